This is an optimization exercise on Yosys and OpenROAD, whose aim is small area, a short achievable clock period and few clock cycles per item, not a production implementation. RTL that was checked went through simulation tests only; none was proved equivalent to the original. Runs are listed by start time; runs that overlapped did not see each other's results, and the first one shown may already differ from the original design. Some runs may be left out. An edit can pass the tests and still lose a function that they never use. For runs 2 to 13, 15, 16, 29, 36 and 37, only the layout was checked, not whether the RTL still works. The clock cells of runs 30 and 34 to 39 come from the design's own scripts or RTL, not from TritonCTS. No driver is modelled on the clock port, so clock power and skew are understated where the tree is cut down; a real chip needs a root buffer or a tree. No activity file was given, so power comes from the tool's default toggle rates.

File: flow/constraint.sdc
create_clock -name core_clock -period 5.5 [get_ports {CLK}]
set_input_delay 1.1000 -clock core_clock [delete_from_list [all_inputs] [get_ports {CLK}]]
set_output_delay 1.1000 -clock core_clock [all_outputs]
set_load 0.01 [all_outputs]
File: flow/design.v
`timescale 1ns / 1ps
module counter_ctrl(
  CLK,
  RSTn,
  start_sig,   
  nxt_pix_sig,      
  cols,                          
  column_addr_sig,  
  row_addr_sig,    
  pix_done_sig  
    );
  input CLK;
  input RSTn;
  input start_sig;
  input nxt_pix_sig;
  input [9:0] cols;
  output pix_done_sig;  
  output [9:0] column_addr_sig;    
  output [9:0] row_addr_sig;   
  reg isCtrlDone;
  reg [17:0] imk;    
  reg [9:0] row_addr;   
  reg [9:0] column_addr;    
  reg start_sig_d;
  wire start_sig_rising_vld;
   always @ (posedge CLK or negedge RSTn)  
    if (!RSTn)
        start_sig_d <= 0;
     else 
        start_sig_d <= start_sig;
  assign start_sig_rising_vld = start_sig & (~start_sig_d);
  always @ (posedge CLK or negedge RSTn) 
    if (!RSTn)
       begin  
        imk <= 18'b0; 
        column_addr <= 10'b0; 
        row_addr <= 10'b0;
        isCtrlDone <= 1'b0;    
        end
     else if (start_sig_rising_vld)
       begin  
        imk <= 18'b1; 
        column_addr <= 10'b1; 
        row_addr <= 10'b1;
        isCtrlDone <= 1'b1;    
        end    
     else if ( nxt_pix_sig )
       begin  
          imk <= imk + 1'b1;
          row_addr <= imk / cols + 1;   
          column_addr <= imk % cols + 1;   
        isCtrlDone <= 1'b1; 
        end
     else isCtrlDone <= 1'b0;    
  assign row_addr_sig = row_addr;
  assign column_addr_sig = column_addr;
  assign pix_done_sig = isCtrlDone;
endmodule
`timescale 1ns / 1ps
module win3by3_gen(
  CLK,
  RSTn,
  center_pix_sig,
  cols,    
  rows,
  rom_data_win,    
  column_addr_sig,     
  row_addr_sig,          
  rom_addr_sig,             
  data_out0,            
  data_out1,
  data_out2,
  data_out3,
  data_out4,
  data_out5,
  data_out6,
  data_out7,
  data_out8,
  win_data_done_sig             
    );
  input CLK;
  input RSTn;
  input [7:0] rom_data_win;
  input [9:0] cols;
  input [9:0] rows;
  input center_pix_sig;  
  input [9:0] column_addr_sig;
  input [9:0] row_addr_sig;
  output [7:0] data_out0;            
  output [7:0] data_out1;
  output [7:0] data_out2;
  output [7:0] data_out3;
  output [7:0] data_out4;
  output [7:0] data_out5;
  output [7:0] data_out6;
  output [7:0] data_out7;
  output [7:0] data_out8;
  output [17:0] rom_addr_sig;
  output win_data_done_sig;
  reg [9:0] m;
  always @ ( posedge CLK or negedge RSTn )
    if ( !RSTn )
       m <= 10'd1;
     else if (  center_pix_sig )
       m <= row_addr_sig[9:0];
  reg [9:0] n;
  always @ ( posedge CLK or negedge RSTn )
    if ( !RSTn )
       n <= 10'd1;
     else if (  center_pix_sig )
       n <= column_addr_sig[9:0];
  reg [3:0] i;
  reg isWinDone;
  reg [17:0] rom_addr;
  reg [7:0] a11;
  reg [7:0] a12;
  reg [7:0] a13;
  reg [7:0] a21;
  reg [7:0] a22;
  reg [7:0] a23;
  reg [7:0] a31;
  reg [7:0] a32;
  reg [7:0] a33;
reg get_9point_vld;
always @ ( posedge CLK or negedge RSTn )
    if (!RSTn)
           get_9point_vld <= 1'b0;
     else if ( center_pix_sig )
            get_9point_vld <= 1'b1;
     else if ( i==4'd10 )
            get_9point_vld <= 1'b0;
always @ ( posedge CLK or negedge RSTn )
    if ( !RSTn )
           isWinDone <= 1'b0;
     else if ( i==4'd10 )
            isWinDone <= 1'b1;
     else
            isWinDone <= 1'b0;
always @ ( posedge CLK or negedge RSTn )
    if ( !RSTn )
           i <= 4'd0;
     else if (i == 4'd10)
            i <= 4'd0;
     else if ( get_9point_vld )
            i <= i + 1'b1;
always @ ( posedge CLK or negedge RSTn )
    if (!RSTn)
            rom_addr <= 0;
     else if ( get_9point_vld)
       case (i)
          4'd0:
            if(!(m==1 || n==1)) rom_addr <= (m-2)*cols + (n-1) -1;
          4'd1:
          if(!(m==1 )) rom_addr <= (m-2)*cols + n -1;
          4'd2:
            if(!(m==1 || n==cols)) rom_addr <= (m-2)*cols + (n+1) -1;
          4'd3:
            if(!(n==1)) rom_addr <= (m-1)*cols + (n-1) -1;
          4'd4:
            rom_addr <= (m-1)*cols + n -1;
          4'd5:
            if(!(n==cols)) rom_addr <= (m-1)*cols + (n+1) -1;
          4'd6:
            if(!(m==cols || n==1)) rom_addr <= m*cols + (n-1) -1;
          4'd7:
            if(!(m==cols)) rom_addr <= m*cols + n -1;
          4'd8:
            if(!(m==cols || n==cols)) rom_addr <= m*cols + (n+1) -1;
          default:;
        endcase
always @ ( posedge CLK or negedge RSTn )
    if (!RSTn)
       begin
          a11 <= 0;
          a12 <= 0;
          a13 <= 0;
          a21 <= 0;
          a22 <= 0;
          a23 <= 0;
          a31 <= 0;
          a32 <= 0;
          a33 <= 0;
        end
     else if ( get_9point_vld )
       case (i)
          4'd2:
          if ( m==1 || n==1 )
                a11 <= 0;
          else
                a11 <= rom_data_win;
          4'd3:
          if ( m==1 )  a12 <= 0;
          else a12 <= rom_data_win;
          4'd4:
          if ( m==1 || n==cols ) a13 <= 0;
          else a13 <= rom_data_win;
          4'd5:
          if ( n==1 ) a21 <= 0;
          else  a21 <= rom_data_win;
          4'd6:
          a22 <= rom_data_win;
          4'd7:
          if ( n==cols ) a23 <= 0;
          else a23 <= rom_data_win;
          4'd8:
          if ( m==cols || n==1 ) a31 <= 0;
          else a31 <= rom_data_win;
          4'd9:
          if ( m==cols ) a32 <= 0;
          else a32 <= rom_data_win;
          4'd10:
          if ( m==cols || n==cols ) a33 <= 0;
          else a33 <= rom_data_win;
          default:;
      endcase
  assign win_data_done_sig = isWinDone;
  assign rom_addr_sig = rom_addr;
  assign data_out0 = a11;
  assign data_out1 = a12;
  assign data_out2 = a13;
  assign data_out3 = a21;
  assign data_out4 = a22;
  assign data_out5 = a23;
  assign data_out6 = a31;
  assign data_out7 = a32;
  assign data_out8 = a33;
endmodule
`timescale 1ns / 1ps
module medfilter3by3(
  CLK,
  RSTn,
  win_data_sig,   
  medfilt_done_sig,    
  data_in0,         
  data_in1,
  data_in2,
  data_in3,
  data_in4,
  data_in5,
  data_in6,
  data_in7,
  data_in8,
  medfilt_data_out     
    );
  input CLK;
  input RSTn;
  input win_data_sig;
  input [7:0] data_in0;        
  input [7:0] data_in1;
  input [7:0] data_in2;
  input [7:0] data_in3;
  input [7:0] data_in4;
  input [7:0] data_in5;
  input [7:0] data_in6;
  input [7:0] data_in7;
  input [7:0] data_in8;
  output medfilt_done_sig;
  output [7:0] medfilt_data_out;
  reg [7:0] a11;
  reg [7:0] a12;
  reg [7:0] a13;
  reg [7:0] a21;
  reg [7:0] a22;
  reg [7:0] a23;
  reg [7:0] a31;
  reg [7:0] a32;
  reg [7:0] a33;
  reg [7:0] b11;
  reg [7:0] b12;
  reg [7:0] b13;
  reg [7:0] b21;
  reg [7:0] b22;
  reg [7:0] b23;
  reg [7:0] b31;
  reg [7:0] b32;
  reg [7:0] b33;
  reg [7:0] c11;
  reg [7:0] c12;
  reg [7:0] c13;
  reg [7:0] c21;
  reg [7:0] c22;
  reg [7:0] c23;
  reg [7:0] c31;
  reg [7:0] c32;
  reg [7:0] c33;
  reg [2:0] i;
  reg [7:0] medfilt_data;
  reg filt_done;
  reg cal_vld;
always @ ( posedge CLK or negedge RSTn )
    if (!RSTn)
      begin
            a11 <= 0;
            a12 <= 0;
            a13 <= 0;
            a21 <= 0;
            a22 <= 0;
            a23 <= 0;
            a31 <= 0;
            a32 <= 0;
            a33 <= 0;
        end
     else if (win_data_sig)
       begin
            a11 <= data_in0;
            a12 <= data_in1;
            a13 <= data_in2;
            a21 <= data_in3;
            a22 <= data_in4;
            a23 <= data_in5;
            a31 <= data_in6;
            a32 <= data_in7;
            a33 <= data_in8;
        end
  always @ ( posedge CLK or negedge RSTn )
    if (!RSTn)
            i <= 3'd0;
     else if( cal_vld & ( i!=3 ) )
            i <= i + 1;
     else 
            i <= 0;
  always @ ( posedge CLK or negedge RSTn )
    if (!RSTn)
            cal_vld <= 1'b0;
     else if( win_data_sig )
            cal_vld <= 1'b1;
     else if( i==3'd3 )
            cal_vld <= 0;            
  always @ ( posedge CLK or negedge RSTn )
    if (!RSTn)
       begin
        filt_done <= 1'b0;
        b11 <= 0;
        b12 <= 0;
        b13 <= 0;
        b21 <= 0;
        b22 <= 0;
        b23 <= 0;
        b31 <= 0;
        b32 <= 0;
        b33 <= 0;
        c11 <= 0;
        c12 <= 0;
        c13 <= 0;
        c21 <= 0;
        c22 <= 0;
        c23 <= 0;
        c31 <= 0;
        c32 <= 0;
        c33 <= 0;
        medfilt_data <= 0;
        end
     else if( cal_vld )
       case(i)
          3'd0:
            begin
             b11 <= max(a11, a21, a31); 
             b12 <= max(a12, a22, a32); 
             b13 <= max(a13, a23, a33);
             b21 <= med(a11, a21, a31); 
             b22 <= med(a12, a22, a32); 
             b23 <= med(a13, a23, a33);
             b31 <= min(a11, a21, a31); 
             b32 <= min(a12, a22, a32); 
             b33 <= min(a13, a23, a33);
            end
          3'd1:
            begin
             c31 <= max(b31, b32, b33);
             c22 <= med(b21, b22, b23);
             c13 <= min(b11, b12, b13); 
             end
          3'd2:
             begin
             medfilt_data <= med(c13, c22, c31);
             filt_done<=1'b1;
             end
          3'd3:
             filt_done <= 1'b0; 
            default:;
        endcase
function [7:0] max; 
  input [7:0] a, b, c;
  begin
    max = (((a >= b) ? a : b) >= c ) ?  ((a >= b) ? a : b) : c;
  end
endfunction
function [7:0] med;
  input [7:0] a, b, c;
  begin
     med = a < b ? (b < c ? b : a < c ? c : a) : (b > c ? b : a > c ? c : a);
  end
endfunction
function [7:0] min;
  input [7:0] a, b, c;
  begin
     min= (((a <= b) ? a : b) <= c ) ?  ((a <= b) ? a : b) : c;
  end
endfunction
  assign medfilt_data_out = medfilt_data;
  assign medfilt_done_sig = filt_done;
endmodule
`timescale 1ns / 1ps
module medfilter2  
(
  CLK, 
  RSTn,
  Start_sig,
  Done_sig,
  Data_out,
  Rom_addr,
  Rom_data
);
  input CLK;
  input RSTn;
  input Start_sig;
  output Done_sig;
  output [7:0] Data_out;
  output [17:0] Rom_addr;
  input [7:0] Rom_data;
  wire [7:0] rom_data; 
  wire [17:0] rom_addr; 
  wire [7:0] data_out0;       
  wire [7:0] data_out1;
  wire [7:0] data_out2;
  wire [7:0] data_out3;
  wire [7:0] data_out4;
  wire [7:0] data_out5;
  wire [7:0] data_out6;
  wire [7:0] data_out7;
  wire [7:0] data_out8;
  wire win_done_sig;
  wire win_start_sig;
  wire [2:0] pixel;
 wire [9:0] column_addr_sig;
 wire [9:0] row_addr_sig;
  win3by3_gen win3by3_gen_inst (
  .CLK(CLK), 
  .RSTn(RSTn),
  .center_pix_sig(win_start_sig), 
  .cols(10'd512),    
  .rows(10'd512),    
  .rom_data_win(rom_data),     
  .column_addr_sig(column_addr_sig),  
  .row_addr_sig(row_addr_sig),      
  .rom_addr_sig(rom_addr), 
  .data_out0(data_out0),    
  .data_out1(data_out1),
  .data_out2(data_out2),
  .data_out3(data_out3),
  .data_out4(data_out4),
  .data_out5(data_out5),
  .data_out6(data_out6),
  .data_out7(data_out7),
  .data_out8(data_out8),
  .win_data_done_sig(win_done_sig)  
    );
  counter_ctrl counter_ctrl_inst(
  .CLK(CLK),
  .RSTn(RSTn),
  .start_sig(Start_sig),   
  .nxt_pix_sig(win_done_sig),   
  .cols(10'd512), 
  .column_addr_sig(column_addr_sig),  
  .row_addr_sig(row_addr_sig),     
  .pix_done_sig(win_start_sig)     
  );
 wire medfilt_done_sig;
 wire [7:0] medfilt_data_wire;
 medfilter3by3 medfilter3by3_inst
(
  .CLK(CLK),
  .RSTn(RSTn), 
  .win_data_sig(win_done_sig),   
  .medfilt_done_sig(medfilt_done_sig),
  .data_in0(data_out0),       
  .data_in1(data_out1),
  .data_in2(data_out2),
  .data_in3(data_out3),
  .data_in4(data_out4),
  .data_in5(data_out5),
  .data_in6(data_out6),
  .data_in7(data_out7),
  .data_in8(data_out8),
  .medfilt_data_out(medfilt_data_wire)      
); 
 wire Done_sig;
 wire [7:0] Data_out;
 assign Done_sig = medfilt_done_sig;
 assign Data_out = medfilt_data_wire;
 assign Rom_addr = rom_addr;
 assign rom_data = Rom_data;
endmodule
File: flow/config.mk
export PLATFORM = sky130hd
export DESIGN_NAME = medfilter2
export DESIGN_NICKNAME = medfilter2
export VERILOG_FILES = /design/flow/design.v
export SDC_FILE = /design/flow/constraint.sdc
export NUM_CORES = 4
export LEC_CHECK = 0
export CAP_MARGIN = 20
export CORE_MARGIN = 2
export CORE_UTILIZATION = 40
export SLEW_MARGIN = 20
File: flow/run.sh
#!/bin/bash
# synth_recipe.tcl (not shown) runs the flow's synth.tcl, then flattens the netlist and writes it again
# the make line also repeats each setting of config.mk as NAME=value (left out here)
make -C /OpenROAD-flow-scripts/flow DESIGN_CONFIG=/design/flow/config.mk WORK_HOME=/design/flow/orfs CLKGATE_MAP_FILE= SYNTH_SCRIPT=/design/flow/synth_recipe.tcl finish
==> summary.txt, run 1 <==
Critical Path AT=about 5500 ps; Most used DFF post-synth=dfrtp_1; GRT Util Overall=23.6%; vias in the first global route=22.1k; first-pass GRT wire length=approximately 130 mm; Buffers on Ports=37; H-tree levels=2; worst slew pin tran=1020 ps; Mapped Area=between 20000 and 30000 sq um; fmax=198 MHz; post-DP HPWL=62.3 mm; core footprint=around 66000 sq um; Clock Sinks=around 330; Final min period=a little over 5000 ps; Placement Rows=between 90 and 100; status=no timing/DRC/antenna violations; commonest cells after routing, fill and taps aside=338 x nand2_1, 338 x ha_1, 325 x dfrtp_1; critical path peak fanout=7; RSZ-0062 raised after global routing=false; die area=about 68000 sq um; Post-synth EDFFs=0; syn nets=around 3.3k; Worst Setup End Kind=flop; Die H=approximately 260 microns; Worst-path clk slew=~70 ps; setup violators final=0; Clock Skews=27.9 ps; Post-Synthesis Cells=about 3.0k; post-synth top area share=about 30%; global placement routability congestion=0.950; CTS Hold Buffers Added=0; # diodes=0; Worst R2R Setup Slack=~440 ps; syn_area_per_cell=~9 sq um; Initial Utilization=40.4%; width of the die=roughly 260 microns; DR WL/cell=about 21 microns; grt ovf=0; clock buffer count from CTS=42; worst skew pair latency=590 ps; final hold violations=0; period utilization=about nine tenths; DRT antenna net count=0; maxcap violations=0; YS warnings=3; DRC=0; I/O pins=38; initial antenna violation count=0; capture point of the worst reg-to-reg path=win3by3_gen_inst.rom_addr[17]$_DFFE_PN0P_; via count=between 20k and 25k; sequential area share after synthesis=between 30% and 40%; top area cells in the synthesized netlist=dfrtp_1 31%, ha_1 16%, mux2_2 8.1%; routed wire length=about 80 mm; Max Root-Sink Buffers=3; Root Driver=clkbuf_16; via/cell ratio=5.70; Final Max Tran Viols=0; FF-to-FF path depth=19; largest net degree at the start of global routing=roughly 120; post-route setup TNS=0 ps; Synth cell types=81; First-pass DRT Iterations=6; Async S/R FF share, synth=between 90% and 100%; Hold Path Class=input pin to asynchronous set/reset pin; final net count=3319; TritonCTS clock tree=yes; critical path class=flop to flop; Slew headroom=a little under a third; Layout area overhead=10.6%; worst path required time=about 6000 ps; share of post-route cells with drive strength above 1=10.8%; Yosys top cell by area=dfrtp_1; r2r startpoint=win3by3_gen_inst.n[2]$_DFFE_PN0P_; DR iter-0 viols=approximately 1.5k; Yosys reg bits=328; Startpoint Class=flop
## routing by layer
layer	up-vias	wire length [microns]	global-route usage (%)
li1	10600	-	-
met1	10700	35800	30.9
met2	583	38500	40.2
met3	151	3530	2.94
met4	0	2750	7.94
met5	-	0	0
## registers in the layout, indices dropped and copies added, names as in the netlist, 10 cells and up
register and count:
win3by3_gen_inst.m 10, win3by3_gen_inst.rom_addr 18, counter_ctrl_inst.row_addr 10, counter_ctrl_inst.imk 18
win3by3_gen_inst.n 10
## synth_stat cells, drive strengths merged (12+ instances only)
cell / number
o2111ai: 14
nand2: 339
a21oi: 155
inv: 252
nand3: 45
o22ai: 22
and3: 21
mux2i: 106
a22o: 18
dfrtp: 326
clkbuf: 77
a21o: 80
nor2: 161
mux2: 190
o221ai: 27
xnor2: 85
a31oi: 12
o211ai: 15
nor2b: 33
nand4: 41
xor2: 57
nor3: 22
buf: 14
o21ai: 250
a31o: 12
a211oi: 16
nand2b: 37
ha: 338
o21bai: 17
o21a: 51
## how the worst max path moves through the flow
stage / from / endpoint / slack [ps] / cells after the start
2_1_floorplan: win3by3_gen_inst.n[0]$_DFFE_PN1P_ / win3by3_gen_inst.rom_addr[17]$_DFFE_PN0P_ / 880 / 18
3_3_place_gp: win3by3_gen_inst.n[2]$_DFFE_PN0P_ / win3by3_gen_inst.rom_addr[17]$_DFFE_PN0P_ / 470 / 19
3_5_place_dp: win3by3_gen_inst.n[2]$_DFFE_PN0P_ / win3by3_gen_inst.rom_addr[17]$_DFFE_PN0P_ / 340 / 19
4_1_cts: win3by3_gen_inst.n[2]$_DFFE_PN0P_ / win3by3_gen_inst.rom_addr[17]$_DFFE_PN0P_ / 310 / 19
5_1_grt: win3by3_gen_inst.n[2]$_DFFE_PN0P_ / win3by3_gen_inst.rom_addr[17]$_DFFE_PN0P_ / 110 / 19
6_report: win3by3_gen_inst.n[2]$_DFFE_PN0P_ / win3by3_gen_inst.rom_addr[17]$_DFFE_PN0P_ / 440 / 19
## through the flow
stage	utilization (%)	hold WS [ps]	instance area, sq um	setup WS, ps	cells
floorplan	-	437	26500	885	2951
global placement	42.4	460	27800	474	3787
detailed placement	42.4	471	27800	337	3787
CTS	44.6	476	29300	311	3860
global route	44.7	383	29300	109	3861
finish	44.7	379	29300	440	3861
## final cells by class
cell class / instances / area, sq um
clock inverters: 14 / 199
clock buffers: 59 / 1230
repair buffers: 64 / 623
inverters: 253 / 950
multi-input cells: 2279 / 17000
fillers: 6368 / 36300
well taps: 864 / 1080
flip-flops and latches: 328 / 8210
## worst max-delay path, stage by stage, from the launching register on
cell	delay [ps]
dfrtp_1	500
inv_1	190
ha_1	230
nand2_1	80
nand2_1	90
a21boi_1	330
nand3_1	170
xnor2_1	280
xnor2_1	180
inv_1	70
ha_1	250
a2111o_1	420
nor2_1	90
a32oi_1	130
a31o_2	330
a21oi_1	360
o22ai_1	200
mux2i_1	150
or4_1	520
o32a_1	350
## cell families (layout without fill, tap and decap cells)
group	count (synthesis)	in the layout	share of synthesized area, %
AO/OA/AOI/OAI	769	769	18.7
XOR/XNOR	142	142	4.69
adder cells (fa/ha/maj)	340	340	16.1
multiplexers	296	296	12.1
flip-flops	328	328	31.0
buffers and inverters	344	390	4.91
AND/OR/NAND/NOR	732	732	12.5
## timing repair
item / in CTS / in global routing
resized for setup: 0 / 1
setup endpoints to repair: 0 / 1
buffers inserted: 0 / 0
Testbench counts, summed over its fixed seeds: cycles 10,223,631, items 786,432.
Power of run 1 is left out: the tool's default activity adds up to more than one toggle a clock period on the data nets, which glitch-free logic cannot reach.
==> run 2, diff against run 1 <==
==> flow/design.v (replaced) <==
`timescale 1ns / 1ps
module medfilter2
(
  CLK,
  RSTn,
  Start_sig,
  Done_sig,
  Data_out,
  Rom_addr,
  Rom_data
);
  input CLK;
  input RSTn;
  input Start_sig;
  output Done_sig;
  output [7:0] Data_out;
  output [17:0] Rom_addr;
  input [7:0] Rom_data;
  reg       start_d;
  reg       run;
  reg [1:0] ph;        
  reg       z;         
  reg       first;     
  reg [8:0] rowA;
  reg [8:0] colA;
  reg       zq;        
  reg       done;
  wire start = Start_sig & ~start_d;
  always @(posedge CLK or negedge RSTn)
    if (!RSTn)
      start_d <= 1'b0;
    else
      start_d <= Start_sig;
  always @(posedge CLK or negedge RSTn)
    if (!RSTn) begin
      run   <= 1'b0;
      ph    <= 2'd0;
      z     <= 1'b0;
      first <= 1'b0;
      rowA  <= 9'd0;
      colA  <= 9'd0;
      zq    <= 1'b0;
      done  <= 1'b0;
    end else if (start) begin
      run   <= 1'b1;
      ph    <= 2'd0;
      z     <= 1'b1;
      first <= 1'b1;
      rowA  <= 9'd511;
      colA  <= 9'd0;
      zq    <= 1'b1;
      done  <= 1'b0;
    end else if (run) begin
      ph <= (ph == 2'd2) ? 2'd0 : ph + 2'd1;
      if (ph == 2'd2) begin
        if (z) begin
          z    <= 1'b0;
          rowA <= rowA - 9'd2;
        end else if (colA == 9'd511) begin
          z    <= 1'b1;
          colA <= 9'd0;
          rowA <= rowA - 9'd1;
        end else begin
          colA <= colA + 9'd1;
          rowA <= rowA - 9'd2;
        end
      end else
        rowA <= rowA + 9'd1;
      zq   <= z | (ph == 2'd0 && rowA == 9'd511) | (ph == 2'd2 && rowA == 9'd0);
      done <= (ph == 2'd0) & ~first & ~(~z & colA == 9'd3);
      if (ph == 2'd0 && !z && colA == 9'd2)
        first <= 1'b0;
    end
  assign Rom_addr = {rowA, colA};
  assign Done_sig = done;
  wire g0 = (ph == 2'd0);
  wire g1 = (ph == 2'd1);
  wire g2 = (ph == 2'd2);
  reg [7:0] s0, s1, s2, s3, s4, s5, s6, s7, s8, s9, s10;
  reg [7:0] r0, r1, r2;
  reg [7:0] dout;
  wire swa = (g0 | g1) & (s0 < s1);
  wire swb = g2 & (s2 < s3);
  wire gab = s10 > s7;
  wire gac = s10 > s4;
  wire gbc = s7 > s4;
  wire oa = g0 ? (gab & gac)   : g1 ? (gab ^ gac)    : (~gab & ~gac);
  wire ob = g0 ? (~gab & gbc)  : g1 ? ~(gab ^ gbc)   : (gab & ~gbc);
  wire oc = g0 ? (~gac & ~gbc) : g1 ? (gac ^ gbc)    : (gac & gbc);
  wire [7:0] op3 = ({8{oa}} & s10) | ({8{ob}} & s7) | ({8{oc}} & s4);
  wire fab = r2 > r1;
  wire fac = r2 > r0;
  wire fbc = r1 > r0;
  wire [7:0] fmed = ({8{fab ^ fac}} & r2) | ({8{~(fab ^ fbc)}} & r1) | ({8{fac ^ fbc}} & r0);
  always @(posedge CLK) begin
    s0  <= Rom_data & {8{~zq}};
    s1  <= swa ? s1 : s0;
    s2  <= swa ? s0 : s1;
    s3  <= swb ? s3 : s2;
    s4  <= swb ? s2 : s3;
    s5  <= s4;
    s6  <= s5;
    s7  <= s6;
    s8  <= s7;
    s9  <= s8;
    s10 <= s9;
    r0  <= op3;
    r1  <= r0;
    r2  <= r1;
    dout <= fmed;
  end
  assign Data_out = dout;
endmodule
==> run 2 against run 1 <==
Against the previous run:
- clock skew down 17 ps
- worst setup slack improved by 2100 ps
- first-iteration DRC count down 81%
- still clean on timing, DRC and antenna
- global-route usage decreased by 8.1 points
- non-clock buffer count fell by 26
- flip-flop and latch count fell by 182
==> summary.txt, run 2 <==
top area cells in the synthesized netlist=dfxtp_1 33%, ha_1 14%, dfrtp_1 10%; GRT Util Overall=15.5% (-8.1 points); Critical Path AT=3240 ps (-2270 ps); Slew headroom=46.7% (+15 points); fmax=338 MHz (+71%); Clock Skews=11.3 ps (-16.6 ps); syn nets=690 (-79%); post-CTS resize count=0 (unchanged); TritonCTS clock tree=yes; Final Max Tran Viols=0 (unchanged); via count=4540 (-79%); DR iter-0 viols=278 (-81%); global placement routability congestion=0.825 (-13%); core footprint=15700 sq um (-76%); die area=16900 sq um (-75%); worst skew pair latency=420 ps (-170 ps); Synth Area in Compound Gates=13.7% (-5.0 points); Initial Utilization=40.5% (+0.13 points); hold_ws=325 ps (-53.8 ps); clock buffer count from CTS=17 (-60%); post-synthesis mux area share=3.46% (-8.6 points); final hold violations=0 (unchanged); YS warnings=1 (-2); Top Registers=colA (9), rowA (9); crit-path max cell delay=440 ps (-80 ps); initial antenna violation count=0 (unchanged); Worst-path clk slew=60 ps (about the same); largest net degree at the start of global routing=27 (-78%); Mapped Area=6360 sq um (-76%); slowest CP cell=dfrtp_1; Max Root-Sink Buffers=2 (-1); top-count cell post-synth=dfxtp_1; Post-Synthesis Cells=607 (-79%); DRC=0 (unchanged); commonest cells after routing, fill and taps aside=104 x dfxtp_1, 72 x ha_1, 64 x inv_1; via/cell ratio=5.16 (-9.4%); # diodes=0 (unchanged); Startpoint Class=flop; DRT antenna net count=0 (unchanged); post-synthesis simple-gate area fraction=12.2% (-0.25 points); status=no timing/DRC/antenna violations; post-synth top area share=32.7% (+1.9 points); period utilization=53.8% (-38 points); RSZ-0062 raised after global routing=false; post-CTS repair timing setup buffer count=0 (unchanged); Async S/R FF share, synth=17.8% (-82 points); worst path required time=5780 ps (-170 ps); worst slew pin tran=799 ps (-226 ps); Placement Rows=46 (-51%); setup violators final=0 (unchanged); sequential area share after synthesis=50.5% (+19 points); Buffers on Ports=37 (unchanged); Synth cell types=56 (-31%); Layout area overhead=18.5%; Final WS setup=2540 ps (+2100 ps); Buf+Inv Stages, Crit Path=0 (-2); Worst path most repeated cell=and3_1; first-pass GRT wire length=20.8 mm (-84%); main combinational cell family by area after synthesis=adder cells; maxcap violations=0 (unchanged); I/O pins=38 (unchanged); Die H=130 microns (-50%); vias in the first global route=4516 (-80%); adder-cell share of the synthesized area=14.2% (-2.0 points); Clock Sinks=146 (-55%); CP top delay family=simple AND/OR/NAND/NOR gates; post-route setup TNS=0 ps (unchanged); post-DP HPWL=8.81 mm (-86%); syn_area_per_cell=10.5 sq um (+17%); width of the die=130 microns (-50%); Most used DFF post-synth=dfxtp_1; Yosys reg bits=146 (-55%); Root Driver=clkbuf_16; critical path peak fanout=9 (+2); grt ovf=0 (unchanged); post-synthesis xor/xnor area fraction=1.24% (-3.5 points); share of post-route cells with drive strength above 1=8.14% (-2.7 points); critical path class=flop to flop; CTS Hold Buffers Added=0 (unchanged); First-pass DRT Iterations=5 (-1); DR WL/cell=13.6 microns (-35%); final net count=733 (-78%); Commonest cells post-synth=104 x dfxtp_1, 72 x ha_1, 64 x inv_1; Hold Path Class=flop to flop; Final min period=2960 ps (-2100 ps); crit path cell chain=ha_1 -> and3_1 -> and3_1 -> and3_1 -> ha_1 -> nand2b_1 -> o21ai_0 -> nor4_1 -> a21o_1 -> nand2_1 -> xor2_1 -> nand2_1; Setup WS pre-CTS=2570 ps (+2230 ps); H-tree levels=4 (+2); Post-synth EDFFs=16 (+16); Yosys top cell by area=dfxtp_1; most common cell after layout, fill and taps aside=dfxtp_1; Worst Setup End Kind=flop; routed wire length=12.0 mm (-85%)
[run 2: layout make-up]
cell class,count,area [sq um]
clock inverters,8,63.8
inverters,64,240
well taps,216,270
multi-input cells,383,2850
clock buffers,24,526
repair buffers,38,378
fillers,1433,8170
flip-flops and latches,146,3210
[run 2: logic make-up after synthesis]
kind of cell | after synthesis
flops | 146
compound gates | 130
simple gates | 152
fa+ha+maj | 72
mux | 20
buf+inv | 78
xor+xnor | 9
[run 2: per-stage QoR]
step,cells,utilization (%),instance area (sq um)
floorplan,607,-,6360
finish,879,48.0,7540
detailed placement,847,44.2,6950
CTS,879,48.0,7540
global placement,847,44.2,6950
global route,879,48.0,7540
[run 2: worst paths after layout]
check                                         start  depth (start not counted)                  end  slack (ps)
worst min register to register        s6[5]$_DFF_P_                          0        s7[5]$_DFF_P_         330
worst max-delay path            colA[0]$_DFFE_PN0P_                         12  rowA[7]$_DFFE_PN0P_        2540
worst max register to register  colA[0]$_DFFE_PN0P_                         12  rowA[7]$_DFFE_PN0P_        2540
min in group asynchronous                      RSTn                          2  colA[7]$_DFFE_PN0P_        1060
worst min-delay path                  s6[5]$_DFF_P_                          0        s7[5]$_DFF_P_         330
max in group asynchronous                      RSTn                          2  rowA[0]$_DFFE_PN0P_        4180
[run 2: worst register-to-register path, cell delays in order (launching register included)]
cell	delay, ps
dfrtp_1	440
ha_1	280
and3_1	210
and3_1	210
and3_1	190
ha_1	180
nand2b_1	280
o21ai_0	210
nor4_1	340
a21o_1	180
nand2_1	60
xor2_1	170
nand2_1	70
[run 2: routing by layer]
metal | wire length, microns | GRT usage (%) | part of all wire (%)
met4 | 163 | 5.63 | 1.4
met1 | 5460 | 19.3 | 46
met5 | 0 | 0 | 0
met2 | 5960 | 25.5 | 50
met3 | 374 | 4.59 | 3.1
Power of run 2 is not shown: the default activity estimate is doubtful for this run.
==> run 3, diff against run 2 <==
--- a/flow/design.v
+++ b/flow/design.v
@@ -31,6 +31,10 @@
       start_d <= 1'b0;
     else
       start_d <= Start_sig;
+  reg       eor;       
+  wire [8:0] row_inc  = rowA + 9'd1;
+  wire [8:0] row_dec1 = rowA - 9'd1;
+  wire [8:0] row_dec2 = {rowA[8:1] - 8'd1, rowA[0]};
   always @(posedge CLK or negedge RSTn)
     if (!RSTn) begin
       run   <= 1'b0;
@@ -41,6 +45,7 @@
       colA  <= 9'd0;
       zq    <= 1'b0;
       done  <= 1'b0;
+      eor   <= 1'b0;
     end else if (start) begin
       run   <= 1'b1;
       ph    <= 2'd0;
@@ -50,23 +55,18 @@
       colA  <= 9'd0;
       zq    <= 1'b1;
       done  <= 1'b0;
+      eor   <= 1'b0;
     end else if (run) begin
-      ph <= (ph == 2'd2) ? 2'd0 : ph + 2'd1;
-      if (ph == 2'd2) begin
-        if (z) begin
-          z    <= 1'b0;
-          rowA <= rowA - 9'd2;
-        end else if (colA == 9'd511) begin
-          z    <= 1'b1;
-          colA <= 9'd0;
-          rowA <= rowA - 9'd1;
-        end else begin
+      ph  <= {ph[0], ~ph[1] & ~ph[0]};
+      eor <= ~z & (colA == 9'd511);
+      if (ph[1]) begin
+        z    <= eor;
+        rowA <= eor ? row_dec1 : row_dec2;
+        if (!z)
           colA <= colA + 9'd1;
-          rowA <= rowA - 9'd2;
-        end
       end else
-        rowA <= rowA + 9'd1;
-      zq   <= z | (ph == 2'd0 && rowA == 9'd511) | (ph == 2'd2 && rowA == 9'd0);
+        rowA <= row_inc;
+      zq   <= z | (ph == 2'd0 && rowA == 9'd511) | (ph[1] && rowA == 9'd0);
       done <= (ph == 2'd0) & ~first & ~(~z & colA == 9'd3);
       if (ph == 2'd0 && !z && colA == 9'd2)
         first <= 1'b0;
--- a/flow/config.mk
+++ b/flow/config.mk
@@ -8,4 +8,5 @@
 export CAP_MARGIN = 20
 export CORE_MARGIN = 2
 export CORE_UTILIZATION = 40
+export SETUP_SLACK_MARGIN = 3.3
 export SLEW_MARGIN = 20
==> run 3 against run 2 <==
Against the previous run:
- count of clock-buffer cells in the layout shrank 6
- clock skew about the same
- synthesized cell count unchanged
- core utilization grew 4.4 points
- via count rose by 1.3%
- routed wire length is 13% higher
- die area up 0.45%
- design area increased by 9.6%
- final cell count rose by 3.8%
- flip-flop and latch count rose by 1
- largest cell class is now multi-input gates
==> summary.txt, run 3 <==
Worst-path clk slew=60 ps (about the same); First-pass DRT Iterations=5 (unchanged); largest net degree at the start of global routing=28 (+3.7%); # diodes=0 (unchanged); DR WL/cell=14.8 microns (+8.9%); crit-path max cell delay=390 ps (-50 ps); worst path required time=5780 ps (about the same); Placement Rows=46 (unchanged); DRC=0 (unchanged); commonest cells after routing, fill and taps aside=90 x dfxtp_1, 64 x ha_1, 61 x inv_1; Max Root-Sink Buffers=2 (unchanged); Final Max Tran Viols=0 (unchanged); H-tree levels=4 (unchanged); CP Capture Point=r0[6]$_DFF_P_; Synth cell types=52 (-7.1%); Final min period=2490 ps (-470 ps); Slew headroom=57.1% (+10 points); most common cell after layout, fill and taps aside=dfxtp_1; Async S/R FF share, synth=18.4% (+0.56 points); initial antenna violation count=0 (unchanged); Hold Path Class=flop to flop; share of post-route cells with drive strength above 1=25.1% (+17 points); Startpoint Class=flop; status=no timing/DRC/antenna violations; die area=17000 sq um (+0.45%); maxcap violations=0 (unchanged); Yosys top cell by area=dfxtp_1; Initial Utilization=40.6% (+0.043 points); global placement routability congestion=0.911 (+10%); critical path peak fanout=7 (-2); DRT antenna net count=0 (unchanged); Root Driver=clkbuf_16; Critical Path AT=2770 ps (-470 ps); Cell Count, Final, Fillers Out=912 (+3.8%); post-DP HPWL=8.82 mm (+0.13%); Fill cells=1384 (-3.4%); GRT Util Overall=16.4% (+0.87 points); vias in the first global route=4671 (+3.4%); Placed Instances=848 (+0.12%); TritonCTS clock tree=yes; capture point of the worst reg-to-reg path=r0[6]$_DFF_P_; critical path class=flop to flop; worst slew pin tran=642 ps (-157 ps); post-route setup TNS=0 ps (unchanged); via count=4598 (+1.3%); Most used DFF post-synth=dfxtp_1; crit path cell chain=ha_4 -> nor2b_4 -> o211ai_1 -> a211oi_2 -> or2_4 -> and2b_2 -> a221oi_4 -> buf_12 -> o221ai_2; Top Registers=colA (9), rowA (9); sequential area share after synthesis=50.6% (+0.15 points); post-placement cell area=6970 sq um (+0.32%); syn_area_per_cell=10.5 sq um (+0.47%); Commonest cells post-synth=104 x dfxtp_1, 72 x ha_1, 65 x inv_1; Layout area overhead=29.2%; register area=3280 sq um (+2.0%); r2r startpoint=s10[1]$_DFF_P_; final hold violations=0 (unchanged); YS warnings=1 (unchanged); CTS Hold Buffers Added=0 (unchanged); fmax=402 MHz (+19%); Clock Sinks=147 (+0.68%); syn nets=690 (unchanged); first-pass GRT wire length=21.8 mm (+5.2%); final net count=766 (+4.5%); clock buffer count from CTS=17 (unchanged); Buf+Inv Stages, Crit Path=1 (+1); multi-input logic area=3280 sq um (+15%); RSZ-0062 raised after global routing=true; Clock Skews=11.0 ps (-0.308 ps); Mapped Area=6390 sq um (+0.47%); crit path from=s10[1]$_DFF_P_; slowest CP cell=dfxtp_2; Worst R2R Setup Slack=3010 ps (+470 ps); Post-Synthesis Cells=607 (unchanged); top area cells in the synthesized netlist=dfxtp_1 33%, ha_1 14%, dfrtp_1 11%; grt ovf=0 (unchanged); fin area=8260 sq um (+9.6%); core footprint=15800 sq um (+0.37%); CP top delay family=compound AO/OA/AOI/OAI gates; routed wire length=13.5 mm (+13%); Die H=130 microns (+0.23%); DR iter-0 viols=198 (-29%); FF-to-FF path depth=9 (-3); I/O pins=38 (unchanged); worst skew pair latency=420 ps (about the same); setup violators final=0 (unchanged); period utilization=45.2% (-8.5 points); Worst Setup End Kind=flop; Critical Path Stages=9 (-3); Buffers on Ports=37 (unchanged); Post-synth EDFFs=16 (unchanged); width of the die=130 microns (+0.23%); post-synth top area share=32.6% (-0.15 points); top-count cell post-synth=dfxtp_1; via/cell ratio=5.04 (-2.4%); Yosys reg bits=147 (+0.68%)
-- run 3: cell type report --
type	instances	area share [%]
clock buffers	18	5.19
clock inverters	14	1.71
inverters	66	3.03
multi-input cells	381	39.7
flip-flops and latches	147	39.7
well taps	216	3.27
repair buffers	70	7.43
-- run 3: cells by family after synthesis --
kind of cell | count (synthesis) | share of synthesized area (%)
AND/OR/NAND/NOR | 157 | 12.3
multiplexers | 19 | 3.29
buffers and inverters | 79 | 4.95
XOR/XNOR | 17 | 2.33
AO/OA/AOI/OAI | 116 | 12.4
flip-flops | 147 | 50.6
adder cells (fa/ha/maj) | 72 | 14.1
-- run 3: how the worst min path moves through the flow --
stage                   from              to  slack, ps  cells past startpoint
5_1_grt        s9[3]$_DFF_P_  s10[3]$_DFF_P_        330                      0
2_1_floorplan  s9[0]$_DFF_P_  s10[0]$_DFF_P_        310                      0
6_report       s6[7]$_DFF_P_   s7[7]$_DFF_P_        320                      0
3_3_place_gp   s6[4]$_DFF_P_   s7[4]$_DFF_P_        310                      0
4_1_cts        s8[3]$_DFF_P_   s9[3]$_DFF_P_        320                      0
3_5_place_dp   s8[2]$_DFF_P_   s9[2]$_DFF_P_        310                      0
-- run 3: timing repair --
action | in CTS | in global routing
endpoints found under the setup margin | 73 | 55
pin swaps | 24 | 18
gates resized for setup | 106 | 53
setup buffers | 27 | 5
cloned | 0 | 0
-- run 3: routing by layer --
metal / up-vias / GRT usage (%) / share of wire (%) / wire length [microns]
met2: 91 / 28.0 / 52 / 7000
li1: 2294 / - / - / -
met4: 0 / 6.20 / 1.9 / 259
met5: - / 0 / 0 / 0
met1: 2197 / 19.8 / 43 / 5810
met3: 16 / 4.48 / 3.2 / 437
-- run 3: per-stage QoR --
stage	util, %	worst slack (ps)	hold WS [ps]
after floorplan	-	3300	310
after global placement	44.2	2790	310
after detailed placement	44.2	2710	312
after CTS	51.1	3160	323
after global routing	52.4	2980	331
final	52.4	3010	320
Power of run 3 is not shown: the default activity estimate is doubtful for this run.
==> run 4, diff against run 3 <==
--- a/flow/config.mk
+++ b/flow/config.mk
@@ -8,5 +8,4 @@
 export CAP_MARGIN = 20
 export CORE_MARGIN = 2
 export CORE_UTILIZATION = 40
-export SETUP_SLACK_MARGIN = 3.3
 export SLEW_MARGIN = 20
==> run 4 against run 3 <==
Against the previous run:
- synthesized area unchanged
- critical path depth decreased by 4
- via count decreased by 4.2%
- flip-flop and latch count unchanged
- synthesized cell count unchanged
- still clean on timing, DRC and antenna
- highest routed layer unchanged
- core utilization decreased by 4.5 points
- clock skew decreased by 3.5 ps
- count of clock-buffer cells in the layout increased by 2
- register-to-register slack got worse by 370 ps
- sequential share of layout area increased by 3.2 points
- non-clock buffer count decreased by 32
- worst setup slack got worse by 370 ps
- critical path type unchanged
- largest cell class is now registers
==> summary.txt, run 4 <==
post-route setup TNS=0 ps (unchanged); M1 WL=5.47 mm (-5.9%); Final Max Tran Viols=0 (unchanged); Commonest cells post-synth=104 x dfxtp_1, 72 x ha_1, 65 x inv_1; I/O pins=38 (unchanged); CTS Hold Buffers Added=0 (unchanged); Worst Setup End Kind=flop; worst skew pair latency=420 ps (about the same); Clock Sinks=147 (unchanged); first-pass GRT wire length=20.8 mm (-4.6%); worst path required time=5630 ps (-150 ps); status=no timing/DRC/antenna violations; FF-to-FF path depth=5 (-4); global placement routability congestion=0.903 (-0.81%); sequential area share after synthesis=50.6% (unchanged); post-CTS resize count=0 (-100%); Initial Utilization=40.6% (unchanged); largest net degree at the start of global routing=28 (unchanged); via/cell ratio=5.00 (-0.76%); # diodes=0 (unchanged); Yosys reg bits=147 (unchanged); Placement Rows=46 (unchanged); First-pass DRT Iterations=4 (-1); width of the die=130 microns (unchanged); DRC=0 (unchanged); Slew headroom=34.3% (-23 points); YS warnings=1 (unchanged); grt ovf=0 (unchanged); critical path peak fanout=20 (+13); DR iter-0 viols=214 (+8.1%); Layout area overhead=18.2%; maxcap violations=0 (unchanged); Mapped Area=6390 sq um (unchanged); Most used DFF post-synth=dfxtp_1; initial antenna violation count=0 (unchanged); fmax=350 MHz (-13%); routed wl met3=422 microns (-3.4%); post-DP HPWL=8.93 mm (+1.2%); Synth cell types=52 (unchanged); Final min period=2850 ps (+367 ps); Die H=130 microns (unchanged); Critical Path AT=2980 ps (+210 ps); post-CTS repair timing setup buffer count=0 (-100%); Async S/R FF share, synth=18.4% (unchanged); top layer in use=met4; Worst-path clk slew=60 ps (about the same); commonest cells after routing, fill and taps aside=104 x dfxtp_1, 72 x ha_1, 65 x inv_1; top-count cell post-synth=dfxtp_1; via count=4403 (-4.2%); setup violators final=0 (unchanged); period utilization=51.9% (+6.7 points); r2r startpoint=ph[1]$_DFFE_PN0P_; crit path from=ph[1]$_DFFE_PN0P_; worst slew pin tran=984 ps (+342 ps); H-tree levels=4 (unchanged); DRT antenna net count=0 (unchanged); DR WL/cell=13.8 microns (-6.9%); Buffers on Ports=37 (unchanged); Clock Skews=7.43 ps (-3.55 ps); TritonCTS clock tree=yes; Hold Path Class=flop to flop; Post-synth EDFFs=16 (unchanged); die area=17000 sq um (unchanged); routed wire length=12.1 mm (-10%); syn nets=690 (unchanged); CP Capture Point=s3[4]$_DFFE_PN_; most common cell after layout, fill and taps aside=dfxtp_1; critical path class=flop to flop; final net count=734 (-4.2%); Startpoint Class=flop; met2 WL post-DR=5.93 mm (-15%); syn_area_per_cell=10.5 sq um (unchanged); capture point of the worst reg-to-reg path=s3[4]$_DFFE_PN_; RSZ-0062 raised after global routing=false; core footprint=15800 sq um (unchanged); GRT Util Overall=15.6% (-0.78 points); Max Root-Sink Buffers=2 (unchanged); Worst R2R Setup Slack=2650 ps (-370 ps); final hold violations=0 (unchanged); clock buffer count from CTS=17 (unchanged); post-synth top area share=32.6% (unchanged); Top Registers=colA (9), rowA (9); vias in the first global route=4542 (-2.8%); Yosys top cell by area=dfxtp_1; top area cells in the synthesized netlist=dfxtp_1 33%, ha_1 14%, dfrtp_1 11%; Root Driver=clkbuf_16; Post-Synthesis Cells=607 (unchanged); share of post-route cells with drive strength above 1=8.43% (-17 points)
[run 4: cell families after synthesis]
kind of cell               count (synthesis)  synth area share (%)
muxes                                     19                  3.29
xor gates and xnor gates                  17                  2.33
and+or+nand+nor                          157                  12.3
adders and majority gates                 72                  14.1
DFF                                      147                  50.6
buffers and inverters                     79                  4.95
AOI/OAI and AO/OA                        116                  12.4
[run 4: final cells by class]
cell class	instances	area [sq um]
multi-input cells	381	2840
fillers	1471	8210
well taps	216	270
inverters	66	248
clock inverters	12	115
repair buffers	38	378
clock buffers	20	467
flip-flops and latches	147	3240
[run 4: how the worst min path moves through the flow]
stage | slack [ps] | cells past startpoint | start | endpoint
CTS | 330 | 0 | s6[0]$_DFF_P_ | s7[0]$_DFF_P_
finish | 330 | 0 | s8[0]$_DFF_P_ | s9[0]$_DFF_P_
detailed placement | 310 | 0 | s6[0]$_DFF_P_ | s7[0]$_DFF_P_
global placement | 310 | 0 | s6[4]$_DFF_P_ | s7[4]$_DFF_P_
global route | 330 | 0 | s5[1]$_DFF_P_ | s6[1]$_DFF_P_
floorplan | 310 | 0 | s9[0]$_DFF_P_ | s10[0]$_DFF_P_
[run 4: metrics by stage]
stage          util (%)  instance area, sq um  hold slack (ps)  setup WS, ps  instances
6_report           47.9                  7560              325          2650        880
5_1_grt            47.9                  7560              332          2450        880
4_1_cts            47.9                  7560              326          2650        880
3_5_place_dp       44.2                  6970              312          2680        848
3_3_place_gp       44.2                  6970              310          2730        848
2_1_floorplan         -                  6390              310          3280        607
[run 4: critical path: stages (launching register included)]
cell	delay (ps)
dfrtp_1	780
clkinv_1	510
or3_1	490
nor3_1	160
a21o_1	370
inv_1	250
[run 4: metal layers]
metal / up-vias / global-route usage (%)
met3: 24 / 4.03
met2: 79 / 26.6
met1: 2078 / 18.2
met4: 0 / 7.82
li1: 2222 / -
met5: - / 0
Power of run 4 is not shown: the default activity estimate is doubtful for this run.
==> run 5, diff against run 4 <==
--- a/flow/design.v
+++ b/flow/design.v
@@ -79,19 +79,29 @@
   reg [7:0] s0, s1, s2, s3, s4, s5, s6, s7, s8, s9, s10;
   reg [7:0] r0, r1, r2;
   reg [7:0] dout;
-  wire swa = (g0 | g1) & (s0 < s1);
-  wire swb = g2 & (s2 < s3);
-  wire gab = s10 > s7;
-  wire gac = s10 > s4;
-  wire gbc = s7 > s4;
+  wire swa = (g0 | g1) & gt8(s1, s0);
+  wire swb = g2 & gt8(s3, s2);
+  wire gab = gt8(s10, s7);
+  wire gac = gt8(s10, s4);
+  wire gbc = gt8(s7, s4);
   wire oa = g0 ? (gab & gac)   : g1 ? (gab ^ gac)    : (~gab & ~gac);
   wire ob = g0 ? (~gab & gbc)  : g1 ? ~(gab ^ gbc)   : (gab & ~gbc);
   wire oc = g0 ? (~gac & ~gbc) : g1 ? (gac ^ gbc)    : (gac & gbc);
   wire [7:0] op3 = ({8{oa}} & s10) | ({8{ob}} & s7) | ({8{oc}} & s4);
-  wire fab = r2 > r1;
-  wire fac = r2 > r0;
-  wire fbc = r1 > r0;
+  wire fab = gt8(r2, r1);
+  wire fac = gt8(r2, r0);
+  wire fbc = gt8(r1, r0);
   wire [7:0] fmed = ({8{fab ^ fac}} & r2) | ({8{~(fab ^ fbc)}} & r1) | ({8{fac ^ fbc}} & r0);
+  function gt8;
+    input [7:0] a, b;
+    reg [7:0] g, p;
+    begin
+      g = a & ~b;
+      p = a | ~b;
+      gt8 = g[7] | p[7] & (g[6] | p[6] & (g[5] | p[5] & (g[4] | p[4] &
+            (g[3] | p[3] & (g[2] | p[2] & (g[1] | p[1] & g[0]))))));
+    end
+  endfunction
   always @(posedge CLK) begin
     s0  <= Rom_data & {8{~zq}};
     s1  <= swa ? s1 : s0;
--- a/flow/config.mk
+++ b/flow/config.mk
@@ -8,4 +8,5 @@
 export CAP_MARGIN = 20
 export CORE_MARGIN = 2
 export CORE_UTILIZATION = 40
+export SETUP_SLACK_MARGIN = 3.3
 export SLEW_MARGIN = 20
==> run 5 against run 4 <==
Against the previous run:
- still clean on timing, DRC and antenna
- synthesized area fell by 5.9%
- core utilization is 4.8 points higher
- first-iteration DRC count up 20%
- clock skew about the same
- worst hold slack lost 3.2 ps
- register-to-register slack improved by 220 ps
- count of clock-buffer cells in the layout is 3 higher
- global-route usage up 0.26 points
- non-clock buffer count rose by 34
- via count is 0.73% higher
- final cell count fell by 4.1%
- highest routed layer unchanged
==> summary.txt, run 5 <==
status=no timing/DRC/antenna violations; DRT antenna net count=0 (unchanged); # diodes=0 (unchanged); Worst R2R Setup Slack=2860 ps (+220 ps); global placement routability congestion=0.871 (-3.6%); Top Registers=colA (9), rowA (9); core footprint=14600 sq um (-7.1%); via count=4435 (+0.73%); adder-cell share of the synthesized area=4.74% (-9.3 points); Buffers on Ports=37 (unchanged); Root Driver=clkbuf_16; hold depth=0 (unchanged); Yosys reg bits=147 (unchanged); Async S/R FF share, synth=18.4% (unchanged); Hold Path Class=flop to flop; Placement Rows=44 (-4.3%); crit path cell chain=nand2b_4 -> maj3_2 -> maj3_2 -> maj3_2 -> o221ai_4 -> a21oi_2 -> maj3_2 -> nor2_8 -> mux2_4; r2r startpoint=s1[0]$_DFFE_PP_; register area=3270 sq um (+1.0%); top-count cell post-synth=dfxtp_1; Critical Path AT=2950 ps (-30 ps); post-route setup TNS=0 ps (unchanged); worst skew pair latency=420 ps (about the same); Worst-path clk slew=60 ps (about the same); maxcap violations=0 (unchanged); DR WL/cell=14.5 microns (+4.9%); largest net degree at the start of global routing=28 (unchanged); Max Root-Sink Buffers=2 (unchanged); capture point of the worst reg-to-reg path=s2[1]$_DFF_P_; Final min period=2640 ps (-218 ps); most common cell after layout, fill and taps aside=dfxtp_1; clock buffer count from CTS=17 (unchanged); Die H=127 microns (-2.9%); setup violators final=0 (unchanged); Synth cell types=70 (+35%); width of the die=127 microns (-2.9%); hold_sp=s9[3]$_DFF_P_; DRC=0 (unchanged); DR iter-0 viols=256 (+20%); critical path peak fanout=7 (-65%); vias in the first global route=4355 (-4.1%); Final Max Tran Viols=0 (unchanged); initial antenna violation count=0 (unchanged); share of post-route cells with drive strength above 1=24.4% (+16 points); via/cell ratio=5.25 (+5.0%); syn nets=589 (-15%); critical path class=flop to flop; FF-to-FF path depth=9 (+4); final hold violations=0 (unchanged); TritonCTS clock tree=yes; post-synthesis mux area share=3.78% (+0.50 points); period utilization=47.9% (-4.0 points); Commonest cells post-synth=104 x dfxtp_1, 44 x inv_1, 43 x nor2_1; die area=16000 sq um (-5.7%); Fill cells=1295 (-12%); worst path required time=5810 ps (+180 ps); Worst Hold End=s10[3]$_DFF_P_; H-tree levels=4 (unchanged); Synth Area in Compound Gates=14.9% (+2.6 points); Yosys top cell by area=dfxtp_1; Startpoint Class=flop; final net count=668 (-9.0%); Layout area overhead=28.1%; post-synthesis simple-gate area fraction=16.4% (+4.1 points); RSZ-0062 raised after global routing=true; Most used DFF post-synth=dfxtp_1; Mapped Area=6020 sq um (-5.9%); grt ovf=0 (unchanged); post-synthesis xor/xnor area fraction=2.62% (+0.29 points); fmax=379 MHz (+8.3%); Clock Sinks=147 (unchanged); main combinational cell family by area after synthesis=simple AND/OR/NAND/NOR gates; I/O pins=38 (unchanged); Initial Utilization=41.1% (+0.55 points); GRT Util Overall=15.8% (+0.26 points); commonest cells after routing, fill and taps aside=89 x dfxtp_1, 42 x inv_1, 40 x nor2_1; Post-synth EDFFs=16 (unchanged); first-pass GRT wire length=20.3 mm (-2.6%); YS warnings=1 (unchanged); worst slew pin tran=559 ps (-425 ps); Worst Setup End Kind=flop; sequential area share after synthesis=53.8% (+3.2 points); Post-Synthesis Cells=568 (-6.4%); crit-path max cell delay=390 ps (-390 ps); Worst path most repeated cell=maj3_2; slowest CP cell=edfxtp_1; Clock Skews=7.84 ps (+0.409 ps); post-DP HPWL=7.83 mm (-12%); Slew headroom=62.6% (+28 points); top area cells in the synthesized netlist=dfxtp_1 35%, dfrtp_1 11%, edfxtp_1 8.0%; syn_area_per_cell=10.6 sq um (+0.59%); CTS Hold Buffers Added=0 (unchanged); post-synth top area share=34.6% (+2.0 points); routed wire length=12.2 mm (+0.64%); multi-input logic area=2810 sq um (-1.1%); First-pass DRT Iterations=5 (+1)
-- run 5: critical path, delay by kind of cell, from the launching register on --
kind | cells | cell delay, ps
adder cells (fa/ha/maj) | 4 | 1300
flip-flops | 1 | 390
multiplexers | 1 | 320
AND/OR/NAND/NOR | 2 | 270
AO/OA/AOI/OAI | 2 | 240
-- run 5: per-stage QoR --
stage                     cells  setup slack (ps)  utilization [%]  hold slack (ps)  cell area (sq um)
final                       844              2860             52.7              322               7710
after global routing        844              2760             52.7              321               7710
after CTS                   841              2870             51.7              326               7570
after detailed placement    778              2820             45.4              312               6650
after global placement      778              2820             45.4              310               6650
after floorplan             568              2990                -              310               6090
-- run 5: final cells by class --
| class | instances | share of cell area, % |
|---|---|---|
| clock buffers | 23 | 6.76 |
| clock inverters | 9 | 1.17 |
| inverters | 46 | 2.30 |
| multi-input cells | 363 | 36.4 |
| flip-flops and latches | 147 | 42.4 |
| well taps | 184 | 2.98 |
| repair buffers | 72 | 7.93 |
-- run 5: repair_timing --
| action | 4_1_cts | 5_1_grt |
|---|---|---|
| endpoints found under the setup margin | 76 | 53 |
| gates resized for setup | 78 | 34 |
| setup buffers | 31 | 3 |
| pin swaps | 32 | 13 |
| gates cloned | 0 | 0 |
-- run 5: worst max path at each step --
| stage | start | endpoint | cells after the start |
|---|---|---|---|
| global route | s3[0]$_DFFE_PP_ | s3[2]$_DFFE_PP_ | 9 |
| detailed placement | Start_sig | colA[4]$_DFFE_PN0P_ | 3 |
| CTS | s3[0]$_DFFE_PP_ | s3[4]$_DFFE_PP_ | 9 |
| global placement | s4[3]$_DFF_P_ | r0[2]$_DFF_P_ | 8 |
| finish | s1[0]$_DFFE_PP_ | s2[1]$_DFF_P_ | 9 |
| floorplan | s0[0]$_DFF_P_ | s2[0]$_DFF_P_ | 9 |
-- run 5: cell families (layout without fill, tap and decap cells) --
group,after synthesis,after routing
AOI/OAI and AO/OA,116,116
and+or+nand+nor,185,185
DFF,147,147
xor gates and xnor gates,18,18
adders and majority gates,25,25
muxes,19,19
buffers and inverters,58,150
-- run 5: per-layer routing --
| layer | vias to the layer above | global-route usage [%] | part of all wire, % |
|---|---|---|---|
| li1 | 2178 | - | - |
| met3 | 21 | 3.75 | 3.3 |
| met4 | 0 | 7.82 | 2.2 |
| met2 | 92 | 26.3 | 49 |
| met1 | 2144 | 19.4 | 45 |
| met5 | - | 0 | 0 |
Power of run 5 is not shown: the default activity estimate is doubtful for this run.
==> run 6, diff against run 5 <==
--- a/flow/config.mk
+++ b/flow/config.mk
@@ -8,5 +8,4 @@
 export CAP_MARGIN = 20
 export CORE_MARGIN = 2
 export CORE_UTILIZATION = 40
-export SETUP_SLACK_MARGIN = 3.3
 export SLEW_MARGIN = 20
==> run 6 against run 5 <==
Against the previous run:
- synthesized cell count unchanged
- worst hold slack got worse by 0.80 ps
- core utilization shrank 3.9 points
- die area did not move
- non-clock buffer count down 34
- via count fell by 5.0%
- critical path type unchanged
- final cell count fell by 4.0%
- sequential share of layout area rose by 2.9 points
- global-route usage is 0.65 points lower
- clock skew barely moved
- first-iteration DRC count fell by 30%
- critical path depth unchanged
==> summary.txt, run 6 <==
status=no timing/DRC/antenna violations; Worst R2R Setup Slack=2720 ps (-150 ps); DRC=0 (unchanged); hold_sp=s8[2]$_DFF_P_; clock buffer count from CTS=17 (unchanged); Final min period=2780 ps (+147 ps); slowest CP cell=a221o_1; post-CTS repair timing setup buffer count=0 (-100%); global placement routability congestion=0.783 (-10%); DR iter-0 viols=178 (-30%); worst slew pin tran=919 ps (+360 ps); DR WL/cell=13.9 microns (-4.1%); Initial Utilization=41.1% (unchanged); vias in the first global route=4239 (-2.7%); Worst-path clk slew=60 ps (about the same); grt ovf=0 (unchanged); worst skew pair latency=420 ps (about the same); setup violators final=0 (unchanged); Setup WS pre-CTS=2770 ps (-50.8 ps); Yosys top cell by area=dfxtp_1; Root Driver=clkbuf_16; Max Root-Sink Buffers=2 (unchanged); syn nets=589 (unchanged); Worst Setup End Kind=flop; worst path required time=5810 ps (about the same); routed wire length=11.2 mm (-7.9%); via count=4212 (-5.0%); sequential area share after synthesis=53.8% (unchanged); Placement Rows=44 (unchanged); first-pass GRT wire length=19.5 mm (-3.8%); hold depth=0 (unchanged); top-count cell post-synth=dfxtp_1; GR peak layer=met2; Buffers on Ports=37 (unchanged); Top Registers=colA (9), rowA (9); crit path cell chain=nand2b_1 -> maj3_2 -> a221oi_1 -> a2111oi_0 -> o221a_2 -> nor2_1 -> mux2i_1 -> o211ai_1 -> a221o_1; Mapped Area=6020 sq um (unchanged); critical path peak fanout=8 (+1); post-DP HPWL=7.79 mm (-0.57%); top area cells in the synthesized netlist=dfxtp_1 35%, dfrtp_1 11%, edfxtp_1 8.0%; syn_area_per_cell=10.6 sq um (unchanged); Critical Path AT=3090 ps (+140 ps); initial antenna violation count=0 (unchanged); GRT met3 Usage=4.64% (+0.89 points); Synth cell types=70 (unchanged); TritonCTS clock tree=yes; GRT Util Overall=15.2% (-0.65 points); # diodes=0 (unchanged); post-CTS resize count=0 (-100%); Worst Hold End=s9[2]$_DFF_P_; FF-to-FF path depth=9 (unchanged); H-tree levels=4 (unchanged); final net count=634 (-5.1%); switching share of power=approximately 37%; Final WS setup=2720 ps (-147 ps); r2r startpoint=s4[0]$_DFF_P_; capture point of the worst reg-to-reg path=r0[0]$_DFF_P_; DRT antenna net count=0 (unchanged); die area=16000 sq um (unchanged); post-route setup TNS=0 ps (unchanged); logic gate share of total power=between 30 and 40%; largest net degree at the start of global routing=28 (unchanged); Async S/R FF share, synth=18.4% (unchanged); Post-synth EDFFs=16 (unchanged); commonest cells after routing, fill and taps aside=104 x dfxtp_1, 44 x inv_1, 43 x nor2_1; Commonest cells post-synth=104 x dfxtp_1, 44 x inv_1, 43 x nor2_1; final core utilization=48.8% (-3.9 points); Peak supply drop=between 200 and 300 uV; Power Density=678 nW/um^2; leak pwr=between 2 and 3 nW; share of post-route cells with drive strength above 1=9.74% (-15 points); Layout area overhead=18.7%; final hold violations=0 (unchanged); post-synth top area share=34.6% (unchanged); via/cell ratio=5.20 (-1.0%); internal power component=approximately 0.0031 W; most common cell after layout, fill and taps aside=dfxtp_1; Post-Synthesis Cells=568 (unchanged); RSZ-0062 raised after global routing=false; met2 GRT Util=25.2% (-1.0 points); Startpoint Class=flop; GR Util met1=18.3% (-1.1 points); Most used DFF post-synth=dfxtp_1; period utilization=50.6% (+2.7 points); clock power share=a little under a quarter; Clock Sinks=147 (unchanged); core footprint=14600 sq um (unchanged); width of the die=127 microns (unchanged); Seq pwr share=about two fifths; Die H=127 microns (unchanged); crit-path max cell delay=390 ps (about the same); First-pass DRT Iterations=4 (-1); critical path class=flop to flop; Slew headroom=38.6% (-24 points); Hold Path Class=flop to flop; YS warnings=1 (unchanged); CTS Hold Buffers Added=0 (unchanged); Psw=0.00177 W; I/O pins=38 (unchanged); Clock Skews=8.12 ps (+0.285 ps); maxcap violations=0 (unchanged); Yosys reg bits=147 (unchanged); fmax=359 MHz (-5.3%); Final Max Tran Viols=0 (unchanged)
[run 6: worst max-delay path by stage]
| stage | slack [ps] | cells after the start | startpoint | to |
|---|---|---|---|---|
| after floorplan | 2970 | 9 | s3[0]$_DFFE_PP_ | s3[0]$_DFFE_PP_ |
| after global placement | 2810 | 9 | s4[0]$_DFF_P_ | r0[0]$_DFF_P_ |
| after detailed placement | 2770 | 9 | s3[0]$_DFFE_PP_ | s3[1]$_DFFE_PP_ |
| after CTS | 2750 | 1 | rowA[2]$_DFFE_PN0P_ | Rom_addr[11] |
| after global routing | 2490 | 9 | s4[0]$_DFF_P_ | r0[7]$_DFF_P_ |
| final | 2720 | 9 | s4[0]$_DFF_P_ | r0[0]$_DFF_P_ |
[run 6: area by class of cell]
type	count	area (sq um)
Fill cell	1354	7500
Sequential cell	147	3240
Multi-Input combinational cell	363	2560
Clock buffer	19	433
Timing Repair Buffer	38	378
Tap cell	184	230
Inverter	46	173
Clock inverter	13	138
[run 6: routing by layer]
| metal | part of all wire (%) | vias up |
|---|---|---|
| li1 | - | 2108 |
| met1 | 46 | 2018 |
| met2 | 48 | 69 |
| met3 | 3.5 | 17 |
| met4 | 1.6 | 0 |
| met5 | 0 | - |
[run 6: metrics by stage]
step                power, W  instance area [sq um]  hold slack [ps]  instances
floorplan            0.00325                   6020              310        568
global placement     0.00369                   6580              310        778
detailed placement   0.00376                   6580              312        778
CTS                  0.00488                   7150              326        810
global route         0.00520                   7150              329        810
finish               0.00485                   7150              321        810
[run 6: worst max-delay path, delay by kind of cell, from the launching register on]
family | cells | cell delay [ps]
simple gates | 2 | 380
flops | 1 | 340
fa+ha+maj | 1 | 320
mux | 1 | 210
compound gates | 5 | 1430
[run 6: kinds of logic after synthesis]
| group | count (synthesis) | share of synthesized area (%) |
|---|---|---|
| xor+xnor | 18 | 2.62 |
| buf+inv | 58 | 3.70 |
| simple gates | 185 | 16.4 |
| flops | 147 | 53.8 |
| compound gates | 116 | 14.9 |
| mux | 19 | 3.78 |
| fa+ha+maj | 25 | 4.74 |
[run 6: power groups by stage]
stage               Clock [W]  Sequential, W  Combinational (W)
floorplan                   0        0.00182            0.00143
global placement            0        0.00191            0.00178
detailed placement          0        0.00194            0.00182
CTS                   0.00113        0.00192            0.00183
global route          0.00119        0.00199            0.00202
finish                0.00111        0.00192            0.00182
==> run 7, diff against run 6 <==
--- a/flow/config.mk
+++ b/flow/config.mk
@@ -5,7 +5,9 @@
 export SDC_FILE = /design/flow/constraint.sdc
 export NUM_CORES = 4
 export LEC_CHECK = 0
+export ABC_CLOCK_PERIOD_IN_PS = 2200
 export CAP_MARGIN = 20
 export CORE_MARGIN = 2
 export CORE_UTILIZATION = 40
+export SETUP_SLACK_MARGIN = 3.4
 export SLEW_MARGIN = 20
==> run 7 against run 6 <==
Against the previous run:
- still clean
- core utilization is 3.4 points higher
- final cell count rose by 4.0%
- count of clock-buffer cells in the layout increased by 1
- synthesized cell count unchanged
- design area is 7.0% higher
- fmax is 6.4% higher
- global-route usage grew 0.78 points
- via count up 3.3%
- non-clock buffer count rose by 32
- critical endpoint is now r0[5]$_DFF_P_
- largest cell class unchanged
==> summary.txt, run 7 <==
most common cell after layout, fill and taps aside=dfxtp_1; setup violators final=0 (unchanged); Top Registers=colA (9), rowA (9); sequential area share after synthesis=53.8% (unchanged); clock buffer count from CTS=17 (unchanged); commonest cells after routing, fill and taps aside=91 x dfxtp_1, 43 x inv_1, 39 x nor2_1; first-pass GRT wire length=20.3 mm (+4.2%); vias in the first global route=4297 (+1.4%); maxcap violations=0 (unchanged); final net count=666 (+5.0%); Clock Sinks=147 (unchanged); period utilization=47.6% (-3.0 points); fmax=382 MHz (+6.4%); Fill cells=1268 (-6.4%); CTS Hold Buffers Added=0 (unchanged); die area=16000 sq um (unchanged); post-DP HPWL=7.92 mm (+1.7%); Yosys reg bits=147 (unchanged); First-pass DRT Iterations=4 (unchanged); post-route setup TNS=0 ps (unchanged); status=no timing/DRC/antenna violations; final hold violations=0 (unchanged); I/O pins=38 (unchanged); Critical Path AT=2920 ps (-170 ps); crit path cell chain=nor2b_4 -> maj3_2 -> a41o_1 -> nor4b_2 -> a311oi_2 -> buf_4 -> buf_6 -> nor2b_4 -> mux2i_1 -> o211ai_1 -> buf_4 -> a221o_1; Worst Setup End Kind=flop; Commonest cells post-synth=104 x dfxtp_1, 44 x inv_1, 43 x nor2_1; top area cells in the synthesized netlist=dfxtp_1 35%, dfrtp_1 11%, edfxtp_1 8.0%; critical path class=flop to flop; worst path required time=5800 ps (about the same); top-count cell post-synth=dfxtp_1; DRT antenna net count=0 (unchanged); GRT Util Overall=16.0% (+0.78 points); Placement Rows=44 (unchanged); Placed Instances=778 (unchanged); routed wire length=12.3 mm (+9.0%); width of the die=127 microns (unchanged); Buffers on Ports=37 (unchanged); CP top delay family=compound AO/OA/AOI/OAI gates; critical path peak fanout=8 (unchanged); via count=4349 (+3.3%); worst skew pair latency=420 ps (about the same); Most used DFF post-synth=dfxtp_1; initial antenna violation count=0 (unchanged); TritonCTS clock tree=yes; syn_area_per_cell=10.6 sq um (unchanged); Final min period=2620 ps (-166 ps); routed wl met3=482 microns (+24%); Max Root-Sink Buffers=2 (unchanged); Synth cell types=70 (unchanged); register area=3280 sq um (+1.2%); Buf+Inv Stages, Crit Path=3 (+3); slowest CP cell=dfxtp_4; Worst-path clk slew=60 ps (about the same); syn nets=589 (unchanged); Die H=127 microns (unchanged); DRC=0 (unchanged); DR WL/cell=14.6 microns (+4.9%); Cell Count, Final, Fillers Out=842 (+4.0%); Initial Utilization=41.1% (unchanged); Async S/R FF share, synth=18.4% (unchanged); share of post-route cells with drive strength above 1=26.9% (+17 points); top layer in use=met4; RSZ-0062 raised after global routing=true; post-synth top area share=34.6% (unchanged); H-tree levels=4 (unchanged); core footprint=14600 sq um (unchanged); Hold Path Class=flop to flop; Clock Skews=8.93 ps (+0.804 ps); Final Max Tran Viols=0 (unchanged); Post-Synthesis Cells=568 (unchanged); via/cell ratio=5.17 (-0.67%); Startpoint Class=flop; Post-synth EDFFs=16 (unchanged); grt ovf=0 (unchanged); M1 WL=5.46 mm (+4.5%); multi-input logic area=2820 sq um (+10%); worst slew pin tran=552 ps (-367 ps); Mapped Area=6020 sq um (unchanged); crit-path max cell delay=360 ps (-30 ps); YS warnings=1 (unchanged); # diodes=0 (unchanged); Layout area overhead=27.0%; largest net degree at the start of global routing=28 (unchanged); global placement routability congestion=0.798 (+1.8%); Slew headroom=62.2% (+24 points); Root Driver=clkbuf_16; Yosys top cell by area=dfxtp_1; DR iter-0 viols=221 (+24%); met2 WL post-DR=6.00 mm (+10%)
run 7: final timing paths:
check / from / endpoint / slack, ps / cells past startpoint
max in group asynchronous: RSTn / ph[1]$_DFFE_PN0P_ / 4160 / 2
hold reg to reg: s6[2]$_DFF_P_ / s7[2]$_DFF_P_ / 320 / 0
hold / removal: s6[2]$_DFF_P_ / s7[2]$_DFF_P_ / 320 / 0
setup reg to reg: s4[4]$_DFF_P_ / r0[5]$_DFF_P_ / 2880 / 12
setup / recovery: s4[4]$_DFF_P_ / r0[5]$_DFF_P_ / 2880 / 12
min in group asynchronous: RSTn / colA[6]$_DFFE_PN0P_ / 1050 / 2
run 7: through the flow:
step / cell area, sq um / hold WS (ps) / worst slack, ps / utilization [%]
global route: 7650 / 328 / 2760 / 52.2
finish: 7650 / 319 / 2880 / 52.2
floorplan: 6100 / 310 / 2990 / -
detailed placement: 6660 / 312 / 2800 / 45.5
global placement: 6660 / 310 / 2830 / 45.5
CTS: 7470 / 324 / 2870 / 51.0
run 7: area by class of cell:
class,count,area share [%]
Multi-Input combinational cell,363,36.8
Clock inverter,12,1.16
Clock buffer,20,6.40
Tap cell,184,3.01
Sequential cell,147,42.8
Inverter,46,2.36
Timing Repair Buffer,70,7.41
run 7: worst register-to-register path, stage by stage (launching register included):
cell and delay [ps]:
dfxtp_4 360, nor2b_4 120, maj3_2 310, a41o_1 230, nor4b_2 240, a311oi_2 60
buf_4 170, buf_6 110, nor2b_4 110, mux2i_1 150, o211ai_1 130, buf_4 190
a221o_1 320
run 7: what timing repair did:
action	CTS	global route
pin swaps	30	18
endpoints found under the setup margin	86	55
buffers inserted	27	5
resized for setup	129	32
run 7: metal layers:
layer	GRT usage [%]	vias up
met3	3.71	20
met4	8.73	0
met1	19.2	2053
li1	-	2175
met5	0	-
met2	26.6	101
run 7: logic make-up after synthesis:
family                   count (synthesis)  share of synthesized area (%)
AND/OR/NAND/NOR                        185                           16.4
flip-flops                             147                           53.8
AO/OA/AOI/OAI                          116                           14.9
buffers and inverters                   58                           3.70
adder cells (fa/ha/maj)                 25                           4.74
multiplexers                            19                           3.78
XOR/XNOR                                18                           2.62
Power of run 7 is not shown: the default activity estimate is doubtful for this run.
==> run 8, diff against run 7 <==
--- a/flow/config.mk
+++ b/flow/config.mk
@@ -5,9 +5,9 @@
 export SDC_FILE = /design/flow/constraint.sdc
 export NUM_CORES = 4
 export LEC_CHECK = 0
-export ABC_CLOCK_PERIOD_IN_PS = 2200
+export ABC_CLOCK_PERIOD_IN_PS = 1500
 export CAP_MARGIN = 20
 export CORE_MARGIN = 2
 export CORE_UTILIZATION = 40
-export SETUP_SLACK_MARGIN = 3.4
+export SETUP_SLACK_MARGIN = 3.3
 export SLEW_MARGIN = 20
==> run 8 against run 7 <==
Against the previous run:
- design area grew 0.88%
- synthesized cell count is the same
- global-route usage shrank 0.13 points
- final cell count grew 0.24%
- clock skew shrank 1.1 ps
- worst setup slack lost 19 ps
- via count grew 2.0%
- die area is the same
- still clean
==> summary.txt, run 8 <==
commonest cells after routing, fill and taps aside=89 x dfxtp_1, 42 x inv_1, 40 x nor2_1; setup violators final=0 (unchanged); Async S/R FF share, synth=18.4% (unchanged); post-synth top area share=34.6% (unchanged); global placement routability congestion=0.871 (+9.2%); top area cells in the synthesized netlist=dfxtp_1 35%, dfrtp_1 11%, edfxtp_1 8.0%; TritonCTS clock tree=yes; Yosys reg bits=147 (unchanged); Buffers on Ports=37 (unchanged); Layout area overhead=28.1%; critical path class=flop to flop; YS warnings=1 (unchanged); width of the die=127 microns (unchanged); Post-Synthesis Cells=568 (unchanged); Placement Rows=44 (unchanged); via/cell ratio=5.25 (+1.7%); Worst Setup End Kind=flop; final net count=668 (+0.30%); largest net degree at the start of global routing=28 (unchanged); DR WL/cell=14.5 microns (-0.59%); DRC=0 (unchanged); I/O pins=38 (unchanged); status=no timing/DRC/antenna violations; DR iter-0 viols=256 (+16%); maxcap violations=0 (unchanged); Mapped Area=6020 sq um (unchanged); Yosys top cell by area=dfxtp_1; worst path required time=5810 ps (about the same); Top Registers=colA (9), rowA (9); Setup WS pre-CTS=2820 ps (+21.2 ps); die area=16000 sq um (unchanged); Clock Sinks=147 (unchanged); first-pass GRT wire length=20.3 mm (-0.20%); # diodes=0 (unchanged); Cell Count, Final, Fillers Out=844 (+0.24%); post-route setup TNS=0 ps (unchanged); Final Max Tran Viols=0 (unchanged); initial antenna violation count=0 (unchanged); critical path peak fanout=7 (-1); most common cell after layout, fill and taps aside=dfxtp_1; Final min period=2640 ps (+19.3 ps); fmax=379 MHz (-0.73%); H-tree levels=4 (unchanged); Die H=127 microns (unchanged); First-pass DRT Iterations=5 (+1); Post-synth EDFFs=16 (unchanged); sequential area share after synthesis=53.8% (unchanged); Hold Path Class=flop to flop; Slew headroom=62.6% (+0.40 points); Most used DFF post-synth=dfxtp_1; DRT antenna net count=0 (unchanged); Placed Instances=778 (unchanged); Critical Path AT=2950 ps (+30 ps); Worst R2R Setup Slack=2860 ps (-20 ps); final hold violations=0 (unchanged); Synth cell types=70 (unchanged); Root Driver=clkbuf_16; grt ovf=0 (unchanged); clock buffer count from CTS=17 (unchanged); Worst-path clk slew=60 ps (about the same); top-count cell post-synth=dfxtp_1; worst skew pair latency=420 ps (about the same); routed wire length=12.2 mm (-0.35%); post-DP HPWL=7.83 mm (-1.1%); GRT Util Overall=15.8% (-0.13 points); period utilization=47.9% (+0.35 points); Commonest cells post-synth=104 x dfxtp_1, 44 x inv_1, 43 x nor2_1; Startpoint Class=flop; worst slew pin tran=559 ps (+6.43 ps); syn nets=589 (unchanged); share of post-route cells with drive strength above 1=24.4% (-2.5 points); Clock Skews=7.84 ps (-1.09 ps); CTS Hold Buffers Added=0 (unchanged); syn_area_per_cell=10.6 sq um (unchanged); Initial Utilization=41.1% (unchanged); Max Root-Sink Buffers=2 (unchanged); Final WS setup=2860 ps (-19.3 ps); core footprint=14600 sq um (unchanged); vias in the first global route=4355 (+1.3%); via count=4435 (+2.0%); RSZ-0062 raised after global routing=true
run 8: layer usage:
layer	GRT usage, %	wire, microns	up-vias
met3	3.75	401	21
met2	26.3	6020	92
li1	-	-	2178
met5	0	0	-
met4	7.82	267	0
met1	19.4	5530	2144
run 8: final timing paths:
kind / from / to / cells past startpoint
setup / recovery: s1[0]$_DFFE_PP_ / s2[1]$_DFF_P_ / 9
hold / removal: s9[3]$_DFF_P_ / s10[3]$_DFF_P_ / 0
setup reg to reg: s1[0]$_DFFE_PP_ / s2[1]$_DFF_P_ / 9
hold reg to reg: s9[3]$_DFF_P_ / s10[3]$_DFF_P_ / 0
max in group asynchronous: RSTn / rowA[8]$_DFFE_PN0P_ / 2
min in group asynchronous: RSTn / colA[5]$_DFFE_PN0P_ / 2
run 8: repair_timing:
| action | in CTS | in global routing |
|---|---|---|
| pin swaps | 32 | 13 |
| gates cloned | 0 | 0 |
| setup endpoints to repair | 76 | 53 |
| buffers inserted | 31 | 3 |
| gates resized for setup | 78 | 34 |
run 8: layout make-up:
| cell class | instances | area (sq um) |
|---|---|---|
| Multi-Input combinational cell | 363 | 2810 |
| Tap cell | 184 | 230 |
| Timing Repair Buffer | 72 | 612 |
| Clock inverter | 9 | 90.1 |
| Inverter | 46 | 178 |
| Sequential cell | 147 | 3270 |
| Fill cell | 1295 | 6930 |
| Clock buffer | 23 | 522 |
run 8: worst max-delay path, cell delays in order (launching register included):
cell      delay (ps)
edfxtp_1         390
nand2b_4          60
maj3_2           310
maj3_2           310
maj3_2           330
o221ai_4         160
a21oi_2           80
maj3_2           350
nor2_8           210
mux2_4           320
run 8: cell families after synthesis:
group	Yosys count	share of synthesized area, %
XOR/XNOR	18	2.62
AO/OA/AOI/OAI	116	14.9
adder cells (fa/ha/maj)	25	4.74
buffers and inverters	58	3.70
multiplexers	19	3.78
AND/OR/NAND/NOR	185	16.4
flip-flops	147	53.8
run 8: stage by stage:
step	util, %	hold WS (ps)	instance area, sq um
2_1_floorplan	-	310	6090
3_3_place_gp	45.4	310	6650
3_5_place_dp	45.4	312	6650
4_1_cts	51.7	326	7570
5_1_grt	52.7	321	7710
6_report	52.7	322	7710
Power of run 8 is not shown: the default activity estimate is doubtful for this run.
==> run 9, diff against run 8 <==
--- a/flow/config.mk
+++ b/flow/config.mk
@@ -5,9 +5,9 @@
 export SDC_FILE = /design/flow/constraint.sdc
 export NUM_CORES = 4
 export LEC_CHECK = 0
-export ABC_CLOCK_PERIOD_IN_PS = 1500
 export CAP_MARGIN = 20
 export CORE_MARGIN = 2
 export CORE_UTILIZATION = 40
-export SETUP_SLACK_MARGIN = 3.3
+export CTS_CLUSTER_DIAMETER = 100
+export CTS_CLUSTER_SIZE = 40
 export SLEW_MARGIN = 20
==> run 9 against run 8 <==
Against the previous run:
- design area shrank 7.3%
- synthesized area is the same
- flip-flop and latch count is the same
- fmax shrank 5.3%
- global-route usage shrank 0.65 points
- still clean on timing, DRC and antenna
- worst hold slack lost 0.80 ps
- via count shrank 5.0%
- first-iteration DRC count shrank 30%
==> summary.txt, run 9 <==
leak pwr=about 2.8 nW; Final Max Tran Viols=0 (unchanged); largest net degree at the start of global routing=28 (unchanged); Async S/R FF share, synth=18.4% (unchanged); Max Root-Sink Buffers=2 (unchanged); initial antenna violation count=0 (unchanged); fin area=7150 sq um (-7.3%); Slew headroom=38.6% (-24 points); First-pass DRT Iterations=4 (-1); critical path class=flop to flop; Startpoint Class=flop; Post-Synthesis Cells=568 (unchanged); post-route setup TNS=0 ps (unchanged); Clock Skews=8.12 ps (+0.285 ps); setup violators final=0 (unchanged); most common cell after layout, fill and taps aside=dfxtp_1; post-CTS resize count=0 (-100%); Final WS setup=2720 ps (-147 ps); post-synth top area share=34.6% (unchanged); Yosys reg bits=147 (unchanged); post-CTS repair timing setup buffer count=0 (-100%); Initial Utilization=41.1% (unchanged); post-placement cell area=6580 sq um (-1.0%); RSZ-0062 raised after global routing=false; YS warnings=1 (unchanged); worst path required time=5810 ps (about the same); Clock Sinks=147 (unchanged); top-count cell post-synth=dfxtp_1; Post-synth EDFFs=16 (unchanged); Top Registers=colA (9), rowA (9); post-synthesis mux area share=3.78% (unchanged); crit-path max cell delay=390 ps (about the same); Hold Path Class=flop to flop; Die H=127 microns (unchanged); TritonCTS clock tree=yes; Placement Rows=44 (unchanged); period utilization=50.6% (+2.7 points); via/cell ratio=5.20 (-1.0%); status=no timing/DRC/antenna violations; syn nets=589 (unchanged); Worst R2R Setup Slack=2720 ps (-150 ps); CTS Hold Buffers Added=0 (unchanged); Synth Area in Compound Gates=14.9% (unchanged); H-tree levels=4 (unchanged); final core utilization=48.8% (-3.9 points); via count=4212 (-5.0%); core footprint=14600 sq um (unchanged); post-synthesis xor/xnor area fraction=2.62% (unchanged); critical path peak fanout=8 (+1); adder-cell share of the synthesized area=4.74% (unchanged); worst slew pin tran=919 ps (+360 ps); post-synthesis simple-gate area fraction=16.4% (unchanged); die area=16000 sq um (unchanged); global placement routability congestion=0.783 (-10%); Root Driver=clkbuf_16; Commonest cells post-synth=104 x dfxtp_1, 44 x inv_1, 43 x nor2_1; vias in the first global route=4239 (-2.7%); first-pass GRT wire length=19.5 mm (-3.8%); Peak supply drop=between 200 and 300 uV; Layout area overhead=18.7%; main combinational cell family by area after synthesis=simple AND/OR/NAND/NOR gates; grt ovf=0 (unchanged); DRC=0 (unchanged); Worst Setup End Kind=flop; slowest CP cell=a221o_1; Buffers on Ports=37 (unchanged); Synth cell types=70 (unchanged); Fill cells=1354 (+4.6%); final net count=634 (-5.1%); worst skew pair latency=420 ps (about the same); Critical Path AT=3090 ps (+140 ps); fmax=359 MHz (-5.3%); Final min period=2780 ps (+147 ps); post-DP HPWL=7.79 mm (-0.57%); Mapped Area=6020 sq um (unchanged); crit path cell chain=nand2b_1 -> maj3_2 -> a221oi_1 -> a2111oi_0 -> o221a_2 -> nor2_1 -> mux2i_1 -> o211ai_1 -> a221o_1; I/O pins=38 (unchanged); width of the die=127 microns (unchanged); Setup WS pre-CTS=2770 ps (-50.8 ps); share of post-route cells with drive strength above 1=9.74% (-15 points); # diodes=0 (unchanged); Power Density=roughly 680 nW/um^2; GRT Util Overall=15.2% (-0.65 points); syn_area_per_cell=10.6 sq um (unchanged); top area cells in the synthesized netlist=dfxtp_1 35%, dfrtp_1 11%, edfxtp_1 8.0%; hold_ws=321 ps (-0.798 ps); Worst-path clk slew=60 ps (about the same); routed wire length=11.2 mm (-7.9%); Most used DFF post-synth=dfxtp_1; final hold violations=0 (unchanged); commonest cells after routing, fill and taps aside=104 x dfxtp_1, 44 x inv_1, 43 x nor2_1; DRT antenna net count=0 (unchanged); clock buffer count from CTS=17 (unchanged); DR WL/cell=13.9 microns (-4.1%); DR iter-0 viols=178 (-30%); sequential area share after synthesis=53.8% (unchanged); Yosys top cell by area=dfxtp_1; maxcap violations=0 (unchanged)
==> run 9: cell counts after synthesis <==
No cell type changed its count.
==> run 9: metal layers <==
metal	up-vias	part of all wire [%]	wire length (microns)	GRT usage [%]
li1	2108	-	-	-
met1	2018	46	5220	18.3
met2	69	48	5450	25.2
met3	17	3.5	389	4.64
met4	0	1.6	178	6.59
met5	-	0	0	0
==> run 9: final timing paths <==
kind | start | end | cells after the start
worst max-delay path | s4[0]$_DFF_P_ | r0[0]$_DFF_P_ | 9
worst min-delay path | s8[2]$_DFF_P_ | s9[2]$_DFF_P_ | 0
worst max register to register | s4[0]$_DFF_P_ | r0[0]$_DFF_P_ | 9
worst min register to register | s8[2]$_DFF_P_ | s9[2]$_DFF_P_ | 0
max in group asynchronous | RSTn | colA[0]$_DFFE_PN0P_ | 2
min in group asynchronous | RSTn | colA[6]$_DFFE_PN0P_ | 2
==> run 9: final cells by class <==
cell class	count	area, sq um	area share (%)
inverter	46	173	2.42
clock inverter	13	138	1.93
multi-input combinational	363	2560	35.8
sequential	147	3240	45.3
timing repair buffer	38	378	5.29
clock buffer	19	433	6.06
tap	184	230	3.22
==> run 9: where the power goes <==
group	leakage, nW	switching [W]	internal (W)
registers	1.36	0.000380	0.00154
logic	1.20	0.000948	0.000874
clock network	0.264	0.000443	0.000665
total	2.82	0.00177	0.00308
==> run 9: cell families after synthesis <==
kind of cell    Yosys count
mux                      19
flops                   147
fa+ha+maj                25
xor+xnor                 18
compound gates          116
simple gates            185
buf+inv                  58
==> run 9: worst max-delay path: cells and delay by family (launching register included) <==
family	cells	cell delay [ps]
AOI/OAI and AO/OA	5	1430
adders and majority gates	1	320
DFF	1	340
muxes	1	210
and+or+nand+nor	2	380
==> run 9: stage by stage <==
| step | power (W) | instances |
|---|---|---|
| after global placement | 0.00369 | 778 |
| after global routing | 0.00520 | 810 |
| after floorplan | 0.00325 | 568 |
| final | 0.00485 | 810 |
| after detailed placement | 0.00376 | 778 |
| after CTS | 0.00488 | 810 |
==> run 10, diff against run 9 <==
--- a/flow/config.mk
+++ b/flow/config.mk
@@ -8,6 +8,7 @@
 export CAP_MARGIN = 20
 export CORE_MARGIN = 2
 export CORE_UTILIZATION = 40
-export CTS_CLUSTER_DIAMETER = 100
-export CTS_CLUSTER_SIZE = 40
+export CTS_BUF_LIST = sky130_fd_sc_hd__clkbuf_8
+export CTS_CLUSTER_DIAMETER = 200
+export CTS_CLUSTER_SIZE = 50
 export SLEW_MARGIN = 20
==> run 10 against run 9 <==
Against the previous run:
- still clean
- clock skew is essentially flat
- register-to-register slack hardly changed
- first-iteration DRC count is 2.8% lower
==> summary.txt, run 10 <==
status=no timing/DRC/antenna violations; Worst R2R Setup Slack=2720 ps (about the same); via count=4196 (-0.38%); FF-to-FF path depth=9 (unchanged); Final Max Tran Viols=0 (unchanged); capture point of the worst reg-to-reg path=r0[0]$_DFF_P_; Power Density=653 nW/um^2 (-3.7%); clock buffer count from CTS=17 (unchanged); post-synthesis xor/xnor area fraction=2.62% (unchanged); Max Root-Sink Buffers=2 (unchanged); crit path cell chain=nand2b_1 -> maj3_2 -> a221oi_1 -> a2111oi_0 -> o221a_2 -> nor2_1 -> mux2i_1 -> o211ai_1 -> a221o_1; Initial Utilization=41.1% (unchanged); Startpoint Class=flop; H-tree levels=4 (unchanged); largest net degree at the start of global routing=28 (unchanged); Die H=127 microns (unchanged); Placement Rows=44 (unchanged); hold_ws=328 ps (+6.39 ps); post-CTS repair timing setup buffer count=0 (unchanged); maxcap violations=0 (unchanged); Setup WS pre-CTS=2770 ps (unchanged); hold_sp=s8[6]$_DFF_P_; post-synthesis simple-gate area fraction=16.4% (unchanged); final net count=634 (unchanged); Final min period=2780 ps (-1.61 ps); I/O pins=38 (unchanged); sequential area share after synthesis=53.8% (unchanged); Yosys top cell by area=dfxtp_1; GR Util met1=18.1% (-0.15 points); leak pwr=2.74 nW (-2.8%); post-DP HPWL=7.79 mm (unchanged); first-pass GRT wire length=19.3 mm (-1.1%); final core utilization=47.5% (-1.3 points); adder-cell share of the synthesized area=4.74% (unchanged); most common cell after layout, fill and taps aside=dfxtp_1; GRT Util Overall=14.9% (-0.27 points); hold depth=0 (unchanged); fmax=359 MHz (about the same); syn_area_per_cell=10.6 sq um (unchanged); DRT antenna net count=0 (unchanged); grt ovf=0 (unchanged); final hold violations=0 (unchanged); Critical Path AT=3110 ps (+20 ps); post-synthesis mux area share=3.78% (unchanged); CTS Hold Buffers Added=0 (unchanged); critical path class=flop to flop; DR iter-0 viols=173 (-2.8%); GR peak layer=met2; via/cell ratio=5.18 (-0.38%); Slew headroom=39.2% (+0.57 points); worst skew pair latency=440 ps (+20 ps); RSZ-0062 raised after global routing=false; Critical Path Stages=9 (unchanged); TritonCTS clock tree=yes; Post-Synthesis Cells=568 (unchanged); worst path required time=5830 ps (+20 ps); DR WL/cell=13.8 microns (-0.52%); width of the die=127 microns (unchanged); top area cells in the synthesized netlist=dfxtp_1 35%, dfrtp_1 11%, edfxtp_1 8.0%; Worst Hold End=s9[6]$_DFF_P_; syn nets=589 (unchanged); post-CTS resize count=0 (unchanged); Async S/R FF share, synth=18.4% (unchanged); die area=16000 sq um (unchanged); Final WS setup=2720 ps (+1.61 ps); Commonest cells post-synth=104 x dfxtp_1, 44 x inv_1, 43 x nor2_1; Post-synth EDFFs=16 (unchanged); setup violators final=0 (unchanged); post-synth top area share=34.6% (unchanged); YS warnings=1 (unchanged); critical path peak fanout=8 (unchanged); Synth cell types=70 (unchanged); First-pass DRT Iterations=4 (unchanged); Cell Count, Final, Fillers Out=810 (unchanged); Buf+Inv Stages, Crit Path=0 (unchanged); vias in the first global route=4207 (-0.75%); commonest cells after routing, fill and taps aside=104 x dfxtp_1, 46 x inv_1, 43 x nor2_1; top-count cell post-synth=dfxtp_1; Root Driver=clkbuf_8; Buffers on Ports=37 (unchanged); Clock Skews=8.02 ps (-0.102 ps); r2r startpoint=s4[0]$_DFF_P_; Mapped Area=6020 sq um (unchanged); Most used DFF post-synth=dfxtp_1; Worst-path clk slew=80 ps (+20 ps); # diodes=0 (unchanged); Placed Instances=778 (unchanged); Layout area overhead=15.6%; share of post-route cells with drive strength above 1=9.74% (unchanged); main combinational cell family by area after synthesis=simple AND/OR/NAND/NOR gates; Clock Sinks=147 (unchanged); CP top delay family=compound AO/OA/AOI/OAI gates; global placement routability congestion=0.783 (unchanged); DRC=0 (unchanged); Worst Setup End Kind=flop; GRT met3 Usage=4.68% (+0.042 points); initial antenna violation count=0 (unchanged); Synth Area in Compound Gates=14.9% (unchanged); crit-path max cell delay=390 ps (about the same); post-route setup TNS=0 ps (unchanged); Top Registers=colA (9), rowA (9); Hold Path Class=flop to flop; met2 GRT Util=24.9% (-0.35 points); core footprint=14600 sq um (unchanged); Yosys reg bits=147 (unchanged); worst slew pin tran=911 ps (-8.49 ps); Peak supply drop=255 uV (-14%); period utilization=50.6% (about the same); Fill cells=1376 (+1.6%); routed wire length=11.2 mm (-0.52%); slowest CP cell=a221o_1
==> run 10: cell types whose count changed in the layout (fill, tap and decap cells not counted), sizes merged <==
cell    previous run  this run
inv               46        48
clkbuf            19        17
==> run 10: layout make-up <==
class                      count  area [sq um]  area share [%]
clock buffer                  17           234            3.36
clock inverter                15           145            2.09
inverter                      46           173            2.48
multi-input combinational    363          2560            36.8
sequential                   147          3240            46.5
tap                          184           230            3.31
timing repair buffer          38           378            5.43
==> run 10: per-layer routing <==
layer  vias to the layer above  wire length (microns)
met2                        78                   5390
met4                         0                    197
li1                       2102                      -
met3                        21                    435
met1                      1995                   5160
met5                         -                      0
==> run 10: stage by stage <==
| step | power (W) | area [sq um] |
|---|---|---|
| after CTS | 0.00457 | 6960 |
| after global routing | 0.00488 | 6960 |
| after global placement | 0.00369 | 6580 |
| final | 0.00454 | 6960 |
| after floorplan | 0.00325 | 6020 |
| after detailed placement | 0.00376 | 6580 |
==> run 10: how the worst max path moves through the flow <==
| stage | start | end | slack [ps] |
|---|---|---|---|
| 2_1_floorplan | s3[0]$_DFFE_PP_ | s3[0]$_DFFE_PP_ | 2970 |
| 3_3_place_gp | s4[0]$_DFF_P_ | r0[0]$_DFF_P_ | 2810 |
| 3_5_place_dp | s3[0]$_DFFE_PP_ | s3[1]$_DFFE_PP_ | 2770 |
| 4_1_cts | rowA[2]$_DFFE_PN0P_ | Rom_addr[11] | 2710 |
| 5_1_grt | s4[0]$_DFF_P_ | r0[7]$_DFF_P_ | 2490 |
| 6_report | s4[0]$_DFF_P_ | r0[0]$_DFF_P_ | 2720 |
==> run 10: cell families (layout without fill, tap and decap cells) <==
kind of cell | count (synthesis) | count (layout)
and+or+nand+nor | 185 | 185
DFF | 147 | 147
AOI/OAI and AO/OA | 116 | 116
buffers and inverters | 58 | 116
adders and majority gates | 25 | 25
muxes | 19 | 19
xor gates and xnor gates | 18 | 18
==> run 10: power breakdown <==
group / internal (W) / switching (W) / total [W]
sequential: 0.00154 / 0.000380 / 0.00191
clock: 0.000397 / 0.000402 / 0.000799
combinational: 0.000875 / 0.000954 / 0.00183
total: 0.00281 / 0.00174 / 0.00454
==> run 11, diff against run 10 <==
--- a/flow/design.v
+++ b/flow/design.v
@@ -95,11 +95,21 @@
   function gt8;
     input [7:0] a, b;
     reg [7:0] g, p;
+    reg [3:0] g2, p2;
+    reg [1:0] g4, p4;
+    integer i;
     begin
       g = a & ~b;
       p = a | ~b;
-      gt8 = g[7] | p[7] & (g[6] | p[6] & (g[5] | p[5] & (g[4] | p[4] &
-            (g[3] | p[3] & (g[2] | p[2] & (g[1] | p[1] & g[0]))))));
+      for (i = 0; i < 4; i = i + 1) begin
+        g2[i] = g[2*i+1] | p[2*i+1] & g[2*i];
+        p2[i] = p[2*i+1] & p[2*i];
+      end
+      for (i = 0; i < 2; i = i + 1) begin
+        g4[i] = g2[2*i+1] | p2[2*i+1] & g2[2*i];
+        p4[i] = p2[2*i+1] & p2[2*i];
+      end
+      gt8 = g4[1] | p4[1] & g4[0];
     end
   endfunction
   always @(posedge CLK) begin
--- a/flow/config.mk
+++ b/flow/config.mk
@@ -9,6 +9,5 @@
 export CORE_MARGIN = 2
 export CORE_UTILIZATION = 40
 export CTS_BUF_LIST = sky130_fd_sc_hd__clkbuf_8
-export CTS_CLUSTER_DIAMETER = 200
-export CTS_CLUSTER_SIZE = 50
+export SETUP_SLACK_MARGIN = 3.3
 export SLEW_MARGIN = 20
==> run 11 against run 10 <==
Against the previous run:
- still clean
- critical path depth stayed put
- core utilization is 4.3 points higher
- routed wire length is 1.4% lower
- via count is 0.95% lower
- count of clock-buffer cells in the layout is 1 higher
- fmax is 8.8% higher
- register-to-register slack better by 230 ps
- design area is 3.8% higher
- synthesized area is 4.6% lower
- worst hold slack worse by 5.5 ps
==> summary.txt, run 11 <==
status=no timing/DRC/antenna violations; syn_area_per_cell=10.6 sq um (+0.15%); top-count cell post-synth=dfxtp_1; Yosys top cell by area=dfxtp_1; core footprint=13900 sq um (-4.8%); via count=4156 (-0.95%); # diodes=0 (unchanged); Final min period=2560 ps (-226 ps); post-DP HPWL=7.29 mm (-6.3%); via/cell ratio=5.09 (-1.7%); Yosys reg bits=147 (unchanged); worst skew pair latency=430 ps (about the same); global placement routability congestion=0.793 (+1.2%); vias in the first global route=4028 (-4.3%); RSZ-0062 raised after global routing=true; GRT Util Overall=15.6% (+0.65 points); Fill cells=1221 (-11%); first-pass GRT wire length=18.6 mm (-3.6%); crit-path max cell delay=330 ps (-60 ps); Layout area overhead=25.8%; Initial Utilization=41.2% (+0.099 points); Die H=124 microns (-2.3%); setup violators final=0 (unchanged); period utilization=46.5% (-4.1 points); register area=3260 sq um (+0.62%); top area cells in the synthesized netlist=dfxtp_1 36%, dfrtp_1 12%, edfxtp_1 8.4%; slowest CP cell=a222oi_1; critical path class=flop to flop; DR WL/cell=13.5 microns (-2.1%); crit path cell chain=nand2b_4 -> maj3_2 -> a221o_1 -> a222oi_1 -> o221ai_2 -> and3_2 -> a311oi_4 -> buf_6 -> o211ai_1; First-pass DRT Iterations=5 (+1); Worst Setup End Kind=flop; worst path required time=5810 ps (-20 ps); Most used DFF post-synth=dfxtp_1; critical path peak fanout=8 (unchanged); CP top delay family=compound AO/OA/AOI/OAI gates; largest net degree at the start of global routing=28 (unchanged); Worst R2R Setup Slack=2940 ps (+230 ps); die area=15300 sq um (-4.5%); Slew headroom=63.5% (+24 points); Post-synth EDFFs=16 (unchanged); TritonCTS clock tree=yes; Buffers on Ports=37 (unchanged); worst slew pin tran=534 ps (-377 ps); H-tree levels=4 (unchanged); Root Driver=clkbuf_8; Worst-path clk slew=80 ps (about the same); share of post-route cells with drive strength above 1=24.7% (+15 points); post-route setup TNS=0 ps (unchanged); multi-input logic area=2510 sq um (-1.8%); Critical Path AT=2870 ps (-240 ps); sequential area share after synthesis=56.4% (+2.6 points); Clock Sinks=147 (unchanged); Mapped Area=5740 sq um (-4.6%); grt ovf=0 (unchanged); Commonest cells post-synth=104 x dfxtp_1, 52 x nand2_1, 51 x inv_1; Post-Synthesis Cells=541 (-4.8%); post-synth top area share=36.3% (+1.7 points); Synth cell types=63 (-10%); Clock Skews=8.19 ps (+0.167 ps); DR iter-0 viols=221 (+28%); routed wire length=11.0 mm (-1.4%); I/O pins=38 (unchanged); fmax=391 MHz (+8.8%); Hold Path Class=flop to flop; maxcap violations=0 (unchanged); most common cell after layout, fill and taps aside=dfxtp_1; final net count=644 (+1.6%); Async S/R FF share, synth=18.4% (unchanged); Startpoint Class=flop; Final Max Tran Viols=0 (unchanged); commonest cells after routing, fill and taps aside=98 x dfxtp_1, 52 x inv_1, 52 x nand2_1; clock buffer count from CTS=17 (unchanged); DRC=0 (unchanged); width of the die=124 microns (-2.3%); syn nets=562 (-4.6%); DRT antenna net count=0 (unchanged); Buf+Inv Stages, Crit Path=1 (+1); YS warnings=1 (unchanged); Max Root-Sink Buffers=2 (unchanged); initial antenna violation count=0 (unchanged); final hold violations=0 (unchanged); Placement Rows=43 (-2.3%); CTS Hold Buffers Added=0 (unchanged); Top Registers=colA (9), rowA (9)
==> run 11: worst register-to-register path: stages, from the launching register on <==
cell and delay (ps):
dfxtp_2 320, nand2b_4 120, maj3_2 290, a221o_1 310, a222oi_1 330, o221ai_2 250, and3_2 290, a311oi_4 280
buf_6 170, o211ai_1 80
==> run 11: kinds of logic (layout without fill, tap and decap cells) <==
kind of cell | Yosys count | after routing | synth area share (%)
buf+inv | 60 | 155 | 4.34
compound gates | 101 | 101 | 13.1
xor+xnor | 19 | 19 | 2.90
mux | 17 | 17 | 3.23
flops | 147 | 147 | 56.4
simple gates | 172 | 172 | 15.3
fa+ha+maj | 25 | 25 | 4.84
==> run 11: repair_timing <==
action                     CTS  global route
cloned                       0             0
setup endpoints to repair   73            66
setup buffers               28             5
pin swaps                   26            12
gates resized for setup    108            29
==> run 11: worst paths after layout <==
path / cells past startpoint / endpoint / start
max in group asynchronous: 2 / rowA[2]$_DFFE_PN0P_ / RSTn
setup reg to reg: 9 / r0[6]$_DFF_P_ / s4[0]$_DFF_P_
hold reg to reg: 0 / s7[2]$_DFF_P_ / s6[2]$_DFF_P_
min in group asynchronous: 2 / colA[6]$_DFFE_PN0P_ / RSTn
setup / recovery: 9 / r0[6]$_DFF_P_ / s4[0]$_DFF_P_
hold / removal: 0 / s7[2]$_DFF_P_ / s6[2]$_DFF_P_
==> run 11: per-layer routing <==
metal | track usage (%) | routed length, microns
met1 | 19.3 | 5050
met2 | 25.3 | 5490
met3 | 4.67 | 421
met4 | 6.32 | 75
met5 | 0 | 0
==> run 11: stage by stage <==
step	cells	hold WS (ps)	cell area [sq um]	worst slack (ps)	utilization, %
3_3_place_gp	751	310	6370	2850	45.7
5_1_grt	816	326	7220	2740	51.8
2_1_floorplan	541	310	5820	3140	-
3_5_place_dp	751	312	6370	2810	45.7
6_report	816	322	7220	2940	51.8
4_1_cts	811	326	7190	2940	51.6
==> run 11: area by class of cell <==
cell class / instances / area share [%]
Multi-Input combinational cell: 334 / 34.8
Clock inverter: 14 / 2.88
Sequential cell: 147 / 45.1
Timing Repair Buffer: 71 / 7.92
Inverter: 52 / 2.77
Clock buffer: 18 / 3.43
Tap cell: 180 / 3.12
Power of run 11 is not shown: the default activity estimate is doubtful for this run.
==> run 12, diff against run 11 <==
--- a/flow/design.v
+++ b/flow/design.v
@@ -67,8 +67,8 @@
       end else
         rowA <= row_inc;
       zq   <= z | (ph == 2'd0 && rowA == 9'd511) | (ph[1] && rowA == 9'd0);
-      done <= (ph == 2'd0) & ~first & ~(~z & colA == 9'd3);
-      if (ph == 2'd0 && !z && colA == 9'd2)
+      done <= ph[1] & ~first & ~(~z & colA == 9'd3);
+      if (ph[1] && !z && colA == 9'd2)
         first <= 1'b0;
     end
   assign Rom_addr = {rowA, colA};
@@ -76,22 +76,42 @@
   wire g0 = (ph == 2'd0);
   wire g1 = (ph == 2'd1);
   wire g2 = (ph == 2'd2);
-  reg [7:0] s0, s1, s2, s3, s4, s5, s6, s7, s8, s9, s10;
-  reg [7:0] r0, r1, r2;
+  reg [7:0] s0, s1, s2, s3, s4, s5;       
+  reg [7:0] t4, t5, t6, t7, t8, t9, t10, t11;   
+  reg [7:0] r0, r1, r2, r3;
   reg [7:0] dout;
-  wire swa = (g0 | g1) & gt8(s1, s0);
-  wire swb = g2 & gt8(s3, s2);
-  wire gab = gt8(s10, s7);
-  wire gac = gt8(s10, s4);
-  wire gbc = gt8(s7, s4);
-  wire oa = g0 ? (gab & gac)   : g1 ? (gab ^ gac)    : (~gab & ~gac);
-  wire ob = g0 ? (~gab & gbc)  : g1 ? ~(gab ^ gbc)   : (gab & ~gbc);
-  wire oc = g0 ? (~gac & ~gbc) : g1 ? (gac ^ gbc)    : (gac & gbc);
-  wire [7:0] op3 = ({8{oa}} & s10) | ({8{ob}} & s7) | ({8{oc}} & s4);
-  wire fab = gt8(r2, r1);
-  wire fac = gt8(r2, r0);
-  wire fbc = gt8(r1, r0);
-  wire [7:0] fmed = ({8{fab ^ fac}} & r2) | ({8{~(fab ^ fbc)}} & r1) | ({8{fac ^ fbc}} & r0);
+  reg qA, hab, hac, hbc;
+  wire cA = gt8(s1, s0);
+  wire cB = gt8(s2, s0);
+  wire a_lo  = ~hab & ~hac;
+  wire b_lo  =  hab & ~hbc;
+  wire c_lo  =  hac &  hbc;
+  wire a_mid =  hab ^ hac;
+  wire b_mid = ~(hab ^ hbc);
+  wire c_mid =  hac ^ hbc;
+  wire a_hi  =  hab &  hac;
+  wire b_hi  = ~hab &  hbc;
+  wire c_hi  = ~hac & ~hbc;
+  wire k1 = g2 & c_lo;
+  wire k2 = g2 & b_lo | g0 & c_mid;
+  wire k3 = g2 & a_lo | g0 & b_mid | g1 & c_hi;
+  wire k4 = g0 & a_mid | g1 & b_hi;
+  wire k5 = g1 & a_hi;
+  wire [7:0] srt = ({8{k1}} & s1) | ({8{k2}} & s2) | ({8{k3}} & s3) |
+                   ({8{k4}} & s4) | ({8{k5}} & s5);
+  reg q_bc, q_ac, x1, x2, x3;
+  wire gab = x3;
+  wire gac = q_ac;
+  wire gbc = q_bc;
+  wire oa = g1 ? (gab & gac)   : g2 ? (gab ^ gac)    : (~gab & ~gac);
+  wire ob = g1 ? (~gab & gbc)  : g2 ? ~(gab ^ gbc)   : (gab & ~gbc);
+  wire oc = g1 ? (~gac & ~gbc) : g2 ? (gac ^ gbc)    : (gac & gbc);
+  wire [7:0] op3 = ({8{oa}} & t11) | ({8{ob}} & t8) | ({8{oc}} & t5);
+  reg f1, f1d, f2;
+  wire fab = f1d;
+  wire fac = f2;
+  wire fbc = f1;
+  wire [7:0] fmed = ({8{fab ^ fac}} & r3) | ({8{~(fab ^ fbc)}} & r2) | ({8{fac ^ fbc}} & r1);
   function gt8;
     input [7:0] a, b;
     reg [7:0] g, p;
@@ -114,19 +134,37 @@
   endfunction
   always @(posedge CLK) begin
     s0  <= Rom_data & {8{~zq}};
-    s1  <= swa ? s1 : s0;
-    s2  <= swa ? s0 : s1;
-    s3  <= swb ? s3 : s2;
-    s4  <= swb ? s2 : s3;
+    s1  <= s0;
+    s2  <= s1;
+    s3  <= s2;
+    s4  <= s3;
     s5  <= s4;
-    s6  <= s5;
-    s7  <= s6;
-    s8  <= s7;
-    s9  <= s8;
-    s10 <= s9;
+    qA  <= cA;
+    if (g1) begin
+      hab <= qA;
+      hac <= cB;
+      hbc <= cA;
+    end
+    t4  <= srt;
+    t5  <= t4;
+    t6  <= t5;
+    t7  <= t6;
+    t8  <= t7;
+    t9  <= t8;
+    t10 <= t9;
+    t11 <= t10;
+    q_bc <= gt8(t7, t4);
+    q_ac <= gt8(t10, t4);
+    x1  <= q_bc;
+    x2  <= x1;
+    x3  <= x2;
     r0  <= op3;
     r1  <= r0;
     r2  <= r1;
+    r3  <= r2;
+    f1  <= gt8(r1, r0);
+    f2  <= gt8(r2, r0);
+    f1d <= f1;
     dout <= fmed;
   end
   assign Data_out = dout;
==> run 12 against run 11 <==
Against the previous run:
- still clean on timing, DRC and antenna
- flip-flop and latch count rose by 44
- final cell count is 10% higher
- first-iteration DRC count grew 3.6%
- die area rose by 15%
- critical path depth shrank 8
- worst setup slack improved by 380 ps
- synthesized cell count up 13%
- count of clock-buffer cells in the layout did not move
- sequential share of layout area is 6.8 points higher
- routed wire length is 8.6% higher
- synthesized area rose by 15%
- design area up 6.7%
==> summary.txt, run 12 <==
Root Driver=clkbuf_8; worst slew pin tran=751 ps (+217 ps); I/O pins=38 (unchanged); DR WL/cell=13.3 microns (-1.7%); Placement Rows=46 (+7.0%); slowest CP cell=dfrtp_2; final hold violations=0 (unchanged); Hold Path Class=flop to flop; post-synth top area share=48.8% (+12 points); share of post-route cells with drive strength above 1=13.3% (-11 points); Post-Synthesis Cells=611 (+13%); post-placement cell area=7200 sq um (+13%); Mapped Area=6610 sq um (+15%); Critical Path AT=1080 ps (-1790 ps); width of the die=133 microns (+7.1%); routed wire length=12.0 mm (+8.6%); die area=17600 sq um (+15%); Startpoint Class=flop; worst skew pair latency=440 ps (about the same); Final WS setup=3320 ps (+378 ps); Buffers on Ports=37 (unchanged); commonest cells after routing, fill and taps aside=161 x dfxtp_1, 61 x inv_1, 47 x nand2_1; top-count cell post-synth=dfxtp_1; Initial Utilization=41.3% (+0.11 points); Final Max Tran Viols=0 (unchanged); critical path class=flop to output pin; Power Density=between 500 and 600 nW/um^2; status=no timing/DRC/antenna violations; fmax=459 MHz (+17%); Worst-path clk slew=90 ps (about the same); Most used DFF post-synth=dfxtp_1; initial antenna violation count=0 (unchanged); Placed Instances=850 (+13%); Buf+Inv Stages, Crit Path=1 (unchanged); Slew headroom=50.0% (-14 points); Async S/R FF share, synth=14.1% (-4.2 points); DRT antenna net count=0 (unchanged); first-pass GRT wire length=20.7 mm (+11%); top area cells in the synthesized netlist=dfxtp_1 49%, dfrtp_1 10%, ha_1 4.2%; Top Registers=colA (9), rowA (9); DR iter-0 viols=229 (+3.6%); leak pwr=3.23 nW; RSZ-0062 raised after global routing=true; core footprint=16000 sq um (+15%); most common cell after layout, fill and taps aside=dfxtp_1; critical path peak fanout=2 (-6); Clock Skews=11.2 ps (+3.02 ps); period utilization=39.6% (-6.9 points); Yosys top cell by area=dfxtp_1; Clock Sinks=191 (+30%); syn nets=644 (+15%); Commonest cells post-synth=161 x dfxtp_1, 60 x inv_1, 47 x nand2_1; post-DP HPWL=8.19 mm (+12%); grt ovf=0 (unchanged); crit-path max cell delay=410 ps (+80 ps); sequential area share after synthesis=60.3% (+3.9 points); Post-synth EDFFs=3 (-13); Max Root-Sink Buffers=2 (unchanged); setup violators final=0 (unchanged); final net count=705 (+9.5%); largest net degree at the start of global routing=33 (+18%); Setup WS pre-CTS=2760 ps (-46.5 ps); clock buffer count from CTS=17 (unchanged); GRT Util Overall=14.3% (-1.2 points); CP top delay family=flip-flops; global placement routability congestion=0.826 (+4.2%); Die H=133 microns (+7.1%); H-tree levels=4 (unchanged); Synth cell types=50 (-21%); via count=4466 (+7.5%); # diodes=0 (unchanged); First-pass DRT Iterations=6 (+1); Cell Count, Final, Fillers Out=901 (+10%); Yosys reg bits=191 (+30%); worst path required time=4400 ps (-1410 ps); crit path cell chain=clkdlybuf4s15_1; vias in the first global route=4350 (+8.0%); Final min period=2180 ps (-378 ps); maxcap violations=0 (unchanged); Peak supply drop=about 240 uV; YS warnings=1 (unchanged); via/cell ratio=4.96 (-2.7%); post-route setup TNS=0 ps (unchanged); DRC=0 (unchanged); Layout area overhead=16.6%; TritonCTS clock tree=yes; fin area=7700 sq um (+6.7%); Worst Setup End Kind=output pin; syn_area_per_cell=10.8 sq um (+1.9%)
[run 12: layout make-up]
class / count / area, sq um
multi-input combinational: 344 / 2340
fill: 1520 / 8300
tap: 216 / 270
clock buffer: 18 / 248
sequential: 191 / 4000
clock inverter: 14 / 189
inverter: 60 / 225
timing repair buffer: 58 / 432
[run 12: power by group]
part           total [W]  internal [W]  switching (W)
Sequential       0.00221       0.00186       0.000348
Combinational    0.00115      0.000545       0.000608
Clock           0.000976      0.000508       0.000468
[run 12: layer usage]
metal,vias to the layer above,track usage (%),part of all wire [%]
li1,2257,-,-
met1,2131,18.7,48
met2,74,23.4,48
met3,4,3.87,3.7
met4,0,4.00,0.44
met5,-,0,0
[run 12: worst paths after layout]
check,startpoint,to,slack [ps],cells after the start
setup / recovery,colA[2]$_DFFE_PN0P_,Rom_addr[2],3320,1
hold / removal,t6[5]$_DFF_P_,t7[5]$_DFF_P_,320,0
setup reg to reg,ph[1]$_DFFE_PN0P_,colA[5]$_DFFE_PN0P_,3500,5
hold reg to reg,t6[5]$_DFF_P_,t7[5]$_DFF_P_,320,0
max in group asynchronous,RSTn,rowA[0]$_DFFE_PN0P_,4170,2
min in group asynchronous,RSTn,colA[0]$_DFFE_PN0P_,1020,2
[run 12: cells by family after synthesis]
family	share of synthesized area [%]
AOI/OAI and AO/OA	12.8
xor gates and xnor gates	1.46
adders and majority gates	6.21
buffers and inverters	4.45
DFF	60.3
muxes	1.36
and+or+nand+nor	13.4
[run 12: timing repair]
action                                  CTS  global route
pin swaps                                 0             0
hold buffers                              0             0
resized for setup                        85             8
endpoints found under the hold margin     0             0
setup buffers                            18             1
endpoints found under the setup margin   35            13
[run 12: per-stage QoR]
stage / util [%] / total power, W / hold WS (ps)
after global routing: 48.2 / 0.00466 / 328
after global placement: 45.0 / 0.00332 / 310
after floorplan: - / 0.00299 / 310
final: 48.2 / 0.00434 / 321
after detailed placement: 45.0 / 0.00339 / 313
after CTS: 48.2 / 0.00438 / 327
==> run 13, diff against run 12 <==
--- a/flow/design.v
+++ b/flow/design.v
@@ -16,6 +16,7 @@
   output [7:0] Data_out;
   output [17:0] Rom_addr;
   input [7:0] Rom_data;
+  reg       st1;       
   reg       start_d;
   reg       run;
   reg [1:0] ph;        
@@ -25,12 +26,15 @@
   reg [8:0] colA;
   reg       zq;        
   reg       done;
-  wire start = Start_sig & ~start_d;
+  wire start = st1 & ~start_d;
   always @(posedge CLK or negedge RSTn)
-    if (!RSTn)
+    if (!RSTn) begin
+      st1     <= 1'b0;
       start_d <= 1'b0;
-    else
-      start_d <= Start_sig;
+    end else begin
+      st1     <= Start_sig;
+      start_d <= st1;
+    end
   reg       eor;       
   wire [8:0] row_inc  = rowA + 9'd1;
   wire [8:0] row_dec1 = rowA - 9'd1;
@@ -76,29 +80,11 @@
   wire g0 = (ph == 2'd0);
   wire g1 = (ph == 2'd1);
   wire g2 = (ph == 2'd2);
-  reg [7:0] s0, s1, s2, s3, s4, s5;       
-  reg [7:0] t4, t5, t6, t7, t8, t9, t10, t11;   
-  reg [7:0] r0, r1, r2, r3;
+  reg [7:0] s0, s1, s2, s3, s4, s5, s6, s7, s8, s9, s10, s11;
+  reg [7:0] r0n, r1n, r2n, r3n;    
   reg [7:0] dout;
-  reg qA, hab, hac, hbc;
-  wire cA = gt8(s1, s0);
-  wire cB = gt8(s2, s0);
-  wire a_lo  = ~hab & ~hac;
-  wire b_lo  =  hab & ~hbc;
-  wire c_lo  =  hac &  hbc;
-  wire a_mid =  hab ^ hac;
-  wire b_mid = ~(hab ^ hbc);
-  wire c_mid =  hac ^ hbc;
-  wire a_hi  =  hab &  hac;
-  wire b_hi  = ~hab &  hbc;
-  wire c_hi  = ~hac & ~hbc;
-  wire k1 = g2 & c_lo;
-  wire k2 = g2 & b_lo | g0 & c_mid;
-  wire k3 = g2 & a_lo | g0 & b_mid | g1 & c_hi;
-  wire k4 = g0 & a_mid | g1 & b_hi;
-  wire k5 = g1 & a_hi;
-  wire [7:0] srt = ({8{k1}} & s1) | ({8{k2}} & s2) | ({8{k3}} & s3) |
-                   ({8{k4}} & s4) | ({8{k5}} & s5);
+  wire swa = (g0 | g1) & gt8(s1, s0);
+  wire swb = g2 & gt8(s3, s2);
   reg q_bc, q_ac, x1, x2, x3;
   wire gab = x3;
   wire gac = q_ac;
@@ -106,12 +92,12 @@
   wire oa = g1 ? (gab & gac)   : g2 ? (gab ^ gac)    : (~gab & ~gac);
   wire ob = g1 ? (~gab & gbc)  : g2 ? ~(gab ^ gbc)   : (gab & ~gbc);
   wire oc = g1 ? (~gac & ~gbc) : g2 ? (gac ^ gbc)    : (gac & gbc);
-  wire [7:0] op3 = ({8{oa}} & t11) | ({8{ob}} & t8) | ({8{oc}} & t5);
+  wire [7:0] op3n = ~(({8{oa}} & s11) | ({8{ob}} & s8) | ({8{oc}} & s5));
   reg f1, f1d, f2;
   wire fab = f1d;
   wire fac = f2;
   wire fbc = f1;
-  wire [7:0] fmed = ({8{fab ^ fac}} & r3) | ({8{~(fab ^ fbc)}} & r2) | ({8{fac ^ fbc}} & r1);
+  wire [7:0] fmed = ~(({8{fab ^ fac}} & r3n) | ({8{~(fab ^ fbc)}} & r2n) | ({8{fac ^ fbc}} & r1n));
   function gt8;
     input [7:0] a, b;
     reg [7:0] g, p;
@@ -134,36 +120,28 @@
   endfunction
   always @(posedge CLK) begin
     s0  <= Rom_data & {8{~zq}};
-    s1  <= s0;
-    s2  <= s1;
-    s3  <= s2;
-    s4  <= s3;
+    s1  <= swa ? s1 : s0;
+    s2  <= swa ? s0 : s1;
+    s3  <= swb ? s3 : s2;
+    s4  <= swb ? s2 : s3;
     s5  <= s4;
-    qA  <= cA;
-    if (g1) begin
-      hab <= qA;
-      hac <= cB;
-      hbc <= cA;
-    end
-    t4  <= srt;
-    t5  <= t4;
-    t6  <= t5;
-    t7  <= t6;
-    t8  <= t7;
-    t9  <= t8;
-    t10 <= t9;
-    t11 <= t10;
-    q_bc <= gt8(t7, t4);
-    q_ac <= gt8(t10, t4);
+    s6  <= s5;
+    s7  <= s6;
+    s8  <= s7;
+    s9  <= s8;
+    s10 <= s9;
+    s11 <= s10;
+    q_bc <= gt8(s7, s4);
+    q_ac <= gt8(s10, s4);
     x1  <= q_bc;
     x2  <= x1;
     x3  <= x2;
-    r0  <= op3;
-    r1  <= r0;
-    r2  <= r1;
-    r3  <= r2;
-    f1  <= gt8(r1, r0);
-    f2  <= gt8(r2, r0);
+    r0n <= op3n;
+    r1n <= r0n;
+    r2n <= r1n;
+    r3n <= r2n;
+    f1  <= gt8(r0n, r1n);
+    f2  <= gt8(r0n, r2n);
     f1d <= f1;
     dout <= fmed;
   end
==> run 13 against run 12 <==
Against the previous run:
- sequential power down 2%
- total power down 0.34%
- critical endpoint is now Rom_addr[8]
- critical path type unchanged
- count of clock-buffer cells in the layout down 1
- flip-flop and latch count down 19
- worst hold slack worse by 4.5 ps
- clock skew up 3.6 ps
- worst setup slack better by 55 ps
==> summary.txt, run 13 <==
status=no timing/DRC/antenna violations; syn nets=566 (-12%); critical path peak fanout=4 (+2); Clock Skews=14.8 ps (+3.59 ps); Top Registers=colA (9), rowA (9); most common cell after layout, fill and taps aside=dfxtp_1; Yosys top cell by area=dfxtp_1; final net count=629 (-11%); Peak supply drop=286 uV (+20%); width of the die=128 microns (-3.6%); Hold Path Class=flop to flop; RSZ-0062 raised after global routing=false; DR WL/cell=13.5 microns (+1.6%); largest net degree at the start of global routing=29 (-12%); Post-synth EDFFs=16 (+13); vias in the first global route=4043 (-7.1%); Power Density=605 nW/um^2 (+7.5%); post-DP HPWL=7.33 mm (-10%); Final WS setup=3380 ps (+55.4 ps); Yosys reg bits=172 (-9.9%); CP top delay family=flip-flops; Max Root-Sink Buffers=2 (unchanged); TritonCTS clock tree=yes; syn_area_per_cell=11.4 sq um (+5.0%); crit-path max cell delay=430 ps (+20 ps); Mapped Area=6120 sq um (-7.4%); Startpoint Class=flop; DRC=0 (unchanged); worst path required time=4400 ps (about the same); clock buffer count from CTS=17 (unchanged); commonest cells after routing, fill and taps aside=128 x dfxtp_1, 48 x inv_1, 33 x nor2_1; post-synth top area share=41.9% (-6.9 points); worst skew pair latency=450 ps (about the same); share of post-route cells with drive strength above 1=18.2% (+4.9 points); critical path class=flop to output pin; worst slew pin tran=760 ps (+9.09 ps); GRT Util Overall=14.2% (-0.18 points); Critical Path AT=1020 ps (-60 ps); Most used DFF post-synth=dfxtp_1; top area cells in the synthesized netlist=dfxtp_1 42%, dfrtp_1 11%, edfxtp_1 7.8%; H-tree levels=4 (unchanged); initial antenna violation count=0 (unchanged); grt ovf=0 (unchanged); top-count cell post-synth=dfxtp_1; maxcap violations=0 (unchanged); Buffers on Ports=37 (unchanged); Commonest cells post-synth=128 x dfxtp_1, 48 x inv_1, 34 x nor2_1; routed wire length=10.8 mm (-9.5%); fmax=471 MHz (+2.6%); Slew headroom=49.0% (-0.97 points); YS warnings=1 (unchanged); crit path cell chain=buf_2; Async S/R FF share, synth=16.3% (+2.1 points); Initial Utilization=40.6% (-0.74 points); DRT antenna net count=0 (unchanged); Worst Setup End Kind=output pin; Clock Sinks=172 (-9.9%); Setup WS pre-CTS=3050 ps (+288 ps); DR iter-0 viols=216 (-5.7%); global placement routability congestion=0.781 (-5.5%); core footprint=15100 sq um (-5.7%); First-pass DRT Iterations=6 (unchanged); Post-Synthesis Cells=539 (-12%); Final min period=2120 ps (-55.4 ps); CTS Hold Buffers Added=0 (unchanged); Root Driver=clkbuf_8; setup violators final=0 (unchanged); # diodes=0 (unchanged); via count=4061 (-9.1%); sequential area share after synthesis=61.1% (+0.80 points); Die H=128 microns (-3.6%); die area=16300 sq um (-7.2%); I/O pins=38 (unchanged); Worst-path clk slew=100 ps (about the same); slowest CP cell=dfrtp_1; leak pwr=3.09 nW (-4.3%); post-route setup TNS=0 ps (unchanged); Buf+Inv Stages, Crit Path=1 (unchanged); Final Max Tran Viols=0 (unchanged); Placement Rows=45 (-2.2%); via/cell ratio=5.06 (+2.0%); final hold violations=0 (unchanged); first-pass GRT wire length=18.6 mm (-9.8%); Synth cell types=49 (-2.0%); Layout area overhead=16.7% (about the same); period utilization=38.6% (-1.0 points)
run 13: final timing paths:
check / cells after the start / startpoint / slack [ps] / to
worst max-delay path: 1 / colA[8]$_DFFE_PN0P_ / 3380 / Rom_addr[8]
worst min-delay path: 0 / s6[2]$_DFF_P_ / 320 / s7[2]$_DFF_P_
worst max register to register: 6 / s2[0]$_DFF_P_ / 3480 / s4[5]$_DFF_P_
min in group asynchronous: 2 / RSTn / 1020 / rowA[3]$_DFFE_PN0P_
max in group asynchronous: 2 / RSTn / 4180 / rowA[8]$_DFFE_PN0P_
worst min register to register: 0 / s6[2]$_DFF_P_ / 320 / s7[2]$_DFF_P_
run 13: layout make-up:
cell class              instances  area, sq um
repair buffers                 59          443
fillers                      1391         7950
flip-flops and latches        172         3760
clock inverters                15          141
multi-input cells             304         2150
clock buffers                  17          234
inverters                      48          180
well taps                     188          235
run 13: metrics by stage:
stage               utilization [%]  instance area [sq um]  hold WS [ps]  instances  total power [W]
floorplan                         -                   6120           310        539          0.00306
global placement               44.3                   6680           310        751          0.00341
detailed placement             44.3                   6680           314        751          0.00349
CTS                            47.2                   7130           322        800          0.00433
global route                   47.3                   7140           334        803          0.00465
finish                         47.3                   7140           317        803          0.00432
run 13: logic make-up after synthesis:
| group | synth area share [%] |
|---|---|
| compound gates | 12.0 |
| buf+inv | 3.99 |
| xor+xnor | 1.72 |
| fa+ha+maj | 6.17 |
| mux | 4.13 |
| flops | 61.1 |
| simple gates | 10.9 |
run 13: power by group:
group	switching, W	total [W]	internal (W)	leakage (nW)
sequential	0.000370	0.00217	0.00180	1.56
clock	0.000490	0.000826	0.000336	0.191
combinational	0.000651	0.00133	0.000675	1.33
total	0.00151	0.00432	0.00281	3.09
run 13: per-layer routing:
| layer | wire length, microns | GRT usage, % | vias up |
|---|---|---|---|
| met5 | 0 | 0 | - |
| met2 | 5310 | 24.1 | 65 |
| met3 | 395 | 4.51 | 8 |
| met4 | 98 | 4.33 | 0 |
| li1 | - | - | 2024 |
| met1 | 5040 | 17.2 | 1964 |
run 13: timing repair:
item                       4_1_cts  5_1_grt
setup endpoints to repair       44       24
cloned                           0        0
setup buffers                   17        3
gates resized for setup         87       10
pin swaps                        0        1
==> run 14, diff against run 13 <==
--- a/flow/design.v
+++ b/flow/design.v
@@ -16,7 +16,6 @@
   output [7:0] Data_out;
   output [17:0] Rom_addr;
   input [7:0] Rom_data;
-  reg       st1;       
   reg       start_d;
   reg       run;
   reg [1:0] ph;        
@@ -26,15 +25,12 @@
   reg [8:0] colA;
   reg       zq;        
   reg       done;
-  wire start = st1 & ~start_d;
+  wire start = Start_sig & ~start_d;
   always @(posedge CLK or negedge RSTn)
-    if (!RSTn) begin
-      st1     <= 1'b0;
+    if (!RSTn)
       start_d <= 1'b0;
-    end else begin
-      st1     <= Start_sig;
-      start_d <= st1;
-    end
+    else
+      start_d <= Start_sig;
   reg       eor;       
   wire [8:0] row_inc  = rowA + 9'd1;
   wire [8:0] row_dec1 = rowA - 9'd1;
@@ -81,7 +77,7 @@
   wire g1 = (ph == 2'd1);
   wire g2 = (ph == 2'd2);
   reg [7:0] s0, s1, s2, s3, s4, s5, s6, s7, s8, s9, s10, s11;
-  reg [7:0] r0n, r1n, r2n, r3n;    
+  reg [7:0] r0, r1, r2, r3;
   reg [7:0] dout;
   wire swa = (g0 | g1) & gt8(s1, s0);
   wire swb = g2 & gt8(s3, s2);
@@ -92,12 +88,12 @@
   wire oa = g1 ? (gab & gac)   : g2 ? (gab ^ gac)    : (~gab & ~gac);
   wire ob = g1 ? (~gab & gbc)  : g2 ? ~(gab ^ gbc)   : (gab & ~gbc);
   wire oc = g1 ? (~gac & ~gbc) : g2 ? (gac ^ gbc)    : (gac & gbc);
-  wire [7:0] op3n = ~(({8{oa}} & s11) | ({8{ob}} & s8) | ({8{oc}} & s5));
+  wire [7:0] op3 = ({8{oa}} & s11) | ({8{ob}} & s8) | ({8{oc}} & s5);
   reg f1, f1d, f2;
   wire fab = f1d;
   wire fac = f2;
   wire fbc = f1;
-  wire [7:0] fmed = ~(({8{fab ^ fac}} & r3n) | ({8{~(fab ^ fbc)}} & r2n) | ({8{fac ^ fbc}} & r1n));
+  wire [7:0] fmed = ({8{fab ^ fac}} & r3) | ({8{~(fab ^ fbc)}} & r2) | ({8{fac ^ fbc}} & r1);
   function gt8;
     input [7:0] a, b;
     reg [7:0] g, p;
@@ -136,12 +132,12 @@
     x1  <= q_bc;
     x2  <= x1;
     x3  <= x2;
-    r0n <= op3n;
-    r1n <= r0n;
-    r2n <= r1n;
-    r3n <= r2n;
-    f1  <= gt8(r0n, r1n);
-    f2  <= gt8(r0n, r2n);
+    r0  <= op3;
+    r1  <= r0;
+    r2  <= r1;
+    r3  <= r2;
+    f1  <= gt8(r1, r0);
+    f2  <= gt8(r2, r0);
     f1d <= f1;
     dout <= fmed;
   end
==> run 14 against run 13 <==
Against the previous run:
- synthesized area increased by 0.59%
- core utilization increased by 0.097 points
- flip-flop and latch count decreased by 1
- total power increased by 0.47%
- clock power increased by 4.0%
- via count increased by 0.17%
- count of clock-buffer cells in the layout increased by 1
- worst setup slack got worse by 46 ps
- global-route usage decreased by 0.42 points
- critical path type is now input pin to flop
- largest power group unchanged
==> summary.txt, run 14 <==
Fill cells=1375 (-1.2%); global placement routability congestion=0.814 (+4.3%); RSZ-0062 raised after global routing=false; worst path required time=5860 ps (+1460 ps); core footprint=15100 sq um (+0.37%); Mapped Area=6160 sq um (+0.59%); Most used DFF post-synth=dfxtp_1; Layout area overhead=16.7% (about the same); Post-synth EDFFs=16 (unchanged); Worst Hold End=s10[7]$_DFF_P_; Peak supply drop=247 uV (-14%); Top Registers=colA (9), rowA (9); width of the die=128 microns (+0.29%); Yosys top cell by area=dfxtp_1; # diodes=0 (unchanged); capture point of the worst reg-to-reg path=rowA[8]$_DFFE_PN0P_; syn_area_per_cell=11.2 sq um (-1.8%); register area=3730 sq um (-0.67%); leak pwr=3.10 nW (+0.37%); DR WL/cell=13.0 microns (-3.7%); setup violators final=0 (unchanged); critical path class=input pin to flop; Synth cell types=56 (+14%); Startpoint Class=input pin; Cell Count, Final, Fillers Out=814 (+1.4%); share of post-route cells with drive strength above 1=16.5% (-1.8 points); Final min period=2170 ps (+46.1 ps); H-tree levels=4 (unchanged); routed wire length=10.6 mm (-2.3%); initial antenna violation count=0 (unchanged); Worst R2R Setup Slack=3470 ps (about the same); Psw=0.00145 W (-4.0%); top-count cell post-synth=dfxtp_1; DR iter-0 viols=186 (-14%); post-synth top area share=41.6% (-0.25 points); commonest cells after routing, fill and taps aside=128 x dfxtp_1, 69 x inv_1, 38 x nor2_1; hold_ws=325 ps (+8.57 ps); Placed Instances=763 (+1.6%); crit path from=Start_sig; most common cell after layout, fill and taps aside=dfxtp_1; post-placement cell area=6710 sq um (+0.47%); Hold Path Class=flop to flop; Worst Setup End Kind=flop; fmax=461 MHz (-2.1%); via/cell ratio=5.00 (-1.2%); DRC=0 (unchanged); switching share of power=33.4% (-1.6 points); logic gate share of total power=30.5% (-0.2 points); CTS Hold Buffers Added=0 (unchanged); post-DP HPWL=7.02 mm (-4.2%); period utilization=39.4% (+0.84 points); worst slew pin tran=762 ps (+2.38 ps); hold_sp=s9[7]$_DFF_P_; Seq pwr share=49.8% (-0.4 points); worst skew pair latency=440 ps (about the same); final hold violations=0 (unchanged); status=no timing/DRC/antenna violations; largest net degree at the start of global routing=28 (-3.4%); YS warnings=1 (unchanged); Max Root-Sink Buffers=2 (unchanged); I/O pins=38 (unchanged); multi-input logic area=2140 sq um (-0.70%); Initial Utilization=40.7% (+0.089 points); TritonCTS clock tree=yes; Async S/R FF share, synth=15.8% (-0.49 points); Placement Rows=45 (unchanged); final net count=640 (+1.7%); via count=4068 (+0.17%); maxcap violations=0 (unchanged); sequential area share after synthesis=60.4% (-0.77 points); first-pass GRT wire length=17.9 mm (-3.8%); Slew headroom=49.0% (about the same); critical path peak fanout=5 (+1); Critical Path AT=2530 ps (+1510 ps); clock power share=19.8% (+0.7 points); hold depth=0 (unchanged); die area=16400 sq um (+0.57%); clock buffer count from CTS=17 (unchanged); internal power component=0.00289 W (+2.9%); Worst-path clk slew=90 ps (about the same); Die H=128 microns (+0.29%); Tot Pwr=0.00434 W (+0.47%); grt ovf=0 (unchanged); Yosys reg bits=171 (-0.58%); top area cells in the synthesized netlist=dfxtp_1 42%, dfrtp_1 11%, edfxtp_1 7.8%; Post-Synthesis Cells=552 (+2.4%); Clock Sinks=171 (-0.58%); Commonest cells post-synth=128 x dfxtp_1, 66 x inv_1, 38 x nor2_1; Final Max Tran Viols=0 (unchanged); fin area=7180 sq um (+0.58%); Power Density=605 nW/um^2 (-0.11%); GRT Util Overall=13.7% (-0.42 points); FF-to-FF path depth=9 (+3); Root Driver=clkbuf_8; Clock Skews=14.7 ps (-0.112 ps); Buffers on Ports=37 (unchanged); post-route setup TNS=0 ps (unchanged); DRT antenna net count=0 (unchanged); r2r startpoint=rowA[1]$_DFFE_PN0P_; First-pass DRT Iterations=4 (-2); vias in the first global route=3924 (-2.9%); syn nets=579 (+2.3%)
==> run 14: metal layers <==
metal | up-vias | wire length (microns) | global-route usage (%)
met5 | - | 0 | 0
met3 | 4 | 420 | 4.63
met2 | 74 | 5160 | 22.7
li1 | 2035 | - | -
met1 | 1955 | 4950 | 16.9
met4 | 0 | 61 | 4.59
==> run 14: power groups by stage <==
stage                     Clock [W]  Sequential, W  Combinational (W)
after floorplan                   0        0.00208           0.000990
after global placement            0        0.00220            0.00122
after detailed placement          0        0.00223            0.00125
after CTS                  0.000889        0.00217            0.00132
after global routing       0.000949        0.00224            0.00148
final                      0.000859        0.00216            0.00132
==> run 14: kinds of logic (layout without fill, tap and decap cells) <==
family / count (synthesis) / count (layout) / synth area share (%)
AO/OA/AOI/OAI: 104 / 104 / 11.9
XOR/XNOR: 10 / 10 / 1.42
adder cells (fa/ha/maj): 34 / 34 / 6.22
buffers and inverters: 83 / 157 / 5.20
flip-flops: 171 / 171 / 60.4
multiplexers: 22 / 22 / 4.23
AND/OR/NAND/NOR: 128 / 128 / 10.6
==> run 14: layout make-up <==
type                       instances  share of cell area [%]
multi-input combinational        298                    29.7
clock inverter                    14                    1.97
timing repair buffer              58                    6.11
tap                              188                    3.27
sequential                       171                    52.0
clock buffer                      18                    3.45
inverter                          67                    3.50
==> run 14: timing repair <==
action,in CTS,in global routing
resized for setup,81,14
endpoints found under the hold margin,0,0
pin swaps,0,1
setup endpoints to repair,53,27
buffers inserted,18,1
==> run 14: worst max-delay path: stages <==
cell and delay [ps]:
clkdlybuf4s50_1 490, nor2b_2 150, buf_6 110, o2111ai_2 170, or3_1 360, a21oi_1 150
==> run 14: worst max path at each step <==
stage	cells after the start	to	slack, ps
after floorplan	4	colA[5]$_DFFE_PN0P_	3350
after global placement	6	colA[5]$_DFFE_PN0P_	2790
after detailed placement	6	colA[5]$_DFFE_PN0P_	2690
after CTS	1	Rom_addr[10]	3210
after global routing	6	colA[5]$_DFFE_PN0P_	3300
final	6	colA[5]$_DFFE_PN0P_	3330
==> run 14: stage by stage <==
stage	setup slack, ps	utilization (%)
5_1_grt	3300	47.4
6_report	3330	47.4
2_1_floorplan	3350	-
3_3_place_gp	2790	44.3
4_1_cts	3210	47.5
3_5_place_dp	2690	44.3
Testbench counts for the RTL of run 14, summed over its fixed seeds: cycles 2,363,946, items 786,432.
==> run 15, diff against run 14 <==
--- a/flow/design.v
+++ b/flow/design.v
@@ -16,32 +16,35 @@
   output [7:0] Data_out;
   output [17:0] Rom_addr;
   input [7:0] Rom_data;
+  reg       st1;       
   reg       start_d;
   reg       run;
   reg [1:0] ph;        
   reg       z;         
   reg       first;     
-  reg [8:0] rowA;
+  reg       up;        
+  reg [9:0] rowA;      
   reg [8:0] colA;
   reg       zq;        
   reg       done;
-  wire start = Start_sig & ~start_d;
+  reg       eor;       
+  wire start = st1 & ~start_d;
   always @(posedge CLK or negedge RSTn)
-    if (!RSTn)
+    if (!RSTn) begin
+      st1     <= 1'b0;
       start_d <= 1'b0;
-    else
-      start_d <= Start_sig;
-  reg       eor;       
-  wire [8:0] row_inc  = rowA + 9'd1;
-  wire [8:0] row_dec1 = rowA - 9'd1;
-  wire [8:0] row_dec2 = {rowA[8:1] - 8'd1, rowA[0]};
+    end else begin
+      st1     <= Start_sig;
+      start_d <= st1;
+    end
   always @(posedge CLK or negedge RSTn)
     if (!RSTn) begin
       run   <= 1'b0;
       ph    <= 2'd0;
       z     <= 1'b0;
       first <= 1'b0;
-      rowA  <= 9'd0;
+      up    <= 1'b0;
+      rowA  <= 10'd0;
       colA  <= 9'd0;
       zq    <= 1'b0;
       done  <= 1'b0;
@@ -51,7 +54,8 @@
       ph    <= 2'd0;
       z     <= 1'b1;
       first <= 1'b1;
-      rowA  <= 9'd511;
+      up    <= 1'b0;
+      rowA  <= 10'd0;
       colA  <= 9'd0;
       zq    <= 1'b1;
       done  <= 1'b0;
@@ -60,24 +64,26 @@
       ph  <= {ph[0], ~ph[1] & ~ph[0]};
       eor <= ~z & (colA == 9'd511);
       if (ph[1]) begin
-        z    <= eor;
-        rowA <= eor ? row_dec1 : row_dec2;
-        if (!z)
+        z  <= eor;
+        up <= z | ~up;
+        if (z)
+          rowA <= rowA[9] ? 10'd1 : rowA + 10'd1;
+        else
           colA <= colA + 9'd1;
-      end else
-        rowA <= row_inc;
-      zq   <= z | (ph == 2'd0 && rowA == 9'd511) | (ph[1] && rowA == 9'd0);
+      end else if (!z)
+        rowA <= up ? rowA - 10'd1 : rowA + 10'd1;
+      zq   <= z | rowA[9];
       done <= ph[1] & ~first & ~(~z & colA == 9'd3);
       if (ph[1] && !z && colA == 9'd2)
         first <= 1'b0;
     end
-  assign Rom_addr = {rowA, colA};
+  assign Rom_addr = {rowA[8:0], colA};
   assign Done_sig = done;
   wire g0 = (ph == 2'd0);
   wire g1 = (ph == 2'd1);
   wire g2 = (ph == 2'd2);
   reg [7:0] s0, s1, s2, s3, s4, s5, s6, s7, s8, s9, s10, s11;
-  reg [7:0] r0, r1, r2, r3;
+  reg [7:0] r0n, r1n, r2n, r3n;    
   reg [7:0] dout;
   wire swa = (g0 | g1) & gt8(s1, s0);
   wire swb = g2 & gt8(s3, s2);
@@ -88,12 +94,12 @@
   wire oa = g1 ? (gab & gac)   : g2 ? (gab ^ gac)    : (~gab & ~gac);
   wire ob = g1 ? (~gab & gbc)  : g2 ? ~(gab ^ gbc)   : (gab & ~gbc);
   wire oc = g1 ? (~gac & ~gbc) : g2 ? (gac ^ gbc)    : (gac & gbc);
-  wire [7:0] op3 = ({8{oa}} & s11) | ({8{ob}} & s8) | ({8{oc}} & s5);
+  wire [7:0] op3n = ~(({8{oa}} & s11) | ({8{ob}} & s8) | ({8{oc}} & s5));
   reg f1, f1d, f2;
   wire fab = f1d;
   wire fac = f2;
   wire fbc = f1;
-  wire [7:0] fmed = ({8{fab ^ fac}} & r3) | ({8{~(fab ^ fbc)}} & r2) | ({8{fac ^ fbc}} & r1);
+  wire [7:0] fmed = ~(({8{fab ^ fac}} & r3n) | ({8{~(fab ^ fbc)}} & r2n) | ({8{fac ^ fbc}} & r1n));
   function gt8;
     input [7:0] a, b;
     reg [7:0] g, p;
@@ -132,12 +138,12 @@
     x1  <= q_bc;
     x2  <= x1;
     x3  <= x2;
-    r0  <= op3;
-    r1  <= r0;
-    r2  <= r1;
-    r3  <= r2;
-    f1  <= gt8(r1, r0);
-    f2  <= gt8(r2, r0);
+    r0n <= op3n;
+    r1n <= r0n;
+    r2n <= r1n;
+    r3n <= r2n;
+    f1  <= gt8(r0n, r1n);
+    f2  <= gt8(r0n, r2n);
     f1d <= f1;
     dout <= fmed;
   end
==> run 15 against run 14 <==
Against the previous run:
- still clean on timing, DRC and antenna
- synthesized cell count grew 0.18%
- clock skew shrank 2.0 ps
- clock power grew 12%
- critical path depth is the same
- core utilization grew 0.43 points
- first-iteration DRC count shrank 0.54%
- combinational power is essentially flat
- die area grew 1.5%
- worst hold slack gained 1.8 ps
- largest cell class unchanged
- highest routed layer unchanged
==> summary.txt, run 15 <==
fmax=460 MHz (-0.22%); crit path from=rowA[4]$_DFFE_PN0P_; via count=4193 (+3.1%); hold_sp=s6[4]$_DFF_P_; largest net degree at the start of global routing=31 (+11%); switching share of power=34.2% (+0.84 points); Layout area overhead=16.8%; H-tree levels=4 (unchanged); Top reg by flops=rowA; syn nets=576 (-0.52%); grt ovf=0 (unchanged); Yosys top cell by area=dfxtp_1; vias in the first global route=4062 (+3.5%); Fill cells=1387 (+0.87%); commonest cells after routing, fill and taps aside=128 x dfxtp_1, 42 x inv_1, 29 x nand2b_1; logic gate share of total power=30.0% (-0.5 points); r2r startpoint=rowA[4]$_DFFE_PN0P_; TritonCTS clock tree=yes; post-route setup TNS=0 ps (unchanged); Yosys reg bits=174 (+1.8%); GRT Util Overall=14.3% (+0.53 points); core footprint=15300 sq um (+0.74%); Buffers on Ports=37 (unchanged); Final min period=2170 ps (+4.84 ps); leak pwr=3.09 nW (-0.30%); post-synth top area share=41.0% (-0.63 points); most common cell after layout, fill and taps aside=dfxtp_1; status=no timing/DRC/antenna violations; CP Capture Point=rowA[9]$_DFFE_PN0P_; critical path class=flop to flop; hold_ws=327 ps (+1.76 ps); Post-synth EDFFs=16 (unchanged); Placement Rows=45 (unchanged); clock buffer count from CTS=17 (unchanged); Mapped Area=6250 sq um (+1.5%); setup violators final=0 (unchanged); Clock Skews=12.7 ps (-1.96 ps); Worst-path clk slew=90 ps (about the same); initial antenna violation count=0 (unchanged); post-DP HPWL=7.45 mm (+6.0%); Hold Path Class=flop to flop; worst skew pair latency=450 ps (about the same); sequential area share after synthesis=60.7% (+0.28 points); routed wire length=11.2 mm (+5.9%); Worst Setup End Kind=flop; FF-to-FF path depth=6 (-3); DRC=0 (unchanged); Worst R2R Setup Slack=3330 ps (-140 ps); Post-Synthesis Cells=553 (+0.18%); maxcap violations=0 (unchanged); die area=16700 sq um (+1.5%); syn_area_per_cell=11.3 sq um (+1.4%); first-pass GRT wire length=18.9 mm (+5.4%); share of post-route cells with drive strength above 1=17.8% (+1.4 points); CTS Hold Buffers Added=0 (unchanged); Power Density=613 nW/um^2 (+1.4%); via/cell ratio=5.03 (+0.60%); Most used DFF post-synth=dfxtp_1; final net count=633 (-1.1%); RSZ-0062 raised after global routing=true; capture point of the worst reg-to-reg path=rowA[9]$_DFFE_PN0P_; Critical Path AT=2520 ps (about the same); # diodes=0 (unchanged); First-pass DRT Iterations=6 (+2); max FFs per register=10; Async S/R FF share, synth=17.2% (+1.5 points); YS warnings=1 (unchanged); Peak supply drop=243 uV (-1.5%); worst slew pin tran=957 ps (+195 ps); final hold violations=0 (unchanged); Startpoint Class=flop; global placement routability congestion=0.807 (-0.86%); I/O pins=38 (unchanged); Clock Sinks=174 (+1.8%); Synth cell types=63 (+13%); multi-input logic area=2180 sq um (+1.9%); top-count cell post-synth=dfxtp_1; width of the die=129 microns (+0.75%); internal power component=0.00295 W (+1.8%); clock power share=21.4% (+1.6 points); Top Registers=rowA (10), colA (9); Psw=0.00153 W (+5.7%); DR WL/cell=13.4 microns (+3.3%); critical path peak fanout=6 (+1); Max Root-Sink Buffers=2 (unchanged); Initial Utilization=41.0% (+0.32 points); Slew headroom=35.9% (-13 points); worst path required time=5840 ps (-20 ps); Commonest cells post-synth=128 x dfxtp_1, 42 x inv_1, 30 x dfrtp_1; register area=3810 sq um (+2.0%); period utilization=39.5% (+0.088 points); DRT antenna net count=0 (unchanged); top area cells in the synthesized netlist=dfxtp_1 41%, dfrtp_1 12%, edfxtp_1 7.7%; Final Max Tran Viols=0 (unchanged); DR iter-0 viols=185 (-0.54%); Root Driver=clkbuf_8; Seq pwr share=48.6% (-1.2 points); Die H=129 microns (+0.75%)
[run 15: cells by family after synthesis]
family                   synth area share [%]
flip-flops                               60.7
AO/OA/AOI/OAI                            15.7
AND/OR/NAND/NOR                          11.2
buffers and inverters                    4.64
adder cells (fa/ha/maj)                  3.68
multiplexers                             2.98
XOR/XNOR                                 1.12
[run 15: layout make-up]
class | count | area share [%]
Sequential cell | 174 | 52.1
Multi-Input combinational cell | 313 | 29.8
Timing Repair Buffer | 62 | 6.22
Tap cell | 211 | 3.61
Clock buffer | 18 | 3.39
Clock inverter | 14 | 2.69
Inverter | 42 | 2.16
[run 15: how the worst min path moves through the flow]
stage	end	slack [ps]	cells past startpoint
2_1_floorplan	s10[0]$_DFF_P_	310	0
3_3_place_gp	s7[6]$_DFF_P_	310	0
3_5_place_dp	x3$_DFF_P_	310	0
4_1_cts	s7[5]$_DFF_P_	330	0
5_1_grt	s7[5]$_DFF_P_	340	0
6_report	s7[4]$_DFF_P_	330	0
[run 15: critical path, cell delays in order, from the launching register on]
cell       delay [ps]
dfrtp_2           410
buf_4             150
or3_4             400
or4_4             440
or4_4             450
a21oi_2           150
o2bb2ai_1          70
[run 15: power groups by stage]
| stage | clock [W] | sequential [W] | combinational, W |
|---|---|---|---|
| finish | 0.000959 | 0.00218 | 0.00134 |
| global route | 0.00104 | 0.00225 | 0.00151 |
| CTS | 0.000988 | 0.00218 | 0.00135 |
| detailed placement | 0 | 0.00224 | 0.00127 |
| global placement | 0 | 0.00222 | 0.00123 |
| floorplan | 0 | 0.00207 | 0.00105 |
[run 15: repair_timing]
item,in CTS,in global routing
gates resized for setup,92,5
pin swaps,1,0
endpoints found under the setup margin,44,5
setup buffers,23,0
[run 15: metal layers]
layer | track usage [%] | up-vias | wire [microns] | share of wire [%]
met2 | 22.6 | 69 | 5250 | 47
met1 | 18.2 | 2002 | 5380 | 48
li1 | - | 2103 | - | -
met5 | 0 | - | 0 | 0
met4 | 6.59 | 0 | 230 | 2.1
met3 | 4.00 | 19 | 350 | 3.1
[run 15: stage by stage]
step / std cells / utilization [%] / total power (W) / setup slack [ps] / cell area (sq um)
global route: 834 / 47.9 / 0.00481 / 3270 / 7300
floorplan: 553 / - / 0.00312 / 3490 / 6250
global placement: 779 / 44.4 / 0.00345 / 3210 / 6770
finish: 834 / 47.9 / 0.00448 / 3330 / 7300
detailed placement: 779 / 44.4 / 0.00352 / 3100 / 6770
CTS: 834 / 47.8 / 0.00452 / 3220 / 7300
==> run 16, diff against run 15 <==
--- a/flow/design.v
+++ b/flow/design.v
@@ -22,12 +22,10 @@
   reg [1:0] ph;        
   reg       z;         
   reg       first;     
-  reg       up;        
-  reg [9:0] rowA;      
+  reg [8:0] rowA;
   reg [8:0] colA;
   reg       zq;        
   reg       done;
-  reg       eor;       
   wire start = st1 & ~start_d;
   always @(posedge CLK or negedge RSTn)
     if (!RSTn) begin
@@ -37,14 +35,17 @@
       st1     <= Start_sig;
       start_d <= st1;
     end
+  reg       eor;       
+  wire [8:0] row_inc  = rowA + 9'd1;
+  wire [8:0] row_dec1 = rowA - 9'd1;
+  wire [8:0] row_dec2 = {rowA[8:1] - 8'd1, rowA[0]};
   always @(posedge CLK or negedge RSTn)
     if (!RSTn) begin
       run   <= 1'b0;
       ph    <= 2'd0;
       z     <= 1'b0;
       first <= 1'b0;
-      up    <= 1'b0;
-      rowA  <= 10'd0;
+      rowA  <= 9'd0;
       colA  <= 9'd0;
       zq    <= 1'b0;
       done  <= 1'b0;
@@ -54,8 +55,7 @@
       ph    <= 2'd0;
       z     <= 1'b1;
       first <= 1'b1;
-      up    <= 1'b0;
-      rowA  <= 10'd0;
+      rowA  <= 9'd511;
       colA  <= 9'd0;
       zq    <= 1'b1;
       done  <= 1'b0;
@@ -64,20 +64,18 @@
       ph  <= {ph[0], ~ph[1] & ~ph[0]};
       eor <= ~z & (colA == 9'd511);
       if (ph[1]) begin
-        z  <= eor;
-        up <= z | ~up;
-        if (z)
-          rowA <= rowA[9] ? 10'd1 : rowA + 10'd1;
-        else
+        z    <= eor;
+        rowA <= eor ? row_dec1 : row_dec2;
+        if (!z)
           colA <= colA + 9'd1;
-      end else if (!z)
-        rowA <= up ? rowA - 10'd1 : rowA + 10'd1;
-      zq   <= z | rowA[9];
+      end else
+        rowA <= row_inc;
+      zq   <= z | (ph == 2'd0 && rowA == 9'd511) | (ph[1] && rowA == 9'd0);
       done <= ph[1] & ~first & ~(~z & colA == 9'd3);
       if (ph[1] && !z && colA == 9'd2)
         first <= 1'b0;
     end
-  assign Rom_addr = {rowA[8:0], colA};
+  assign Rom_addr = {rowA, colA};
   assign Done_sig = done;
   wire g0 = (ph == 2'd0);
   wire g1 = (ph == 2'd1);
--- a/flow/config.mk
+++ b/flow/config.mk
@@ -9,5 +9,5 @@
 export CORE_MARGIN = 2
 export CORE_UTILIZATION = 40
 export CTS_BUF_LIST = sky130_fd_sc_hd__clkbuf_8
-export SETUP_SLACK_MARGIN = 3.3
+export SETUP_SLACK_MARGIN = 3.55
 export SLEW_MARGIN = 20
==> run 16 against run 15 <==
Against the previous run:
- count of clock-buffer cells in the layout shrank 1
- highest routed layer unchanged
- core utilization grew 1.2 points
- worst hold slack lost 6.6 ps
- fmax grew 2.3%
- design area grew 1.3%
- largest power group unchanged
- register-to-register slack gained 230 ps
==> summary.txt, run 16 <==
Startpoint Class=flop; Yosys top cell by area=dfxtp_1; fmax=471 MHz (+2.3%); Initial Utilization=40.6% (-0.41 points); clock buffer count from CTS=17 (unchanged); Root Driver=clkbuf_8; crit path cell chain=buf_2; setup violators final=0 (unchanged); Setup WS pre-CTS=3050 ps (-48.0 ps); First-pass DRT Iterations=5 (-1); post-synth top area share=41.9% (+0.88 points); via count=4135 (-1.4%); first-pass GRT wire length=19.0 mm (+0.33%); YS warnings=1 (unchanged); # diodes=0 (unchanged); commonest cells after routing, fill and taps aside=125 x dfxtp_1, 45 x inv_1, 32 x nor2_1; I/O pins=38 (unchanged); Final WS setup=3370 ps (+48.8 ps); post-route setup TNS=0 ps (unchanged); critical path peak fanout=4 (-2); Mapped Area=6120 sq um (-2.1%); worst slew pin tran=760 ps (-197 ps); GRT Util Overall=14.4% (+0.16 points); Buf+Inv Stages, Crit Path=1 (unchanged); RSZ-0062 raised after global routing=true; maxcap violations=0 (unchanged); slowest CP cell=dfrtp_1; width of the die=128 microns (-1.0%); routed wire length=11.2 mm (+0.32%); Worst-path clk slew=100 ps (about the same); worst skew pair latency=450 ps (about the same); core footprint=15100 sq um (-1.1%); Die H=128 microns (-1.0%); Worst Setup End Kind=output pin; post-DP HPWL=7.33 mm (-1.5%); DR iter-0 viols=222 (+20%); DRT antenna net count=0 (unchanged); Clock Skews=14.3 ps (+1.57 ps); final net count=639 (+0.95%); Slew headroom=49.0% (+13 points); grt ovf=0 (unchanged); syn nets=566 (-1.7%); Clock Sinks=172 (-1.1%); Post-synth EDFFs=16 (unchanged); Hold Path Class=flop to flop; vias in the first global route=4095 (+0.81%); largest net degree at the start of global routing=29 (-6.5%); crit-path max cell delay=430 ps (-20 ps); global placement routability congestion=0.781 (-3.3%); DRC=0 (unchanged); H-tree levels=4 (unchanged); Placement Rows=45 (unchanged); Synth Area in Compound Gates=12.0% (-3.7 points); adder-cell share of the synthesized area=6.17% (+2.5 points); sequential area share after synthesis=61.1% (+0.48 points); Max Root-Sink Buffers=2 (unchanged); worst path required time=4400 ps (-1440 ps); multi-input logic area=2270 sq um (+4.3%); Layout area overhead=20.9%; Psw=0.00158 W (+3.3%); clock power share=18.4% (-3.0 points); TritonCTS clock tree=yes; top area cells in the synthesized netlist=dfxtp_1 42%, dfrtp_1 11%, edfxtp_1 7.8%; internal power component=0.00292 W (-1.0%); post-synthesis simple-gate area fraction=10.9% (-0.35 points); final hold violations=0 (unchanged); Yosys reg bits=172 (-1.1%); status=no timing/DRC/antenna violations; Power Density=608 nW/um^2 (-0.85%); Buffers on Ports=37 (unchanged); Synth cell types=49 (-22%); Seq pwr share=48.5% (about the same); Commonest cells post-synth=128 x dfxtp_1, 48 x inv_1, 34 x nor2_1; leak pwr=3.18 nW (+2.9%); post-synthesis mux area share=4.13% (+1.1 points); main combinational cell family by area after synthesis=compound AO/OA/AOI/OAI gates; top-count cell post-synth=dfxtp_1; critical path class=flop to output pin; Most used DFF post-synth=dfxtp_1; Top Registers=colA (9), rowA (9); period utilization=38.6% (-0.89 points); via/cell ratio=5.09 (+1.2%); Placed Instances=751 (-3.6%); Peak supply drop=291 uV (+20%); switching share of power=35.2% (+0.96 points); Fill cells=1365 (-1.6%); Cell Count, Final, Fillers Out=813 (-2.5%); die area=16300 sq um (-2.0%); Post-Synthesis Cells=539 (-2.5%); Async S/R FF share, synth=16.3% (-0.96 points); most common cell after layout, fill and taps aside=dfxtp_1; initial antenna violation count=0 (unchanged); register area=3770 sq um (-1.1%); DR WL/cell=13.8 microns (+2.9%); Final min period=2130 ps (-48.8 ps); share of post-route cells with drive strength above 1=23.7% (+5.9 points); logic gate share of total power=33.1% (+3.1 points); CP top delay family=flip-flops; syn_area_per_cell=11.4 sq um (+0.44%); post-synthesis xor/xnor area fraction=1.72% (+0.60 points); Final Max Tran Viols=0 (unchanged); Critical Path AT=1030 ps (-1490 ps)
-- run 16: cell count changes in the layout (fill, tap and decap cells not counted), moves of 6 or more --
cell / previous run / this run
dlygate4sd2_1: 7 / 0
mux2_2: 13 / 3
maj3_2: 0 / 8
nor2_1: 26 / 32
nand2_1: 21 / 31
mux2_4: 0 / 11
nand2b_1: 29 / 22
a31oi_1: 13 / 6
buf_6: 0 / 16
-- run 16: per-layer routing --
| layer | GRT usage, % | up-vias | share of wire, % |
|---|---|---|---|
| met3 | 4.51 | 9 | 3.6 |
| li1 | - | 2048 | - |
| met1 | 17.4 | 2011 | 46 |
| met2 | 24.9 | 67 | 50 |
| met5 | 0 | - | 0 |
| met4 | 4.40 | 0 | 0.94 |
-- run 16: layout make-up --
cell class              instances  share of cell area [%]
clock buffers                  17                    3.16
inverters                      48                    2.52
well taps                     188                    3.18
clock inverters                15                    1.91
repair buffers                 68                    7.64
flip-flops and latches        172                    50.9
multi-input cells             305                    30.7
-- run 16: worst paths after layout --
| check | from | end | slack, ps | cells past startpoint |
|---|---|---|---|---|
| min | s6[2]$_DFF_P_ | s7[2]$_DFF_P_ | 320 | 0 |
| min in group asynchronous | RSTn | rowA[3]$_DFFE_PN0P_ | 1020 | 2 |
| min reg2reg | s6[2]$_DFF_P_ | s7[2]$_DFF_P_ | 320 | 0 |
| max | colA[8]$_DFFE_PN0P_ | Rom_addr[8] | 3370 | 1 |
| max reg2reg | s2[0]$_DFF_P_ | s4[5]$_DFF_P_ | 3560 | 6 |
| max in group asynchronous | RSTn | run$_DFFE_PN0P_ | 4180 | 2 |
-- run 16: cells by family (layout without fill, tap and decap cells) --
| logic type | after synthesis | after routing |
|---|---|---|
| flops | 172 | 172 |
| simple gates | 132 | 132 |
| xor+xnor | 12 | 12 |
| buf+inv | 63 | 148 |
| compound gates | 105 | 106 |
| mux | 22 | 22 |
| fa+ha+maj | 33 | 33 |
-- run 16: repair_timing --
| action | 4_1_cts | 5_1_grt |
|---|---|---|
| setup endpoints to repair | 76 | 64 |
| pin swaps | 5 | 9 |
| setup buffers | 22 | 7 |
| gates resized for setup | 136 | 34 |
| hold buffers | 0 | 0 |
| gates cloned | 1 | 0 |
-- run 16: per-stage QoR --
step | power, W | util, % | instance area (sq um) | hold WS [ps]
6_report | 0.00450 | 49.0 | 7400 | 321
5_1_grt | 0.00482 | 49.0 | 7400 | 334
4_1_cts | 0.00442 | 47.8 | 7210 | 322
3_5_place_dp | 0.00349 | 44.3 | 6680 | 314
3_3_place_gp | 0.00341 | 44.3 | 6680 | 310
2_1_floorplan | 0.00306 | - | 6120 | 310
-- run 16: worst register-to-register path, delay by kind of cell (launching register included) --
family	cells	cell delay, ps
muxes	1	310
AOI/OAI and AO/OA	3	750
adders and majority gates	1	310
and+or+nand+nor	1	140
DFF	1	330
-- run 16: power by group through the flow --
stage               sequential (W)  clock, W  combinational [W]
floorplan                  0.00209         0           0.000972
global placement           0.00220         0            0.00121
detailed placement         0.00223         0            0.00125
CTS                        0.00218  0.000854            0.00138
global route               0.00225  0.000912            0.00165
finish                     0.00218  0.000826            0.00149
==> run 17, diff against run 16 <==
--- a/flow/design.v
+++ b/flow/design.v
@@ -41,26 +41,23 @@
   wire [8:0] row_dec2 = {rowA[8:1] - 8'd1, rowA[0]};
   always @(posedge CLK or negedge RSTn)
     if (!RSTn) begin
-      run   <= 1'b0;
-      ph    <= 2'd0;
-      z     <= 1'b0;
-      first <= 1'b0;
-      rowA  <= 9'd0;
-      colA  <= 9'd0;
-      zq    <= 1'b0;
-      done  <= 1'b0;
-      eor   <= 1'b0;
-    end else if (start) begin
-      run   <= 1'b1;
+      run  <= 1'b0;
+      done <= 1'b0;
+    end else begin
+      if (start)
+        run <= 1'b1;
+      done <= run & ~start & ph[1] & ~first & ~(~z & colA == 9'd3);
+    end
+  always @(posedge CLK)
+    if (start) begin
       ph    <= 2'd0;
       z     <= 1'b1;
       first <= 1'b1;
       rowA  <= 9'd511;
       colA  <= 9'd0;
       zq    <= 1'b1;
-      done  <= 1'b0;
       eor   <= 1'b0;
-    end else if (run) begin
+    end else begin
       ph  <= {ph[0], ~ph[1] & ~ph[0]};
       eor <= ~z & (colA == 9'd511);
       if (ph[1]) begin
@@ -71,7 +68,6 @@
       end else
         rowA <= row_inc;
       zq   <= z | (ph == 2'd0 && rowA == 9'd511) | (ph[1] && rowA == 9'd0);
-      done <= ph[1] & ~first & ~(~z & colA == 9'd3);
       if (ph[1] && !z && colA == 9'd2)
         first <= 1'b0;
     end
--- a/flow/config.mk
+++ b/flow/config.mk
@@ -9,5 +9,5 @@
 export CORE_MARGIN = 2
 export CORE_UTILIZATION = 40
 export CTS_BUF_LIST = sky130_fd_sc_hd__clkbuf_8
-export SETUP_SLACK_MARGIN = 3.55
+export SETUP_SLACK_MARGIN = 3.3
 export SLEW_MARGIN = 20
==> run 17 against run 16 <==
Against the previous run:
- count of clock-buffer cells in the layout increased by 2
- non-clock buffer count decreased by 15
- global-route usage shrank 0.82 points
- clock power is 0.8% higher
- synthesized cell count shrank 1.7%
- synthesized area shrank 2.3%
- flip-flop and latch count unchanged
- clock skew fell by 3.0 ps
- die area is 2.2% lower
- register-to-register slack lost 110 ps
- routed wire length shrank 5.8%
- largest cell class unchanged
==> summary.txt, run 17 <==
status=no timing/DRC/antenna violations; Worst R2R Setup Slack=3450 ps (-110 ps); leak pwr=2.86 nW (-9.9%); Slew headroom=37.6% (-11 points); critical path peak fanout=5 (+1); syn nets=557 (-1.6%); YS warnings=1 (unchanged); register area=3670 sq um (-2.4%); Fill cells=1309 (-4.1%); syn_area_per_cell=11.3 sq um (-0.63%); Buffers on Ports=37 (unchanged); post-synth top area share=50.9% (+9.0 points); vias in the first global route=3827 (-6.5%); setup violators final=0 (unchanged); multi-input logic area=2170 sq um (-4.4%); Power Density=609 nW/um^2 (+0.12%); width of the die=126 microns (-1.1%); DR WL/cell=13.5 microns (-2.7%); hold_ws=326 ps (+5.88 ps); GRT Util Overall=13.6% (-0.82 points); final hold violations=0 (unchanged); core footprint=14600 sq um (-3.3%); Placement Rows=44 (-2.2%); grt ovf=0 (unchanged); DRC=0 (unchanged); first-pass GRT wire length=17.8 mm (-6.2%); Most used DFF post-synth=dfxtp_1; Worst-path clk slew=90 ps (about the same); global placement routability congestion=0.803 (+2.8%); worst slew pin tran=934 ps (+174 ps); Initial Utilization=41.0% (+0.43 points); commonest cells after routing, fill and taps aside=133 x dfxtp_1, 40 x inv_1, 32 x nand2_1; TritonCTS clock tree=yes; via/cell ratio=5.03 (-1.1%); Final min period=2150 ps (+25.8 ps); Yosys top cell by area=dfxtp_1; Setup WS pre-CTS=3100 ps (+56.1 ps); final core utilization=48.3% (-0.75 points); Yosys reg bits=172 (unchanged); die area=15900 sq um (-2.2%); Clock Skews=11.3 ps (-3.01 ps); Synth cell types=52 (+6.1%); worst skew pair latency=450 ps (about the same); critical path class=flop to output pin; H-tree levels=4 (unchanged); most common cell after layout, fill and taps aside=dfxtp_1; I/O pins=38 (unchanged); Post-synth EDFFs=16 (unchanged); final net count=617 (-3.4%); period utilization=39.1% (+0.47 points); maxcap violations=0 (unchanged); Max Root-Sink Buffers=2 (unchanged); Cell Count, Final, Fillers Out=787 (-3.2%); Final Max Tran Viols=0 (unchanged); Top Registers=colA (9), rowA (9); post-route setup TNS=0 ps (unchanged); CP top delay family=flip-flops; worst path required time=4400 ps (about the same); post-DP HPWL=7.08 mm (-3.4%); Async S/R FF share, synth=2.33% (-14 points); fmax=465 MHz (-1.2%); Root Driver=clkbuf_8; routed wire length=10.6 mm (-5.8%); Mapped Area=5980 sq um (-2.3%); DRT antenna net count=0 (unchanged); Critical Path AT=1050 ps (+20 ps); clock buffer count from CTS=17 (unchanged); Hold Path Class=flop to flop; CTS Hold Buffers Added=0 (unchanged); Buf+Inv Stages, Crit Path=1 (unchanged); largest net degree at the start of global routing=29 (unchanged); Final WS setup=3350 ps (-25.8 ps); via count=3960 (-4.2%); First-pass DRT Iterations=6 (+1); Placed Instances=739 (-1.6%); Peak supply drop=265 uV (-9.0%); top area cells in the synthesized netlist=dfxtp_1 51%, edfxtp_1 8.0%, ha_1 3.3%; RSZ-0062 raised after global routing=false; Worst Setup End Kind=output pin; Clock Sinks=172 (unchanged); DR iter-0 viols=255 (+15%); crit-path max cell delay=380 ps (-50 ps); share of post-route cells with drive strength above 1=17.2% (-6.4 points); Layout area overhead=17.8%; Commonest cells post-synth=152 x dfxtp_1, 40 x inv_1, 32 x nand2_1; Startpoint Class=flop; crit path cell chain=clkdlybuf4s15_1; Die H=126 microns (-1.1%); top-count cell post-synth=dfxtp_1; # diodes=0 (unchanged); slowest CP cell=dfxtp_4; sequential area share after synthesis=60.6% (-0.58 points); initial antenna violation count=0 (unchanged); Post-Synthesis Cells=530 (-1.7%)
## run 17: cell types whose count changed after synthesis, moves of 4 or more
cell,before,now
maj3_2,6,1
mux2_4,4,0
dfrtp_1,28,4
mux2_2,10,14
clkbuf_1,13,8
nor2_1,34,27
and3_1,6,1
inv_1,48,40
a22oi_1,5,1
nor2b_1,17,27
o22ai_1,11,5
dfxtp_1,128,152
## run 17: final timing paths
| kind | start | end | cells after the start |
|---|---|---|---|
| worst max-delay path | colA[1]$_SDFFE_PP0P_ | Rom_addr[1] | 1 |
| worst min-delay path | s9[3]$_DFF_P_ | s10[3]$_DFF_P_ | 0 |
| worst max register to register | s3[2]$_DFFE_PN_ | s4[2]$_DFF_P_ | 7 |
| worst min register to register | s9[3]$_DFF_P_ | s10[3]$_DFF_P_ | 0 |
| max in group asynchronous | RSTn | start_d$_DFF_PN0_ | 1 |
| min in group asynchronous | RSTn | done$_DFF_PN0_ | 1 |
## run 17: layout make-up
class | count | share of cell area [%]
clock inverters | 13 | 1.62
multi-input cells | 306 | 30.8
inverters | 40 | 2.18
repair buffers | 53 | 6.23
well taps | 184 | 3.27
flip-flops and latches | 172 | 52.2
clock buffers | 19 | 3.71
## run 17: layer usage
metal  part of all wire, %  GRT usage [%]  wire [microns]  up-vias
met4                   1.0           5.24             106        0
met1                    47           16.9            5030     1880
met5                     0              0               0        -
met2                    48           22.2            5090       65
li1                      -              -               -     2003
met3                   3.5           4.39             369       12
## run 17: logic make-up (layout without fill, tap and decap cells)
logic type,count (synthesis),after routing,synth area share [%]
AO/OA/AOI/OAI,100,100,11.8
XOR/XNOR,15,15,2.20
adder cells (fa/ha/maj),28,28,5.38
buffers and inverters,52,125,3.30
flip-flops,172,172,60.6
multiplexers,23,23,4.16
AND/OR/NAND/NOR,140,140,12.6
## run 17: power by group
part | internal (W) | leakage, nW | switching [W]
Sequential | 0.00180 | 1.49 | 0.000402
Clock | 0.000384 | 0.193 | 0.000449
Combinational | 0.000641 | 1.18 | 0.000614
Total | 0.00282 | 2.86 | 0.00147
## run 17: metrics by stage
| stage | instance area, sq um | total power (W) |
|---|---|---|
| 4_1_cts | 6960 | 0.00428 |
| 3_3_place_gp | 6540 | 0.00338 |
| 3_5_place_dp | 6540 | 0.00345 |
| 2_1_floorplan | 5980 | 0.00302 |
| 6_report | 7040 | 0.00429 |
| 5_1_grt | 7040 | 0.00460 |
## run 17: repair_timing
item | CTS | global route
pin swaps | 0 | 1
resized for setup | 78 | 19
setup buffers | 2 | 14
endpoints found under the setup margin | 41 | 44
Testbench counts for the RTL of run 17, summed over its fixed seeds: cycles 2,363,949, items 786,432.
==> run 18, diff against run 17 <==
--- a/flow/config.mk
+++ b/flow/config.mk
@@ -9,5 +9,5 @@
 export CORE_MARGIN = 2
 export CORE_UTILIZATION = 40
 export CTS_BUF_LIST = sky130_fd_sc_hd__clkbuf_8
-export SETUP_SLACK_MARGIN = 3.3
+export SETUP_SLACK_MARGIN = 3.6
 export SLEW_MARGIN = 20
==> run 18 against run 17 <==
Against the previous run:
- still clean on timing, DRC and antenna
- design area grew 5.7%
- clock skew about the same
- die area unchanged
- clock power decreased by 2%
- synthesized area is the same
- final cell count up 2.2%
- worst setup slack gained 100 ps
- core utilization up 2.8 points
- critical path type unchanged
- largest power group unchanged
- highest routed layer unchanged
==> summary.txt, run 18 <==
status=no timing/DRC/antenna violations; CP Capture Point=Done_sig; die area=15900 sq um (unchanged); slowest CP cell=dfrtp_1; critical path class=flop to output pin; Worst Setup End Kind=output pin; Worst R2R Setup Slack=3480 ps (+30 ps); fin area=7450 sq um (+5.7%); Mapped Area=5980 sq um (unchanged); Peak supply drop=275 uV (+3.9%); Slew headroom=40.8% (+3.2 points); syn_area_per_cell=11.3 sq um (unchanged); top-count cell post-synth=dfxtp_1; core footprint=14600 sq um (unchanged); DRT antenna net count=0 (unchanged); Clock Skews=11.1 ps (-0.154 ps); syn nets=557 (unchanged); Power Density=609 nW/um^2 (about the same); Layout area overhead=24.5%; final net count=634 (+2.8%); Critical Path Stages=1 (unchanged); Initial Utilization=41.0% (unchanged); Synth cell types=52 (unchanged); post-synth top area share=50.9% (unchanged); clock buffer count from CTS=17 (unchanged); Critical Path AT=950 ps (-100 ps); leak pwr=3.05 nW (+6.4%); DR iter-0 viols=263 (+3.1%); YS warnings=1 (unchanged); # diodes=0 (unchanged); Final min period=2050 ps (-104 ps); post-placement cell area=6540 sq um (unchanged); maxcap violations=0 (unchanged); routed wire length=11.3 mm (+6.9%); Root Driver=clkbuf_8; Final Max Tran Viols=0 (unchanged); final hold violations=0 (unchanged); Final WS setup=3450 ps (+104 ps); I/O pins=38 (unchanged); DRC=0 (unchanged); Top Registers=colA (9), rowA (9); Async S/R FF share, synth=2.33% (unchanged); setup violators final=0 (unchanged); most common cell after layout, fill and taps aside=dfxtp_1; CP top delay family=flip-flops; Max Root-Sink Buffers=2 (unchanged); largest net degree at the start of global routing=19 (-34%); Die H=126 microns (unchanged); Worst-path clk slew=90 ps (about the same); Buf+Inv Stages, Crit Path=1 (unchanged); critical path peak fanout=1 (-4); H-tree levels=4 (unchanged); worst slew pin tran=886 ps (-48.3 ps); share of post-route cells with drive strength above 1=26.0% (+8.7 points); crit path from=done$_DFF_PN0_; width of the die=126 microns (unchanged); worst path required time=4400 ps (about the same); Placement Rows=44 (unchanged); RSZ-0062 raised after global routing=true; global placement routability congestion=0.797 (-0.72%); via count=4103 (+3.6%); capture point of the worst reg-to-reg path=s4[6]$_DFF_P_; grt ovf=0 (unchanged); TritonCTS clock tree=yes; Yosys reg bits=172 (unchanged); Buffers on Ports=37 (unchanged); Startpoint Class=flop; Post-synth EDFFs=16 (unchanged); commonest cells after routing, fill and taps aside=130 x dfxtp_1, 35 x inv_1, 32 x nand2_1; Most used DFF post-synth=dfxtp_1; vias in the first global route=3932 (+2.7%); r2r startpoint=s3[6]$_DFFE_PN_; via/cell ratio=5.10 (+1.4%); fmax=488 MHz (+5.1%); FF-to-FF path depth=8 (+1); first-pass GRT wire length=18.2 mm (+2.3%); First-pass DRT Iterations=5 (-1); sequential area share after synthesis=60.6% (unchanged); post-route setup TNS=0 ps (unchanged); Clock Sinks=172 (unchanged); hold_ws=329 ps (+2.89 ps); crit path cell chain=buf_6; initial antenna violation count=0 (unchanged); Setup WS pre-CTS=3030 ps (-71.5 ps); Hold Path Class=flop to flop; Yosys top cell by area=dfxtp_1; crit-path max cell delay=380 ps (about the same); Post-Synthesis Cells=530 (unchanged); period utilization=37.2% (-1.9 points); post-DP HPWL=7.08 mm (about the same); GRT Util Overall=14.2% (+0.59 points); worst skew pair latency=460 ps (about the same); final core utilization=51.0% (+2.8 points); top area cells in the synthesized netlist=dfxtp_1 51%, edfxtp_1 8.0%, ha_1 3.3%; DR WL/cell=14.1 microns (+4.7%); Commonest cells post-synth=152 x dfxtp_1, 40 x inv_1, 32 x nand2_1
[run 18: cell type report]
cell class | count | area, sq um
Fill cell | 1250 | 7140
Sequential cell | 172 | 3690
Multi-Input combinational cell | 306 | 2350
Timing Repair Buffer | 70 | 639
Clock buffer | 17 | 234
Tap cell | 184 | 230
Inverter | 40 | 168
Clock inverter | 15 | 134
[run 18: worst register-to-register path: cells and delay by family (launching register included)]
| kind | cells | cell delay, ps |
|---|---|---|
| multiplexers | 1 | 300 |
| AND/OR/NAND/NOR | 2 | 510 |
| AO/OA/AOI/OAI | 1 | 60 |
| buffers and inverters | 3 | 340 |
| adder cells (fa/ha/maj) | 1 | 330 |
| flip-flops | 1 | 380 |
[run 18: worst min-delay path by stage]
stage	from	end	slack [ps]	depth (start not counted)
floorplan	s9[0]$_DFF_P_	s10[0]$_DFF_P_	310	0
global route	s9[3]$_DFF_P_	s10[3]$_DFF_P_	330	0
finish	s9[6]$_DFF_P_	s10[6]$_DFF_P_	330	0
CTS	s9[3]$_DFF_P_	s10[3]$_DFF_P_	330	0
global placement	x1$_DFF_P_	x2$_DFF_P_	310	0
detailed placement	s6[0]$_DFF_P_	s7[0]$_DFF_P_	310	0
[run 18: power by group]
group | switching [W] | total [W] | internal (W) | leakage (nW)
Sequential | 0.000398 | 0.00220 | 0.00180 | 1.49
Combinational | 0.000715 | 0.00152 | 0.000803 | 1.37
Clock | 0.000485 | 0.000815 | 0.000330 | 0.182
Total | 0.00160 | 0.00453 | 0.00293 | 3.05
[run 18: kinds of logic after synthesis]
family                   count (synthesis)  share of synthesized area [%]
AO/OA/AOI/OAI                          100                           11.8
AND/OR/NAND/NOR                        140                           12.6
XOR/XNOR                                15                           2.20
multiplexers                            23                           4.16
adder cells (fa/ha/maj)                 28                           5.38
buffers and inverters                   52                           3.30
flip-flops                             172                           60.6
[run 18: metrics by stage]
stage	instances	power [W]
finish	804	0.00453
detailed placement	739	0.00344
CTS	793	0.00439
global placement	739	0.00337
global route	804	0.00483
floorplan	530	0.00302
[run 18: metal layers]
metal,GRT usage [%],share of wire (%),vias to the layer above
li1,-,-,2025
met1,17.0,45,1988
met2,23.8,50,74
met3,4.09,3.7,16
met4,6.40,1.5,0
met5,0,0,-
[run 18: what timing repair did]
item | CTS | global route
setup endpoints to repair | 79 | 71
cloned | 0 | 1
hold buffers | 0 | 0
setup buffers | 22 | 10
pin swaps | 5 | 8
gates resized for setup | 180 | 49
hold endpoints to repair | 0 | 0
==> run 19, diff against run 18 <==
==> flow/flow/run.sh (new file) <==
#!/bin/bash
# The standard layout (standard.sh), with the port buffers that the
# placement step inserts made the library's smallest buffer instead of a
# delay cell; timing repair resizes them where needed.
export BUFFER_PORTS_ARGS="-buffer_cell sky130_fd_sc_hd__buf_1"
bash standard.sh > standard.log 2>&1
==> flow/standard.sh (new file) <==
#!/bin/bash
# synth_recipe.tcl (not shown) runs the flow's synth.tcl, then flattens the netlist and writes it again
# the make line also repeats each setting of config.mk as NAME=value (left out here)
make -C /OpenROAD-flow-scripts/flow DESIGN_CONFIG=/design/flow/config.mk WORK_HOME=/design/flow/orfs CLKGATE_MAP_FILE= SYNTH_SCRIPT=/design/flow/synth_recipe.tcl "${@:-finish}"
--- a/flow/config.mk
+++ b/flow/config.mk
@@ -9,5 +9,5 @@
 export CORE_MARGIN = 2
 export CORE_UTILIZATION = 40
 export CTS_BUF_LIST = sky130_fd_sc_hd__clkbuf_8
-export SETUP_SLACK_MARGIN = 3.6
+export SETUP_SLACK_MARGIN = 3.3
 export SLEW_MARGIN = 20
removed: flow/run.sh
==> run 19 against run 18 <==
Against the previous run:
- sequential share of layout area up 4.4 points
- die area stayed put
- highest routed layer unchanged
- flip-flop and latch count unchanged
- worst hold slack worse by 1.1 ps
- core utilization down 4.7 points
- count of clock-buffer cells in the layout did not move
- non-clock buffer count decreased by 28
- design area decreased by 9.2%
- clock skew grew 2.6 ps
- final cell count down 3.5%
- critical path depth unchanged
- critical endpoint is now Rom_addr[14]
- register-to-register slack got worse by 70 ps
==> summary.txt, run 19 <==
Slew headroom=40.0% (-0.81 points); crit-path max cell delay=410 ps (+30 ps); DRT antenna net count=0 (unchanged); width of the die=126 microns (unchanged); grt ovf=0 (unchanged); post-DP HPWL=7.03 mm (-0.69%); Post-synth EDFFs=16 (unchanged); Synth cell types=52 (unchanged); DRC=0 (unchanged); Setup WS pre-CTS=3370 ps (+341 ps); DR WL/cell=13.4 microns (-5.1%); TritonCTS clock tree=yes; leak pwr=2.67 nW (-13%); Hold Path Class=flop to flop; Buf+Inv Stages, Crit Path=1 (unchanged); top area cells in the synthesized netlist=dfxtp_1 51%, edfxtp_1 8.0%, ha_1 3.3%; Peak supply drop=272 uV (-1.1%); Tot Pwr=0.00423 W (-6.6%); commonest cells after routing, fill and taps aside=137 x dfxtp_1, 39 x inv_1, 37 x buf_1; top-count cell post-synth=dfxtp_1; post-synth top area share=50.9% (unchanged); final core utilization=46.3% (-4.7 points); period utilization=38.9% (+1.7 points); initial antenna violation count=0 (unchanged); largest net degree at the start of global routing=29 (+10); H-tree levels=4 (unchanged); Power Density=626 nW/um^2 (+2.9%); routed wire length=10.4 mm (-8.4%); Root Driver=clkbuf_8; YS warnings=1 (unchanged); Worst-path clk slew=100 ps (about the same); Final Max Tran Viols=0 (unchanged); via count=3870 (-5.7%); Clock Skews=13.7 ps (+2.57 ps); hold_ws=328 ps (-1.07 ps); status=no timing/DRC/antenna violations; Layout area overhead=13.0%; worst skew pair latency=460 ps (about the same); # diodes=0 (unchanged); critical path peak fanout=7 (+6); Fill cells=1332 (+6.6%); sequential area share after synthesis=60.6% (unchanged); critical path class=flop to output pin; setup violators final=0 (unchanged); Yosys reg bits=172 (unchanged); Mapped Area=5980 sq um (unchanged); GRT Util Overall=13.7% (-0.50 points); syn_area_per_cell=11.3 sq um (unchanged); Initial Utilization=41.0% (unchanged); die area=15900 sq um (unchanged); post-route setup TNS=0 ps (unchanged); via/cell ratio=4.99 (-2.3%); Worst Setup End Kind=output pin; Buffers on Ports=37 (unchanged); global placement routability congestion=0.800 (+0.38%); CP top delay family=flip-flops; slowest CP cell=dfxtp_2; worst path required time=4400 ps (about the same); Async S/R FF share, synth=2.33% (unchanged); Die H=126 microns (unchanged); Most used DFF post-synth=dfxtp_1; fmax=467 MHz (-4.4%); Max Root-Sink Buffers=2 (unchanged); Post-Synthesis Cells=530 (unchanged); Commonest cells post-synth=152 x dfxtp_1, 40 x inv_1, 32 x nand2_1; first-pass GRT wire length=17.5 mm (-3.5%); Clock Sinks=172 (unchanged); Critical Path AT=1040 ps (+90 ps); Startpoint Class=flop; Top Registers=colA (9), rowA (9); syn nets=557 (unchanged); Final WS setup=3360 ps (-93.1 ps); most common cell after layout, fill and taps aside=dfxtp_1; maxcap violations=0 (unchanged); I/O pins=38 (unchanged); First-pass DRT Iterations=4 (-1); vias in the first global route=3814 (-3.0%); worst slew pin tran=898 ps (+12.2 ps); Yosys top cell by area=dfxtp_1; core footprint=14600 sq um (unchanged); final net count=606 (-4.4%); clock buffer count from CTS=17 (unchanged); share of post-route cells with drive strength above 1=12.2% (-14 points); RSZ-0062 raised after global routing=true; Final min period=2140 ps (+93.1 ps); DR iter-0 viols=222 (-16%); Placement Rows=44 (unchanged); final hold violations=0 (unchanged); crit path cell chain=buf_1
## run 19: area by class of cell
| cell class | count | area, sq um | area share [%] |
|---|---|---|---|
| Sequential cell | 172 | 3650 | 54.0 |
| Multi-Input combinational cell | 306 | 2170 | 32.1 |
| Clock buffer | 17 | 234 | 3.46 |
| Tap cell | 184 | 230 | 3.41 |
| Timing Repair Buffer | 42 | 176 | 2.61 |
| Clock inverter | 15 | 151 | 2.24 |
| Inverter | 40 | 150 | 2.22 |
## run 19: logic make-up after synthesis
kind of cell    share of synthesized area (%)
mux                                      4.16
flops                                    60.6
simple gates                             12.6
xor+xnor                                 2.20
compound gates                           11.8
fa+ha+maj                                5.38
buf+inv                                  3.30
## run 19: repair_timing
item	CTS	global route
setup endpoints to repair	9	25
hold buffers	0	0
resized for setup	9	11
buffers inserted	0	4
pin swaps	0	1
## run 19: worst paths after layout
check / startpoint / to / slack, ps / depth (start not counted)
hold reg to reg: s6[3]$_DFF_P_ / s7[3]$_DFF_P_ / 330 / 0
setup reg to reg: ph[1]$_SDFF_PP0_ / colA[5]$_SDFFE_PP0P_ / 3410 / 5
setup / recovery: rowA[5]$_SDFF_PP1_ / Rom_addr[14] / 3360 / 1
min in group asynchronous: RSTn / run$_DFFE_PN0P_ / 460 / 1
max in group asynchronous: RSTn / start_d$_DFF_PN0_ / 4830 / 1
hold / removal: s6[3]$_DFF_P_ / s7[3]$_DFF_P_ / 330 / 0
## run 19: metal layers
layer	global-route usage [%]	part of all wire, %	vias up
li1	-	-	1966
met1	16.5	48	1838
met2	22.0	47	56
met3	4.89	3.1	10
met4	6.46	1.4	0
met5	0	0	-
## run 19: where the power goes
part	switching [W]	internal (W)	total, W	leakage [nW]
Sequential	0.000397	0.00179	0.00219	1.48
Clock	0.000480	0.000373	0.000853	0.186
Combinational	0.000611	0.000580	0.00119	0.996
Total	0.00149	0.00274	0.00423	2.67
## run 19: stage by stage
| stage | cell area [sq um] | std cells |
|---|---|---|
| after floorplan | 5980 | 530 |
| after global placement | 6310 | 740 |
| after detailed placement | 6310 | 740 |
| after CTS | 6710 | 772 |
| after global routing | 6760 | 776 |
| final | 6760 | 776 |
==> run 20, diff against run 19 <==
--- a/flow/config.mk
+++ b/flow/config.mk
@@ -5,6 +5,7 @@
 export SDC_FILE = /design/flow/constraint.sdc
 export NUM_CORES = 4
 export LEC_CHECK = 0
+export ABC_AREA = 1
 export CAP_MARGIN = 20
 export CORE_MARGIN = 2
 export CORE_UTILIZATION = 40
==> run 20 against run 19 <==
Against the previous run:
- synthesized cell count up 32%
- design area up 1.2%
- worst hold slack better by 4.5 ps
- global-route usage down 0.36 points
- still clean on timing, DRC and antenna
- worst setup slack better by 14 ps
- sequential share of layout area down 0.88 points
- critical endpoint is now Rom_addr[13]
- via count up 12%
- combinational power up 3%
- routed wire length down 3.0%
==> summary.txt, run 20 <==
worst slew pin tran=657 ps (-241 ps); period utilization=38.7% (-0.26 points); Placement Rows=45 (+2.3%); first-pass GRT wire length=17.6 mm (about the same); I/O pins=38 (unchanged); Worst Setup End Kind=output pin; Yosys top cell by area=dfxtp_1; Initial Utilization=40.5% (-0.48 points); commonest cells after routing, fill and taps aside=150 x nand2_1, 145 x dfxtp_1, 117 x inv_1; post-synthesis mux area share=0% (-4.2 points); Die H=127 microns (+0.89%); Most used DFF post-synth=dfxtp_1; post-synth top area share=49.9% (-0.92 points); initial antenna violation count=0 (unchanged); routed wire length=10.1 mm (-3.0%); share of post-route cells with drive strength above 1=7.11% (-5.1 points); main combinational cell family by area after synthesis=simple AND/OR/NAND/NOR gates; via/cell ratio=4.57 (-8.4%); H-tree levels=4 (unchanged); most common cell after layout, fill and taps aside=nand2_1; Synth Area in Compound Gates=7.31% (-4.5 points); Power Density=615 nW/um^2 (-1.8%); fmax=470 MHz (+0.67%); adder-cell share of the synthesized area=3.29% (-2.1 points); hold_ws=333 ps (+4.51 ps); setup violators final=0 (unchanged); status=no timing/DRC/antenna violations; Layout area overhead=12.3%; Buf+Inv Stages, Crit Path=1 (unchanged); CP Capture Point=Rom_addr[13]; Clock Skews=9.34 ps (-4.37 ps); Hold Path Class=flop to flop; post-DP HPWL=7.15 mm (+1.6%); crit-path max cell delay=410 ps (about the same); crit path cell chain=buf_1; Clock Sinks=172 (unchanged); post-route setup TNS=0 ps (unchanged); Fill cells=1445 (+8.5%); post-synthesis xor/xnor area fraction=0.575% (-1.6 points); CP top delay family=flip-flops; Post-synth EDFFs=16 (unchanged); FF-to-FF path depth=7 (+2); grt ovf=0 (unchanged); DR WL/cell=10.6 microns (-21%); sequential area share after synthesis=59.5% (-1.1 points); global placement routability congestion=0.851 (+6.3%); Worst R2R Setup Slack=3710 ps (+300 ps); Final Max Tran Viols=0 (unchanged); maxcap violations=0 (unchanged); Critical Path AT=1030 ps (about the same); Root Driver=clkbuf_8; top-count cell post-synth=dfxtp_1; Top Registers=colA (9), rowA (9); Startpoint Class=flop; Slew headroom=55.9% (+16 points); r2r startpoint=ph[1]$_SDFF_PP0_; syn nets=725 (+30%); DRT antenna net count=0 (unchanged); width of the die=127 microns (+0.89%); syn_area_per_cell=8.73 sq um (-23%); Worst-path clk slew=80 ps (-20 ps); # diodes=0 (unchanged); final net count=776 (+28%); slowest CP cell=dfxtp_1; largest net degree at the start of global routing=25 (-14%); Post-Synthesis Cells=698 (+32%); Yosys reg bits=172 (unchanged); leak pwr=3.30 nW (+24%); die area=16200 sq um (+1.8%); post-synthesis simple-gate area fraction=21.6% (+9.1 points); clock buffer count from CTS=17 (unchanged); worst skew pair latency=440 ps (-20 ps); top area cells in the synthesized netlist=dfxtp_1 50%, nand2_1 9.2%, edfxtp_1 7.9%; final core utilization=45.5% (-0.84 points); RSZ-0062 raised after global routing=false; First-pass DRT Iterations=4 (unchanged); Async S/R FF share, synth=2.33% (unchanged); core footprint=15000 sq um (+3.0%); Critical Path Stages=1 (unchanged); Final min period=2130 ps (-14.3 ps); final hold violations=0 (unchanged); GRT Util Overall=13.4% (-0.36 points); post-CTS repair timing setup buffer count=0 (unchanged); Mapped Area=6090 sq um (+1.8%); critical path class=flop to output pin; crit path from=rowA[4]$_SDFF_PP1_; Synth cell types=40 (-23%); DRC=0 (unchanged); critical path peak fanout=5 (-2); Commonest cells post-synth=152 x dfxtp_1, 150 x nand2_1, 116 x inv_1; Buffers on Ports=37 (unchanged); capture point of the worst reg-to-reg path=r0n[7]$_DFF_P_; CTS Hold Buffers Added=0 (unchanged); YS warnings=1 (unchanged); vias in the first global route=4163 (+9.2%); Max Root-Sink Buffers=2 (unchanged); Peak supply drop=316 uV (+16%); DR iter-0 viols=183 (-18%); TritonCTS clock tree=yes; via count=4329 (+12%); worst path required time=4400 ps (about the same)
## run 20: cell types whose count changed in the layout (fill, tap and decap cells not counted), moves of 11 or more
cell	previous run	this run
nand2_1	32	150
mux2_2	14	0
nand2b_1	22	1
a222oi_1	12	0
a21oi_1	26	13
o21ai_0	13	35
inv_1	39	117
nor2b_1	27	0
nor2_1	27	78
nand3_1	4	52
maj3_1	11	0
a221oi_1	12	0
## run 20: timing repair
item	in CTS	in global routing
endpoints found under the setup margin	2	6
gates resized for setup	2	6
hold endpoints to repair	0	0
## run 20: cell families after synthesis
| logic type | count (synthesis) |
|---|---|
| flops | 172 |
| fa+ha+maj | 16 |
| compound gates | 77 |
| buf+inv | 123 |
| xor+xnor | 4 |
| simple gates | 306 |
## run 20: per-layer routing
layer	vias up	wire (microns)	GRT usage (%)
met5	-	0	0
li1	2311	-	-
met3	12	336	4.61
met2	63	4860	22.7
met1	1943	4740	15.3
met4	0	138	5.69
## run 20: power by group
part	total [W]	switching [W]	internal, W
clock network	0.000852	0.000436	0.000415
registers	0.00212	0.000318	0.00180
logic	0.00123	0.000783	0.000452
total	0.00421	0.00154	0.00267
## run 20: layout make-up
cell class	count	area (sq um)	share of cell area, %
Sequential cell	172	3630	53.1
Multi-Input combinational cell	403	2000	29.2
Inverter	118	445	6.51
Clock buffer	18	248	3.62
Tap cell	188	235	3.44
Clock inverter	12	140	2.05
Timing Repair Buffer	37	140	2.05
## run 20: worst min-delay path by stage
stage | depth (start not counted) | to | startpoint
after global placement | 0 | s7[4]$_DFF_P_ | s6[4]$_DFF_P_
final | 0 | s10[3]$_DFF_P_ | s9[3]$_DFF_P_
after global routing | 0 | s10[7]$_DFF_P_ | s9[7]$_DFF_P_
after detailed placement | 0 | s10[3]$_DFF_P_ | s9[3]$_DFF_P_
after floorplan | 0 | s10[0]$_DFF_P_ | s9[0]$_DFF_P_
after CTS | 0 | s10[3]$_DFF_P_ | s9[3]$_DFF_P_
## run 20: through the flow
| stage | cells | worst slack (ps) | cell area (sq um) | power [W] |
|---|---|---|---|---|
| floorplan | 698 | 3940 | 6090 | 0.00302 |
| global placement | 918 | 3780 | 6440 | 0.00332 |
| detailed placement | 918 | 3750 | 6440 | 0.00338 |
| CTS | 948 | 3320 | 6830 | 0.00424 |
| global route | 948 | 3310 | 6840 | 0.00458 |
| finish | 948 | 3370 | 6840 | 0.00421 |
==> run 21, diff against run 20 <==
--- a/flow/config.mk
+++ b/flow/config.mk
@@ -5,10 +5,9 @@
 export SDC_FILE = /design/flow/constraint.sdc
 export NUM_CORES = 4
 export LEC_CHECK = 0
-export ABC_AREA = 1
 export CAP_MARGIN = 20
 export CORE_MARGIN = 2
-export CORE_UTILIZATION = 40
+export CORE_UTILIZATION = 60
 export CTS_BUF_LIST = sky130_fd_sc_hd__clkbuf_8
 export SETUP_SLACK_MARGIN = 3.3
 export SLEW_MARGIN = 20
==> run 21 against run 20 <==
Against the previous run:
- still clean
- worst setup slack worse by 3.0 ps
- highest routed layer unchanged
- count of clock-buffer cells in the layout unchanged
- core utilization increased by 23 points
- critical path type unchanged
- synthesized cell count decreased by 24%
- die area shrank 34%
- register-to-register slack got worse by 220 ps
- clock skew about the same
- critical path depth unchanged
- routed wire length up 5.7%
==> summary.txt, run 21 <==
status=no timing/DRC/antenna violations; Synth cell types=52 (+30%); clock buffer count from CTS=17 (unchanged); critical path peak fanout=6 (+1); crit path cell chain=buf_1; Final min period=2130 ps (+3.03 ps); Power Density=637 nW/um^2 (+3.6%); syn_area_per_cell=11.3 sq um (+29%); share of post-route cells with drive strength above 1=12.0% (+4.9 points); final net count=605 (-22%); most common cell after layout, fill and taps aside=dfxtp_1; DRC=0 (unchanged); final core utilization=68.9% (+23 points); Post-synth EDFFs=16 (unchanged); first-pass GRT wire length=17.7 mm (+1.0%); Worst-path clk slew=90 ps (about the same); GRT Util Overall=20.5% (+7.1 points); Buffers on Ports=37 (unchanged); Top Registers=colA (9), rowA (9); fmax=470 MHz (-0.14%); final hold violations=0 (unchanged); H-tree levels=4 (unchanged); First-pass DRT Iterations=4 (unchanged); Clock Skews=9.67 ps (+0.335 ps); CP top delay family=flip-flops; I/O pins=38 (unchanged); grt ovf=0 (unchanged); worst slew pin tran=897 ps (+239 ps); Startpoint Class=flop; vias in the first global route=3834 (-7.9%); post-DP HPWL=7.29 mm (+2.0%); YS warnings=1 (unchanged); width of the die=104 microns (-18%); Layout area overhead=12.0%; global placement routability congestion=0.811 (-4.6%); slowest CP cell=dfxtp_1; top area cells in the synthesized netlist=dfxtp_1 51%, edfxtp_1 8.0%, ha_1 3.3%; worst skew pair latency=450 ps (about the same); RSZ-0062 raised after global routing=false; Root Driver=clkbuf_8; post-placement cell area=6250 sq um (-3.0%); period utilization=38.7% (+0.055 points); routed wire length=10.6 mm (+5.7%); TritonCTS clock tree=yes; die area=10800 sq um (-34%); syn nets=557 (-23%); via/cell ratio=5.44 (+19%); Slew headroom=40.1% (-16 points); leak pwr=2.68 nW (-19%); crit-path max cell delay=410 ps (about the same); Clock Sinks=172 (unchanged); Yosys top cell by area=dfxtp_1; Critical Path AT=1030 ps (about the same); initial antenna violation count=0 (unchanged); commonest cells after routing, fill and taps aside=138 x dfxtp_1, 40 x inv_1, 37 x buf_1; Post-Synthesis Cells=530 (-24%); DR WL/cell=14.7 microns (+38%); critical path class=flop to output pin; Worst R2R Setup Slack=3490 ps (-220 ps); Commonest cells post-synth=152 x dfxtp_1, 40 x inv_1, 32 x nand2_1; Die H=104 microns (-18%); Max Root-Sink Buffers=2 (unchanged); post-route setup TNS=0 ps (unchanged); DRT antenna net count=0 (unchanged); sequential area share after synthesis=60.6% (+1.1 points); maxcap violations=0 (unchanged); Peak supply drop=387 uV (+23%); setup violators final=0 (unchanged); DR iter-0 viols=147 (-20%); Worst Setup End Kind=output pin; Mapped Area=5980 sq um (-1.8%); Placed Instances=689 (-25%); largest net degree at the start of global routing=22 (-12%); via count=3939 (-9.0%); post-synth top area share=50.9% (+0.92 points); Yosys reg bits=172 (unchanged); Most used DFF post-synth=dfxtp_1; top-count cell post-synth=dfxtp_1; worst path required time=4400 ps (about the same); # diodes=0 (unchanged); Buf+Inv Stages, Crit Path=1 (unchanged); Cell Count, Final, Fillers Out=724 (-24%); Async S/R FF share, synth=2.33% (unchanged); hold_ws=329 ps (-4.26 ps); Hold Path Class=flop to flop; Final Max Tran Viols=0 (unchanged); Initial Utilization=61.5% (+21 points); Placement Rows=36 (-20%); fin area=6700 sq um (-2.0%); core footprint=9730 sq um (-35%)
## run 21: changes by cell type in the layout (fill, tap and decap cells not counted), sizes merged, moves of 13 or more
| cell | before | now |
|---|---|---|
| nor2 | 81 | 27 |
| a21oi | 13 | 26 |
| inv | 122 | 50 |
| nand2b | 1 | 22 |
| nand2 | 155 | 32 |
| mux2 | 0 | 15 |
| nand3 | 53 | 4 |
| nor2b | 0 | 27 |
| o21ai | 36 | 13 |
## run 21: worst paths after layout
path / from / endpoint / cells past startpoint
worst max-delay path: colA[5]$_SDFFE_PP0P_ / Rom_addr[5] / 1
worst min-delay path: s6[6]$_DFF_P_ / s7[6]$_DFF_P_ / 0
worst max register to register: ph[1]$_SDFF_PP0_ / zq$_SDFF_PP1_ / 5
worst min register to register: s6[6]$_DFF_P_ / s7[6]$_DFF_P_ / 0
max in group asynchronous: RSTn / run$_DFFE_PN0P_ / 1
min in group asynchronous: RSTn / st1$_DFF_PN0_ / 1
## run 21: per-layer routing
metal / vias up / GRT usage [%] / share of wire (%)
met4: 0 / 7.63 / 1.4
met2: 55 / 34.2 / 50
li1: 1968 / - / -
met1: 1902 / 25.2 / 45
met3: 14 / 6.14 / 2.9
met5: - / 0 / 0
## run 21: area by class of cell
| type | instances | area [sq um] |
|---|---|---|
| clock buffers | 18 | 248 |
| clock inverters | 14 | 145 |
| fillers | 757 | 3030 |
| inverters | 40 | 150 |
| multi-input cells | 306 | 2180 |
| flip-flops and latches | 172 | 3640 |
| well taps | 133 | 166 |
| repair buffers | 41 | 173 |
## run 21: worst register-to-register path: stages, from the launching register on
cell      delay [ps]
dfxtp_2          410
buf_6            230
or3b_2           500
or4_1            420
nor4b_1          250
a2111o_1         150
## run 21: kinds of logic after synthesis
family	Yosys count	synth area share (%)
simple gates	140	12.6
compound gates	100	11.8
mux	23	4.16
xor+xnor	15	2.20
fa+ha+maj	28	5.38
flops	172	60.6
buf+inv	52	3.30
## run 21: through the flow
| step | setup slack, ps | power, W |
|---|---|---|
| after floorplan | 3590 | 0.00302 |
| after global placement | 3410 | 0.00333 |
| after detailed placement | 3330 | 0.00339 |
| after CTS | 3300 | 0.00427 |
| after global routing | 3310 | 0.00456 |
| final | 3370 | 0.00427 |
## run 21: what timing repair did
| item | CTS | global route |
|---|---|---|
| hold buffers | 0 | 0 |
| hold endpoints to repair | 0 | 0 |
| resized for setup | 5 | 14 |
| endpoints found under the setup margin | 13 | 20 |
| setup buffers | 3 | 0 |
| pin swaps | 1 | 0 |
## run 21: power by group
group	switching [W]	internal [W]	total, W
sequential	0.000414	0.00179	0.00221
combinational	0.000623	0.000581	0.00120
clock	0.000472	0.000388	0.000859
==> run 22, diff against run 21 <==
--- a/flow/design.v
+++ b/flow/design.v
@@ -36,9 +36,8 @@
       start_d <= st1;
     end
   reg       eor;       
-  wire [8:0] row_inc  = rowA + 9'd1;
+  wire [8:0] row_inc2 = {rowA[8:1] + 8'd1, rowA[0]};
   wire [8:0] row_dec1 = rowA - 9'd1;
-  wire [8:0] row_dec2 = {rowA[8:1] - 8'd1, rowA[0]};
   always @(posedge CLK or negedge RSTn)
     if (!RSTn) begin
       run  <= 1'b0;
@@ -62,12 +61,15 @@
       eor <= ~z & (colA == 9'd511);
       if (ph[1]) begin
         z    <= eor;
-        rowA <= eor ? row_dec1 : row_dec2;
+        if (!eor)
+          rowA <= row_dec1;
         if (!z)
           colA <= colA + 9'd1;
-      end else
-        rowA <= row_inc;
-      zq   <= z | (ph == 2'd0 && rowA == 9'd511) | (ph[1] && rowA == 9'd0);
+      end else if (ph[0])
+        rowA <= row_dec1;
+      else
+        rowA <= row_inc2;
+      zq   <= z | (ph == 2'd0 && rowA == 9'd511) | (ph[0] && rowA == 9'd0);
       if (ph[1] && !z && colA == 9'd2)
         first <= 1'b0;
     end
--- a/flow/config.mk
+++ b/flow/config.mk
@@ -7,7 +7,7 @@
 export LEC_CHECK = 0
 export CAP_MARGIN = 20
 export CORE_MARGIN = 2
-export CORE_UTILIZATION = 60
+export CORE_UTILIZATION = 40
 export CTS_BUF_LIST = sky130_fd_sc_hd__clkbuf_8
 export SETUP_SLACK_MARGIN = 3.3
 export SLEW_MARGIN = 20
==> run 22 against run 21 <==
Against the previous run:
- still clean
- worst setup slack got worse by 4.9 ps
- via count fell by 3.0%
- routed wire length fell by 5.1%
- die area rose by 46%
- count of clock-buffer cells in the layout did not move
==> summary.txt, run 22 <==
Async S/R FF share, synth=2.33% (unchanged); worst skew pair latency=440 ps (about the same); Yosys top cell by area=dfxtp_1; Buffers on Ports=37 (unchanged); Final min period=2130 ps (+4.88 ps); fmax=469 MHz (-0.23%); Root Driver=clkbuf_8; Top Registers=colA (9), rowA (9); leak pwr=2.75 nW (+2.7%); clock buffer count from CTS=17 (unchanged); Mapped Area=5890 sq um (-1.6%); Critical Path AT=1030 ps (about the same); r2r startpoint=s3[5]$_DFFE_PN_; slowest CP cell=dfxtp_1; I/O pins=38 (unchanged); routed wire length=10.1 mm (-5.1%); status=no timing/DRC/antenna violations; critical path class=flop to output pin; M1 WL=4.77 mm (-1.4%); RSZ-0062 raised after global routing=false; worst slew pin tran=988 ps (+91.4 ps); Fill cells=1364 (+80%); register area=3640 sq um (-0.14%); crit path cell chain=buf_1; setup violators final=0 (unchanged); syn_area_per_cell=11.2 sq um (-0.82%); YS warnings=1 (unchanged); top layer in use=met4; Final Max Tran Viols=0 (unchanged); width of the die=125 microns (+21%); sequential area share after synthesis=61.5% (+0.97 points); syn nets=552 (-0.90%); Max Root-Sink Buffers=2 (unchanged); top-count cell post-synth=dfxtp_1; via count=3820 (-3.0%); Worst Setup End Kind=output pin; CP Capture Point=Rom_addr[5]; Peak supply drop=243 uV (-37%); met2 WL post-DR=4.76 mm (-11%); Critical Path Stages=1 (unchanged); CP top delay family=flip-flops; Clock Sinks=172 (unchanged); routed wl met3=403 microns (+30%); Layout area overhead=12.7%; final hold violations=0 (unchanged); FF-to-FF path depth=7 (+2); Worst R2R Setup Slack=3500 ps (about the same); CTS Hold Buffers Added=0 (unchanged); post-DP HPWL=6.96 mm (-4.6%); post-route setup TNS=0 ps (unchanged); Clock Skews=9.02 ps (-0.647 ps); Post-synth EDFFs=16 (unchanged); crit path from=colA[5]$_SDFFE_PP0P_; Yosys reg bits=172 (unchanged); # diodes=0 (unchanged); die area=15700 sq um (+46%); Tot Pwr=0.00415 W (-2.7%); Synth cell types=44 (-15%); capture point of the worst reg-to-reg path=s4[1]$_DFF_P_; Final WS setup=3370 ps (-4.88 ps); grt ovf=0 (unchanged); Post-Synthesis Cells=526 (-0.75%); H-tree levels=4 (unchanged); Cell Count, Final, Fillers Out=774 (+6.9%); Commonest cells post-synth=152 x dfxtp_1, 52 x inv_1, 30 x nor2_1; vias in the first global route=3822 (-0.31%); Worst-path clk slew=80 ps (about the same); DRT antenna net count=0 (unchanged); maxcap violations=0 (unchanged); crit-path max cell delay=420 ps (about the same); Setup WS pre-CTS=3120 ps (-207 ps); final net count=604 (-0.17%); commonest cells after routing, fill and taps aside=142 x dfxtp_1, 56 x inv_1, 37 x buf_1; Most used DFF post-synth=dfxtp_1; critical path peak fanout=6 (unchanged); Startpoint Class=flop; hold_ws=327 ps (-1.80 ps); Placement Rows=44 (+22%); multi-input logic area=2010 sq um (-7.5%); worst path required time=4400 ps (about the same); GRT Util Overall=13.7% (-6.8 points); Buf+Inv Stages, Crit Path=1 (unchanged); global placement routability congestion=0.808 (-0.41%); Placed Instances=732 (+6.2%); Die H=125 microns (+21%); DRC=0 (unchanged); Initial Utilization=40.7% (-21 points); Hold Path Class=flop to flop; Slew headroom=34.0% (-6.1 points); TritonCTS clock tree=yes; top area cells in the synthesized netlist=dfxtp_1 52%, edfxtp_1 8.2%, inv_1 3.3%; post-synth top area share=51.7% (+0.81 points); DR WL/cell=13.1 microns (-11%); largest net degree at the start of global routing=19 (-14%); share of post-route cells with drive strength above 1=12.0% (+0.020 points); most common cell after layout, fill and taps aside=dfxtp_1; period utilization=38.8% (+0.089 points); initial antenna violation count=0 (unchanged); core footprint=14500 sq um (+49%); first-pass GRT wire length=17.5 mm (-1.4%); DR iter-0 viols=170 (+16%); Power Density=626 nW/um^2 (-1.7%); via/cell ratio=4.94 (-9.3%); First-pass DRT Iterations=5 (+1)
## run 22: cell count changes in the layout (fill, tap and decap cells not counted), moves of 7 or more
cell | previous run | this run
buf_4 | 3 | 10
nand2b_1 | 22 | 15
nand2_1 | 32 | 24
inv_1 | 40 | 56
o22ai_1 | 5 | 13
a22oi_1 | 1 | 8
## run 22: routing by layer
| metal | global-route usage [%] | vias to the layer above |
|---|---|---|
| li1 | - | 1939 |
| met1 | 17.1 | 1804 |
| met2 | 22.2 | 63 |
| met3 | 4.15 | 14 |
| met4 | 5.36 | 0 |
| met5 | 0 | - |
## run 22: power breakdown
group          switching (W)  internal, W  total [W]
combinational       0.000597     0.000610    0.00121
clock               0.000425     0.000317   0.000742
sequential          0.000397      0.00181    0.00221
## run 22: through the flow
stage / area, sq um / utilization, %
floorplan: 5890 / -
global placement: 6200 / 42.8
detailed placement: 6200 / 42.8
CTS: 6580 / 45.4
global route: 6630 / 45.8
finish: 6630 / 45.8
## run 22: kinds of logic after synthesis
kind of cell,Yosys count,share of synthesized area (%)
multiplexers,20,3.70
adder cells (fa/ha/maj),31,5.99
AND/OR/NAND/NOR,124,11.0
XOR/XNOR,12,1.78
AO/OA/AOI/OAI,100,11.7
flip-flops,172,61.5
buffers and inverters,67,4.31
## run 22: area by class of cell
class,instances,area share [%]
Timing Repair Buffer,48,3.53
Clock buffer,18,3.73
Clock inverter,13,1.13
Sequential cell,172,54.8
Tap cell,184,3.47
Multi-Input combinational cell,287,30.3
Inverter,52,2.94
## run 22: worst min-delay path by stage
stage             startpoint        endpoint  slack, ps  depth (start not counted)
2_1_floorplan  s9[0]$_DFF_P_  s10[0]$_DFF_P_        310                          0
3_3_place_gp   s6[2]$_DFF_P_   s7[2]$_DFF_P_        310                          0
3_5_place_dp   s6[7]$_DFF_P_   s7[7]$_DFF_P_        310                          0
4_1_cts        s9[1]$_DFF_P_  s10[1]$_DFF_P_        330                          0
5_1_grt           x1$_DFF_P_      x2$_DFF_P_        340                          0
6_report       s6[2]$_DFF_P_   s7[2]$_DFF_P_        330                          0
## run 22: timing repair
action / CTS / global route
resized for setup: 4 / 8
buffers inserted: 5 / 6
pin swaps: 0 / 1
endpoints found under the setup margin: 20 / 19
endpoints found under the hold margin: 0 / 0
## run 22: worst register-to-register path, delay by kind of cell (launching register included)
| kind | cells | cell delay (ps) |
|---|---|---|
| DFF | 1 | 390 |
| buffers and inverters | 2 | 230 |
| and+or+nand+nor | 2 | 240 |
| adders and majority gates | 2 | 710 |
| muxes | 1 | 330 |
Testbench counts for the RTL of run 22, summed over its fixed seeds: cycles 2,363,949, items 786,432.
==> run 23, diff against run 22 <==
==> flow/flow/run.sh (replaced) <==
#!/bin/bash
# The standard layout (standard.sh) with two changes:
# - the port buffers that placement inserts are the library's smallest
#   buffer instead of a delay cell; timing repair resizes them where needed;
# - clock tree synthesis does not add dummy loads to the clock nets.
export BUFFER_PORTS_ARGS="-buffer_cell sky130_fd_sc_hd__buf_1"
export CTS_ARGS="-sink_clustering_enable -repair_clock_nets -buf_list sky130_fd_sc_hd__clkbuf_8 -dont_use_dummy_load"
bash standard.sh > standard.log 2>&1
--- a/flow/config.mk
+++ b/flow/config.mk
@@ -5,9 +5,9 @@
 export SDC_FILE = /design/flow/constraint.sdc
 export NUM_CORES = 4
 export LEC_CHECK = 0
-export CAP_MARGIN = 20
+export CAP_MARGIN = 0
 export CORE_MARGIN = 2
 export CORE_UTILIZATION = 40
 export CTS_BUF_LIST = sky130_fd_sc_hd__clkbuf_8
 export SETUP_SLACK_MARGIN = 3.3
-export SLEW_MARGIN = 20
+export SLEW_MARGIN = 0
==> run 23 against run 22 <==
Against the previous run:
- still clean
- final cell count fell by 1.8%
- fmax rose by 0.74%
- design area is 1.4% lower
==> summary.txt, run 23 <==
status=no timing/DRC/antenna violations; commonest cells after routing, fill and taps aside=145 x dfxtp_1, 52 x inv_1, 37 x buf_1; Synth cell types=44 (unchanged); final net count=604 (unchanged); Peak supply drop=234 uV (-3.5%); Setup WS pre-CTS=3120 ps (unchanged); Worst R2R Setup Slack=3480 ps (-20 ps); Buf+Inv Stages, Crit Path=1 (unchanged); routed wire length=10.1 mm (-0.47%); First-pass DRT Iterations=5 (unchanged); r2r startpoint=s3[5]$_DFFE_PN_; Layout area overhead=11.1%; Worst-path clk slew=80 ps (about the same); critical path peak fanout=6 (unchanged); initial antenna violation count=0 (unchanged); sequential area share after synthesis=61.5% (unchanged); Cell Count, Final, Fillers Out=760 (-1.8%); RSZ-0062 raised after global routing=true; top area cells in the synthesized netlist=dfxtp_1 52%, edfxtp_1 8.2%, inv_1 3.3%; YS warnings=1 (unchanged); GRT Util Overall=13.5% (-0.15 points); Initial Utilization=40.7% (unchanged); syn nets=552 (unchanged); Max Root-Sink Buffers=2 (unchanged); post-DP HPWL=6.96 mm (unchanged); I/O pins=38 (unchanged); capture point of the worst reg-to-reg path=s4[6]$_DFF_P_; Top Registers=colA (9), rowA (9); final hold violations=0 (unchanged); post-route setup TNS=0 ps (unchanged); Yosys top cell by area=dfxtp_1; Final Max Tran Viols=0 (unchanged); grt ovf=0 (unchanged); period utilization=38.5% (-0.29 points); setup violators final=0 (unchanged); CP Capture Point=Rom_addr[2]; top-count cell post-synth=dfxtp_1; post-synth top area share=51.7% (unchanged); slowest CP cell=dfxtp_1; Buffers on Ports=37 (unchanged); first-pass GRT wire length=17.3 mm (-0.94%); DR WL/cell=13.2 microns (+1.4%); Post-Synthesis Cells=526 (unchanged); TritonCTS clock tree=yes; Die H=125 microns (unchanged); worst skew pair latency=440 ps (about the same); H-tree levels=4 (unchanged); Placed Instances=732 (unchanged); syn_area_per_cell=11.2 sq um (unchanged); leak pwr=2.69 nW (-2.3%); worst path required time=4400 ps (about the same); # diodes=0 (unchanged); Clock Skews=30.1 ps (+21.1 ps); Root Driver=clkbuf_8; width of the die=125 microns (unchanged); Final min period=2120 ps (-15.8 ps); Mapped Area=5890 sq um (unchanged); Hold Path Class=flop to flop; crit-path max cell delay=420 ps (about the same); Yosys reg bits=172 (unchanged); DRT antenna net count=0 (unchanged); via/cell ratio=5.00 (+1.4%); share of post-route cells with drive strength above 1=10.1% (-2.0 points); crit path cell chain=buf_1; Tot Pwr=0.00405 W (-2.6%); FF-to-FF path depth=7 (unchanged); Commonest cells post-synth=152 x dfxtp_1, 52 x inv_1, 30 x nor2_1; Critical Path AT=1020 ps (about the same); maxcap violations=0 (unchanged); Post-synth EDFFs=16 (unchanged); Startpoint Class=flop; Final WS setup=3380 ps (+15.8 ps); fin area=6540 sq um (-1.4%); largest net degree at the start of global routing=19 (unchanged); crit path from=colA[2]$_SDFFE_PP0P_; fmax=472 MHz (+0.74%); global placement routability congestion=0.808 (unchanged); via count=3802 (-0.47%); DRC=0 (unchanged); core footprint=14500 sq um (unchanged); CP top delay family=flip-flops; worst slew pin tran=973 ps (-15.3 ps); clock buffer count from CTS=17 (unchanged); Clock Sinks=172 (unchanged); Most used DFF post-synth=dfxtp_1; post-placement cell area=6200 sq um (unchanged); Worst Setup End Kind=output pin; vias in the first global route=3812 (-0.26%); Critical Path Stages=1 (unchanged); Power Density=619 nW/um^2 (-1.2%); most common cell after layout, fill and taps aside=dfxtp_1; Async S/R FF share, synth=2.33% (unchanged); die area=15700 sq um (unchanged); critical path class=flop to output pin; Placement Rows=44 (unchanged); CTS Hold Buffers Added=0 (unchanged); Slew headroom=35.0% (+1.0 points); DR iter-0 viols=203 (+19%)
## run 23: cell counts after synthesis
No cell type changed its count.
## run 23: worst register-to-register path, delay by kind of cell, from the launching register on
kind,cells,cell delay [ps]
adder cells (fa/ha/maj),2,720
AND/OR/NAND/NOR,2,240
multiplexers,1,320
buffers and inverters,2,240
flip-flops,1,380
## run 23: final cells by class
type	instances	area, sq um
inverters	52	195
repair buffers	48	234
multi-input cells	287	2010
fillers	1369	7940
well taps	184	230
flip-flops and latches	172	3630
clock buffers	17	234
## run 23: worst min path at each step
stage / start / end / cells past startpoint
2_1_floorplan: s9[0]$_DFF_P_ / s10[0]$_DFF_P_ / 0
3_3_place_gp: s6[2]$_DFF_P_ / s7[2]$_DFF_P_ / 0
3_5_place_dp: s6[7]$_DFF_P_ / s7[7]$_DFF_P_ / 0
4_1_cts: s6[5]$_DFF_P_ / s7[5]$_DFF_P_ / 0
5_1_grt: s6[5]$_DFF_P_ / s7[5]$_DFF_P_ / 0
6_report: s6[5]$_DFF_P_ / s7[5]$_DFF_P_ / 0
## run 23: what timing repair did
| action | CTS | global route |
|---|---|---|
| endpoints found under the setup margin | 19 | 18 |
| pin swaps | 0 | 1 |
| gates resized for setup | 3 | 6 |
| setup buffers | 5 | 6 |
## run 23: per-layer routing
layer  vias to the layer above  wire length [microns]  global-route usage (%)
met1                      1801                   4860                    16.9
met2                        65                   4660                    22.0
met5                         -                      0                       0
met4                         0                    138                    4.18
met3                        12                    400                    4.79
li1                       1924                      -                       -
## run 23: report_power, final
group	internal, W	switching (W)
clock network	0.000273	0.000360
logic	0.000609	0.000597
registers	0.00181	0.000399
## run 23: per-stage QoR
stage / hold WS, ps / utilization [%]
floorplan: 310 / -
global placement: 312 / 42.8
detailed placement: 314 / 42.8
CTS: 320 / 44.8
global route: 322 / 45.2
finish: 311 / 45.2
## run 23: logic make-up (layout without fill, tap and decap cells)
group,Yosys count,after routing,share of synthesized area (%)
flip-flops,172,172,61.5
AND/OR/NAND/NOR,124,124,11.0
AO/OA/AOI/OAI,100,100,11.7
buffers and inverters,67,117,4.31
adder cells (fa/ha/maj),31,31,5.99
multiplexers,20,20,3.70
XOR/XNOR,12,12,1.78
==> run 24, diff against run 23 <==
--- a/flow/config.mk
+++ b/flow/config.mk
@@ -5,9 +5,9 @@
 export SDC_FILE = /design/flow/constraint.sdc
 export NUM_CORES = 4
 export LEC_CHECK = 0
-export CAP_MARGIN = 0
+export CAP_MARGIN = 20
 export CORE_MARGIN = 2
 export CORE_UTILIZATION = 40
 export CTS_BUF_LIST = sky130_fd_sc_hd__clkbuf_8
 export SETUP_SLACK_MARGIN = 3.3
-export SLEW_MARGIN = 0
+export SLEW_MARGIN = 20
==> run 24 against run 23 <==
Against the previous run:
- still clean on timing, DRC and antenna
- total power is the same
- register-to-register slack is essentially flat
- final cell count is the same
- flip-flop and latch count is the same
- routed wire length is the same
- fmax is the same
- critical path type unchanged
- largest cell class unchanged
==> summary.txt, run 24 <==
core footprint=14500 sq um (unchanged); commonest cells after routing, fill and taps aside=145 x dfxtp_1, 52 x inv_1, 37 x buf_1; Top Registers=colA (9), rowA (9); via count=3802 (unchanged); top-count cell post-synth=dfxtp_1; Post-Synthesis Cells=526 (unchanged); Root Driver=clkbuf_8; most common cell after layout, fill and taps aside=dfxtp_1; DR iter-0 viols=203 (unchanged); logic gate share of total power=29.8% (about the same); Synth cell types=44 (unchanged); Placement Rows=44 (unchanged); H-tree levels=4 (unchanged); Initial Utilization=40.7% (unchanged); status=no timing/DRC/antenna violations; GRT Util Overall=13.5% (unchanged); # diodes=0 (unchanged); global placement routability congestion=0.808 (unchanged); final net count=604 (unchanged); DR WL/cell=13.2 microns (unchanged); syn nets=552 (unchanged); Post-synth EDFFs=16 (unchanged); share of post-route cells with drive strength above 1=10.1% (unchanged); post-DP HPWL=6.96 mm (unchanged); internal power component=0.00269 W (unchanged); Peak supply drop=234 uV (unchanged); GR peak layer=met2; Cell Count, Final, Fillers Out=760 (unchanged); clock power share=15.6% (about the same); vias in the first global route=3812 (unchanged); worst skew pair latency=440 ps (about the same); Startpoint Class=flop; Clock Skews=30.1 ps (unchanged); grt ovf=0 (unchanged); critical path class=flop to output pin; DRC=0 (unchanged); Buffers on Ports=37 (unchanged); Worst Setup End Kind=output pin; critical path peak fanout=6 (unchanged); met2 GRT Util=22.0% (unchanged); Hold Path Class=flop to flop; GR Util met1=16.9% (unchanged); Worst-path clk slew=80 ps (about the same); setup violators final=0 (unchanged); sequential area share after synthesis=61.5% (unchanged); DRT antenna net count=0 (unchanged); Most used DFF post-synth=dfxtp_1; switching share of power=33.5% (unchanged); Yosys reg bits=172 (unchanged); Mapped Area=5890 sq um (unchanged); die area=15700 sq um (unchanged); top area cells in the synthesized netlist=dfxtp_1 52%, edfxtp_1 8.2%, inv_1 3.3%; Commonest cells post-synth=152 x dfxtp_1, 52 x inv_1, 30 x nor2_1; via/cell ratio=5.00 (unchanged); crit path cell chain=buf_1; post-synth top area share=51.7% (unchanged); worst path required time=4400 ps (about the same); Yosys top cell by area=dfxtp_1; Die H=125 microns (unchanged); period utilization=38.5% (unchanged); CP top delay family=flip-flops; CTS Hold Buffers Added=0 (unchanged); post-route setup TNS=0 ps (unchanged); width of the die=125 microns (unchanged); Async S/R FF share, synth=2.33% (unchanged); Placed Instances=732 (unchanged); Seq pwr share=54.6% (about the same); worst slew pin tran=973 ps (unchanged); syn_area_per_cell=11.2 sq um (unchanged); Psw=0.00136 W (unchanged); Final min period=2120 ps (unchanged); routed wire length=10.1 mm (unchanged); First-pass DRT Iterations=5 (unchanged); clock buffer count from CTS=17 (unchanged); slowest CP cell=dfxtp_1; largest net degree at the start of global routing=19 (unchanged); YS warnings=1 (unchanged); Layout area overhead=11.1% (unchanged); maxcap violations=0 (unchanged); Power Density=619 nW/um^2 (unchanged); Slew headroom=35.0% (unchanged); initial antenna violation count=0 (unchanged); crit-path max cell delay=420 ps (about the same); leak pwr=2.69 nW (unchanged); final hold violations=0 (unchanged); TritonCTS clock tree=yes; first-pass GRT wire length=17.3 mm (unchanged); GRT met3 Usage=4.79% (unchanged); fmax=472 MHz (unchanged); Final Max Tran Viols=0 (unchanged); I/O pins=38 (unchanged); Max Root-Sink Buffers=2 (unchanged); RSZ-0062 raised after global routing=true; Clock Sinks=172 (unchanged); Critical Path AT=1020 ps (about the same); Buf+Inv Stages, Crit Path=1 (unchanged)
[run 24: final cells by class]
class / count / area (sq um)
Tap cell: 184 / 230
Clock buffer: 17 / 234
Multi-Input combinational cell: 287 / 2010
Fill cell: 1369 / 7940
Timing Repair Buffer: 48 / 234
Inverter: 52 / 195
Sequential cell: 172 / 3630
[run 24: metrics by stage]
stage | util (%) | setup slack, ps | power [W] | hold WS, ps | cell area, sq um
2_1_floorplan | - | 3490 | 0.00303 | 310 | 5890
3_3_place_gp | 42.8 | 3170 | 0.00330 | 312 | 6200
3_5_place_dp | 42.8 | 3120 | 0.00337 | 314 | 6200
4_1_cts | 44.8 | 3310 | 0.00405 | 320 | 6490
5_1_grt | 45.2 | 3290 | 0.00435 | 322 | 6540
6_report | 45.2 | 3380 | 0.00405 | 311 | 6540
[run 24: logic make-up after synthesis]
logic type	Yosys count	share of synthesized area (%)
mux	20	3.70
xor+xnor	12	1.78
fa+ha+maj	31	5.99
flops	172	61.5
compound gates	100	11.7
simple gates	124	11.0
buf+inv	67	4.31
[run 24: what timing repair did]
item | in CTS | in global routing
pin swaps | 0 | 1
gates resized for setup | 3 | 6
setup endpoints to repair | 19 | 18
buffers inserted | 5 | 6
[run 24: worst paths after layout]
path | slack [ps] | startpoint | cells past startpoint | end
worst min register to register | 310 | s6[5]$_DFF_P_ | 0 | s7[5]$_DFF_P_
max in group asynchronous | 4800 | RSTn | 1 | done$_DFF_PN0_
worst max register to register | 3480 | s3[5]$_DFFE_PN_ | 7 | s4[6]$_DFF_P_
worst max-delay path | 3380 | colA[2]$_SDFFE_PP0P_ | 1 | Rom_addr[2]
min in group asynchronous | 500 | RSTn | 1 | st1$_DFF_PN0_
worst min-delay path | 310 | s6[5]$_DFF_P_ | 0 | s7[5]$_DFF_P_
[run 24: metal layers]
metal	vias up	part of all wire (%)
met4	0	1.4
li1	1924	-
met5	-	0
met2	65	46
met1	1801	48
met3	12	4.0
[run 24: power groups by stage]
stage,clock [W],combinational [W],sequential [W]
2_1_floorplan,0,0.000946,0.00208
3_3_place_gp,0,0.00110,0.00220
3_5_place_dp,0,0.00114,0.00223
4_1_cts,0.000665,0.00117,0.00221
5_1_grt,0.000716,0.00136,0.00228
6_report,0.000633,0.00121,0.00221
==> run 25, diff against run 24 <==
--- a/flow/design.v
+++ b/flow/design.v
@@ -45,7 +45,7 @@
     end else begin
       if (start)
         run <= 1'b1;
-      done <= run & ~start & ph[1] & ~first & ~(~z & colA == 9'd3);
+      done <= run & ~start & ph[0] & ~first & ~(~z & colA == 9'd3);
     end
   always @(posedge CLK)
     if (start) begin
@@ -70,7 +70,7 @@
       else
         rowA <= row_inc2;
       zq   <= z | (ph == 2'd0 && rowA == 9'd511) | (ph[0] && rowA == 9'd0);
-      if (ph[1] && !z && colA == 9'd2)
+      if (ph[0] && !z && colA == 9'd2)
         first <= 1'b0;
     end
   assign Rom_addr = {rowA, colA};
@@ -78,19 +78,20 @@
   wire g0 = (ph == 2'd0);
   wire g1 = (ph == 2'd1);
   wire g2 = (ph == 2'd2);
-  reg [7:0] s0, s1, s2, s3, s4, s5, s6, s7, s8, s9, s10, s11;
+  reg [7:0] s0, s1, s2, s3, s4, s5, s6, s7, s8, s9, s10;
   reg [7:0] r0n, r1n, r2n, r3n;    
   reg [7:0] dout;
-  wire swa = (g0 | g1) & gt8(s1, s0);
-  wire swb = g2 & gt8(s3, s2);
+  wire cA = gt8(s1, s0);
+  wire cB = gt8(s2, s0);
+  wire hold1 = (g0 | g1) & cA;
   reg q_bc, q_ac, x1, x2, x3;
   wire gab = x3;
   wire gac = q_ac;
   wire gbc = q_bc;
-  wire oa = g1 ? (gab & gac)   : g2 ? (gab ^ gac)    : (~gab & ~gac);
-  wire ob = g1 ? (~gab & gbc)  : g2 ? ~(gab ^ gbc)   : (gab & ~gbc);
-  wire oc = g1 ? (~gac & ~gbc) : g2 ? (gac ^ gbc)    : (gac & gbc);
-  wire [7:0] op3n = ~(({8{oa}} & s11) | ({8{ob}} & s8) | ({8{oc}} & s5));
+  wire oa = g0 ? (gab & gac)   : g1 ? (gab ^ gac)    : (~gab & ~gac);
+  wire ob = g0 ? (~gab & gbc)  : g1 ? ~(gab ^ gbc)   : (gab & ~gbc);
+  wire oc = g0 ? (~gac & ~gbc) : g1 ? (gac ^ gbc)    : (gac & gbc);
+  wire [7:0] op3n = ~(({8{oa}} & s10) | ({8{ob}} & s7) | ({8{oc}} & s4));
   reg f1, f1d, f2;
   wire fab = f1d;
   wire fac = f2;
@@ -118,19 +119,20 @@
   endfunction
   always @(posedge CLK) begin
     s0  <= Rom_data & {8{~zq}};
-    s1  <= swa ? s1 : s0;
-    s2  <= swa ? s0 : s1;
-    s3  <= swb ? s3 : s2;
-    s4  <= swb ? s2 : s3;
+    s1  <= hold1 ? s1 : s0;
+    s2  <= g2 ? s1 :
+           g0 ? (cA ? s0 : s1) :
+           (cB ? s2 : (cA ? s0 : s1));
+    s3  <= (g1 & cB) ? s0 : s2;
+    s4  <= s3;
     s5  <= s4;
     s6  <= s5;
     s7  <= s6;
     s8  <= s7;
     s9  <= s8;
     s10 <= s9;
-    s11 <= s10;
-    q_bc <= gt8(s7, s4);
-    q_ac <= gt8(s10, s4);
+    q_bc <= gt8(s6, s3);
+    q_ac <= gt8(s9, s3);
     x1  <= q_bc;
     x2  <= x1;
     x3  <= x2;
==> run 25 against run 24 <==
Against the previous run:
- critical endpoint is now Rom_addr[11]
- first-iteration DRC count grew 5.9%
- fmax grew 0.25%
- total power shrank 3.5%
- largest cell class unchanged
- register-to-register slack lost 50 ps
- routed wire length shrank 2.0%
- critical path depth is the same
- highest routed layer unchanged
- count of clock-buffer cells in the layout is the same
- sequential share of layout area shrank 0.40 points
- clock skew shrank 12 ps
- combinational power shrank 3%
- core utilization shrank 0.19 points
==> summary.txt, run 25 <==
capture point of the worst reg-to-reg path=s3[3]$_DFF_P_; syn_area_per_cell=11.3 sq um (+0.95%); Seq pwr share=54.1% (-0.5 points); commonest cells after routing, fill and taps aside=139 x dfxtp_1, 42 x inv_1, 37 x nand2_1, 37 x buf_1, 25 x nor2_1; routed wire length=9.86 mm (-2.0%); DR iter-0 viols=215 (+5.9%); final hold violations=0 (unchanged); critical path peak fanout=8 (+2); TritonCTS clock tree=yes; post-route setup TNS=0 ps (unchanged); crit path cell chain=buf_1; Die H=124 microns (-1.1%); Slew headroom=44.8% (+9.8 points); first-pass GRT wire length=16.7 mm (-3.7%); Mapped Area=5750 sq um (-2.3%); share of post-route cells with drive strength above 1=9.45% (-0.61 points); syn nets=535 (-3.1%); Hold Path Class=flop to flop; largest net degree at the start of global routing=19 (unchanged); Peak supply drop=240 uV (+2.3%); GRT Util Overall=14.1% (+0.58 points); FF-to-FF path depth=6 (-1); slowest CP cell=dfxtp_2; internal power component=0.00258 W (-4.2%); Synth cell types=57 (+30%); grt ovf=0 (unchanged); Clock Sinks=164 (-4.7%); YS warnings=1 (unchanged); final net count=578 (-4.3%); fmax=473 MHz (+0.25%); DRC=0 (unchanged); worst skew pair latency=430 ps (about the same); crit-path max cell delay=410 ps (about the same); post-synth top area share=50.1% (-1.6 points); crit path from=rowA[2]$_SDFFE_PP1P_; Worst-path clk slew=80 ps (about the same); Buf+Inv Stages, Crit Path=1 (unchanged); Yosys reg bits=164 (-4.7%); Commonest cells post-synth=144 x dfxtp_1, 42 x inv_1, 37 x nand2_1; Layout area overhead=9.42%; DRT antenna net count=0 (unchanged); logic gate share of total power=30.0% (+0.2 points); Max Root-Sink Buffers=2 (unchanged); Final Max Tran Viols=0 (unchanged); First-pass DRT Iterations=5 (unchanged); switching share of power=34.0% (+0.49 points); hold_ws=316 ps (+4.37 ps); DR WL/cell=13.5 microns (+2.0%); via count=3694 (-2.8%); CTS Hold Buffers Added=0 (unchanged); global placement routability congestion=0.824 (+2.0%); r2r startpoint=s0[2]$_DFF_P_; maxcap violations=0 (unchanged); CP Capture Point=Rom_addr[11]; Placement Rows=43 (-2.3%); Yosys top cell by area=dfxtp_1; Top Registers=colA (9), rowA (9); Clock Skews=18.4 ps (-11.8 ps); final core utilization=45.0% (-0.19 points); Initial Utilization=41.1% (+0.45 points); top area cells in the synthesized netlist=dfxtp_1 50%, edfxtp_1 8.4%, ha_1 3.3%; H-tree levels=4 (unchanged); clock power share=15.9% (+0.3 points); core footprint=14000 sq um (-3.4%); Root Driver=clkbuf_8; leak pwr=2.58 nW (-3.9%); Async S/R FF share, synth=2.44% (+0.11 points); Final min period=2110 ps (-5.24 ps); width of the die=124 microns (-1.1%); Critical Path AT=1010 ps (about the same); Psw=0.00133 W (-2.1%); top-count cell post-synth=dfxtp_1; Power Density=621 nW/um^2 (+0.35%); die area=15400 sq um (-2.2%); Worst Setup End Kind=output pin; vias in the first global route=3497 (-8.3%); via/cell ratio=5.06 (+1.2%); Buffers on Ports=37 (unchanged); initial antenna violation count=0 (unchanged); Post-synth EDFFs=16 (unchanged); critical path class=flop to output pin; setup violators final=0 (unchanged); Post-Synthesis Cells=509 (-3.2%); status=no timing/DRC/antenna violations; period utilization=38.4% (-0.095 points); # diodes=0 (unchanged); I/O pins=38 (unchanged); Worst R2R Setup Slack=3430 ps (-50 ps); post-DP HPWL=6.94 mm (-0.24%); worst path required time=4400 ps (about the same); Most used DFF post-synth=dfxtp_1; most common cell after layout, fill and taps aside=dfxtp_1; RSZ-0062 raised after global routing=false; CP top delay family=flip-flops; clock buffer count from CTS=17 (unchanged); Startpoint Class=flop; Critical Path Stages=1 (unchanged); worst slew pin tran=827 ps (-146 ps); sequential area share after synthesis=60.2% (-1.3 points)
[run 25: kinds of logic after synthesis]
logic type,after synthesis,share of synthesized area [%]
flops,164,60.2
simple gates,130,11.5
compound gates,97,12.1
buf+inv,57,4.15
fa+ha+maj,29,5.81
mux,18,4.18
xor+xnor,14,2.13
[run 25: final cells by class]
class,instances,area (sq um)
Fill cell,1306,7690
Sequential cell,164,3470
Multi-Input combinational cell,288,2050
Clock buffer,17,234
Tap cell,180,225
Inverter,43,161
Timing Repair Buffer,38,146
[run 25: worst min-delay path by stage]
stage | start | end | slack, ps | cells past startpoint
final | s5[2]$_DFF_P_ | s6[2]$_DFF_P_ | 320 | 0
after global routing | s9[0]$_DFF_P_ | s10[0]$_DFF_P_ | 330 | 0
after CTS | s5[2]$_DFF_P_ | s6[2]$_DFF_P_ | 320 | 0
after detailed placement | s8[2]$_DFF_P_ | s9[2]$_DFF_P_ | 310 | 0
after global placement | s8[5]$_DFF_P_ | s9[5]$_DFF_P_ | 310 | 0
after floorplan | s5[0]$_DFF_P_ | s6[0]$_DFF_P_ | 310 | 0
[run 25: power groups by stage]
stage          Sequential, W  Combinational [W]  Clock [W]
3_3_place_gp         0.00210            0.00113          0
6_report             0.00212            0.00117   0.000621
4_1_cts              0.00211            0.00117   0.000643
2_1_floorplan        0.00199           0.000985          0
5_1_grt              0.00219            0.00132   0.000699
3_5_place_dp         0.00213            0.00116          0
[run 25: what timing repair did]
action                                  4_1_cts  5_1_grt
pin swaps                                     0        1
endpoints found under the setup margin       10       17
resized for setup                             3        6
setup buffers                                 0        1
[run 25: per-layer routing]
| layer | track usage, % | wire (microns) | vias up |
|---|---|---|---|
| li1 | - | - | 1850 |
| met1 | 18.1 | 4750 | 1758 |
| met2 | 22.0 | 4530 | 72 |
| met3 | 4.76 | 437 | 14 |
| met4 | 5.27 | 141 | 0 |
| met5 | 0 | 0 | - |
[run 25: stage by stage]
step | area (sq um) | power (W) | cells | worst slack (ps)
floorplan | 5750 | 0.00298 | 509 | 3460
global placement | 6040 | 0.00323 | 712 | 3160
detailed placement | 6040 | 0.00330 | 712 | 3010
CTS | 6270 | 0.00393 | 729 | 3300
global route | 6290 | 0.00421 | 730 | 3310
finish | 6290 | 0.00391 | 730 | 3390
Testbench counts for the RTL of run 25, summed over its fixed seeds: cycles 2,363,946, items 786,432.
==> run 26, diff against run 25 <==
--- a/flow/config.mk
+++ b/flow/config.mk
@@ -9,5 +9,5 @@
 export CORE_MARGIN = 2
 export CORE_UTILIZATION = 40
 export CTS_BUF_LIST = sky130_fd_sc_hd__clkbuf_8
-export SETUP_SLACK_MARGIN = 3.3
+export SETUP_SLACK_MARGIN = 3.2
 export SLEW_MARGIN = 20
==> run 26 against run 25 <==
Against the previous run:
- worst setup slack got worse by 88 ps
- sequential power hardly changed
- non-clock buffer count down 1
- routed wire length decreased by 0.17%
- final cell count fell by 0.14%
- critical path depth stayed put
- largest cell class unchanged
==> summary.txt, run 26 <==
met2 WL post-DR=4.57 mm (+0.84%); Psw=0.00132 W (-0.33%); sequential area share after synthesis=60.2% (unchanged); Post-Synthesis Cells=509 (unchanged); via/cell ratio=5.02 (-0.78%); post-synth top area share=50.1% (unchanged); crit path from=rowA[2]$_SDFFE_PP1P_; crit-path max cell delay=480 ps (+70 ps); routed wire length=9.84 mm (-0.17%); largest net degree at the start of global routing=19 (unchanged); Final min period=2200 ps (+88.3 ps); First-pass DRT Iterations=5 (unchanged); TritonCTS clock tree=yes; syn nets=535 (unchanged); Layout area overhead=9.16%; worst path required time=4400 ps (about the same); Final Max Tran Viols=0 (unchanged); Slew headroom=44.8% (unchanged); Worst-path clk slew=80 ps (about the same); Async S/R FF share, synth=2.44% (unchanged); Die H=124 microns (unchanged); die area=15400 sq um (unchanged); via count=3660 (-0.92%); Root Driver=clkbuf_8; Placement Rows=43 (unchanged); Peak supply drop=240 uV (about the same); CTS Hold Buffers Added=0 (unchanged); worst skew pair latency=430 ps (about the same); clock buffer count from CTS=17 (unchanged); Yosys top cell by area=dfxtp_1; top area cells in the synthesized netlist=dfxtp_1 50%, edfxtp_1 8.4%, ha_1 3.3%; width of the die=124 microns (unchanged); syn_area_per_cell=11.3 sq um (unchanged); Initial Utilization=41.1% (unchanged); top layer in use=met4; crit path cell chain=buf_1; Most used DFF post-synth=dfxtp_1; CP top delay family=flip-flops; leak pwr=2.58 nW (-0.18%); Worst R2R Setup Slack=3430 ps (about the same); period utilization=40.0% (+1.6 points); Top Registers=colA (9), rowA (9); status=no timing/DRC/antenna violations; Max Root-Sink Buffers=2 (unchanged); Startpoint Class=flop; logic gate share of total power=29.8% (-0.2 points); Yosys reg bits=164 (unchanged); Hold Path Class=flop to flop; vias in the first global route=3497 (unchanged); multi-input logic area=2050 sq um (unchanged); final hold violations=0 (unchanged); Mapped Area=5750 sq um (unchanged); DRT antenna net count=0 (unchanged); Post-synth EDFFs=16 (unchanged); Seq pwr share=54.3% (+0.2 points); Fill cells=1308 (+0.15%); grt ovf=0 (unchanged); post-CTS repair timing setup buffer count=0 (unchanged); DR WL/cell=13.5 microns (about the same); core footprint=14000 sq um (unchanged); switching share of power=34.0% (about the same); DR iter-0 viols=213 (-0.93%); maxcap violations=0 (unchanged); clock power share=15.9% (about the same); CP Capture Point=Rom_addr[11]; r2r startpoint=s0[2]$_DFF_P_; Clock Sinks=164 (unchanged); commonest cells after routing, fill and taps aside=143 x dfxtp_1, 42 x inv_1, 37 x nand2_1, 37 x buf_1, 25 x nor2_1; top-count cell post-synth=dfxtp_1; Critical Path Stages=1 (unchanged); YS warnings=1 (unchanged); post-DP HPWL=6.94 mm (unchanged); Synth cell types=57 (unchanged); Buffers on Ports=37 (unchanged); register area=3460 sq um (-0.22%); final net count=577 (-0.17%); capture point of the worst reg-to-reg path=s3[3]$_DFF_P_; Buf+Inv Stages, Crit Path=1 (unchanged); RSZ-0062 raised after global routing=false; critical path peak fanout=8 (unchanged); setup violators final=0 (unchanged); global placement routability congestion=0.824 (unchanged); M1 WL=4.77 mm (+0.38%); Placed Instances=712 (unchanged); worst slew pin tran=827 ps (unchanged); Critical Path AT=1100 ps (+90 ps); fmax=454 MHz (-4.0%); internal power component=0.00257 W (-0.41%); post-route setup TNS=0 ps (unchanged); critical path class=flop to output pin; Power Density=620 nW/um^2 (-0.14%); FF-to-FF path depth=6 (unchanged); initial antenna violation count=0 (unchanged); Commonest cells post-synth=144 x dfxtp_1, 42 x inv_1, 37 x nand2_1; Cell Count, Final, Fillers Out=729 (-0.14%); Clock Skews=19.5 ps (+1.13 ps); DRC=0 (unchanged); GRT Util Overall=14.1% (unchanged); first-pass GRT wire length=16.7 mm (unchanged); slowest CP cell=dfxtp_1; routed wl met3=380 microns (-13%); most common cell after layout, fill and taps aside=dfxtp_1; Worst Setup End Kind=output pin; H-tree levels=4 (unchanged); share of post-route cells with drive strength above 1=8.56% (-0.89 points); I/O pins=38 (unchanged); # diodes=0 (unchanged)
run 26: changes by cell type in the layout (fill, tap and decap cells not counted), sizes merged:
| cell | delta |
|---|---|
| buf | -1 |
run 26: worst min path at each step:
| stage | from | endpoint | slack (ps) | cells past startpoint |
|---|---|---|---|---|
| 2_1_floorplan | s5[0]$_DFF_P_ | s6[0]$_DFF_P_ | 310 | 0 |
| 3_3_place_gp | s8[5]$_DFF_P_ | s9[5]$_DFF_P_ | 310 | 0 |
| 5_1_grt | s9[0]$_DFF_P_ | s10[0]$_DFF_P_ | 330 | 0 |
| 3_5_place_dp | s8[2]$_DFF_P_ | s9[2]$_DFF_P_ | 310 | 0 |
| 4_1_cts | s5[2]$_DFF_P_ | s6[2]$_DFF_P_ | 320 | 0 |
| 6_report | s5[2]$_DFF_P_ | s6[2]$_DFF_P_ | 320 | 0 |
run 26: logic make-up (layout without fill, tap and decap cells):
kind of cell               Yosys count  in the layout  synth area share [%]
AOI/OAI and AO/OA                   97             97                  12.1
and+or+nand+nor                    130            130                  11.5
muxes                               18             18                  4.18
xor gates and xnor gates            14             14                  2.13
buffers and inverters               57             97                  4.15
adders and majority gates           29             29                  5.81
DFF                                164            164                  60.2
run 26: repair_timing:
action | CTS | global route
resized for setup | 1 | 3
endpoints found under the hold margin | 0 | 0
setup endpoints to repair | 8 | 14
run 26: area by class of cell:
type	instances	share of cell area, %
clock buffers	17	3.73
inverters	43	2.57
multi-input cells	288	32.7
flip-flops and latches	164	55.2
well taps	180	3.59
repair buffers	37	2.21
run 26: through the flow:
stage	setup slack [ps]	utilization (%)	cell area [sq um]	hold slack [ps]	power, W
3_5_place_dp	3010	43.2	6040	313	0.00330
4_1_cts	3270	44.8	6270	325	0.00393
3_3_place_gp	3160	43.2	6040	312	0.00323
5_1_grt	3210	44.9	6280	332	0.00420
2_1_floorplan	3460	-	5750	310	0.00298
6_report	3300	44.9	6280	318	0.00389
run 26: power by group through the flow:
stage	registers (W)	logic (W)	clock network, W
finish	0.00211	0.00116	0.000621
global placement	0.00210	0.00113	0
detailed placement	0.00213	0.00116	0
global route	0.00219	0.00131	0.000700
CTS	0.00211	0.00117	0.000643
floorplan	0.00199	0.000985	0
run 26: per-layer routing:
layer / GRT usage, % / vias up
met5: 0 / -
met1: 18.1 / 1740
met3: 4.76 / 11
met2: 22.0 / 62
li1: - / 1847
met4: 5.27 / 0
==> run 27, diff against run 26 <==
--- a/flow/design.v
+++ b/flow/design.v
@@ -35,7 +35,7 @@
       st1     <= Start_sig;
       start_d <= st1;
     end
-  reg       eor;       
+  wire      eor = ~z & (&colA);    
   wire [8:0] row_inc2 = {rowA[8:1] + 8'd1, rowA[0]};
   wire [8:0] row_dec1 = rowA - 9'd1;
   always @(posedge CLK or negedge RSTn)
@@ -55,10 +55,8 @@
       rowA  <= 9'd511;
       colA  <= 9'd0;
       zq    <= 1'b1;
-      eor   <= 1'b0;
     end else begin
       ph  <= {ph[0], ~ph[1] & ~ph[0]};
-      eor <= ~z & (colA == 9'd511);
       if (ph[1]) begin
         z    <= eor;
         if (!eor)
--- a/flow/config.mk
+++ b/flow/config.mk
@@ -9,5 +9,5 @@
 export CORE_MARGIN = 2
 export CORE_UTILIZATION = 40
 export CTS_BUF_LIST = sky130_fd_sc_hd__clkbuf_8
-export SETUP_SLACK_MARGIN = 3.2
+export SETUP_SLACK_MARGIN = 3.3
 export SLEW_MARGIN = 20
==> run 27 against run 26 <==
Against the previous run:
- still clean on timing, DRC and antenna
- clock power barely moved
- critical path depth did not move
- global-route usage barely moved
- synthesized cell count rose by 0.79%
- design area fell by 0.62%
- final cell count rose by 0.55%
- fmax rose by 3.6%
- via count barely moved
- core utilization rose by 0.068 points
- flip-flop and latch count fell by 1
- sequential share of layout area rose by 0.14 points
- critical endpoint is now Rom_addr[6]
- largest cell class unchanged
==> summary.txt, run 27 <==
status=no timing/DRC/antenna violations; top area cells in the synthesized netlist=dfxtp_1 50%, edfxtp_1 8.4%, ha_1 3.3%; Tot Pwr=0.00382 W (-1.8%); Commonest cells post-synth=143 x dfxtp_1, 43 x inv_1, 34 x nand2_1; Top Registers=colA (9), rowA (9); crit-path max cell delay=410 ps (-70 ps); core footprint=13900 sq um (-0.77%); Synth Area in Compound Gates=12.3% (+0.27 points); via/cell ratio=4.99 (-0.63%); Clock Sinks=163 (-0.61%); RSZ-0062 raised after global routing=false; M1 WL=4.85 mm (+1.7%); Die H=123 microns (-0.54%); post-synthesis simple-gate area fraction=12.1% (+0.63 points); Most used DFF post-synth=dfxtp_1; Peak supply drop=241 uV (+0.61%); vias in the first global route=3532 (+1.0%); DR iter-0 viols=219 (+2.8%); Final Max Tran Viols=0 (unchanged); critical path peak fanout=4 (-4); post-route setup TNS=0 ps (unchanged); Layout area overhead=9.70%; via count=3657 (-0.082%); post-synth top area share=50.3% (+0.21 points); hold depth=0 (unchanged); share of post-route cells with drive strength above 1=7.23% (-1.3 points); final net count=581 (+0.69%); Final min period=2130 ps (-75.7 ps); Power Density=613 nW/um^2 (-1.2%); met2 WL post-DR=4.59 mm (+0.53%); post-synthesis mux area share=3.74% (-0.44 points); width of the die=123 microns (-0.54%); worst skew pair latency=440 ps (about the same); top-count cell post-synth=dfxtp_1; Hold Path Class=flop to flop; Yosys reg bits=163 (-0.61%); CP top delay family=flip-flops; DRT antenna net count=0 (unchanged); Placement Rows=43 (unchanged); # diodes=0 (unchanged); maxcap violations=0 (unchanged); Placed Instances=716 (+0.56%); period utilization=38.7% (-1.4 points); adder-cell share of the synthesized area=5.70% (-0.11 points); Worst Setup End Kind=output pin; Worst-path clk slew=80 ps (about the same); worst path required time=4400 ps (about the same); post-DP HPWL=6.92 mm (-0.31%); main combinational cell family by area after synthesis=compound AO/OA/AOI/OAI gates; fmax=470 MHz (+3.6%); Yosys top cell by area=dfxtp_1; clock buffer count from CTS=17 (unchanged); Cell Count, Final, Fillers Out=733 (+0.55%); First-pass DRT Iterations=5 (unchanged); syn nets=539 (+0.75%); TritonCTS clock tree=yes; top layer in use=met4; fin area=6240 sq um (-0.62%); Critical Path AT=1030 ps (-70 ps); YS warnings=1 (unchanged); H-tree levels=4 (unchanged); Synth cell types=51 (-11%); crit path cell chain=buf_1; Slew headroom=46.5% (+1.8 points); syn_area_per_cell=11.1 sq um (-1.9%); Clock Skews=28.7 ps (+9.21 ps); grt ovf=0 (unchanged); final core utilization=45.0% (+0.068 points); worst slew pin tran=801 ps (-26.2 ps); routed wl met3=327 microns (-14%); Root Driver=clkbuf_8; Buffers on Ports=37 (unchanged); post-CTS repair timing setup buffer count=0 (unchanged); Max Root-Sink Buffers=2 (unchanged); leak pwr=2.53 nW (-1.9%); Critical Path Stages=1 (unchanged); I/O pins=38 (unchanged); sequential area share after synthesis=60.5% (+0.32 points); Initial Utilization=41.0% (-0.14 points); commonest cells after routing, fill and taps aside=136 x dfxtp_1, 43 x inv_1, 37 x buf_1; die area=15200 sq um (-1.1%); largest net degree at the start of global routing=19 (unchanged); initial antenna violation count=0 (unchanged); Async S/R FF share, synth=2.45% (+0.015 points); most common cell after layout, fill and taps aside=dfxtp_1; DRC=0 (unchanged); Post-synth EDFFs=16 (unchanged); Fill cells=1327 (+1.5%); routed wire length=9.86 mm (+0.17%); CTS Hold Buffers Added=0 (unchanged); GRT Util Overall=14.1% (-0.025 points); final hold violations=0 (unchanged); global placement routability congestion=0.827 (+0.39%); setup violators final=0 (unchanged); post-synthesis xor/xnor area fraction=1.69% (-0.44 points); Startpoint Class=flop; first-pass GRT wire length=16.6 mm (-0.54%); slowest CP cell=dfxtp_1; Mapped Area=5690 sq um (-1.1%); post-placement cell area=5990 sq um (-0.73%); critical path class=flop to output pin; FF-to-FF path depth=6 (unchanged); DR WL/cell=13.4 microns (-0.37%); Post-Synthesis Cells=513 (+0.79%); Buf+Inv Stages, Crit Path=1 (unchanged)
[run 27: cell types whose count changed after synthesis, sizes merged, moves of 3 or more]
cell	change
a21oi	+7
a21o	-3
xor2	-4
nand3	+7
a221oi	-3
nand2	-3
o22ai	-3
[run 27: cells by family (layout without fill, tap and decap cells)]
| family | count (synthesis) | in the layout |
|---|---|---|
| DFF | 163 | 163 |
| and+or+nand+nor | 137 | 137 |
| AOI/OAI and AO/OA | 98 | 98 |
| buffers and inverters | 58 | 98 |
| adders and majority gates | 28 | 28 |
| muxes | 18 | 18 |
| xor gates and xnor gates | 11 | 11 |
[run 27: final timing paths]
kind	end	slack (ps)	from
worst min-delay path	s6[1]$_DFF_P_	300	s5[1]$_DFF_P_
min in group asynchronous	st1$_DFF_PN0_	490	RSTn
worst min register to register	s6[1]$_DFF_P_	300	s5[1]$_DFF_P_
worst max register to register	s2[0]$_DFFE_PP_	3430	s1[0]$_DFFE_PN_
worst max-delay path	Rom_addr[6]	3370	colA[6]$_SDFFE_PP0P_
max in group asynchronous	done$_DFF_PN0_	4830	RSTn
[run 27: area by class of cell]
type / instances / area, sq um / area share, %
clock buffer: 17 / 234 / 3.75
inverter: 44 / 165 / 2.65
multi-input combinational: 292 / 2020 / 32.4
sequential: 163 / 3450 / 55.3
tap: 180 / 225 / 3.61
timing repair buffer: 37 / 139 / 2.23
[run 27: layer usage]
metal | vias to the layer above | global-route usage (%)
met5 | - | 0
met3 | 9 | 4.70
met2 | 50 | 22.3
met1 | 1727 | 18.0
li1 | 1871 | -
met4 | 0 | 4.90
[run 27: per-stage QoR]
step / setup slack (ps) / hold WS, ps
6_report: 3370 / 298
5_1_grt: 3310 / 300
2_1_floorplan: 3580 / 310
3_3_place_gp: 3480 / 312
4_1_cts: 3300 / 300
3_5_place_dp: 3430 / 313
[run 27: timing repair]
action                                  CTS  global route
gates resized for setup                   1             7
endpoints found under the hold margin     0             0
endpoints found under the setup margin    1             7
[run 27: where the power goes]
| part | switching, W | leakage (nW) | internal [W] |
|---|---|---|---|
| combinational | 0.000584 | 1.00 | 0.000529 |
| sequential | 0.000382 | 1.40 | 0.00171 |
| clock | 0.000346 | 0.122 | 0.000272 |
Testbench counts for the RTL of run 27, summed over its fixed seeds: cycles 2,363,946, items 786,432.
==> run 28, diff against run 27 <==
==> flow/flow/run.sh (replaced) <==
#!/bin/bash
# The standard layout (standard.sh) with three changes:
# - the port buffers that placement inserts are the library's smallest
#   buffer instead of a delay cell; timing repair resizes them where needed;
# - clock tree synthesis does not add dummy loads to the clock nets;
# - after clock tree synthesis, flow/clocktree.tcl replaces its tree with a
#   two-level one: a root buffer on the clock port driving six leaf buffers,
#   each driving the flip-flops of one region of the core. Later steps
#   (routing, timing repair) run as in the standard flow.
export BUFFER_PORTS_ARGS="-buffer_cell sky130_fd_sc_hd__buf_1"
export CTS_ARGS="-sink_clustering_enable -repair_clock_nets -buf_list sky130_fd_sc_hd__clkbuf_8 -dont_use_dummy_load"
export POST_CTS_TCL="$PWD/flow/clocktree.tcl"
export MCTS_LEAVES=6
export MCTS_LEAF=sky130_fd_sc_hd__clkbuf_16
bash standard.sh > standard.log 2>&1
==> flow/flow/clocktree.tcl (new file) <==
# Replace the clock tree that clock_tree_synthesis built by a two-level
# tree: one root buffer fed by the clock port, driving NLEAF leaf buffers,
# each driving the clock pins of the flip-flops in one region of the core
# (regions split at the median x, then each half at its median y).
set block [ord::get_db_block]
set nleaf [expr {[info exists ::env(MCTS_LEAVES)] ? $::env(MCTS_LEAVES) : 4}]
set leaf_master [[ord::get_db] findMaster [expr {[info exists ::env(MCTS_LEAF)] ? $::env(MCTS_LEAF) : "sky130_fd_sc_hd__clkbuf_16"}]]
set root_master [[ord::get_db] findMaster sky130_fd_sc_hd__clkbuf_8]
set clk_net [$block findNet CLK]

# the clock nets: CLK and every net driven by a clock tree buffer
set tree_insts {}
set sinks {}
proc walk {net} {
  global tree_insts sinks
  foreach it [$net getITerms] {
    if {[$it isOutputSignal]} { continue }
    set inst [$it getInst]
    set mname [[$inst getMaster] getName]
    if {[string match "sky130_fd_sc_hd__clkbuf_*" $mname] || [string match "sky130_fd_sc_hd__clkinv*" $mname]} {
      lappend tree_insts $inst
      foreach o [$inst getITerms] {
        if {[$o isOutputSignal] && [$o getNet] ne "NULL"} { walk [$o getNet] }
      }
    } else {
      lappend sinks $it
    }
  }
}
walk $clk_net
puts "clocktree: [llength $sinks] sinks, removing [llength $tree_insts] tree cells"

foreach inst $tree_insts {
  foreach it [$inst getITerms] {
    set n [$it getNet]
    if {$n ne "NULL" && [$it isOutputSignal]} {
      foreach s [$n getITerms] { $s disconnect }
      odb::dbNet_destroy $n
    }
  }
}
foreach inst $tree_insts { odb::dbInst_destroy $inst }
foreach s $sinks { if {[$s getNet] ne "NULL"} { $s disconnect } }

proc center {it} {
  set b [[$it getInst] getBBox]
  return [list [expr {([$b xMin] + [$b xMax]) / 2}] [expr {([$b yMin] + [$b yMax]) / 2}]]
}
proc split_groups {items n axis} {
  if {$n <= 1} { return [list $items] }
  set keyed {}
  foreach it $items { lappend keyed [list [lindex [center $it] $axis] $it] }
  set sorted [lsort -integer -index 0 $keyed]
  set half [expr {[llength $sorted] * ($n / 2) / $n}]
  set a {}; set b {}
  set i 0
  foreach k $sorted { if {$i < $half} { lappend a [lindex $k 1] } else { lappend b [lindex $k 1] }; incr i }
  set na [expr {$n / 2}]
  return [concat [split_groups $a $na [expr {1 - $axis}]] [split_groups $b [expr {$n - $na}] [expr {1 - $axis}]]]
}
set groups [split_groups $sinks $nleaf 0]

set root [odb::dbInst_create $block $root_master clkroot]
set rnet [odb::dbNet_create $block clknet_root]
$rnet setSigType CLOCK
[$root findITerm A] connect $clk_net
[$root findITerm X] connect $rnet
set sx 0; set sy 0
set k 0
foreach g $groups {
  set x 0; set y 0
  foreach it $g { set c [center $it]; incr x [lindex $c 0]; incr y [lindex $c 1] }
  set x [expr {$x / [llength $g]}]; set y [expr {$y / [llength $g]}]
  set leaf [odb::dbInst_create $block $leaf_master clkleaf_$k]
  set lnet [odb::dbNet_create $block clknet_leaf_$k]
  $lnet setSigType CLOCK
  [$leaf findITerm A] connect $rnet
  [$leaf findITerm X] connect $lnet
  foreach it $g { $it connect $lnet }
  $leaf setLocation $x $y
  $leaf setPlacementStatus PLACED
  incr sx $x; incr sy $y
  puts "clocktree: leaf $k drives [llength $g] sinks at ($x, $y)"
  incr k
}
$root setLocation [expr {$sx / $k}] [expr {$sy / $k}]
$root setPlacementStatus PLACED
$clk_net setSigType CLOCK
detailed_placement
check_placement -verbose
==> run 28 against run 27 <==
Against the previous run:
- synthesized area is the same
- synthesized cell count unchanged
- the flow now stops in clock tree synthesis (4_1_cts)
==> summary.txt, run 28 <==
global placement routability congestion=0.827 (unchanged); Yosys reg bits=163 (unchanged); sequential area share after synthesis=60.5% (unchanged); stop err=Error: cts.tcl, 90 divide by zero; post-DP HPWL=6.92 mm (unchanged); Yosys top cell by area=dfxtp_1; Buffers on Ports=37 (unchanged); Commonest cells post-synth=143 x dfxtp_1, 43 x inv_1, 34 x nand2_1; status=aborted with a tool error; Synth cell types=51 (unchanged); Post-synth EDFFs=16 (unchanged); top area cells in the synthesized netlist=dfxtp_1 50%, edfxtp_1 8.4%, ha_1 3.3%; syn_area_per_cell=11.1 sq um (unchanged); I/O pins=38 (unchanged); syn nets=539 (unchanged); Die H=123 microns (unchanged); Clock Sinks=163 (unchanged); post-synth top area share=50.3% (unchanged); Mapped Area=5690 sq um (unchanged); YS warnings=1 (unchanged); Stopped at=clock tree synthesis (4_1_cts); top-count cell post-synth=dfxtp_1; Initial Utilization=41.0% (unchanged); Post-Synthesis Cells=513 (unchanged); width of the die=123 microns (unchanged); Most used DFF post-synth=dfxtp_1; Async S/R FF share, synth=2.45% (unchanged); Placement Rows=43 (unchanged)
## run 28: kinds of logic after synthesis
| kind of cell | after synthesis | share of synthesized area (%) |
|---|---|---|
| AO/OA/AOI/OAI | 98 | 12.3 |
| buffers and inverters | 58 | 3.92 |
| AND/OR/NAND/NOR | 137 | 12.1 |
| flip-flops | 163 | 60.5 |
| XOR/XNOR | 11 | 1.69 |
| adder cells (fa/ha/maj) | 28 | 5.70 |
| multiplexers | 18 | 3.74 |
## run 28: how the worst max path moves through the flow
stage | startpoint | to | slack [ps] | cells after the start
3_5_place_dp | s1[0]$_DFFE_PN_ | s2[0]$_DFFE_PP_ | 3430 | 6
3_3_place_gp | s1[0]$_DFFE_PN_ | s2[1]$_DFFE_PP_ | 3480 | 6
2_1_floorplan | s1[0]$_DFFE_PN_ | s2[0]$_DFFE_PP_ | 3580 | 6
## run 28: metrics by stage
stage	setup slack, ps	std cells	area [sq um]	hold WS (ps)
3_3_place_gp	3480	716	5990	312
2_1_floorplan	3580	513	5690	310
3_5_place_dp	3430	716	5990	313
==> run 29, diff against run 28 <==
--- a/flow/design.v
+++ b/flow/design.v
@@ -45,7 +45,7 @@
     end else begin
       if (start)
         run <= 1'b1;
-      done <= run & ~start & ph[0] & ~first & ~(~z & colA == 9'd3);
+      done <= run & ~start & (ph == 2'd0) & ~first & ~(~z & colA == 9'd3);
     end
   always @(posedge CLK)
     if (start) begin
@@ -68,7 +68,7 @@
       else
         rowA <= row_inc2;
       zq   <= z | (ph == 2'd0 && rowA == 9'd511) | (ph[0] && rowA == 9'd0);
-      if (ph[0] && !z && colA == 9'd2)
+      if (ph == 2'd0 && !z && colA == 9'd2)
         first <= 1'b0;
     end
   assign Rom_addr = {rowA, colA};
@@ -77,24 +77,25 @@
   wire g1 = (ph == 2'd1);
   wire g2 = (ph == 2'd2);
   reg [7:0] s0, s1, s2, s3, s4, s5, s6, s7, s8, s9, s10;
-  reg [7:0] r0n, r1n, r2n, r3n;    
+  reg [7:0] r0n, r1n, r2n;    
   reg [7:0] dout;
   wire cA = gt8(s1, s0);
   wire cB = gt8(s2, s0);
   wire hold1 = (g0 | g1) & cA;
-  reg q_bc, q_ac, x1, x2, x3;
+  wire cbc = gt8(s6, s3);
+  wire cac = gt8(s9, s3);
+  reg  x1, x2, x3;
+  reg  sa, sb, sc;
   wire gab = x3;
-  wire gac = q_ac;
-  wire gbc = q_bc;
-  wire oa = g0 ? (gab & gac)   : g1 ? (gab ^ gac)    : (~gab & ~gac);
-  wire ob = g0 ? (~gab & gbc)  : g1 ? ~(gab ^ gbc)   : (gab & ~gbc);
-  wire oc = g0 ? (~gac & ~gbc) : g1 ? (gac ^ gbc)    : (gac & gbc);
-  wire [7:0] op3n = ~(({8{oa}} & s10) | ({8{ob}} & s7) | ({8{oc}} & s4));
+  wire oa = g2 ? (gab & cac)   : g0 ? (gab ^ cac)    : (~gab & ~cac);
+  wire ob = g2 ? (~gab & cbc)  : g0 ? ~(gab ^ cbc)   : (gab & ~cbc);
+  wire oc = g2 ? (~cac & ~cbc) : g0 ? (cac ^ cbc)    : (cac & cbc);
+  wire [7:0] op3n = ~(({8{sa}} & s10) | ({8{sb}} & s7) | ({8{sc}} & s4));
   reg f1, f1d, f2;
   wire fab = f1d;
   wire fac = f2;
   wire fbc = f1;
-  wire [7:0] fmed = ~(({8{fab ^ fac}} & r3n) | ({8{~(fab ^ fbc)}} & r2n) | ({8{fac ^ fbc}} & r1n));
+  wire [7:0] fmed = ~(({8{fab ^ fac}} & r2n) | ({8{~(fab ^ fbc)}} & r1n) | ({8{fac ^ fbc}} & r0n));
   function gt8;
     input [7:0] a, b;
     reg [7:0] g, p;
@@ -129,17 +130,17 @@
     s8  <= s7;
     s9  <= s8;
     s10 <= s9;
-    q_bc <= gt8(s6, s3);
-    q_ac <= gt8(s9, s3);
-    x1  <= q_bc;
+    x1  <= cbc;
     x2  <= x1;
     x3  <= x2;
+    sa  <= oa;
+    sb  <= ob;
+    sc  <= oc;
     r0n <= op3n;
     r1n <= r0n;
     r2n <= r1n;
-    r3n <= r2n;
-    f1  <= gt8(r0n, r1n);
-    f2  <= gt8(r0n, r2n);
+    f1  <= gt8(op3n, r0n);
+    f2  <= gt8(op3n, r1n);
     f1d <= f1;
     dout <= fmed;
   end
==> flow/flow/run.sh (replaced) <==
#!/bin/bash
# The standard layout (standard.sh) with two changes:
# - the port buffers that placement inserts are the library's smallest
#   buffer instead of a delay cell; timing repair resizes them where needed;
# - clock tree synthesis does not add dummy loads to the clock nets.
export BUFFER_PORTS_ARGS="-buffer_cell sky130_fd_sc_hd__buf_1"
export CTS_ARGS="-sink_clustering_enable -repair_clock_nets -buf_list sky130_fd_sc_hd__clkbuf_8 -dont_use_dummy_load"
bash standard.sh > standard.log 2>&1
--- a/flow/config.mk
+++ b/flow/config.mk
@@ -9,5 +9,5 @@
 export CORE_MARGIN = 2
 export CORE_UTILIZATION = 40
 export CTS_BUF_LIST = sky130_fd_sc_hd__clkbuf_8
-export SETUP_SLACK_MARGIN = 3.3
+export SETUP_SLACK_MARGIN = 3.4
 export SLEW_MARGIN = 20
removed: flow/flow/clocktree.tcl
==> run 29 against run 28 <==
Against the previous run:
- the run now finishes clean
- synthesized cell count up 0.78%
- synthesized area fell by 1.9%
==> summary.txt, run 29 <==
status=no timing/DRC/antenna violations; Yosys top cell by area=dfxtp_1; Psw=around 0.0014 W; syn_area_per_cell=10.8 sq um (-2.7%); fmax=445 MHz; Worst R2R Setup Slack=between 3000 and 4000 ps; via/cell ratio=5.05; CP top delay family=adder cells; Placement Rows=43 (unchanged); largest net degree at the start of global routing=19; final hold violations=0; Peak supply drop=approximately 260 uV; crit path cell chain=nor2b_4 -> maj3_2 -> a221oi_2 -> nor2_1 -> maj3_2 -> o21a_1 -> ha_1 -> mux2i_1 -> o21ai_1; FF-to-FF path depth=9; maxcap violations=0; Die H=122 microns (-0.93%); Tot Pwr=between 0.004 and 0.005 W; top area cells in the synthesized netlist=dfxtp_1 49%, edfxtp_1 8.6%, ha_1 3.4%; crit-path max cell delay=340 ps; Post-Synthesis Cells=517 (+0.78%); r2r startpoint=s9[0]$_DFF_P_; Worst path most repeated cell=maj3_2; Initial Utilization=40.5% (-0.47 points); Seq pwr share=49.3%; final net count=about 600; top-count cell post-synth=dfxtp_1; Hold Path Class=flop to flop; RSZ-0062 raised after global routing=true; worst skew pair latency=approximately 450 ps; setup violators final=0; Worst Setup End Kind=flop; Top Registers=colA (9), rowA (9); logic gate share of total power=a little over a third; Post-synth EDFFs=16 (unchanged); worst path required time=approximately 5800 ps; die area=around 15000 sq um; H-tree levels=4; met2 GRT Util=22.7%; worst slew pin tran=between 800 and 900 ps; switching share of power=roughly a third; TritonCTS clock tree=yes; initial antenna violation count=0; Async S/R FF share, synth=2.56% (+0.11 points); first-pass GRT wire length=approximately 17 mm; period utilization=approximately two fifths; hold depth=0; post-synth top area share=48.8% (-1.5 points); vias in the first global route=3541; critical path peak fanout=2; grt ovf=0; GR peak layer=met2; I/O pins=38 (unchanged); clock power share=between 10% and 20%; CTS Hold Buffers Added=0; DRT antenna net count=0; most common cell after layout, fill and taps aside=dfxtp_1; YS warnings=1 (unchanged); Root Driver=clkbuf_8; Final Max Tran Viols=0; Buffers on Ports=37 (unchanged); commonest cells after routing, fill and taps aside=115 x dfxtp_1, 36 x inv_1, 36 x nand2_1; internal power component=0.00273 W; hold_sp=s5[3]$_DFF_P_; Clock Sinks=156 (-4.3%); Slew headroom=46.1%; DR iter-0 viols=~260; Worst-path clk slew=90 ps; Layout area overhead=15.8%; slowest CP cell=maj3_2; # diodes=0; Fill cells=roughly 1.3k; Startpoint Class=flop; Yosys reg bits=156 (-4.3%); capture point of the worst reg-to-reg path=sc$_DFF_P_; sequential area share after synthesis=59.2% (-1.3 points); First-pass DRT Iterations=7; Clock Skews=~32 ps; GRT Util Overall=between 10% and 20%; critical path class=flop to flop; share of post-route cells with drive strength above 1=roughly a fifth; post-route setup TNS=0 ps; DR WL/cell=13.5 microns; Buf+Inv Stages, Crit Path=0; Worst Hold End=s6[3]$_DFF_P_; post-DP HPWL=6.98 mm (+0.90%); syn nets=543 (+0.74%); clock buffer count from CTS=17; GR Util met1=18.0%; Commonest cells post-synth=136 x dfxtp_1, 37 x inv_1, 36 x nand2_1; Critical Path AT=~2600 ps; register area=about 3400 sq um; via count=3814; Most used DFF post-synth=dfxtp_1; Synth cell types=51 (unchanged); DRC=0; multi-input logic area=roughly 2100 sq um; routed wire length=just over 10 mm; width of the die=122 microns (-0.93%); GRT met3 Usage=under 10%; core footprint=13800 sq um; leak pwr=roughly 2.6 nW; Mapped Area=5580 sq um (-1.9%); Power Density=roughly 650 nW/um^2; global placement routability congestion=0.784 (-5.2%); Final min period=between 2000 and 2500 ps; Max Root-Sink Buffers=2
==> run 29: metal layers <==
layer | up-vias | part of all wire (%)
met5 | - | 0
met2 | 63 | 48
met4 | 0 | 1.0
met3 | 7 | 4.3
li1 | 1934 | -
met1 | 1810 | 47
==> run 29: worst reg2reg max path: stages (launching register included) <==
cell and delay, ps:
dfxtp_2 330, nor2b_4 120, maj3_2 320, a221oi_2 230, nor2_1 80, maj3_2 340, o21a_1 210, ha_1 270
mux2i_1 120, o21ai_1 80
==> run 29: final cells by class <==
type	count	area share [%]
timing repair buffer	60	5.56
clock buffer	17	3.62
tap	180	3.49
inverter	37	2.19
sequential	156	51.9
multi-input combinational	305	33.2
==> run 29: worst max-delay path by stage <==
| stage | start | endpoint | slack (ps) | depth (start not counted) |
|---|---|---|---|---|
| floorplan | s0[5]$_DFF_P_ | s2[2]$_DFFE_PP_ | 3380 | 6 |
| global placement | s0[0]$_DFF_P_ | s3[6]$_DFF_P_ | 3180 | 6 |
| detailed placement | s0[0]$_DFF_P_ | s3[7]$_DFF_P_ | 3120 | 6 |
| CTS | s9[0]$_DFF_P_ | sc$_DFF_P_ | 3260 | 9 |
| global route | s9[0]$_DFF_P_ | sa$_DFF_P_ | 3130 | 9 |
| finish | s9[0]$_DFF_P_ | sc$_DFF_P_ | 3250 | 9 |
==> run 29: stage by stage <==
| step | instances | hold slack, ps | area [sq um] | utilization (%) | setup slack, ps |
|---|---|---|---|---|---|
| global route | 755 | 325 | 6460 | 46.9 | 3130 |
| floorplan | 517 | 310 | 5640 | - | 3380 |
| global placement | 715 | 311 | 5920 | 43.0 | 3180 |
| CTS | 743 | 321 | 6310 | 45.8 | 3260 |
| finish | 755 | 319 | 6460 | 46.9 | 3250 |
| detailed placement | 715 | 314 | 5920 | 43.0 | 3120 |
==> run 29: repair_timing <==
item	4_1_cts	5_1_grt
pin swaps	7	10
buffers inserted	11	12
resized for setup	33	28
setup endpoints to repair	33	50
==> run 29: logic make-up (layout without fill, tap and decap cells) <==
kind of cell / Yosys count / count (layout) / synth area share, %
xor+xnor: 9 / 9 / 1.41
buf+inv: 56 / 114 / 4.10
mux: 20 / 20 / 3.88
simple gates: 142 / 142 / 12.9
compound gates: 108 / 108 / 13.1
flops: 156 / 156 / 59.2
fa+ha+maj: 26 / 26 / 5.36
==> run 29: power groups by stage <==
| stage | Sequential (W) | Combinational, W | Clock [W] |
|---|---|---|---|
| 6_report | 0.00206 | 0.00150 | 0.000616 |
| 5_1_grt | 0.00213 | 0.00169 | 0.000685 |
| 4_1_cts | 0.00206 | 0.00142 | 0.000633 |
| 3_5_place_dp | 0.00208 | 0.00127 | 0 |
| 3_3_place_gp | 0.00206 | 0.00124 | 0 |
| 2_1_floorplan | 0.00192 | 0.00111 | 0 |
==> run 30, diff against run 29 <==
--- a/flow/design.v
+++ b/flow/design.v
@@ -45,7 +45,7 @@
     end else begin
       if (start)
         run <= 1'b1;
-      done <= run & ~start & (ph == 2'd0) & ~first & ~(~z & colA == 9'd3);
+      done <= run & ~start & ph[0] & ~first & ~(~z & colA == 9'd3);
     end
   always @(posedge CLK)
     if (start) begin
@@ -68,7 +68,7 @@
       else
         rowA <= row_inc2;
       zq   <= z | (ph == 2'd0 && rowA == 9'd511) | (ph[0] && rowA == 9'd0);
-      if (ph == 2'd0 && !z && colA == 9'd2)
+      if (ph[0] && !z && colA == 9'd2)
         first <= 1'b0;
     end
   assign Rom_addr = {rowA, colA};
@@ -77,25 +77,24 @@
   wire g1 = (ph == 2'd1);
   wire g2 = (ph == 2'd2);
   reg [7:0] s0, s1, s2, s3, s4, s5, s6, s7, s8, s9, s10;
-  reg [7:0] r0n, r1n, r2n;    
+  reg [7:0] r0n, r1n, r2n, r3n;    
   reg [7:0] dout;
   wire cA = gt8(s1, s0);
   wire cB = gt8(s2, s0);
   wire hold1 = (g0 | g1) & cA;
-  wire cbc = gt8(s6, s3);
-  wire cac = gt8(s9, s3);
-  reg  x1, x2, x3;
-  reg  sa, sb, sc;
+  reg q_bc, q_ac, x1, x2, x3;
   wire gab = x3;
-  wire oa = g2 ? (gab & cac)   : g0 ? (gab ^ cac)    : (~gab & ~cac);
-  wire ob = g2 ? (~gab & cbc)  : g0 ? ~(gab ^ cbc)   : (gab & ~cbc);
-  wire oc = g2 ? (~cac & ~cbc) : g0 ? (cac ^ cbc)    : (cac & cbc);
-  wire [7:0] op3n = ~(({8{sa}} & s10) | ({8{sb}} & s7) | ({8{sc}} & s4));
+  wire gac = q_ac;
+  wire gbc = q_bc;
+  wire oa = g0 ? (gab & gac)   : g1 ? (gab ^ gac)    : (~gab & ~gac);
+  wire ob = g0 ? (~gab & gbc)  : g1 ? ~(gab ^ gbc)   : (gab & ~gbc);
+  wire oc = g0 ? (~gac & ~gbc) : g1 ? (gac ^ gbc)    : (gac & gbc);
+  wire [7:0] op3n = ~(({8{oa}} & s10) | ({8{ob}} & s7) | ({8{oc}} & s4));
   reg f1, f1d, f2;
   wire fab = f1d;
   wire fac = f2;
   wire fbc = f1;
-  wire [7:0] fmed = ~(({8{fab ^ fac}} & r2n) | ({8{~(fab ^ fbc)}} & r1n) | ({8{fac ^ fbc}} & r0n));
+  wire [7:0] fmed = ~(({8{fab ^ fac}} & r3n) | ({8{~(fab ^ fbc)}} & r2n) | ({8{fac ^ fbc}} & r1n));
   function gt8;
     input [7:0] a, b;
     reg [7:0] g, p;
@@ -130,17 +129,17 @@
     s8  <= s7;
     s9  <= s8;
     s10 <= s9;
-    x1  <= cbc;
+    q_bc <= gt8(s6, s3);
+    q_ac <= gt8(s9, s3);
+    x1  <= q_bc;
     x2  <= x1;
     x3  <= x2;
-    sa  <= oa;
-    sb  <= ob;
-    sc  <= oc;
     r0n <= op3n;
     r1n <= r0n;
     r2n <= r1n;
-    f1  <= gt8(op3n, r0n);
-    f2  <= gt8(op3n, r1n);
+    r3n <= r2n;
+    f1  <= gt8(r0n, r1n);
+    f2  <= gt8(r0n, r2n);
     f1d <= f1;
     dout <= fmed;
   end
==> flow/flow/run.sh (replaced) <==
#!/bin/bash
# The standard layout (standard.sh) with three changes:
# - the port buffers that placement inserts are the library's smallest
#   buffer instead of a delay cell; timing repair resizes them where needed;
# - clock tree synthesis does not add dummy loads to the clock nets;
# - after clock tree synthesis, flow/clocktree.tcl replaces its tree with a
#   two-level one: a root buffer on the clock port driving six leaf buffers,
#   each driving the flip-flops of one region of the core. Later steps
#   (routing, timing repair) run as in the standard flow.
export BUFFER_PORTS_ARGS="-buffer_cell sky130_fd_sc_hd__buf_1"
export CTS_ARGS="-sink_clustering_enable -repair_clock_nets -buf_list sky130_fd_sc_hd__clkbuf_8 -dont_use_dummy_load"
export POST_CTS_TCL="$PWD/flow/clocktree.tcl"
export MCTS_LEAVES=6
export MCTS_LEAF=sky130_fd_sc_hd__clkbuf_16
bash standard.sh > standard.log 2>&1
==> flow/flow/clocktree.tcl (new file) <==
# Replace the clock tree that clock_tree_synthesis built by a two-level
# tree: one root buffer fed by the clock port, driving NLEAF leaf buffers,
# each driving the clock pins of the flip-flops in one region of the core
# (regions split at the median x, then each half at its median y).
set block [ord::get_db_block]
set nleaf [expr {[info exists ::env(MCTS_LEAVES)] ? $::env(MCTS_LEAVES) : 4}]
set leaf_master [[ord::get_db] findMaster [expr {[info exists ::env(MCTS_LEAF)] ? $::env(MCTS_LEAF) : "sky130_fd_sc_hd__clkbuf_16"}]]
set root_master [[ord::get_db] findMaster sky130_fd_sc_hd__clkbuf_8]
set clk_net [$block findNet CLK]

# the clock nets: CLK and every net driven by a clock tree buffer
set ::mcts_tree {}
set ::mcts_sinks {}
proc walk {net} {
  foreach it [$net getITerms] {
    if {[$it isOutputSignal]} { continue }
    set inst [$it getInst]
    set mname [[$inst getMaster] getName]
    if {[string match "sky130_fd_sc_hd__clkbuf_*" $mname] || [string match "sky130_fd_sc_hd__clkinv*" $mname]} {
      lappend ::mcts_tree $inst
      foreach o [$inst getITerms] {
        if {[$o isOutputSignal] && [$o getNet] ne "NULL"} { walk [$o getNet] }
      }
    } else {
      lappend ::mcts_sinks $it
    }
  }
}
walk $clk_net
set tree_insts $::mcts_tree
set sinks $::mcts_sinks
puts "clocktree: [llength $sinks] sinks, removing [llength $tree_insts] tree cells"

foreach inst $tree_insts {
  foreach it [$inst getITerms] {
    set n [$it getNet]
    if {$n ne "NULL" && [$it isOutputSignal]} {
      foreach s [$n getITerms] { $s disconnect }
      odb::dbNet_destroy $n
    }
  }
}
foreach inst $tree_insts { odb::dbInst_destroy $inst }
foreach s $sinks { if {[$s getNet] ne "NULL"} { $s disconnect } }

proc center {it} {
  set b [[$it getInst] getBBox]
  return [list [expr {([$b xMin] + [$b xMax]) / 2}] [expr {([$b yMin] + [$b yMax]) / 2}]]
}
proc split_groups {items n axis} {
  if {$n <= 1} { return [list $items] }
  set keyed {}
  foreach it $items { lappend keyed [list [lindex [center $it] $axis] $it] }
  set sorted [lsort -integer -index 0 $keyed]
  set half [expr {[llength $sorted] * ($n / 2) / $n}]
  set a {}; set b {}
  set i 0
  foreach k $sorted { if {$i < $half} { lappend a [lindex $k 1] } else { lappend b [lindex $k 1] }; incr i }
  set na [expr {$n / 2}]
  return [concat [split_groups $a $na [expr {1 - $axis}]] [split_groups $b [expr {$n - $na}] [expr {1 - $axis}]]]
}
set groups [split_groups $sinks $nleaf 0]

set root [odb::dbInst_create $block $root_master clkroot]
set rnet [odb::dbNet_create $block clknet_root]
$rnet setSigType CLOCK
[$root findITerm A] connect $clk_net
[$root findITerm X] connect $rnet
set sx 0; set sy 0
set k 0
foreach g $groups {
  set x 0; set y 0
  foreach it $g { set c [center $it]; incr x [lindex $c 0]; incr y [lindex $c 1] }
  set x [expr {$x / [llength $g]}]; set y [expr {$y / [llength $g]}]
  set leaf [odb::dbInst_create $block $leaf_master clkleaf_$k]
  set lnet [odb::dbNet_create $block clknet_leaf_$k]
  $lnet setSigType CLOCK
  [$leaf findITerm A] connect $rnet
  [$leaf findITerm X] connect $lnet
  foreach it $g { $it connect $lnet }
  $leaf setLocation $x $y
  $leaf setPlacementStatus PLACED
  incr sx $x; incr sy $y
  puts "clocktree: leaf $k drives [llength $g] sinks at ($x, $y)"
  incr k
}
$root setLocation [expr {$sx / $k}] [expr {$sy / $k}]
$root setPlacementStatus PLACED
$clk_net setSigType CLOCK
detailed_placement
check_placement -verbose
==> run 30 against run 29 <==
Against the previous run:
- core utilization shrank 1.7 points
- total power shrank 9.3%
- combinational power shrank 23%
- worst hold slack gained 17 ps
- global-route usage shrank 1.1 points
- fmax grew 8.4%
- register-to-register slack gained 170 ps
- sequential power grew 2%
- die area grew 1.9%
- largest cell class unchanged
- largest power group unchanged
==> summary.txt, run 30 <==
Synth cell types=51 (unchanged); worst path required time=5650 ps (-160 ps); Clock Skews=8.72 ps (-23.5 ps); YS warnings=1 (unchanged); Async S/R FF share, synth=2.45% (-0.11 points); Layout area overhead=10.3%; Top Registers=colA (9), rowA (9); Initial Utilization=41.0% (+0.47 points); status=no timing/DRC/antenna violations; worst skew pair latency=390 ps (-60 ps); post-synth top area share=50.3% (+1.5 points); Most used DFF post-synth=dfxtp_1; DRT antenna net count=0 (unchanged); Post-synth EDFFs=16 (unchanged); syn_area_per_cell=11.1 sq um (+2.7%); Worst R2R Setup Slack=3430 ps (+170 ps); global placement routability congestion=0.827 (+5.4%); most common cell after layout, fill and taps aside=dfxtp_1; grt ovf=0 (unchanged); critical path peak fanout=6 (+4); syn nets=539 (-0.74%); top-count cell post-synth=dfxtp_1; worst slew pin tran=834 ps (+26.5 ps); Post-Synthesis Cells=513 (-0.77%); Yosys reg bits=163 (+4.5%); slowest CP cell=edfxtp_1; Power Density=604 nW/um^2 (-6.6%); Mapped Area=5690 sq um (+2.0%); DRC=0 (unchanged); routed wire length=9.87 mm (-3.0%); share of post-route cells with drive strength above 1=12.2% (-7.4 points); Critical Path AT=2220 ps (-330 ps); CP top delay family=compound AO/OA/AOI/OAI gates; # diodes=0 (unchanged); Slew headroom=44.3% (-1.8 points); Worst-path clk slew=100 ps (about the same); Cell Count, Final, Fillers Out=729 (-3.4%); first-pass GRT wire length=16.5 mm (-0.83%); leak pwr=2.57 nW (-2.9%); GRT Util Overall=13.2% (-1.1 points); final hold violations=0 (unchanged); commonest cells after routing, fill and taps aside=121 x dfxtp_1, 43 x inv_1, 34 x nand2_1; crit-path max cell delay=420 ps (+80 ps); critical path class=flop to flop; final net count=577 (-4.3%); I/O pins=38 (unchanged); vias in the first global route=3508 (-0.93%); setup violators final=0 (unchanged); core footprint=13900 sq um (+0.78%); FF-to-FF path depth=6 (-3); Final Max Tran Viols=0 (unchanged); Buffers on Ports=37 (unchanged); Commonest cells post-synth=143 x dfxtp_1, 43 x inv_1, 34 x nand2_1; Placed Instances=716 (+0.14%); post-DP HPWL=6.92 mm (-0.89%); Worst Setup End Kind=flop; Buf+Inv Stages, Crit Path=0 (unchanged); post-route setup TNS=0 ps (unchanged); via/cell ratio=4.99 (-1.2%); Hold Path Class=flop to flop; maxcap violations=0 (unchanged); crit path cell chain=nor2b_4 -> o21ai_1 -> o311ai_1 -> a221o_1 -> o21bai_4 -> mux2_4; period utilization=37.7% (-3.2 points); largest net degree at the start of global routing=29 (+10); Peak supply drop=224 uV (-14%); sequential area share after synthesis=60.5% (+1.3 points); Startpoint Class=flop; First-pass DRT Iterations=4 (-3); via count=3639 (-4.6%); Clock Sinks=163 (+4.5%); die area=15200 sq um (+1.9%); Placement Rows=43 (unchanged); Critical Path Stages=6 (-3); hold depth=0 (unchanged); Final min period=2070 ps (-174 ps); RSZ-0062 raised after global routing=true; Yosys top cell by area=dfxtp_1; top area cells in the synthesized netlist=dfxtp_1 50%, edfxtp_1 8.4%, ha_1 3.3%; fmax=483 MHz (+8.4%); initial antenna violation count=0 (unchanged); DR iter-0 viols=187 (-29%); Die H=123 microns (+0.94%); width of the die=123 microns (+0.94%); DR WL/cell=13.5 microns (+0.41%)
[run 30: cell types whose count changed after synthesis, moves of 5 or more]
cell      change
mux2_4        +5
nand3_1       +5
nor2b_1       +5
mux2_1        +6
mux2_2       -13
inv_1         +6
o21ai_0       -9
clkbuf_1      -6
dfxtp_1       +7
o21ai_1       +7
[run 30: metrics by stage]
step / utilization [%] / total power, W / area [sq um] / hold slack, ps / worst slack (ps)
6_report: 45.2 / 0.00379 / 6280 / 336 / 3430
5_1_grt: 45.2 / 0.00409 / 6280 / 340 / 3360
3_5_place_dp: 43.2 / 0.00323 / 5990 / 313 / 3430
3_3_place_gp: 43.2 / 0.00316 / 5990 / 312 / 3480
2_1_floorplan: - / 0.00289 / 5690 / 310 / 3580
[run 30: final timing paths]
path                                      start         endpoint
max in group asynchronous                  RSTn   done$_DFF_PN0_
min in group asynchronous                  RSTn    st1$_DFF_PN0_
worst min register to register    s5[1]$_DFF_P_    s6[1]$_DFF_P_
worst min-delay path              s5[1]$_DFF_P_    s6[1]$_DFF_P_
worst max-delay path            s1[2]$_DFFE_PN_  s2[0]$_DFFE_PP_
worst max register to register  s1[2]$_DFFE_PN_  s2[0]$_DFFE_PP_
[run 30: metal layers]
metal  global-route usage [%]  wire length [microns]
met3                     2.12                    363
met5                        0                      0
met2                     22.4                   4640
met4                     2.84                     93
met1                     17.8                   4780
[run 30: cell families (layout without fill, tap and decap cells)]
group	count (synthesis)	in the layout	share of synthesized area, %
flops	163	163	60.5
buf+inv	58	94	3.92
xor+xnor	11	11	1.69
compound gates	98	98	12.3
simple gates	137	137	12.1
fa+ha+maj	28	28	5.70
mux	18	18	3.74
[run 30: power breakdown]
part	internal [W]	switching [W]	total [W]	leakage, nW
Clock	0.000214	0.000324	0.000538	0.0811
Combinational	0.000564	0.000594	0.00116	1.08
Sequential	0.00172	0.000376	0.00210	1.41
[run 30: worst register-to-register path, stage by stage, from the launching register on]
cell and delay (ps):
edfxtp_1 420, nor2b_4 150, o21ai_1 140, o311ai_1 120, a221o_1 390, o21bai_4 290
mux2_4 330
[run 30: area by class of cell]
type                       instances  area, sq um
timing repair buffer              43          201
buffer                             7          164
tap                              180          225
fill                            1310         7600
multi-input combinational        292         2030
inverter                          44          165
sequential                       163         3490
Testbench counts for the RTL of run 30, summed over its fixed seeds: cycles 2,363,946, items 786,432.
==> run 31, diff against run 30 <==
==> flow/flow/run.sh (replaced) <==
#!/bin/bash
# The standard layout (standard.sh) with two changes:
# - the port buffers that placement inserts are the library's smallest
#   buffer instead of a delay cell; timing repair resizes them where needed;
# - clock tree synthesis does not add dummy loads to the clock nets.
export BUFFER_PORTS_ARGS="-buffer_cell sky130_fd_sc_hd__buf_1"
export CTS_ARGS="-sink_clustering_enable -repair_clock_nets -buf_list sky130_fd_sc_hd__clkbuf_8 -dont_use_dummy_load"
bash standard.sh > standard.log 2>&1
removed: flow/flow/clocktree.tcl
==> run 31 against run 30 <==
Against the previous run:
- core utilization rose by 0.78 points
- first-iteration DRC count rose by 27%
- via count rose by 1.9%
- still clean
- die area did not move
- fmax rose by 0.40%
- synthesized cell count did not move
- total power rose by 2.4%
- sequential power barely moved
- global-route usage rose by 0.87 points
==> summary.txt, run 31 <==
syn_area_per_cell=11.1 sq um (unchanged); status=no timing/DRC/antenna violations; GRT Util Overall=14.1% (+0.87 points); Clock Sinks=163 (unchanged); Yosys top cell by area=dfxtp_1; vias in the first global route=3545 (+1.1%); crit path cell chain=nor2b_4 -> o21ai_1 -> o311ai_1 -> a221o_1 -> o21bai_4 -> mux2_4; slowest CP cell=edfxtp_1; via count=3707 (+1.9%); worst skew pair latency=450 ps (+60 ps); Most used DFF post-synth=dfxtp_1; first-pass GRT wire length=16.6 mm (+0.59%); Post-Synthesis Cells=513 (unchanged); commonest cells after routing, fill and taps aside=121 x dfxtp_1, 43 x inv_1, 34 x nand2_1; DR iter-0 viols=238 (+27%); DR WL/cell=13.5 microns (-0.39%); H-tree levels=4; fin area=6380 sq um (+1.7%); maxcap violations=0 (unchanged); final hold violations=0 (unchanged); worst path required time=5680 ps (+30 ps); Power Density=608 nW/um^2 (+0.63%); Startpoint Class=flop; Buf+Inv Stages, Crit Path=0 (unchanged); core footprint=13900 sq um (unchanged); Clock Skews=28.9 ps (+20.2 ps); YS warnings=1 (unchanged); Synth cell types=51 (unchanged); post-placement cell area=5990 sq um (unchanged); I/O pins=38 (unchanged); CP top delay family=compound AO/OA/AOI/OAI gates; RSZ-0062 raised after global routing=true; most common cell after layout, fill and taps aside=dfxtp_1; Worst-path clk slew=80 ps (-20 ps); critical path peak fanout=6 (unchanged); setup violators final=0 (unchanged); post-route setup TNS=0 ps (unchanged); Placement Rows=43 (unchanged); largest net degree at the start of global routing=19 (-34%); via/cell ratio=5.00 (about the same); Worst Setup End Kind=flop; routed wire length=10.0 mm (+1.4%); Initial Utilization=41.0% (unchanged); fmax=485 MHz (+0.40%); Hold Path Class=flop to flop; Top Registers=colA (9), rowA (9); post-DP HPWL=6.92 mm (unchanged); Buffers on Ports=37 (unchanged); Commonest cells post-synth=143 x dfxtp_1, 43 x inv_1, 34 x nand2_1; global placement routability congestion=0.827 (unchanged); TritonCTS clock tree=yes; syn nets=539 (unchanged); Critical Path AT=2240 ps (+20 ps); grt ovf=0 (unchanged); top-count cell post-synth=dfxtp_1; initial antenna violation count=0 (unchanged); top area cells in the synthesized netlist=dfxtp_1 50%, edfxtp_1 8.4%, ha_1 3.3%; clock buffer count from CTS=17; Max Root-Sink Buffers=2; Yosys reg bits=163 (unchanged); final net count=590 (+2.3%); Peak supply drop=237 uV (+5.8%); Die H=123 microns (unchanged); Layout area overhead=12.2%; critical path class=flop to flop; DRT antenna net count=0 (unchanged); worst slew pin tran=828 ps (-5.61 ps); post-synth top area share=50.3% (unchanged); Post-synth EDFFs=16 (unchanged); Slew headroom=44.7% (+0.37 points); Root Driver=clkbuf_8; crit-path max cell delay=410 ps (about the same); First-pass DRT Iterations=5 (+1); sequential area share after synthesis=60.5% (unchanged); DRC=0 (unchanged); Final Max Tran Viols=0 (unchanged); Async S/R FF share, synth=2.45% (unchanged); period utilization=37.5% (-0.15 points); Mapped Area=5690 sq um (unchanged); Final min period=2060 ps (-8.36 ps); leak pwr=2.64 nW (+2.6%); share of post-route cells with drive strength above 1=14.6% (+2.4 points); # diodes=0 (unchanged); width of the die=123 microns (unchanged); die area=15200 sq um (unchanged)
-- run 31: cell counts after synthesis --
No cell type changed its count.
-- run 31: cell families (layout without fill, tap and decap cells) --
kind of cell / after synthesis / after routing / share of synthesized area (%)
AOI/OAI and AO/OA: 98 / 98 / 12.3
xor gates and xnor gates: 11 / 11 / 1.69
adders and majority gates: 28 / 28 / 5.70
buffers and inverters: 58 / 107 / 3.92
DFF: 163 / 163 / 60.5
muxes: 18 / 18 / 3.74
and+or+nand+nor: 137 / 137 / 12.1
-- run 31: routing by layer --
metal | vias to the layer above | global-route usage [%] | wire, microns
met5 | - | 0 | 0
met4 | 0 | 4.90 | 100
met3 | 11 | 4.70 | 390
met2 | 62 | 22.3 | 4680
met1 | 1745 | 18.0 | 4840
li1 | 1889 | - | -
-- run 31: power breakdown --
| group | internal (W) | total (W) | switching [W] |
|---|---|---|---|
| combinational | 0.000564 | 0.00116 | 0.000598 |
| clock | 0.000272 | 0.000619 | 0.000347 |
| sequential | 0.00172 | 0.00210 | 0.000378 |
-- run 31: final timing paths --
check / from / end / slack (ps) / depth (start not counted)
max: s1[2]$_DFFE_PN_ / s2[0]$_DFFE_PP_ / 3440 / 6
max in group asynchronous: RSTn / done$_DFF_PN0_ / 4840 / 1
min reg2reg: s5[1]$_DFF_P_ / s6[1]$_DFF_P_ / 300 / 0
max reg2reg: s1[2]$_DFFE_PN_ / s2[0]$_DFFE_PP_ / 3440 / 6
min: s5[1]$_DFF_P_ / s6[1]$_DFF_P_ / 300 / 0
min in group asynchronous: RSTn / st1$_DFF_PN0_ / 480 / 1
-- run 31: area by class of cell --
| cell class | count | area (sq um) |
|---|---|---|
| Multi-Input combinational cell | 292 | 2030 |
| Tap cell | 180 | 225 |
| Timing Repair Buffer | 46 | 226 |
| Inverter | 44 | 165 |
| Fill cell | 1307 | 7500 |
| Sequential cell | 163 | 3500 |
| Clock buffer | 17 | 234 |
-- run 31: repair_timing --
| item | CTS | global route |
|---|---|---|
| gates resized for setup | 28 | 26 |
| buffers inserted | 0 | 9 |
| endpoints found under the setup margin | 18 | 28 |
| pin swaps | 0 | 5 |
| hold buffers | 0 | 0 |
-- run 31: per-stage QoR --
stage	total power (W)	worst slack [ps]	hold WS, ps	utilization [%]	std cells
4_1_cts	0.00387	3350	300	45.1	733
6_report	0.00388	3440	298	46.0	742
5_1_grt	0.00418	3360	300	46.0	742
3_3_place_gp	0.00316	3480	312	43.2	716
2_1_floorplan	0.00289	3580	310	-	513
3_5_place_dp	0.00323	3430	313	43.2	716
-- run 31: worst register-to-register path, delay by kind of cell (launching register included) --
family,cells,cell delay (ps)
AO/OA/AOI/OAI,4,940
flip-flops,1,410
multiplexers,1,330
AND/OR/NAND/NOR,1,150
==> run 32, diff against run 31 <==
--- a/flow/config.mk
+++ b/flow/config.mk
@@ -9,5 +9,5 @@
 export CORE_MARGIN = 2
 export CORE_UTILIZATION = 40
 export CTS_BUF_LIST = sky130_fd_sc_hd__clkbuf_8
-export SETUP_SLACK_MARGIN = 3.4
+export SETUP_SLACK_MARGIN = 3.5
 export SLEW_MARGIN = 20
==> run 32 against run 31 <==
Against the previous run:
- still clean
- design area is 4.7% higher
- routed wire length is 4.2% higher
- global-route usage is 0.66 points higher
- fmax is 2.5% higher
- synthesized cell count stayed put
- sequential share of layout area is 2.4 points lower
- register-to-register slack better by 60 ps
- die area stayed put
- clock power hardly changed
- critical endpoint is now Done_sig
==> summary.txt, run 32 <==
crit path from=done$_DFF_PN0_; global placement routability congestion=0.827 (unchanged); Yosys top cell by area=dfxtp_1; r2r startpoint=s1[2]$_DFFE_PN_; first-pass GRT wire length=17.3 mm (+4.4%); most common cell after layout, fill and taps aside=dfxtp_1; critical path peak fanout=1 (-5); leak pwr=2.80 nW (+6.2%); switching share of power=33.6% (-0.49 points); Placed Instances=716 (unchanged); Initial Utilization=41.0% (unchanged); CP top delay family=flip-flops; Most used DFF post-synth=dfxtp_1; Final min period=2010 ps (-49.9 ps); DRC=0 (unchanged); worst path required time=4400 ps (-1280 ps); Commonest cells post-synth=143 x dfxtp_1, 43 x inv_1, 34 x nand2_1; Mapped Area=5690 sq um (unchanged); Layout area overhead=17.5%; commonest cells after routing, fill and taps aside=117 x dfxtp_1, 43 x inv_1, 33 x nand2_1; clock power share=15.4% (-0.5 points); worst slew pin tran=825 ps (-3.88 ps); slowest CP cell=dfrtp_1; final core utilization=48.2% (+2.2 points); routed wire length=10.4 mm (+4.2%); Tot Pwr=0.00404 W (+4.0%); Cell Count, Final, Fillers Out=759 (+2.3%); grt ovf=0 (unchanged); top-count cell post-synth=dfxtp_1; TritonCTS clock tree=yes; Clock Sinks=163 (unchanged); initial antenna violation count=0 (unchanged); Final Max Tran Viols=0 (unchanged); crit path cell chain=clkbuf_2; post-route setup TNS=0 ps (unchanged); vias in the first global route=3710 (+4.7%); Root Driver=clkbuf_8; die area=15200 sq um (unchanged); GRT Util Overall=14.7% (+0.66 points); Worst Setup End Kind=output pin; Buf+Inv Stages, Crit Path=1 (+1); worst skew pair latency=450 ps (about the same); hold_ws=299 ps (+0.0530 ps); fmax=497 MHz (+2.5%); Synth cell types=51 (unchanged); critical path class=flop to output pin; final hold violations=0 (unchanged); Critical Path AT=910 ps (-1330 ps); Die H=123 microns (unchanged); Buffers on Ports=37 (unchanged); logic gate share of total power=33.1% (+3.2 points); Post-synth EDFFs=16 (unchanged); internal power component=0.00268 W (+4.8%); clock buffer count from CTS=17 (unchanged); H-tree levels=4 (unchanged); Power Density=604 nW/um^2 (-0.66%); CTS Hold Buffers Added=0 (unchanged); Top Registers=colA (9), rowA (9); Max Root-Sink Buffers=2 (unchanged); Clock Skews=28.3 ps (-0.622 ps); # diodes=0 (unchanged); Yosys reg bits=163 (unchanged); YS warnings=1 (unchanged); syn nets=539 (unchanged); setup violators final=0 (unchanged); First-pass DRT Iterations=5 (unchanged); DR iter-0 viols=218 (-8.4%); hold_sp=s5[1]$_DFF_P_; via count=3789 (+2.2%); status=no timing/DRC/antenna violations; Hold Path Class=flop to flop; Async S/R FF share, synth=2.45% (unchanged); crit-path max cell delay=360 ps (-50 ps); core footprint=13900 sq um (unchanged); DR WL/cell=13.7 microns (+1.9%); Seq pwr share=51.5% (-2.6 points); via/cell ratio=4.99 (about the same); Startpoint Class=flop; maxcap violations=0 (unchanged); Fill cells=1264 (-3.3%); DRT antenna net count=0 (unchanged); final net count=607 (+2.9%); post-DP HPWL=6.92 mm (unchanged); Psw=0.00136 W (+2.5%); I/O pins=38 (unchanged); Worst-path clk slew=80 ps (about the same); period utilization=36.6% (-0.91 points); post-synth top area share=50.3% (unchanged); RSZ-0062 raised after global routing=true; Slew headroom=44.9% (+0.26 points); share of post-route cells with drive strength above 1=20.2% (+5.6 points); Peak supply drop=279 uV (+18%); sequential area share after synthesis=60.5% (unchanged); largest net degree at the start of global routing=19 (unchanged); width of the die=123 microns (unchanged); Post-Synthesis Cells=513 (unchanged); syn_area_per_cell=11.1 sq um (unchanged); Placement Rows=43 (unchanged); top area cells in the synthesized netlist=dfxtp_1 50%, edfxtp_1 8.4%, ha_1 3.3%
==> run 32: final cells by class <==
| class | count | area, sq um | area share [%] |
|---|---|---|---|
| clock buffers | 17 | 234 | 3.50 |
| inverters | 44 | 165 | 2.47 |
| multi-input cells | 292 | 2050 | 30.6 |
| flip-flops and latches | 163 | 3500 | 52.4 |
| well taps | 180 | 225 | 3.37 |
| repair buffers | 63 | 509 | 7.62 |
==> run 32: worst register-to-register path, stage by stage (launching register included) <==
cell and delay (ps):
edfxtp_1 410, nor2b_4 150, o21ai_1 120, o311ai_1 110
a221o_1 350, o21bai_4 280, mux2_4 330
==> run 32: power groups by stage <==
| stage | combinational, W | sequential (W) | clock (W) |
|---|---|---|---|
| 2_1_floorplan | 0.000912 | 0.00198 | 0 |
| 3_3_place_gp | 0.00108 | 0.00208 | 0 |
| 3_5_place_dp | 0.00112 | 0.00211 | 0 |
| 4_1_cts | 0.00129 | 0.00207 | 0.000644 |
| 5_1_grt | 0.00150 | 0.00215 | 0.000689 |
| 6_report | 0.00134 | 0.00208 | 0.000620 |
==> run 32: cells by family (layout without fill, tap and decap cells) <==
kind of cell / count (synthesis) / in the layout / share of synthesized area [%]
DFF: 163 / 163 / 60.5
and+or+nand+nor: 137 / 137 / 12.1
AOI/OAI and AO/OA: 98 / 98 / 12.3
buffers and inverters: 58 / 124 / 3.92
adders and majority gates: 28 / 28 / 5.70
muxes: 18 / 18 / 3.74
xor gates and xnor gates: 11 / 11 / 1.69
==> run 32: worst paths after layout <==
| check | to | slack [ps] | depth (start not counted) |
|---|---|---|---|
| max | Done_sig | 3490 | 1 |
| min | s6[1]$_DFF_P_ | 300 | 0 |
| max reg2reg | s2[0]$_DFFE_PP_ | 3500 | 6 |
| min reg2reg | s6[1]$_DFF_P_ | 300 | 0 |
| max in group asynchronous | done$_DFF_PN0_ | 4840 | 1 |
| min in group asynchronous | st1$_DFF_PN0_ | 480 | 1 |
==> run 32: repair_timing <==
action                                  4_1_cts  5_1_grt
cloned                                        0        0
buffers inserted                             23        3
gates resized for setup                      75       22
endpoints found under the setup margin       33       59
pin swaps                                     3        5
==> run 32: per-stage QoR <==
stage | setup WS, ps | cell area (sq um)
6_report | 3490 | 6690
5_1_grt | 3410 | 6690
4_1_cts | 3460 | 6580
3_5_place_dp | 3430 | 5990
3_3_place_gp | 3480 | 5990
2_1_floorplan | 3580 | 5690
==> run 32: layer usage <==
metal	vias to the layer above	share of wire [%]	track usage [%]
met5	-	0	0
met4	0	0.87	4.90
met3	9	3.9	4.70
met2	72	48	23.9
met1	1787	48	18.6
li1	1921	-	-
==> run 33, diff against run 32 <==
--- a/flow/design.v
+++ b/flow/design.v
@@ -35,7 +35,7 @@
       st1     <= Start_sig;
       start_d <= st1;
     end
-  wire      eor = ~z & (&colA);    
+  reg       eor;       
   wire [8:0] row_inc2 = {rowA[8:1] + 8'd1, rowA[0]};
   wire [8:0] row_dec1 = rowA - 9'd1;
   always @(posedge CLK or negedge RSTn)
@@ -55,8 +55,10 @@
       rowA  <= 9'd511;
       colA  <= 9'd0;
       zq    <= 1'b1;
+      eor   <= 1'b0;
     end else begin
       ph  <= {ph[0], ~ph[1] & ~ph[0]};
+      eor <= ~z & (colA == 9'd511);
       if (ph[1]) begin
         z    <= eor;
         if (!eor)
--- a/flow/config.mk
+++ b/flow/config.mk
@@ -9,5 +9,5 @@
 export CORE_MARGIN = 2
 export CORE_UTILIZATION = 40
 export CTS_BUF_LIST = sky130_fd_sc_hd__clkbuf_8
-export SETUP_SLACK_MARGIN = 3.5
+export SETUP_SLACK_MARGIN = 3.4
 export SLEW_MARGIN = 20
==> run 33 against run 32 <==
Against the previous run:
- fmax is 1.1% lower
- design area is 4.6% lower
- register-to-register slack better by 40 ps
- non-clock buffer count is 21 lower
- critical endpoint is now Rom_addr[3]
==> summary.txt, run 33 <==
syn nets=535 (-0.74%); Power Density=619 nW/um^2 (+2.5%); DR WL/cell=13.5 microns (-1.8%); Initial Utilization=41.1% (+0.14 points); Layout area overhead=10.9%; post-placement cell area=6040 sq um (+0.73%); critical path peak fanout=5 (+4); Critical Path AT=940 ps (+30 ps); Placement Rows=43 (unchanged); RSZ-0062 raised after global routing=false; Worst Setup End Kind=output pin; Slew headroom=45.0% (+0.077 points); capture point of the worst reg-to-reg path=s2[1]$_DFFE_PP_; global placement routability congestion=0.824 (-0.39%); worst skew pair latency=430 ps (-20 ps); Peak supply drop=238 uV (-15%); Post-synth EDFFs=16 (unchanged); post-DP HPWL=6.94 mm (+0.31%); FF-to-FF path depth=6 (unchanged); leak pwr=2.65 nW (-5.3%); r2r startpoint=s0[2]$_DFF_P_; Final WS setup=3460 ps (-22.3 ps); Buf+Inv Stages, Crit Path=1 (unchanged); CP top delay family=flip-flops; First-pass DRT Iterations=7 (+2); slowest CP cell=dfxtp_2; # diodes=0 (unchanged); via/cell ratio=5.06 (+1.3%); Post-Synthesis Cells=509 (-0.78%); hold_sp=s5[2]$_DFF_P_; worst path required time=4400 ps (about the same); hold depth=0 (unchanged); Final min period=2040 ps (+22.3 ps); Yosys top cell by area=dfxtp_1; Worst R2R Setup Slack=3540 ps (+40 ps); syn_area_per_cell=11.3 sq um (+1.9%); H-tree levels=4 (unchanged); Worst-path clk slew=80 ps (about the same); Tot Pwr=0.00395 W (-2.2%); Most used DFF post-synth=dfxtp_1; commonest cells after routing, fill and taps aside=127 x dfxtp_1, 42 x inv_1, 37 x nand2_1; post-synth top area share=50.1% (-0.21 points); first-pass GRT wire length=16.6 mm (-3.9%); Buffers on Ports=37 (unchanged); status=no timing/DRC/antenna violations; Root Driver=clkbuf_8; I/O pins=38 (unchanged); Top Registers=colA (9), rowA (9); crit path cell chain=buf_1; share of post-route cells with drive strength above 1=15.5% (-4.7 points); Clock Sinks=164 (+0.61%); top-count cell post-synth=dfxtp_1; core footprint=14000 sq um (+0.78%); final hold violations=0 (unchanged); vias in the first global route=3497 (-5.7%); DR iter-0 viols=211 (-3.2%); setup violators final=0 (unchanged); Max Root-Sink Buffers=2 (unchanged); width of the die=124 microns (+0.54%); Startpoint Class=flop; period utilization=37.0% (+0.41 points); top area cells in the synthesized netlist=dfxtp_1 50%, edfxtp_1 8.4%, ha_1 3.3%; post-route setup TNS=0 ps (unchanged); Clock Skews=17.0 ps (-11.2 ps); die area=15400 sq um (+1.1%); Mapped Area=5750 sq um (+1.1%); Commonest cells post-synth=144 x dfxtp_1, 42 x inv_1, 37 x nand2_1; DRC=0 (unchanged); CTS Hold Buffers Added=0 (unchanged); DRT antenna net count=0 (unchanged); fin area=6380 sq um (-4.6%); final net count=582 (-4.1%); worst slew pin tran=823 ps (-1.16 ps); Final Max Tran Viols=0 (unchanged); Die H=124 microns (+0.54%); YS warnings=1 (unchanged); Worst Hold End=s6[2]$_DFF_P_; grt ovf=0 (unchanged); fmax=491 MHz (-1.1%); crit-path max cell delay=360 ps (about the same); Yosys reg bits=164 (+0.61%); sequential area share after synthesis=60.2% (-0.32 points); critical path class=flop to output pin; routed wire length=9.91 mm (-5.0%); maxcap violations=0 (unchanged); TritonCTS clock tree=yes; most common cell after layout, fill and taps aside=dfxtp_1; Synth cell types=57 (+12%); initial antenna violation count=0 (unchanged); Hold Path Class=flop to flop; clock buffer count from CTS=17 (unchanged); Fill cells=1299 (+2.8%); GRT Util Overall=14.1% (-0.66 points); Async S/R FF share, synth=2.44% (-0.015 points); Setup WS pre-CTS=3010 ps (-416 ps); via count=3711 (-2.1%); largest net degree at the start of global routing=19 (unchanged)
-- run 33: cell types whose count changed in the layout (fill, tap and decap cells not counted), sizes merged, moves of 3 or more --
| cell | delta |
|---|---|
| clkbuf | +5 |
| nand2 | +3 |
| buf | -26 |
| o22ai | +3 |
| a21o | +3 |
| nand3 | -7 |
| xor2 | +4 |
| a21oi | -7 |
| a221oi | +3 |
-- run 33: stage by stage --
step	cells	hold slack (ps)	util (%)
2_1_floorplan	509	310	-
3_3_place_gp	712	312	43.2
3_5_place_dp	712	313	43.2
4_1_cts	729	325	45.1
5_1_grt	734	332	45.6
6_report	734	318	45.6
-- run 33: worst max path at each step --
stage | start | to | cells past startpoint
finish | colA[3]$_SDFFE_PP0P_ | Rom_addr[3] | 1
global route | colA[2]$_SDFFE_PP0P_ | Rom_addr[2] | 1
CTS | colA[4]$_SDFFE_PP0P_ | Rom_addr[4] | 1
detailed placement | s0[2]$_DFF_P_ | s1[1]$_DFFE_PN_ | 6
global placement | s0[2]$_DFF_P_ | s1[0]$_DFFE_PN_ | 6
floorplan | s0[2]$_DFF_P_ | s1[0]$_DFFE_PN_ | 6
-- run 33: report_power, final --
part	internal, W	total, W	switching [W]
combinational	0.000606	0.00121	0.000608
clock	0.000273	0.000619	0.000346
sequential	0.00174	0.00212	0.000379
-- run 33: cells by family (layout without fill, tap and decap cells) --
group | Yosys count | after routing | synth area share [%]
DFF | 164 | 164 | 60.2
and+or+nand+nor | 130 | 130 | 11.5
AOI/OAI and AO/OA | 97 | 97 | 12.1
buffers and inverters | 57 | 102 | 4.15
adders and majority gates | 29 | 29 | 5.81
muxes | 18 | 18 | 4.18
xor gates and xnor gates | 14 | 14 | 2.13
-- run 33: final cells by class --
class	count	area, sq um	share of cell area, %
Sequential cell	164	3500	54.8
Tap cell	180	225	3.53
Multi-Input combinational cell	288	2070	32.4
Clock buffer	17	234	3.67
Timing Repair Buffer	42	195	3.06
Inverter	43	161	2.53
-- run 33: metal layers --
metal  GRT usage (%)  share of wire (%)  vias up
met5               0                  0        -
li1                -                  -     1860
met4            5.27                1.4        0
met2            22.0                 46       84
met3            4.76                4.6       13
met1            18.1                 48     1754
-- run 33: repair_timing --
item,4_1_cts,5_1_grt
gates resized for setup,28,15
gates cloned,0,0
buffers inserted,0,5
pin swaps,0,1
setup endpoints to repair,30,34
Testbench counts for the RTL of run 33, summed over its fixed seeds: cycles 2,363,946, items 786,432.
==> run 34, diff against run 33 <==
==> flow/flow/run.sh (replaced) <==
#!/bin/bash
# The standard layout (standard.sh) with three changes:
# - the port buffers that placement inserts are the library's smallest
#   buffer instead of a delay cell; timing repair resizes them where needed;
# - clock tree synthesis does not add dummy loads to the clock nets;
# - after clock tree synthesis, flow/clocktree.tcl replaces its tree with a
#   two-level one: a root buffer on the clock port driving six leaf buffers,
#   each driving the flip-flops of one region of the core. Later steps
#   (routing, timing repair) run as in the standard flow.
export BUFFER_PORTS_ARGS="-buffer_cell sky130_fd_sc_hd__buf_1"
export CTS_ARGS="-sink_clustering_enable -repair_clock_nets -buf_list sky130_fd_sc_hd__clkbuf_8 -dont_use_dummy_load"
export POST_CTS_TCL="$PWD/flow/clocktree.tcl"
export MCTS_LEAVES=6
export MCTS_LEAF=sky130_fd_sc_hd__clkbuf_16
bash standard.sh > standard.log 2>&1
==> flow/flow/clocktree.tcl: back to that of run 30 <==
==> run 34 against run 33 <==
Against the previous run:
- still clean on timing, DRC and antenna
- worst hold slack gained 14 ps
- first-iteration DRC count fell by 3.8%
- final cell count fell by 1.9%
- largest power group unchanged
- highest routed layer unchanged
==> summary.txt, run 34 <==
worst skew pair latency=400 ps (-30 ps); sequential area share after synthesis=60.2% (unchanged); Worst Setup End Kind=output pin; Seq pwr share=55.1% (+1.5 points); first-pass GRT wire length=16.4 mm (-1.7%); Most used DFF post-synth=dfxtp_1; DR WL/cell=13.5 microns (+0.16%); post-DP HPWL=6.94 mm (unchanged); Clock Skews=5.31 ps (-11.7 ps); vias in the first global route=3407 (-2.6%); worst slew pin tran=822 ps (-1.28 ps); Psw=0.00131 W (-2.0%); crit path cell chain=buf_1; Buf+Inv Stages, Crit Path=1 (unchanged); Placed Instances=712 (unchanged); die area=15400 sq um (unchanged); Commonest cells post-synth=144 x dfxtp_1, 42 x inv_1, 37 x nand2_1; top area cells in the synthesized netlist=dfxtp_1 50%, edfxtp_1 8.4%, ha_1 3.3%; Post-Synthesis Cells=509 (unchanged); via/cell ratio=5.04 (-0.31%); final net count=568 (-2.4%); Worst-path clk slew=100 ps (+20 ps); setup violators final=0 (unchanged); Buffers on Ports=37 (unchanged); Layout area overhead=9.05%; post-synth top area share=50.1% (unchanged); I/O pins=38 (unchanged); commonest cells after routing, fill and taps aside=127 x dfxtp_1, 42 x inv_1, 37 x nand2_1; Mapped Area=5750 sq um (unchanged); critical path class=flop to output pin; DRC=0 (unchanged); status=no timing/DRC/antenna violations; largest net degree at the start of global routing=29 (+10); Peak supply drop=259 uV (+9.1%); period utilization=37.1% (+0.045 points); initial antenna violation count=0 (unchanged); Cell Count, Final, Fillers Out=720 (-1.9%); First-pass DRT Iterations=5 (-2); DR iter-0 viols=203 (-3.8%); Async S/R FF share, synth=2.44% (unchanged); width of the die=124 microns (unchanged); fmax=491 MHz (-0.12%); # diodes=0 (unchanged); hold depth=0 (unchanged); Placement Rows=43 (unchanged); YS warnings=1 (unchanged); top-count cell post-synth=dfxtp_1; RSZ-0062 raised after global routing=false; Tot Pwr=0.00384 W (-2.7%); leak pwr=2.58 nW (-2.6%); final core utilization=44.8% (-0.76 points); Final min period=2040 ps (+2.48 ps); global placement routability congestion=0.824 (unchanged); internal power component=0.00254 W (-3.1%); logic gate share of total power=30.8% (about the same); Clock Sinks=164 (unchanged); maxcap violations=0 (unchanged); CP top delay family=flip-flops; FF-to-FF path depth=6 (unchanged); Synth cell types=57 (unchanged); via count=3629 (-2.2%); critical path peak fanout=5 (unchanged); Final Max Tran Viols=0 (unchanged); slowest CP cell=dfxtp_2; worst path required time=4400 ps (about the same); final hold violations=0 (unchanged); Top Registers=colA (9), rowA (9); most common cell after layout, fill and taps aside=dfxtp_1; Critical Path Stages=1 (unchanged); syn nets=535 (unchanged); syn_area_per_cell=11.3 sq um (unchanged); Yosys reg bits=164 (unchanged); GRT Util Overall=13.0% (-1.0 points); routed wire length=9.74 mm (-1.7%); post-route setup TNS=0 ps (unchanged); DRT antenna net count=0 (unchanged); Power Density=613 nW/um^2 (-1.1%); switching share of power=34.0% (+0.24 points); Post-synth EDFFs=16 (unchanged); grt ovf=0 (unchanged); Critical Path AT=940 ps (about the same); share of post-route cells with drive strength above 1=12.8% (-2.7 points); Initial Utilization=41.1% (unchanged); Hold Path Class=flop to flop; crit-path max cell delay=380 ps (+20 ps); Yosys top cell by area=dfxtp_1; Die H=124 microns (unchanged); core footprint=14000 sq um (unchanged); Startpoint Class=flop; Slew headroom=45.1% (+0.085 points); clock power share=14.0% (-1.7 points)
==> run 34: path summary, 6_finish.rpt <==
path                                       from              end  slack, ps
max                        colA[3]$_SDFFE_PP0P_      Rom_addr[3]       3460
min                               s8[4]$_DFF_P_    s9[4]$_DFF_P_        330
max reg2reg                     s2[0]$_DFFE_PP_  s2[0]$_DFFE_PP_       3550
min reg2reg                       s8[4]$_DFF_P_    s9[4]$_DFF_P_        330
max in group asynchronous                  RSTn  run$_DFFE_PN0P_       4810
min in group asynchronous                  RSTn   done$_DFF_PN0_        510
==> run 34: power by group through the flow <==
stage / clock network (W) / registers [W] / logic, W
finish: 0.000539 / 0.00212 / 0.00118
global route: 0.000605 / 0.00220 / 0.00133
detailed placement: 0 / 0.00213 / 0.00116
floorplan: 0 / 0.00199 / 0.000985
global placement: 0 / 0.00210 / 0.00113
==> run 34: cells by family after synthesis <==
group | count (synthesis) | synth area share (%)
simple gates | 130 | 11.5
fa+ha+maj | 29 | 5.81
buf+inv | 57 | 4.15
mux | 18 | 4.18
compound gates | 97 | 12.1
flops | 164 | 60.2
xor+xnor | 14 | 2.13
==> run 34: layout make-up <==
class | instances | area [sq um]
Buffer | 7 | 164
Fill cell | 1305 | 7720
Inverter | 43 | 161
Multi-Input combinational cell | 288 | 2070
Sequential cell | 164 | 3490
Tap cell | 180 | 225
Timing Repair Buffer | 38 | 161
==> run 34: through the flow <==
step	cell area [sq um]	setup slack, ps	hold WS (ps)
finish	6270	3460	332
global route	6270	3400	331
detailed placement	6040	3010	313
global placement	6040	3160	312
floorplan	5750	3460	310
==> run 34: metal layers <==
metal | share of wire, % | routed length [microns] | vias to the layer above | global-route usage, %
li1 | - | - | 1830 | -
met3 | 3.6 | 354 | 10 | 2.01
met2 | 47 | 4530 | 60 | 22.0
met4 | 1.4 | 138 | 0 | 2.67
met1 | 48 | 4710 | 1729 | 17.8
met5 | 0 | 0 | - | 0
==> run 35, diff against run 34 <==
--- a/flow/config.mk
+++ b/flow/config.mk
@@ -7,7 +7,7 @@
 export LEC_CHECK = 0
 export CAP_MARGIN = 20
 export CORE_MARGIN = 2
-export CORE_UTILIZATION = 40
+export CORE_UTILIZATION = 55
 export CTS_BUF_LIST = sky130_fd_sc_hd__clkbuf_8
 export SETUP_SLACK_MARGIN = 3.4
 export SLEW_MARGIN = 20
==> run 35 against run 34 <==
Against the previous run:
- combinational power about the same
- clock power barely moved
- die area down 26%
- flip-flop and latch count unchanged
- synthesized area is the same
- clock skew is 3.0 ps higher
- worst setup slack about the same
- synthesized cell count did not move
- critical endpoint is now Rom_addr[2]
- fmax about the same
- critical path type unchanged
- register-to-register slack worse by 20 ps
- via count is 1.2% lower
- sequential power barely moved
==> summary.txt, run 35 <==
status=no timing/DRC/antenna violations; period utilization=37.1% (about the same); register area=3490 sq um (unchanged); switching share of power=33.9% (-0.099 points); initial antenna violation count=0 (unchanged); crit path cell chain=buf_1; commonest cells after routing, fill and taps aside=127 x dfxtp_1, 42 x inv_1, 37 x nand2_1; Synth Area in Compound Gates=12.1% (unchanged); Clock Sinks=164 (unchanged); crit-path max cell delay=390 ps (about the same); critical path class=flop to output pin; post-synth top area share=50.1% (unchanged); fin area=6230 sq um (-0.72%); leak pwr=2.58 nW (-0.33%); CP top delay family=flip-flops; Psw=0.00131 W (about the same); multi-input logic area=2060 sq um (-0.48%); # diodes=0 (unchanged); fmax=491 MHz (about the same); Most used DFF post-synth=dfxtp_1; First-pass DRT Iterations=5 (unchanged); core footprint=10200 sq um (-27%); Die H=106 microns (-14%); hold_ws=333 ps (+0.639 ps); top-count cell post-synth=dfxtp_1; worst skew pair latency=390 ps (about the same); final net count=572 (+0.70%); Final min period=2040 ps (-0.210 ps); DRT antenna net count=0 (unchanged); maxcap violations=0 (unchanged); worst slew pin tran=829 ps (+6.74 ps); Placed Instances=668 (-6.2%); Top Registers=colA (9), rowA (9); Power Density=618 nW/um^2 (+0.95%); Commonest cells post-synth=144 x dfxtp_1, 42 x inv_1, 37 x nand2_1; setup violators final=0 (unchanged); Placement Rows=37 (-14%); Worst-path clk slew=100 ps (about the same); slowest CP cell=dfxtp_2; Hold Path Class=flop to flop; width of the die=106 microns (-14%); die area=11300 sq um (-26%); post-placement cell area=5980 sq um (-0.91%); Async S/R FF share, synth=2.44% (unchanged); via count=3587 (-1.2%); first-pass GRT wire length=16.2 mm (-0.89%); global placement routability congestion=0.783 (-5.0%); adder-cell share of the synthesized area=5.81% (unchanged); Layout area overhead=8.27%; DRC=0 (unchanged); Clock Skews=8.31 ps (+2.99 ps); syn_area_per_cell=11.3 sq um (unchanged); top area cells in the synthesized netlist=dfxtp_1 50%, edfxtp_1 8.4%, ha_1 3.3%; post-route setup TNS=0 ps (unchanged); critical path peak fanout=6 (+1); Startpoint Class=flop; post-synthesis mux area share=4.18% (unchanged); Post-synth EDFFs=16 (unchanged); grt ovf=0 (unchanged); post-synthesis simple-gate area fraction=11.5% (unchanged); Final Max Tran Viols=0 (unchanged); GRT Util Overall=17.3% (+4.3 points); syn nets=535 (unchanged); Buffers on Ports=37 (unchanged); vias in the first global route=3402 (-0.15%); Cell Count, Final, Fillers Out=680 (-5.6%); routed wire length=9.51 mm (-2.3%); Worst Setup End Kind=output pin; worst path required time=4400 ps (about the same); RSZ-0062 raised after global routing=false; Slew headroom=44.4% (-0.71 points); Yosys reg bits=164 (unchanged); main combinational cell family by area after synthesis=compound AO/OA/AOI/OAI gates; Yosys top cell by area=dfxtp_1; largest net degree at the start of global routing=29 (unchanged); final hold violations=0 (unchanged); Synth cell types=57 (unchanged); YS warnings=1 (unchanged); Post-Synthesis Cells=509 (unchanged); Tot Pwr=0.00385 W (+0.23%); Initial Utilization=56.2% (+15 points); Critical Path AT=940 ps (about the same); logic gate share of total power=31.3% (+0.5 points); most common cell after layout, fill and taps aside=dfxtp_1; DR iter-0 viols=221 (+8.9%); Fill cells=888 (-32%); sequential area share after synthesis=60.2% (unchanged); post-DP HPWL=6.67 mm (-3.9%); DR WL/cell=14.0 microns (+3.4%); internal power component=0.00255 W (+0.38%); share of post-route cells with drive strength above 1=11.6% (-1.2 points); Peak supply drop=352 uV (+36%); Buf+Inv Stages, Crit Path=1 (unchanged); Mapped Area=5750 sq um (unchanged); Seq pwr share=54.8% (-0.3 points); post-synthesis xor/xnor area fraction=2.13% (unchanged); clock power share=13.9% (about the same); I/O pins=38 (unchanged); via/cell ratio=5.28 (+4.7%)
run 35: cell counts after synthesis:
No cell type changed its count.
run 35: final cells by class:
class | count | area share, %
flip-flops and latches | 164 | 56.1
multi-input cells | 288 | 33.0
repair buffers | 42 | 2.91
well taps | 136 | 2.73
plain buffers | 7 | 2.63
inverters | 43 | 2.59
run 35: logic make-up (layout without fill, tap and decap cells):
logic type	after synthesis	count (layout)
adders and majority gates	29	29
xor gates and xnor gates	14	14
buffers and inverters	57	92
AOI/OAI and AO/OA	97	97
DFF	164	164
and+or+nand+nor	130	130
muxes	18	18
run 35: stage by stage:
| stage | setup WS [ps] | util [%] |
|---|---|---|
| after floorplan | 3460 | - |
| after global placement | 3170 | 58.5 |
| after detailed placement | 3050 | 58.5 |
| after global routing | 3400 | 60.9 |
| final | 3460 | 60.9 |
run 35: power groups by stage:
| stage | clock network, W | registers [W] | logic (W) |
|---|---|---|---|
| 2_1_floorplan | 0 | 0.00199 | 0.000985 |
| 3_3_place_gp | 0 | 0.00211 | 0.00115 |
| 3_5_place_dp | 0 | 0.00213 | 0.00117 |
| 5_1_grt | 0.000600 | 0.00218 | 0.00137 |
| 6_report | 0.000536 | 0.00211 | 0.00121 |
run 35: final timing paths:
path	from	slack (ps)	depth (start not counted)	end
worst min-delay path	s8[7]$_DFF_P_	330	0	s9[7]$_DFF_P_
min in group asynchronous	RSTn	510	1	done$_DFF_PN0_
worst max register to register	s0[7]$_DFF_P_	3530	5	s2[2]$_DFFE_PP_
worst min register to register	s8[7]$_DFF_P_	330	0	s9[7]$_DFF_P_
max in group asynchronous	RSTn	4800	1	run$_DFFE_PN0P_
worst max-delay path	colA[2]$_SDFFE_PP0P_	3460	1	Rom_addr[2]
run 35: per-layer routing:
layer  global-route usage [%]  routed length (microns)  vias up
li1                         -                        -     1838
met1                     22.7                     4420     1685
met2                     30.9                     4620       54
met3                     2.33                      324       10
met4                     3.38                      136        0
met5                        0                        0        -
==> run 36, diff against run 35 <==
--- a/flow/design.v
+++ b/flow/design.v
@@ -16,9 +16,7 @@
   output [7:0] Data_out;
   output [17:0] Rom_addr;
   input [7:0] Rom_data;
-  reg       st1;       
-  reg       start_d;
-  reg       run;
+  reg       run;       
   reg [1:0] ph;        
   reg       z;         
   reg       first;     
@@ -26,15 +24,7 @@
   reg [8:0] colA;
   reg       zq;        
   reg       done;
-  wire start = st1 & ~start_d;
-  always @(posedge CLK or negedge RSTn)
-    if (!RSTn) begin
-      st1     <= 1'b0;
-      start_d <= 1'b0;
-    end else begin
-      st1     <= Start_sig;
-      start_d <= st1;
-    end
+  wire start = Start_sig & ~run;
   reg       eor;       
   wire [8:0] row_inc2 = {rowA[8:1] + 8'd1, rowA[0]};
   wire [8:0] row_dec1 = rowA - 9'd1;
--- a/flow/config.mk
+++ b/flow/config.mk
@@ -7,7 +7,7 @@
 export LEC_CHECK = 0
 export CAP_MARGIN = 20
 export CORE_MARGIN = 2
-export CORE_UTILIZATION = 55
+export CORE_UTILIZATION = 40
 export CTS_BUF_LIST = sky130_fd_sc_hd__clkbuf_8
 export SETUP_SLACK_MARGIN = 3.4
 export SLEW_MARGIN = 20
==> run 36 against run 35 <==
Against the previous run:
- critical path depth unchanged
- via count rose by 1.1%
- sequential share of layout area down 0.95 points
- largest power group unchanged
- core utilization fell by 16 points
- total power up 6.6%
- fmax fell by 0.67%
- global-route usage shrank 4.6 points
- synthesized cell count grew 0.39%
- first-iteration DRC count down 9.0%
- design area increased by 0.40%
- routed wire length decreased by 1.5%
==> summary.txt, run 36 <==
Synth cell types=56 (-1.8%); Critical Path Stages=1 (unchanged); setup violators final=0 (unchanged); hold_ws=333 ps (+0.0250 ps); DRT antenna net count=0 (unchanged); Worst Setup End Kind=output pin; core footprint=13900 sq um (+36%); top area cells in the synthesized netlist=dfxtp_1 51%, edfxtp_1 8.5%, ha_1 3.3%; fmax=487 MHz (-0.67%); syn_area_per_cell=11.1 sq um (-1.9%); Yosys top cell by area=dfxtp_1; post-synth top area share=50.9% (+0.75 points); logic gate share of total power=32.0% (+0.7 points); global placement routability congestion=0.777 (-0.72%); # diodes=0 (unchanged); Hold Path Class=flop to flop; post-route setup TNS=0 ps (unchanged); worst skew pair latency=390 ps (about the same); CP top delay family=flip-flops; hold depth=0 (unchanged); DR WL/cell=12.9 microns (-7.9%); internal power component=0.00267 W (+5.0%); Mapped Area=5670 sq um (-1.5%); DR iter-0 viols=201 (-9.0%); Buf+Inv Stages, Crit Path=1 (unchanged); leak pwr=2.59 nW (+0.64%); Post-synth EDFFs=16 (unchanged); via/cell ratio=4.98 (-5.6%); grt ovf=0 (unchanged); Peak supply drop=250 uV (-29%); commonest cells after routing, fill and taps aside=125 x dfxtp_1, 43 x inv_1, 38 x nand2_1; post-DP HPWL=6.62 mm (-0.83%); Async S/R FF share, synth=1.23% (-1.2 points); initial antenna violation count=0 (unchanged); top-count cell post-synth=dfxtp_1; status=no timing/DRC/antenna violations; Final min period=2050 ps (+13.7 ps); FF-to-FF path depth=6 (+1); Clock Sinks=162 (-1.2%); Most used DFF post-synth=dfxtp_1; Startpoint Class=flop; YS warnings=1 (unchanged); Final Max Tran Viols=0 (unchanged); routed wire length=9.37 mm (-1.5%); I/O pins=38 (unchanged); Seq pwr share=55.0% (+0.2 points); crit path cell chain=buf_2; Initial Utilization=40.8% (-15 points); most common cell after layout, fill and taps aside=dfxtp_1; Die H=123 microns (+16%); first-pass GRT wire length=15.9 mm (-1.7%); RSZ-0062 raised after global routing=true; worst slew pin tran=817 ps (-12.3 ps); vias in the first global route=3420 (+0.53%); Worst R2R Setup Slack=3450 ps (-80 ps); DRC=0 (unchanged); GRT Util Overall=12.7% (-4.6 points); via count=3627 (+1.1%); clock power share=13.0% (-0.9 points); worst path required time=4400 ps (about the same); slowest CP cell=dfxtp_1; period utilization=37.3% (+0.25 points); maxcap violations=0 (unchanged); Top Registers=colA (9), rowA (9); Clock Skews=8.91 ps (+0.599 ps); Yosys reg bits=162 (-1.2%); Power Density=656 nW/um^2 (+6.2%); crit-path max cell delay=400 ps (about the same); die area=15100 sq um (+34%); Critical Path AT=950 ps (about the same); syn nets=537 (+0.37%); Psw=0.00143 W (+9.7%); Slew headroom=45.4% (+1.1 points); critical path peak fanout=4 (-2); switching share of power=34.9% (+0.98 points); sequential area share after synthesis=60.2% (about the same); First-pass DRT Iterations=5 (unchanged); Commonest cells post-synth=144 x dfxtp_1, 43 x inv_1, 38 x nand2_1; Buffers on Ports=37 (unchanged); Layout area overhead=10.3%; Placement Rows=43 (+16%); final hold violations=0 (unchanged); critical path class=flop to output pin; Worst-path clk slew=100 ps (about the same); largest net degree at the start of global routing=28 (-3.4%); share of post-route cells with drive strength above 1=11.7% (+0.098 points); width of the die=123 microns (+16%); Post-Synthesis Cells=511 (+0.39%); final net count=576 (+0.70%)
## run 36: cell count changes in the layout (fill, tap and decap cells not counted), sizes merged, moves of 3 or more
cell	change
a221oi	-3
xor2	-4
a21oi	+4
buf	-3
a21o	-3
o22ai	-3
## run 36: path summary, 6_finish.rpt
kind | from | endpoint
max | rowA[0]$_SDFFE_PP1P_ | Rom_addr[9]
min | s5[0]$_DFF_P_ | s6[0]$_DFF_P_
max reg2reg | s1[2]$_DFFE_PN_ | s2[2]$_DFFE_PP_
min reg2reg | s5[0]$_DFF_P_ | s6[0]$_DFF_P_
max in group asynchronous | RSTn | run$_DFFE_PN0P_
min in group asynchronous | RSTn | done$_DFF_PN0_
## run 36: metal layers
| layer | track usage [%] | part of all wire, % |
|---|---|---|
| met3 | 2.08 | 3.7 |
| met4 | 2.13 | 1.1 |
| met2 | 22.5 | 47 |
| met5 | 0 | 0 |
| met1 | 16.6 | 48 |
## run 36: layout make-up
class	count	area, sq um
sequential	162	3450
inverter	45	169
tap	180	225
multi-input combinational	293	2060
timing repair buffer	41	185
buffer	7	164
fill	1300	7630
## run 36: kinds of logic after synthesis
group / count (synthesis) / synth area share [%]
AOI/OAI and AO/OA: 98 / 12.4
xor gates and xnor gates: 12 / 1.85
adders and majority gates: 28 / 5.72
buffers and inverters: 56 / 3.78
DFF: 162 / 60.2
muxes: 18 / 3.75
and+or+nand+nor: 137 / 12.2
## run 36: power by group through the flow
| stage | clock (W) | sequential, W | combinational [W] |
|---|---|---|---|
| after floorplan | 0 | 0.00213 | 0.00103 |
| after global routing | 0.000597 | 0.00235 | 0.00149 |
| after global placement | 0 | 0.00224 | 0.00125 |
| after detailed placement | 0 | 0.00226 | 0.00128 |
| final | 0.000535 | 0.00226 | 0.00131 |
## run 36: stage by stage
| step | area, sq um | instances | worst slack, ps | total power [W] | util, % |
|---|---|---|---|---|---|
| floorplan | 5670 | 511 | 3580 | 0.00316 | - |
| global placement | 5990 | 717 | 3350 | 0.00349 | 43.1 |
| detailed placement | 5990 | 717 | 3300 | 0.00355 | 43.1 |
| global route | 6250 | 728 | 3370 | 0.00444 | 45.0 |
| finish | 6250 | 728 | 3450 | 0.00410 | 45.0 |
==> run 37, diff against run 36 <==
--- a/flow/design.v
+++ b/flow/design.v
@@ -71,8 +71,10 @@
   reg [7:0] s0, s1, s2, s3, s4, s5, s6, s7, s8, s9, s10;
   reg [7:0] r0n, r1n, r2n, r3n;    
   reg [7:0] dout;
-  wire cA = gt8(s1, s0);
-  wire cB = gt8(s2, s0);
+  wire [7:0] din = Rom_data & {8{~zq}};
+  reg  qX, qY, qXd;
+  wire cA = g0 ? qX : (qXd ? qY : qX);
+  wire cB = qXd ? qX : qY;
   wire hold1 = (g0 | g1) & cA;
   reg q_bc, q_ac, x1, x2, x3;
   wire gab = x3;
@@ -108,7 +110,10 @@
     end
   endfunction
   always @(posedge CLK) begin
-    s0  <= Rom_data & {8{~zq}};
+    s0  <= din;
+    qX  <= gt8(s0, din);
+    qY  <= gt8(s1, din);
+    qXd <= qX;
     s1  <= hold1 ? s1 : s0;
     s2  <= g2 ? s1 :
            g0 ? (cA ? s0 : s1) :
==> run 37 against run 36 <==
Against the previous run:
- total power about the same
- synthesized area rose by 1.1%
- sequential share of layout area is 0.10 points higher
- critical endpoint is now qX$_DFF_P_
==> summary.txt, run 37 <==
status=no timing/DRC/antenna violations; initial antenna violation count=0 (unchanged); grt ovf=0 (unchanged); Worst path most repeated cell=maj3_2; Final min period=2180 ps (+124 ps); final core utilization=45.7% (+0.65 points); CP top delay family=adder cells; Slew headroom=39.9% (-5.6 points); GRT Util Overall=13.0% (+0.24 points); hold depth=0 (unchanged); post-synth top area share=51.4% (+0.48 points); Yosys top cell by area=dfxtp_1; via/cell ratio=5.09 (+2.2%); DR WL/cell=13.7 microns (+6.1%); leak pwr=2.57 nW (-0.85%); hold_ws=334 ps (+1.37 ps); Async S/R FF share, synth=1.21% (-0.022 points); worst path required time=5840 ps (+1440 ps); syn nets=536 (-0.19%); Yosys reg bits=165 (+1.9%); slowest CP cell=maj3_2; Top Registers=colA (9), rowA (9); Setup WS pre-CTS=2930 ps (-365 ps); Buffers on Ports=37 (unchanged); CP Capture Point=qX$_DFF_P_; fmax=460 MHz (-5.7%); YS warnings=1 (unchanged); Power Density=644 nW/um^2 (-1.8%); crit-path max cell delay=310 ps (-90 ps); post-DP HPWL=6.84 mm (+3.3%); Mapped Area=5730 sq um (+1.1%); syn_area_per_cell=11.2 sq um (+1.3%); FF-to-FF path depth=6 (unchanged); DR iter-0 viols=184 (-8.5%); Clock Skews=6.81 ps (-2.10 ps); I/O pins=38 (unchanged); first-pass GRT wire length=16.5 mm (+3.4%); RSZ-0062 raised after global routing=true; top-count cell post-synth=dfxtp_1; global placement routability congestion=0.830 (+6.7%); Hold Path Class=flop to flop; final hold violations=0 (unchanged); share of post-route cells with drive strength above 1=17.3% (+5.7 points); Worst R2R Setup Slack=3460 ps (about the same); critical path peak fanout=3 (-1); commonest cells after routing, fill and taps aside=126 x dfxtp_1, 41 x inv_1, 30 x nand2_1; Layout area overhead=11.1%; top area cells in the synthesized netlist=dfxtp_1 51%, edfxtp_1 8.4%, ha_1 3.3%; DRT antenna net count=0 (unchanged); worst skew pair latency=390 ps (about the same); r2r startpoint=r1n[0]$_DFF_P_; Die H=124 microns (+0.54%); most common cell after layout, fill and taps aside=dfxtp_1; DRC=0 (unchanged); Peak supply drop=234 uV (-6.5%); Final Max Tran Viols=0 (unchanged); crit path from=Rom_data[3]; die area=15300 sq um (+1.1%); Synth cell types=49 (-13%); core footprint=13900 sq um (+0.39%); Worst-path clk slew=100 ps (about the same); sequential area share after synthesis=60.6% (+0.38 points); routed wire length=9.86 mm (+5.3%); # diodes=0 (unchanged); vias in the first global route=3464 (+1.3%); period utilization=39.6% (+2.3 points); maxcap violations=0 (unchanged); Initial Utilization=41.1% (+0.30 points); First-pass DRT Iterations=6 (+1); Post-synth EDFFs=16 (unchanged); Buf+Inv Stages, Crit Path=1 (unchanged); Worst Setup End Kind=flop; Post-Synthesis Cells=510 (-0.20%); Most used DFF post-synth=dfxtp_1; Commonest cells post-synth=147 x dfxtp_1, 41 x inv_1, 30 x nand2_1; post-route setup TNS=0 ps (unchanged); Placement Rows=43 (unchanged); worst slew pin tran=900 ps (+83.8 ps); capture point of the worst reg-to-reg path=f1$_DFF_P_; width of the die=124 microns (+0.54%); final net count=570 (-1.0%); critical path class=input pin to flop; setup violators final=0 (unchanged); Critical Path Stages=8 (+7); Final WS setup=3320 ps (-124 ps); Clock Sinks=165 (+1.9%); crit path cell chain=buf_1 -> nor2b_1 -> maj3_2 -> maj3_2 -> o21ai_2 -> o41ai_2 -> nor3_1 -> maj3_2; largest net degree at the start of global routing=29 (+3.6%); Critical Path AT=2520 ps (+1570 ps); Startpoint Class=input pin; via count=3678 (+1.4%)
-- run 37: changes by cell type after synthesis, moves of 4 or more --
| cell | delta |
|---|---|
| nor2_1 | -4 |
| nor3_1 | +4 |
| nor2b_1 | -6 |
| o22ai_1 | -5 |
| clkbuf_1 | +6 |
| mux2_2 | +15 |
| maj3_1 | +5 |
| maj3_2 | +5 |
| o21ai_0 | +8 |
| mux2_1 | -6 |
| nand2_1 | -8 |
| mux2_4 | -5 |
-- run 37: cell type report --
class                   count  area (sq um)
well taps                 180           225
repair buffers             40           180
fillers                  1282          7570
plain buffers               7           164
flip-flops and latches    165          3520
multi-input cells         289          2120
inverters                  41           154
-- run 37: stage by stage --
| stage | cells | total power, W | cell area [sq um] |
|---|---|---|---|
| floorplan | 510 | 0.00313 | 5730 |
| finish | 722 | 0.00410 | 6370 |
| global placement | 712 | 0.00343 | 6040 |
| global route | 722 | 0.00442 | 6370 |
| detailed placement | 712 | 0.00349 | 6040 |
-- run 37: logic make-up (layout without fill, tap and decap cells) --
group | count (synthesis) | after routing | share of synthesized area (%)
compound gates | 97 | 97 | 11.9
xor+xnor | 11 | 11 | 1.68
fa+ha+maj | 38 | 38 | 7.51
buf+inv | 56 | 88 | 3.67
flops | 165 | 165 | 60.6
mux | 19 | 19 | 3.65
simple gates | 124 | 124 | 11.0
-- run 37: power by group --
group	switching (W)	total [W]	internal (W)
clock	0.000327	0.000541	0.000214
sequential	0.000437	0.00228	0.00185
combinational	0.000642	0.00128	0.000637
total	0.00141	0.00410	0.00270
-- run 37: routing by layer --
metal / GRT usage, % / vias to the layer above / routed length [microns] / part of all wire, %
met5: 0 / - / 0 / 0
met4: 3.05 / 0 / 103 / 1.0
met3: 1.83 / 8 / 279 / 2.8
met2: 21.1 / 47 / 4610 / 47
met1: 18.3 / 1771 / 4870 / 49
li1: - / 1852 / - / -
-- run 37: worst min path at each step --
stage	start	endpoint	slack, ps
6_report	s5[2]$_DFF_P_	s6[2]$_DFF_P_	330
3_5_place_dp	s5[2]$_DFF_P_	s6[2]$_DFF_P_	310
2_1_floorplan	s5[0]$_DFF_P_	s6[0]$_DFF_P_	310
5_1_grt	s8[5]$_DFF_P_	s9[5]$_DFF_P_	340
3_3_place_gp	s5[3]$_DFF_P_	s6[3]$_DFF_P_	310
-- run 37: worst register-to-register path: stages (launching register included) --
cell	delay, ps
dfxtp_2	330
nand2b_1	140
maj3_2	320
maj3_2	310
maj3_2	310
maj3_2	320
a221oi_2	230
==> run 38, diff against run 37 <==
--- a/flow/design.v
+++ b/flow/design.v
@@ -16,7 +16,9 @@
   output [7:0] Data_out;
   output [17:0] Rom_addr;
   input [7:0] Rom_data;
-  reg       run;       
+  reg       st1;       
+  reg       start_d;
+  reg       run;
   reg [1:0] ph;        
   reg       z;         
   reg       first;     
@@ -24,7 +26,15 @@
   reg [8:0] colA;
   reg       zq;        
   reg       done;
-  wire start = Start_sig & ~run;
+  wire start = st1 & ~start_d;
+  always @(posedge CLK or negedge RSTn)
+    if (!RSTn) begin
+      st1     <= 1'b0;
+      start_d <= 1'b0;
+    end else begin
+      st1     <= Start_sig;
+      start_d <= st1;
+    end
   reg       eor;       
   wire [8:0] row_inc2 = {rowA[8:1] + 8'd1, rowA[0]};
   wire [8:0] row_dec1 = rowA - 9'd1;
@@ -71,10 +81,8 @@
   reg [7:0] s0, s1, s2, s3, s4, s5, s6, s7, s8, s9, s10;
   reg [7:0] r0n, r1n, r2n, r3n;    
   reg [7:0] dout;
-  wire [7:0] din = Rom_data & {8{~zq}};
-  reg  qX, qY, qXd;
-  wire cA = g0 ? qX : (qXd ? qY : qX);
-  wire cB = qXd ? qX : qY;
+  wire cA = gt8(s1, s0);
+  wire cB = gt8(s2, s0);
   wire hold1 = (g0 | g1) & cA;
   reg q_bc, q_ac, x1, x2, x3;
   wire gab = x3;
@@ -110,10 +118,7 @@
     end
   endfunction
   always @(posedge CLK) begin
-    s0  <= din;
-    qX  <= gt8(s0, din);
-    qY  <= gt8(s1, din);
-    qXd <= qX;
+    s0  <= Rom_data & {8{~zq}};
     s1  <= hold1 ? s1 : s0;
     s2  <= g2 ? s1 :
            g0 ? (cA ? s0 : s1) :
--- a/flow/config.mk
+++ b/flow/config.mk
@@ -9,5 +9,5 @@
 export CORE_MARGIN = 2
 export CORE_UTILIZATION = 40
 export CTS_BUF_LIST = sky130_fd_sc_hd__clkbuf_8
-export SETUP_SLACK_MARGIN = 3.4
+export SETUP_SLACK_MARGIN = 3.35
 export SLEW_MARGIN = 20
==> run 38 against run 37 <==
Against the previous run:
- critical endpoint is now Rom_addr[11]
- synthesized cell count fell by 0.20%
- global-route usage up 0.075 points
- critical path type is now flop to output pin
- clock skew shrank 1.2 ps
- first-iteration DRC count rose by 0.54%
- total power shrank 6.8%
- design area fell by 2.0%
- routed wire length decreased by 2.1%
==> summary.txt, run 38 <==
CP Capture Point=Rom_addr[11]; capture point of the worst reg-to-reg path=s2[1]$_DFFE_PP_; die area=15400 sq um (+0.36%); r2r startpoint=s1[6]$_DFFE_PN_; Initial Utilization=41.1% (about the same); post-placement cell area=6040 sq um (about the same); Placement Rows=43 (unchanged); DRC=0 (unchanged); CP top delay family=flip-flops; Async S/R FF share, synth=2.44% (+1.2 points); width of the die=124 microns (+0.18%); Critical Path Stages=1 (-7); routed wire length=9.66 mm (-2.1%); Hold Path Class=flop to flop; commonest cells after routing, fill and taps aside=131 x dfxtp_1, 42 x inv_1, 37 x nand2_1; Post-synth EDFFs=16 (unchanged); # diodes=0 (unchanged); largest net degree at the start of global routing=29 (unchanged); GRT Util Overall=13.0% (+0.075 points); Post-Synthesis Cells=509 (-0.20%); worst skew pair latency=400 ps (about the same); internal power component=0.00252 W (-6.5%); Commonest cells post-synth=144 x dfxtp_1, 42 x inv_1, 37 x nand2_1; most common cell after layout, fill and taps aside=dfxtp_1; grt ovf=0 (unchanged); vias in the first global route=3407 (-1.6%); top-count cell post-synth=dfxtp_1; Cell Count, Final, Fillers Out=720 (-0.28%); fmax=479 MHz (+4.3%); worst slew pin tran=821 ps (-79.1 ps); Most used DFF post-synth=dfxtp_1; Clock Sinks=164 (-0.61%); share of post-route cells with drive strength above 1=9.81% (-7.5 points); initial antenna violation count=0 (unchanged); Final min period=2090 ps (-90.3 ps); period utilization=37.9% (-1.6 points); RSZ-0062 raised after global routing=false; Placed Instances=712 (unchanged); crit-path max cell delay=420 ps (+110 ps); clock power share=14.1% (+0.9 points); Layout area overhead=8.48%; Final Max Tran Viols=0 (unchanged); Final WS setup=3410 ps (+90.3 ps); YS warnings=1 (unchanged); Slew headroom=45.1% (+5.3 points); Peak supply drop=257 uV (+9.7%); top area cells in the synthesized netlist=dfxtp_1 50%, edfxtp_1 8.4%, ha_1 3.3%; Worst Setup End Kind=output pin; Worst-path clk slew=100 ps (about the same); hold_ws=333 ps (-1.58 ps); via count=3623 (-1.5%); syn_area_per_cell=11.3 sq um (+0.57%); leak pwr=2.55 nW (-0.88%); maxcap violations=0 (unchanged); Worst R2R Setup Slack=3480 ps (+20 ps); worst path required time=4400 ps (-1440 ps); crit path from=rowA[2]$_SDFFE_PP1P_; post-synth top area share=50.1% (-1.2 points); setup violators final=0 (unchanged); slowest CP cell=dfxtp_2; Seq pwr share=55.2% (-0.4 points); Yosys top cell by area=dfxtp_1; final hold violations=0 (unchanged); fin area=6240 sq um (-2.0%); Top Registers=colA (9), rowA (9); Mapped Area=5750 sq um (+0.37%); switching share of power=34.1% (-0.22 points); Synth cell types=57 (+16%); global placement routability congestion=0.824 (-0.72%); Critical Path AT=990 ps (-1530 ps); first-pass GRT wire length=16.4 mm (-0.72%); post-DP HPWL=6.94 mm (+1.5%); I/O pins=38 (unchanged); DRT antenna net count=0 (unchanged); critical path class=flop to output pin; crit path cell chain=buf_1; Die H=124 microns (+0.18%); core footprint=14000 sq um (+0.39%); Fill cells=1309 (+2.1%); Startpoint Class=flop; Psw=0.00130 W (-7.4%); syn nets=535 (-0.19%); logic gate share of total power=30.7% (-0.5 points); DR iter-0 viols=185 (+0.54%); status=no timing/DRC/antenna violations; sequential area share after synthesis=60.2% (-0.40 points); final net count=568 (-0.35%); Buffers on Ports=37 (unchanged); post-route setup TNS=0 ps (unchanged); Yosys reg bits=164 (-0.61%); First-pass DRT Iterations=5 (-1); critical path peak fanout=8 (+5); via/cell ratio=5.03 (-1.2%); FF-to-FF path depth=6 (unchanged); DR WL/cell=13.4 microns (-1.8%); Power Density=613 nW/um^2 (-4.9%); Buf+Inv Stages, Crit Path=1 (unchanged); Clock Skews=5.56 ps (-1.24 ps); Setup WS pre-CTS=3010 ps (+82.1 ps)
run 38: changes by cell type after synthesis, moves of 4 or more:
cell / delta
nand2_1: +7
o21ai_0: -8
nor2b_1: +4
mux2_4: +12
maj3_1: -4
o22ai_1: +8
xor2_1: +5
mux2_2: -15
nor3_1: -6
clkbuf_1: -5
a21oi_1: -4
maj3_2: -5
run 38: kinds of logic (layout without fill, tap and decap cells):
group,after synthesis,count (layout),synth area share (%)
compound gates,97,97,12.1
mux,18,18,4.18
simple gates,130,130,11.5
flops,164,164,60.2
fa+ha+maj,29,29,5.81
buf+inv,57,88,4.15
xor+xnor,14,14,2.13
run 38: metal layers:
metal | track usage [%] | wire length, microns | vias to the layer above
met3 | 2.01 | 375 | 10
met4 | 2.67 | 138 | 0
met5 | 0 | 0 | -
met1 | 17.8 | 4680 | 1720
met2 | 22.0 | 4460 | 63
li1 | - | - | 1830
run 38: metrics by stage:
step | power [W] | util, %
after detailed placement | 0.00330 | 43.2
after global routing | 0.00411 | 44.6
after global placement | 0.00323 | 43.2
after floorplan | 0.00298 | -
final | 0.00382 | 44.6
run 38: cell type report:
type | instances | area (sq um) | share of cell area [%]
multi-input combinational | 288 | 2060 | 33.0
sequential | 164 | 3480 | 55.8
tap | 180 | 225 | 3.61
timing repair buffer | 38 | 148 | 2.37
buffer | 7 | 164 | 2.63
inverter | 43 | 161 | 2.59
run 38: power by group through the flow:
stage                     Clock, W  Sequential (W)  Combinational (W)
after detailed placement         0         0.00213            0.00116
after floorplan                  0         0.00199           0.000985
final                     0.000539         0.00211            0.00117
after global placement           0         0.00210            0.00113
after global routing      0.000605         0.00219            0.00132
run 38: worst min-delay path by stage:
stage                              from             to  slack (ps)  cells past startpoint
final                     s8[4]$_DFF_P_  s9[4]$_DFF_P_         330                      0
after floorplan           s5[0]$_DFF_P_  s6[0]$_DFF_P_         310                      0
after global routing      s8[4]$_DFF_P_  s9[4]$_DFF_P_         330                      0
after detailed placement  s8[2]$_DFF_P_  s9[2]$_DFF_P_         310                      0
after global placement    s8[5]$_DFF_P_  s9[5]$_DFF_P_         310                      0
Testbench counts for the RTL of run 38, summed over its fixed seeds: cycles 2,363,946, items 786,432.
==> run 39, diff against run 38 <==
--- a/flow/config.mk
+++ b/flow/config.mk
@@ -9,5 +9,5 @@
 export CORE_MARGIN = 2
 export CORE_UTILIZATION = 40
 export CTS_BUF_LIST = sky130_fd_sc_hd__clkbuf_8
-export SETUP_SLACK_MARGIN = 3.35
+export SETUP_SLACK_MARGIN = 3.45
 export SLEW_MARGIN = 20
==> run 39 against run 38 <==
Against the previous run:
- still clean on timing, DRC and antenna
- combinational power is 9% higher
- clock power hardly changed
- routed wire length is 3.0% higher
- die area stayed put
- critical path depth stayed put
- first-iteration DRC count is 9.7% higher
- largest power group unchanged
==> summary.txt, run 39 <==
crit-path max cell delay=380 ps (-40 ps); YS warnings=1 (unchanged); fmax=499 MHz (+4.1%); vias in the first global route=3458 (+1.5%); final net count=585 (+3.0%); top area cells in the synthesized netlist=dfxtp_1 50%, edfxtp_1 8.4%, ha_1 3.3%; post-DP HPWL=6.94 mm (unchanged); setup violators final=0 (unchanged); Synth cell types=57 (unchanged); RSZ-0062 raised after global routing=true; Mapped Area=5750 sq um (unchanged); critical path peak fanout=1 (-7); I/O pins=38 (unchanged); DRT antenna net count=0 (unchanged); syn nets=535 (unchanged); Power Density=605 nW/um^2 (-1.3%); first-pass GRT wire length=16.6 mm (+1.3%); Final Max Tran Viols=0 (unchanged); Worst R2R Setup Slack=3550 ps (+70 ps); Slew headroom=44.4% (-0.75 points); sequential area share after synthesis=60.2% (unchanged); status=no timing/DRC/antenna violations; Top Registers=colA (9), rowA (9); crit path cell chain=clkbuf_2; via/cell ratio=5.05 (+0.44%); final hold violations=0 (unchanged); Buf+Inv Stages, Crit Path=1 (unchanged); Worst-path clk slew=100 ps (about the same); most common cell after layout, fill and taps aside=dfxtp_1; Post-Synthesis Cells=509 (unchanged); commonest cells after routing, fill and taps aside=127 x dfxtp_1, 42 x inv_1, 37 x nand2_1; Layout area overhead=11.8%; Clock Skews=7.03 ps (+1.47 ps); First-pass DRT Iterations=5 (unchanged); grt ovf=0 (unchanged); post-route setup TNS=0 ps (unchanged); Final min period=2000 ps (-82.5 ps); Startpoint Class=flop; Yosys top cell by area=dfxtp_1; maxcap violations=0 (unchanged); core footprint=14000 sq um (unchanged); global placement routability congestion=0.824 (unchanged); die area=15400 sq um (unchanged); share of post-route cells with drive strength above 1=16.9% (+7.1 points); Peak supply drop=259 uV (+0.85%); Initial Utilization=41.1% (unchanged); worst slew pin tran=832 ps (+11.2 ps); Final WS setup=3500 ps (+82.5 ps); leak pwr=2.70 nW (+5.8%); worst path required time=4400 ps (about the same); Fill cells=1297 (-0.92%); Worst Setup End Kind=output pin; largest net degree at the start of global routing=29 (unchanged); Critical Path AT=900 ps (-90 ps); period utilization=36.4% (-1.5 points); worst skew pair latency=400 ps (about the same); GRT Util Overall=13.2% (+0.15 points); Commonest cells post-synth=144 x dfxtp_1, 42 x inv_1, 37 x nand2_1; post-synth top area share=50.1% (unchanged); Placement Rows=43 (unchanged); Yosys reg bits=164 (unchanged); width of the die=124 microns (unchanged); Hold Path Class=flop to flop; slowest CP cell=dfrtp_1; DR WL/cell=13.5 microns (+0.67%); initial antenna violation count=0 (unchanged); syn_area_per_cell=11.3 sq um (unchanged); critical path class=flop to output pin; Setup WS pre-CTS=3010 ps (unchanged); CP top delay family=flip-flops; Most used DFF post-synth=dfxtp_1; routed wire length=9.95 mm (+3.0%); Buffers on Ports=37 (unchanged); top-count cell post-synth=dfxtp_1; Clock Sinks=164 (unchanged); # diodes=0 (unchanged); Die H=124 microns (unchanged); via count=3725 (+2.8%); DRC=0 (unchanged); Async S/R FF share, synth=2.44% (unchanged); Post-synth EDFFs=16 (unchanged); DR iter-0 viols=203 (+9.7%)
-- run 39: cell count changes in the layout (fill, tap and decap cells not counted), moves of 4 or more --
| cell | previous run | this run |
|---|---|---|
| buf_1 | 36 | 17 |
| buf_2 | 0 | 17 |
| buf_4 | 1 | 18 |
| dfxtp_1 | 131 | 127 |
| dfxtp_2 | 12 | 7 |
| dfxtp_4 | 1 | 10 |
-- run 39: per-stage QoR --
stage | cell area [sq um] | hold slack (ps) | power (W) | utilization, % | cells
after global placement | 6040 | 312 | 0.00323 | 43.2 | 712
after floorplan | 5750 | 310 | 0.00298 | - | 509
final | 6430 | 332 | 0.00389 | 46.0 | 737
after global routing | 6430 | 331 | 0.00419 | 46.0 | 737
after detailed placement | 6040 | 313 | 0.00330 | 43.2 | 712
-- run 39: final cells by class --
type,count,area (sq um),share of cell area (%)
repair buffers,55,305,4.75
plain buffers,7,164,2.55
inverters,43,161,2.51
well taps,180,225,3.50
flip-flops and latches,164,3510,54.6
multi-input cells,288,2070,32.1
-- run 39: path summary, 6_finish.rpt --
check	from	cells past startpoint	end
setup reg to reg	s1[6]$_DFFE_PN_	6	s2[1]$_DFFE_PP_
hold / removal	s8[4]$_DFF_P_	0	s9[4]$_DFF_P_
hold reg to reg	s8[4]$_DFF_P_	0	s9[4]$_DFF_P_
max in group asynchronous	RSTn	1	done$_DFF_PN0_
min in group asynchronous	RSTn	1	start_d$_DFF_PN0_
setup / recovery	done$_DFF_PN0_	1	Done_sig
-- run 39: cell families after synthesis --
logic type	Yosys count	share of synthesized area, %
flops	164	60.2
simple gates	130	11.5
compound gates	97	12.1
buf+inv	57	4.15
fa+ha+maj	29	5.81
mux	18	4.18
xor+xnor	14	2.13
-- run 39: power by group --
group,switching (W),internal (W),total [W]
sequential,0.000353,0.00173,0.00208
combinational,0.000637,0.000630,0.00127
clock,0.000324,0.000213,0.000538
-- run 39: layer usage --
| layer | wire length [microns] | global-route usage (%) | vias to the layer above |
|---|---|---|---|
| li1 | - | - | 1866 |
| met1 | 4730 | 17.9 | 1779 |
| met2 | 4690 | 22.4 | 70 |
| met3 | 393 | 2.01 | 10 |
| met4 | 138 | 2.67 | 0 |
| met5 | 0 | 0 | - |

-- port drivers added, routing unchanged --
Ports are ideal in the flow. The routed layouts listed here were re-timed in OpenROAD.
Step 1: set_driving_cell puts a clkbuf_16 on CLK and a buf_2 on each other input, an assumption about the parent block.
Step 2 also shifts input and output timing later by t, the mid clock arrival at the registers, as if the neighbouring blocks saw the same clock.
Slacks: no drivers / after step 1 / after step 2; pairs: no drivers / after step 1.
run | t (ns) | setup WS [ns] | latest minus earliest clock arrival (ns) | slew at the worst register clock pin (ns) | worst slew at a driven data input, ns
run 1 | 0.642 | 0.440 / 0.440 / 0.440 | 0.030 / 0.030 | 0.07 / 0.07 | 0.06
run 2 | 0.455 | 2.543 / 2.543 / 2.543 | 0.012 / 0.013 | 0.06 / 0.06 | 0.03
run 3 | 0.454 | 3.012 / 3.012 / 3.012 | 0.013 / 0.013 | 0.06 / 0.06 | 0.03
run 4 | 0.456 | 2.645 / 2.645 / 2.645 | 0.011 / 0.011 | 0.06 / 0.06 | 0.04
run 5 | 0.463 | 2.863 / 2.863 / 2.863 | 0.011 / 0.010 | 0.06 / 0.06 | 0.03
run 6 | 0.459 | 2.716 / 2.716 / 2.716 | 0.009 / 0.009 | 0.06 / 0.06 | 0.03
run 7 | 0.461 | 2.883 / 2.883 / 2.883 | 0.009 / 0.009 | 0.06 / 0.06 | 0.03
run 8 | 0.463 | 2.863 / 2.863 / 2.863 | 0.011 / 0.010 | 0.06 / 0.06 | 0.03
run 9 | 0.459 | 2.716 / 2.716 / 2.716 | 0.009 / 0.009 | 0.06 / 0.06 | 0.03
run 10 | 0.474 | 2.718 / 2.703 / 2.718 | 0.010 / 0.010 | 0.08 / 0.08 | 0.03
run 11 | 0.468 | 2.944 / 2.944 / 2.944 | 0.009 / 0.009 | 0.08 / 0.08 | 0.03
run 12 | 0.466 | 3.322 / 3.286 / 2.912 | 0.011 / 0.012 | 0.09 / 0.09 | 0.03
run 13 | 0.479 | 3.377 / 3.341 / 3.476 | 0.016 / 0.016 | 0.10 / 0.10 | 0.03
run 14 | 0.462 | 3.331 / 3.344 / 2.882 | 0.017 / 0.018 | 0.09 / 0.09 | 0.03
run 15 | 0.482 | 3.326 / 3.326 / 3.326 | 0.016 / 0.016 | 0.10 / 0.10 | 0.03
run 16 | 0.477 | 3.375 / 3.339 / 3.557 | 0.015 / 0.015 | 0.10 / 0.10 | 0.03
run 17 | 0.474 | 3.349 / 3.317 / 3.452 | 0.013 / 0.013 | 0.09 / 0.09 | 0.03
run 18 | 0.481 | 3.452 / 3.421 / 3.481 | 0.012 / 0.012 | 0.10 / 0.10 | 0.04
run 19 | 0.490 | 3.359 / 3.322 / 3.410 | 0.014 / 0.014 | 0.10 / 0.10 | 0.03
run 20 | 0.476 | 3.374 / 3.336 / 3.710 | 0.010 / 0.009 | 0.09 / 0.09 | 0.03
run 21 | 0.479 | 3.371 / 3.337 / 3.487 | 0.010 / 0.010 | 0.09 / 0.09 | 0.03
run 22 | 0.473 | 3.366 / 3.329 / 3.495 | 0.010 / 0.010 | 0.09 / 0.09 | 0.03
run 23 | 0.460 | 3.381 / 3.346 / 3.479 | 0.030 / 0.030 | 0.08 / 0.08 | 0.03
run 24 | 0.460 | 3.381 / 3.346 / 3.479 | 0.030 / 0.030 | 0.08 / 0.08 | 0.03
run 25 | 0.459 | 3.387 / 3.353 / 3.432 | 0.024 / 0.023 | 0.08 / 0.08 | 0.03
run 26 | 0.458 | 3.298 / 3.265 / 3.432 | 0.023 / 0.023 | 0.08 / 0.08 | 0.03
run 27 | 0.463 | 3.374 / 3.340 / 3.434 | 0.031 / 0.030 | 0.09 / 0.09 | 0.03
run 29 | 0.467 | 3.254 / 3.254 / 3.254 | 0.035 / 0.036 | 0.09 / 0.09 | 0.04
run 30 | 0.427 | 3.428 / 3.428 / 3.428 | 0.009 / 0.010 | 0.10 / 0.10 | 0.03
run 31 | 0.466 | 3.436 / 3.407 / 3.436 | 0.030 / 0.031 | 0.09 / 0.09 | 0.03
run 32 | 0.466 | 3.486 / 3.453 / 3.501 | 0.029 / 0.030 | 0.09 / 0.09 | 0.03
run 33 | 0.456 | 3.464 / 3.431 / 3.542 | 0.023 / 0.022 | 0.08 / 0.08 | 0.03
run 34 | 0.430 | 3.461 / 3.426 / 3.552 | 0.006 / 0.007 | 0.10 / 0.10 | 0.03
run 35 | 0.423 | 3.462 / 3.427 / 3.527 | 0.009 / 0.008 | 0.10 / 0.10 | 0.03
run 36 | 0.422 | 3.448 / 3.415 / 3.313 | 0.013 / 0.013 | 0.10 / 0.10 | 0.03
run 37 | 0.420 | 3.324 / 3.336 / 2.916 | 0.009 / 0.008 | 0.10 / 0.10 | 0.03
run 38 | 0.430 | 3.414 / 3.379 / 3.485 | 0.007 / 0.007 | 0.10 / 0.10 | 0.03
run 39 | 0.431 | 3.497 / 3.461 / 3.547 | 0.007 / 0.007 | 0.10 / 0.10 | 0.03
After both steps every run listed still meets setup and hold. The setup slack of run 14, which loses most, moves by +0.013 ns with the drivers and by -0.449 ns with both steps.
